Source: an optimization exercise on an open RTL-to-GDS flow (aim: small area, a short achievable clock period and few clock cycles per item). Production flows keep margins and buffers that such runs may drop.
RTL that was checked went through simulation tests only; none was proved equivalent to the original.
The runs stand in the order in which they began. Some may have run side by side, so a run need not build on the results above it, and the first need not be the original design.
Not every run is shown, and edits may drop behaviour that the tests do not exercise.
No functional check of the RTL was part of runs 1 to 8.

$ cat design/flow/design.v
module p_datapath
	(clk, counter, data_ina, data_inb, data_rdy,key_ina, key_inb, cipher_out);
input clk, data_ina, data_inb;
input [1:0] data_rdy;
input [7:0] counter;
input [63:0] key_ina, key_inb;	
output [127:0] cipher_out;
wire [63:0] Xout_a, Xout_b, Yout_a, Yout_b;
data_share2 share_a(.clk(clk), .data_rdy(data_rdy), .counter(counter[0]), .data_in(data_ina), 
						 .key_in(key_ina), .X_out(Xout_a), .Y_out(Yout_a), .Y_in(Yout_b));				 
data_share2 share_b(.clk(clk), .data_rdy(data_rdy), .counter(counter[0]), .data_in(data_inb), 
						 .key_in(key_inb), .X_out(Xout_b), .Y_out(Yout_b), .Y_in(Yout_a));
wire [127:0] res1, res2;
reg sel1, sel2;
always @(*) begin
	if (134 <= counter) begin
		sel1 <= 1;
		sel2 <= 1;
	end
	else begin		
		sel1 <= 0;
		sel2 <= 0;
	end
end
quick_mux_128 SHARE_A_OUT_MUX_128( .in1({Xout_a, Yout_a}), .in2(128'd0), .out(res1), .sel(sel1) );
quick_mux_128 SHARE_B_OUT_MUX_128( .in1({Xout_b, Yout_b}), .in2(128'd0), .out(res2), .sel(sel2) );
assign cipher_out = res1 ^ res2;
endmodule  
module data_share2(clk, data_rdy, counter, data_in,key_in, X_out, Y_out, Y_in);
input clk, counter, data_in;
input [63:0] key_in;
input [1:0] data_rdy;	
input [63:0] Y_in;
output [63:0] X_out, Y_out;
reg [63:0] X, Y;
wire [63:0] XL1_1, XL2_1, XL8_1;
assign XL1_1 = {X[62:0], X[63]}; 
assign XL2_1 = {X[61:0], X[63:62]}; 
assign XL8_1 = {X[55:0], X[63:56]}; 
wire [63:0] YL1_1, YL8_2;
assign YL1_1 = {Y[62:0], Y[63]}; 
assign YL8_2 = {Y_in[55:0], Y_in[63:56]}; 
wire [63:0] sout1, sout2;
sub1 s1(Y, XL2_1, XL8_1, XL1_1, sout1);
sub1 s2(X, key_in, YL1_1, YL8_2, sout2);
always@(posedge clk)
begin
   if(data_rdy ==1) begin
		{X, Y} <= {data_in, X, Y[63:1]};
	end
	else if(data_rdy ==3) begin			
		if (counter == 1'b0) begin							
			X <= sout1 ;
			Y <= X;
		end
		else begin
			X <= sout2;
		end
	end
end
assign X_out = X;
assign Y_out = Y;
endmodule
module sub1(i1, i2, i3, i4, o1);
input [63:0] i1, i2, i3, i4;
output [63:0] o1;
wire [63:0] andout;
and4 a1(i3[3:0], i4[3:0], andout[3:0]);
and4 a2(i3[7:4], i4[7:4], andout[7:4]);
and4 a3(i3[11:8], i4[11:8], andout[11:8]);
and4 a4(i3[15:12], i4[15:12], andout[15:12]);
and4 a5(i3[19:16], i4[19:16], andout[19:16]);
and4 a6(i3[23:20], i4[23:20], andout[23:20]);
and4 a7(i3[27:24], i4[27:24], andout[27:24]);
and4 a8(i3[31:28], i4[31:28], andout[31:28]);
and4 a9(i3[35:32], i4[35:32], andout[35:32]);
and4 a10(i3[39:36], i4[39:36], andout[39:36]);
and4 a11(i3[43:40], i4[43:40], andout[43:40]);
and4 a12(i3[47:44], i4[47:44], andout[47:44]);
and4 a13(i3[51:48], i4[51:48], andout[51:48]);
and4 a14(i3[55:52], i4[55:52], andout[55:52]);
and4 a15(i3[59:56], i4[59:56], andout[59:56]);
and4 a16(i3[63:60], i4[63:60], andout[63:60]);
assign o1 = i1 ^ i2 ^ andout;
endmodule
module and4(a1, a2, andout);
input [3:0] a1,a2;
output [3:0] andout;
assign andout = a1 & a2;
endmodule
module quick_mux_128(in1, in2, out, sel);
input [127:0] in1,in2;
input sel;
output [127:0] out;
assign out = sel?(in1):in2;
endmodule	
`timescale 1ns / 1ps
module p_keysch10(clk, counter, data_in, data_rdy, key_out);
input clk, data_in;
input [1:0] data_rdy;
input [7:0] counter;
output [63:0] key_out;
reg [63:0] KX, KY;
localparam [0:67] Z = 68'b10101111011100000011010010011000101000010001111110010110110011101011;
localparam [63:0] c = 64'hfffffffffffffffc;
always@(posedge clk)
begin
	if(data_rdy == 2) begin
		{KX, KY} <= {data_in, KX, KY[63:1]};
	end
	else if(data_rdy == 3) begin
		if(counter[0] == 1'b1) begin
			KX <= c ^ Z[counter[7:1]] ^ KY ^ {KX[2:0],KX[63:3]} ^ {KX[3:0],KX[63:4]};
			KY <= KX;
		end
	end
end
assign key_out = KY ;
endmodule
`timescale 1ns / 1ps
module p_keysch11(clk, counter, data_in, data_rdy, key_out);
input clk, data_in;
input [1:0] data_rdy;
input [7:0] counter;
output [63:0] key_out;
reg [63:0] KX, KY;
always@(posedge clk)
begin
	if(data_rdy ==2) begin
		{KX, KY} <= {data_in, KX, KY[63:1]};
	end
	else if(data_rdy ==3) begin
		if(counter[0] == 1'b1) begin
			KX <= KY ^ {KX[2:0],KX[63:3]} ^ {KX[3:0],KX[63:4]};
			KY <= KX;
		end
	end
end
assign key_out = KY ;
endmodule
`timescale 1ns / 1ps
module simon2share(clk, data_ina, data_inb, data_rdy, cipher_out, Done);
input clk;
input data_ina, data_inb;
input [1:0] data_rdy;
output [127:0] cipher_out;
output reg Done;
reg [7:0] counter;
wire [63:0] keya, keyb;
always@(posedge clk)
begin
	if(data_rdy==0) begin
		counter <= 0;
	end
	else if(data_rdy ==3) begin			
		counter <= counter + 1;
	end
end
always @(posedge clk) begin
	if(data_rdy == 3 && (counter == 135))
		Done <= 1;			
	else
		Done <= 0;
end
p_datapath mydatapath(.clk(clk), .counter(counter), 
							 .data_ina(data_ina), .data_inb(data_inb),
							 .data_rdy(data_rdy), 
							 .key_ina(keya), .key_inb(keyb), 
							 .cipher_out(cipher_out));
p_keysch10 mykeysch_a(.clk(clk), .counter(counter), 
							 .data_in(data_ina), .data_rdy(data_rdy), .key_out(keya));
p_keysch11 mykeysch_b(.clk(clk), .counter(counter), 
							 .data_in(data_inb), .data_rdy(data_rdy), .key_out(keyb));						 
endmodule
$ cat design/flow/run.sh
#!/bin/bash
# synth_recipe.tcl (not shown) runs the flow's synth.tcl, then flattens the netlist and writes it again
# the make line also repeats each setting of config.mk as NAME=value (left out here)
make -C /OpenROAD-flow-scripts/flow DESIGN_CONFIG=/design/flow/config.mk WORK_HOME=/design/flow/orfs CLKGATE_MAP_FILE= SYNTH_SCRIPT=/design/flow/synth_recipe.tcl finish
$ cat design/flow/config.mk
export PLATFORM = sky130hd
export DESIGN_NAME = simon2share
export DESIGN_NICKNAME = simon2share
export VERILOG_FILES = /design/flow/design.v
export SDC_FILE = /design/flow/constraint.sdc
export NUM_CORES = 4
export LEC_CHECK = 0
export CAP_MARGIN = 20
export CORE_MARGIN = 2
export CORE_UTILIZATION = 40
export PLACE_DENSITY = 0.6
export SLEW_MARGIN = 20
$ cat design/flow/constraint.sdc
create_clock -name core_clock -period 5.0 [get_ports {clk}]
set_input_delay 1.0000 -clock core_clock [delete_from_list [all_inputs] [get_ports {clk}]]
set_output_delay 1.0000 -clock core_clock [all_outputs]
set_load 0.01 [all_outputs]
==> qor.txt, run 1 <==
gate count after technology mapping -> 3439
# port buffers -> 133
most frequent cell after synthesis -> nand2_1
area delta synth->final -> 12.06%
ANT nets after route -> 0
Post-synth ARST share -> 0
largest area contributor in the netlist -> edfxtp_1
CTS H-tree lvls -> 2
Worst Setup SP -> counter[0]$_SDFFE_PN0P_
crit path buf inv count -> 3
Yosys top cell area share -> 0.4702
Starting Density -> 0.4053
worst skew pair latency -> 0.62 ns
Via-to-Cell Ratio -> 5.149
row count -> 104
Die Area -> 84050 sq um
worst path required time -> 4.00 ns
# hold bufs at CTS -> 0
hold path startpoint -> mykeysch_a.KY[49]$_DFFE_PP_
Post-route DRC -> 0
total gr overflow -> 0
Fmax achieved -> 223.9 MHz
GPL Wtd Cong -> 0.8336
Die W -> 289.9 um
Yosys cell types -> 40
crit-path max FO -> 69
minimum clock period -> 4.467 ns
Initial DRC Count -> 2448
RR Endpoint -> mykeysch_a.KX[0]$_DFFE_PP_
layout cells sized above 1 -> 0.07159
worst reg2reg setup slack -> 2.50 ns
diode count -> 0
initial antenna violation count -> 0
drt wl/cell -> 19.84 um
Slew @ Worst Pin -> 0.9708 ns
Synthesis Warnings -> 5
crit share post-route -> 0.8934
R2R cell count -> 7
CTS tree -> yes
slowest cell on the critical path -> dfxtp_4
post-DP HPWL -> 61880 um
Synth area leaders -> edfxtp_1, xnor2_1, nand2_1
number of global-route vias before repair -> 21753
first-pass GRT wire length -> 137000 um
hold path endpoint -> mykeysch_a.KY[48]$_DFFE_PP_
Seq cells post-synth -> 521
Main synth FF type -> edfxtp_1
synthesized net count -> 3448
DR pass1 iterations -> 5
syn_area_per_cell -> 9.509 sq um
Setup CP Type -> register to primary output
Hold Path Depth -> 2
RSZ-0062 raised after global routing -> no
Critical Path AT -> 3.47 ns
clk_skew -> 0.01972 ns
worst reg2reg startpoint -> counter[3]$_SDFFE_PN0P_
Mapped Area -> 32700 sq um
Core Area -> 80680 sq um
die height -> 289.9 um
clk sinks -> 521
clock-pin slew on the worst setup and hold paths -> 0.06 ns
most common library cells after synthesis -> nand2_1, xnor2_1, edfxtp_1
Slew Limit Headroom -> 0.3528
Max-Cap Viols -> 0
status -> no timing/DRC/antenna violations
largest delay contributor family on the critical path -> buffers and inverters
gr usage total -> 0.2079
Via Count -> 23150
IO Pins -> 134
Post-synth EDFFs -> 512
post-CTS setup buffers -> 0
Worst Setup Start Kind -> register
CP Cell Sequence -> inv_1, ha_1, o21ai_0, nand2_1, nand2_4, buf_12, nor2_1, clkdlybuf4s50_1
worst min path class -> register to register
Clock Path Buffers -> 3
CTS buffer count -> 59
final hold slack -> 0.6170 ns
Total Wirelength -> 89210 um
final-stage net count -> 3400
fin. max-slew vios -> 0
Final setup violation count -> 0
pin count of the biggest net entering global routing -> 211
sequential share of the synthesized area -> 0.4757
kind of end point of the critical path -> primary output
clk root buf -> clkbuf_16
Final Hold Fails -> 0
post-CTS resize count -> 0
Worst path max stage delay -> 0.68 ns
## sequential cells by signal (all words and copies together), names as in the netlist
register and count:
counter 8, mydatapath.share_a.Y 64, Done 1, mydatapath.share_a.X 64, mydatapath.share_b.Y 64, mykeysch_b.KX 64, mydatapath.share_b.X 64, mykeysch_b.KY 64
mykeysch_a.KX 64, mykeysch_a.KY 64
## area by class of cell
type,instances,area [sq um]
Clock inverter,27,166.4
Sequential cell,521,15560
Clock buffer,79,1594
Tap cell,1060,1326
Multi-Input combinational cell,2636,16110
Inverter,3,11.26
Timing Repair Buffer,170,1881
Fill cell,7712,44030
## per-layer routing
metal,vias up,track usage,share of wire
li1,11153,-,-
met1,11110,0.2921,0.45
met2,747,0.3371,0.47
met3,140,0.02696,0.059
met4,0,0.05780,0.026
met5,-,0,0
## cells in the final DEF, fill, tap and decap left out, types with 8 or more instances in the layout
cell type and count:
clkbuf_16 61, nand2_1 842, clkinv_1 18, xor2_1 196
mux2_2 128, xnor2_1 708, buf_12 20, dfxtp_1 8
o21ai_0 199, clkbuf_1 18, buf_4 16, nor2_1 326
clkdlybuf4s50_1 132, edfxtp_1 512, a21oi_1 191
## worst max-delay path by stage
stage               cells after the start  slack, ns                         end
floorplan                               2      -0.99  mykeysch_a.KX[0]$_DFFE_PP_
global placement                        8       1.16              cipher_out[33]
detailed placement                      8       1.09              cipher_out[79]
CTS                                     8       0.42              cipher_out[79]
global route                            8       0.17              cipher_out[71]
finish                                  8       0.53              cipher_out[20]
## worst reg2reg max path, stage by stage, from the launching register on
cell	delay (ns)
dfxtp_1	0.48
inv_1	0.18
ha_1	0.21
or3b_1	0.40
o32ai_1	0.30
a311oi_1	0.14
a311oi_1	0.38
mux2i_1	0.13
## logic make-up after synthesis
logic type	count (synthesis)	share of synthesized area
fa+ha+maj	4	0.001531
buf+inv	282	0.03333
compound gates	407	0.06413
xor+xnor	904	0.2421
flops	521	0.4757
simple gates	1191	0.1385
mux	130	0.04469
## per-stage QoR
stage / setup WS, ns / instances / utilization / setup TNS, ns / cell area, sq um
6_report: 0.5331 / 4496 / 0.4542 / 0 / 36650
5_1_grt: 0.1727 / 4496 / 0.4542 / 0 / 36650
4_1_cts: 0.4210 / 4495 / 0.4539 / 0 / 36620
3_5_place_dp: 1.093 / 4389 / 0.4321 / 0 / 34860
3_3_place_gp: 1.159 / 4389 / 0.4321 / 0 / 34860
2_1_floorplan: -0.9947 / 3439 / - / -265.34 / 32740
Power of run 1 is not shown: the default activity estimate is doubtful for this run.
==> run 2, diff against run 1 <==
==> design/flow/design.v (replaced) <==
`timescale 1ns / 1ps
module p_datapath(clk, comp, Done, data_ina, data_inb, key_ina, key_inb, cipher_out);
input clk, comp, Done, data_ina, data_inb;
input [63:0] key_ina, key_inb;
output [127:0] cipher_out;
wire [63:0] Xout_a, Xout_b, Yout_a, Yout_b;
data_share2 share_a(.clk(clk), .comp(comp), .data_in(data_ina), .key_in(key_ina),
		    .X_out(Xout_a), .Y_out(Yout_a), .X_in(Xout_b));
data_share2 share_b(.clk(clk), .comp(comp), .data_in(data_inb), .key_in(key_inb),
		    .X_out(Xout_b), .Y_out(Yout_b), .X_in(Xout_a));
wire [127:0] res1 = {Xout_a, Yout_a} & {128{Done}};
wire [127:0] res2 = {Xout_b, Yout_b} & {128{Done}};
assign cipher_out = res1 ^ res2;
endmodule
module data_share2(clk, comp, data_in, key_in, X_out, Y_out, X_in);
input clk, comp, data_in;
input [63:0] key_in;
input [63:0] X_in;
output [63:0] X_out, Y_out;
reg [63:0] X, Y;
wire [63:0] XL1 = {X[62:0], X[63]};
wire [63:0] XL2 = {X[61:0], X[63:62]};
wire [63:0] XL8 = {X[55:0], X[63:56]};
wire [63:0] XoL8 = {X_in[55:0], X_in[63:56]};
wire [63:0] own = XL1 & XL8;
wire [63:0] xprod = XL1 & XoL8;
always@(posedge clk)
begin
	if (comp) begin
		X <= Y ^ XL2 ^ own ^ xprod ^ key_in;
		Y <= X;
	end
	else begin
		{X, Y} <= {data_in, X, Y[63:1]};
	end
end
assign X_out = X;
assign Y_out = Y;
endmodule
`timescale 1ns / 1ps
module p_keysch10(clk, comp, load_key, z, data_in, key_out);
input clk, comp, load_key, z, data_in;
output [63:0] key_out;
reg [63:0] KX, KY;
localparam [63:0] c = 64'hfffffffffffffffc;
always@(posedge clk)
begin
	if (comp) begin
		KX <= c ^ {63'd0, z} ^ KY ^ {KX[2:0],KX[63:3]} ^ {KX[3:0],KX[63:4]};
		KY <= KX;
	end
	else begin
		{KX, KY} <= {load_key ? data_in : KY[0], KX, KY[63:1]};
	end
end
assign key_out = KY;
endmodule
`timescale 1ns / 1ps
module p_keysch11(clk, comp, load_key, data_in, key_out);
input clk, comp, load_key, data_in;
output [63:0] key_out;
reg [63:0] KX, KY;
always@(posedge clk)
begin
	if (comp) begin
		KX <= KY ^ {KX[2:0],KX[63:3]} ^ {KX[3:0],KX[63:4]};
		KY <= KX;
	end
	else begin
		{KX, KY} <= {load_key ? data_in : KY[0], KX, KY[63:1]};
	end
end
assign key_out = KY;
endmodule
`timescale 1ns / 1ps
module simon2share(clk, data_ina, data_inb, data_rdy, cipher_out, Done);
input clk;
input data_ina, data_inb;
input [1:0] data_rdy;
output [127:0] cipher_out;
output reg Done;
localparam [0:127] Z = {68'b10101111011100000011010010011000101000010001111110010110110011101011, 60'd0};
reg [6:0] counter;	 
reg comp;		 
wire load_key = (data_rdy == 2);
always @(posedge clk)
begin
	if (data_rdy == 0 || data_rdy == 2)
		counter <= 0;
	else
		counter <= counter + 1;
end
always @(posedge clk)
begin
	comp <= (data_rdy == 1 && counter == 127) || (data_rdy == 3 && comp);
	Done <= (data_rdy == 3) && comp && (counter == 67);
end
wire z = Z[counter];
wire [63:0] keya, keyb;
p_datapath mydatapath(.clk(clk), .comp(comp), .Done(Done),
		      .data_ina(data_ina), .data_inb(data_inb),
		      .key_ina(keya), .key_inb(keyb),
		      .cipher_out(cipher_out));
p_keysch10 mykeysch_a(.clk(clk), .comp(comp), .load_key(load_key), .z(z),
		      .data_in(data_ina), .key_out(keya));
p_keysch11 mykeysch_b(.clk(clk), .comp(comp), .load_key(load_key),
		      .data_in(data_inb), .key_out(keyb));
endmodule
==> run 2 against run 1 <==
First-iteration DRC count down 71%. Register-to-register slack better by 0.30 ns. Worst setup slack better by 1.1 ns. Highest routed layer unchanged. Count of clock-buffer cells in the layout down 2. Flip-flop and latch count unchanged.
==> qor.txt, run 2 <==
status -> no timing/DRC/antenna violations (unchanged)
final-stage net count -> 2525 (was 3400)
Synth area leaders -> dfxtp_1, xnor2_1, mux2_2 (was edfxtp_1, xnor2_1, nand2_1)
minimum clock period -> 3.363 ns (was 4.467 ns)
CTS H-tree lvls -> 2 (unchanged)
Mapped Area -> 24560 sq um (was 32700 sq um)
layout cells sized above 1 -> 0.1654 (was 0.07159)
CTS buffer count -> 56 (was 59)
Die Area -> 63400 sq um (was 84050 sq um)
ANT nets after route -> 0 (unchanged)
Core Area -> 60580 sq um (was 80680 sq um)
post-CTS resize count -> 0 (unchanged)
GPL Wtd Cong -> 0.7952 (was 0.8336)
worst path required time -> 4.00 ns (about the same)
Seq cells post-synth -> 521 (unchanged)
Slew Limit Headroom -> 0.4149 (was 0.3528)
clk root buf -> clkbuf_16 (unchanged)
R2R cell count -> 2 (was 7)
Fmax achieved -> 297.3 MHz (was 223.9 MHz)
most common cell after layout, fill and taps aside -> dfxtp_1 (was nand2_1)
Setup CP Type -> register to primary output (unchanged)
diode count -> 0 (unchanged)
Via-to-Cell Ratio -> 4.711 (was 5.149)
gr usage total -> 0.1650 (was 0.2079)
crit-path max FO -> 5 (was 69)
Yosys top cell area share -> 0.4247 (was 0.4702)
Setup TNS Final -> 0 ns (unchanged)
syn_area_per_cell -> 10.20 sq um (was 9.509 sq um)
final hold slack -> 0.5160 ns (was 0.6170 ns)
first-pass GRT wire length -> 85480 um (was 137000 um)
row count -> 90 (was 104)
total gr overflow -> 0 (unchanged)
Hold Path Depth -> 2 (unchanged)
most frequent cell after synthesis -> dfxtp_1 (was nand2_1)
kind of end point of the critical path -> primary output (unchanged)
Die W -> 251.8 um (was 289.9 um)
# hold bufs at CTS -> 0 (unchanged)
Layout fillers -> 5683 (was 7712)
initial antenna violation count -> 0 (unchanged)
synthesized net count -> 2420 (was 3448)
gate count after technology mapping -> 2407 (was 3439)
crit share post-route -> 0.6726 (was 0.8934)
DR pass1 iterations -> 4 (was 5)
worst skew pair latency -> 0.60 ns (was 0.62 ns)
most common library cells after synthesis -> dfxtp_1, xnor2_1, mux2_2 (was nand2_1, xnor2_1, edfxtp_1)
most frequent cells in the layout -> dfxtp_1, xnor2_1, mux2_2 (was nand2_1, xnor2_1, edfxtp_1)
post-CTS setup buffers -> 0 (unchanged)
Clock Path Buffers -> 3 (unchanged)
CTS tree -> yes (unchanged)
Final Hold Fails -> 0 (unchanged)
post-DP HPWL -> 36960 um (was 61880 um)
drt wl/cell -> 15.75 um (was 19.84 um)
Main synth FF type -> dfxtp_1 (was edfxtp_1)
fin. max-slew vios -> 0 (unchanged)
Slew @ Worst Pin -> 0.8776 ns (was 0.9708 ns)
clock-pin slew on the worst setup and hold paths -> 0.06 ns (about the same)
Max-Cap Viols -> 0 (unchanged)
Via Count -> 15707 (was 23150)
Yosys cell types -> 35 (was 40)
Final setup violation count -> 0 (unchanged)
worst min path class -> register to register (unchanged)
Worst Setup Start Kind -> register (unchanged)
clk sinks -> 521 (unchanged)
sequential share of the synthesized area -> 0.4247 (was 0.4757)
RSZ-0062 raised after global routing -> no (unchanged)
die height -> 251.8 um (was 289.9 um)
Post-route DRC -> 0 (unchanged)
# port buffers -> 133 (unchanged)
number of global-route vias before repair -> 15685 (was 21753)
Starting Density -> 0.4054 (was 0.4053)
Total Wirelength -> 52500 um (was 89210 um)
Critical Path AT -> 2.36 ns (was 3.47 ns)
pin count of the biggest net entering global routing -> 130 (was 211)
Post-synth EDFFs -> 0 (was 512)
IO Pins -> 134 (unchanged)
Synthesis Warnings -> 4 (was 5)
largest area contributor in the netlist -> dfxtp_1 (was edfxtp_1)
Initial DRC Count -> 720 (was 2448)
Post-synth ARST share -> 0 (unchanged)
area delta synth->final -> 16.17% (was 12.06%)
clk_skew -> 0.02166 ns (was 0.01972 ns)
-- run 2: cell count changes after synthesis, moves of 3 or more --
cell | previous run | this run
o21ai_0 | 199 | 5
mux2_2 | 128 | 320
edfxtp_1 | 512 | 0
a211oi_1 | 0 | 3
inv_1 | 3 | 6
xor2_1 | 196 | 259
and2_1 | 1 | 133
dfxtp_1 | 9 | 521
nor2_1 | 326 | 192
nand2_1 | 843 | 134
ha_1 | 4 | 8
xnor2_1 | 708 | 513
clkbuf_1 | 250 | 70
-- run 2: cells by family after synthesis --
| kind of cell | Yosys count | share of synthesized area |
|---|---|---|
| XOR/XNOR | 772 | 0.2753 |
| AO/OA/AOI/OAI | 206 | 0.04366 |
| adder cells (fa/ha/maj) | 8 | 0.004076 |
| multiplexers | 322 | 0.1475 |
| AND/OR/NAND/NOR | 476 | 0.08788 |
| flip-flops | 521 | 0.4247 |
| buffers and inverters | 102 | 0.01686 |
-- run 2: worst paths after layout --
kind | start | to | slack, ns
setup / recovery | mydatapath.share_b.X[18]$_DFF_P_ | cipher_out[82] | 1.64
hold / removal | counter[6]$_SDFF_PP0_ | Done$_DFF_P_ | 0.52
setup reg to reg | comp$_DFF_P_ | mykeysch_a.KY[22]$_DFF_P_ | 2.80
hold reg to reg | counter[6]$_SDFF_PP0_ | Done$_DFF_P_ | 0.52
-- run 2: layout make-up --
cell class,instances,area [sq um],area share
clock buffer,77,1612,0.05649
sequential,521,10440,0.3658
tap,782,978.4,0.03430
timing repair buffer,142,1474,0.05166
clock inverter,21,284.0,0.009955
multi-input combinational,1784,13720,0.4807
inverter,7,28.78,0.001009
-- run 2: worst max-delay path, stage by stage, from the launching register on --
cell and delay [ns]:
dfxtp_1 0.42, xor2_1 0.58, and2_1 0.22, clkdlybuf4s50_1 0.55
-- run 2: routing by layer --
metal,vias to the layer above,global-route usage,share of wire
met2,163,0.2699,0.47
met1,7418,0.2281,0.49
met3,62,0.02641,0.029
met4,0,0.03804,0.018
li1,8064,-,-
met5,-,0,0
-- run 2: metrics by stage --
step	util	setup slack [ns]	std cells	area [sq um]
5_1_grt	0.4709	1.535	3334	28530
2_1_floorplan	-	2.965	2407	24560
3_5_place_dp	0.4393	2.118	3235	26610
4_1_cts	0.4706	1.450	3333	28510
6_report	0.4709	1.637	3334	28530
3_3_place_gp	0.4393	2.229	3235	26610
Power of run 2 is not shown: the default activity estimate is doubtful for this run.
==> run 3, diff against run 2 <==
--- a/design/flow/config.mk
+++ b/design/flow/config.mk
@@ -11,2 +11,3 @@
 export PLACE_DENSITY = 0.6
+export SETUP_SLACK_MARGIN = 2.6
 export SLEW_MARGIN = 20
==> run 3 against run 2 <==
Cell area rose by 8.0%. Via count rose by 3.9%. Count of clock-buffer cells in the layout did not move. Global-route usage rose by 0.80 points. Non-clock buffer count rose by 110. Core utilization rose by 3.8 points. Sequential share of layout area fell by 2.0 points. Synthesized area did not move. First-iteration DRC count rose by 19%. Critical path type unchanged. Critical endpoint is now cipher_out[111].
==> qor.txt, run 3 <==
Worst Setup Start Kind -> register (unchanged)
Via Count -> 16313 (was 15707)
GPL Wtd Cong -> 0.7952 (unchanged)
clk sinks -> 521 (unchanged)
Synthesis Warnings -> 4 (unchanged)
Die Area -> 63400 sq um (unchanged)
Clock Path Buffers -> 3 (unchanged)
initial antenna violation count -> 2 (was 0)
synthesized net count -> 2420 (unchanged)
Die W -> 251.8 um (unchanged)
gate count after technology mapping -> 2407 (unchanged)
crit-path max FO -> 7 (was 5)
post-DP HPWL -> 36960 um (unchanged)
Slew @ Worst Pin -> 0.8748 ns (was 0.8776 ns)
clk root buf -> clkbuf_16 (unchanged)
# port buffers -> 133 (unchanged)
Hold Path Depth -> 1 (was 2)
most frequent cell after synthesis -> dfxtp_1 (unchanged)
gr usage total -> 0.1730 (was 0.1650)
hold path endpoint -> mydatapath.share_b.Y[38]$_DFF_P_ (was Done$_DFF_P_)
Most common cell on crit path -> buf_12
worst min path class -> register to register (unchanged)
Synth area leaders -> dfxtp_1, xnor2_1, mux2_2 (unchanged)
slowest cell on the critical path -> dfxtp_4 (was xor2_1)
clock-pin slew on the worst setup and hold paths -> 0.06 ns (about the same)
Yosys top cell area share -> 0.4247 (unchanged)
Main synth FF type -> dfxtp_1 (unchanged)
largest delay contributor family on the critical path -> buffers and inverters (was XOR/XNOR gates)
crit path buf inv count -> 4 (was 1)
Final setup violation count -> 0 (unchanged)
CP Cell Sequence -> buf_12, clkbuf_16, buf_12, and2_4, buf_6 (was xor2_1, and2_1, clkdlybuf4s50_1)
Post-route DRC -> 0 (unchanged)
pre-CTS WS -> 2.118 ns (unchanged)
worst reg2reg setup slack -> 2.81 ns (was 2.80 ns)
Design Area, Final -> 30810 sq um (was 28530 sq um)
RSZ-0062 raised after global routing -> yes (was no)
status -> no timing/DRC/antenna violations (unchanged)
pin count of the biggest net entering global routing -> 117 (was 130)
most frequent cells in the layout -> xnor2_1, dfxtp_1, mux2_2 (was dfxtp_1, xnor2_1, mux2_2)
worst skew pair latency -> 0.61 ns (was 0.60 ns)
RR Endpoint -> mykeysch_a.KY[22]$_DFF_P_ (unchanged)
clk_skew -> 0.02286 ns (was 0.02166 ns)
layout cells sized above 1 -> 0.3080 (was 0.1654)
CTS tree -> yes (unchanged)
Critical Path AT -> 1.71 ns (was 2.36 ns)
Setup TNS Final -> 0 ns (unchanged)
WL met3 -> 1776 um (was 1502 um)
most common library cells after synthesis -> dfxtp_1, xnor2_1, mux2_2 (unchanged)
Slew Limit Headroom -> 0.4168 (was 0.4149)
minimum clock period -> 2.709 ns (was 3.363 ns)
final worst slack -> 2.291 ns (was 1.637 ns)
Seq cells post-synth -> 521 (unchanged)
IO Pins -> 134 (unchanged)
# hold bufs at CTS -> 0 (unchanged)
sequential share of the synthesized area -> 0.4247 (unchanged)
die height -> 251.8 um (unchanged)
total gr overflow -> 0 (unchanged)
wire length on met2 -> 27880 um (was 24440 um)
ANT nets after route -> 0 (unchanged)
DR pass1 iterations -> 5 (was 4)
worst path required time -> 4.00 ns (about the same)
CTS H-tree lvls -> 2 (unchanged)
final-stage net count -> 2635 (was 2525)
row count -> 90 (unchanged)
Starting Density -> 0.4054 (unchanged)
hold path startpoint -> mydatapath.share_b.Y[39]$_DFF_P_ (was counter[6]$_SDFF_PP0_)
area delta synth->final -> 25.43% (was 16.17%)
Core Area -> 60580 sq um (unchanged)
Initial DRC Count -> 857 (was 720)
dpl cell area -> 26610 sq um (unchanged)
Max Used Layer -> met4 (unchanged)
final hold slack -> 0.5163 ns (was 0.5160 ns)
Post-synth ARST share -> 0 (unchanged)
Layout fillers -> 5449 (was 5683)
Final Hold Fails -> 0 (unchanged)
most common cell after layout, fill and taps aside -> xnor2_1 (was dfxtp_1)
Met1 Wirelength -> 27670 um (was 25630 um)
Setup CP Type -> register to primary output (unchanged)
Post-synth EDFFs -> 0 (unchanged)
Fmax achieved -> 369.1 MHz (was 297.3 MHz)
Yosys cell types -> 35 (unchanged)
crit share post-route -> 0.5419 (was 0.6726)
Max-Cap Viols -> 0 (unchanged)
Total Wirelength -> 58360 um (was 52500 um)
Via-to-Cell Ratio -> 4.734 (was 4.711)
fin. max-slew vios -> 0 (unchanged)
largest area contributor in the netlist -> dfxtp_1 (unchanged)
Worst path max stage delay -> 0.42 ns (was 0.58 ns)
number of global-route vias before repair -> 16116 (was 15685)
R2R cell count -> 2 (unchanged)
CTS buffer count -> 56 (unchanged)
drt wl/cell -> 16.94 um (was 15.75 um)
syn_area_per_cell -> 10.20 sq um (unchanged)
kind of end point of the critical path -> primary output (unchanged)
Mapped Area -> 24560 sq um (unchanged)
worst reg2reg startpoint -> comp$_DFF_P_ (unchanged)
first-pass GRT wire length -> 88690 um (was 85480 um)
-- run 3: cell count changes in the layout (fill, tap and decap cells not counted), sizes merged --
cell,before,now
dlymetal6s2s,0,56
buf,9,157
diode,0,2
clkdlybuf4s50,133,4
clkbuf,77,112
-- run 3: repair_timing --
action	CTS	global route
pin swaps	62	15
cloned	0	9
resized for setup	238	357
setup endpoints to repair	129	129
setup buffers	68	34
-- run 3: how the worst max path moves through the flow --
stage / startpoint / slack [ns] / end / depth (start not counted)
floorplan: Done$_DFF_P_ / 2.96 / cipher_out[100] / 3
global placement: Done$_DFF_P_ / 2.23 / cipher_out[90] / 2
detailed placement: Done$_DFF_P_ / 2.12 / cipher_out[82] / 2
CTS: Done$_DFF_P_ / 1.97 / cipher_out[109] / 3
global route: Done$_DFF_P_ / 2.24 / cipher_out[111] / 5
finish: Done$_DFF_P_ / 2.29 / cipher_out[111] / 5
-- run 3: cell families after synthesis --
family,after synthesis,share of synthesized area
xor+xnor,772,0.2753
simple gates,476,0.08788
compound gates,206,0.04366
flops,521,0.4247
buf+inv,102,0.01686
fa+ha+maj,8,0.004076
mux,322,0.1475
-- run 3: final cells by class --
class | count | area, sq um | area share
sequential | 521 | 10670 | 0.3463
antenna | 2 | 5.005 | 0.0001625
clock buffer | 77 | 1612 | 0.05231
inverter | 7 | 28.78 | 0.0009342
multi-input combinational | 1784 | 14680 | 0.4765
tap | 782 | 978.4 | 0.03176
clock inverter | 21 | 284.0 | 0.009220
timing repair buffer | 252 | 2551 | 0.08282
-- run 3: through the flow --
stage / util / instances
final: 0.5085 / 3446
after global routing: 0.5085 / 3446
after CTS: 0.4965 / 3401
after detailed placement: 0.4393 / 3235
after global placement: 0.4393 / 3235
after floorplan: - / 2407
-- run 3: metal layers --
metal / global-route usage / vias up
met2: 0.2878 / 210
met4: 0.04007 / 0
met1: 0.2367 / 7825
met5: 0 / -
li1: - / 8216
met3: 0.02589 / 62
Power of run 3 is not shown: the default activity estimate is doubtful for this run.
==> run 4, diff against run 3 <==
--- a/design/flow/config.mk
+++ b/design/flow/config.mk
@@ -11,3 +11,3 @@
 export PLACE_DENSITY = 0.6
-export SETUP_SLACK_MARGIN = 2.6
+export SETUP_SLACK_MARGIN = 2.0
 export SLEW_MARGIN = 20
==> run 4 against run 3 <==
Core utilization is 1.2 points lower. Global-route usage up 0.19 points. Flip-flop and latch count unchanged. Hold slack lost 0.00097 ns.
==> qor.txt, run 4 <==
Setup TNS Final -> 0 ns (unchanged)
most common library cells after synthesis -> dfxtp_1, xnor2_1, mux2_2 (unchanged)
Yosys top cell area share -> 0.4247 (unchanged)
die height -> 251.8 um (unchanged)
status -> no timing/DRC/antenna violations (unchanged)
sequential share of the synthesized area -> 0.4247 (unchanged)
most common cell after layout, fill and taps aside -> xnor2_1 (unchanged)
Clock Path Buffers -> 3 (unchanged)
syn_area_per_cell -> 10.20 sq um (unchanged)
CTS tree -> yes (unchanged)
hold path endpoint -> Done$_DFF_P_ (was mydatapath.share_b.Y[38]$_DFF_P_)
most frequent cell after synthesis -> dfxtp_1 (unchanged)
Post-synth ARST share -> 0 (unchanged)
most frequent cells in the layout -> xnor2_1, dfxtp_1, mux2_2 (unchanged)
gate count after technology mapping -> 2407 (unchanged)
# port buffers -> 133 (unchanged)
Mapped Area -> 24560 sq um (unchanged)
crit share post-route -> 0.5966 (was 0.5419)
drt wl/cell -> 16.39 um (was 16.94 um)
total gr overflow -> 0 (unchanged)
post-DP HPWL -> 36960 um (unchanged)
Slew @ Worst Pin -> 0.8730 ns (was 0.8748 ns)
Total Wirelength -> 55760 um (was 58360 um)
CTS H-tree lvls -> 2 (unchanged)
Worst Setup Start Kind -> register (unchanged)
final-stage net count -> 2589 (was 2635)
Hold Path Depth -> 2 (was 1)
row count -> 90 (unchanged)
Post-route DRC -> 0 (unchanged)
R2R cell count -> 2 (unchanged)
minimum clock period -> 2.983 ns (was 2.709 ns)
Yosys cell types -> 35 (unchanged)
Initial DRC Count -> 729 (was 857)
RSZ-0062 raised after global routing -> yes (unchanged)
Core Area -> 60580 sq um (unchanged)
CTS buffer count -> 56 (unchanged)
worst reg2reg startpoint -> comp$_DFF_P_ (unchanged)
crit-path max FO -> 36 (was 7)
Starting Density -> 0.4054 (unchanged)
Via Count -> 16002 (was 16313)
Final Hold Fails -> 0 (unchanged)
first-pass GRT wire length -> 89440 um (was 88690 um)
clk root buf -> clkbuf_16 (unchanged)
area of the multi-input gates -> 14540 sq um (was 14680 sq um)
clk_skew -> 0.02261 ns (was 0.02286 ns)
synthesized net count -> 2420 (unchanged)
dpl cell area -> 26610 sq um (unchanged)
fin. max-slew vios -> 0 (unchanged)
number of global-route vias before repair -> 16181 (was 16116)
hold path startpoint -> counter[6]$_SDFF_PP0_ (was mydatapath.share_b.Y[39]$_DFF_P_)
largest area contributor in the netlist -> dfxtp_1 (unchanged)
Synth area leaders -> dfxtp_1, xnor2_1, mux2_2 (unchanged)
Die Area -> 63400 sq um (unchanged)
Post-synth EDFFs -> 0 (unchanged)
clock-pin slew on the worst setup and hold paths -> 0.06 ns (about the same)
Critical Path AT -> 1.98 ns (was 1.71 ns)
Fmax achieved -> 335.2 MHz (was 369.1 MHz)
Seq cells post-synth -> 521 (unchanged)
Synthesis Warnings -> 4 (unchanged)
Final setup violation count -> 0 (unchanged)
Main synth FF type -> dfxtp_1 (unchanged)
worst path required time -> 4.00 ns (about the same)
DR pass1 iterations -> 7 (was 5)
worst min path class -> register to register (unchanged)
clk sinks -> 521 (unchanged)
area delta synth->final -> 22.55% (was 25.43%)
Design Area, Final -> 30100 sq um (was 30810 sq um)
gr usage total -> 0.1749 (was 0.1730)
layout cells sized above 1 -> 0.2443 (was 0.3080)
ANT nets after route -> 0 (unchanged)
GPL Wtd Cong -> 0.7952 (unchanged)
Slew Limit Headroom -> 0.4180 (was 0.4168)
Setup CP Type -> register to primary output (unchanged)
Layout fillers -> 5509 (was 5449)
worst skew pair latency -> 0.60 ns (was 0.61 ns)
FF+latch area -> 10600 sq um (was 10670 sq um)
# hold bufs at CTS -> 0 (unchanged)
worst reg2reg setup slack -> 2.81 ns (about the same)
pin count of the biggest net entering global routing -> 117 (unchanged)
initial antenna violation count -> 2 (unchanged)
Max-Cap Viols -> 0 (unchanged)
RR Endpoint -> mykeysch_a.KY[22]$_DFF_P_ (unchanged)
Worst Setup SP -> Done$_DFF_P_ (unchanged)
IO Pins -> 134 (unchanged)
Via-to-Cell Ratio -> 4.705 (was 4.734)
Die W -> 251.8 um (unchanged)
kind of end point of the critical path -> primary output (unchanged)
-- run 4: cell count changes in the layout (fill, tap and decap cells not counted), sizes merged --
cell and change:
buf -85, clkdlybuf4s50 +61, diode +1, clkbuf -34, dlymetal6s2s -45, dlygate4sd2 +57
-- run 4: kinds of logic after synthesis --
logic type	Yosys count	synth area share
adders and majority gates	8	0.004076
muxes	322	0.1475
xor gates and xnor gates	772	0.2753
and+or+nand+nor	476	0.08788
DFF	521	0.4247
AOI/OAI and AO/OA	206	0.04366
buffers and inverters	102	0.01686
-- run 4: metal layers --
layer	GRT usage	part of all wire	vias to the layer above	routed length, um
li1	-	-	8151	-
met1	0.2406	0.48	7594	26700
met2	0.2903	0.47	193	26320
met3	0.02589	0.032	64	1766
met4	0.03905	0.017	0	969
met5	0	0	-	0
-- run 4: layout make-up --
class	count	area share
Sequential cell	521	0.3522
Antenna cell	3	0.0002494
Clock inverter	21	0.009437
Timing Repair Buffer	206	0.06797
Multi-Input combinational cell	1784	0.4831
Inverter	7	0.0009561
Clock buffer	77	0.05354
Tap cell	782	0.03251
-- run 4: worst max path at each step --
stage | to | slack, ns
2_1_floorplan | cipher_out[100] | 2.96
3_3_place_gp | cipher_out[90] | 2.23
3_5_place_dp | cipher_out[82] | 2.12
4_1_cts | cipher_out[92] | 1.88
5_1_grt | cipher_out[102] | 1.88
6_report | cipher_out[99] | 2.02
-- run 4: repair_timing --
item                                    CTS  global route
gates cloned                              2             1
pin swaps                                55             1
buffers inserted                         58             4
endpoints found under the setup margin  129            71
resized for setup                       246            29
-- run 4: stage by stage --
stage	std cells	util	worst slack [ns]	hold WS, ns
global placement	3235	0.4393	2.229	0.5027
floorplan	2407	-	2.965	0.4809
global route	3401	0.4968	1.884	0.5394
finish	3401	0.4968	2.017	0.5153
CTS	3393	0.4943	1.879	0.5117
detailed placement	3235	0.4393	2.118	0.4956
-- run 4: worst max-delay path, cell delays in order, from the launching register on --
cell and delay [ns]:
dfxtp_4 0.43, buf_12 0.22, and2_1 0.17, clkdlybuf4s50_1 0.53
Power of run 4 is not shown: the default activity estimate is doubtful for this run.
==> run 5, diff against run 4 <==
--- a/design/flow/design.v
+++ b/design/flow/design.v
@@ -1,4 +1,4 @@
 `timescale 1ns / 1ps
-module p_datapath(clk, comp, Done, data_ina, data_inb, key_ina, key_inb, cipher_out);
-input clk, comp, Done, data_ina, data_inb;
+module p_datapath(clk, comp, gate_x, gate_y, data_ina, data_inb, key_ina, key_inb, cipher_out);
+input clk, comp, gate_x, gate_y, data_ina, data_inb;
 input [63:0] key_ina, key_inb;
@@ -10,4 +10,5 @@
 		    .X_out(Xout_b), .Y_out(Yout_b), .X_in(Xout_a));
-wire [127:0] res1 = {Xout_a, Yout_a} & {128{Done}};
-wire [127:0] res2 = {Xout_b, Yout_b} & {128{Done}};
+wire [127:0] gate = {{64{gate_x}}, {64{gate_y}}};
+wire [127:0] res1 = {Xout_a, Yout_a} & gate;
+wire [127:0] res2 = {Xout_b, Yout_b} & gate;
 assign cipher_out = res1 ^ res2;
@@ -84,2 +85,3 @@
 reg comp;		 
+reg last;		 
 wire load_key = (data_rdy == 2);
@@ -96,2 +98,3 @@
 	Done <= (data_rdy == 3) && comp && (counter == 67);
+	last <= (data_rdy == 3) && ((comp && counter == 66) || last);
 end
@@ -99,3 +102,3 @@
 wire [63:0] keya, keyb;
-p_datapath mydatapath(.clk(clk), .comp(comp), .Done(Done),
+p_datapath mydatapath(.clk(clk), .comp(comp), .gate_x(last), .gate_y(Done),
 		      .data_ina(data_ina), .data_inb(data_inb),
--- a/design/flow/config.mk
+++ b/design/flow/config.mk
@@ -7,2 +7,3 @@
 export LEC_CHECK = 0
+export ABC_AREA = 1
 export CAP_MARGIN = 20
@@ -11,3 +12,3 @@
 export PLACE_DENSITY = 0.6
-export SETUP_SLACK_MARGIN = 2.0
+export SETUP_SLACK_MARGIN = 2.6
 export SLEW_MARGIN = 20
==> run 5 against run 4 <==
Still clean. Worst setup slack improved by 0.085 ns. Synthesized area rose by 0.94%. First-iteration DRC count rose by 77%. Hold slack got worse by 0.044 ns. Global-route usage rose by 2.9 points. Critical path depth rose by 5. Non-clock buffer count rose by 46. Final cell count rose by 23%. Cell area rose by 2.8%. Routed wire length rose by 23%. Critical path type unchanged. Highest routed layer unchanged.
==> qor.txt, run 5 <==
Core Util, Final -> 0.5033 (was 0.4968)
GPL Wtd Cong -> 0.8388 (was 0.7952)
Critical Path AT -> 1.90 ns (was 1.98 ns)
crit-path max FO -> 7 (was 36)
largest family of logic cells by synthesized area -> XOR/XNOR gates (unchanged)
Mapped Area -> 24790 sq um (was 24560 sq um)
DR pass1 iterations -> 7 (unchanged)
clock-pin slew on the worst setup and hold paths -> 0.06 ns (about the same)
pre-CTS WS -> 1.782 ns (was 2.118 ns)
Seq cells post-synth -> 522 (was 521)
fin. max-slew vios -> 0 (unchanged)
wire length on met2 -> 31870 um (was 26320 um)
Initial DRC Count -> 1293 (was 729)
most frequent cell after synthesis -> nand2_1 (was dfxtp_1)
Via Count -> 20625 (was 16002)
Most common cell on crit path -> buf_6
kind of end point of the critical path -> primary output (unchanged)
CTS H-tree lvls -> 2 (unchanged)
row count -> 91 (was 90)
Core Area -> 61480 sq um (was 60580 sq um)
Synthesis Warnings -> 4 (unchanged)
clk root buf -> clkbuf_16 (unchanged)
Fmax achieved -> 345.1 MHz (was 335.2 MHz)
Setup CP Type -> register to primary output (unchanged)
Post-route DRC -> 0 (unchanged)
sequential share of the synthesized area -> 0.4215 (was 0.4247)
Starting Density -> 0.4032 (was 0.4054)
ANT nets after route -> 0 (unchanged)
Die W -> 252.9 um (was 251.8 um)
slowest cell on the critical path -> dfxtp_4 (was clkdlybuf4s50_1)
area delta synth->final -> 24.83% (was 22.55%)
Clock Path Buffers -> 3 (unchanged)
most frequent cells in the layout -> nand2_1, dfxtp_1, o21ai_0 (was xnor2_1, dfxtp_1, mux2_2)
Final Hold Fails -> 0 (unchanged)
synthesized net count -> 3178 (was 2420)
initial antenna violation count -> 0 (was 2)
gr usage total -> 0.2040 (was 0.1749)
crit path buf inv count -> 7 (was 2)
Worst path max stage delay -> 0.37 ns (was 0.53 ns)
die height -> 252.9 um (was 251.8 um)
Setup TNS Final -> 0 ns (unchanged)
clk sinks -> 522 (was 521)
Yosys top cell area share -> 0.4215 (was 0.4247)
post-DP HPWL -> 42630 um (was 36960 um)
number of global-route vias before repair -> 19075 (was 16181)
CTS buffer count -> 57 (was 56)
simple-gate portion of the synthesized area -> 0.1668 (was 0.08788)
Synth area leaders -> dfxtp_1, xor2_1, nand2_1 (was dfxtp_1, xnor2_1, mux2_2)
crit share post-route -> 0.5796 (was 0.5966)
worst skew pair latency -> 0.61 ns (was 0.60 ns)
worst min path class -> register to register (unchanged)
Final setup violation count -> 0 (unchanged)
CP Cell Sequence -> buf_12, inv_16, buf_16, buf_4, buf_8, buf_6, nor2_4, buf_6 (was buf_12, and2_1, clkdlybuf4s50_1)
worst path required time -> 4.00 ns (about the same)
Max Used Layer -> met4 (unchanged)
XOR/XNOR Fraction of Synth Area -> 0.1908 (was 0.2753)
Met1 Wirelength -> 32290 um (was 26700 um)
most common library cells after synthesis -> nand2_1, dfxtp_1, o21ai_0 (was dfxtp_1, xnor2_1, mux2_2)
Max-Cap Viols -> 0 (unchanged)
Die Area -> 63980 sq um (was 63400 sq um)
gate count after technology mapping -> 3165 (was 2407)
compound-gate portion of the synthesized area -> 0.1412 (was 0.04366)
minimum clock period -> 2.898 ns (was 2.983 ns)
Post-Synth Adder-Cell Area -> 0.004038 (was 0.004076)
final worst slack -> 2.102 ns (was 2.017 ns)
final-stage net count -> 3361 (was 2589)
syn_area_per_cell -> 7.833 sq um (was 10.20 sq um)
clk_skew -> 0.01486 ns (was 0.02261 ns)
most common cell after layout, fill and taps aside -> nand2_1 (was xnor2_1)
diode count -> 0 (was 3)
drt wl/cell -> 16.36 um (was 16.39 um)
IO Pins -> 134 (unchanged)
post-synthesis mux area share -> 0 (was 0.1475)
layout cells sized above 1 -> 0.1812 (was 0.2443)
WL met3 -> 2422 um (was 1766 um)
first-pass GRT wire length -> 104000 um (was 89440 um)
total gr overflow -> 0 (unchanged)
Slew Limit Headroom -> 0.4732 (was 0.4180)
Post-synth EDFFs -> 0 (unchanged)
Via-to-Cell Ratio -> 4.929 (was 4.705)
largest delay contributor family on the critical path -> buffers and inverters (unchanged)
RSZ-0062 raised after global routing -> yes (unchanged)
largest area contributor in the netlist -> dfxtp_1 (unchanged)
status -> no timing/DRC/antenna violations (unchanged)
CTS tree -> yes (unchanged)
# port buffers -> 133 (unchanged)
Post-synth ARST share -> 0 (unchanged)
Slew @ Worst Pin -> 0.7902 ns (was 0.8730 ns)
pin count of the biggest net entering global routing -> 247 (was 117)
Yosys cell types -> 28 (was 35)
Total Wirelength -> 68470 um (was 55760 um)
Worst Setup Start Kind -> register (unchanged)
Main synth FF type -> dfxtp_1 (unchanged)
==> run 5: changes by cell type after synthesis, moves of 34 or more <==
cell	previous run	this run
a21oi_1	189	71
and2_1	133	0
inv_1	6	256
nand2_1	134	723
buf_6	1	41
mux2_2	320	0
o221ai_1	1	35
xor2_1	259	315
xnor2_1	513	225
nand3_1	4	97
o21ai_0	5	448
==> run 5: metrics by stage <==
stage | instance area (sq um) | hold slack [ns] | std cells
final | 30950 | 0.4717 | 4184
after global routing | 30950 | 0.4893 | 4184
after global placement | 26340 | 0.4659 | 3969
after CTS | 30110 | 0.4706 | 4151
after detailed placement | 26340 | 0.4666 | 3969
after floorplan | 24790 | 0.4358 | 3165
==> run 5: area by class of cell <==
| cell class | instances | area, sq um |
|---|---|---|
| fillers | 5787 | 30540 |
| inverters | 260 | 1018 |
| repair inverters | 2 | 31.28 |
| repair buffers | 252 | 2406 |
| clock inverters | 25 | 264.0 |
| clock buffers | 80 | 1655 |
| flip-flops and latches | 522 | 10560 |
| multi-input cells | 2253 | 14020 |
| well taps | 790 | 988.4 |
==> run 5: logic make-up after synthesis <==
| family | after synthesis |
|---|---|
| simple gates | 1059 |
| compound gates | 646 |
| xor+xnor | 540 |
| flops | 522 |
| buf+inv | 390 |
| fa+ha+maj | 8 |
==> run 5: worst paths after layout <==
path / startpoint / end / slack, ns / cells past startpoint
hold / removal: mykeysch_a.KX[57]$_DFF_P_ / mykeysch_a.KX[54]$_DFF_P_ / 0.47 / 1
hold reg to reg: mykeysch_a.KX[57]$_DFF_P_ / mykeysch_a.KX[54]$_DFF_P_ / 0.47 / 1
setup / recovery: last$_DFF_P_ / cipher_out[73] / 2.10 / 8
setup reg to reg: comp$_DFF_P_ / mykeysch_b.KX[16]$_DFF_P_ / 2.81 / 6
==> run 5: what timing repair did <==
item,4_1_cts,5_1_grt
buffers inserted,70,29
pin swaps,56,23
cloned,7,4
hold buffers,0,0
gates resized for setup,665,332
endpoints found under the setup margin,129,174
==> run 5: metal layers <==
metal / up-vias / track usage
met2: 347 / 0.3275
met4: 0 / 0.07540
met3: 101 / 0.02590
met1: 9617 / 0.2801
li1: 10560 / -
met5: - / 0
Power of run 5 is not shown: the default activity estimate is doubtful for this run.
==> run 6, diff against run 5 <==
--- a/design/flow/config.mk
+++ b/design/flow/config.mk
@@ -7,7 +7,6 @@
 export LEC_CHECK = 0
-export ABC_AREA = 1
 export CAP_MARGIN = 20
 export CORE_MARGIN = 2
-export CORE_UTILIZATION = 40
-export PLACE_DENSITY = 0.6
+export CORE_UTILIZATION = 65
+export PLACE_DENSITY = 0.75
 export SETUP_SLACK_MARGIN = 2.6
==> run 6 against run 5 <==
Core utilization rose by 31 points. Die area is 38% lower. First-iteration DRC count down 41%. Register-to-register slack hardly changed. Routed wire length shrank 12%. Global-route usage up 9.9 points. Maximum frequency is 0.12% higher. Clock skew fell by 0.0042 ns.
==> qor.txt, run 6 <==
status -> no timing/DRC/antenna violations (unchanged)
RR Endpoint -> mydatapath.share_a.Y[26]$_DFF_P_ (was mykeysch_b.KX[16]$_DFF_P_)
Post-route DRC -> 0 (unchanged)
most common cell after layout, fill and taps aside -> xnor2_1 (was nand2_1)
Die Area -> 39390 sq um (was 63980 sq um)
RSZ-0062 raised after global routing -> yes (unchanged)
Initial DRC Count -> 762 (was 1293)
diode count -> 0 (unchanged)
Final setup violation count -> 0 (unchanged)
CTS H-tree lvls -> 2 (unchanged)
CP Cell Sequence -> buf_4, and2_1, clkdlybuf4s50_1 (was buf_12, inv_16, buf_16, buf_4, buf_8, buf_6, nor2_4, buf_6)
Via-to-Cell Ratio -> 5.364 (was 4.929)
Critical Path AT -> 1.89 ns (was 1.90 ns)
CTS buffer count -> 53 (was 57)
fin. max-slew vios -> 0 (unchanged)
worst reg2reg setup slack -> 2.81 ns (about the same)
row count -> 71 (was 91)
Yosys top cell area share -> 0.4251 (was 0.4215)
Worst Setup Start Kind -> register (unchanged)
worst skew pair latency -> 0.58 ns (was 0.61 ns)
Core Area -> 37490 sq um (was 61480 sq um)
crit path buf inv count -> 2 (was 7)
Setup TNS Final -> 0 ns (unchanged)
Synthesis Warnings -> 4 (unchanged)
number of global-route vias before repair -> 16889 (was 19075)
clk root buf -> clkbuf_16 (unchanged)
worst reg2reg startpoint -> comp$_DFF_P_ (unchanged)
clock-pin slew on the worst setup and hold paths -> 0.06 ns (about the same)
final-stage net count -> 2636 (was 3361)
most frequent cell after synthesis -> dfxtp_1 (was nand2_1)
Slew @ Worst Pin -> 0.8008 ns (was 0.7902 ns)
Final Hold Fails -> 0 (unchanged)
crit share post-route -> 0.5789 (was 0.5796)
# port buffers -> 133 (unchanged)
syn_area_per_cell -> 10.21 sq um (was 7.833 sq um)
initial antenna violation count -> 0 (unchanged)
slowest cell on the critical path -> clkdlybuf4s50_1 (was dfxtp_4)
Hold Path Depth -> 1 (unchanged)
worst path required time -> 4.00 ns (about the same)
Yosys cell types -> 33 (was 28)
Synth area leaders -> dfxtp_1, xnor2_1, mux2_2 (was dfxtp_1, xor2_1, nand2_1)
largest delay contributor family on the critical path -> buffers and inverters (unchanged)
post-DP HPWL -> 35610 um (was 42630 um)
layout cells sized above 1 -> 0.3261 (was 0.1812)
largest area contributor in the netlist -> dfxtp_1 (unchanged)
first-pass GRT wire length -> 93430 um (was 104000 um)
DR pass1 iterations -> 5 (was 7)
CTS tree -> yes (unchanged)
crit-path max FO -> 4 (was 7)
Seq cells post-synth -> 522 (unchanged)
Main synth FF type -> dfxtp_1 (unchanged)
total gr overflow -> 0 (unchanged)
minimum clock period -> 2.895 ns (was 2.898 ns)
pin count of the biggest net entering global routing -> 163 (was 247)
clk sinks -> 522 (unchanged)
hold path endpoint -> mydatapath.share_b.Y[37]$_DFF_P_ (was mykeysch_a.KX[54]$_DFF_P_)
Layout fillers -> 2317 (was 5787)
# hold bufs at CTS -> 0 (unchanged)
Post-synth EDFFs -> 0 (unchanged)
Die W -> 198.5 um (was 252.9 um)
Total Wirelength -> 60510 um (was 68470 um)
most common library cells after synthesis -> dfxtp_1, xnor2_1, mux2_2 (was nand2_1, dfxtp_1, o21ai_0)
most frequent cells in the layout -> xnor2_1, dfxtp_1, mux2_2 (was nand2_1, dfxtp_1, o21ai_0)
R2R cell count -> 2 (was 6)
synthesized net count -> 2420 (was 3178)
Fmax achieved -> 345.5 MHz (was 345.1 MHz)
Post-synth ARST share -> 0 (unchanged)
Max-Cap Viols -> 0 (unchanged)
gr usage total -> 0.3030 (was 0.2040)
worst min path class -> register to register (unchanged)
clk_skew -> 0.01066 ns (was 0.01486 ns)
Setup CP Type -> register to primary output (unchanged)
ANT nets after route -> 0 (unchanged)
Mapped Area -> 24580 sq um (was 24790 sq um)
GPL Wtd Cong -> 0.8073 (was 0.8388)
Worst path max stage delay -> 0.54 ns (was 0.37 ns)
die height -> 198.5 um (was 252.9 um)
IO Pins -> 134 (unchanged)
Starting Density -> 0.6558 (was 0.4032)
kind of end point of the critical path -> primary output (unchanged)
Via Count -> 17005 (was 20625)
Slew Limit Headroom -> 0.4662 (was 0.4732)
drt wl/cell -> 19.09 um (was 16.36 um)
sequential share of the synthesized area -> 0.4251 (was 0.4215)
gate count after technology mapping -> 2407 (was 3165)
hold path startpoint -> mydatapath.share_b.Y[38]$_DFF_P_ (was mykeysch_a.KX[57]$_DFF_P_)
Clock Path Buffers -> 3 (unchanged)
area delta synth->final -> 24.37% (was 24.83%)
run 6: per-stage QoR:
stage | cells | cell area, sq um | utilization | hold WS [ns] | setup slack [ns]
after floorplan | 2407 | 24580 | - | 0.4697 | 3.014
after global placement | 2962 | 26290 | 0.7012 | 0.4899 | 2.199
after detailed placement | 2962 | 26290 | 0.7012 | 0.5016 | 2.130
after CTS | 3152 | 30150 | 0.8042 | 0.5200 | 2.099
after global routing | 3170 | 30570 | 0.8156 | 0.5376 | 2.041
final | 3170 | 30570 | 0.8156 | 0.5179 | 2.105
run 6: final cells by class:
| type | count | area [sq um] | area share |
|---|---|---|---|
| clock buffer | 75 | 1540 | 0.05038 |
| clock inverter | 16 | 111.4 | 0.003642 |
| inverter | 6 | 22.52 | 0.0007366 |
| multi-input combinational | 1783 | 14760 | 0.4828 |
| sequential | 522 | 10830 | 0.3542 |
| tap | 511 | 639.4 | 0.02091 |
| timing repair buffer | 257 | 2670 | 0.08733 |
run 6: cell families (layout without fill, tap and decap cells):
logic type / Yosys count / count (layout) / share of synthesized area
xor gates and xnor gates: 772 / 772 / 0.2750
muxes: 324 / 324 / 0.1487
DFF: 522 / 522 / 0.4251
adders and majority gates: 8 / 8 / 0.004072
AOI/OAI and AO/OA: 199 / 199 / 0.04138
buffers and inverters: 102 / 354 / 0.01674
and+or+nand+nor: 480 / 480 / 0.08897
run 6: layer usage:
| metal | track usage | up-vias | routed length [um] |
|---|---|---|---|
| li1 | - | 8260 | - |
| met1 | 0.4012 | 8311 | 26580 |
| met2 | 0.5196 | 329 | 29640 |
| met3 | 0.03120 | 105 | 2274 |
| met4 | 0.1017 | 0 | 2007 |
| met5 | 0 | - | 0 |
run 6: worst max-delay path by stage:
stage	from	endpoint	slack [ns]	cells past startpoint
global route	mydatapath.share_b.Y[63]$_DFF_P_	cipher_out[63]	2.04	3
finish	Done$_DFF_P_	cipher_out[12]	2.11	3
detailed placement	Done$_DFF_P_	cipher_out[38]	2.13	2
floorplan	counter[0]$_SDFF_PP0_	mykeysch_a.KX[0]$_DFF_P_	3.01	6
global placement	Done$_DFF_P_	cipher_out[34]	2.20	2
CTS	Done$_DFF_P_	cipher_out[13]	2.10	3
run 6: what timing repair did:
action	4_1_cts	5_1_grt
setup buffers	96	17
endpoints found under the hold margin	0	0
cloned	3	1
resized for setup	584	138
setup endpoints to repair	129	129
pin swaps	64	11
Power of run 6 is not shown: the default activity estimate is doubtful for this run.
==> run 7, diff against run 6 <==
==> design/flow/flow/run.sh (new file) <==
#!/bin/bash
# Standard ORFS layout, with each tool's output logged here.
cp standard.sh std_copy.sh.txt
bash standard.sh > standard.log 2>&1
==> design/flow/standard.sh (new file) <==
#!/bin/bash
# synth_recipe.tcl (not shown) runs the flow's synth.tcl, then flattens the netlist and writes it again
# the make line also repeats each setting of config.mk as NAME=value (left out here)
make -C /OpenROAD-flow-scripts/flow DESIGN_CONFIG=/design/flow/config.mk WORK_HOME=/design/flow/orfs CLKGATE_MAP_FILE= SYNTH_SCRIPT=/design/flow/synth_recipe.tcl "${@:-finish}"
--- a/design/flow/config.mk
+++ b/design/flow/config.mk
@@ -9,4 +9,4 @@
 export CORE_MARGIN = 2
-export CORE_UTILIZATION = 65
-export PLACE_DENSITY = 0.75
+export CORE_UTILIZATION = 40
+export PLACE_DENSITY = 0.6
 export SETUP_SLACK_MARGIN = 2.6
removed: design/flow/run.sh
==> run 7 against run 6 <==
Still clean on timing, DRC and antenna. Flip-flop and latch count stayed put. Critical path depth is the same. Sequential share of layout area down 0.95 points. Die area up 61%. Count of clock-buffer cells in the layout increased by 7. First-iteration DRC count rose by 3.0%. Non-clock buffer count grew 15. Maximum frequency down 0.98%.
==> qor.txt, run 7 <==
Post-route DRC -> 0 (unchanged)
fin. max-slew vios -> 0 (unchanged)
status -> no timing/DRC/antenna violations (unchanged)
hold path endpoint -> mykeysch_a.KX[29]$_DFF_P_ (was mydatapath.share_b.Y[37]$_DFF_P_)
post-DP HPWL -> 37710 um (was 35610 um)
gr usage total -> 0.1865 (was 0.3030)
most common cell after layout, fill and taps aside -> xnor2_1 (unchanged)
gate count after technology mapping -> 2407 (unchanged)
worst path required time -> 4.00 ns (about the same)
clk_skew -> 0.02884 ns (was 0.01066 ns)
Synthesis Warnings -> 4 (unchanged)
first-pass GRT wire length -> 94450 um (was 93430 um)
area delta synth->final -> 27.92% (was 24.37%)
Fmax achieved -> 342.1 MHz (was 345.5 MHz)
clock-pin slew on the worst setup and hold paths -> 0.06 ns (about the same)
Slew Limit Headroom -> 0.4993 (was 0.4662)
ANT nets after route -> 0 (unchanged)
most frequent cell after synthesis -> dfxtp_1 (unchanged)
drt wl/cell -> 17.04 um (was 19.09 um)
crit-path max FO -> 32 (was 4)
Starting Density -> 0.4058 (was 0.6558)
Slew @ Worst Pin -> 0.7511 ns (was 0.8008 ns)
Yosys cell types -> 33 (unchanged)
Post-synth EDFFs -> 0 (unchanged)
row count -> 90 (was 71)
worst reg2reg setup slack -> 2.88 ns (was 2.81 ns)
Seq cells post-synth -> 522 (unchanged)
final worst slack -> 2.077 ns (was 2.105 ns)
pre-CTS WS -> 1.997 ns (was 2.130 ns)
kind of end point of the critical path -> primary output (unchanged)
largest area contributor in the netlist -> dfxtp_1 (unchanged)
Max-Cap Viols -> 0 (unchanged)
crit share post-route -> 0.5846 (was 0.5789)
Setup CP Type -> register to primary output (unchanged)
R2R cell count -> 6 (was 2)
Initial DRC Count -> 785 (was 762)
Final setup violation count -> 0 (unchanged)
Via-to-Cell Ratio -> 4.741 (was 5.364)
Total Wirelength -> 59090 um (was 60510 um)
Post-synth ARST share -> 0 (unchanged)
Yosys top cell area share -> 0.4251 (unchanged)
Critical Path AT -> 1.92 ns (was 1.89 ns)
sequential share of the synthesized area -> 0.4251 (unchanged)
syn_area_per_cell -> 10.21 sq um (unchanged)
most common library cells after synthesis -> dfxtp_1, xnor2_1, mux2_2 (unchanged)
hold path startpoint -> mykeysch_a.KX[30]$_DFF_P_ (was mydatapath.share_b.Y[38]$_DFF_P_)
Clock Path Buffers -> 3 (unchanged)
Main synth FF type -> dfxtp_1 (unchanged)
number of global-route vias before repair -> 16794 (was 16889)
most frequent cells in the layout -> xnor2_1, dfxtp_1, mux2_2 (unchanged)
Synth area leaders -> dfxtp_1, xnor2_1, mux2_2 (unchanged)
# port buffers -> 133 (unchanged)
RSZ-0062 raised after global routing -> yes (unchanged)
worst min path class -> register to register (unchanged)
# hold bufs at CTS -> 0 (unchanged)
minimum clock period -> 2.923 ns (was 2.895 ns)
Mapped Area -> 24580 sq um (unchanged)
Hold Path Depth -> 2 (was 1)
Setup TNS Final -> 0 ns (unchanged)
pin count of the biggest net entering global routing -> 124 (was 163)
clk sinks -> 522 (unchanged)
RR Endpoint -> mykeysch_a.KX[0]$_DFF_P_ (was mydatapath.share_a.Y[26]$_DFF_P_)
layout cells sized above 1 -> 0.3340 (was 0.3261)
die height -> 251.9 um (was 198.5 um)
initial antenna violation count -> 1 (was 0)
Die W -> 251.9 um (was 198.5 um)
total gr overflow -> 0 (unchanged)
GPL Wtd Cong -> 0.7737 (was 0.8073)
worst skew pair latency -> 0.62 ns (was 0.58 ns)
CTS buffer count -> 55 (was 53)
CTS tree -> yes (unchanged)
final-stage net count -> 2653 (was 2636)
Final Hold Fails -> 0 (unchanged)
DR pass1 iterations -> 4 (was 5)
clk root buf -> clkbuf_16 (unchanged)
Die Area -> 63460 sq um (was 39390 sq um)
synthesized net count -> 2420 (unchanged)
Core Area -> 60580 sq um (was 37490 sq um)
CTS H-tree lvls -> 2 (unchanged)
Via Count -> 16443 (was 17005)
IO Pins -> 134 (unchanged)
worst reg2reg startpoint -> counter[1]$_SDFF_PP0_ (was comp$_DFF_P_)
Worst Setup Start Kind -> register (unchanged)
Layout fillers -> 5371 (was 2317)
diode count -> 0 (unchanged)
## run 7: cell families (layout without fill, tap and decap cells)
kind of cell,Yosys count,count (layout),share of synthesized area
fa+ha+maj,8,8,0.004072
flops,522,522,0.4251
simple gates,480,480,0.08897
mux,324,324,0.1487
compound gates,199,199,0.04138
buf+inv,102,381,0.01674
xor+xnor,772,772,0.2750
## run 7: per-stage QoR
| stage | hold slack (ns) | instances | util | area, sq um |
|---|---|---|---|---|
| after global placement | 0.4921 | 3235 | 0.4395 | 26630 |
| after floorplan | 0.4697 | 2407 | - | 24580 |
| after CTS | 0.5227 | 3461 | 0.5139 | 31130 |
| after detailed placement | 0.5109 | 3235 | 0.4395 | 26630 |
| final | 0.5147 | 3468 | 0.5191 | 31450 |
| after global routing | 0.5393 | 3468 | 0.5191 | 31450 |
## run 7: final cells by class
cell class / instances / area [sq um] / area share
Multi-Input combinational cell: 1783 / 14890 / 0.4734
Timing Repair Buffer: 272 / 2786 / 0.08861
Inverter: 6 / 22.52 / 0.0007162
Tap cell: 782 / 978.4 / 0.03111
Sequential cell: 522 / 10840 / 0.3447
Clock inverter: 21 / 281.5 / 0.008952
Clock buffer: 82 / 1649 / 0.05244
## run 7: routing by layer
metal,track usage,part of all wire
met4,0.05427,0.026
met5,0,0
met3,0.02806,0.032
met1,0.2483,0.46
met2,0.3134,0.48
## run 7: repair_timing
item	in CTS	in global routing
setup endpoints to repair	129	129
setup buffers	117	7
gates resized for setup	729	78
gates cloned	6	0
pin swaps	73	9
## run 7: how the worst max path moves through the flow
| stage | start | to | slack (ns) | cells after the start |
|---|---|---|---|---|
| 6_report | last$_DFF_P_ | cipher_out[72] | 2.08 | 3 |
| 3_3_place_gp | Done$_DFF_P_ | cipher_out[49] | 2.08 | 3 |
| 3_5_place_dp | Done$_DFF_P_ | cipher_out[44] | 2.00 | 3 |
| 4_1_cts | last$_DFF_P_ | cipher_out[84] | 2.04 | 3 |
| 5_1_grt | last$_DFF_P_ | cipher_out[116] | 1.98 | 3 |
| 2_1_floorplan | counter[0]$_SDFF_PP0_ | mykeysch_a.KX[0]$_DFF_P_ | 3.01 | 6 |
## run 7: worst max-delay path, stage by stage (launching register included)
cell,delay (ns)
dfxtp_4,0.39
buf_12,0.23
and2_1,0.17
clkdlybuf4s50_1,0.53
Power of run 7 is not shown: the default activity estimate is doubtful for this run.
==> run 8, diff against run 7 <==
==> design/flow/flow/run.sh (replaced) <==
#!/bin/bash
# Standard ORFS layout with two changes to how buffers are made:
#  - ports get a buf_2 instead of the default port buffer cell;
#  - before placement repair, high-fanout nets (the output gates, the
#    round/shift select) are split into buffer trees by repair_design.
# make's full output goes to standard.log; ORFS keeps per-step logs in orfs/logs.
set -uo pipefail
here=$(pwd)
export BUFFER_PORTS_ARGS="-buffer_cell sky130_fd_sc_hd__buf_2"
export PRE_RESIZE_TCL="$here/flow/pre_resize.tcl"
bash standard.sh > standard.log 2>&1
==> design/flow/flow/pre_resize.tcl (new file) <==
# Limit fanout so repair_design builds balanced buffer trees for wide nets.
set_max_fanout 16 [current_design]
==> run 8 against run 7 <==
Still clean. Global-route usage shrank 0.74 points. Die area unchanged. First-iteration DRC count is 4.5% lower. Clock skew shrank 0.0097 ns. Critical path type unchanged. Routed wire length down 0.88%. Maximum frequency up 0.12%. Hold slack lost 0.014 ns.
==> qor.txt, run 8 <==
status -> no timing/DRC/antenna violations (unchanged)
Yosys cell types -> 33 (unchanged)
Post-route DRC -> 0 (unchanged)
Starting Density -> 0.4058 (unchanged)
post-synthesis mux area share -> 0.1487 (unchanged)
Final Hold Fails -> 0 (unchanged)
worst reg2reg startpoint -> comp$_DFF_P_ (was counter[1]$_SDFF_PP0_)
RSZ-0062 raised after global routing -> yes (unchanged)
clock-pin slew on the worst setup and hold paths -> 0.06 ns (about the same)
row count -> 90 (unchanged)
initial antenna violation count -> 0 (was 1)
Die Area -> 63460 sq um (unchanged)
post-DP HPWL -> 41710 um (was 37710 um)
Yosys top cell area share -> 0.4251 (unchanged)
pin count of the biggest net entering global routing -> 17 (was 124)
Mapped Area -> 24580 sq um (unchanged)
crit-path max FO -> 8 (was 32)
diode count -> 0 (unchanged)
Setup CP Type -> register to primary output (unchanged)
Seq cells post-synth -> 522 (unchanged)
Total Wirelength -> 58570 um (was 59090 um)
most common library cells after synthesis -> dfxtp_1, xnor2_1, mux2_2 (unchanged)
Met1 Wirelength -> 26940 um (was 27300 um)
sequential share of the synthesized area -> 0.4251 (unchanged)
IO Pins -> 134 (unchanged)
Main synth FF type -> dfxtp_1 (unchanged)
clk_skew -> 0.01910 ns (was 0.02884 ns)
first-pass GRT wire length -> 91130 um (was 94450 um)
clk sinks -> 522 (unchanged)
Post-synth ARST share -> 0 (unchanged)
wire length on met2 -> 28540 um (was 28340 um)
Worst Setup Start Kind -> register (unchanged)
fin. max-slew vios -> 0 (unchanged)
compound-gate portion of the synthesized area -> 0.04138 (unchanged)
DR pass1 iterations -> 5 (was 4)
Post-Synth Adder-Cell Area -> 0.004072 (unchanged)
minimum clock period -> 2.920 ns (was 2.923 ns)
Max-Cap Viols -> 0 (unchanged)
largest family of logic cells by synthesized area -> XOR/XNOR gates (unchanged)
Via-to-Cell Ratio -> 4.720 (was 4.741)
total gr overflow -> 0 (unchanged)
Final setup violation count -> 0 (unchanged)
Slew @ Worst Pin -> 0.6367 ns (was 0.7511 ns)
GPL Wtd Cong -> 0.7699 (was 0.7737)
crit share post-route -> 0.5839 (was 0.5846)
worst reg2reg setup slack -> 2.71 ns (was 2.88 ns)
most frequent cells in the layout -> xnor2_1, dfxtp_1, mux2_2 (unchanged)
worst path required time -> 4.00 ns (about the same)
worst skew pair latency -> 0.60 ns (was 0.62 ns)
Max Used Layer -> met4 (unchanged)
RR Endpoint -> mydatapath.share_b.Y[23]$_DFF_P_ (was mykeysch_a.KX[0]$_DFF_P_)
die height -> 251.9 um (unchanged)
Initial DRC Count -> 750 (was 785)
gate count after technology mapping -> 2407 (unchanged)
gr usage total -> 0.1792 (was 0.1865)
dpl cell area -> 26570 sq um (was 26630 sq um)
number of global-route vias before repair -> 16458 (was 16794)
Layout fillers -> 5403 (was 5371)
XOR/XNOR Fraction of Synth Area -> 0.2750 (unchanged)
WL met3 -> 1760 um (was 1899 um)
final-stage net count -> 2674 (was 2653)
CTS tree -> yes (unchanged)
Slew Limit Headroom -> 0.5755 (was 0.4993)
Synth area leaders -> dfxtp_1, xnor2_1, mux2_2 (unchanged)
Fmax achieved -> 342.5 MHz (was 342.1 MHz)
CTS H-tree lvls -> 2 (unchanged)
most common cell after layout, fill and taps aside -> xnor2_1 (unchanged)
simple-gate portion of the synthesized area -> 0.08897 (unchanged)
Synthesis Warnings -> 4 (unchanged)
CTS buffer count -> 54 (was 55)
Clock Path Buffers -> 3 (unchanged)
worst min path class -> register to register (unchanged)
R2R cell count -> 6 (unchanged)
synthesized net count -> 2420 (unchanged)
clk root buf -> clkbuf_16 (unchanged)
syn_area_per_cell -> 10.21 sq um (unchanged)
most frequent cell after synthesis -> dfxtp_1 (unchanged)
Via Count -> 16432 (was 16443)
Critical Path AT -> 1.92 ns (about the same)
ANT nets after route -> 0 (unchanged)
largest area contributor in the netlist -> dfxtp_1 (unchanged)
Design Area, Final -> 30910 sq um (was 31450 sq um)
kind of end point of the critical path -> primary output (unchanged)
Worst Setup SP -> Done$_DFF_P_ (was last$_DFF_P_)
drt wl/cell -> 16.82 um (was 17.04 um)
# port buffers -> 133 (unchanged)
layout cells sized above 1 -> 0.3346 (was 0.3340)
critical path endpoint -> cipher_out[46] (was cipher_out[72])
area delta synth->final -> 25.74% (was 27.92%)
Post-synth EDFFs -> 0 (unchanged)
Core Area -> 60580 sq um (unchanged)
Die W -> 251.9 um (unchanged)
==> run 8: worst min path at each step <==
stage	depth (start not counted)	end	from	slack [ns]
detailed placement	1	counter[0]$_SDFF_PP0_	counter[0]$_SDFF_PP0_	0.52
finish	1	mydatapath.share_b.Y[17]$_DFF_P_	mydatapath.share_b.Y[18]$_DFF_P_	0.50
global placement	1	counter[0]$_SDFF_PP0_	counter[0]$_SDFF_PP0_	0.50
floorplan	1	counter[0]$_SDFF_PP0_	counter[0]$_SDFF_PP0_	0.47
CTS	2	mykeysch_a.KX[13]$_DFF_P_	mykeysch_a.KX[14]$_DFF_P_	0.53
global route	1	mydatapath.share_a.Y[17]$_DFF_P_	mydatapath.share_a.Y[18]$_DFF_P_	0.52
==> run 8: final cells by class <==
type / instances / area [sq um] / share of cell area
repair buffers: 294 / 2858 / 0.09245
inverters: 6 / 22.52 / 0.0007286
multi-input cells: 1783 / 14750 / 0.4771
clock buffers: 85 / 1599 / 0.05173
well taps: 782 / 978.4 / 0.03165
clock inverters: 9 / 73.82 / 0.002388
flip-flops and latches: 522 / 10630 / 0.3439
==> run 8: repair_timing <==
item / 4_1_cts / 5_1_grt
pin swaps: 21 / 43
gates resized for setup: 339 / 319
setup endpoints to repair: 623 / 219
hold buffers: 0 / 0
cloned: 4 / 4
buffers inserted: 38 / 45
==> run 8: kinds of logic (layout without fill, tap and decap cells) <==
group | after synthesis | in the layout
AOI/OAI and AO/OA | 199 | 199
xor gates and xnor gates | 772 | 772
adders and majority gates | 8 | 8
buffers and inverters | 102 | 394
DFF | 522 | 522
muxes | 324 | 324
and+or+nand+nor | 480 | 480
==> run 8: metal layers <==
metal	up-vias	global-route usage
li1	8317	-
met1	7839	0.2365
met2	201	0.3033
met3	75	0.02682
met4	0	0.05258
met5	-	0
==> run 8: critical path: stages, from the launching register on <==
cell and delay (ns):
dfxtp_4 0.35, buf_12 0.13, buf_12 0.12, buf_12 0.13
buf_16 0.15, clkbuf_16 0.17, and2_4 0.14, buf_6 0.11
==> run 8: through the flow <==
stage | worst slack [ns] | utilization | std cells | hold WS [ns] | TNS [ns]
floorplan | 3.014 | - | 2407 | 0.4697 | 0
CTS | 2.045 | 0.4811 | 3432 | 0.5316 | 0
detailed placement | -1.460 | 0.4386 | 3296 | 0.5151 | -69.72
global placement | 2.486 | 0.4285 | 3235 | 0.4978 | 0
global route | 2.034 | 0.5102 | 3481 | 0.5199 | 0
finish | 2.080 | 0.5102 | 3481 | 0.5012 | 0
Power of run 8 is not shown: the default activity estimate is doubtful for this run.
==> run 9, diff against run 8 <==
--- a/design/flow/design.v
+++ b/design/flow/design.v
@@ -82,3 +82,3 @@
 output reg Done;
-localparam [0:127] Z = {68'b10101111011100000011010010011000101000010001111110010110110011101011, 60'd0};
+localparam [0:127] ZN = {67'b0101111011100000011010010011000101000010001111110010110110011101011, 60'd0, 1'b1};
 reg [6:0] counter;	 
@@ -100,3 +100,5 @@
 end
-wire z = Z[counter];
+reg z;
+always @(posedge clk)
+	z <= ZN[counter];
 wire [63:0] keya, keyb;
==> design/flow/flow/run.sh (replaced) <==
#!/bin/bash
# Standard ORFS layout (standard.sh) with two changes to buffering:
#  - ports get a buf_2 as port buffer instead of the default cell;
#  - after global placement, each output-gate flip-flop (Done, last) gets a
#    two-level buffer tree: one buffer per cluster of its loads (gate_tree.tcl).
# make's full output goes to standard.log; ORFS keeps per-step logs in orfs/logs.
set -uo pipefail
here=$(pwd)
export BUFFER_PORTS_ARGS="-buffer_cell sky130_fd_sc_hd__buf_2"
export POST_GLOBAL_PLACE_TCL="$here/flow/gate_tree.tcl"
export GATE_TREE_FANOUT=16
export GATE_TREE_CELL=sky130_fd_sc_hd__buf_4
bash standard.sh > standard.log 2>&1
==> design/flow/flow/gate_tree.tcl (new file) <==
# Build a two-level buffer tree for each output-gate net: the gate flip-flop
# drives one buffer per cluster of loads, placed at the cluster's centre.
proc gate_tree_kmeans {pts k} {
  # pts: list of {x y}; returns list of cluster indices
  set n [llength $pts]
  set cent {}
  for {set c 0} {$c < $k} {incr c} {
    lappend cent [lindex [lsort -real -index 2 [lmap p $pts {list {*}$p [expr {atan2([lindex $p 1]-0.0, [lindex $p 0]-0.0)}]}]] [expr {($c * $n) / $k}]]
  }
  set cent [lmap c $cent {lrange $c 0 1}]
  set asg [lrepeat $n 0]
  for {set it 0} {$it < 30} {incr it} {
    set i 0
    foreach p $pts {
      set best 0; set bd 1e30
      set c 0
      foreach q $cent {
        set d [expr {abs([lindex $p 0]-[lindex $q 0]) + abs([lindex $p 1]-[lindex $q 1])}]
        if {$d < $bd} { set bd $d; set best $c }
        incr c
      }
      lset asg $i $best
      incr i
    }
    set newc {}
    for {set c 0} {$c < $k} {incr c} {
      set sx 0.0; set sy 0.0; set m 0
      set i 0
      foreach p $pts {
        if {[lindex $asg $i] == $c} { set sx [expr {$sx + [lindex $p 0]}]; set sy [expr {$sy + [lindex $p 1]}]; incr m }
        incr i
      }
      if {$m > 0} { lappend newc [list [expr {$sx/$m}] [expr {$sy/$m}]] } else { lappend newc [lindex $cent $c] }
    }
    set cent $newc
  }
  return [list $asg $cent]
}

proc gate_tree {flop_name per_buf cell} {
  set block [ord::get_db_block]
  set dbu [$block getDbUnitsPerMicron]
  set inst [$block findInst $flop_name]
  if {$inst == "NULL"} { puts "gate_tree: no instance $flop_name"; return }
  set net [[$inst findITerm Q] getNet]
  # drop buffers already hanging on the net, so the tree sees the real loads
  for {set pass 0} {$pass < 8} {incr pass} {
    set bufs {}
    foreach it [$net getITerms] {
      if {[$it isOutputSignal]} continue
      set li [$it getInst]
      set m [$li getMaster]
      if {[string match "*__buf_*" [$m getName]] || [string match "*__clkbuf_*" [$m getName]]} {
        set onet [[$li findITerm X] getNet]
        # keep port buffers
        if {[llength [$onet getBTerms]] > 0} continue
        lappend bufs [get_cells [$li getName]]
      }
    }
    if {[llength $bufs] == 0} break
    remove_buffers $bufs
    set net [[$inst findITerm Q] getNet]
  }
  set pins {}; set pts {}
  foreach it [$net getITerms] {
    if {[$it isOutputSignal]} continue
    set li [$it getInst]
    set loc [$it getAvgXY]
    if {[lindex $loc 0] == 0} { set b [$li getBBox]; set loc [list 1 [expr {([$b xMin]+[$b xMax])/2}] [expr {([$b yMin]+[$b yMax])/2}]] }
    lappend pins "[$li getName]/[[$it getMTerm] getName]"
    lappend pts [list [expr {double([lindex $loc 1])/$dbu}] [expr {double([lindex $loc 2])/$dbu}]]
  }
  set n [llength $pins]
  set k [expr {max(1, int(ceil(double($n) / $per_buf)))}]
  puts "gate_tree: $flop_name net [$net getName] loads $n clusters $k"
  lassign [gate_tree_kmeans $pts $k] asg cent
  for {set c 0} {$c < $k} {incr c} {
    set lp {}
    set i 0
    foreach p $pins { if {[lindex $asg $i] == $c} { lappend lp [get_pins $p] }; incr i }
    if {[llength $lp] == 0} continue
    set xy [lindex $cent $c]
    insert_buffer -buffer_cell $cell -net [get_nets [$net getName]] -load_pins $lp -location $xy
  }
}

# Hook body (sourced after global placement): one tree per output-gate flop.
foreach flop {Done$_DFF_P_ last$_DFF_P_} {
  gate_tree $flop $::env(GATE_TREE_FANOUT) $::env(GATE_TREE_CELL)
}
removed: design/flow/flow/pre_resize.tcl
==> run 9 against run 8 <==
Still clean on timing, DRC and antenna. Maximum frequency increased by 13%. Worst setup slack improved by 0.34 ns. Clock skew increased by 0.0062 ns. Cell area decreased by 0.45%. Flip-flop and latch count increased by 1. Count of clock-buffer cells in the layout increased by 2. Synthesized area increased by 0.16%. Final cell count decreased by 1.9%. Routed wire length decreased by 5.4%. Core utilization decreased by 0.23 points. Highest routed layer unchanged.
==> qor.txt, run 9 <==
status -> no timing/DRC/antenna violations (unchanged)
Mapped Area -> 24620 sq um (was 24580 sq um)
# port buffers -> 133 (unchanged)
Core Area -> 60580 sq um (unchanged)
Die W -> 252.1 um (was 251.9 um)
Post-Synth Adder-Cell Area -> 0.002541 (was 0.004072)
diode count -> 0 (unchanged)
ANT nets after route -> 0 (unchanged)
layout cells sized above 1 -> 0.3543 (was 0.3346)
Clock Path Buffers -> 3 (unchanged)
total gr overflow -> 0 (unchanged)
Total Wirelength -> 55410 um (was 58570 um)
Worst Setup SP -> last$_DFF_P_ (was Done$_DFF_P_)
clock-pin slew on the worst setup and hold paths -> 0.06 ns (about the same)
post-DP HPWL -> 37450 um (was 41710 um)
die height -> 252.1 um (was 251.9 um)
gate count after technology mapping -> 2401 (was 2407)
minimum clock period -> 2.584 ns (was 2.920 ns)
Seq cells post-synth -> 523 (was 522)
Fmax achieved -> 387.0 MHz (was 342.5 MHz)
sequential share of the synthesized area -> 0.4252 (was 0.4251)
clk_skew -> 0.02530 ns (was 0.01910 ns)
post-synthesis mux area share -> 0.1505 (was 0.1487)
worst reg2reg setup slack -> 2.87 ns (was 2.71 ns)
largest family of logic cells by synthesized area -> XOR/XNOR gates (unchanged)
final-stage net count -> 2599 (was 2674)
initial antenna violation count -> 0 (unchanged)
Post-synth EDFFs -> 0 (unchanged)
worst skew pair latency -> 0.60 ns (about the same)
fin. max-slew vios -> 0 (unchanged)
number of global-route vias before repair -> 16268 (was 16458)
drt wl/cell -> 16.22 um (was 16.82 um)
CTS H-tree lvls -> 2 (unchanged)
Setup TNS Final -> 0 ns (unchanged)
row count -> 90 (unchanged)
CTS buffer count -> 56 (was 54)
Yosys top cell area share -> 0.4252 (was 0.4251)
IO Pins -> 134 (unchanged)
pin count of the biggest net entering global routing -> 191 (was 17)
compound-gate portion of the synthesized area -> 0.04009 (was 0.04138)
Final setup violation count -> 0 (unchanged)
XOR/XNOR Fraction of Synth Area -> 0.2760 (was 0.2750)
worst reg2reg startpoint -> comp$_DFF_P_ (unchanged)
area delta synth->final -> 24.96% (was 25.74%)
RSZ-0062 raised after global routing -> yes (unchanged)
Post-synth ARST share -> 0 (unchanged)
simple-gate portion of the synthesized area -> 0.08760 (was 0.08897)
clk sinks -> 523 (was 522)
worst path required time -> 4.00 ns (about the same)
Starting Density -> 0.4064 (was 0.4058)
most common cell after layout, fill and taps aside -> xnor2_1 (unchanged)
most frequent cell after synthesis -> dfxtp_1 (unchanged)
Via-to-Cell Ratio -> 4.711 (was 4.720)
first-pass GRT wire length -> 87900 um (was 91130 um)
Synthesis Warnings -> 4 (unchanged)
DR pass1 iterations -> 5 (unchanged)
hold path startpoint -> mydatapath.share_a.X[53]$_DFF_P_ (was mydatapath.share_b.Y[18]$_DFF_P_)
gr usage total -> 0.1705 (was 0.1792)
synthesized net count -> 2411 (was 2420)
Post-route DRC -> 0 (unchanged)
Main synth FF type -> dfxtp_1 (unchanged)
Slew Limit Headroom -> 0.3711 (was 0.5755)
Non-Filler Instances -> 3415 (was 3481)
Max-Cap Viols -> 0 (unchanged)
clk root buf -> clkbuf_16 (unchanged)
Setup CP Type -> register to primary output (unchanged)
crit share post-route -> 0.5167 (was 0.5839)
placed cell count -> 3237 (was 3296)
Worst Setup Start Kind -> register (unchanged)
Via Count -> 16088 (was 16432)
# hold bufs at CTS -> 0 (unchanged)
Die Area -> 63560 sq um (was 63460 sq um)
most frequent cells in the layout -> xnor2_1, dfxtp_1, mux2_2 (unchanged)
crit-path max FO -> 6 (was 8)
kind of end point of the critical path -> primary output (unchanged)
syn_area_per_cell -> 10.26 sq um (was 10.21 sq um)
Layout fillers -> 5346 (was 5403)
Final Hold Fails -> 0 (unchanged)
Slew @ Worst Pin -> 0.9433 ns (was 0.6367 ns)
Synth area leaders -> dfxtp_1, xnor2_1, mux2_2 (unchanged)
Yosys cell types -> 28 (was 33)
CTS tree -> yes (unchanged)
Critical Path AT -> 1.58 ns (was 1.92 ns)
Initial DRC Count -> 803 (was 750)
worst min path class -> register to register (unchanged)
most common library cells after synthesis -> dfxtp_1, xnor2_1, mux2_2 (unchanged)
largest area contributor in the netlist -> dfxtp_1 (unchanged)
run 9: cell types whose count changed after synthesis, sizes merged, moves of 2 or more:
| cell | previous run | this run |
|---|---|---|
| xnor2 | 514 | 517 |
| buf | 27 | 69 |
| nor3 | 4 | 0 |
| clkbuf | 69 | 26 |
| ha | 8 | 5 |
| mux2i | 3 | 8 |
| nor2b | 5 | 3 |
| inv | 6 | 2 |
| nand3 | 3 | 5 |
run 9: cell type report:
cell class                      count  area, sq um  share of cell area
Clock buffer                       87         1729             0.05619
Clock inverter                     15        131.4            0.004270
Inverter                            2        7.507           0.0002440
Multi-Input combinational cell   1781        14910              0.4845
Sequential cell                   523        10700              0.3477
Tap cell                          782        978.4             0.03180
Timing Repair Buffer              225         2315             0.07522
run 9: routing by layer:
metal  global-route usage  part of all wire
met1               0.2284              0.48
met2               0.2844              0.47
met3              0.02657             0.028
met4              0.04920             0.021
met5                    0                 0
run 9: logic make-up (layout without fill, tap and decap cells):
kind of cell             count (synthesis)  count (layout)
adder cells (fa/ha/maj)                  5               5
AO/OA/AOI/OAI                          196             196
AND/OR/NAND/NOR                        475             475
flip-flops                             523             523
multiplexers                           329             329
XOR/XNOR                               776             776
buffers and inverters                   97             329
run 9: path summary, 6_finish.rpt:
kind / to / cells past startpoint
setup / recovery: cipher_out[70] / 4
hold / removal: mydatapath.share_a.X[52]$_DFF_P_ / 2
setup reg to reg: mydatapath.share_b.Y[34]$_DFF_P_ / 2
hold reg to reg: mydatapath.share_a.X[52]$_DFF_P_ / 2
run 9: timing repair:
| action | 4_1_cts | 5_1_grt |
|---|---|---|
| resized for setup | 323 | 161 |
| buffers inserted | 61 | 5 |
| pin swaps | 59 | 6 |
| setup endpoints to repair | 129 | 129 |
| gates cloned | 4 | 6 |
| endpoints found under the hold margin | 0 | 0 |
run 9: stage by stage:
stage / instance area [sq um] / setup WS, ns / utilization / hold WS (ns)
2_1_floorplan: 24620 / 3.074 / - / 0.4889
3_3_place_gp: 25940 / 2.508 / 0.4282 / 0.5156
3_5_place_dp: 26010 / 2.646 / 0.4293 / 0.5255
4_1_cts: 29900 / 2.395 / 0.4935 / 0.5209
5_1_grt: 30770 / 2.353 / 0.5079 / 0.5383
6_report: 30770 / 2.416 / 0.5079 / 0.5213
run 9: critical path, cell delays in order (launching register included):
cell	delay, ns
dfxtp_4	0.41
buf_12	0.18
clkbuf_16	0.16
and2_4	0.14
buf_6	0.09
Testbench counts for the RTL of run 9, summed over its fixed seeds: cycles 20,800, items 64.
Power of run 9 is not shown: the default activity estimate is doubtful for this run.
==> run 10, diff against run 9 <==
==> design/flow/run.sh (new file) <==
#!/bin/bash
# synth_recipe.tcl (not shown) runs the flow's synth.tcl, then flattens the netlist and writes it again
# the make line also repeats each setting of config.mk as NAME=value (left out here)
make -C /OpenROAD-flow-scripts/flow DESIGN_CONFIG=/design/flow/config.mk WORK_HOME=/design/flow/orfs CLKGATE_MAP_FILE= SYNTH_SCRIPT=/design/flow/synth_recipe.tcl finish
removed: design/flow/flow/run.sh
removed: design/flow/flow/gate_tree.tcl
removed: design/flow/standard.sh
==> run 10 against run 9 <==
Register-to-register slack better by 0.07 ns. Count of clock-buffer cells in the layout grew 2. Global-route usage increased by 1.5 points. Non-clock buffer count is 86 higher. Highest routed layer unchanged. Via count increased by 3.3%. Core utilization up 2.0 points. Critical endpoint is now cipher_out[41]. Synthesized area did not move. Sequential share of layout area is 0.67 points lower. Worst setup slack worse by 0.23 ns. Cell area grew 4.0%. Still clean. Hold slack worse by 0.0023 ns. First-iteration DRC count decreased by 6.6%.
==> qor.txt, run 10 <==
status -> no timing/DRC/antenna violations (unchanged)
minimum clock period -> 2.817 ns (was 2.584 ns)
Die W -> 252.1 um (unchanged)
sequential share of the synthesized area -> 0.4252 (unchanged)
Synthesis Warnings -> 4 (unchanged)
Slew @ Worst Pin -> 0.9674 ns (was 0.9433 ns)
die height -> 252.1 um (unchanged)
post-DP HPWL -> 37570 um (was 37450 um)
final worst slack -> 2.183 ns (was 2.416 ns)
Worst path max stage delay -> 0.38 ns (was 0.41 ns)
worst path required time -> 4.00 ns (about the same)
synthesized net count -> 2411 (unchanged)
Core Area -> 60580 sq um (unchanged)
diode count -> 0 (unchanged)
most common cell after layout, fill and taps aside -> xnor2_1 (unchanged)
syn_area_per_cell -> 10.26 sq um (unchanged)
initial antenna violation count -> 1 (was 0)
Fmax achieved -> 355.0 MHz (was 387.0 MHz)
Synth area leaders -> dfxtp_1, xnor2_1, mux2_2 (unchanged)
drt wl/cell -> 17.53 um (was 16.22 um)
kind of end point of the critical path -> primary output (unchanged)
CTS H-tree lvls -> 2 (unchanged)
FF+latch area -> 10910 sq um (was 10700 sq um)
# port buffers -> 133 (unchanged)
fin. max-slew vios -> 0 (unchanged)
gr usage total -> 0.1859 (was 0.1705)
Main synth FF type -> dfxtp_1 (unchanged)
area delta synth->final -> 29.90% (was 24.96%)
clk sinks -> 523 (unchanged)
total gr overflow -> 0 (unchanged)
most common library cells after synthesis -> dfxtp_1, xnor2_1, mux2_2 (unchanged)
number of global-route vias before repair -> 16814 (was 16268)
Core Util, Final -> 0.5280 (was 0.5079)
crit share post-route -> 0.5634 (was 0.5167)
Clock Path Buffers -> 3 (unchanged)
final-stage net count -> 2686 (was 2599)
slowest cell on the critical path -> dfxtp_4 (unchanged)
Initial DRC Count -> 750 (was 803)
Setup TNS Final -> 0 ns (unchanged)
Yosys top cell area share -> 0.4252 (unchanged)
crit-path max FO -> 6 (unchanged)
Post-synth ARST share -> 0 (unchanged)
Max-Cap Viols -> 0 (unchanged)
Worst Setup Start Kind -> register (unchanged)
GPL Wtd Cong -> 0.7758
Die Area -> 63560 sq um (unchanged)
row count -> 90 (unchanged)
gate count after technology mapping -> 2401 (unchanged)
Mapped Area -> 24620 sq um (unchanged)
clock-pin slew on the worst setup and hold paths -> 0.06 ns (about the same)
Via Count -> 16615 (was 16088)
worst min path class -> register to register (unchanged)
Setup CP Type -> register to primary output (unchanged)
Layout fillers -> 5289 (was 5346)
final hold slack -> 0.5190 ns (was 0.5213 ns)
most frequent cell after synthesis -> dfxtp_1 (unchanged)
Final Hold Fails -> 0 (unchanged)
layout cells sized above 1 -> 0.3816 (was 0.3543)
CP Cell Sequence -> buf_12, buf_12, buf_16, buf_6, and2_4, buf_6 (was buf_12, clkbuf_16, and2_4, buf_6)
Total Wirelength -> 61440 um (was 55410 um)
Critical Path AT -> 1.82 ns (was 1.58 ns)
ANT nets after route -> 0 (unchanged)
worst skew pair latency -> 0.60 ns (about the same)
CTS buffer count -> 57 (was 56)
pin count of the biggest net entering global routing -> 117 (was 191)
Slew Limit Headroom -> 0.3551 (was 0.3711)
clk root buf -> clkbuf_16 (unchanged)
Post-synth EDFFs -> 0 (unchanged)
pre-CTS WS -> 2.024 ns (was 2.646 ns)
Starting Density -> 0.4064 (unchanged)
area of the multi-input gates -> 14870 sq um (was 14910 sq um)
CTS tree -> yes (unchanged)
Seq cells post-synth -> 523 (unchanged)
first-pass GRT wire length -> 94060 um (was 87900 um)
Post-route DRC -> 0 (unchanged)
Yosys cell types -> 28 (unchanged)
RSZ-0062 raised after global routing -> yes (unchanged)
Final setup violation count -> 0 (unchanged)
largest area contributor in the netlist -> dfxtp_1 (unchanged)
Via-to-Cell Ratio -> 4.740 (was 4.711)
most frequent cells in the layout -> xnor2_1, dfxtp_1, mux2_2 (unchanged)
DR pass1 iterations -> 4 (was 5)
IO Pins -> 134 (unchanged)
clk_skew -> 0.01386 ns (was 0.02530 ns)
==> run 10: cell counts after synthesis <==
No cell type changed its count.
==> run 10: final timing paths <==
| kind | from | to | slack [ns] | cells past startpoint |
|---|---|---|---|---|
| setup reg to reg | comp$_DFF_P_ | mydatapath.share_a.Y[33]$_DFF_P_ | 2.94 | 2 |
| hold / removal | mydatapath.share_a.Y[10]$_DFF_P_ | mydatapath.share_a.Y[9]$_DFF_P_ | 0.52 | 1 |
| setup / recovery | Done$_DFF_P_ | cipher_out[41] | 2.18 | 6 |
| hold reg to reg | mydatapath.share_a.Y[10]$_DFF_P_ | mydatapath.share_a.Y[9]$_DFF_P_ | 0.52 | 1 |
==> run 10: worst max-delay path, delay by kind of cell (launching register included) <==
family | cells | cell delay, ns
buf+inv | 5 | 0.68
flops | 1 | 0.38
simple gates | 1 | 0.13
==> run 10: cells by family (layout without fill, tap and decap cells) <==
group | Yosys count | count (layout) | synth area share
muxes | 329 | 329 | 0.1505
xor gates and xnor gates | 776 | 776 | 0.2760
adders and majority gates | 5 | 5 | 0.002541
DFF | 523 | 523 | 0.4252
and+or+nand+nor | 475 | 475 | 0.08760
AOI/OAI and AO/OA | 196 | 196 | 0.04009
buffers and inverters | 97 | 419 | 0.01804
==> run 10: cell type report <==
type	count	share of cell area
Tap cell	782	0.03059
Clock buffer	89	0.05437
Multi-Input combinational cell	1781	0.4647
Sequential cell	523	0.3410
Timing Repair Buffer	311	0.1037
Inverter	2	0.0002347
Clock inverter	17	0.005320
==> run 10: what timing repair did <==
item,4_1_cts,5_1_grt
hold buffers,0,0
buffers inserted,125,36
gates cloned,6,3
pin swaps,71,4
endpoints found under the setup margin,129,129
resized for setup,675,375
==> run 10: stage by stage <==
| stage | cells | area, sq um |
|---|---|---|
| finish | 3505 | 31990 |
| global route | 3505 | 31990 |
| detailed placement | 3229 | 26650 |
| floorplan | 2401 | 24620 |
| CTS | 3466 | 31160 |
| global placement | 3229 | 26650 |
==> run 10: routing by layer <==
metal / GRT usage / vias up / routed length (um)
met5: 0 / - / 0
met4: 0.04970 / 0 / 1305
met3: 0.02513 / 74 / 1891
met2: 0.3125 / 207 / 29310
met1: 0.2506 / 7992 / 28930
li1: - / 8342 / -
Power of run 10 is not shown: the default activity estimate is doubtful for this run.
==> run 11, diff against run 10 <==
==> design/flow/flow/run.sh (new file) <==
#!/bin/bash
# Standard ORFS layout (standard.sh) with two changes to buffering:
#  - ports get a buf_2 as port buffer instead of the default cell;
#  - after global placement, each output-gate flip-flop (Done, last) gets a
#    two-level buffer tree: one buffer per cluster of its loads (gate_tree.tcl).
# make's full output goes to standard.log; ORFS keeps per-step logs in orfs/logs.
set -uo pipefail
here=$(pwd)
export BUFFER_PORTS_ARGS="-buffer_cell sky130_fd_sc_hd__buf_2"
export POST_GLOBAL_PLACE_TCL="$here/flow/gate_tree.tcl"
export GATE_TREE_FANOUT=16
export GATE_TREE_CELL=sky130_fd_sc_hd__buf_4
bash standard.sh > standard.log 2>&1
==> design/flow/flow/gate_tree.tcl: back to that of run 9 <==
==> design/flow/standard.sh (new file) <==
#!/bin/bash
# synth_recipe.tcl (not shown) runs the flow's synth.tcl, then flattens the netlist and writes it again
# the make line also repeats each setting of config.mk as NAME=value (left out here)
make -C /OpenROAD-flow-scripts/flow DESIGN_CONFIG=/design/flow/config.mk WORK_HOME=/design/flow/orfs CLKGATE_MAP_FILE= SYNTH_SCRIPT=/design/flow/synth_recipe.tcl "${@:-finish}"
--- a/design/flow/config.mk
+++ b/design/flow/config.mk
@@ -10,2 +10,4 @@
 export CORE_UTILIZATION = 40
+export CTS_CLUSTER_DIAMETER = 60
+export CTS_CLUSTER_SIZE = 20
 export PLACE_DENSITY = 0.6
removed: design/flow/run.sh
==> run 11 against run 10 <==
Sequential share of layout area increased by 1.0 points. Largest cell class unchanged. Flip-flop and latch count unchanged. Critical endpoint is now cipher_out[70]. Synthesized cell count unchanged. Still clean.
==> qor.txt, run 11 <==
status -> no timing/DRC/antenna violations (unchanged)
Main synth FF type -> dfxtp_1 (unchanged)
most common cell after layout, fill and taps aside -> xnor2_1 (unchanged)
Slew Limit Headroom -> 0.3400 (was 0.3551)
clk sinks -> 523 (unchanged)
first-pass GRT wire length -> 87600 um (was 94060 um)
slowest cell on the critical path -> dfxtp_4 (unchanged)
DR pass1 iterations -> 5 (was 4)
largest delay contributor family on the critical path -> buffers and inverters (unchanged)
busiest grt layer -> met2 (unchanged)
CTS tree -> yes (unchanged)
row count -> 90 (unchanged)
Post-synth EDFFs -> 0 (unchanged)
Worst path max stage delay -> 0.42 ns (was 0.38 ns)
Mapped Area -> 24620 sq um (unchanged)
initial antenna violation count -> 0 (was 1)
met1 global-route usage -> 0.2290 (was 0.2506)
number of global-route vias before repair -> 16120 (was 16814)
worst min path class -> register to register (unchanged)
Final setup violation count -> 0 (unchanged)
CP Cell Sequence -> buf_12, clkbuf_16, and2_4, buf_6 (was buf_12, buf_12, buf_16, buf_6, and2_4, buf_6)
Die Area -> 63560 sq um (unchanged)
sequential share of the synthesized area -> 0.4252 (unchanged)
gr usage total -> 0.1699 (was 0.1859)
pre-CTS WS -> 2.646 ns (was 2.024 ns)
Post-synth ARST share -> 0 (unchanged)
clk_skew -> 0.01711 ns (was 0.01386 ns)
Worst Setup Start Kind -> register (unchanged)
gate count after technology mapping -> 2401 (unchanged)
final-stage net count -> 2591 (was 2686)
Seq cells post-synth -> 523 (unchanged)
Yosys cell types -> 28 (unchanged)
minimum clock period -> 2.568 ns (was 2.817 ns)
CTS H-tree lvls -> 2 (unchanged)
Core Area -> 60580 sq um (unchanged)
synthesized net count -> 2411 (unchanged)
Initial DRC Count -> 838 (was 750)
Die W -> 252.1 um (unchanged)
Via-to-Cell Ratio -> 4.740 (about the same)
most frequent cell after synthesis -> dfxtp_1 (unchanged)
IO Pins -> 134 (unchanged)
Synthesis Warnings -> 4 (unchanged)
most common library cells after synthesis -> dfxtp_1, xnor2_1, mux2_2 (unchanged)
M3 GR Usage -> 0.02626 (was 0.02513)
Post-route DRC -> 0 (unchanged)
Critical Path AT -> 1.57 ns (was 1.82 ns)
final worst slack -> 2.432 ns (was 2.183 ns)
Setup CP Type -> register to primary output (unchanged)
Synth area leaders -> dfxtp_1, xnor2_1, mux2_2 (unchanged)
crit share post-route -> 0.5135 (was 0.5634)
total gr overflow -> 0 (unchanged)
crit path buf inv count -> 3 (was 5)
layout cells sized above 1 -> 0.3523 (was 0.3816)
met2 capacity usage during global routing -> 0.2848 (was 0.3125)
worst skew pair latency -> 0.58 ns (was 0.60 ns)
Setup TNS Final -> 0 ns (unchanged)
# port buffers -> 133 (unchanged)
ANT nets after route -> 0 (unchanged)
die height -> 252.1 um (unchanged)
clock-pin slew on the worst setup and hold paths -> 0.08 ns (was 0.06 ns)
Final Hold Fails -> 0 (unchanged)
RSZ-0062 raised after global routing -> yes (unchanged)
diode count -> 0 (unchanged)
Starting Density -> 0.4064 (unchanged)
worst path required time -> 4.00 ns (about the same)
fin. max-slew vios -> 0 (unchanged)
Slew @ Worst Pin -> 0.9900 ns (was 0.9674 ns)
clk root buf -> clkbuf_16 (unchanged)
pin count of the biggest net entering global routing -> 191 (was 117)
Via Count -> 16098 (was 16615)
Fmax achieved -> 389.5 MHz (was 355.0 MHz)
Clock Path Buffers -> 3 (unchanged)
largest area contributor in the netlist -> dfxtp_1 (unchanged)
Yosys top cell area share -> 0.4252 (unchanged)
drt wl/cell -> 16.26 um (was 17.53 um)
post-DP HPWL -> 37450 um (was 37570 um)
crit-path max FO -> 6 (unchanged)
Core Util, Final -> 0.5034 (was 0.5280)
Max-Cap Viols -> 0 (unchanged)
syn_area_per_cell -> 10.26 sq um (unchanged)
most frequent cells in the layout -> xnor2_1, dfxtp_1, mux2_2 (unchanged)
Total Wirelength -> 55210 um (was 61440 um)
kind of end point of the critical path -> primary output (unchanged)
area delta synth->final -> 23.86% (was 29.90%)
CTS buffer count -> 42 (was 57)
==> run 11: cell counts after synthesis <==
No cell type changed its count.
==> run 11: layout make-up <==
| cell class | count | area [sq um] |
|---|---|---|
| clock buffer | 48 | 1157 |
| clock inverter | 29 | 366.6 |
| multi-input combinational | 1781 | 14920 |
| fill | 5373 | 30090 |
| timing repair buffer | 231 | 2362 |
| inverter | 2 | 7.507 |
| sequential | 523 | 10710 |
| tap | 782 | 978.4 |
==> run 11: through the flow <==
step / area, sq um / hold slack, ns / cells
detailed placement: 26010 / 0.5255 / 3237
CTS: 29570 / 0.5206 / 3387
global placement: 25940 / 0.5156 / 3228
global route: 30500 / 0.5445 / 3396
finish: 30500 / 0.5255 / 3396
floorplan: 24620 / 0.4889 / 2401
==> run 11: what timing repair did <==
action	in CTS	in global routing
pin swaps	59	6
gates cloned	4	6
resized for setup	314	173
endpoints found under the setup margin	129	129
buffers inserted	69	3
hold buffers	0	0
==> run 11: layer usage <==
layer	vias up	routed length, um
met1	7713	26140
met5	-	0
met2	180	26300
li1	8140	-
met3	65	1700
met4	0	1056
==> run 11: kinds of logic (layout without fill, tap and decap cells) <==
logic type,Yosys count,count (layout),share of synthesized area
buffers and inverters,97,310,0.01804
AND/OR/NAND/NOR,475,475,0.08760
XOR/XNOR,776,776,0.2760
multiplexers,329,329,0.1505
adder cells (fa/ha/maj),5,5,0.002541
flip-flops,523,523,0.4252
AO/OA/AOI/OAI,196,196,0.04009
==> run 11: final timing paths <==
check,startpoint,cells past startpoint,slack [ns],endpoint
setup / recovery,last$_DFF_P_,4,2.43,cipher_out[70]
hold / removal,mydatapath.share_a.X[50]$_DFF_P_,2,0.53,mydatapath.share_a.X[49]$_DFF_P_
setup reg to reg,comp$_DFF_P_,2,2.86,mykeysch_b.KY[33]$_DFF_P_
hold reg to reg,mydatapath.share_a.X[50]$_DFF_P_,2,0.53,mydatapath.share_a.X[49]$_DFF_P_
==> run 11: worst min-delay path, stage by stage, from the launching register on <==
cell and delay, ns:
dfxtp_2 0.36, nor2_1 0.10, a21oi_1 0.04
Power of run 11 is not shown: the default activity estimate is doubtful for this run.
==> run 12, diff against run 11 <==
--- a/design/flow/config.mk
+++ b/design/flow/config.mk
@@ -10,4 +10,4 @@
 export CORE_UTILIZATION = 40
-export CTS_CLUSTER_DIAMETER = 60
-export CTS_CLUSTER_SIZE = 20
+export CTS_CLUSTER_DIAMETER = 80
+export CTS_CLUSTER_SIZE = 30
 export PLACE_DENSITY = 0.6
==> run 12 against run 11 <==
Still clean. Count of clock-buffer cells in the layout down 20. Synthesized area is the same. Worst setup slack worse by 0.034 ns. Synthesized cell count stayed put. Largest cell class unchanged.
==> qor.txt, run 12 <==
status -> no timing/DRC/antenna violations (unchanged)
clk root buf -> clkbuf_16 (unchanged)
clock-pin slew on the worst setup and hold paths -> 0.10 ns (was 0.08 ns)
# port buffers -> 133 (unchanged)
Critical Path AT -> 1.60 ns (was 1.57 ns)
CTS buffer count -> 28 (was 42)
worst reg2reg setup slack -> 2.86 ns (about the same)
Starting Density -> 0.4064 (unchanged)
CTS H-tree lvls -> 1 (was 2)
XOR/XNOR Fraction of Synth Area -> 0.2760 (unchanged)
Main synth FF type -> dfxtp_1 (unchanged)
row count -> 90 (unchanged)
hold path startpoint -> mydatapath.share_a.X[17]$_DFF_P_ (was mydatapath.share_a.X[50]$_DFF_P_)
Max-Cap Viols -> 0 (unchanged)
Mapped Area -> 24620 sq um (unchanged)
crit share post-route -> 0.5202 (was 0.5135)
CTS tree -> yes (unchanged)
fin. max-slew vios -> 0 (unchanged)
IO Pins -> 134 (unchanged)
minimum clock period -> 2.601 ns (was 2.568 ns)
gate count after technology mapping -> 2401 (unchanged)
hold path endpoint -> mydatapath.share_a.X[16]$_DFF_P_ (was mydatapath.share_a.X[49]$_DFF_P_)
compound-gate portion of the synthesized area -> 0.04009 (unchanged)
worst skew pair latency -> 0.61 ns (was 0.58 ns)
most common cell after layout, fill and taps aside -> xnor2_1 (unchanged)
kind of end point of the critical path -> primary output (unchanged)
Core Area -> 60580 sq um (unchanged)
RR Endpoint -> mydatapath.share_b.Y[37]$_DFF_P_ (was mykeysch_b.KY[33]$_DFF_P_)
Total Wirelength -> 54140 um (was 55210 um)
Die Area -> 63560 sq um (unchanged)
syn_area_per_cell -> 10.26 sq um (unchanged)
Final Hold Fails -> 0 (unchanged)
DR pass1 iterations -> 4 (was 5)
post-DP HPWL -> 37450 um (unchanged)
Hold Path Depth -> 2 (unchanged)
Post-Synth Adder-Cell Area -> 0.002541 (unchanged)
sequential share of the synthesized area -> 0.4252 (unchanged)
Yosys top cell area share -> 0.4252 (unchanged)
Seq cells post-synth -> 523 (unchanged)
Fmax achieved -> 384.4 MHz (was 389.5 MHz)
total gr overflow -> 0 (unchanged)
worst reg2reg startpoint -> comp$_DFF_P_ (unchanged)
largest area contributor in the netlist -> dfxtp_1 (unchanged)
die height -> 252.1 um (unchanged)
clk sinks -> 523 (unchanged)
final-stage net count -> 2570 (was 2591)
pin count of the biggest net entering global routing -> 191 (unchanged)
first-pass GRT wire length -> 86150 um (was 87600 um)
Clock Path Buffers -> 3 (unchanged)
post-synthesis mux area share -> 0.1505 (unchanged)
Via-to-Cell Ratio -> 4.724 (was 4.740)
layout cells sized above 1 -> 0.3495 (was 0.3523)
number of global-route vias before repair -> 15854 (was 16120)
most common library cells after synthesis -> dfxtp_1, xnor2_1, mux2_2 (unchanged)
synthesized net count -> 2411 (unchanged)
most frequent cells in the layout -> xnor2_1, dfxtp_1, mux2_2 (unchanged)
Yosys cell types -> 28 (unchanged)
Slew Limit Headroom -> 0.3402 (was 0.3400)
crit-path max FO -> 6 (unchanged)
Initial DRC Count -> 846 (was 838)
R2R cell count -> 2 (unchanged)
ANT nets after route -> 0 (unchanged)
initial antenna violation count -> 0 (unchanged)
Setup CP Type -> register to primary output (unchanged)
Worst Setup Start Kind -> register (unchanged)
Via Count -> 15886 (was 16098)
simple-gate portion of the synthesized area -> 0.08760 (unchanged)
worst path required time -> 4.00 ns (about the same)
Layout fillers -> 5408 (was 5373)
RSZ-0062 raised after global routing -> yes (unchanged)
worst min path class -> register to register (unchanged)
drt wl/cell -> 16.10 um (was 16.26 um)
Die W -> 252.1 um (unchanged)
most frequent cell after synthesis -> dfxtp_1 (unchanged)
Synth area leaders -> dfxtp_1, xnor2_1, mux2_2 (unchanged)
diode count -> 0 (unchanged)
Post-synth ARST share -> 0 (unchanged)
Post-route DRC -> 0 (unchanged)
largest family of logic cells by synthesized area -> XOR/XNOR gates (unchanged)
Post-synth EDFFs -> 0 (unchanged)
Setup TNS Final -> 0 ns (unchanged)
Final setup violation count -> 0 (unchanged)
Slew @ Worst Pin -> 0.9897 ns (was 0.9900 ns)
Synthesis Warnings -> 4 (unchanged)
clk_skew -> 0.02178 ns (was 0.01711 ns)
area delta synth->final -> 22.24% (was 23.86%)
gr usage total -> 0.1656 (was 0.1699)
==> run 12: how the worst max path moves through the flow <==
stage,cells past startpoint,slack (ns),startpoint,to
global route,4,2.34,last$_DFF_P_,cipher_out[125]
finish,4,2.40,last$_DFF_P_,cipher_out[70]
CTS,4,2.37,last$_DFF_P_,cipher_out[74]
floorplan,3,3.07,last$_DFF_P_,cipher_out[118]
global placement,3,2.51,Done$_DFF_P_,cipher_out[42]
detailed placement,3,2.65,last$_DFF_P_,cipher_out[110]
==> run 12: kinds of logic (layout without fill, tap and decap cells) <==
group / after synthesis / after routing
adders and majority gates: 5 / 5
buffers and inverters: 97 / 277
muxes: 329 / 329
AOI/OAI and AO/OA: 196 / 196
xor gates and xnor gates: 776 / 776
DFF: 523 / 523
and+or+nand+nor: 475 / 475
==> run 12: area by class of cell <==
| class | count | area (sq um) | area share |
|---|---|---|---|
| clock buffer | 28 | 700.7 | 0.02328 |
| clock inverter | 23 | 325.3 | 0.01081 |
| inverter | 2 | 7.507 | 0.0002494 |
| multi-input combinational | 1781 | 15000 | 0.4982 |
| sequential | 523 | 10750 | 0.3570 |
| tap | 782 | 978.4 | 0.03251 |
| timing repair buffer | 224 | 2345 | 0.07790 |
==> run 12: layer usage <==
layer / GRT usage / share of wire / vias up
met4: 0.03060 / 0.012 / 0
met2: 0.2850 / 0.48 / 136
met3: 0.01565 / 0.021 / 36
met5: 0 / 0 / -
li1: - / - / 8099
met1: 0.2274 / 0.48 / 7615
==> run 12: stage by stage <==
step | setup slack (ns) | hold WS [ns] | cell area (sq um) | instances | utilization
floorplan | 3.074 | 0.4889 | 24620 | 2401 | -
global placement | 2.508 | 0.5156 | 25940 | 3228 | 0.4282
detailed placement | 2.646 | 0.5255 | 26010 | 3237 | 0.4293
CTS | 2.367 | 0.5279 | 29110 | 3349 | 0.4805
global route | 2.336 | 0.5431 | 30100 | 3363 | 0.4968
finish | 2.399 | 0.5304 | 30100 | 3363 | 0.4968
==> run 12: what timing repair did <==
action | 4_1_cts | 5_1_grt
gates resized for setup | 338 | 186
pin swaps | 55 | 7
setup buffers | 57 | 8
endpoints found under the setup margin | 129 | 129
hold buffers | 0 | 0
gates cloned | 4 | 6
==> run 12: worst max-delay path, stage by stage, from the launching register on <==
cell	delay, ns
dfxtp_4	0.43
buf_12	0.18
clkbuf_16	0.15
and2_4	0.13
buf_6	0.09
Power of run 12 is not shown: the default activity estimate is doubtful for this run.
==> run 13, diff against run 12 <==
--- a/design/flow/config.mk
+++ b/design/flow/config.mk
@@ -10,6 +10,4 @@
 export CORE_UTILIZATION = 40
-export CTS_CLUSTER_DIAMETER = 80
-export CTS_CLUSTER_SIZE = 30
 export PLACE_DENSITY = 0.6
-export SETUP_SLACK_MARGIN = 2.6
+export SETUP_SLACK_MARGIN = 2.45
 export SLEW_MARGIN = 20
==> run 13 against run 12 <==
Largest cell class unchanged. Maximum frequency up 1.3%. Non-clock buffer count down 2. Still clean on timing, DRC and antenna. Via count increased by 0.97%. Clock skew is 0.0026 ns higher. First-iteration DRC count down 8.9%. Cell area increased by 0.65%. Highest routed layer unchanged. Synthesized cell count unchanged.
==> qor.txt, run 13 <==
status -> no timing/DRC/antenna violations (unchanged)
Final setup violation count -> 0 (unchanged)
critical path endpoint -> cipher_out[43] (was cipher_out[70])
Initial DRC Count -> 771 (was 846)
Met1 Wirelength -> 26270 um (was 26250 um)
Synthesis Warnings -> 4 (unchanged)
Slew @ Worst Pin -> 0.9465 ns (was 0.9897 ns)
Yosys top cell area share -> 0.4252 (unchanged)
Critical Path Stages -> 4 (unchanged)
WL met3 -> 1653 um (was 1157 um)
wire length on met2 -> 26010 um (was 26070 um)
Clock Path Buffers -> 3 (unchanged)
Yosys cell types -> 28 (unchanged)
row count -> 90 (unchanged)
fin. max-slew vios -> 0 (unchanged)
Seq cells post-synth -> 523 (unchanged)
initial antenna violation count -> 0 (unchanged)
Via-to-Cell Ratio -> 4.701 (was 4.724)
Setup TNS Final -> 0 ns (unchanged)
Final Hold Fails -> 0 (unchanged)
Mapped Area -> 24620 sq um (unchanged)
placed cell count -> 3237 (unchanged)
CTS H-tree lvls -> 2 (was 1)
slowest cell on the critical path -> dfxtp_4 (unchanged)
CTS tree -> yes (unchanged)
largest area contributor in the netlist -> dfxtp_1 (unchanged)
Max Used Layer -> met4 (unchanged)
Critical Path AT -> 1.57 ns (was 1.60 ns)
synthesized net count -> 2411 (unchanged)
kind of end point of the critical path -> primary output (unchanged)
layout cells sized above 1 -> 0.3392 (was 0.3495)
area of the multi-input gates -> 14810 sq um (was 15000 sq um)
area delta synth->final -> 23.03% (was 22.24%)
Core Area -> 60580 sq um (unchanged)
number of global-route vias before repair -> 16149 (was 15854)
first-pass GRT wire length -> 87110 um (was 86150 um)
most frequent cell after synthesis -> dfxtp_1 (unchanged)
minimum clock period -> 2.567 ns (was 2.601 ns)
Die W -> 252.1 um (unchanged)
crit share post-route -> 0.5134 (was 0.5202)
gr usage total -> 0.1689 (was 0.1656)
worst reg2reg setup slack -> 2.87 ns (was 2.86 ns)
ANT nets after route -> 0 (unchanged)
final-stage net count -> 2596 (was 2570)
worst reg2reg startpoint -> comp$_DFF_P_ (unchanged)
Fmax achieved -> 389.5 MHz (was 384.4 MHz)
pin count of the biggest net entering global routing -> 191 (unchanged)
total gr overflow -> 0 (unchanged)
worst path required time -> 4.00 ns (about the same)
RSZ-0062 raised after global routing -> yes (unchanged)
drt wl/cell -> 16.12 um (was 16.10 um)
crit-path max FO -> 6 (unchanged)
post-DP HPWL -> 37450 um (unchanged)
Worst Setup SP -> Done$_DFF_P_ (was last$_DFF_P_)
FF+latch area -> 10700 sq um (was 10750 sq um)
most common library cells after synthesis -> dfxtp_1, xnor2_1, mux2_2 (unchanged)
clk_skew -> 0.02440 ns (was 0.02178 ns)
Post-synth EDFFs -> 0 (unchanged)
Slew Limit Headroom -> 0.3690 (was 0.3402)
diode count -> 0 (unchanged)
sequential share of the synthesized area -> 0.4252 (unchanged)
clk sinks -> 523 (unchanged)
CP Cell Sequence -> buf_12, clkbuf_16, and2_4, buf_6 (unchanged)
syn_area_per_cell -> 10.26 sq um (unchanged)
clock-pin slew on the worst setup and hold paths -> 0.06 ns (was 0.10 ns)
largest delay contributor family on the critical path -> buffers and inverters (was flip-flops)
Worst path max stage delay -> 0.37 ns (was 0.43 ns)
Post-synth ARST share -> 0 (unchanged)
crit path buf inv count -> 3 (unchanged)
worst min path class -> register to register (unchanged)
RR Endpoint -> mydatapath.share_b.Y[34]$_DFF_P_ (was mydatapath.share_b.Y[37]$_DFF_P_)
Main synth FF type -> dfxtp_1 (unchanged)
die height -> 252.1 um (unchanged)
DR pass1 iterations -> 4 (unchanged)
Max-Cap Viols -> 0 (unchanged)
clk root buf -> clkbuf_16 (unchanged)
worst skew pair latency -> 0.60 ns (was 0.61 ns)
R2R cell count -> 2 (unchanged)
gate count after technology mapping -> 2401 (unchanged)
Die Area -> 63560 sq um (unchanged)
most frequent cells in the layout -> xnor2_1, dfxtp_1, mux2_2 (unchanged)
Synth area leaders -> dfxtp_1, xnor2_1, mux2_2 (unchanged)
Total Wirelength -> 55010 um (was 54140 um)
most common cell after layout, fill and taps aside -> xnor2_1 (unchanged)
Non-Filler Instances -> 3412 (was 3363)
CTS buffer count -> 56 (was 28)
Starting Density -> 0.4064 (unchanged)
Layout fillers -> 5425 (was 5408)
# port buffers -> 133 (unchanged)
Post-route DRC -> 0 (unchanged)
IO Pins -> 134 (unchanged)
Via Count -> 16040 (was 15886)
Setup CP Type -> register to primary output (unchanged)
Worst Setup Start Kind -> register (unchanged)
## run 13: cell count changes in the layout (fill, tap and decap cells not counted), sizes merged
cell / before / now
buf: 219 / 217
bufinv: 1 / 2
clkbuf: 33 / 92
clkinv: 10 / 11
inv: 13 / 3
## run 13: kinds of logic (layout without fill, tap and decap cells)
group | after synthesis | in the layout | share of synthesized area
buffers and inverters | 97 | 326 | 0.01804
flip-flops | 523 | 523 | 0.4252
multiplexers | 329 | 329 | 0.1505
AND/OR/NAND/NOR | 475 | 475 | 0.08760
AO/OA/AOI/OAI | 196 | 196 | 0.04009
adder cells (fa/ha/maj) | 5 | 5 | 0.002541
XOR/XNOR | 776 | 776 | 0.2760
## run 13: worst min-delay path by stage
stage | from | endpoint | slack, ns | cells after the start
detailed placement | mykeysch_a.KX[27]$_DFF_P_ | mykeysch_a.KX[26]$_DFF_P_ | 0.53 | 2
global placement | mykeysch_a.KX[32]$_DFF_P_ | mykeysch_a.KX[31]$_DFF_P_ | 0.52 | 2
floorplan | counter[0]$_SDFF_PP0_ | counter[0]$_SDFF_PP0_ | 0.49 | 1
finish | mykeysch_a.KX[22]$_DFF_P_ | mykeysch_a.KX[21]$_DFF_P_ | 0.52 | 2
global route | mydatapath.share_a.X[53]$_DFF_P_ | mydatapath.share_a.X[52]$_DFF_P_ | 0.54 | 2
CTS | mykeysch_a.KX[22]$_DFF_P_ | mykeysch_a.KX[21]$_DFF_P_ | 0.52 | 2
## run 13: layout make-up
type	count	area share
clock buffer	87	0.05708
clock inverter	15	0.004337
inverter	2	0.0002478
multi-input combinational	1781	0.4887
sequential	523	0.3531
tap	782	0.03230
timing repair buffer	222	0.06418
## run 13: metrics by stage
stage / utilization / hold slack [ns] / worst slack [ns] / instance area, sq um
finish: 0.5000 / 0.5214 / 2.433 / 30290
global route: 0.5000 / 0.5383 / 2.366 / 30290
CTS: 0.4877 / 0.5209 / 2.395 / 29540
detailed placement: 0.4293 / 0.5255 / 2.646 / 26010
global placement: 0.4282 / 0.5156 / 2.508 / 25940
floorplan: - / 0.4889 / 3.074 / 24620
## run 13: tightest hold or removal path: stages (launching register included)
cell	delay, ns
dfxtp_1	0.35
nor2_1	0.10
a21oi_1	0.04
## run 13: timing repair
action | CTS | global route
pin swaps | 58 | 8
setup endpoints to repair | 129 | 118
hold buffers | 0 | 0
gates cloned | 1 | 6
gates resized for setup | 256 | 139
buffers inserted | 59 | 7
## run 13: per-layer routing
layer / vias to the layer above / track usage
met1: 7660 / 0.2262
met2: 181 / 0.2826
met4: 0 / 0.04582
met3: 57 / 0.02667
li1: 8142 / -
met5: - / 0
Power of run 13 is not shown: the default activity estimate is doubtful for this run.
==> run 14, diff against run 13 <==
--- a/design/flow/config.mk
+++ b/design/flow/config.mk
@@ -9,4 +9,4 @@
 export CORE_MARGIN = 2
-export CORE_UTILIZATION = 40
-export PLACE_DENSITY = 0.6
+export CORE_UTILIZATION = 55
+export PLACE_DENSITY = 0.7
 export SETUP_SLACK_MARGIN = 2.45
==> run 14 against run 13 <==
Flip-flop and latch count is the same. Routed wire length down 2.4%. First-iteration DRC count rose by 6.7%. Clock skew shrank 0.0076 ns. Maximum frequency increased by 0.90%. Sequential share of layout area is 0.86 points higher. Cell area down 1.9%. Hold slack worse by 0.0077 ns. Via count is 1.3% higher. Final cell count shrank 5.4%. Synthesized cell count unchanged. Core utilization up 17 points. Critical endpoint is now cipher_out[64].
==> qor.txt, run 14 <==
Initial DRC Count -> 823 (was 771)
fin. max-slew vios -> 0 (unchanged)
Via-to-Cell Ratio -> 5.035 (was 4.701)
Setup CP Type -> register to primary output (unchanged)
Via Count -> 16254 (was 16040)
Worst Setup SP -> mydatapath.share_b.X[0]$_DFF_P_ (was Done$_DFF_P_)
Main synth FF type -> dfxtp_1 (unchanged)
final-stage net count -> 2600 (was 2596)
ANT nets after route -> 0 (unchanged)
Yosys cell types -> 28 (unchanged)
CTS H-tree lvls -> 2 (unchanged)
most common library cells after synthesis -> dfxtp_1, xnor2_1, mux2_2 (unchanged)
crit share post-route -> 0.5089 (was 0.5134)
die height -> 215.6 um (was 252.1 um)
worst skew pair latency -> 0.59 ns (was 0.60 ns)
largest area contributor in the netlist -> dfxtp_1 (unchanged)
IO Pins -> 134 (unchanged)
pin count of the biggest net entering global routing -> 170 (was 191)
drt wl/cell -> 16.63 um (was 16.12 um)
Slew @ Worst Pin -> 0.9236 ns (was 0.9465 ns)
crit-path max FO -> 5 (was 6)
CTS buffer count -> 55 (was 56)
area delta synth->final -> 20.69% (was 23.03%)
Die Area -> 46480 sq um (was 63560 sq um)
gr usage total -> 0.2255 (was 0.1689)
diode count -> 0 (unchanged)
hold path startpoint -> mykeysch_a.KX[39]$_DFF_P_ (was mykeysch_a.KX[22]$_DFF_P_)
Final Hold Fails -> 0 (unchanged)
post-DP HPWL -> 35440 um (was 37450 um)
Core Area -> 44220 sq um (was 60580 sq um)
Setup TNS Final -> 0 ns (unchanged)
Post-synth ARST share -> 0 (unchanged)
initial antenna violation count -> 0 (unchanged)
Mapped Area -> 24620 sq um (unchanged)
sequential share of the synthesized area -> 0.4252 (unchanged)
first-pass GRT wire length -> 86000 um (was 87110 um)
Fmax achieved -> 393.0 MHz (was 389.5 MHz)
worst path required time -> 4.00 ns (about the same)
kind of end point of the critical path -> primary output (unchanged)
Non-Filler Instances -> 3228 (was 3412)
placed cell count -> 3047 (was 3237)
clock-pin slew on the worst setup and hold paths -> 0.06 ns (about the same)
status -> no timing/DRC/antenna violations (unchanged)
Critical Path AT -> 1.54 ns (was 1.57 ns)
Core Util, Final -> 0.6720 (was 0.5000)
clk_skew -> 0.01684 ns (was 0.02440 ns)
syn_area_per_cell -> 10.26 sq um (unchanged)
Synthesis Warnings -> 4 (unchanged)
minimum clock period -> 2.544 ns (was 2.567 ns)
total gr overflow -> 0 (unchanged)
most frequent cells in the layout -> xnor2_1, dfxtp_1, mux2_2 (unchanged)
gate count after technology mapping -> 2401 (unchanged)
Total Wirelength -> 53690 um (was 55010 um)
# port buffers -> 133 (unchanged)
most frequent cell after synthesis -> dfxtp_1 (unchanged)
Final setup violation count -> 0 (unchanged)
worst min path class -> register to register (unchanged)
Slew Limit Headroom -> 0.3843 (was 0.3690)
row count -> 77 (was 90)
Max-Cap Viols -> 0 (unchanged)
Die W -> 215.6 um (was 252.1 um)
Clock Path Buffers -> 3 (unchanged)
RSZ-0062 raised after global routing -> yes (unchanged)
Starting Density -> 0.5568 (was 0.4064)
clk root buf -> clkbuf_16 (unchanged)
synthesized net count -> 2411 (unchanged)
Seq cells post-synth -> 523 (unchanged)
layout cells sized above 1 -> 0.3244 (was 0.3392)
DR pass1 iterations -> 4 (unchanged)
worst reg2reg startpoint -> comp$_DFF_P_ (unchanged)
clk sinks -> 523 (unchanged)
Post-route DRC -> 0 (unchanged)
Post-synth EDFFs -> 0 (unchanged)
Synth area leaders -> dfxtp_1, xnor2_1, mux2_2 (unchanged)
Worst Setup Start Kind -> register (unchanged)
number of global-route vias before repair -> 16180 (was 16149)
most common cell after layout, fill and taps aside -> xnor2_1 (unchanged)
Yosys top cell area share -> 0.4252 (unchanged)
Layout fillers -> 3337 (was 5425)
CTS tree -> yes (unchanged)
[run 14: cell counts after synthesis]
No cell type changed its count.
[run 14: path summary, 6_finish.rpt]
| path | endpoint | slack [ns] | depth (start not counted) |
|---|---|---|---|
| setup / recovery | cipher_out[64] | 2.46 | 3 |
| setup reg to reg | mykeysch_a.KY[28]$_DFF_P_ | 2.83 | 2 |
| hold reg to reg | mykeysch_a.KX[38]$_DFF_P_ | 0.51 | 2 |
| hold / removal | mykeysch_a.KX[38]$_DFF_P_ | 0.51 | 2 |
[run 14: final cells by class]
class                      count  area, sq um  area share
clock buffer                  88         1703     0.05730
clock inverter                15        156.4    0.005263
inverter                       2        7.507   0.0002526
multi-input combinational   1781        14620      0.4919
sequential                   523        10750      0.3617
tap                          592        740.7     0.02493
timing repair buffer         227         1743     0.05865
[run 14: through the flow]
| stage | instance area, sq um | worst slack [ns] | hold WS, ns |
|---|---|---|---|
| after floorplan | 24620 | 3.074 | 0.4889 |
| after global placement | 25680 | 2.579 | 0.5145 |
| after detailed placement | 25760 | 2.739 | 0.5146 |
| after CTS | 29170 | 2.449 | 0.5215 |
| after global routing | 29720 | 2.399 | 0.5435 |
| final | 29720 | 2.456 | 0.5137 |
[run 14: cells by family (layout without fill, tap and decap cells)]
| kind of cell | Yosys count | after routing | share of synthesized area |
|---|---|---|---|
| AOI/OAI and AO/OA | 196 | 196 | 0.04009 |
| xor gates and xnor gates | 776 | 776 | 0.2760 |
| adders and majority gates | 5 | 5 | 0.002541 |
| buffers and inverters | 97 | 332 | 0.01804 |
| DFF | 523 | 523 | 0.4252 |
| muxes | 329 | 329 | 0.1505 |
| and+or+nand+nor | 475 | 475 | 0.08760 |
[run 14: critical path, cell delays in order, from the launching register on]
cell	delay [ns]
dfxtp_1	0.46
xor2_2	0.18
and2_1	0.16
buf_2	0.14
[run 14: layer usage]
metal  GRT usage  share of wire  vias up
li1            -              -     8160
met1      0.3152           0.48     7804
met2      0.3693           0.47      220
met3     0.02988          0.032       70
met4     0.05632          0.019        0
met5           0              0        -
[run 14: what timing repair did]
| item | 4_1_cts | 5_1_grt |
|---|---|---|
| hold buffers | 0 | 0 |
| resized for setup | 211 | 124 |
| setup endpoints to repair | 129 | 118 |
| pin swaps | 64 | 8 |
| gates cloned | 0 | 5 |
| buffers inserted | 69 | 4 |
Power of run 14 is not shown: the default activity estimate is doubtful for this run.
==> run 15, diff against run 14 <==
--- a/design/flow/design.v
+++ b/design/flow/design.v
@@ -1,4 +1,4 @@
 `timescale 1ns / 1ps
-module p_datapath(clk, comp, gate_x, gate_y, data_ina, data_inb, key_ina, key_inb, cipher_out);
-input clk, comp, gate_x, gate_y, data_ina, data_inb;
+module p_datapath(clk, comp, gate_x_n, gate_y_n, data_ina, data_inb, key_ina, key_inb, cipher_out);
+input clk, comp, gate_x_n, gate_y_n, data_ina, data_inb;
 input [63:0] key_ina, key_inb;
@@ -10,3 +10,3 @@
 		    .X_out(Xout_b), .Y_out(Yout_b), .X_in(Xout_a));
-wire [127:0] gate = {{64{gate_x}}, {64{gate_y}}};
+wire [127:0] gate = ~{{64{gate_x_n}}, {64{gate_y_n}}};
 wire [127:0] res1 = {Xout_a, Yout_a} & gate;
@@ -20,3 +20,7 @@
 output [63:0] X_out, Y_out;
-reg [63:0] X, Y;
+localparam [63:0] PX = 64'haaaaaaaaaaaaaaaa;
+localparam [63:0] PY = ~PX;
+reg [63:0] Xs, Ys;
+wire [63:0] X = Xs ^ PX;
+wire [63:0] Y = Ys ^ PY;
 wire [63:0] XL1 = {X[62:0], X[63]};
@@ -30,7 +34,7 @@
 	if (comp) begin
-		X <= Y ^ XL2 ^ own ^ xprod ^ key_in;
-		Y <= X;
+		Xs <= (Y ^ XL2 ^ own ^ xprod ^ key_in) ^ PX;
+		Ys <= X ^ PY;
 	end
 	else begin
-		{X, Y} <= {data_in, X, Y[63:1]};
+		{Xs, Ys} <= {data_in, X, Y[63:1]} ^ {PX, PY};
 	end
@@ -44,3 +48,7 @@
 output [63:0] key_out;
-reg [63:0] KX, KY;
+localparam [63:0] PX = 64'haaaaaaaaaaaaaaaa;
+localparam [63:0] PY = ~PX;
+reg [63:0] KXs, KYs;
+wire [63:0] KX = KXs ^ PX;
+wire [63:0] KY = KYs ^ PY;
 localparam [63:0] c = 64'hfffffffffffffffc;
@@ -49,7 +57,7 @@
 	if (comp) begin
-		KX <= c ^ {63'd0, z} ^ KY ^ {KX[2:0],KX[63:3]} ^ {KX[3:0],KX[63:4]};
-		KY <= KX;
+		KXs <= (c ^ {63'd0, z} ^ KY ^ {KX[2:0],KX[63:3]} ^ {KX[3:0],KX[63:4]}) ^ PX;
+		KYs <= KX ^ PY;
 	end
 	else begin
-		{KX, KY} <= {load_key ? data_in : KY[0], KX, KY[63:1]};
+		{KXs, KYs} <= {load_key ? data_in : KY[0], KX, KY[63:1]} ^ {PX, PY};
 	end
@@ -62,3 +70,7 @@
 output [63:0] key_out;
-reg [63:0] KX, KY;
+localparam [63:0] PX = 64'haaaaaaaaaaaaaaaa;
+localparam [63:0] PY = ~PX;
+reg [63:0] KXs, KYs;
+wire [63:0] KX = KXs ^ PX;
+wire [63:0] KY = KYs ^ PY;
 always@(posedge clk)
@@ -66,7 +78,7 @@
 	if (comp) begin
-		KX <= KY ^ {KX[2:0],KX[63:3]} ^ {KX[3:0],KX[63:4]};
-		KY <= KX;
+		KXs <= (KY ^ {KX[2:0],KX[63:3]} ^ {KX[3:0],KX[63:4]}) ^ PX;
+		KYs <= KX ^ PY;
 	end
 	else begin
-		{KX, KY} <= {load_key ? data_in : KY[0], KX, KY[63:1]};
+		{KXs, KYs} <= {load_key ? data_in : KY[0], KX, KY[63:1]} ^ {PX, PY};
 	end
@@ -85,3 +97,3 @@
 reg comp;		 
-reg last;		 
+reg last_n, done_n;
 wire load_key = (data_rdy == 2);
@@ -98,3 +110,4 @@
 	Done <= (data_rdy == 3) && comp && (counter == 67);
-	last <= (data_rdy == 3) && ((comp && counter == 66) || last);
+	done_n <= !((data_rdy == 3) && comp && (counter == 67));
+	last_n <= !((data_rdy == 3) && ((comp && counter == 66) || !last_n));
 end
@@ -104,3 +117,3 @@
 wire [63:0] keya, keyb;
-p_datapath mydatapath(.clk(clk), .comp(comp), .gate_x(last), .gate_y(Done),
+p_datapath mydatapath(.clk(clk), .comp(comp), .gate_x_n(last_n), .gate_y_n(done_n),
 		      .data_ina(data_ina), .data_inb(data_inb),
--- a/design/flow/flow/run.sh
+++ b/design/flow/flow/run.sh
@@ -3,3 +3,3 @@
 #  - ports get a buf_2 as port buffer instead of the default cell;
-#  - after global placement, each output-gate flip-flop (Done, last) gets a
+#  - after global placement, each output-gate flip-flop (done_n, last_n) gets a
 #    two-level buffer tree: one buffer per cluster of its loads (gate_tree.tcl).
@@ -10,2 +10,3 @@
 export POST_GLOBAL_PLACE_TCL="$here/flow/gate_tree.tcl"
+export GATE_TREE_FLOPS='done_n$_DFF_P_ last_n$_DFF_P_'
 export GATE_TREE_FANOUT=16
--- a/design/flow/flow/gate_tree.tcl
+++ b/design/flow/flow/gate_tree.tcl
@@ -87,3 +87,3 @@
 # Hook body (sourced after global placement): one tree per output-gate flop.
-foreach flop {Done$_DFF_P_ last$_DFF_P_} {
+foreach flop $::env(GATE_TREE_FLOPS) {
   gate_tree $flop $::env(GATE_TREE_FANOUT) $::env(GATE_TREE_CELL)
--- a/design/flow/config.mk
+++ b/design/flow/config.mk
@@ -9,4 +9,4 @@
 export CORE_MARGIN = 2
-export CORE_UTILIZATION = 55
-export PLACE_DENSITY = 0.7
+export CORE_UTILIZATION = 40
+export PLACE_DENSITY = 0.6
 export SETUP_SLACK_MARGIN = 2.45
==> run 15 against run 14 <==
Highest routed layer unchanged. Sequential share of layout area is 0.67 points lower. Critical endpoint is now cipher_out[99]. Core utilization is 16 points lower. Clock skew is 0.0037 ns higher. Maximum frequency is 0.67% lower. Critical path type unchanged. Still clean. Routed wire length is 1.8% higher. Synthesized area is 2.1% lower.
==> qor.txt, run 15 <==
number of global-route vias before repair -> 15653 (was 16180)
worst reg2reg startpoint -> comp$_DFF_P_ (unchanged)
Core Area -> 59350 sq um (was 44220 sq um)
Slew Limit Headroom -> 0.3869 (was 0.3843)
Critical Path Stages -> 4 (was 3)
diode count -> 0 (unchanged)
Worst path max stage delay -> 0.38 ns (was 0.46 ns)
pin count of the biggest net entering global routing -> 131 (was 170)
CTS tree -> yes (unchanged)
Yosys top cell area share -> 0.4352 (was 0.4252)
Final setup violation count -> 0 (unchanged)
# hold bufs at CTS -> 0 (unchanged)
slowest cell on the critical path -> dfxtp_4 (was dfxtp_1)
minimum clock period -> 2.561 ns (was 2.544 ns)
layout cells sized above 1 -> 0.2266 (was 0.3244)
fin. max-slew vios -> 0 (unchanged)
worst skew pair latency -> 0.61 ns (was 0.59 ns)
Clock Path Buffers -> 3 (unchanged)
initial antenna violation count -> 0 (unchanged)
most common library cells after synthesis -> xnor2_1, dfxtp_1, mux2i_1 (was dfxtp_1, xnor2_1, mux2_2)
most frequent cell after synthesis -> xnor2_1 (was dfxtp_1)
area delta synth->final -> 25.42% (was 20.69%)
ANT nets after route -> 0 (unchanged)
CP Cell Sequence -> buf_12, buf_12, nor2b_1, buf_2 (was xor2_2, and2_1, buf_2)
R2R cell count -> 2 (unchanged)
crit path buf inv count -> 3 (was 1)
Main synth FF type -> dfxtp_1 (unchanged)
Die Area -> 62240 sq um (was 46480 sq um)
final hold slack -> 0.4784 ns (was 0.5137 ns)
gate count after technology mapping -> 2272 (was 2401)
Critical Path AT -> 1.56 ns (was 1.54 ns)
largest area contributor in the netlist -> dfxtp_1 (unchanged)
Max-Cap Viols -> 0 (unchanged)
Fmax achieved -> 390.4 MHz (was 393.0 MHz)
Slew @ Worst Pin -> 0.9197 ns (was 0.9236 ns)
sequential share of the synthesized area -> 0.4352 (was 0.4252)
critical path endpoint -> cipher_out[99] (was cipher_out[64])
Most common cell on crit path -> buf_12
CTS buffer count -> 57 (was 55)
final-stage net count -> 2472 (was 2600)
total gr overflow -> 0 (unchanged)
most common cell after layout, fill and taps aside -> xnor2_1 (unchanged)
worst reg2reg setup slack -> 2.86 ns (was 2.83 ns)
Initial DRC Count -> 663 (was 823)
Total Wirelength -> 54640 um (was 53690 um)
Via-to-Cell Ratio -> 4.717 (was 5.035)
die height -> 249.5 um (was 215.6 um)
status -> no timing/DRC/antenna violations (unchanged)
crit share post-route -> 0.5123 (was 0.5089)
DR pass1 iterations -> 4 (unchanged)
Mapped Area -> 24110 sq um (was 24620 sq um)
Synth area leaders -> dfxtp_1, xnor2_1, mux2i_1 (was dfxtp_1, xnor2_1, mux2_2)
kind of end point of the critical path -> primary output (unchanged)
Layout fillers -> 5226 (was 3337)
clk_skew -> 0.02057 ns (was 0.01684 ns)
most frequent cells in the layout -> xnor2_1, mux2i_1, dfxtp_1 (was xnor2_1, dfxtp_1, mux2_2)
clock-pin slew on the worst setup and hold paths -> 0.06 ns (about the same)
IO Pins -> 134 (unchanged)
largest delay contributor family on the critical path -> buffers and inverters (was flip-flops)
# port buffers -> 133 (unchanged)
Post-synth ARST share -> 0 (unchanged)
clk root buf -> clkbuf_16 (unchanged)
first-pass GRT wire length -> 87700 um (was 86000 um)
Setup CP Type -> register to primary output (unchanged)
FF+latch area -> 10730 sq um (was 10750 sq um)
post-DP HPWL -> 37750 um (was 35440 um)
Yosys cell types -> 33 (was 28)
RSZ-0062 raised after global routing -> yes (unchanged)
Setup TNS Final -> 0 ns (unchanged)
gr usage total -> 0.1736 (was 0.2255)
Worst Setup SP -> last_n$_DFF_P_ (was mydatapath.share_b.X[0]$_DFF_P_)
clk sinks -> 524 (was 523)
worst min path class -> register to register (unchanged)
Seq cells post-synth -> 524 (was 523)
crit-path max FO -> 10 (was 5)
Synthesis Warnings -> 4 (unchanged)
Final Hold Fails -> 0 (unchanged)
CTS H-tree lvls -> 2 (unchanged)
Post-route DRC -> 0 (unchanged)
Die W -> 249.5 um (was 215.6 um)
worst path required time -> 4.00 ns (about the same)
syn_area_per_cell -> 10.61 sq um (was 10.26 sq um)
area of the multi-input gates -> 14600 sq um (was 14620 sq um)
drt wl/cell -> 16.64 um (was 16.63 um)
row count -> 89 (was 77)
RR Endpoint -> mydatapath.share_a.Xs[26]$_DFF_P_ (was mykeysch_a.KY[28]$_DFF_P_)
Via Count -> 15491 (was 16254)
synthesized net count -> 2282 (was 2411)
Starting Density -> 0.4061 (was 0.5568)
Worst Setup Start Kind -> register (unchanged)
Post-synth EDFFs -> 0 (unchanged)
## run 15: cell count changes in the layout (fill, tap and decap cells not counted), moves of 24 or more
cell / change
xor2_1: -65
xnor2_1: +64
mux2_2: -319
buf_6: +27
buf_2: -28
and2_1: -104
nor2_4: +41
a21oi_1: -185
and2_4: -24
o21ai_0: +64
mux2i_1: +437
nor2_1: -87
## run 15: final cells by class
class                   instances  share of cell area
inverters                       5           0.0006208
clock buffers                  85             0.05636
clock inverters                23            0.009518
repair buffers                214             0.06348
flip-flops and latches        524              0.3550
multi-input cells            1660              0.4830
well taps                     773             0.03199
## run 15: through the flow
stage,utilization,area [sq um],instances,setup slack (ns)
2_1_floorplan,-,24110,2272,3.027
3_3_place_gp,0.4296,25500,3103,2.416
3_5_place_dp,0.4305,25550,3110,2.738
4_1_cts,0.4952,29390,3276,2.383
5_1_grt,0.5094,30230,3284,2.338
6_report,0.5094,30230,3284,2.439
## run 15: cell families (layout without fill, tap and decap cells)
logic type | count (synthesis) | count (layout) | share of synthesized area
adder cells (fa/ha/maj) | 5 | 5 | 0.002595
XOR/XNOR | 774 | 774 | 0.2812
multiplexers | 448 | 448 | 0.1868
flip-flops | 524 | 524 | 0.4352
buffers and inverters | 88 | 327 | 0.01651
AND/OR/NAND/NOR | 354 | 354 | 0.06052
AO/OA/AOI/OAI | 79 | 79 | 0.01718
## run 15: repair_timing
action | in CTS | in global routing
pin swaps | 44 | 43
buffers inserted | 54 | 4
gates resized for setup | 284 | 168
cloned | 4 | 4
endpoints found under the setup margin | 128 | 114
## run 15: how the worst min path moves through the flow
stage               cells after the start                           endpoint                               from
floorplan                               1  mydatapath.share_a.Ys[10]$_DFF_P_  mydatapath.share_a.Ys[11]$_DFF_P_
global placement                        1  mydatapath.share_b.Ys[41]$_DFF_P_  mydatapath.share_b.Ys[42]$_DFF_P_
detailed placement                      1  mydatapath.share_b.Ys[10]$_DFF_P_  mydatapath.share_b.Ys[11]$_DFF_P_
CTS                                     1  mydatapath.share_b.Ys[26]$_DFF_P_  mydatapath.share_b.Ys[27]$_DFF_P_
global route                            1  mydatapath.share_b.Ys[26]$_DFF_P_  mydatapath.share_b.Ys[27]$_DFF_P_
finish                                  1  mydatapath.share_b.Ys[26]$_DFF_P_  mydatapath.share_b.Ys[27]$_DFF_P_
## run 15: worst reg2reg max path, cell delays in order, from the launching register on
cell and delay, ns:
dfxtp_4 0.93, buf_12 0.62, mux2i_1 0.50
## run 15: layer usage
| metal | wire length (um) | share of wire | up-vias | GRT usage |
|---|---|---|---|---|
| li1 | - | - | 7807 | - |
| met4 | 960 | 0.018 | 0 | 0.04492 |
| met1 | 26580 | 0.49 | 7426 | 0.2400 |
| met5 | 0 | 0 | - | 0 |
| met3 | 1770 | 0.032 | 67 | 0.02587 |
| met2 | 25320 | 0.46 | 191 | 0.2835 |
Testbench counts for the RTL of run 15, summed over its fixed seeds: cycles 20,800, items 64.
Power of run 15 is not shown: the default activity estimate is doubtful for this run.
==> run 16, diff against run 15 <==
--- a/design/flow/config.mk
+++ b/design/flow/config.mk
@@ -9,4 +9,4 @@
 export CORE_MARGIN = 2
-export CORE_UTILIZATION = 40
-export PLACE_DENSITY = 0.6
+export CORE_UTILIZATION = 60
+export PLACE_DENSITY = 0.75
 export SETUP_SLACK_MARGIN = 2.45
==> run 16 against run 15 <==
Maximum frequency grew 0.71%. Final cell count fell by 7.8%. Global-route usage is 7.4 points higher. Clock skew down 0.0071 ns. Critical path type unchanged.
==> qor.txt, run 16 <==
status -> no timing/DRC/antenna violations (unchanged)
gr usage total -> 0.2474 (was 0.1736)
Core Area -> 39730 sq um (was 59350 sq um)
Mapped Area -> 24110 sq um (unchanged)
worst reg2reg startpoint -> comp$_DFF_P_ (unchanged)
worst skew pair latency -> 0.59 ns (was 0.61 ns)
pin count of the biggest net entering global routing -> 138 (was 131)
syn_area_per_cell -> 10.61 sq um (unchanged)
IO Pins -> 134 (unchanged)
die height -> 204.4 um (was 249.5 um)
hold path startpoint -> mydatapath.share_b.Ys[60]$_DFF_P_ (was mydatapath.share_b.Ys[27]$_DFF_P_)
total gr overflow -> 0 (unchanged)
drt wl/cell -> 17.46 um (was 16.64 um)
largest family of logic cells by synthesized area -> XOR/XNOR gates (unchanged)
initial antenna violation count -> 0 (unchanged)
fin. max-slew vios -> 0 (unchanged)
XOR/XNOR Fraction of Synth Area -> 0.2812 (unchanged)
synthesized net count -> 2282 (unchanged)
Via-to-Cell Ratio -> 5.188 (was 4.717)
Core Util, Final -> 0.7255 (was 0.5094)
Slew Limit Headroom -> 0.3777 (was 0.3869)
Layout fillers -> 2786 (was 5226)
# port buffers -> 133 (unchanged)
Critical Path AT -> 1.54 ns (was 1.56 ns)
CTS H-tree lvls -> 2 (unchanged)
Max-Cap Viols -> 0 (unchanged)
final worst slack -> 2.457 ns (was 2.439 ns)
Final Hold Fails -> 0 (unchanged)
Worst Setup Start Kind -> register (unchanged)
post-synthesis mux area share -> 0.1868 (unchanged)
final-stage net count -> 2468 (was 2472)
RSZ-0062 raised after global routing -> yes (unchanged)
area delta synth->final -> 19.58% (was 25.42%)
number of global-route vias before repair -> 15459 (was 15653)
Post-route DRC -> 0 (unchanged)
diode count -> 0 (unchanged)
simple-gate portion of the synthesized area -> 0.06052 (unchanged)
crit share post-route -> 0.5087 (was 0.5123)
ANT nets after route -> 0 (unchanged)
Synth area leaders -> dfxtp_1, xnor2_1, mux2i_1 (unchanged)
first-pass GRT wire length -> 83060 um (was 87700 um)
row count -> 73 (was 89)
Fmax achieved -> 393.2 MHz (was 390.4 MHz)
gate count after technology mapping -> 2272 (unchanged)
clk root buf -> clkbuf_16 (unchanged)
worst path required time -> 4.00 ns (about the same)
Starting Density -> 0.6067 (was 0.4061)
FF+latch area -> 10660 sq um (was 10730 sq um)
minimum clock period -> 2.543 ns (was 2.561 ns)
Slew @ Worst Pin -> 0.9334 ns (was 0.9197 ns)
clock-pin slew on the worst setup and hold paths -> 0.06 ns (about the same)
CTS tree -> yes (unchanged)
most frequent cell after synthesis -> xnor2_1 (unchanged)
clk sinks -> 524 (unchanged)
Die W -> 204.4 um (was 249.5 um)
Die Area -> 41800 sq um (was 62240 sq um)
DR pass1 iterations -> 5 (was 4)
Initial DRC Count -> 825 (was 663)
Clock Path Buffers -> 3 (unchanged)
compound-gate portion of the synthesized area -> 0.01718 (unchanged)
worst min path class -> register to register (unchanged)
crit-path max FO -> 9 (was 10)
Total Wirelength -> 52870 um (was 54640 um)
clk_skew -> 0.01343 ns (was 0.02057 ns)
Yosys top cell area share -> 0.4352 (unchanged)
Design Area, Final -> 28830 sq um (was 30230 sq um)
Synthesis Warnings -> 4 (unchanged)
sequential share of the synthesized area -> 0.4352 (unchanged)
most common cell after layout, fill and taps aside -> xnor2_1 (unchanged)
post-DP HPWL -> 35170 um (was 37750 um)
kind of end point of the critical path -> primary output (unchanged)
most frequent cells in the layout -> xnor2_1, mux2i_1, dfxtp_1 (unchanged)
Setup TNS Final -> 0 ns (unchanged)
Seq cells post-synth -> 524 (unchanged)
pre-CTS WS -> 2.791 ns (was 2.738 ns)
Via Count -> 15704 (was 15491)
Final setup violation count -> 0 (unchanged)
Post-synth EDFFs -> 0 (unchanged)
most common library cells after synthesis -> xnor2_1, dfxtp_1, mux2i_1 (unchanged)
largest area contributor in the netlist -> dfxtp_1 (unchanged)
area of the multi-input gates -> 14060 sq um (was 14600 sq um)
dpl cell area -> 25240 sq um (was 25550 sq um)
Worst Setup SP -> last_n$_DFF_P_ (unchanged)
Post-Synth Adder-Cell Area -> 0.002595 (unchanged)
Main synth FF type -> dfxtp_1 (unchanged)
Yosys cell types -> 33 (unchanged)
Setup CP Type -> register to primary output (unchanged)
layout cells sized above 1 -> 0.1942 (was 0.2266)
Post-synth ARST share -> 0 (unchanged)
CTS buffer count -> 54 (was 57)
run 16: stage by stage:
step | hold WS, ns | std cells
final | 0.4821 | 3027
after global routing | 0.5010 | 3027
after CTS | 0.4899 | 3004
after detailed placement | 0.4780 | 2863
after global placement | 0.4693 | 2856
after floorplan | 0.4591 | 2272
run 16: per-layer routing:
| metal | GRT usage | up-vias | share of wire |
|---|---|---|---|
| met5 | 0 | - | 0 |
| met4 | 0.06237 | 0 | 0.022 |
| met3 | 0.03938 | 76 | 0.035 |
| met2 | 0.4044 | 247 | 0.47 |
| met1 | 0.3418 | 7587 | 0.47 |
| li1 | - | 7794 | - |
run 16: cell families after synthesis:
kind of cell / Yosys count
buffers and inverters: 88
adder cells (fa/ha/maj): 5
multiplexers: 448
AO/OA/AOI/OAI: 79
AND/OR/NAND/NOR: 354
flip-flops: 524
XOR/XNOR: 774
run 16: repair_timing:
action	CTS	global route
gates resized for setup	152	103
setup buffers	41	16
setup endpoints to repair	128	89
hold buffers	0	0
cloned	0	7
pin swaps	41	21
run 16: final timing paths:
check	endpoint	slack, ns	cells past startpoint
max	cipher_out[97]	2.46	4
min	mydatapath.share_b.Ys[59]$_DFF_P_	0.48	1
max reg2reg	mykeysch_b.KXs[45]$_DFF_P_	2.91	2
min reg2reg	mydatapath.share_b.Ys[59]$_DFF_P_	0.48	1
run 16: cell type report:
type | instances | area share
Clock inverter | 17 | 0.006771
Timing Repair Buffer | 213 | 0.05482
Multi-Input combinational cell | 1660 | 0.4877
Inverter | 5 | 0.0006511
Clock buffer | 83 | 0.05738
Sequential cell | 524 | 0.3699
Tap cell | 525 | 0.02279
run 16: critical path: stages, from the launching register on:
cell and delay (ns):
dfxtp_4 0.35, buf_12 0.17, clkbuf_16 0.18, nor2b_1 0.11, buf_2 0.13
Power of run 16 is not shown: the default activity estimate is doubtful for this run.
==> run 17, diff against run 16 <==
--- a/design/flow/config.mk
+++ b/design/flow/config.mk
@@ -11,3 +11,2 @@
 export PLACE_DENSITY = 0.75
-export SETUP_SLACK_MARGIN = 2.45
 export SLEW_MARGIN = 20
==> run 17 against run 16 <==
Register-to-register slack improved by 0.03 ns. Count of clock-buffer cells in the layout unchanged. Via count down 2.1%. Critical path type unchanged. Largest cell class unchanged.
==> qor.txt, run 17 <==
Synthesis Warnings -> 4 (unchanged)
Max-Cap Viols -> 0 (unchanged)
kind of end point of the critical path -> primary output (unchanged)
clk sinks -> 524 (unchanged)
die height -> 204.4 um (unchanged)
CTS buffer count -> 54 (unchanged)
Total Wirelength -> 49750 um (was 52870 um)
post-synthesis mux area share -> 0.1868 (unchanged)
Slew @ Worst Pin -> 0.9169 ns (was 0.9334 ns)
# hold bufs at CTS -> 0 (unchanged)
ANT nets after route -> 0 (unchanged)
Yosys cell types -> 33 (unchanged)
diode count -> 0 (unchanged)
Core Area -> 39730 sq um (unchanged)
largest family of logic cells by synthesized area -> XOR/XNOR gates (unchanged)
Setup CP Type -> register to primary output (unchanged)
worst skew pair latency -> 0.59 ns (about the same)
most frequent cells in the layout -> xnor2_1, dfxtp_1, mux2i_1 (was xnor2_1, mux2i_1, dfxtp_1)
minimum clock period -> 2.840 ns (was 2.543 ns)
Slew Limit Headroom -> 0.3887 (was 0.3777)
post-CTS resize count -> 0 (was 152)
drt wl/cell -> 16.79 um (was 17.46 um)
CTS H-tree lvls -> 2 (unchanged)
gate count after technology mapping -> 2272 (unchanged)
area delta synth->final -> 12.37% (was 19.58%)
final-stage net count -> 2404 (was 2468)
layout cells sized above 1 -> 0.1005 (was 0.1942)
sequential share of the synthesized area -> 0.4352 (unchanged)
total gr overflow -> 0 (unchanged)
crit share post-route -> 0.5679 (was 0.5087)
clk_skew -> 0.01917 ns (was 0.01343 ns)
syn_area_per_cell -> 10.61 sq um (unchanged)
gr usage total -> 0.2396 (was 0.2474)
largest area contributor in the netlist -> dfxtp_1 (unchanged)
compound-gate portion of the synthesized area -> 0.01718 (unchanged)
hold path startpoint -> mydatapath.share_b.Ys[60]$_DFF_P_ (unchanged)
CTS tree -> yes (unchanged)
Die W -> 204.4 um (unchanged)
Die Area -> 41800 sq um (unchanged)
most frequent cell after synthesis -> xnor2_1 (unchanged)
initial antenna violation count -> 0 (unchanged)
fin. max-slew vios -> 0 (unchanged)
Via Count -> 15368 (was 15704)
simple-gate portion of the synthesized area -> 0.06052 (unchanged)
Seq cells post-synth -> 524 (unchanged)
worst min path class -> register to register (unchanged)
Clock Path Buffers -> 3 (unchanged)
Setup TNS Final -> 0 ns (unchanged)
post-CTS setup buffers -> 0 (was 41)
crit-path max FO -> 5 (was 9)
row count -> 73 (unchanged)
Mapped Area -> 24110 sq um (unchanged)
Post-synth EDFFs -> 0 (unchanged)
post-DP HPWL -> 35170 um (unchanged)
most common cell after layout, fill and taps aside -> xnor2_1 (unchanged)
Synth area leaders -> dfxtp_1, xnor2_1, mux2i_1 (unchanged)
first-pass GRT wire length -> 80720 um (was 83060 um)
Post-Synth Adder-Cell Area -> 0.002595 (unchanged)
Starting Density -> 0.6067 (unchanged)
# port buffers -> 133 (unchanged)
Worst Setup Start Kind -> register (unchanged)
Final Hold Fails -> 0 (unchanged)
Post-route DRC -> 0 (unchanged)
Post-synth ARST share -> 0 (unchanged)
worst reg2reg startpoint -> comp$_DFF_P_ (unchanged)
Via-to-Cell Ratio -> 5.187 (was 5.188)
Fmax achieved -> 352.2 MHz (was 393.2 MHz)
clock-pin slew on the worst setup and hold paths -> 0.06 ns (about the same)
Final setup violation count -> 0 (unchanged)
most common library cells after synthesis -> xnor2_1, dfxtp_1, mux2i_1 (unchanged)
Main synth FF type -> dfxtp_1 (unchanged)
Worst Setup SP -> mydatapath.share_b.Xs[11]$_DFF_P_ (was last_n$_DFF_P_)
RSZ-0062 raised after global routing -> no (was yes)
synthesized net count -> 2282 (unchanged)
IO Pins -> 134 (unchanged)
Initial DRC Count -> 682 (was 825)
Critical Path AT -> 1.84 ns (was 1.54 ns)
DR pass1 iterations -> 5 (unchanged)
status -> no timing/DRC/antenna violations (unchanged)
Yosys top cell area share -> 0.4352 (unchanged)
worst path required time -> 4.00 ns (about the same)
clk root buf -> clkbuf_16 (unchanged)
XOR/XNOR Fraction of Synth Area -> 0.2812 (unchanged)
number of global-route vias before repair -> 15099 (was 15459)
pin count of the biggest net entering global routing -> 138 (unchanged)
## run 17: layout make-up
type                       instances  area (sq um)
fill                            3101         12640
timing repair buffer             149         848.3
sequential                       524         10500
clock buffer                      83          1654
clock inverter                    17         195.2
multi-input combinational       1660         13220
tap                              525         656.9
inverter                           5         18.77
## run 17: routing by layer
layer | wire length [um] | GRT usage | vias up
li1 | - | - | 7687
met1 | 24470 | 0.3342 | 7393
met2 | 22720 | 0.3866 | 215
met3 | 1536 | 0.03731 | 73
met4 | 1019 | 0.06341 | 0
met5 | 0 | 0 | -
## run 17: cells by family after synthesis
family	after synthesis
buffers and inverters	88
AOI/OAI and AO/OA	79
adders and majority gates	5
xor gates and xnor gates	774
muxes	448
DFF	524
and+or+nand+nor	354
## run 17: metrics by stage
step | setup WS, ns | utilization | area (sq um) | cells | hold WS, ns
floorplan | 3.027 | - | 24110 | 2272 | 0.4591
global placement | 2.441 | 0.6339 | 25190 | 2856 | 0.4693
detailed placement | 2.791 | 0.6352 | 25240 | 2863 | 0.4780
CTS | 2.148 | 0.6818 | 27090 | 2963 | 0.4900
global route | 2.048 | 0.6818 | 27090 | 2963 | 0.5016
finish | 2.160 | 0.6818 | 27090 | 2963 | 0.4815
## run 17: final timing paths
path	to	cells after the start	slack [ns]
max	cipher_out[75]	3	2.16
min	mydatapath.share_b.Ys[59]$_DFF_P_	1	0.48
max reg2reg	mykeysch_b.KXs[32]$_DFF_P_	2	2.94
min reg2reg	mydatapath.share_b.Ys[59]$_DFF_P_	1	0.48
## run 17: worst max-delay path, cell delays in order, from the launching register on
cell	delay [ns]
dfxtp_1	0.43
xor2_1	0.49
nor2b_1	0.19
buf_2	0.13
Power of run 17 is not shown: the default activity estimate is doubtful for this run.
==> run 18, diff against run 17 <==
--- a/design/flow/config.mk
+++ b/design/flow/config.mk
@@ -11,2 +11,3 @@
 export PLACE_DENSITY = 0.75
+export SETUP_SLACK_MARGIN = 2.2
 export SLEW_MARGIN = 20
==> run 18 against run 17 <==
Critical path depth unchanged. Critical path type unchanged. Still clean on timing, DRC and antenna. Count of clock-buffer cells in the layout unchanged. Maximum frequency increased by 3.9%. Routed wire length increased by 0.38%.
==> qor.txt, run 18 <==
Slew @ Worst Pin -> 0.9183 ns (was 0.9169 ns)
diode count -> 0 (unchanged)
CTS buffer count -> 54 (unchanged)
CTS H-tree lvls -> 2 (unchanged)
post-CTS resize count -> 13 (was 0)
# port buffers -> 133 (unchanged)
crit-path max FO -> 5 (unchanged)
number of global-route vias before repair -> 15136 (was 15099)
CP Cell Sequence -> xor2_1, nor2b_1, buf_2 (unchanged)
Layout fillers -> 3060 (was 3101)
clk_skew -> 0.01333 ns (was 0.01917 ns)
Core Util, Final -> 0.6877 (was 0.6818)
Clock Path Buffers -> 3 (unchanged)
Total Wirelength -> 49940 um (was 49750 um)
CTS tree -> yes (unchanged)
ANT nets after route -> 0 (unchanged)
hold path startpoint -> mydatapath.share_b.Ys[60]$_DFF_P_ (unchanged)
total gr overflow -> 0 (unchanged)
Worst path max stage delay -> 0.44 ns (was 0.49 ns)
Seq cells post-synth -> 524 (unchanged)
gr usage total -> 0.2400 (was 0.2396)
clk sinks -> 524 (unchanged)
Yosys top cell area share -> 0.4352 (unchanged)
placed cell count -> 2863 (unchanged)
Die W -> 204.4 um (unchanged)
Initial DRC Count -> 663 (was 682)
Main synth FF type -> dfxtp_1 (unchanged)
Setup CP Type -> register to primary output (unchanged)
layout cells sized above 1 -> 0.1132 (was 0.1005)
post-CTS setup buffers -> 0 (unchanged)
most common library cells after synthesis -> xnor2_1, dfxtp_1, mux2i_1 (unchanged)
Worst Setup SP -> mydatapath.share_a.Xs[55]$_DFF_P_ (was mydatapath.share_b.Xs[11]$_DFF_P_)
Yosys cell types -> 33 (unchanged)
crit share post-route -> 0.5469 (was 0.5679)
crit path buf inv count -> 1 (unchanged)
slowest cell on the critical path -> dfxtp_1 (was xor2_1)
Synth area leaders -> dfxtp_1, xnor2_1, mux2i_1 (unchanged)
Post-synth ARST share -> 0 (unchanged)
sequential share of the synthesized area -> 0.4352 (unchanged)
initial antenna violation count -> 0 (unchanged)
IO Pins -> 134 (unchanged)
most frequent cells in the layout -> xnor2_1, dfxtp_1, mux2i_1 (unchanged)
Critical Path AT -> 1.73 ns (was 1.84 ns)
fin. max-slew vios -> 0 (unchanged)
Non-Filler Instances -> 2963 (unchanged)
Setup TNS Final -> 0 ns (unchanged)
Slew Limit Headroom -> 0.3878 (was 0.3887)
row count -> 73 (unchanged)
synthesized net count -> 2282 (unchanged)
most common cell after layout, fill and taps aside -> xnor2_1 (unchanged)
final-stage net count -> 2404 (unchanged)
DR pass1 iterations -> 5 (unchanged)
Final setup violation count -> 0 (unchanged)
clock-pin slew on the worst setup and hold paths -> 0.06 ns (about the same)
area delta synth->final -> 13.36% (was 12.37%)
gate count after technology mapping -> 2272 (unchanged)
Post-synth EDFFs -> 0 (unchanged)
worst path required time -> 4.00 ns (about the same)
kind of end point of the critical path -> primary output (unchanged)
Final Hold Fails -> 0 (unchanged)
die height -> 204.4 um (unchanged)
post-DP HPWL -> 35170 um (unchanged)
worst reg2reg startpoint -> comp$_DFF_P_ (unchanged)
worst min path class -> register to register (unchanged)
Die Area -> 41800 sq um (unchanged)
Fmax achieved -> 365.7 MHz (was 352.2 MHz)
worst skew pair latency -> 0.59 ns (about the same)
RSZ-0062 raised after global routing -> no (unchanged)
Core Area -> 39730 sq um (unchanged)
Via-to-Cell Ratio -> 5.180 (was 5.187)
syn_area_per_cell -> 10.61 sq um (unchanged)
most frequent cell after synthesis -> xnor2_1 (unchanged)
# hold bufs at CTS -> 0 (unchanged)
pin count of the biggest net entering global routing -> 138 (unchanged)
Synthesis Warnings -> 4 (unchanged)
clk root buf -> clkbuf_16 (unchanged)
largest area contributor in the netlist -> dfxtp_1 (unchanged)
minimum clock period -> 2.734 ns (was 2.840 ns)
first-pass GRT wire length -> 80850 um (was 80720 um)
Max-Cap Viols -> 0 (unchanged)
status -> no timing/DRC/antenna violations (unchanged)
Design Area, Final -> 27330 sq um (was 27090 sq um)
Starting Density -> 0.6067 (unchanged)
Mapped Area -> 24110 sq um (unchanged)
Post-route DRC -> 0 (unchanged)
dpl cell area -> 25240 sq um (unchanged)
Worst Setup Start Kind -> register (unchanged)
Via Count -> 15347 (was 15368)
drt wl/cell -> 16.85 um (was 16.79 um)
largest delay contributor family on the critical path -> flip-flops (was XOR/XNOR gates)
run 18: path summary, 6_finish.rpt:
path	slack, ns	cells after the start	to
setup / recovery	2.27	3	cipher_out[119]
hold / removal	0.48	1	mydatapath.share_b.Ys[59]$_DFF_P_
setup reg to reg	2.93	2	mykeysch_b.KXs[45]$_DFF_P_
hold reg to reg	0.48	1	mydatapath.share_b.Ys[59]$_DFF_P_
run 18: cell type report:
cell class                 count  area, sq um  share of cell area
tap                          525        656.9             0.02404
timing repair buffer         149        848.3             0.03105
clock buffer                  83         1654             0.06053
multi-input combinational   1660        13450              0.4922
inverter                       5        18.77           0.0006868
sequential                   524        10500              0.3843
clock inverter                17        195.2            0.007143
run 18: cell families after synthesis:
family / Yosys count / synth area share
xor+xnor: 774 / 0.2812
flops: 524 / 0.4352
mux: 448 / 0.1868
buf+inv: 88 / 0.01651
compound gates: 79 / 0.01718
simple gates: 354 / 0.06052
fa+ha+maj: 5 / 0.002595
run 18: worst register-to-register path, stage by stage (launching register included):
cell	delay, ns
dfxtp_4	0.94
buf_12	0.54
o21ai_0	0.43
run 18: per-stage QoR:
step                      hold slack (ns)  setup slack [ns]
after global placement             0.4693             2.441
after global routing               0.5016             2.205
final                              0.4834             2.266
after detailed placement           0.4780             2.791
after floorplan                    0.4591             3.027
after CTS                          0.4899             2.202
run 18: per-layer routing:
layer,vias up,track usage,share of wire
li1,7659,-,-
met1,7382,0.3338,0.49
met2,232,0.3874,0.46
met3,74,0.03731,0.032
met4,0,0.06599,0.021
met5,-,0,0
Power of run 18 is not shown: the default activity estimate is doubtful for this run.
==> run 19, diff against run 18 <==
--- a/design/flow/config.mk
+++ b/design/flow/config.mk
@@ -10,4 +10,6 @@
 export CORE_UTILIZATION = 60
+export CTS_CLUSTER_DIAMETER = 90
+export CTS_CLUSTER_SIZE = 28
 export PLACE_DENSITY = 0.75
-export SETUP_SLACK_MARGIN = 2.2
+export SETUP_SLACK_MARGIN = 2.45
 export SLEW_MARGIN = 20
==> run 19 against run 18 <==
Highest routed layer unchanged. Global-route usage down 0.56 points. Cell area up 0.56%. Worst setup slack better by 0.19 ns. First-iteration DRC count up 2.3%. Count of clock-buffer cells in the layout down 57. Sequential share of layout area up 0.45 points. Core utilization up 0.38 points. Non-clock buffer count up 49. Maximum frequency up 7.4%. Register-to-register slack worse by 0.02 ns. Final cell count down 0.81%. Clock skew up 0.017 ns.
==> qor.txt, run 19 <==
Synthesis Warnings -> 4 (unchanged)
final-stage net count -> 2421 (was 2404)
RSZ-0062 raised after global routing -> yes (was no)
Initial DRC Count -> 678 (was 663)
slowest cell on the critical path -> dfxtp_4 (was dfxtp_1)
largest delay contributor family on the critical path -> flip-flops (unchanged)
row count -> 73 (unchanged)
Yosys cell types -> 33 (unchanged)
pin count of the biggest net entering global routing -> 138 (unchanged)
minimum clock period -> 2.547 ns (was 2.734 ns)
initial antenna violation count -> 0 (unchanged)
synthesized net count -> 2282 (unchanged)
area delta synth->final -> 13.99% (was 13.36%)
fin. max-slew vios -> 0 (unchanged)
kind of end point of the critical path -> primary output (unchanged)
# port buffers -> 133 (unchanged)
gate count after technology mapping -> 2272 (unchanged)
Final setup violation count -> 0 (unchanged)
DR pass1 iterations -> 4 (was 5)
clk sinks -> 524 (unchanged)
clk root buf -> clkbuf_16 (unchanged)
R2R cell count -> 2 (unchanged)
Worst Setup Start Kind -> register (unchanged)
Clock Path Buffers -> 3 (unchanged)
Die W -> 204.4 um (unchanged)
Final Hold Fails -> 0 (unchanged)
Max-Cap Viols -> 0 (unchanged)
die height -> 204.4 um (unchanged)
clk_skew -> 0.03072 ns (was 0.01333 ns)
CTS tree -> yes (unchanged)
post-DP HPWL -> 35170 um (unchanged)
diode count -> 0 (unchanged)
most frequent cell after synthesis -> xnor2_1 (unchanged)
Slew @ Worst Pin -> 0.8948 ns (was 0.9183 ns)
CTS buffer count -> 22 (was 54)
worst skew pair latency -> 0.57 ns (was 0.59 ns)
Seq cells post-synth -> 524 (unchanged)
Worst path max stage delay -> 0.42 ns (was 0.44 ns)
sequential share of the synthesized area -> 0.4352 (unchanged)
CP Cell Sequence -> xor2_4, nor2b_1, buf_2 (was xor2_1, nor2b_1, buf_2)
Core Area -> 39730 sq um (unchanged)
Post-synth EDFFs -> 0 (unchanged)
Core Util, Final -> 0.6916 (was 0.6877)
Die Area -> 41800 sq um (unchanged)
Via Count -> 15268 (was 15347)
ANT nets after route -> 0 (unchanged)
gr usage total -> 0.2344 (was 0.2400)
total gr overflow -> 0 (unchanged)
number of global-route vias before repair -> 14764 (was 15136)
Setup TNS Final -> 0 ns (unchanged)
Post-route DRC -> 0 (unchanged)
Via-to-Cell Ratio -> 5.195 (was 5.180)
crit-path max FO -> 5 (unchanged)
Hold Path Depth -> 1 (unchanged)
most frequent cells in the layout -> xnor2_1, mux2i_1, dfxtp_1 (was xnor2_1, dfxtp_1, mux2i_1)
crit share post-route -> 0.5094 (was 0.5469)
CTS H-tree lvls -> 1 (was 2)
most common library cells after synthesis -> xnor2_1, dfxtp_1, mux2i_1 (unchanged)
Critical Path AT -> 1.55 ns (was 1.73 ns)
IO Pins -> 134 (unchanged)
largest area contributor in the netlist -> dfxtp_1 (unchanged)
Synth area leaders -> dfxtp_1, xnor2_1, mux2i_1 (unchanged)
Post-synth ARST share -> 0 (unchanged)
crit path buf inv count -> 1 (unchanged)
Mapped Area -> 24110 sq um (unchanged)
worst path required time -> 4.00 ns (about the same)
Layout fillers -> 3018 (was 3060)
Fmax achieved -> 392.6 MHz (was 365.7 MHz)
Starting Density -> 0.6067 (unchanged)
Slew Limit Headroom -> 0.4035 (was 0.3878)
most common cell after layout, fill and taps aside -> xnor2_1 (unchanged)
status -> no timing/DRC/antenna violations (unchanged)
first-pass GRT wire length -> 79540 um (was 80850 um)
final hold slack -> 0.4955 ns (was 0.4834 ns)
Main synth FF type -> dfxtp_1 (unchanged)
clock-pin slew on the worst setup and hold paths -> 0.11 ns (was 0.06 ns)
syn_area_per_cell -> 10.61 sq um (unchanged)
Yosys top cell area share -> 0.4352 (unchanged)
Critical Path Stages -> 3 (unchanged)
layout cells sized above 1 -> 0.1649 (was 0.1132)
drt wl/cell -> 17.12 um (was 16.85 um)
worst min path class -> register to register (unchanged)
Total Wirelength -> 50320 um (was 49940 um)
Setup CP Type -> register to primary output (unchanged)
==> run 19: cell count changes in the layout (fill, tap and decap cells not counted), sizes merged <==
cell      previous run  this run
buf                149       193
clkinv               9         0
clkinvlp             4         1
bufinv               4         0
clkbuf              83        31
==> run 19: through the flow <==
stage                     instances  worst slack, ns  instance area (sq um)
after global routing           2939            2.422                  27480
after floorplan                2272            3.027                  24110
final                          2939            2.453                  27480
after CTS                      2914            2.309                  26810
after global placement         2856            2.441                  25190
after detailed placement       2863            2.791                  25240
==> run 19: worst paths after layout <==
path                                                        start                           endpoint  slack (ns)
worst max-delay path            mydatapath.share_b.Xs[35]$_DFF_P_                     cipher_out[99]        2.45
worst min-delay path            mydatapath.share_a.Ys[39]$_DFF_P_  mydatapath.share_a.Ys[38]$_DFF_P_        0.50
worst max register to register                       comp$_DFF_P_  mydatapath.share_a.Xs[26]$_DFF_P_        2.91
worst min register to register  mydatapath.share_a.Ys[39]$_DFF_P_  mydatapath.share_a.Ys[38]$_DFF_P_        0.50
==> run 19: cells by family after synthesis <==
group,share of synthesized area
xor gates and xnor gates,0.2812
DFF,0.4352
muxes,0.1868
and+or+nand+nor,0.06052
buffers and inverters,0.01651
AOI/OAI and AO/OA,0.01718
adders and majority gates,0.002595
==> run 19: cell type report <==
| type | count | area, sq um | area share |
|---|---|---|---|
| multi-input cells | 1660 | 14080 | 0.5124 |
| well taps | 525 | 656.9 | 0.02391 |
| repair buffers | 198 | 1434 | 0.05218 |
| clock inverters | 1 | 7.507 | 0.0002732 |
| clock buffers | 26 | 596.8 | 0.02172 |
| flip-flops and latches | 524 | 10680 | 0.3888 |
| inverters | 5 | 18.77 | 0.0006830 |
==> run 19: what timing repair did <==
| action | 4_1_cts | 5_1_grt |
|---|---|---|
| hold buffers | 0 | 0 |
| gates resized for setup | 137 | 114 |
| endpoints found under the setup margin | 128 | 83 |
| gates cloned | 0 | 5 |
| setup buffers | 24 | 20 |
| pin swaps | 26 | 21 |
| hold endpoints to repair | 0 | 0 |
==> run 19: worst register-to-register path, stage by stage (launching register included) <==
cell and delay (ns):
dfxtp_4 0.95, buf_12 0.64, mux2i_1 0.39
==> run 19: metal layers <==
layer	wire, um	track usage
met1	24440	0.3335
met2	23530	0.3904
met3	1328	0.02344
met4	1013	0.04141
met5	0	0
Power of run 19 is not shown: the default activity estimate is doubtful for this run.
==> run 20, diff against run 19 <==
--- a/design/flow/config.mk
+++ b/design/flow/config.mk
@@ -9,6 +9,6 @@
 export CORE_MARGIN = 2
-export CORE_UTILIZATION = 60
+export CORE_UTILIZATION = 80
 export CTS_CLUSTER_DIAMETER = 90
 export CTS_CLUSTER_SIZE = 28
-export PLACE_DENSITY = 0.75
+export PLACE_DENSITY = 0.9
 export SETUP_SLACK_MARGIN = 2.45
==> run 20 against run 19 <==
Still clean. Core utilization grew 22 points. Clock skew shrank 0.0087 ns. Cell area shrank 1.9%. Register-to-register slack lost 0.35 ns. Synthesized area is the same. Critical path depth grew 1. Synthesized cell count is the same. Critical path type unchanged. Largest cell class unchanged.
==> qor.txt, run 20 <==
synthesized net count -> 2282 (unchanged)
Mapped Area -> 24110 sq um (unchanged)
IO Pins -> 134 (unchanged)
CP Cell Sequence -> buf_12, buf_6, nor2_1, buf_2 (was xor2_4, nor2b_1, buf_2)
Critical Path AT -> 1.58 ns (was 1.55 ns)
Core Area -> 29640 sq um (was 39730 sq um)
Layout fillers -> 1204 (was 3018)
area delta synth->final -> 11.80% (was 13.99%)
initial antenna violation count -> 0 (unchanged)
layout cells sized above 1 -> 0.1455 (was 0.1649)
DR pass1 iterations -> 5 (was 4)
status -> no timing/DRC/antenna violations (unchanged)
Synthesis Warnings -> 4 (unchanged)
post-DP HPWL -> 36430 um (was 35170 um)
kind of end point of the critical path -> primary output (unchanged)
Non-Filler Instances -> 2781 (was 2939)
final-stage net count -> 2400 (was 2421)
clk sinks -> 524 (unchanged)
sequential share of the synthesized area -> 0.4352 (unchanged)
CTS buffer count -> 22 (unchanged)
Starting Density -> 0.8133 (was 0.6067)
largest delay contributor family on the critical path -> buffers and inverters (was flip-flops)
Slew @ Worst Pin -> 1.057 ns (was 0.8948 ns)
worst min path class -> register to register (unchanged)
Total Wirelength -> 59120 um (was 50320 um)
Post-synth ARST share -> 0 (unchanged)
syn_area_per_cell -> 10.61 sq um (unchanged)
total gr overflow -> 0 (unchanged)
most common cell after layout, fill and taps aside -> xnor2_1 (unchanged)
Via Count -> 16426 (was 15268)
Setup CP Type -> register to primary output (unchanged)
worst reg2reg setup slack -> 2.56 ns (was 2.91 ns)
Via-to-Cell Ratio -> 5.907 (was 5.195)
worst skew pair latency -> 0.57 ns (about the same)
dpl cell area -> 25060 sq um (was 25240 sq um)
area of the multi-input gates -> 14060 sq um (was 14080 sq um)
Synth area leaders -> dfxtp_1, xnor2_1, mux2i_1 (unchanged)
Final setup violation count -> 0 (unchanged)
placed cell count -> 2728 (was 2863)
fin. max-slew vios -> 0 (unchanged)
Seq cells post-synth -> 524 (unchanged)
FF+latch area -> 10700 sq um (was 10680 sq um)
pin count of the biggest net entering global routing -> 130 (was 138)
most common library cells after synthesis -> xnor2_1, dfxtp_1, mux2i_1 (unchanged)
Post-synth EDFFs -> 0 (unchanged)
Setup TNS Final -> 0 ns (unchanged)
Yosys cell types -> 33 (unchanged)
row count -> 63 (was 73)
crit-path max FO -> 15 (was 5)
crit share post-route -> 0.5165 (was 0.5094)
minimum clock period -> 2.582 ns (was 2.547 ns)
die height -> 177.6 um (was 204.4 um)
Worst path max stage delay -> 0.38 ns (was 0.42 ns)
slowest cell on the critical path -> dfxtp_4 (unchanged)
drt wl/cell -> 21.26 um (was 17.12 um)
Initial DRC Count -> 1371 (was 678)
Yosys top cell area share -> 0.4352 (unchanged)
first-pass GRT wire length -> 85550 um (was 79540 um)
final hold slack -> 0.5036 ns (was 0.4955 ns)
Die W -> 177.6 um (was 204.4 um)
Post-route DRC -> 0 (unchanged)
Max-Cap Viols -> 0 (unchanged)
Design Area, Final -> 26950 sq um (was 27480 sq um)
clk_skew -> 0.02198 ns (was 0.03072 ns)
CTS tree -> yes (unchanged)
number of global-route vias before repair -> 15822 (was 14764)
Clock Path Buffers -> 3 (unchanged)
gr usage total -> 0.3406 (was 0.2344)
Slew Limit Headroom -> 0.2951 (was 0.4035)
Main synth FF type -> dfxtp_1 (unchanged)
diode count -> 0 (unchanged)
Final Hold Fails -> 0 (unchanged)
CTS H-tree lvls -> 1 (unchanged)
largest area contributor in the netlist -> dfxtp_1 (unchanged)
Fmax achieved -> 387.2 MHz (was 392.6 MHz)
Worst Setup Start Kind -> register (unchanged)
worst path required time -> 4.00 ns (about the same)
Die Area -> 31540 sq um (was 41800 sq um)
gate count after technology mapping -> 2272 (unchanged)
# port buffers -> 133 (unchanged)
clock-pin slew on the worst setup and hold paths -> 0.11 ns (about the same)
RSZ-0062 raised after global routing -> yes (unchanged)
ANT nets after route -> 0 (unchanged)
crit path buf inv count -> 3 (was 1)
most frequent cell after synthesis -> xnor2_1 (unchanged)
clk root buf -> clkbuf_16 (unchanged)
most frequent cells in the layout -> xnor2_1, dfxtp_1, mux2i_1 (was xnor2_1, mux2i_1, dfxtp_1)
run 20: changes by cell type in the layout (fill, tap and decap cells not counted), moves of 5 or more:
cell	delta
dfxtp_1	+11
clkbuf_16	-5
buf_12	-7
dfxtp_4	+10
dfxtp_2	-21
nor2b_1	+6
nor2_2	-9
xor2_2	-8
nor2_1	+11
xor2_4	+8
nor2b_4	-7
buf_4	-9
run 20: worst register-to-register path, cell delays in order (launching register included):
cell	delay (ns)
dfxtp_4	1.05
buf_4	0.56
buf_4	0.42
mux2i_1	0.31
run 20: worst paths after layout:
| path | from | endpoint | cells past startpoint |
|---|---|---|---|
| worst max-delay path | done_n$_DFF_P_ | cipher_out[49] | 4 |
| worst min-delay path | mydatapath.share_b.Ys[45]$_DFF_P_ | mydatapath.share_b.Ys[44]$_DFF_P_ | 1 |
| worst max register to register | comp$_DFF_P_ | mydatapath.share_b.Ys[26]$_DFF_P_ | 3 |
| worst min register to register | mydatapath.share_b.Ys[45]$_DFF_P_ | mydatapath.share_b.Ys[44]$_DFF_P_ | 1 |
run 20: per-stage QoR:
stage | worst slack [ns] | utilization
after detailed placement | 2.728 | 0.8454
after global routing | 2.393 | 0.9093
after global placement | 2.517 | 0.8436
after CTS | 2.335 | 0.8902
after floorplan | 3.027 | -
final | 2.418 | 0.9093
run 20: cell type report:
cell class / count / share of cell area
Multi-Input combinational cell: 1660 / 0.5217
Sequential cell: 524 / 0.3968
Timing Repair Buffer: 177 / 0.04085
Clock buffer: 24 / 0.02149
Tap cell: 390 / 0.01811
Inverter: 5 / 0.0006964
Clock inverter: 1 / 0.0003250
run 20: routing by layer:
metal / global-route usage / up-vias / routed length [um]
met5: 0 / - / 0
met4: 0.09665 / 0 / 1876
met2: 0.5743 / 537 / 29160
met1: 0.4617 / 8144 / 24970
met3: 0.04156 / 142 / 3102
li1: - / 7603 / -
run 20: timing repair:
action                     CTS  global route
hold buffers                 0             0
gates resized for setup    135            87
setup endpoints to repair  128            92
buffers inserted             7            21
cloned                       0             0
pin swaps                   14            15
run 20: kinds of logic after synthesis:
| logic type | count (synthesis) | share of synthesized area |
|---|---|---|
| AO/OA/AOI/OAI | 79 | 0.01718 |
| XOR/XNOR | 774 | 0.2812 |
| adder cells (fa/ha/maj) | 5 | 0.002595 |
| buffers and inverters | 88 | 0.01651 |
| flip-flops | 524 | 0.4352 |
| multiplexers | 448 | 0.1868 |
| AND/OR/NAND/NOR | 354 | 0.06052 |
Power of run 20 is not shown: the default activity estimate is doubtful for this run.
==> run 21, diff against run 20 <==
--- a/design/flow/config.mk
+++ b/design/flow/config.mk
@@ -9,7 +9,7 @@
 export CORE_MARGIN = 2
-export CORE_UTILIZATION = 80
+export CORE_UTILIZATION = 70
 export CTS_CLUSTER_DIAMETER = 90
 export CTS_CLUSTER_SIZE = 28
-export PLACE_DENSITY = 0.9
-export SETUP_SLACK_MARGIN = 2.45
+export PLACE_DENSITY = 0.82
+export SETUP_SLACK_MARGIN = 2.6
 export SLEW_MARGIN = 20
==> run 21 against run 20 <==
Worst setup slack better by 0.033 ns. Critical path depth unchanged. Routed wire length shrank 5.4%. Clock skew is 0.00068 ns lower. Count of clock-buffer cells in the layout unchanged. Flip-flop and latch count unchanged. Non-clock buffer count increased by 63. Register-to-register slack better by 0.23 ns. Hold slack worse by 0.015 ns. Cell area rose by 4.6%. Sequential share of layout area down 1.6 points. Maximum frequency increased by 1.3%.
==> qor.txt, run 21 <==
fin. max-slew vios -> 0 (unchanged)
Die W -> 189.6 um (was 177.6 um)
worst min path class -> register to register (unchanged)
Post-synth ARST share -> 0 (unchanged)
worst path required time -> 4.00 ns (about the same)
most common cell after layout, fill and taps aside -> xnor2_1 (unchanged)
Post-synth EDFFs -> 0 (unchanged)
synthesized net count -> 2282 (unchanged)
Post-route DRC -> 0 (unchanged)
worst skew pair latency -> 0.55 ns (was 0.57 ns)
post-DP HPWL -> 35820 um (was 36430 um)
CTS tree -> yes (unchanged)
final-stage net count -> 2463 (was 2400)
final hold slack -> 0.4884 ns (was 0.5036 ns)
status -> no timing/DRC/antenna violations (unchanged)
Yosys cell types -> 33 (unchanged)
Yosys top cell area share -> 0.4352 (unchanged)
area delta synth->final -> 16.96% (was 11.80%)
most frequent cell after synthesis -> xnor2_1 (unchanged)
most frequent cells in the layout -> xnor2_1, mux2i_1, dfxtp_1 (was xnor2_1, dfxtp_1, mux2i_1)
initial antenna violation count -> 0 (unchanged)
Fmax achieved -> 392.3 MHz (was 387.2 MHz)
ANT nets after route -> 0 (unchanged)
Main synth FF type -> dfxtp_1 (unchanged)
first-pass GRT wire length -> 87210 um (was 85550 um)
DR pass1 iterations -> 5 (unchanged)
clock-pin slew on the worst setup and hold paths -> 0.11 ns (about the same)
Clock Path Buffers -> 3 (unchanged)
Max Used Layer -> met4 (unchanged)
Mapped Area -> 24110 sq um (unchanged)
Final setup violation count -> 0 (unchanged)
clk root buf -> clkbuf_16 (unchanged)
clk sinks -> 524 (unchanged)
diode count -> 0 (unchanged)
WL met3 -> 1867 um (was 3102 um)
Final Hold Fails -> 0 (unchanged)
# hold bufs at CTS -> 0 (unchanged)
die height -> 189.6 um (was 177.6 um)
row count -> 67 (was 63)
crit share post-route -> 0.5099 (was 0.5165)
pin count of the biggest net entering global routing -> 120 (was 130)
number of global-route vias before repair -> 16134 (was 15822)
Seq cells post-synth -> 524 (unchanged)
Via-to-Cell Ratio -> 5.561 (was 5.907)
Setup CP Type -> register to primary output (unchanged)
layout cells sized above 1 -> 0.1993 (was 0.1455)
gr usage total -> 0.3007 (was 0.3406)
Synth area leaders -> dfxtp_1, xnor2_1, mux2i_1 (unchanged)
# port buffers -> 133 (unchanged)
Via Count -> 16138 (was 16426)
drt wl/cell -> 19.26 um (was 21.26 um)
Critical Path AT -> 1.55 ns (was 1.58 ns)
CTS H-tree lvls -> 1 (unchanged)
total gr overflow -> 0 (unchanged)
sequential share of the synthesized area -> 0.4352 (unchanged)
Layout fillers -> 1947 (was 1204)
Slew @ Worst Pin -> 1.110 ns (was 1.057 ns)
Core Area -> 33700 sq um (was 29640 sq um)
kind of end point of the critical path -> primary output (unchanged)
Total Wirelength -> 55900 um (was 59120 um)
gate count after technology mapping -> 2272 (unchanged)
Die Area -> 35940 sq um (was 31540 sq um)
most common library cells after synthesis -> xnor2_1, dfxtp_1, mux2i_1 (unchanged)
Slew Limit Headroom -> 0.2598 (was 0.2951)
syn_area_per_cell -> 10.61 sq um (unchanged)
Setup TNS Final -> 0 ns (unchanged)
Synthesis Warnings -> 4 (unchanged)
Max-Cap Viols -> 0 (unchanged)
IO Pins -> 134 (unchanged)
largest area contributor in the netlist -> dfxtp_1 (unchanged)
Worst Setup Start Kind -> register (unchanged)
clk_skew -> 0.02131 ns (was 0.02198 ns)
minimum clock period -> 2.549 ns (was 2.582 ns)
wire length on met2 -> 27040 um (was 29160 um)
crit-path max FO -> 6 (was 15)
RSZ-0062 raised after global routing -> yes (unchanged)
Met1 Wirelength -> 25690 um (was 24970 um)
Starting Density -> 0.7153 (was 0.8133)
Initial DRC Count -> 1066 (was 1371)
CTS buffer count -> 22 (unchanged)
run 21: routing by layer:
metal,vias up,GRT usage
li1,7743,-
met1,7975,0.4219
met2,331,0.5062
met3,89,0.02767
met4,0,0.07036
met5,-,0
run 21: timing repair:
| action | in CTS | in global routing |
|---|---|---|
| resized for setup | 265 | 112 |
| setup buffers | 79 | 5 |
| endpoints found under the setup margin | 128 | 128 |
| pin swaps | 75 | 19 |
| gates cloned | 3 | 3 |
run 21: path summary, 6_finish.rpt:
check,start,end,slack (ns),cells past startpoint
max,last_n$_DFF_P_,cipher_out[103],2.45,4
min,mydatapath.share_a.Xs[1]$_DFF_P_,mydatapath.share_a.Xs[0]$_DFF_P_,0.49,1
max reg2reg,comp$_DFF_P_,mydatapath.share_a.Ys[29]$_DFF_P_,2.79,2
min reg2reg,mydatapath.share_a.Xs[1]$_DFF_P_,mydatapath.share_a.Xs[0]$_DFF_P_,0.49,1
run 21: cell families (layout without fill, tap and decap cells):
| family | count (synthesis) | count (layout) | share of synthesized area |
|---|---|---|---|
| AND/OR/NAND/NOR | 354 | 354 | 0.06052 |
| buffers and inverters | 88 | 270 | 0.01651 |
| AO/OA/AOI/OAI | 79 | 79 | 0.01718 |
| XOR/XNOR | 774 | 774 | 0.2812 |
| adder cells (fa/ha/maj) | 5 | 5 | 0.002595 |
| flip-flops | 524 | 524 | 0.4352 |
| multiplexers | 448 | 448 | 0.1868 |
run 21: worst max-delay path: stages, from the launching register on:
cell and delay [ns]:
dfxtp_4 0.38, buf_12 0.16, clkbuf_16 0.17, nor2b_1 0.13, buf_2 0.15
run 21: area by class of cell:
| class | count | area (sq um) | share of cell area |
|---|---|---|---|
| clock buffers | 24 | 579.3 | 0.02055 |
| clock inverters | 1 | 8.758 | 0.0003106 |
| inverters | 5 | 18.77 | 0.0006657 |
| multi-input cells | 1660 | 14330 | 0.5083 |
| flip-flops and latches | 524 | 10740 | 0.3808 |
| well taps | 448 | 560.5 | 0.01988 |
| repair buffers | 240 | 1961 | 0.06954 |
run 21: stage by stage:
step / cell area [sq um] / util / instances / worst slack (ns)
global placement: 25100 / 0.7447 / 2780 / 2.493
CTS: 27630 / 0.8199 / 2894 / 2.491
finish: 28190 / 0.8366 / 2902 / 2.451
global route: 28190 / 0.8366 / 2902 / 2.412
floorplan: 24110 / - / 2272 / 3.027
detailed placement: 25150 / 0.7463 / 2787 / 2.810
Power of run 21 is not shown: the default activity estimate is doubtful for this run.
==> run 22, diff against run 21 <==
--- a/design/flow/config.mk
+++ b/design/flow/config.mk
@@ -13,3 +13,3 @@
 export PLACE_DENSITY = 0.82
-export SETUP_SLACK_MARGIN = 2.6
+export SETUP_SLACK_MARGIN = 2.45
 export SLEW_MARGIN = 20
==> run 22 against run 21 <==
Still clean. Count of clock-buffer cells in the layout unchanged. Core utilization decreased by 3.5 points. Non-clock buffer count decreased by 63. Critical endpoint is now cipher_out[114].
==> qor.txt, run 22 <==
area delta synth->final -> 12.03% (was 16.96%)
CTS H-tree lvls -> 1 (unchanged)
Total Wirelength -> 51410 um (was 55900 um)
CP Cell Sequence -> xnor2_2, nor2_1, buf_2 (was buf_12, clkbuf_16, nor2b_1, buf_2)
Final Hold Fails -> 0 (unchanged)
kind of end point of the critical path -> primary output (unchanged)
Final setup violation count -> 0 (unchanged)
ANT nets after route -> 0 (unchanged)
Main synth FF type -> dfxtp_1 (unchanged)
Synth area leaders -> dfxtp_1, xnor2_1, mux2i_1 (unchanged)
worst reg2reg setup slack -> 2.73 ns (was 2.79 ns)
crit-path max FO -> 5 (was 6)
drt wl/cell -> 18.11 um (was 19.26 um)
R2R cell count -> 2 (unchanged)
Max-Cap Viols -> 0 (unchanged)
gate count after technology mapping -> 2272 (unchanged)
die height -> 189.6 um (unchanged)
Fmax achieved -> 397.1 MHz (was 392.3 MHz)
most frequent cells in the layout -> xnor2_1, dfxtp_1, mux2i_1 (was xnor2_1, mux2i_1, dfxtp_1)
Via-to-Cell Ratio -> 5.441 (was 5.561)
clk root buf -> clkbuf_16 (unchanged)
Synthesis Warnings -> 4 (unchanged)
Via Count -> 15446 (was 16138)
syn_area_per_cell -> 10.61 sq um (unchanged)
final hold slack -> 0.5004 ns (was 0.4884 ns)
synthesized net count -> 2282 (unchanged)
minimum clock period -> 2.518 ns (was 2.549 ns)
total gr overflow -> 0 (unchanged)
clk_skew -> 0.01665 ns (was 0.02131 ns)
Setup TNS Final -> 0 ns (unchanged)
fin. max-slew vios -> 0 (unchanged)
RR Endpoint -> mydatapath.share_a.Ys[27]$_DFF_P_ (was mydatapath.share_a.Ys[29]$_DFF_P_)
clock-pin slew on the worst setup and hold paths -> 0.11 ns (about the same)
Slew Limit Headroom -> 0.2720 (was 0.2598)
Worst Setup SP -> mydatapath.share_a.Xs[50]$_DFF_P_ (was last_n$_DFF_P_)
row count -> 67 (unchanged)
number of global-route vias before repair -> 15434 (was 16134)
worst path required time -> 4.00 ns (about the same)
CTS tree -> yes (unchanged)
# hold bufs at CTS -> 0 (unchanged)
pin count of the biggest net entering global routing -> 120 (unchanged)
worst skew pair latency -> 0.55 ns (about the same)
Core Area -> 33700 sq um (unchanged)
final-stage net count -> 2400 (was 2463)
final worst slack -> 2.482 ns (was 2.451 ns)
first-pass GRT wire length -> 82480 um (was 87210 um)
Post-route DRC -> 0 (unchanged)
Post-synth EDFFs -> 0 (unchanged)
Clock Path Buffers -> 3 (unchanged)
clk sinks -> 524 (unchanged)
worst min path class -> register to register (unchanged)
critical path endpoint -> cipher_out[114] (was cipher_out[103])
crit share post-route -> 0.5036 (was 0.5099)
Post-synth ARST share -> 0 (unchanged)
diode count -> 0 (unchanged)
Yosys cell types -> 33 (unchanged)
Slew @ Worst Pin -> 1.092 ns (was 1.110 ns)
Worst path max stage delay -> 0.41 ns (was 0.38 ns)
Core Util, Final -> 0.8013 (was 0.8366)
Initial DRC Count -> 919 (was 1066)
CTS buffer count -> 22 (unchanged)
gr usage total -> 0.2831 (was 0.3007)
Seq cells post-synth -> 524 (unchanged)
Die Area -> 35940 sq um (unchanged)
layout cells sized above 1 -> 0.1485 (was 0.1993)
most common cell after layout, fill and taps aside -> xnor2_1 (unchanged)
Yosys top cell area share -> 0.4352 (unchanged)
Mapped Area -> 24110 sq um (unchanged)
status -> no timing/DRC/antenna violations (unchanged)
Setup CP Type -> register to primary output (unchanged)
# port buffers -> 133 (unchanged)
RSZ-0062 raised after global routing -> yes (unchanged)
Die W -> 189.6 um (unchanged)
most frequent cell after synthesis -> xnor2_1 (unchanged)
pre-CTS WS -> 2.810 ns (unchanged)
Worst Setup Start Kind -> register (unchanged)
IO Pins -> 134 (unchanged)
sequential share of the synthesized area -> 0.4352 (unchanged)
most common library cells after synthesis -> xnor2_1, dfxtp_1, mux2i_1 (unchanged)
post-DP HPWL -> 35820 um (unchanged)
largest area contributor in the netlist -> dfxtp_1 (unchanged)
worst reg2reg startpoint -> comp$_DFF_P_ (unchanged)
DR pass1 iterations -> 4 (was 5)
Starting Density -> 0.7153 (unchanged)
slowest cell on the critical path -> dfxtp_1 (was dfxtp_4)
initial antenna violation count -> 0 (unchanged)
Critical Path AT -> 1.52 ns (was 1.55 ns)
-- run 22: cell counts after synthesis --
Identical to the previous run, type by type.
-- run 22: through the flow --
step	std cells	cell area, sq um
detailed placement	2787	25150
CTS	2829	26590
finish	2839	27000
floorplan	2272	24110
global route	2839	27000
global placement	2780	25100
-- run 22: layout make-up --
type                    count  area [sq um]
well taps                 448         560.5
inverters                   5         18.77
clock inverters             1         8.758
clock buffers              24         579.3
fillers                  2201          6695
multi-input cells        1660         14010
flip-flops and latches    524         10670
repair buffers            177          1156
-- run 22: how the worst min path moves through the flow --
stage                     slack [ns]  cells after the start                                 to                         startpoint
after floorplan                 0.46                      1  mydatapath.share_a.Ys[10]$_DFF_P_  mydatapath.share_a.Ys[11]$_DFF_P_
after global placement          0.47                      1  mydatapath.share_b.Ys[44]$_DFF_P_  mydatapath.share_b.Ys[45]$_DFF_P_
after detailed placement        0.48                      1  mydatapath.share_b.Ys[52]$_DFF_P_  mydatapath.share_b.Ys[53]$_DFF_P_
after CTS                       0.51                      1  mydatapath.share_b.Ys[42]$_DFF_P_  mydatapath.share_b.Ys[43]$_DFF_P_
after global routing            0.52                      1  mydatapath.share_b.Ys[42]$_DFF_P_  mydatapath.share_b.Ys[43]$_DFF_P_
final                           0.50                      1  mydatapath.share_b.Ys[42]$_DFF_P_  mydatapath.share_b.Ys[43]$_DFF_P_
-- run 22: routing by layer --
metal	vias to the layer above	track usage	part of all wire
li1	7594	-	-
met1	7546	0.4040	0.47
met2	245	0.4658	0.47
met3	61	0.02822	0.035
met4	0	0.06828	0.019
met5	-	0	0
-- run 22: kinds of logic (layout without fill, tap and decap cells) --
logic type / Yosys count / count (layout) / share of synthesized area
compound gates: 79 / 79 / 0.01718
fa+ha+maj: 5 / 5 / 0.002595
simple gates: 354 / 354 / 0.06052
buf+inv: 88 / 207 / 0.01651
xor+xnor: 774 / 774 / 0.2812
flops: 524 / 524 / 0.4352
mux: 448 / 448 / 0.1868
-- run 22: timing repair --
item | CTS | global route
endpoints found under the setup margin | 128 | 73
setup buffers | 17 | 10
gates cloned | 0 | 0
gates resized for setup | 132 | 84
pin swaps | 19 | 12
-- run 22: worst max-delay path: cells and delay by family, from the launching register on --
kind | cells | cell delay [ns]
xor gates and xnor gates | 1 | 0.34
buffers and inverters | 1 | 0.15
DFF | 1 | 0.41
and+or+nand+nor | 1 | 0.07
Power of run 22 is not shown: the default activity estimate is doubtful for this run.
==> run 23, diff against run 22 <==
--- a/design/flow/config.mk
+++ b/design/flow/config.mk
@@ -15 +15,2 @@
 export SLEW_MARGIN = 20
+export TNS_END_PERCENT = 5
==> run 23 against run 22 <==
Routed wire length down 3.1%. Largest cell class unchanged. Synthesized area unchanged. Final cell count down 0.63%. Sequential share of layout area up 0.65 points. Via count down 0.87%. Die area unchanged. Maximum frequency down 5.3%. Hold slack about the same. Register-to-register slack better by 0.08 ns. Still clean on timing, DRC and antenna. Non-clock buffer count down 18.
==> qor.txt, run 23 <==
status -> no timing/DRC/antenna violations (unchanged)
layout cells sized above 1 -> 0.1146 (was 0.1485)
hold path startpoint -> mydatapath.share_b.Ys[43]$_DFF_P_ (unchanged)
initial antenna violation count -> 0 (unchanged)
clk_skew -> 0.01705 ns (was 0.01665 ns)
Starting Density -> 0.7153 (unchanged)
clock-pin slew on the worst setup and hold paths -> 0.11 ns (about the same)
worst skew pair latency -> 0.55 ns (about the same)
hold path endpoint -> mydatapath.share_b.Ys[42]$_DFF_P_ (unchanged)
R2R cell count -> 2 (unchanged)
crit-path max FO -> 5 (unchanged)
row count -> 67 (unchanged)
Setup CP Type -> register to primary output (unchanged)
Clock Path Buffers -> 3 (unchanged)
Worst Setup Start Kind -> register (unchanged)
ANT nets after route -> 0 (unchanged)
Initial DRC Count -> 969 (was 919)
final-stage net count -> 2382 (was 2400)
Yosys cell types -> 33 (unchanged)
gate count after technology mapping -> 2272 (unchanged)
CTS tree -> yes (unchanged)
Slew @ Worst Pin -> 1.092 ns (about the same)
largest delay contributor family on the critical path -> flip-flops (unchanged)
crit path buf inv count -> 1 (unchanged)
syn_area_per_cell -> 10.61 sq um (unchanged)
most common library cells after synthesis -> xnor2_1, dfxtp_1, mux2i_1 (unchanged)
synthesized net count -> 2282 (unchanged)
Synth area leaders -> dfxtp_1, xnor2_1, mux2i_1 (unchanged)
Post-route DRC -> 0 (unchanged)
largest area contributor in the netlist -> dfxtp_1 (unchanged)
most common cell after layout, fill and taps aside -> xnor2_1 (unchanged)
dpl cell area -> 25150 sq um (unchanged)
Setup TNS Final -> 0 ns (unchanged)
worst reg2reg startpoint -> comp$_DFF_P_ (unchanged)
Core Area -> 33700 sq um (unchanged)
Hold Path Depth -> 1 (unchanged)
most frequent cells in the layout -> xnor2_1, dfxtp_1, mux2i_1 (unchanged)
Yosys top cell area share -> 0.4352 (unchanged)
crit share post-route -> 0.5318 (was 0.5036)
minimum clock period -> 2.659 ns (was 2.518 ns)
gr usage total -> 0.2779 (was 0.2831)
Via-to-Cell Ratio -> 5.428 (was 5.441)
# hold bufs at CTS -> 0 (unchanged)
IO Pins -> 134 (unchanged)
first-pass GRT wire length -> 81250 um (was 82480 um)
Die W -> 189.6 um (unchanged)
Fmax achieved -> 376.1 MHz (was 397.1 MHz)
Layout fillers -> 2377 (was 2201)
sequential share of the synthesized area -> 0.4352 (unchanged)
Total Wirelength -> 49810 um (was 51410 um)
Post-synth EDFFs -> 0 (unchanged)
Main synth FF type -> dfxtp_1 (unchanged)
Seq cells post-synth -> 524 (unchanged)
Synthesis Warnings -> 4 (unchanged)
Final setup violation count -> 0 (unchanged)
drt wl/cell -> 17.66 um (was 18.11 um)
Slew Limit Headroom -> 0.2721 (was 0.2720)
pin count of the biggest net entering global routing -> 120 (unchanged)
DR pass1 iterations -> 5 (was 4)
most frequent cell after synthesis -> xnor2_1 (unchanged)
clk root buf -> clkbuf_16 (unchanged)
kind of end point of the critical path -> primary output (unchanged)
worst reg2reg setup slack -> 2.81 ns (was 2.73 ns)
Critical Path Stages -> 3 (unchanged)
area delta synth->final -> 8.943% (was 12.03%)
number of global-route vias before repair -> 15221 (was 15434)
Die Area -> 35940 sq um (unchanged)
clk sinks -> 524 (unchanged)
CTS H-tree lvls -> 1 (unchanged)
Max-Cap Viols -> 0 (unchanged)
fin. max-slew vios -> 0 (unchanged)
CTS buffer count -> 22 (unchanged)
Final Hold Fails -> 0 (unchanged)
CP Cell Sequence -> xor2_2, nor2b_1, buf_2 (was xnor2_2, nor2_1, buf_2)
worst path required time -> 4.00 ns (about the same)
Via Count -> 15311 (was 15446)
Post-synth ARST share -> 0 (unchanged)
RSZ-0062 raised after global routing -> yes (unchanged)
die height -> 189.6 um (unchanged)
Critical Path AT -> 1.66 ns (was 1.52 ns)
Worst path max stage delay -> 0.50 ns (was 0.41 ns)
total gr overflow -> 0 (unchanged)
RR Endpoint -> mydatapath.share_a.Ys[27]$_DFF_P_ (unchanged)
diode count -> 0 (unchanged)
post-DP HPWL -> 35820 um (unchanged)
worst min path class -> register to register (unchanged)
# port buffers -> 133 (unchanged)
slowest cell on the critical path -> dfxtp_1 (unchanged)
Design Area, Final -> 26260 sq um (was 27000 sq um)
Mapped Area -> 24110 sq um (unchanged)
## run 23: metrics by stage
step	cells	hold slack, ns	worst slack [ns]	util
finish	2821	0.5007	2.341	0.7793
global route	2821	0.5216	2.309	0.7793
floorplan	2272	0.4591	3.027	-
CTS	2817	0.5064	2.325	0.7739
global placement	2780	0.4695	2.493	0.7447
detailed placement	2787	0.4805	2.810	0.7463
## run 23: worst reg2reg max path, cell delays in order (launching register included)
cell	delay, ns
dfxtp_4	1.06
buf_12	0.69
mux2i_1	0.37
## run 23: cell families after synthesis
| group | after synthesis | synth area share |
|---|---|---|
| muxes | 448 | 0.1868 |
| and+or+nand+nor | 354 | 0.06052 |
| xor gates and xnor gates | 774 | 0.2812 |
| adders and majority gates | 5 | 0.002595 |
| DFF | 524 | 0.4352 |
| buffers and inverters | 88 | 0.01651 |
| AOI/OAI and AO/OA | 79 | 0.01718 |
## run 23: worst max-delay path by stage
| stage | startpoint | end | slack (ns) |
|---|---|---|---|
| global route | mydatapath.share_a.Xs[23]$_DFF_P_ | cipher_out[87] | 2.31 |
| finish | mydatapath.share_b.Xs[11]$_DFF_P_ | cipher_out[75] | 2.34 |
| floorplan | last_n$_DFF_P_ | cipher_out[100] | 3.03 |
| global placement | done_n$_DFF_P_ | cipher_out[3] | 2.49 |
| CTS | mydatapath.share_a.Xs[34]$_DFF_P_ | cipher_out[98] | 2.33 |
| detailed placement | mydatapath.share_a.Xs[25]$_DFF_P_ | cipher_out[89] | 2.81 |
## run 23: final cells by class
type,count,area [sq um],share of cell area
Multi-Input combinational cell,1660,13620,0.5185
Sequential cell,524,10550,0.4016
Timing Repair Buffer,159,930.9,0.03545
Clock buffer,24,579.3,0.02206
Tap cell,448,560.5,0.02134
Inverter,5,18.77,0.0007147
Clock inverter,1,8.758,0.0003335
## run 23: repair_timing
item                                    in CTS  in global routing
buffers inserted                             5                  4
resized for setup                           48                 42
endpoints found under the setup margin     128                128
pin swaps                                    6                  6
## run 23: per-layer routing
metal,GRT usage,vias to the layer above,wire length [um]
met4,0.06082,0,1119
met5,0,-,0
li1,-,7559,-
met2,0.4565,237,23270
met3,0.02509,64,1486
met1,0.4011,7451,23940
Power of run 23 is not shown: the default activity estimate is doubtful for this run.
==> run 24, diff against run 23 <==
--- a/design/flow/config.mk
+++ b/design/flow/config.mk
@@ -9,8 +9,7 @@
 export CORE_MARGIN = 2
-export CORE_UTILIZATION = 70
+export CORE_UTILIZATION = 75
 export CTS_CLUSTER_DIAMETER = 90
 export CTS_CLUSTER_SIZE = 28
-export PLACE_DENSITY = 0.82
+export PLACE_DENSITY = 0.86
 export SETUP_SLACK_MARGIN = 2.45
 export SLEW_MARGIN = 20
-export TNS_END_PERCENT = 5
==> run 24 against run 23 <==
Still clean on timing, DRC and antenna. First-iteration DRC count rose by 13%. Non-clock buffer count rose by 14. Final cell count fell by 1.1%. Flip-flop and latch count did not move. Via count rose by 2.6%. Core utilization rose by 7.0 points. Critical endpoint is now cipher_out[127]. Largest cell class unchanged.
==> qor.txt, run 24 <==
Die W -> 183.3 um (was 189.6 um)
layout cells sized above 1 -> 0.1395 (was 0.1146)
Synth area leaders -> dfxtp_1, xnor2_1, mux2i_1 (unchanged)
gr usage total -> 0.3034 (was 0.2779)
first-pass GRT wire length -> 82530 um (was 81250 um)
Mapped Area -> 24110 sq um (unchanged)
Final Hold Fails -> 0 (unchanged)
CTS tree -> yes (unchanged)
IO Pins -> 134 (unchanged)
largest delay contributor family on the critical path -> flip-flops (unchanged)
synthesized net count -> 2282 (unchanged)
FF+latch area -> 10680 sq um (was 10550 sq um)
worst min path class -> register to register (unchanged)
Yosys top cell area share -> 0.4352 (unchanged)
Total Wirelength -> 52290 um (was 49810 um)
Slew Limit Headroom -> 0.2496 (was 0.2721)
clk root buf -> clkbuf_16 (unchanged)
clk_skew -> 0.01851 ns (was 0.01705 ns)
ANT nets after route -> 0 (unchanged)
most common cell after layout, fill and taps aside -> xnor2_1 (unchanged)
Final setup violation count -> 0 (unchanged)
Layout fillers -> 1827 (was 2377)
area of the multi-input gates -> 14000 sq um (was 13620 sq um)
CP Cell Sequence -> xor2_2, nor2b_1, buf_2 (unchanged)
Post-synth ARST share -> 0 (unchanged)
diode count -> 0 (unchanged)
syn_area_per_cell -> 10.61 sq um (unchanged)
die height -> 183.3 um (was 189.6 um)
final-stage net count -> 2396 (was 2382)
drt wl/cell -> 18.75 um (was 17.66 um)
Synthesis Warnings -> 4 (unchanged)
initial antenna violation count -> 0 (unchanged)
area delta synth->final -> 11.52% (was 8.943%)
Max-Cap Viols -> 0 (unchanged)
DR pass1 iterations -> 5 (unchanged)
worst skew pair latency -> 0.55 ns (about the same)
Seq cells post-synth -> 524 (unchanged)
Via Count -> 15710 (was 15311)
Starting Density -> 0.7620 (was 0.7153)
# hold bufs at CTS -> 0 (unchanged)
slowest cell on the critical path -> dfxtp_1 (unchanged)
Post-route DRC -> 0 (unchanged)
post-DP HPWL -> 35730 um (was 35820 um)
number of global-route vias before repair -> 15404 (was 15221)
Setup CP Type -> register to primary output (unchanged)
status -> no timing/DRC/antenna violations (unchanged)
worst path required time -> 4.00 ns (about the same)
row count -> 65 (was 67)
kind of end point of the critical path -> primary output (unchanged)
CTS buffer count -> 22 (unchanged)
Yosys cell types -> 33 (unchanged)
Slew @ Worst Pin -> 1.126 ns (was 1.092 ns)
Core Area -> 31640 sq um (was 33700 sq um)
Post-synth EDFFs -> 0 (unchanged)
clock-pin slew on the worst setup and hold paths -> 0.11 ns (about the same)
total gr overflow -> 0 (unchanged)
fin. max-slew vios -> 0 (unchanged)
gate count after technology mapping -> 2272 (unchanged)
Critical Path AT -> 1.53 ns (was 1.66 ns)
most frequent cells in the layout -> xnor2_1, dfxtp_1, mux2i_1 (unchanged)
Worst Setup Start Kind -> register (unchanged)
sequential share of the synthesized area -> 0.4352 (unchanged)
Die Area -> 33590 sq um (was 35940 sq um)
most frequent cell after synthesis -> xnor2_1 (unchanged)
most common library cells after synthesis -> xnor2_1, dfxtp_1, mux2i_1 (unchanged)
Via-to-Cell Ratio -> 5.633 (was 5.428)
crit-path max FO -> 5 (unchanged)
crit path buf inv count -> 1 (unchanged)
CTS H-tree lvls -> 1 (unchanged)
crit share post-route -> 0.5059 (was 0.5318)
# port buffers -> 133 (unchanged)
pin count of the biggest net entering global routing -> 123 (was 120)
Worst path max stage delay -> 0.47 ns (was 0.50 ns)
Initial DRC Count -> 1095 (was 969)
Fmax achieved -> 395.3 MHz (was 376.1 MHz)
minimum clock period -> 2.530 ns (was 2.659 ns)
RSZ-0062 raised after global routing -> yes (unchanged)
Main synth FF type -> dfxtp_1 (unchanged)
Setup TNS Final -> 0 ns (unchanged)
largest area contributor in the netlist -> dfxtp_1 (unchanged)
Clock Path Buffers -> 3 (unchanged)
clk sinks -> 524 (unchanged)
run 24: cell families after synthesis:
kind of cell | share of synthesized area
DFF | 0.4352
and+or+nand+nor | 0.06052
AOI/OAI and AO/OA | 0.01718
adders and majority gates | 0.002595
buffers and inverters | 0.01651
muxes | 0.1868
xor gates and xnor gates | 0.2812
run 24: timing repair:
action | in CTS | in global routing
setup endpoints to repair | 128 | 61
pin swaps | 14 | 16
buffers inserted | 8 | 13
resized for setup | 131 | 75
run 24: worst paths after layout:
kind	startpoint	end	slack (ns)	cells after the start
worst max-delay path	mydatapath.share_b.Xs[63]$_DFF_P_	cipher_out[127]	2.47	3
worst min-delay path	mykeysch_b.KYs[42]$_DFF_P_	mykeysch_b.KYs[41]$_DFF_P_	0.49	1
worst max register to register	comp$_DFF_P_	mydatapath.share_b.Ys[25]$_DFF_P_	2.72	2
worst min register to register	mykeysch_b.KYs[42]$_DFF_P_	mykeysch_b.KYs[41]$_DFF_P_	0.49	1
run 24: routing by layer:
layer / wire, um / GRT usage / vias to the layer above
met5: 0 / 0 / -
met4: 934 / 0.06272 / 0
met2: 25690 / 0.5164 / 312
li1: - / - / 7603
met1: 23920 / 0.4228 / 7735
met3: 1744 / 0.03018 / 60
run 24: layout make-up:
| cell class | instances | share of cell area |
|---|---|---|
| Multi-Input combinational cell | 1660 | 0.5209 |
| Sequential cell | 524 | 0.3973 |
| Inverter | 5 | 0.0006981 |
| Tap cell | 402 | 0.01871 |
| Clock inverter | 1 | 0.0003258 |
| Timing Repair Buffer | 173 | 0.04044 |
| Clock buffer | 24 | 0.02155 |
run 24: through the flow:
step | hold WS (ns) | utilization | setup WS, ns | cells | area (sq um)
2_1_floorplan | 0.4591 | - | 3.027 | 2272 | 24110
3_5_place_dp | 0.4777 | 0.7944 | 2.771 | 2743 | 25130
5_1_grt | 0.5221 | 0.8498 | 2.394 | 2789 | 26880
4_1_cts | 0.5022 | 0.8358 | 2.337 | 2776 | 26440
6_report | 0.4940 | 0.8498 | 2.470 | 2789 | 26880
3_3_place_gp | 0.4728 | 0.7927 | 2.507 | 2736 | 25080
run 24: worst reg2reg max path, delay by kind of cell, from the launching register on:
family	cells	cell delay (ns)
mux	1	0.49
flops	1	1.11
buf+inv	1	0.61
Power of run 24 is not shown: the default activity estimate is doubtful for this run.
==> run 25, diff against run 24 <==
--- a/design/flow/config.mk
+++ b/design/flow/config.mk
@@ -9,6 +9,6 @@
 export CORE_MARGIN = 2
-export CORE_UTILIZATION = 75
+export CORE_UTILIZATION = 65
 export CTS_CLUSTER_DIAMETER = 90
 export CTS_CLUSTER_SIZE = 28
-export PLACE_DENSITY = 0.86
+export PLACE_DENSITY = 0.78
 export SETUP_SLACK_MARGIN = 2.45
==> run 25 against run 24 <==
Die area up 15%. Clock skew decreased by 0.0020 ns. Core utilization is 9.6 points lower. Critical path depth up 1. Register-to-register slack improved by 0.16 ns. Routed wire length is 1.8% lower. Sequential share of layout area fell by 0.86 points. Global-route usage shrank 4.2 points. Critical path type unchanged. Critical endpoint is now cipher_out[14].
==> qor.txt, run 25 <==
Die W -> 196.6 um (was 183.3 um)
Yosys cell types -> 33 (unchanged)
CTS H-tree lvls -> 1 (unchanged)
DR pass1 iterations -> 5 (unchanged)
diode count -> 0 (unchanged)
simple-gate portion of the synthesized area -> 0.06052 (unchanged)
syn_area_per_cell -> 10.61 sq um (unchanged)
most frequent cell after synthesis -> xnor2_1 (unchanged)
worst skew pair latency -> 0.56 ns (was 0.55 ns)
Post-Synth Adder-Cell Area -> 0.002595 (unchanged)
compound-gate portion of the synthesized area -> 0.01718 (unchanged)
Via Count -> 15430 (was 15710)
Total Wirelength -> 51350 um (was 52290 um)
Slew @ Worst Pin -> 1.104 ns (was 1.126 ns)
final-stage net count -> 2416 (was 2396)
dpl cell area -> 25150 sq um (was 25130 sq um)
Synth area leaders -> dfxtp_1, xnor2_1, mux2i_1 (unchanged)
Initial DRC Count -> 759 (was 1095)
CP Cell Sequence -> buf_12, buf_12, nor2_4, buf_2 (was xor2_2, nor2b_1, buf_2)
Seq cells post-synth -> 524 (unchanged)
# port buffers -> 133 (unchanged)
Critical Path AT -> 1.55 ns (was 1.53 ns)
Setup TNS Final -> 0 ns (unchanged)
die height -> 196.6 um (was 183.3 um)
area delta synth->final -> 14.14% (was 11.52%)
Hold Path Depth -> 1 (unchanged)
Design Area, Final -> 27520 sq um (was 26880 sq um)
Max-Cap Viols -> 0 (unchanged)
CTS tree -> yes (unchanged)
clk_skew -> 0.01649 ns (was 0.01851 ns)
first-pass GRT wire length -> 82070 um (was 82530 um)
XOR/XNOR Fraction of Synth Area -> 0.2812 (unchanged)
worst path required time -> 4.00 ns (about the same)
crit share post-route -> 0.5095 (was 0.5059)
synthesized net count -> 2282 (unchanged)
Via-to-Cell Ratio -> 5.369 (was 5.633)
gate count after technology mapping -> 2272 (unchanged)
Final setup violation count -> 0 (unchanged)
# hold bufs at CTS -> 0 (unchanged)
drt wl/cell -> 17.87 um (was 18.75 um)
Mapped Area -> 24110 sq um (unchanged)
initial antenna violation count -> 0 (unchanged)
number of global-route vias before repair -> 15225 (was 15404)
Fmax achieved -> 392.5 MHz (was 395.3 MHz)
kind of end point of the critical path -> primary output (unchanged)
Main synth FF type -> dfxtp_1 (unchanged)
RR Endpoint -> mykeysch_b.KXs[59]$_DFF_P_ (was mydatapath.share_b.Ys[25]$_DFF_P_)
largest family of logic cells by synthesized area -> XOR/XNOR gates (unchanged)
clk root buf -> clkbuf_16 (unchanged)
Synthesis Warnings -> 4 (unchanged)
Most common cell on crit path -> buf_12
Post-synth EDFFs -> 0 (unchanged)
clk sinks -> 524 (unchanged)
Layout fillers -> 2546 (was 1827)
Post-route DRC -> 0 (unchanged)
layout cells sized above 1 -> 0.1687 (was 0.1395)
row count -> 70 (was 65)
RSZ-0062 raised after global routing -> yes (unchanged)
Yosys top cell area share -> 0.4352 (unchanged)
sequential share of the synthesized area -> 0.4352 (unchanged)
worst reg2reg startpoint -> comp$_DFF_P_ (unchanged)
crit-path max FO -> 8 (was 5)
post-DP HPWL -> 35530 um (was 35730 um)
Starting Density -> 0.6600 (was 0.7620)
gr usage total -> 0.2614 (was 0.3034)
Worst Setup Start Kind -> register (unchanged)
ANT nets after route -> 0 (unchanged)
Final Hold Fails -> 0 (unchanged)
worst min path class -> register to register (unchanged)
minimum clock period -> 2.548 ns (was 2.530 ns)
most common cell after layout, fill and taps aside -> xnor2_1 (unchanged)
Clock Path Buffers -> 3 (unchanged)
largest delay contributor family on the critical path -> flip-flops (unchanged)
worst reg2reg setup slack -> 2.88 ns (was 2.72 ns)
R2R cell count -> 2 (unchanged)
Core Area -> 36520 sq um (was 31640 sq um)
Die Area -> 38640 sq um (was 33590 sq um)
post-synthesis mux area share -> 0.1868 (unchanged)
hold path endpoint -> mydatapath.share_b.Ys[24]$_DFF_P_ (was mykeysch_b.KYs[41]$_DFF_P_)
slowest cell on the critical path -> dfxtp_4 (was dfxtp_1)
CTS buffer count -> 22 (unchanged)
crit path buf inv count -> 3 (was 1)
Worst path max stage delay -> 0.47 ns (about the same)
total gr overflow -> 0 (unchanged)
clock-pin slew on the worst setup and hold paths -> 0.10 ns (was 0.11 ns)
hold path startpoint -> mydatapath.share_b.Ys[25]$_DFF_P_ (was mykeysch_b.KYs[42]$_DFF_P_)
most frequent cells in the layout -> xnor2_1, mux2i_1, dfxtp_1 (was xnor2_1, dfxtp_1, mux2i_1)
fin. max-slew vios -> 0 (unchanged)
largest area contributor in the netlist -> dfxtp_1 (unchanged)
Slew Limit Headroom -> 0.2639 (was 0.2496)
status -> no timing/DRC/antenna violations (unchanged)
IO Pins -> 134 (unchanged)
most common library cells after synthesis -> xnor2_1, dfxtp_1, mux2i_1 (unchanged)
pin count of the biggest net entering global routing -> 160 (was 123)
Post-synth ARST share -> 0 (unchanged)
Setup CP Type -> register to primary output (unchanged)
## run 25: final cells by class
| type | count | area (sq um) | area share |
|---|---|---|---|
| repair buffers | 193 | 1418 | 0.05152 |
| multi-input cells | 1660 | 14210 | 0.5165 |
| flip-flops and latches | 524 | 10700 | 0.3888 |
| inverters | 5 | 18.77 | 0.0006821 |
| well taps | 468 | 585.6 | 0.02128 |
| clock buffers | 23 | 575.6 | 0.02092 |
| clock inverters | 1 | 8.758 | 0.0003183 |
## run 25: repair_timing
action,4_1_cts,5_1_grt
gates resized for setup,142,156
pin swaps,22,26
cloned,0,4
setup buffers,19,20
endpoints found under the setup margin,128,92
## run 25: routing by layer
metal	GRT usage	vias up	part of all wire
li1	-	7633	-
met5	0	-	0
met1	0.3730	7531	0.48
met3	0.02070	59	0.024
met4	0.05180	0	0.018
met2	0.4388	207	0.47
## run 25: logic make-up after synthesis
logic type | count (synthesis)
xor gates and xnor gates | 774
DFF | 524
muxes | 448
and+or+nand+nor | 354
buffers and inverters | 88
AOI/OAI and AO/OA | 79
adders and majority gates | 5
## run 25: worst register-to-register path, cell delays in order (launching register included)
cell and delay, ns:
dfxtp_4 0.77, buf_4 0.88, o21ai_0 0.31
## run 25: how the worst max path moves through the flow
stage                      endpoint                               from  cells after the start
floorplan           cipher_out[100]                     last_n$_DFF_P_                      3
global placement     cipher_out[88]                     last_n$_DFF_P_                      3
detailed placement   cipher_out[75]  mydatapath.share_a.Xs[11]$_DFF_P_                      3
CTS                  cipher_out[73]   mydatapath.share_a.Xs[9]$_DFF_P_                      3
global route        cipher_out[107]                     last_n$_DFF_P_                      4
finish               cipher_out[14]                     done_n$_DFF_P_                      4
## run 25: per-stage QoR
stage                 util  instances  hold slack, ns  worst slack [ns]
floorplan                -       2272          0.4591             3.027
global placement    0.6872       2800          0.4706             2.478
detailed placement  0.6886       2807          0.4777             2.784
CTS                 0.7306       2850          0.5053             2.332
global route        0.7534       2874          0.5248             2.387
finish              0.7534       2874          0.4993             2.452
Power of run 25 is not shown: the default activity estimate is doubtful for this run.
==> run 26, diff against run 25 <==
--- a/design/flow/flow/run.sh
+++ b/design/flow/flow/run.sh
@@ -11,3 +11,3 @@
 export GATE_TREE_FLOPS='done_n$_DFF_P_ last_n$_DFF_P_'
-export GATE_TREE_FANOUT=16
+export GATE_TREE_FANOUT=10
 export GATE_TREE_CELL=sky130_fd_sc_hd__buf_4
--- a/design/flow/config.mk
+++ b/design/flow/config.mk
@@ -9,6 +9,6 @@
 export CORE_MARGIN = 2
-export CORE_UTILIZATION = 65
+export CORE_UTILIZATION = 70
 export CTS_CLUSTER_DIAMETER = 90
 export CTS_CLUSTER_SIZE = 28
-export PLACE_DENSITY = 0.78
+export PLACE_DENSITY = 0.82
 export SETUP_SLACK_MARGIN = 2.45
==> run 26 against run 25 <==
Still clean. Die area decreased by 7.0%. Global-route usage increased by 2.1 points. First-iteration DRC count increased by 16%. Synthesized cell count unchanged. Final cell count decreased by 1.0%. Highest routed layer unchanged.
==> qor.txt, run 26 <==
Setup CP Type -> register to primary output (unchanged)
Critical Path AT -> 1.55 ns (about the same)
fin. max-slew vios -> 0 (unchanged)
worst min path class -> register to register (unchanged)
Final Hold Fails -> 0 (unchanged)
RSZ-0062 raised after global routing -> yes (unchanged)
worst reg2reg setup slack -> 2.81 ns (was 2.88 ns)
Post-route DRC -> 0 (unchanged)
Max-Cap Viols -> 0 (unchanged)
drt wl/cell -> 18.16 um (was 17.87 um)
post-DP HPWL -> 35630 um (was 35530 um)
Mapped Area -> 24110 sq um (unchanged)
Main synth FF type -> dfxtp_1 (unchanged)
gate count after technology mapping -> 2272 (unchanged)
Final setup violation count -> 0 (unchanged)
Seq cells post-synth -> 524 (unchanged)
syn_area_per_cell -> 10.61 sq um (unchanged)
sequential share of the synthesized area -> 0.4352 (unchanged)
clk sinks -> 524 (unchanged)
minimum clock period -> 2.549 ns (was 2.548 ns)
Synthesis Warnings -> 4 (unchanged)
CP Cell Sequence -> buf_12, buf_4, nor2b_1, buf_2 (was buf_12, buf_12, nor2_4, buf_2)
Die Area -> 35940 sq um (was 38640 sq um)
total gr overflow -> 0 (unchanged)
worst reg2reg startpoint -> comp$_DFF_P_ (unchanged)
CTS buffer count -> 22 (unchanged)
placed cell count -> 2792 (was 2807)
Max Used Layer -> met4 (unchanged)
wire length on met2 -> 24700 um (was 24310 um)
Setup TNS Final -> 0 ns (unchanged)
Slew @ Worst Pin -> 1.097 ns (was 1.104 ns)
Slew Limit Headroom -> 0.2687 (was 0.2639)
gr usage total -> 0.2829 (was 0.2614)
clock-pin slew on the worst setup and hold paths -> 0.10 ns (about the same)
Via Count -> 15510 (was 15430)
Synth area leaders -> dfxtp_1, xnor2_1, mux2i_1 (unchanged)
ANT nets after route -> 0 (unchanged)
Hold Path Depth -> 1 (unchanged)
largest area contributor in the netlist -> dfxtp_1 (unchanged)
hold path startpoint -> mydatapath.share_b.Ys[43]$_DFF_P_ (was mydatapath.share_b.Ys[25]$_DFF_P_)
pin count of the biggest net entering global routing -> 120 (was 160)
Non-Filler Instances -> 2844 (was 2874)
synthesized net count -> 2282 (unchanged)
# hold bufs at CTS -> 0 (unchanged)
Clock Path Buffers -> 3 (unchanged)
clk root buf -> clkbuf_16 (unchanged)
most frequent cells in the layout -> xnor2_1, dfxtp_1, mux2i_1 (was xnor2_1, mux2i_1, dfxtp_1)
Fmax achieved -> 392.3 MHz (was 392.5 MHz)
most common cell after layout, fill and taps aside -> xnor2_1 (unchanged)
status -> no timing/DRC/antenna violations (unchanged)
CTS tree -> yes (unchanged)
worst skew pair latency -> 0.56 ns (about the same)
R2R cell count -> 2 (unchanged)
row count -> 67 (was 70)
area delta synth->final -> 12.56% (was 14.14%)
Post-synth ARST share -> 0 (unchanged)
diode count -> 0 (unchanged)
die height -> 189.6 um (was 196.6 um)
hold path endpoint -> mydatapath.share_b.Ys[42]$_DFF_P_ (was mydatapath.share_b.Ys[24]$_DFF_P_)
Total Wirelength -> 51650 um (was 51350 um)
Post-synth EDFFs -> 0 (unchanged)
Worst path max stage delay -> 0.39 ns (was 0.47 ns)
Starting Density -> 0.7153 (was 0.6600)
Die W -> 189.6 um (was 196.6 um)
Initial DRC Count -> 884 (was 759)
CTS H-tree lvls -> 1 (unchanged)
most common library cells after synthesis -> xnor2_1, dfxtp_1, mux2i_1 (unchanged)
crit share post-route -> 0.5099 (was 0.5095)
Met1 Wirelength -> 24380 um (was 24860 um)
slowest cell on the critical path -> dfxtp_4 (unchanged)
initial antenna violation count -> 0 (unchanged)
IO Pins -> 134 (unchanged)
first-pass GRT wire length -> 82720 um (was 82070 um)
worst path required time -> 4.00 ns (about the same)
clk_skew -> 0.01823 ns (was 0.01649 ns)
Yosys top cell area share -> 0.4352 (unchanged)
Worst Setup Start Kind -> register (unchanged)
layout cells sized above 1 -> 0.1544 (was 0.1687)
crit-path max FO -> 6 (was 8)
Core Area -> 33700 sq um (was 36520 sq um)
# port buffers -> 133 (unchanged)
DR pass1 iterations -> 4 (was 5)
number of global-route vias before repair -> 15446 (was 15225)
RR Endpoint -> mydatapath.share_b.Ys[24]$_DFF_P_ (was mykeysch_b.KXs[59]$_DFF_P_)
Via-to-Cell Ratio -> 5.454 (was 5.369)
WL met3 -> 1673 um (was 1242 um)
kind of end point of the critical path -> primary output (unchanged)
most frequent cell after synthesis -> xnor2_1 (unchanged)
Yosys cell types -> 33 (unchanged)
final-stage net count -> 2406 (was 2416)
-- run 26: cell count changes in the layout (fill, tap and decap cells not counted), sizes merged --
cell / previous run / this run
buf: 190 / 183
clkbuf: 26 / 23
-- run 26: logic make-up (layout without fill, tap and decap cells) --
group | after synthesis | after routing | synth area share
mux | 448 | 448 | 0.1868
flops | 524 | 524 | 0.4352
fa+ha+maj | 5 | 5 | 0.002595
compound gates | 79 | 79 | 0.01718
buf+inv | 88 | 212 | 0.01651
xor+xnor | 774 | 774 | 0.2812
simple gates | 354 | 354 | 0.06052
-- run 26: final cells by class --
class / count / area (sq um)
Inverter: 5 / 18.77
Clock buffer: 23 / 575.6
Fill cell: 2150 / 6568
Timing Repair Buffer: 183 / 1190
Multi-Input combinational cell: 1660 / 14080
Tap cell: 448 / 560.5
Clock inverter: 1 / 8.758
Sequential cell: 524 / 10700
-- run 26: worst max path at each step --
stage	end	start	slack (ns)
global route	cipher_out[111]	last_n$_DFF_P_	2.37
detailed placement	cipher_out[2]	done_n$_DFF_P_	2.77
floorplan	cipher_out[100]	last_n$_DFF_P_	3.03
global placement	cipher_out[3]	done_n$_DFF_P_	2.49
CTS	cipher_out[124]	last_n$_DFF_P_	2.45
finish	cipher_out[111]	last_n$_DFF_P_	2.45
-- run 26: per-stage QoR --
step | utilization | hold slack, ns | area (sq um) | setup slack (ns)
finish | 0.8051 | 0.5007 | 27130 | 2.451
global route | 0.8051 | 0.5214 | 27130 | 2.366
CTS | 0.7912 | 0.5034 | 26660 | 2.448
detailed placement | 0.7474 | 0.4760 | 25190 | 2.771
global placement | 0.7447 | 0.4695 | 25100 | 2.493
floorplan | - | 0.4591 | 24110 | 3.027
-- run 26: worst max-delay path: cells and delay by family (launching register included) --
kind | cells | cell delay, ns
buffers and inverters | 3 | 0.45
DFF | 1 | 0.39
and+or+nand+nor | 1 | 0.15
-- run 26: timing repair --
| action | CTS | global route |
|---|---|---|
| resized for setup | 138 | 104 |
| pin swaps | 17 | 13 |
| setup buffers | 16 | 12 |
| endpoints found under the setup margin | 128 | 78 |
-- run 26: metal layers --
| metal | global-route usage | vias to the layer above |
|---|---|---|
| met4 | 0.05665 | 0 |
| met5 | 0 | - |
| li1 | - | 7644 |
| met3 | 0.02583 | 54 |
| met1 | 0.3998 | 7562 |
| met2 | 0.4769 | 250 |
Power of run 26 is not shown: the default activity estimate is doubtful for this run.
==> run 27, diff against run 26 <==
--- a/design/flow/flow/run.sh
+++ b/design/flow/flow/run.sh
@@ -11,4 +11,4 @@
 export GATE_TREE_FLOPS='done_n$_DFF_P_ last_n$_DFF_P_'
-export GATE_TREE_FANOUT=10
-export GATE_TREE_CELL=sky130_fd_sc_hd__buf_4
+export GATE_TREE_FANOUT=22
+export GATE_TREE_CELL=sky130_fd_sc_hd__buf_8
 bash standard.sh > standard.log 2>&1
==> run 27 against run 26 <==
Still clean. Maximum frequency shrank 0.73%. Flip-flop and latch count unchanged. Hold slack gained 0.0019 ns. Final cell count barely moved. Count of clock-buffer cells in the layout grew 1. Via count up 0.53%. Global-route usage about the same. Critical endpoint is now cipher_out[11]. Largest cell class unchanged.
==> qor.txt, run 27 <==
Initial DRC Count -> 808 (was 884)
worst skew pair latency -> 0.56 ns (about the same)
drt wl/cell -> 18.26 um (was 18.16 um)
Worst path max stage delay -> 0.43 ns (was 0.39 ns)
Mapped Area -> 24110 sq um (unchanged)
Via Count -> 15592 (was 15510)
largest area contributor in the netlist -> dfxtp_1 (unchanged)
crit share post-route -> 0.5136 (was 0.5099)
Final Hold Fails -> 0 (unchanged)
worst min path class -> register to register (unchanged)
clk root buf -> clkbuf_16 (unchanged)
Die W -> 189.6 um (unchanged)
Setup CP Type -> register to primary output (unchanged)
Max-Cap Viols -> 0 (unchanged)
final hold slack -> 0.5025 ns (was 0.5007 ns)
CTS H-tree lvls -> 1 (unchanged)
crit-path max FO -> 7 (was 6)
synthesized net count -> 2282 (unchanged)
worst path required time -> 4.00 ns (about the same)
gr usage total -> 0.2829 (about the same)
area delta synth->final -> 12.62% (was 12.56%)
pin count of the biggest net entering global routing -> 120 (unchanged)
clk_skew -> 0.01675 ns (was 0.01823 ns)
most common cell after layout, fill and taps aside -> xnor2_1 (unchanged)
post-DP HPWL -> 35850 um (was 35630 um)
Die Area -> 35940 sq um (unchanged)
Worst Setup Start Kind -> register (unchanged)
Slew Limit Headroom -> 0.2735 (was 0.2687)
Non-Filler Instances -> 2842 (was 2844)
Synth area leaders -> dfxtp_1, xnor2_1, mux2i_1 (unchanged)
first-pass GRT wire length -> 82800 um (was 82720 um)
IO Pins -> 134 (unchanged)
die height -> 189.6 um (unchanged)
Main synth FF type -> dfxtp_1 (unchanged)
Critical Path AT -> 1.57 ns (was 1.55 ns)
fin. max-slew vios -> 0 (unchanged)
Yosys cell types -> 33 (unchanged)
clk sinks -> 524 (unchanged)
CP Cell Sequence -> buf_12, clkbuf_16, nor2_2, buf_2 (was buf_12, buf_4, nor2b_1, buf_2)
Post-route DRC -> 0 (unchanged)
slowest cell on the critical path -> dfxtp_4 (unchanged)
final-stage net count -> 2403 (was 2406)
Post-synth EDFFs -> 0 (unchanged)
clock-pin slew on the worst setup and hold paths -> 0.11 ns (was 0.10 ns)
CTS tree -> yes (unchanged)
kind of end point of the critical path -> primary output (unchanged)
R2R cell count -> 2 (unchanged)
Setup TNS Final -> 0 ns (unchanged)
Fmax achieved -> 389.4 MHz (was 392.3 MHz)
Core Area -> 33700 sq um (unchanged)
worst reg2reg setup slack -> 2.77 ns (was 2.81 ns)
Hold Path Depth -> 1 (unchanged)
RSZ-0062 raised after global routing -> yes (unchanged)
Starting Density -> 0.7153 (unchanged)
placed cell count -> 2784 (was 2792)
sequential share of the synthesized area -> 0.4352 (unchanged)
Total Wirelength -> 51900 um (was 51650 um)
Layout fillers -> 2185 (was 2150)
diode count -> 0 (unchanged)
Via-to-Cell Ratio -> 5.486 (was 5.454)
total gr overflow -> 0 (unchanged)
syn_area_per_cell -> 10.61 sq um (unchanged)
gate count after technology mapping -> 2272 (unchanged)
most frequent cells in the layout -> xnor2_1, dfxtp_1, mux2i_1 (unchanged)
# hold bufs at CTS -> 0 (unchanged)
Final setup violation count -> 0 (unchanged)
Synthesis Warnings -> 4 (unchanged)
Post-synth ARST share -> 0 (unchanged)
number of global-route vias before repair -> 15402 (was 15446)
Yosys top cell area share -> 0.4352 (unchanged)
Slew @ Worst Pin -> 1.090 ns (was 1.097 ns)
most common library cells after synthesis -> xnor2_1, dfxtp_1, mux2i_1 (unchanged)
Clock Path Buffers -> 3 (unchanged)
minimum clock period -> 2.568 ns (was 2.549 ns)
# port buffers -> 133 (unchanged)
layout cells sized above 1 -> 0.1512 (was 0.1544)
status -> no timing/DRC/antenna violations (unchanged)
most frequent cell after synthesis -> xnor2_1 (unchanged)
CTS buffer count -> 22 (unchanged)
DR pass1 iterations -> 4 (unchanged)
ANT nets after route -> 0 (unchanged)
row count -> 67 (unchanged)
Seq cells post-synth -> 524 (unchanged)
initial antenna violation count -> 0 (unchanged)
==> run 27: routing by layer <==
layer	vias up	routed length [um]	share of wire	track usage
li1	7612	-	-	-
met2	264	24620	0.47	0.4701
met4	0	1113	0.021	0.05844
met3	64	1858	0.036	0.02619
met1	7652	24310	0.47	0.4046
met5	-	0	0	0
==> run 27: logic make-up (layout without fill, tap and decap cells) <==
| family | after synthesis | after routing | synth area share |
|---|---|---|---|
| xor gates and xnor gates | 774 | 774 | 0.2812 |
| DFF | 524 | 524 | 0.4352 |
| muxes | 448 | 448 | 0.1868 |
| and+or+nand+nor | 354 | 354 | 0.06052 |
| buffers and inverters | 88 | 210 | 0.01651 |
| AOI/OAI and AO/OA | 79 | 79 | 0.01718 |
| adders and majority gates | 5 | 5 | 0.002595 |
==> run 27: worst paths after layout <==
check	start	endpoint
setup reg to reg	comp$_DFF_P_	mydatapath.share_a.Ys[31]$_DFF_P_
setup / recovery	done_n$_DFF_P_	cipher_out[11]
hold reg to reg	mydatapath.share_b.Ys[39]$_DFF_P_	mydatapath.share_b.Ys[38]$_DFF_P_
hold / removal	mydatapath.share_b.Ys[39]$_DFF_P_	mydatapath.share_b.Ys[38]$_DFF_P_
==> run 27: repair_timing <==
action / in CTS / in global routing
setup endpoints to repair: 128 / 90
setup buffers: 16 / 15
pin swaps: 19 / 19
gates resized for setup: 131 / 99
cloned: 0 / 2
==> run 27: final cells by class <==
| class | count | area [sq um] | area share |
|---|---|---|---|
| multi-input combinational | 1660 | 14060 | 0.5179 |
| sequential | 524 | 10670 | 0.3930 |
| timing repair buffer | 180 | 1251 | 0.04609 |
| clock buffer | 24 | 579.3 | 0.02134 |
| tap | 448 | 560.5 | 0.02065 |
| inverter | 5 | 18.77 | 0.0006913 |
| clock inverter | 1 | 8.758 | 0.0003226 |
==> run 27: through the flow <==
step           area, sq um  utilization  setup WS [ns]
2_1_floorplan        24110            -          3.027
3_3_place_gp         25100       0.7447          2.493
3_5_place_dp         25170       0.7469          2.803
4_1_cts              26620       0.7898          2.438
5_1_grt              27150       0.8056          2.383
6_report             27150       0.8056          2.432
==> run 27: worst max-delay path, delay by kind of cell, from the launching register on <==
kind / cells / cell delay, ns
AND/OR/NAND/NOR: 1 / 0.12
buffers and inverters: 3 / 0.47
flip-flops: 1 / 0.43
Power of run 27 is not shown: the default activity estimate is doubtful for this run.
==> run 28, diff against run 27 <==
--- a/design/flow/flow/run.sh
+++ b/design/flow/flow/run.sh
@@ -11,4 +11,4 @@
 export GATE_TREE_FLOPS='done_n$_DFF_P_ last_n$_DFF_P_'
-export GATE_TREE_FANOUT=22
-export GATE_TREE_CELL=sky130_fd_sc_hd__buf_8
+export GATE_TREE_FANOUT=16
+export GATE_TREE_CELL=sky130_fd_sc_hd__buf_4
 bash standard.sh > standard.log 2>&1
--- a/design/flow/config.mk
+++ b/design/flow/config.mk
@@ -13,3 +13,3 @@
 export PLACE_DENSITY = 0.82
-export SETUP_SLACK_MARGIN = 2.45
+export SETUP_SLACK_MARGIN = 2.5
 export SLEW_MARGIN = 20
==> run 28 against run 27 <==
Sequential share of layout area down 1.5 points. Maximum frequency down 2.6%. Highest routed layer unchanged. Routed wire length up 8.8%. Global-route usage up 0.89 points. Final cell count up 1.7%. Flip-flop and latch count unchanged. Register-to-register slack worse by 0.04 ns. Worst setup slack worse by 0.068 ns.
==> qor.txt, run 28 <==
status -> no timing/DRC/antenna violations (unchanged)
compound-gate portion of the synthesized area -> 0.01718 (unchanged)
Initial DRC Count -> 921 (was 808)
simple-gate portion of the synthesized area -> 0.06052 (unchanged)
minimum clock period -> 2.636 ns (was 2.568 ns)
row count -> 67 (unchanged)
most frequent cells in the layout -> xnor2_1, mux2i_1, dfxtp_1 (was xnor2_1, dfxtp_1, mux2i_1)
Layout fillers -> 1912 (was 2185)
total gr overflow -> 0 (unchanged)
Design Area, Final -> 28330 sq um (was 27150 sq um)
Fmax achieved -> 379.3 MHz (was 389.4 MHz)
Slew Limit Headroom -> 0.2618 (was 0.2735)
Critical Path AT -> 1.64 ns (was 1.57 ns)
worst reg2reg startpoint -> comp$_DFF_P_ (unchanged)
Hold Path Depth -> 1 (unchanged)
pre-CTS WS -> 2.810 ns (was 2.803 ns)
clk sinks -> 524 (unchanged)
Final setup violation count -> 0 (unchanged)
Max-Cap Viols -> 0 (unchanged)
largest area contributor in the netlist -> dfxtp_1 (unchanged)
clock-pin slew on the worst setup and hold paths -> 0.11 ns (about the same)
Setup CP Type -> register to primary output (unchanged)
Total Wirelength -> 56470 um (was 51900 um)
pin count of the biggest net entering global routing -> 120 (unchanged)
Main synth FF type -> dfxtp_1 (unchanged)
Setup TNS Final -> 0 ns (unchanged)
syn_area_per_cell -> 10.61 sq um (unchanged)
most common library cells after synthesis -> xnor2_1, dfxtp_1, mux2i_1 (unchanged)
area delta synth->final -> 17.53% (was 12.62%)
IO Pins -> 134 (unchanged)
sequential share of the synthesized area -> 0.4352 (unchanged)
Final Hold Fails -> 0 (unchanged)
kind of end point of the critical path -> primary output (unchanged)
Post-Synth Adder-Cell Area -> 0.002595 (unchanged)
Die W -> 189.6 um (unchanged)
Mapped Area -> 24110 sq um (unchanged)
Starting Density -> 0.7153 (unchanged)
Seq cells post-synth -> 524 (unchanged)
layout cells sized above 1 -> 0.2018 (was 0.1512)
first-pass GRT wire length -> 84870 um (was 82800 um)
Yosys top cell area share -> 0.4352 (unchanged)
die height -> 189.6 um (unchanged)
CTS tree -> yes (unchanged)
diode count -> 0 (unchanged)
Clock Path Buffers -> 3 (unchanged)
worst reg2reg setup slack -> 2.73 ns (was 2.77 ns)
R2R cell count -> 2 (unchanged)
crit-path max FO -> 5 (was 7)
worst min path class -> register to register (unchanged)
initial antenna violation count -> 0 (unchanged)
gate count after technology mapping -> 2272 (unchanged)
gr usage total -> 0.2917 (was 0.2829)
Post-synth ARST share -> 0 (unchanged)
final worst slack -> 2.364 ns (was 2.432 ns)
# port buffers -> 133 (unchanged)
number of global-route vias before repair -> 15721 (was 15402)
crit share post-route -> 0.5273 (was 0.5136)
Via-to-Cell Ratio -> 5.541 (was 5.486)
post-synthesis mux area share -> 0.1868 (unchanged)
fin. max-slew vios -> 0 (unchanged)
Yosys cell types -> 33 (unchanged)
Synth area leaders -> dfxtp_1, xnor2_1, mux2i_1 (unchanged)
worst path required time -> 4.00 ns (about the same)
Worst Setup Start Kind -> register (unchanged)
Synthesis Warnings -> 4 (unchanged)
hold path endpoint -> mykeysch_b.KYs[24]$_DFF_P_ (was mydatapath.share_b.Ys[38]$_DFF_P_)
CTS buffer count -> 22 (unchanged)
RSZ-0062 raised after global routing -> yes (unchanged)
clk_skew -> 0.02134 ns (was 0.01675 ns)
hold path startpoint -> mykeysch_b.KYs[25]$_DFF_P_ (was mydatapath.share_b.Ys[39]$_DFF_P_)
XOR/XNOR Fraction of Synth Area -> 0.2812 (unchanged)
Die Area -> 35940 sq um (unchanged)
RR Endpoint -> mydatapath.share_a.Xs[38]$_DFF_P_ (was mydatapath.share_a.Ys[31]$_DFF_P_)
drt wl/cell -> 19.53 um (was 18.26 um)
post-DP HPWL -> 35820 um (was 35850 um)
synthesized net count -> 2282 (unchanged)
dpl cell area -> 25150 sq um (was 25170 sq um)
Post-synth EDFFs -> 0 (unchanged)
Slew @ Worst Pin -> 1.107 ns (was 1.090 ns)
Via Count -> 16018 (was 15592)
ANT nets after route -> 0 (unchanged)
DR pass1 iterations -> 5 (was 4)
worst skew pair latency -> 0.56 ns (about the same)
Post-route DRC -> 0 (unchanged)
CTS H-tree lvls -> 1 (unchanged)
most common cell after layout, fill and taps aside -> xnor2_1 (unchanged)
final-stage net count -> 2452 (was 2403)
largest family of logic cells by synthesized area -> XOR/XNOR gates (unchanged)
most frequent cell after synthesis -> xnor2_1 (unchanged)
clk root buf -> clkbuf_16 (unchanged)
Core Area -> 33700 sq um (unchanged)
## run 28: cell counts after synthesis
No cell type changed its count.
## run 28: cells by family after synthesis
family                     after synthesis
xor gates and xnor gates               774
and+or+nand+nor                        354
DFF                                    524
muxes                                  448
adders and majority gates                5
AOI/OAI and AO/OA                       79
buffers and inverters                   88
## run 28: how the worst max path moves through the flow
stage / startpoint / endpoint / slack (ns)
final: last_n$_DFF_P_ / cipher_out[97] / 2.36
after global routing: last_n$_DFF_P_ / cipher_out[97] / 2.37
after CTS: mydatapath.share_b.Xs[25]$_DFF_P_ / cipher_out[89] / 2.45
after detailed placement: mydatapath.share_a.Xs[25]$_DFF_P_ / cipher_out[89] / 2.81
after global placement: done_n$_DFF_P_ / cipher_out[3] / 2.49
after floorplan: last_n$_DFF_P_ / cipher_out[100] / 3.03
## run 28: stage by stage
stage	hold WS, ns	instances	util
2_1_floorplan	0.4591	2272	-
3_3_place_gp	0.4695	2780	0.7447
3_5_place_dp	0.4805	2787	0.7463
4_1_cts	0.5064	2846	0.8053
5_1_grt	0.5216	2891	0.8407
6_report	0.4998	2891	0.8407
## run 28: cell type report
type	instances	area, sq um	share of cell area
well taps	448	560.5	0.01978
flip-flops and latches	524	10720	0.3782
clock inverters	1	8.758	0.0003091
inverters	5	18.77	0.0006624
clock buffers	24	579.3	0.02045
repair buffers	229	1999	0.07057
multi-input cells	1660	14450	0.5100
## run 28: per-layer routing
metal / vias up / track usage / share of wire
li1: 7719 / - / -
met1: 7899 / 0.4132 / 0.45
met2: 326 / 0.4901 / 0.49
met3: 74 / 0.02564 / 0.035
met4: 0 / 0.06202 / 0.021
met5: - / 0 / 0
## run 28: timing repair
action / in CTS / in global routing
buffers inserted: 31 / 38
endpoints found under the setup margin: 128 / 126
cloned: 3 / 7
resized for setup: 218 / 192
endpoints found under the hold margin: 0 / 0
hold buffers: 0 / 0
pin swaps: 36 / 63
## run 28: worst max-delay path, stage by stage (launching register included)
cell and delay (ns):
dfxtp_4 0.39, buf_12 0.15, clkbuf_16 0.17, nor2b_1 0.20, buf_2 0.17
Power of run 28 is not shown: the default activity estimate is doubtful for this run.
==> run 29, diff against run 28 <==
--- a/design/flow/config.mk
+++ b/design/flow/config.mk
@@ -13,3 +13,3 @@
 export PLACE_DENSITY = 0.82
-export SETUP_SLACK_MARGIN = 2.5
+export SETUP_SLACK_MARGIN = 2.4
 export SLEW_MARGIN = 20
==> run 29 against run 28 <==
Critical path depth down 1. Final cell count down 2.2%. Cell area down 6.3%. Global-route usage down 1.1 points. Highest routed layer unchanged. Worst setup slack better by 0.062 ns. Synthesized cell count unchanged. Synthesized area unchanged. Core utilization down 5.3 points. Still clean. Maximum frequency up 2.4%. Non-clock buffer count down 65. Routed wire length down 11%.
==> qor.txt, run 29 <==
status -> no timing/DRC/antenna violations (unchanged)
Synth area leaders -> dfxtp_1, xnor2_1, mux2i_1 (unchanged)
most common library cells after synthesis -> xnor2_1, dfxtp_1, mux2i_1 (unchanged)
Setup TNS Final -> 0 ns (unchanged)
largest family of logic cells by synthesized area -> XOR/XNOR gates (unchanged)
CTS tree -> yes (unchanged)
worst reg2reg setup slack -> 2.81 ns (was 2.73 ns)
Slew @ Worst Pin -> 1.113 ns (was 1.107 ns)
clk sinks -> 524 (unchanged)
Clock Path Buffers -> 3 (unchanged)
area delta synth->final -> 10.15% (was 17.53%)
Core Area -> 33700 sq um (unchanged)
gr usage total -> 0.2805 (was 0.2917)
ANT nets after route -> 0 (unchanged)
Worst path max stage delay -> 0.42 ns (was 0.39 ns)
crit share post-route -> 0.5148 (was 0.5273)
Synthesis Warnings -> 4 (unchanged)
compound-gate portion of the synthesized area -> 0.01718 (unchanged)
Via-to-Cell Ratio -> 5.428 (was 5.541)
most common cell after layout, fill and taps aside -> xnor2_1 (unchanged)
pin count of the biggest net entering global routing -> 120 (unchanged)
Post-Synth Adder-Cell Area -> 0.002595 (unchanged)
Total Wirelength -> 50180 um (was 56470 um)
kind of end point of the critical path -> primary output (unchanged)
Starting Density -> 0.7153 (unchanged)
Final setup violation count -> 0 (unchanged)
sequential share of the synthesized area -> 0.4352 (unchanged)
largest area contributor in the netlist -> dfxtp_1 (unchanged)
layout cells sized above 1 -> 0.1312 (was 0.2018)
row count -> 67 (unchanged)
# port buffers -> 133 (unchanged)
slowest cell on the critical path -> dfxtp_2 (was dfxtp_4)
Post-synth ARST share -> 0 (unchanged)
most frequent cells in the layout -> xnor2_1, dfxtp_1, mux2i_1 (was xnor2_1, mux2i_1, dfxtp_1)
IO Pins -> 134 (unchanged)
clock-pin slew on the worst setup and hold paths -> 0.11 ns (about the same)
synthesized net count -> 2282 (unchanged)
Post-route DRC -> 0 (unchanged)
Hold Path Depth -> 1 (unchanged)
DR pass1 iterations -> 5 (unchanged)
CTS H-tree lvls -> 1 (unchanged)
Die Area -> 35940 sq um (unchanged)
Yosys top cell area share -> 0.4352 (unchanged)
clk_skew -> 0.02138 ns (was 0.02134 ns)
XOR/XNOR Fraction of Synth Area -> 0.2812 (unchanged)
Die W -> 189.6 um (unchanged)
gate count after technology mapping -> 2272 (unchanged)
die height -> 189.6 um (unchanged)
worst skew pair latency -> 0.56 ns (about the same)
hold path startpoint -> mydatapath.share_b.Ys[43]$_DFF_P_ (was mykeysch_b.KYs[25]$_DFF_P_)
Yosys cell types -> 33 (unchanged)
Main synth FF type -> dfxtp_1 (unchanged)
Final Hold Fails -> 0 (unchanged)
Worst Setup Start Kind -> register (unchanged)
Via Count -> 15339 (was 16018)
Critical Path AT -> 1.57 ns (was 1.64 ns)
Setup CP Type -> register to primary output (unchanged)
first-pass GRT wire length -> 81930 um (was 84870 um)
total gr overflow -> 0 (unchanged)
Fmax achieved -> 388.5 MHz (was 379.3 MHz)
RSZ-0062 raised after global routing -> yes (unchanged)
Mapped Area -> 24110 sq um (unchanged)
RR Endpoint -> mykeysch_a.KXs[20]$_DFF_P_ (was mydatapath.share_a.Xs[38]$_DFF_P_)
post-DP HPWL -> 35820 um (unchanged)
post-synthesis mux area share -> 0.1868 (unchanged)
worst path required time -> 4.00 ns (about the same)
crit-path max FO -> 5 (unchanged)
R2R cell count -> 2 (unchanged)
minimum clock period -> 2.574 ns (was 2.636 ns)
syn_area_per_cell -> 10.61 sq um (unchanged)
diode count -> 0 (unchanged)
Initial DRC Count -> 875 (was 921)
CTS buffer count -> 22 (unchanged)
Seq cells post-synth -> 524 (unchanged)
largest delay contributor family on the critical path -> flip-flops (was buffers and inverters)
CP Cell Sequence -> xor2_2, nor2b_1, buf_2 (was buf_12, clkbuf_16, nor2b_1, buf_2)
Slew Limit Headroom -> 0.2582 (was 0.2618)
Post-synth EDFFs -> 0 (unchanged)
simple-gate portion of the synthesized area -> 0.06052 (unchanged)
worst reg2reg startpoint -> comp$_DFF_P_ (unchanged)
drt wl/cell -> 17.76 um (was 19.53 um)
final-stage net count -> 2387 (was 2452)
initial antenna violation count -> 0 (unchanged)
worst min path class -> register to register (unchanged)
Max-Cap Viols -> 0 (unchanged)
crit path buf inv count -> 1 (was 3)
clk root buf -> clkbuf_16 (unchanged)
most frequent cell after synthesis -> xnor2_1 (unchanged)
number of global-route vias before repair -> 15350 (was 15721)
fin. max-slew vios -> 0 (unchanged)
hold path endpoint -> mydatapath.share_b.Ys[42]$_DFF_P_ (was mykeysch_b.KYs[24]$_DFF_P_)
[run 29: how the worst max path moves through the flow]
stage / slack (ns) / end / from / cells past startpoint
2_1_floorplan: 3.03 / cipher_out[100] / last_n$_DFF_P_ / 3
3_3_place_gp: 2.49 / cipher_out[3] / done_n$_DFF_P_ / 3
3_5_place_dp: 2.81 / cipher_out[89] / mydatapath.share_a.Xs[25]$_DFF_P_ / 3
4_1_cts: 2.31 / cipher_out[89] / mydatapath.share_a.Xs[25]$_DFF_P_ / 3
5_1_grt: 2.37 / cipher_out[89] / mydatapath.share_a.Xs[25]$_DFF_P_ / 3
6_report: 2.43 / cipher_out[89] / mydatapath.share_a.Xs[25]$_DFF_P_ / 3
[run 29: worst register-to-register path: cells and delay by family (launching register included)]
kind / cells / cell delay (ns)
buffers and inverters: 1 / 0.71
DFF: 1 / 1.08
muxes: 1 / 0.32
[run 29: cells by family after synthesis]
logic type      Yosys count
mux                     448
fa+ha+maj                 5
buf+inv                  88
simple gates            354
flops                   524
compound gates           79
xor+xnor                774
[run 29: cell type report]
cell class	count	area, sq um
clock buffer	24	579.3
multi-input combinational	1660	13840
timing repair buffer	164	972.2
tap	448	560.5
inverter	5	18.77
fill	2329	7148
clock inverter	1	8.758
sequential	524	10570
[run 29: timing repair]
item / CTS / global route
hold buffers: 0 / 0
resized for setup: 98 / 36
setup buffers: 14 / 0
gates cloned: 0 / 0
pin swaps: 18 / 0
endpoints found under the setup margin: 128 / 70
[run 29: metal layers]
| metal | wire, um | GRT usage |
|---|---|---|
| met5 | 0 | 0 |
| met4 | 1077 | 0.06142 |
| met3 | 1530 | 0.02269 |
| met2 | 23510 | 0.4632 |
| met1 | 24070 | 0.4044 |
[run 29: stage by stage]
step	area, sq um	util	hold WS [ns]	worst slack, ns	instances
after global placement	25100	0.7447	0.4695	2.493	2780
final	26550	0.7879	0.5010	2.426	2826
after CTS	26310	0.7806	0.5064	2.311	2826
after detailed placement	25150	0.7463	0.4805	2.810	2787
after floorplan	24110	-	0.4591	3.027	2272
after global routing	26550	0.7879	0.5216	2.371	2826
Power of run 29 is not shown: the default activity estimate is doubtful for this run.
==> run 30, diff against run 29 <==
==> design/flow/flow/run.sh (replaced) <==
#!/bin/bash
# Standard ORFS layout (standard.sh) with changes to buffering only:
#  - ports get a buf_2 as port buffer instead of the default cell;
#  - after global placement (post_gp.tcl):
#    * each output-gate flip-flop (done_n, last_n) gets a two-level buffer
#      tree, one buffer per cluster of its loads (gate_tree.tcl);
#    * each output's share-combining XOR that also feeds the round logic gets
#      a private copy placed at the output gate (clone_out.tcl).
# make's full output goes to standard.log; ORFS keeps per-step logs in orfs/logs.
set -uo pipefail
here=$(pwd)
export FLOW_DIR_V="$here/flow"
export BUFFER_PORTS_ARGS="-buffer_cell sky130_fd_sc_hd__buf_2"
export POST_GLOBAL_PLACE_TCL="$here/flow/post_gp.tcl"
export GATE_TREE_FLOPS='done_n$_DFF_P_ last_n$_DFF_P_'
export GATE_TREE_FANOUT=16
export GATE_TREE_CELL=sky130_fd_sc_hd__buf_4
bash standard.sh > standard.log 2>&1
==> design/flow/flow/clone_out.tcl (new file) <==
# Give each output's share-combining gate (the XOR/XNOR of the two shares that
# feeds the output gate) a private copy when the same gate also feeds the round
# logic, so the output path drives one nearby load.
proc clone_out_xor {port_pattern} {
  set block [ord::get_db_block]
  set n 0
  foreach bt [$block getBTerms] {
    if {![string match $port_pattern [$bt getName]]} continue
    set pnet [$bt getNet]
    # port buffer
    set pbuf ""
    foreach it [$pnet getITerms] { if {[$it isOutputSignal]} { set pbuf [$it getInst] } }
    if {$pbuf == ""} continue
    set gnet [[$pbuf findITerm A] getNet]
    set gate ""
    foreach it [$gnet getITerms] { if {[$it isOutputSignal]} { set gate [$it getInst] } }
    if {$gate == ""} continue
    foreach git [$gate getITerms] {
      if {![$git isInputSignal]} continue
      set xnet [$git getNet]
      if {$xnet == "NULL"} continue
      set x ""
      foreach it [$xnet getITerms] { if {[$it isOutputSignal]} { set x [$it getInst] } }
      if {$x == ""} continue
      set m [[$x getMaster] getName]
      if {![string match "*xor2*" $m] && ![string match "*xnor2*" $m]} continue
      set nloads 0
      foreach it [$xnet getITerms] { if {[$it isInputSignal]} { incr nloads } }
      if {$nloads < 2} continue
      set cname "[$x getName]_oclone"
      set c [odb::dbInst_create $block [$x getMaster] $cname]
      foreach xit [$x getITerms] {
        if {![$xit isInputSignal]} continue
        [$c findITerm [[$xit getMTerm] getName]] connect [$xit getNet]
      }
      set cnet [odb::dbNet_create $block "${cname}_net"]
      set oname [[[lindex [lmap t [$x getITerms] {expr {[$t isOutputSignal] ? $t : [continue]}}] 0] getMTerm] getName]
      [$c findITerm $oname] connect $cnet
      $git disconnect
      $git connect $cnet
      set loc [$gate getLocation]
      $c setLocation [lindex $loc 0] [lindex $loc 1]
      $c setPlacementStatus PLACED
      incr n
    }
  }
  puts "clone_out_xor: cloned $n gates"
}

# Hook body (sourced after global placement, after gate_tree.tcl).
clone_out_xor {cipher_out*}
--- a/design/flow/flow/gate_tree.tcl
+++ b/design/flow/flow/gate_tree.tcl
@@ -56,3 +56,3 @@
         if {[llength [$onet getBTerms]] > 0} continue
-        lappend bufs [get_cells [$li getName]]
+        lappend bufs [$li getName]
       }
@@ -60,3 +60,4 @@
     if {[llength $bufs] == 0} break
-    remove_buffers $bufs
+    # one at a time: remove_buffers is given exactly one instance per call
+    foreach b $bufs { remove_buffers [get_cells $b] }
     set net [[$inst findITerm Q] getNet]
==> design/flow/flow/post_gp.tcl (new file) <==
# After global placement: buffer trees for the output gates, then private
# copies of the output XORs.
source $::env(FLOW_DIR_V)/gate_tree.tcl
source $::env(FLOW_DIR_V)/clone_out.tcl
--- a/design/flow/config.mk
+++ b/design/flow/config.mk
@@ -13,3 +13,3 @@
 export PLACE_DENSITY = 0.82
-export SETUP_SLACK_MARGIN = 2.4
+export SETUP_SLACK_MARGIN = 2.6
 export SLEW_MARGIN = 20
==> run 30 against run 29 <==
Still clean. Non-clock buffer count increased by 21. Final cell count is 3.0% higher. Global-route usage rose by 2.2 points. Worst setup slack worse by 0.074 ns. Cell area increased by 5.3%. Core utilization grew 4.1 points. Sequential share of layout area is 1.6 points lower. Clock skew decreased by 0.0043 ns. Via count is 7.1% higher. Critical path type unchanged.
==> qor.txt, run 30 <==
row count -> 67 (unchanged)
first-pass GRT wire length -> 87800 um (was 81930 um)
Seq cells post-synth -> 524 (unchanged)
Critical Path AT -> 1.65 ns (was 1.57 ns)
syn_area_per_cell -> 10.61 sq um (unchanged)
pre-CTS WS -> 2.858 ns (was 2.810 ns)
worst reg2reg setup slack -> 2.81 ns (about the same)
Post-Synth Adder-Cell Area -> 0.002595 (unchanged)
total gr overflow -> 0 (unchanged)
drt wl/cell -> 20.02 um (was 17.76 um)
gate count after technology mapping -> 2272 (unchanged)
simple-gate portion of the synthesized area -> 0.06052 (unchanged)
# port buffers -> 133 (unchanged)
Core Util, Final -> 0.8294 (was 0.7879)
crit share post-route -> 0.5296 (was 0.5148)
Post-synth ARST share -> 0 (unchanged)
Post-synth EDFFs -> 0 (unchanged)
R2R cell count -> 2 (unchanged)
Via-to-Cell Ratio -> 5.644 (was 5.428)
Core Area -> 33700 sq um (unchanged)
largest area contributor in the netlist -> dfxtp_1 (unchanged)
CTS tree -> yes (unchanged)
Yosys top cell area share -> 0.4352 (unchanged)
layout cells sized above 1 -> 0.1580 (was 0.1312)
largest delay contributor family on the critical path -> buffers and inverters (was flip-flops)
XOR/XNOR Fraction of Synth Area -> 0.2812 (unchanged)
RSZ-0062 raised after global routing -> yes (unchanged)
crit path buf inv count -> 3 (was 1)
diode count -> 0 (unchanged)
worst min path class -> register to register (unchanged)
post-synthesis mux area share -> 0.1868 (unchanged)
Final Hold Fails -> 0 (unchanged)
kind of end point of the critical path -> primary output (unchanged)
most frequent cells in the layout -> xnor2_1, mux2i_1, dfxtp_1 (was xnor2_1, dfxtp_1, mux2i_1)
most common cell after layout, fill and taps aside -> xnor2_1 (unchanged)
Main synth FF type -> dfxtp_1 (unchanged)
Die Area -> 35940 sq um (unchanged)
slowest cell on the critical path -> dfxtp_4 (was dfxtp_2)
die height -> 189.6 um (unchanged)
Max-Cap Viols -> 0 (unchanged)
Initial DRC Count -> 1066 (was 875)
DR pass1 iterations -> 5 (unchanged)
Synth area leaders -> dfxtp_1, xnor2_1, mux2i_1 (unchanged)
Slew Limit Headroom -> 0.2671 (was 0.2582)
Die W -> 189.6 um (unchanged)
FF+latch area -> 10670 sq um (was 10570 sq um)
Yosys cell types -> 33 (unchanged)
# hold bufs at CTS -> 0 (unchanged)
Worst Setup Start Kind -> register (unchanged)
minimum clock period -> 2.648 ns (was 2.574 ns)
CP Cell Sequence -> buf_12, clkbuf_16, nor2b_1, buf_2 (was xor2_2, nor2b_1, buf_2)
RR Endpoint -> mydatapath.share_a.Ys[32]$_DFF_P_ (was mykeysch_a.KXs[20]$_DFF_P_)
CTS buffer count -> 22 (unchanged)
synthesized net count -> 2282 (unchanged)
Fmax achieved -> 377.6 MHz (was 388.5 MHz)
clk root buf -> clkbuf_16 (unchanged)
status -> no timing/DRC/antenna violations (unchanged)
Synthesis Warnings -> 4 (unchanged)
largest family of logic cells by synthesized area -> XOR/XNOR gates (unchanged)
worst path required time -> 4.00 ns (about the same)
busiest grt layer -> met2 (unchanged)
met2 capacity usage during global routing -> 0.4949 (was 0.4632)
M3 GR Usage -> 0.03892 (was 0.02269)
met1 global-route usage -> 0.4193 (was 0.4044)
number of global-route vias before repair -> 16164 (was 15350)
worst skew pair latency -> 0.56 ns (about the same)
Mapped Area -> 24110 sq um (unchanged)
gr usage total -> 0.3023 (was 0.2805)
Critical Path Stages -> 4 (was 3)
Setup TNS Final -> 0 ns (unchanged)
area delta synth->final -> 15.95% (was 10.15%)
Worst path max stage delay -> 0.38 ns (was 0.42 ns)
fin. max-slew vios -> 0 (unchanged)
Clock Path Buffers -> 3 (unchanged)
IO Pins -> 134 (unchanged)
most frequent cell after synthesis -> xnor2_1 (unchanged)
pin count of the biggest net entering global routing -> 120 (unchanged)
most common library cells after synthesis -> xnor2_1, dfxtp_1, mux2i_1 (unchanged)
final worst slack -> 2.352 ns (was 2.426 ns)
Final setup violation count -> 0 (unchanged)
area of the multi-input gates -> 14310 sq um (was 13840 sq um)
sequential share of the synthesized area -> 0.4352 (unchanged)
Via Count -> 16423 (was 15339)
clk_skew -> 0.01712 ns (was 0.02138 ns)
Starting Density -> 0.7153 (unchanged)
clk sinks -> 524 (unchanged)
critical path endpoint -> cipher_out[101] (was cipher_out[89])
Setup CP Type -> register to primary output (unchanged)
CTS H-tree lvls -> 1 (unchanged)
ANT nets after route -> 0 (unchanged)
Layout fillers -> 1979 (was 2329)
final-stage net count -> 2472 (was 2387)
Total Wirelength -> 58270 um (was 50180 um)
Slew @ Worst Pin -> 1.099 ns (was 1.113 ns)
compound-gate portion of the synthesized area -> 0.01718 (unchanged)
Worst Setup SP -> last_n$_DFF_P_ (was mydatapath.share_a.Xs[25]$_DFF_P_)
Post-route DRC -> 0 (unchanged)
clock-pin slew on the worst setup and hold paths -> 0.11 ns (about the same)
crit-path max FO -> 10 (was 5)
initial antenna violation count -> 0 (unchanged)
post-DP HPWL -> 39040 um (was 35820 um)
worst reg2reg startpoint -> comp$_DFF_P_ (unchanged)
-- run 30: cell counts after synthesis --
No cell type changed its count.
-- run 30: worst min-delay path by stage --
stage	start	to	slack [ns]	cells after the start
floorplan	mydatapath.share_a.Ys[11]$_DFF_P_	mydatapath.share_a.Ys[10]$_DFF_P_	0.46	1
global placement	mydatapath.share_b.Ys[45]$_DFF_P_	mydatapath.share_b.Ys[44]$_DFF_P_	0.47	1
detailed placement	mydatapath.share_b.Ys[59]$_DFF_P_	mydatapath.share_b.Ys[58]$_DFF_P_	0.48	1
CTS	mydatapath.share_b.Ys[41]$_DFF_P_	mydatapath.share_b.Ys[40]$_DFF_P_	0.50	1
global route	mydatapath.share_b.Xs[3]$_DFF_P_	mydatapath.share_b.Xs[2]$_DFF_P_	0.50	1
finish	mydatapath.share_b.Xs[3]$_DFF_P_	mydatapath.share_b.Xs[2]$_DFF_P_	0.49	1
-- run 30: metrics by stage --
stage | hold slack (ns) | instances | instance area (sq um)
floorplan | 0.4591 | 2272 | 24110
global placement | 0.4695 | 2780 | 25100
detailed placement | 0.4758 | 2851 | 25710
CTS | 0.5038 | 2884 | 26850
global route | 0.5049 | 2910 | 27950
finish | 0.4885 | 2910 | 27950
-- run 30: metal layers --
layer | wire length (um) | vias up
li1 | - | 7823
met3 | 2491 | 90
met5 | 0 | -
met1 | 25920 | 8099
met4 | 1578 | 0
met2 | 28280 | 411
-- run 30: cells by family (layout without fill, tap and decap cells) --
logic type,after synthesis,after routing
compound gates,79,79
mux,448,448
fa+ha+maj,5,5
buf+inv,88,214
xor+xnor,774,838
simple gates,354,354
flops,524,524
-- run 30: layout make-up --
type | count | share of cell area
Multi-Input combinational cell | 1724 | 0.5121
Sequential cell | 524 | 0.3818
Timing Repair Buffer | 185 | 0.06446
Clock buffer | 23 | 0.02059
Tap cell | 448 | 0.02006
Inverter | 5 | 0.0006715
Clock inverter | 1 | 0.0003134
-- run 30: worst register-to-register path, stage by stage (launching register included) --
cell	delay (ns)
dfxtp_4	1.08
buf_12	0.63
mux2i_1	0.43
-- run 30: what timing repair did --
action                                  in CTS  in global routing
cloned                                       6                  2
pin swaps                                   39                 33
buffers inserted                             3                 24
resized for setup                          128                221
endpoints found under the setup margin     128                128
Power of run 30 is not shown: the default activity estimate is doubtful for this run.
==> run 31, diff against run 30 <==
--- a/design/flow/config.mk
+++ b/design/flow/config.mk
@@ -13,3 +13,3 @@
 export PLACE_DENSITY = 0.82
-export SETUP_SLACK_MARGIN = 2.6
+export SETUP_SLACK_MARGIN = 2.45
 export SLEW_MARGIN = 20
==> run 31 against run 30 <==
Count of clock-buffer cells in the layout stayed put. Sequential share of layout area is 1.8 points higher. Via count is 3.3% lower. Global-route usage is 0.84 points lower. Die area stayed put. Cell area is 5.3% lower. Critical path depth is 1 lower. First-iteration DRC count is 14% lower. Synthesized cell count stayed put. Core utilization is 4.4 points lower. Clock skew is 0.0023 ns lower. Highest routed layer unchanged.
==> qor.txt, run 31 <==
Final Hold Fails -> 0 (unchanged)
Initial DRC Count -> 917 (was 1066)
Slew @ Worst Pin -> 1.108 ns (was 1.099 ns)
Yosys cell types -> 33 (unchanged)
Core Area -> 33700 sq um (unchanged)
Total Wirelength -> 53080 um (was 58270 um)
Mapped Area -> 24110 sq um (unchanged)
R2R cell count -> 2 (unchanged)
crit-path max FO -> 20 (was 10)
RR Endpoint -> mydatapath.share_b.Xs[21]$_DFF_P_ (was mydatapath.share_a.Ys[32]$_DFF_P_)
Clock Path Buffers -> 3 (unchanged)
syn_area_per_cell -> 10.61 sq um (unchanged)
largest delay contributor family on the critical path -> flip-flops (was buffers and inverters)
slowest cell on the critical path -> dfxtp_4 (unchanged)
Via Count -> 15888 (was 16423)
worst reg2reg setup slack -> 2.83 ns (was 2.81 ns)
drt wl/cell -> 18.45 um (was 20.02 um)
area delta synth->final -> 9.779% (was 15.95%)
number of global-route vias before repair -> 15861 (was 16164)
Post-synth ARST share -> 0 (unchanged)
Worst path max stage delay -> 0.52 ns (was 0.38 ns)
Seq cells post-synth -> 524 (unchanged)
Setup TNS Final -> 0 ns (unchanged)
RSZ-0062 raised after global routing -> yes (unchanged)
fin. max-slew vios -> 0 (unchanged)
most frequent cells in the layout -> xnor2_1, dfxtp_1, mux2i_1 (was xnor2_1, mux2i_1, dfxtp_1)
die height -> 189.6 um (unchanged)
Setup CP Type -> register to primary output (unchanged)
crit path buf inv count -> 2 (was 3)
Design Area, Final -> 26460 sq um (was 27950 sq um)
Die Area -> 35940 sq um (unchanged)
CTS H-tree lvls -> 1 (unchanged)
Hold Path Depth -> 1 (unchanged)
Post-synth EDFFs -> 0 (unchanged)
DR pass1 iterations -> 6 (was 5)
Layout fillers -> 2344 (was 1979)
clk_skew -> 0.01479 ns (was 0.01712 ns)
FF+latch area -> 10590 sq um (was 10670 sq um)
layout cells sized above 1 -> 0.1037 (was 0.1580)
Synthesis Warnings -> 4 (unchanged)
CP Cell Sequence -> buf_6, nor2_1, buf_2 (was buf_12, clkbuf_16, nor2b_1, buf_2)
Final setup violation count -> 0 (unchanged)
minimum clock period -> 2.543 ns (was 2.648 ns)
gr usage total -> 0.2939 (was 0.3023)
Main synth FF type -> dfxtp_1 (unchanged)
row count -> 67 (unchanged)
first-pass GRT wire length -> 85450 um (was 87800 um)
worst min path class -> register to register (unchanged)
Critical Path AT -> 1.54 ns (was 1.65 ns)
diode count -> 0 (unchanged)
hold path endpoint -> mydatapath.share_b.Ys[2]$_DFF_P_ (was mydatapath.share_b.Xs[2]$_DFF_P_)
total gr overflow -> 0 (unchanged)
gate count after technology mapping -> 2272 (unchanged)
clock-pin slew on the worst setup and hold paths -> 0.11 ns (about the same)
placed cell count -> 2851 (unchanged)
# port buffers -> 133 (unchanged)
Yosys top cell area share -> 0.4352 (unchanged)
clk sinks -> 524 (unchanged)
most common cell after layout, fill and taps aside -> xnor2_1 (unchanged)
area of the multi-input gates -> 13790 sq um (was 14310 sq um)
CTS buffer count -> 22 (unchanged)
crit share post-route -> 0.5086 (was 0.5296)
Starting Density -> 0.7153 (unchanged)
status -> no timing/DRC/antenna violations (unchanged)
worst reg2reg startpoint -> comp$_DFF_P_ (unchanged)
worst path required time -> 4.00 ns (about the same)
ANT nets after route -> 0 (unchanged)
Fmax achieved -> 393.2 MHz (was 377.6 MHz)
most frequent cell after synthesis -> xnor2_1 (unchanged)
Die W -> 189.6 um (unchanged)
kind of end point of the critical path -> primary output (unchanged)
pin count of the biggest net entering global routing -> 120 (unchanged)
worst skew pair latency -> 0.56 ns (about the same)
post-DP HPWL -> 39040 um (unchanged)
clk root buf -> clkbuf_16 (unchanged)
sequential share of the synthesized area -> 0.4352 (unchanged)
hold path startpoint -> mydatapath.share_b.Ys[3]$_DFF_P_ (was mydatapath.share_b.Xs[3]$_DFF_P_)
most common library cells after synthesis -> xnor2_1, dfxtp_1, mux2i_1 (unchanged)
synthesized net count -> 2282 (unchanged)
largest area contributor in the netlist -> dfxtp_1 (unchanged)
final-stage net count -> 2439 (was 2472)
Worst Setup Start Kind -> register (unchanged)
IO Pins -> 134 (unchanged)
Non-Filler Instances -> 2877 (was 2910)
initial antenna violation count -> 0 (unchanged)
dpl cell area -> 25710 sq um (unchanged)
Slew Limit Headroom -> 0.2612 (was 0.2671)
Synth area leaders -> dfxtp_1, xnor2_1, mux2i_1 (unchanged)
Max-Cap Viols -> 0 (unchanged)
Via-to-Cell Ratio -> 5.522 (was 5.644)
CTS tree -> yes (unchanged)
Post-route DRC -> 0 (unchanged)
run 31: per-stage QoR:
stage               hold WS, ns  utilization  setup slack [ns]
floorplan                0.4591            -             3.027
global placement         0.4695       0.7447             2.493
detailed placement       0.4758       0.7629             2.858
CTS                      0.5038       0.7820             2.447
global route             0.5196       0.7853             2.418
finish                   0.5008       0.7853             2.457
run 31: layer usage:
metal,share of wire,vias up,global-route usage
li1,-,7760,-
met1,0.47,7732,0.4134
met2,0.47,320,0.4837
met3,0.042,76,0.03523
met4,0.023,0,0.07394
met5,0,-,0
run 31: kinds of logic (layout without fill, tap and decap cells):
kind of cell               count (synthesis)  after routing  share of synthesized area
xor gates and xnor gates                 774            838                     0.2812
buffers and inverters                     88            181                    0.01651
and+or+nand+nor                          354            354                    0.06052
adders and majority gates                  5              5                   0.002595
AOI/OAI and AO/OA                         79             79                    0.01718
DFF                                      524            524                     0.4352
muxes                                    448            448                     0.1868
run 31: final cells by class:
type,instances,share of cell area
timing repair buffer,152,0.03485
clock inverter,1,0.0003310
sequential,524,0.4002
clock buffer,23,0.02175
tap,448,0.02118
multi-input combinational,1724,0.5209
inverter,5,0.0007092
run 31: worst max path at each step:
| stage | slack (ns) | endpoint | cells after the start | from |
|---|---|---|---|---|
| final | 2.46 | cipher_out[98] | 3 | last_n$_DFF_P_ |
| after global placement | 2.49 | cipher_out[3] | 3 | done_n$_DFF_P_ |
| after floorplan | 3.03 | cipher_out[100] | 3 | last_n$_DFF_P_ |
| after global routing | 2.42 | cipher_out[63] | 4 | done_n$_DFF_P_ |
| after CTS | 2.45 | cipher_out[96] | 3 | last_n$_DFF_P_ |
| after detailed placement | 2.86 | cipher_out[96] | 3 | last_n$_DFF_P_ |
run 31: repair_timing:
item                       CTS  global route
setup endpoints to repair  128            87
setup buffers                0             2
hold buffers                 0             0
resized for setup           34            46
Power of run 31 is not shown: the default activity estimate is doubtful for this run.
==> run 32, diff against run 31 <==
--- a/design/flow/config.mk
+++ b/design/flow/config.mk
@@ -9,6 +9,6 @@
 export CORE_MARGIN = 2
-export CORE_UTILIZATION = 70
+export CORE_UTILIZATION = 75
 export CTS_CLUSTER_DIAMETER = 90
 export CTS_CLUSTER_SIZE = 28
-export PLACE_DENSITY = 0.82
+export PLACE_DENSITY = 0.86
 export SETUP_SLACK_MARGIN = 2.45
==> run 32 against run 31 <==
Still clean on timing, DRC and antenna. First-iteration DRC count up 26%. Core utilization rose by 5.0 points. Register-to-register slack worse by 0.09 ns. Cell area decreased by 0.19%. Routed wire length about the same. Maximum frequency shrank 0.46%. Final cell count decreased by 1.6%. Count of clock-buffer cells in the layout did not move. Clock skew rose by 0.00083 ns. Non-clock buffer count unchanged. Global-route usage rose by 2.2 points. Critical path type unchanged.
==> qor.txt, run 32 <==
status -> no timing/DRC/antenna violations (unchanged)
worst skew pair latency -> 0.56 ns (about the same)
row count -> 65 (was 67)
RSZ-0062 raised after global routing -> yes (unchanged)
clk sinks -> 524 (unchanged)
Main synth FF type -> dfxtp_1 (unchanged)
Slew Limit Headroom -> 0.2606 (was 0.2612)
CTS buffer count -> 22 (unchanged)
first-pass GRT wire length -> 85230 um (was 85450 um)
sequential share of the synthesized area -> 0.4352 (unchanged)
worst path required time -> 4.00 ns (about the same)
Seq cells post-synth -> 524 (unchanged)
layout cells sized above 1 -> 0.1042 (was 0.1037)
Worst Setup SP -> last_n$_DFF_P_ (unchanged)
clk_skew -> 0.01563 ns (was 0.01479 ns)
gr usage total -> 0.3162 (was 0.2939)
crit share post-route -> 0.5110 (was 0.5086)
Clock Path Buffers -> 3 (unchanged)
simple-gate portion of the synthesized area -> 0.06052 (unchanged)
most common cell after layout, fill and taps aside -> xnor2_1 (unchanged)
crit-path max FO -> 20 (unchanged)
clock-pin slew on the worst setup and hold paths -> 0.11 ns (about the same)
Setup CP Type -> register to primary output (unchanged)
diode count -> 0 (unchanged)
gate count after technology mapping -> 2272 (unchanged)
most frequent cell after synthesis -> xnor2_1 (unchanged)
total gr overflow -> 0 (unchanged)
CTS H-tree lvls -> 1 (unchanged)
hold path startpoint -> mydatapath.share_b.Ys[22]$_DFF_P_ (was mydatapath.share_b.Ys[3]$_DFF_P_)
final-stage net count -> 2439 (unchanged)
Via-to-Cell Ratio -> 5.637 (was 5.522)
Total Wirelength -> 53120 um (was 53080 um)
Worst Setup Start Kind -> register (unchanged)
area of the multi-input gates -> 13780 sq um (was 13790 sq um)
Setup TNS Final -> 0 ns (unchanged)
Initial DRC Count -> 1160 (was 917)
Die W -> 183.3 um (was 189.6 um)
worst min path class -> register to register (unchanged)
placed cell count -> 2807 (was 2851)
area delta synth->final -> 9.571% (was 9.779%)
Slew @ Worst Pin -> 1.109 ns (was 1.108 ns)
# port buffers -> 133 (unchanged)
worst reg2reg startpoint -> comp$_DFF_P_ (unchanged)
Starting Density -> 0.7620 (was 0.7153)
Yosys cell types -> 33 (unchanged)
Final Hold Fails -> 0 (unchanged)
minimum clock period -> 2.555 ns (was 2.543 ns)
Max-Cap Viols -> 0 (unchanged)
most common library cells after synthesis -> xnor2_1, dfxtp_1, mux2i_1 (unchanged)
kind of end point of the critical path -> primary output (unchanged)
initial antenna violation count -> 0 (unchanged)
drt wl/cell -> 18.76 um (was 18.45 um)
# hold bufs at CTS -> 0 (unchanged)
CTS tree -> yes (unchanged)
Core Area -> 31640 sq um (was 33700 sq um)
most frequent cells in the layout -> xnor2_1, dfxtp_1, mux2i_1 (unchanged)
Post-synth EDFFs -> 0 (unchanged)
R2R cell count -> 3 (was 2)
IO Pins -> 134 (unchanged)
ANT nets after route -> 0 (unchanged)
post-DP HPWL -> 38910 um (was 39040 um)
Critical Path AT -> 1.55 ns (was 1.54 ns)
fin. max-slew vios -> 0 (unchanged)
post-synthesis mux area share -> 0.1868 (unchanged)
Fmax achieved -> 391.4 MHz (was 393.2 MHz)
clk root buf -> clkbuf_16 (unchanged)
Synth area leaders -> dfxtp_1, xnor2_1, mux2i_1 (unchanged)
DR pass1 iterations -> 5 (was 6)
post-CTS setup buffers -> 0 (unchanged)
synthesized net count -> 2282 (unchanged)
die height -> 183.3 um (was 189.6 um)
compound-gate portion of the synthesized area -> 0.01718 (unchanged)
Post-route DRC -> 0 (unchanged)
Mapped Area -> 24110 sq um (unchanged)
Layout fillers -> 1929 (was 2344)
Non-Filler Instances -> 2831 (was 2877)
largest family of logic cells by synthesized area -> XOR/XNOR gates (unchanged)
pin count of the biggest net entering global routing -> 123 (was 120)
largest area contributor in the netlist -> dfxtp_1 (unchanged)
Yosys top cell area share -> 0.4352 (unchanged)
Die Area -> 33590 sq um (was 35940 sq um)
Hold Path Depth -> 1 (unchanged)
number of global-route vias before repair -> 15505 (was 15861)
Via Count -> 15959 (was 15888)
Post-synth ARST share -> 0 (unchanged)
syn_area_per_cell -> 10.61 sq um (unchanged)
Synthesis Warnings -> 4 (unchanged)
FF+latch area -> 10600 sq um (was 10590 sq um)
Post-Synth Adder-Cell Area -> 0.002595 (unchanged)
Final setup violation count -> 0 (unchanged)
XOR/XNOR Fraction of Synth Area -> 0.2812 (unchanged)
==> run 32: cell counts after synthesis <==
Identical to the previous run, type by type.
==> run 32: cell families (layout without fill, tap and decap cells) <==
family                   Yosys count  after routing
flip-flops                       524            524
AO/OA/AOI/OAI                     79             79
XOR/XNOR                         774            838
buffers and inverters             88            181
adder cells (fa/ha/maj)            5              5
AND/OR/NAND/NOR                  354            354
multiplexers                     448            448
==> run 32: what timing repair did <==
| action | in CTS | in global routing |
|---|---|---|
| endpoints found under the setup margin | 128 | 54 |
| hold endpoints to repair | 0 | 0 |
| resized for setup | 37 | 47 |
==> run 32: area by class of cell <==
class                   instances  area share
clock buffers                  23     0.02179
clock inverters                 1   0.0003316
inverters                       5   0.0007106
multi-input cells            1724      0.5216
flip-flops and latches        524      0.4013
well taps                     402     0.01904
repair buffers                152     0.03520
==> run 32: worst paths after layout <==
| check | endpoint | slack (ns) |
|---|---|---|
| worst max-delay path | cipher_out[92] | 2.45 |
| worst min-delay path | mydatapath.share_b.Ys[21]$_DFF_P_ | 0.50 |
| worst max register to register | mykeysch_a.KXs[31]$_DFF_P_ | 2.74 |
| worst min register to register | mydatapath.share_b.Ys[21]$_DFF_P_ | 0.50 |
==> run 32: metal layers <==
layer / part of all wire / routed length (um) / GRT usage
met1: 0.46 / 24480 / 0.4467
met2: 0.47 / 25100 / 0.5244
met3: 0.041 / 2194 / 0.02919
met4: 0.025 / 1343 / 0.08032
met5: 0 / 0 / 0
==> run 32: metrics by stage <==
stage | util | setup WS, ns | hold slack (ns) | cell area, sq um
2_1_floorplan | - | 3.027 | 0.4591 | 24110
3_3_place_gp | 0.7927 | 2.507 | 0.4728 | 25080
3_5_place_dp | 0.8121 | 2.791 | 0.4765 | 25690
4_1_cts | 0.8326 | 2.395 | 0.5038 | 26340
5_1_grt | 0.8349 | 2.433 | 0.5180 | 26410
6_report | 0.8349 | 2.445 | 0.4995 | 26410
==> run 32: critical path, cell delays in order (launching register included) <==
cell	delay, ns
dfxtp_4	0.44
buf_8	0.19
nor2_1	0.19
buf_2	0.17
Power of run 32 is not shown: the default activity estimate is doubtful for this run.
==> run 33, diff against run 32 <==
--- a/design/flow/config.mk
+++ b/design/flow/config.mk
@@ -9,7 +9,7 @@
 export CORE_MARGIN = 2
-export CORE_UTILIZATION = 75
+export CORE_UTILIZATION = 70
 export CTS_CLUSTER_DIAMETER = 90
 export CTS_CLUSTER_SIZE = 28
-export PLACE_DENSITY = 0.86
-export SETUP_SLACK_MARGIN = 2.45
+export PLACE_DENSITY = 0.82
+export SETUP_SLACK_MARGIN = 2.4
 export SLEW_MARGIN = 20
==> run 33 against run 32 <==
Maximum frequency fell by 0.14%. Critical path depth rose by 1. Count of clock-buffer cells in the layout did not move. Cell area fell by 0.16%. Global-route usage fell by 2.2 points. Synthesized cell count did not move. Routed wire length fell by 0.52%. Final cell count rose by 1.6%. Worst setup slack got worse by 0.0036 ns. Non-clock buffer count did not move. Critical path type unchanged. Critical endpoint is now cipher_out[49]. Largest cell class unchanged.
==> qor.txt, run 33 <==
status -> no timing/DRC/antenna violations (unchanged)
Final setup violation count -> 0 (unchanged)
crit-path max FO -> 15 (was 20)
Worst path max stage delay -> 0.37 ns (was 0.44 ns)
Via Count -> 15869 (was 15959)
Via-to-Cell Ratio -> 5.516 (was 5.637)
Post-synth EDFFs -> 0 (unchanged)
total gr overflow -> 0 (unchanged)
Synth area leaders -> dfxtp_1, xnor2_1, mux2i_1 (unchanged)
Fmax achieved -> 390.9 MHz (was 391.4 MHz)
final hold slack -> 0.4988 ns (was 0.4995 ns)
syn_area_per_cell -> 10.61 sq um (unchanged)
Initial DRC Count -> 939 (was 1160)
DR pass1 iterations -> 7 (was 5)
die height -> 189.6 um (was 183.3 um)
slowest cell on the critical path -> dfxtp_4 (unchanged)
first-pass GRT wire length -> 85460 um (was 85230 um)
Yosys top cell area share -> 0.4352 (unchanged)
most common cell after layout, fill and taps aside -> xnor2_1 (unchanged)
Die Area -> 35940 sq um (was 33590 sq um)
Post-synth ARST share -> 0 (unchanged)
Starting Density -> 0.7153 (was 0.7620)
CTS buffer count -> 22 (unchanged)
diode count -> 0 (unchanged)
largest delay contributor family on the critical path -> buffers and inverters (was flip-flops)
number of global-route vias before repair -> 15869 (was 15505)
Final Hold Fails -> 0 (unchanged)
fin. max-slew vios -> 0 (unchanged)
Critical Path AT -> 1.56 ns (was 1.55 ns)
pin count of the biggest net entering global routing -> 120 (was 123)
synthesized net count -> 2282 (unchanged)
largest area contributor in the netlist -> dfxtp_1 (unchanged)
Die W -> 189.6 um (was 183.3 um)
sequential share of the synthesized area -> 0.4352 (unchanged)
crit path buf inv count -> 3 (was 2)
IO Pins -> 134 (unchanged)
Worst Setup Start Kind -> register (unchanged)
placed cell count -> 2851 (was 2807)
initial antenna violation count -> 0 (unchanged)
gate count after technology mapping -> 2272 (unchanged)
area delta synth->final -> 9.395% (was 9.571%)
drt wl/cell -> 18.37 um (was 18.76 um)
Yosys cell types -> 33 (unchanged)
Design Area, Final -> 26370 sq um (was 26410 sq um)
worst min path class -> register to register (unchanged)
CTS tree -> yes (unchanged)
post-DP HPWL -> 39040 um (was 38910 um)
Setup TNS Final -> 0 ns (unchanged)
crit share post-route -> 0.5117 (was 0.5110)
Non-Filler Instances -> 2877 (was 2831)
Total Wirelength -> 52840 um (was 53120 um)
ANT nets after route -> 0 (unchanged)
minimum clock period -> 2.558 ns (was 2.555 ns)
most frequent cell after synthesis -> xnor2_1 (unchanged)
dpl cell area -> 25710 sq um (was 25690 sq um)
final-stage net count -> 2439 (unchanged)
Synthesis Warnings -> 4 (unchanged)
clk root buf -> clkbuf_16 (unchanged)
# port buffers -> 133 (unchanged)
Setup CP Type -> register to primary output (unchanged)
Post-route DRC -> 0 (unchanged)
clk_skew -> 0.01520 ns (was 0.01563 ns)
gr usage total -> 0.2939 (was 0.3162)
worst path required time -> 4.00 ns (about the same)
Slew @ Worst Pin -> 1.103 ns (was 1.109 ns)
most frequent cells in the layout -> xnor2_1, dfxtp_1, mux2i_1 (unchanged)
layout cells sized above 1 -> 0.08687 (was 0.1042)
CP Cell Sequence -> buf_4, buf_6, nor2_1, buf_2 (was buf_8, nor2_1, buf_2)
clock-pin slew on the worst setup and hold paths -> 0.11 ns (about the same)
most common library cells after synthesis -> xnor2_1, dfxtp_1, mux2i_1 (unchanged)
Max-Cap Viols -> 0 (unchanged)
Seq cells post-synth -> 524 (unchanged)
Main synth FF type -> dfxtp_1 (unchanged)
Mapped Area -> 24110 sq um (unchanged)
clk sinks -> 524 (unchanged)
# hold bufs at CTS -> 0 (unchanged)
Core Area -> 33700 sq um (was 31640 sq um)
CTS H-tree lvls -> 1 (unchanged)
Slew Limit Headroom -> 0.2644 (was 0.2606)
row count -> 67 (was 65)
worst skew pair latency -> 0.55 ns (was 0.56 ns)
RSZ-0062 raised after global routing -> yes (unchanged)
Clock Path Buffers -> 3 (unchanged)
kind of end point of the critical path -> primary output (unchanged)
[run 33: repair_timing]
item / in CTS / in global routing
pin swaps: 0 / 0
gates cloned: 0 / 0
resized for setup: 9 / 22
setup buffers: 0 / 2
setup endpoints to repair: 122 / 77
[run 33: cell families after synthesis]
kind of cell,share of synthesized area
buf+inv,0.01651
simple gates,0.06052
fa+ha+maj,0.002595
mux,0.1868
flops,0.4352
xor+xnor,0.2812
compound gates,0.01718
[run 33: final cells by class]
type / instances / area, sq um
Timing Repair Buffer: 152 / 894.6
Sequential cell: 524 / 10530
Inverter: 5 / 18.77
Tap cell: 448 / 560.5
Clock inverter: 1 / 8.758
Fill cell: 2363 / 7330
Clock buffer: 23 / 575.6
Multi-Input combinational cell: 1724 / 13780
[run 33: final timing paths]
| check | start | endpoint | slack (ns) | cells after the start |
|---|---|---|---|---|
| setup / recovery | done_n$_DFF_P_ | cipher_out[49] | 2.44 | 4 |
| hold / removal | mykeysch_a.KYs[38]$_DFF_P_ | mykeysch_a.KYs[37]$_DFF_P_ | 0.50 | 1 |
| setup reg to reg | comp$_DFF_P_ | mydatapath.share_a.Ys[27]$_DFF_P_ | 2.83 | 2 |
| hold reg to reg | mykeysch_a.KYs[38]$_DFF_P_ | mykeysch_a.KYs[37]$_DFF_P_ | 0.50 | 1 |
[run 33: worst register-to-register path: stages (launching register included)]
cell	delay, ns
dfxtp_4	1.07
buf_12	0.67
mux2i_1	0.36
[run 33: through the flow]
step                  util  setup slack, ns
finish              0.7825            2.442
global route        0.7825            2.351
global placement    0.7447            2.493
floorplan                -            3.027
CTS                 0.7807            2.402
detailed placement  0.7629            2.858
[run 33: routing by layer]
layer | GRT usage | vias up | routed length (um) | part of all wire
met5 | 0 | - | 0 | 0
met4 | 0.07901 | 0 | 1333 | 0.025
met3 | 0.03966 | 80 | 2343 | 0.044
met2 | 0.4813 | 325 | 24720 | 0.47
met1 | 0.4104 | 7711 | 24440 | 0.46
li1 | - | 7753 | - | -
Power of run 33 is not shown: the default activity estimate is doubtful for this run.
==> run 34, diff against run 33 <==
--- a/design/flow/config.mk
+++ b/design/flow/config.mk
@@ -13,3 +13,3 @@
 export PLACE_DENSITY = 0.82
-export SETUP_SLACK_MARGIN = 2.4
+export SETUP_SLACK_MARGIN = 2.5
 export SLEW_MARGIN = 20
==> run 34 against run 33 <==
Sequential share of layout area down 1.2 points. Flip-flop and latch count unchanged. Non-clock buffer count up 20. Clock skew up 0.0055 ns. Worst setup slack better by 0.019 ns. Cell area up 4.5%. Hold slack better by 0.0048 ns. Via count up 3.1%. Die area unchanged. Global-route usage up 0.13 points. Core utilization up 3.5 points.
==> qor.txt, run 34 <==
ANT nets after route -> 0 (unchanged)
Worst Setup Start Kind -> register (unchanged)
# hold bufs at CTS -> 0 (unchanged)
syn_area_per_cell -> 10.61 sq um (unchanged)
area delta synth->final -> 14.33% (was 9.395%)
kind of end point of the critical path -> primary output (unchanged)
Clock Path Buffers -> 3 (unchanged)
diode count -> 0 (unchanged)
RSZ-0062 raised after global routing -> yes (unchanged)
clock-pin slew on the worst setup and hold paths -> 0.11 ns (about the same)
Layout fillers -> 2083 (was 2363)
Total Wirelength -> 57110 um (was 52840 um)
Seq cells post-synth -> 524 (unchanged)
Slew Limit Headroom -> 0.2706 (was 0.2644)
Yosys cell types -> 33 (unchanged)
Synthesis Warnings -> 4 (unchanged)
die height -> 189.6 um (unchanged)
Post-synth ARST share -> 0 (unchanged)
Final setup violation count -> 0 (unchanged)
Final Hold Fails -> 0 (unchanged)
Die W -> 189.6 um (unchanged)
Synth area leaders -> dfxtp_1, xnor2_1, mux2i_1 (unchanged)
Post-route DRC -> 0 (unchanged)
row count -> 67 (unchanged)
number of global-route vias before repair -> 15942 (was 15869)
Main synth FF type -> dfxtp_1 (unchanged)
total gr overflow -> 0 (unchanged)
layout cells sized above 1 -> 0.1511 (was 0.08687)
most frequent cell after synthesis -> xnor2_1 (unchanged)
fin. max-slew vios -> 0 (unchanged)
Via-to-Cell Ratio -> 5.647 (was 5.516)
most frequent cells in the layout -> xnor2_1, mux2i_1, dfxtp_1 (was xnor2_1, dfxtp_1, mux2i_1)
Via Count -> 16360 (was 15869)
IO Pins -> 134 (unchanged)
Initial DRC Count -> 1038 (was 939)
synthesized net count -> 2282 (unchanged)
Fmax achieved -> 393.9 MHz (was 390.9 MHz)
CTS H-tree lvls -> 1 (unchanged)
most common library cells after synthesis -> xnor2_1, dfxtp_1, mux2i_1 (unchanged)
Setup TNS Final -> 0 ns (unchanged)
clk root buf -> clkbuf_16 (unchanged)
crit-path max FO -> 8 (was 15)
Mapped Area -> 24110 sq um (unchanged)
gate count after technology mapping -> 2272 (unchanged)
clk_skew -> 0.02070 ns (was 0.01520 ns)
Slew @ Worst Pin -> 1.094 ns (was 1.103 ns)
CTS buffer count -> 22 (unchanged)
largest area contributor in the netlist -> dfxtp_1 (unchanged)
initial antenna violation count -> 0 (unchanged)
pin count of the biggest net entering global routing -> 120 (unchanged)
Setup CP Type -> register to primary output (unchanged)
status -> no timing/DRC/antenna violations (unchanged)
Yosys top cell area share -> 0.4352 (unchanged)
Starting Density -> 0.7153 (unchanged)
Critical Path AT -> 1.54 ns (was 1.56 ns)
worst min path class -> register to register (unchanged)
worst path required time -> 4.00 ns (about the same)
worst skew pair latency -> 0.56 ns (was 0.55 ns)
post-DP HPWL -> 39040 um (unchanged)
clk sinks -> 524 (unchanged)
sequential share of the synthesized area -> 0.4352 (unchanged)
CTS tree -> yes (unchanged)
minimum clock period -> 2.539 ns (was 2.558 ns)
# port buffers -> 133 (unchanged)
DR pass1 iterations -> 5 (was 7)
Post-synth EDFFs -> 0 (unchanged)
most common cell after layout, fill and taps aside -> xnor2_1 (unchanged)
drt wl/cell -> 19.71 um (was 18.37 um)
first-pass GRT wire length -> 85820 um (was 85460 um)
gr usage total -> 0.2952 (was 0.2939)
Die Area -> 35940 sq um (unchanged)
crit share post-route -> 0.5078 (was 0.5117)
Core Area -> 33700 sq um (unchanged)
final-stage net count -> 2459 (was 2439)
Max-Cap Viols -> 0 (unchanged)
-- run 34: final timing paths --
kind	slack, ns	start	to	cells past startpoint
setup / recovery	2.46	last_n$_DFF_P_	cipher_out[66]	4
hold / removal	0.50	mykeysch_a.KYs[38]$_DFF_P_	mykeysch_a.KYs[37]$_DFF_P_	1
setup reg to reg	2.80	comp$_DFF_P_	mydatapath.share_b.Xs[21]$_DFF_P_	2
hold reg to reg	0.50	mykeysch_a.KYs[38]$_DFF_P_	mykeysch_a.KYs[37]$_DFF_P_	1
-- run 34: layout make-up --
| class | instances | area, sq um | area share |
|---|---|---|---|
| sequential | 524 | 10670 | 0.3870 |
| clock inverter | 1 | 8.758 | 0.0003178 |
| clock buffer | 23 | 575.6 | 0.02088 |
| inverter | 5 | 18.77 | 0.0006810 |
| tap | 448 | 560.5 | 0.02034 |
| timing repair buffer | 172 | 1496 | 0.05430 |
| multi-input combinational | 1724 | 14230 | 0.5165 |
-- run 34: cell families after synthesis --
kind of cell,share of synthesized area
buffers and inverters,0.01651
muxes,0.1868
xor gates and xnor gates,0.2812
and+or+nand+nor,0.06052
DFF,0.4352
AOI/OAI and AO/OA,0.01718
adders and majority gates,0.002595
-- run 34: repair_timing --
action,4_1_cts,5_1_grt
resized for setup,72,213
pin swaps,0,12
gates cloned,0,11
endpoints found under the setup margin,128,107
buffers inserted,4,7
-- run 34: layer usage --
metal	part of all wire	track usage
met1	0.45	0.4115
met2	0.48	0.4856
met3	0.039	0.03855
met4	0.028	0.07841
met5	0	0
-- run 34: critical path, stage by stage (launching register included) --
cell and delay (ns):
dfxtp_4 0.38, buf_12 0.15, buf_12 0.14, nor2_1 0.16, buf_2 0.16
-- run 34: through the flow --
step | cells | cell area [sq um] | hold WS, ns | util | setup WS (ns)
finish | 2897 | 27560 | 0.5035 | 0.8178 | 2.461
CTS | 2879 | 26500 | 0.5038 | 0.7862 | 2.465
global placement | 2780 | 25100 | 0.4695 | 0.7447 | 2.493
detailed placement | 2851 | 25710 | 0.4758 | 0.7629 | 2.858
floorplan | 2272 | 24110 | 0.4591 | - | 3.027
global route | 2897 | 27560 | 0.5231 | 0.8178 | 2.428
Power of run 34 is not shown: the default activity estimate is doubtful for this run.
==> run 35, diff against run 34 <==
--- a/design/flow/config.mk
+++ b/design/flow/config.mk
@@ -13,3 +13,3 @@
 export PLACE_DENSITY = 0.82
-export SETUP_SLACK_MARGIN = 2.5
+export SETUP_SLACK_MARGIN = 2.55
 export SLEW_MARGIN = 20
==> run 35 against run 34 <==
Largest cell class unchanged. Register-to-register slack improved by 0.04 ns. Flip-flop and latch count is the same. Synthesized cell count unchanged. Sequential share of layout area decreased by 0.47 points. Non-clock buffer count is 8 higher. Maximum frequency decreased by 3.5%.
==> qor.txt, run 35 <==
CP Cell Sequence -> buf_12, clkbuf_16, nor2b_1, buf_2 (was buf_12, buf_12, nor2_1, buf_2)
Yosys top cell area share -> 0.4352 (unchanged)
most common library cells after synthesis -> xnor2_1, dfxtp_1, mux2i_1 (unchanged)
Main synth FF type -> dfxtp_1 (unchanged)
clk sinks -> 524 (unchanged)
Post-synth ARST share -> 0 (unchanged)
Total Wirelength -> 57960 um (was 57110 um)
crit path buf inv count -> 3 (unchanged)
Initial DRC Count -> 1015 (was 1038)
Via Count -> 16421 (was 16360)
diode count -> 0 (unchanged)
Yosys cell types -> 33 (unchanged)
most frequent cells in the layout -> xnor2_1, mux2i_1, dfxtp_1 (unchanged)
Starting Density -> 0.7153 (unchanged)
slowest cell on the critical path -> dfxtp_4 (unchanged)
synthesized net count -> 2282 (unchanged)
worst path required time -> 4.00 ns (about the same)
# port buffers -> 133 (unchanged)
Hold Path Depth -> 1 (unchanged)
Post-synth EDFFs -> 0 (unchanged)
area delta synth->final -> 15.75% (was 14.33%)
worst min path class -> register to register (unchanged)
clock-pin slew on the worst setup and hold paths -> 0.11 ns (about the same)
Critical Path AT -> 1.63 ns (was 1.54 ns)
# hold bufs at CTS -> 0 (unchanged)
Final Hold Fails -> 0 (unchanged)
FF+latch area -> 10670 sq um (about the same)
worst skew pair latency -> 0.56 ns (about the same)
layout cells sized above 1 -> 0.1559 (was 0.1511)
largest delay contributor family on the critical path -> buffers and inverters (unchanged)
Setup TNS Final -> 0 ns (unchanged)
CTS buffer count -> 22 (unchanged)
status -> no timing/DRC/antenna violations (unchanged)
drt wl/cell -> 19.95 um (was 19.71 um)
first-pass GRT wire length -> 87790 um (was 85820 um)
crit share post-route -> 0.5261 (was 0.5078)
Layout fillers -> 1985 (was 2083)
total gr overflow -> 0 (unchanged)
largest area contributor in the netlist -> dfxtp_1 (unchanged)
gr usage total -> 0.3023 (was 0.2952)
ANT nets after route -> 0 (unchanged)
CTS tree -> yes (unchanged)
Core Area -> 33700 sq um (unchanged)
Slew Limit Headroom -> 0.2725 (was 0.2706)
Clock Path Buffers -> 3 (unchanged)
Synth area leaders -> dfxtp_1, xnor2_1, mux2i_1 (unchanged)
area of the multi-input gates -> 14310 sq um (was 14230 sq um)
Worst Setup Start Kind -> register (unchanged)
Fmax achieved -> 380.2 MHz (was 393.9 MHz)
final hold slack -> 0.4905 ns (was 0.5035 ns)
Die W -> 189.6 um (unchanged)
RSZ-0062 raised after global routing -> yes (unchanged)
IO Pins -> 134 (unchanged)
die height -> 189.6 um (unchanged)
Critical Path Stages -> 4 (unchanged)
Worst path max stage delay -> 0.37 ns (was 0.38 ns)
Final setup violation count -> 0 (unchanged)
fin. max-slew vios -> 0 (unchanged)
most frequent cell after synthesis -> xnor2_1 (unchanged)
Seq cells post-synth -> 524 (unchanged)
number of global-route vias before repair -> 16167 (was 15942)
clk_skew -> 0.01561 ns (was 0.02070 ns)
Via-to-Cell Ratio -> 5.653 (was 5.647)
pin count of the biggest net entering global routing -> 120 (unchanged)
clk root buf -> clkbuf_16 (unchanged)
Mapped Area -> 24110 sq um (unchanged)
row count -> 67 (unchanged)
Max-Cap Viols -> 0 (unchanged)
sequential share of the synthesized area -> 0.4352 (unchanged)
minimum clock period -> 2.630 ns (was 2.539 ns)
most common cell after layout, fill and taps aside -> xnor2_1 (unchanged)
DR pass1 iterations -> 5 (unchanged)
R2R cell count -> 2 (unchanged)
final-stage net count -> 2467 (was 2459)
Post-route DRC -> 0 (unchanged)
post-DP HPWL -> 39040 um (unchanged)
crit-path max FO -> 10 (was 8)
syn_area_per_cell -> 10.61 sq um (unchanged)
gate count after technology mapping -> 2272 (unchanged)
initial antenna violation count -> 0 (unchanged)
Die Area -> 35940 sq um (unchanged)
CTS H-tree lvls -> 1 (unchanged)
Slew @ Worst Pin -> 1.091 ns (was 1.094 ns)
Setup CP Type -> register to primary output (unchanged)
kind of end point of the critical path -> primary output (unchanged)
Synthesis Warnings -> 4 (unchanged)
==> run 35: per-stage QoR <==
stage / util / setup WS (ns) / cells / area [sq um]
after floorplan: - / 3.027 / 2272 / 24110
after global placement: 0.7447 / 2.493 / 2780 / 25100
after detailed placement: 0.7629 / 2.858 / 2851 / 25710
after CTS: 0.7967 / 2.478 / 2884 / 26850
after global routing: 0.8280 / 2.345 / 2905 / 27900
final: 0.8280 / 2.370 / 2905 / 27900
==> run 35: routing by layer <==
metal	global-route usage	vias to the layer above	part of all wire
met1	0.4194	8103	0.44
met3	0.03892	97	0.044
li1	-	7821	-
met5	0	-	0
met4	0.09153	0	0.027
met2	0.4949	400	0.48
==> run 35: layout make-up <==
cell class / count / share of cell area
Sequential cell: 524 / 0.3823
Multi-Input combinational cell: 1724 / 0.5127
Clock inverter: 1 / 0.0003139
Inverter: 5 / 0.0006726
Tap cell: 448 / 0.02009
Timing Repair Buffer: 180 / 0.06323
Clock buffer: 23 / 0.02063
==> run 35: final timing paths <==
check,from,end,slack [ns]
worst max-delay path,last_n$_DFF_P_,cipher_out[101],2.37
worst min-delay path,mydatapath.share_b.Xs[3]$_DFF_P_,mydatapath.share_b.Xs[2]$_DFF_P_,0.49
worst max register to register,comp$_DFF_P_,mydatapath.share_a.Ys[39]$_DFF_P_,2.84
worst min register to register,mydatapath.share_b.Xs[3]$_DFF_P_,mydatapath.share_b.Xs[2]$_DFF_P_,0.49
==> run 35: worst register-to-register path, delay by kind of cell, from the launching register on <==
kind                   cells  cell delay, ns
buffers and inverters      1            0.61
flip-flops                 1            1.08
multiplexers               1            0.41
==> run 35: timing repair <==
item	in CTS	in global routing
resized for setup	128	219
pin swaps	35	33
setup endpoints to repair	128	128
cloned	6	2
buffers inserted	3	19
==> run 35: cells by family (layout without fill, tap and decap cells) <==
logic type,count (synthesis),count (layout),synth area share
AOI/OAI and AO/OA,79,79,0.01718
xor gates and xnor gates,774,838,0.2812
adders and majority gates,5,5,0.002595
buffers and inverters,88,209,0.01651
DFF,524,524,0.4352
muxes,448,448,0.1868
and+or+nand+nor,354,354,0.06052
Power of run 35 is not shown: the default activity estimate is doubtful for this run.
==> run 36, diff against run 35 <==
--- a/design/flow/flow/post_gp.tcl
+++ b/design/flow/flow/post_gp.tcl
@@ -4 +4,4 @@
 source $::env(FLOW_DIR_V)/clone_out.tcl
+# The state flip-flops all drive an output path: start them at drive strength 2.
+foreach c [get_cells -hierarchical *share*DFF*] { replace_cell $c sky130_fd_sc_hd__dfxtp_2 }
+foreach f $::env(GATE_TREE_FLOPS) { replace_cell [get_cells $f] sky130_fd_sc_hd__dfxtp_4 }
--- a/design/flow/config.mk
+++ b/design/flow/config.mk
@@ -13,3 +13,3 @@
 export PLACE_DENSITY = 0.82
-export SETUP_SLACK_MARGIN = 2.55
+export SETUP_SLACK_MARGIN = 2.45
 export SLEW_MARGIN = 20
==> run 36 against run 35 <==
Via count down 3.4%. Hold slack got worse by 0.029 ns. Flip-flop and latch count unchanged. Final cell count fell by 0.90%. Still clean. Clock skew is 0.0024 ns higher. Sequential share of layout area grew 2.2 points. Maximum frequency up 2.2%.
==> qor.txt, run 36 <==
status -> no timing/DRC/antenna violations (unchanged)
ANT nets after route -> 0 (unchanged)
M3 GR Usage -> 0.04151 (was 0.03892)
Max-Cap Viols -> 0 (unchanged)
busiest grt layer -> met2 (unchanged)
pre-CTS WS -> 2.885 ns (was 2.858 ns)
most common cell after layout, fill and taps aside -> xnor2_1 (unchanged)
most common library cells after synthesis -> xnor2_1, dfxtp_1, mux2i_1 (unchanged)
diode count -> 0 (unchanged)
post-DP HPWL -> 39270 um (was 39040 um)
Post-route DRC -> 0 (unchanged)
CTS buffer count -> 22 (unchanged)
gate count after technology mapping -> 2272 (unchanged)
Worst Setup Start Kind -> register (unchanged)
pin count of the biggest net entering global routing -> 120 (unchanged)
area delta synth->final -> 11.05% (was 15.75%)
initial antenna violation count -> 0 (unchanged)
Main synth FF type -> dfxtp_1 (unchanged)
worst path required time -> 4.00 ns (about the same)
most frequent cell after synthesis -> xnor2_1 (unchanged)
drt wl/cell -> 18.60 um (was 19.95 um)
final-stage net count -> 2439 (was 2467)
clock-pin slew on the worst setup and hold paths -> 0.11 ns (about the same)
met2 capacity usage during global routing -> 0.4890 (was 0.4949)
IO Pins -> 134 (unchanged)
first-pass GRT wire length -> 85860 um (was 87790 um)
Starting Density -> 0.7153 (unchanged)
Initial DRC Count -> 878 (was 1015)
RSZ-0062 raised after global routing -> yes (unchanged)
# hold bufs at CTS -> 0 (unchanged)
kind of end point of the critical path -> primary output (unchanged)
DR pass1 iterations -> 5 (unchanged)
largest area contributor in the netlist -> dfxtp_1 (unchanged)
clk_skew -> 0.01799 ns (was 0.01561 ns)
Slew Limit Headroom -> 0.2600 (was 0.2725)
crit-path max FO -> 20 (was 10)
Critical Path AT -> 1.57 ns (was 1.63 ns)
Die W -> 189.6 um (unchanged)
Setup CP Type -> register to primary output (unchanged)
final worst slack -> 2.427 ns (was 2.370 ns)
minimum clock period -> 2.573 ns (was 2.630 ns)
Seq cells post-synth -> 524 (unchanged)
Via Count -> 15861 (was 16421)
Die Area -> 35940 sq um (unchanged)
crit share post-route -> 0.5147 (was 0.5261)
Slew @ Worst Pin -> 1.110 ns (was 1.091 ns)
clk sinks -> 524 (unchanged)
Setup TNS Final -> 0 ns (unchanged)
Fmax achieved -> 388.6 MHz (was 380.2 MHz)
sequential share of the synthesized area -> 0.4352 (unchanged)
synthesized net count -> 2282 (unchanged)
clk root buf -> clkbuf_16 (unchanged)
# port buffers -> 133 (unchanged)
CTS H-tree lvls -> 1 (unchanged)
total gr overflow -> 0 (unchanged)
Final setup violation count -> 0 (unchanged)
Via-to-Cell Ratio -> 5.509 (was 5.653)
die height -> 189.6 um (unchanged)
Synth area leaders -> dfxtp_1, xnor2_1, mux2i_1 (unchanged)
Post-synth EDFFs -> 0 (unchanged)
Synthesis Warnings -> 4 (unchanged)
Core Area -> 33700 sq um (unchanged)
worst skew pair latency -> 0.55 ns (was 0.56 ns)
worst min path class -> register to register (unchanged)
Mapped Area -> 24110 sq um (unchanged)
Layout fillers -> 2320 (was 1985)
CTS tree -> yes (unchanged)
fin. max-slew vios -> 0 (unchanged)
Post-synth ARST share -> 0 (unchanged)
met1 global-route usage -> 0.4082 (was 0.4194)
most frequent cells in the layout -> xnor2_1, mux2i_1, dfxtp_1 (unchanged)
number of global-route vias before repair -> 15865 (was 16167)
syn_area_per_cell -> 10.61 sq um (unchanged)
Clock Path Buffers -> 3 (unchanged)
Total Wirelength -> 53560 um (was 57960 um)
Yosys cell types -> 33 (unchanged)
Yosys top cell area share -> 0.4352 (unchanged)
gr usage total -> 0.2965 (was 0.3023)
Final Hold Fails -> 0 (unchanged)
row count -> 67 (unchanged)
layout cells sized above 1 -> 0.1859 (was 0.1559)
-- run 36: area by class of cell --
cell class                 instances  area (sq um)  area share
inverter                           5         18.77   0.0007011
timing repair buffer             152         945.9     0.03534
multi-input combinational       1724         13820      0.5163
sequential                       524         10830      0.4046
clock inverter                     1         8.758   0.0003272
clock buffer                      25         583.1     0.02178
tap                              448         560.5     0.02094
-- run 36: final timing paths --
kind | from | end | slack [ns] | depth (start not counted)
max | last_n$_DFF_P_ | cipher_out[90] | 2.43 | 4
min | mydatapath.share_a.Ys[42]$_DFF_P_ | mydatapath.share_a.Ys[41]$_DFF_P_ | 0.46 | 1
min reg2reg | mydatapath.share_a.Ys[42]$_DFF_P_ | mydatapath.share_a.Ys[41]$_DFF_P_ | 0.46 | 1
max reg2reg | comp$_DFF_P_ | mydatapath.share_b.Xs[21]$_DFF_P_ | 2.81 | 2
-- run 36: timing repair --
action / in CTS / in global routing
buffers inserted: 2 / 0
setup endpoints to repair: 102 / 81
resized for setup: 5 / 27
-- run 36: routing by layer --
layer	vias to the layer above	share of wire	wire length, um
li1	7765	-	-
met1	7723	0.46	24850
met2	305	0.47	25280
met3	68	0.039	2077
met4	0	0.025	1355
met5	-	0	0
-- run 36: logic make-up after synthesis --
group / synth area share
xor gates and xnor gates: 0.2812
muxes: 0.1868
AOI/OAI and AO/OA: 0.01718
and+or+nand+nor: 0.06052
buffers and inverters: 0.01651
DFF: 0.4352
adders and majority gates: 0.002595
-- run 36: stage by stage --
stage	instances	hold WS [ns]	utilization	cell area [sq um]
2_1_floorplan	2272	0.4591	-	24110
3_3_place_gp	2780	0.4695	0.7447	25100
3_5_place_dp	2851	0.4467	0.7726	26040
4_1_cts	2879	0.4629	0.7915	26670
5_1_grt	2879	0.4781	0.7943	26770
6_report	2879	0.4614	0.7943	26770
-- run 36: critical path: stages (launching register included) --
cell and delay, ns:
dfxtp_4 0.37, buf_12 0.15, buf_12 0.16, nor2_1 0.18, buf_2 0.17
Power of run 36 is not shown: the default activity estimate is doubtful for this run.
==> run 37, diff against run 36 <==
==> design/flow/flow/post_gp.tcl (replaced) <==
# After global placement: buffer trees for the output gates, then private
# copies of the output XORs.
source $::env(FLOW_DIR_V)/gate_tree.tcl
source $::env(FLOW_DIR_V)/clone_out.tcl
--- a/design/flow/config.mk
+++ b/design/flow/config.mk
@@ -12,3 +12,3 @@
 export CTS_CLUSTER_SIZE = 28
-export PLACE_DENSITY = 0.82
+export PLACE_DENSITY = 0.75
 export SETUP_SLACK_MARGIN = 2.45
==> run 37 against run 36 <==
Flip-flop and latch count stayed put. Register-to-register slack better by 0.14 ns. Worst setup slack better by 0.057 ns. Clock skew is 0.0035 ns lower. Synthesized area stayed put. Still clean. Final cell count stayed put. Non-clock buffer count is 1 higher.
==> qor.txt, run 37 <==
Worst Setup Start Kind -> register (unchanged)
Core Util, Final -> 0.7873 (was 0.7943)
Post-route DRC -> 0 (unchanged)
minimum clock period -> 2.516 ns (was 2.573 ns)
fin. max-slew vios -> 0 (unchanged)
Final Hold Fails -> 0 (unchanged)
CTS buffer count -> 22 (unchanged)
worst skew pair latency -> 0.56 ns (was 0.55 ns)
Starting Density -> 0.7153 (unchanged)
RSZ-0062 raised after global routing -> yes (unchanged)
R2R cell count -> 5 (was 2)
worst path required time -> 4.00 ns (about the same)
Slew @ Worst Pin -> 0.9166 ns (was 1.110 ns)
Die W -> 189.6 um (unchanged)
Clock Path Buffers -> 3 (unchanged)
# port buffers -> 133 (unchanged)
ANT nets after route -> 0 (unchanged)
Synth area leaders -> dfxtp_1, xnor2_1, mux2i_1 (unchanged)
crit-path max FO -> 6 (was 20)
Seq cells post-synth -> 524 (unchanged)
Total Wirelength -> 53350 um (was 53560 um)
diode count -> 0 (unchanged)
Yosys top cell area share -> 0.4352 (unchanged)
most common cell after layout, fill and taps aside -> xnor2_1 (unchanged)
sequential share of the synthesized area -> 0.4352 (unchanged)
CTS H-tree lvls -> 1 (unchanged)
Core Area -> 33700 sq um (unchanged)
Worst Setup SP -> mydatapath.share_a.Xs[6]$_DFF_P_ (was last_n$_DFF_P_)
Via-to-Cell Ratio -> 5.494 (was 5.509)
clock-pin slew on the worst setup and hold paths -> 0.11 ns (about the same)
Yosys cell types -> 33 (unchanged)
kind of end point of the critical path -> primary output (unchanged)
clk_skew -> 0.01453 ns (was 0.01799 ns)
most common library cells after synthesis -> xnor2_1, dfxtp_1, mux2i_1 (unchanged)
worst min path class -> register to register (unchanged)
Die Area -> 35940 sq um (unchanged)
Fmax achieved -> 397.4 MHz (was 388.6 MHz)
Met1 Wirelength -> 25200 um (was 24850 um)
Design Area, Final -> 26530 sq um (was 26770 sq um)
Synthesis Warnings -> 4 (unchanged)
Mapped Area -> 24110 sq um (unchanged)
worst reg2reg setup slack -> 2.95 ns (was 2.81 ns)
CTS tree -> yes (unchanged)
DR pass1 iterations -> 7 (was 5)
Via Count -> 15816 (was 15861)
Max Used Layer -> met4 (unchanged)
Main synth FF type -> dfxtp_1 (unchanged)
gr usage total -> 0.2948 (was 0.2965)
gate count after technology mapping -> 2272 (unchanged)
most frequent cell after synthesis -> xnor2_1 (unchanged)
worst reg2reg startpoint -> counter[0]$_SDFF_PP0_ (was comp$_DFF_P_)
initial antenna violation count -> 0 (unchanged)
Post-synth ARST share -> 0 (unchanged)
pin count of the biggest net entering global routing -> 145 (was 120)
Max-Cap Viols -> 0 (unchanged)
pre-CTS WS -> 2.840 ns (was 2.885 ns)
Final setup violation count -> 0 (unchanged)
clk root buf -> clkbuf_16 (unchanged)
status -> no timing/DRC/antenna violations (unchanged)
RR Endpoint -> z$_DFF_P_ (was mydatapath.share_b.Xs[21]$_DFF_P_)
Critical Path AT -> 1.52 ns (was 1.57 ns)
drt wl/cell -> 18.53 um (was 18.60 um)
Post-synth EDFFs -> 0 (unchanged)
most frequent cells in the layout -> xnor2_1, dfxtp_1, mux2i_1 (was xnor2_1, mux2i_1, dfxtp_1)
die height -> 189.6 um (unchanged)
Hold Path Depth -> 1 (unchanged)
synthesized net count -> 2282 (unchanged)
WL met3 -> 2108 um (was 2077 um)
final worst slack -> 2.484 ns (was 2.427 ns)
syn_area_per_cell -> 10.61 sq um (unchanged)
layout cells sized above 1 -> 0.1078 (was 0.1859)
largest area contributor in the netlist -> dfxtp_1 (unchanged)
Setup CP Type -> register to primary output (unchanged)
hold path endpoint -> mydatapath.share_a.Ys[58]$_DFF_P_ (was mydatapath.share_a.Ys[41]$_DFF_P_)
hold path startpoint -> mydatapath.share_a.Ys[59]$_DFF_P_ (was mydatapath.share_a.Ys[42]$_DFF_P_)
row count -> 67 (unchanged)
Setup TNS Final -> 0 ns (unchanged)
crit share post-route -> 0.5032 (was 0.5147)
IO Pins -> 134 (unchanged)
Slew Limit Headroom -> 0.3889 (was 0.2600)
total gr overflow -> 0 (unchanged)
clk sinks -> 524 (unchanged)
first-pass GRT wire length -> 85690 um (was 85860 um)
Initial DRC Count -> 923 (was 878)
dpl cell area -> 25670 sq um (was 26040 sq um)
post-DP HPWL -> 39380 um (was 39270 um)
area delta synth->final -> 10.06% (was 11.05%)
number of global-route vias before repair -> 15480 (was 15865)
final-stage net count -> 2440 (was 2439)
wire length on met2 -> 25090 um (was 25280 um)
run 37: cell counts after synthesis:
No cell type changed its count.
run 37: worst max path at each step:
stage                                 end  cells after the start
after floorplan           cipher_out[100]                      3
after global placement     cipher_out[88]                      3
after detailed placement   cipher_out[97]                      3
after CTS                  cipher_out[97]                      3
after global routing       cipher_out[70]                      3
final                      cipher_out[70]                      3
run 37: layout make-up:
class	instances	area, sq um
Tap cell	448	560.5
Multi-Input combinational cell	1724	13820
Fill cell	2351	7168
Inverter	5	18.77
Clock inverter	1	8.758
Clock buffer	24	579.3
Timing Repair Buffer	153	945.9
Sequential cell	524	10600
run 37: critical path, stage by stage (launching register included):
cell and delay [ns]:
dfxtp_1 0.56, xnor2_1 0.13, nor2_1 0.12, buf_2 0.16
run 37: logic make-up (layout without fill, tap and decap cells):
logic type | count (synthesis) | after routing | synth area share
simple gates | 354 | 354 | 0.06052
mux | 448 | 448 | 0.1868
xor+xnor | 774 | 838 | 0.2812
fa+ha+maj | 5 | 5 | 0.002595
buf+inv | 88 | 183 | 0.01651
flops | 524 | 524 | 0.4352
compound gates | 79 | 79 | 0.01718
run 37: timing repair:
item | CTS | global route
setup buffers | 5 | 0
endpoints found under the hold margin | 0 | 0
hold buffers | 0 | 0
endpoints found under the setup margin | 128 | 64
resized for setup | 30 | 66
run 37: per-stage QoR:
step,hold WS (ns),std cells
global route,0.5197,2879
finish,0.5000,2879
detailed placement,0.4780,2849
global placement,0.4691,2778
CTS,0.5058,2879
floorplan,0.4591,2272
run 37: layer usage:
| layer | global-route usage | up-vias |
|---|---|---|
| li1 | - | 7753 |
| met1 | 0.4211 | 7743 |
| met2 | 0.4879 | 270 |
| met3 | 0.03468 | 50 |
| met4 | 0.05337 | 0 |
| met5 | 0 | - |
Power of run 37 is not shown: the default activity estimate is doubtful for this run.
==> run 38, diff against run 37 <==
--- a/design/flow/config.mk
+++ b/design/flow/config.mk
@@ -10,5 +10,5 @@
 export CORE_UTILIZATION = 70
-export CTS_CLUSTER_DIAMETER = 90
-export CTS_CLUSTER_SIZE = 28
-export PLACE_DENSITY = 0.75
+export CTS_CLUSTER_DIAMETER = 80
+export CTS_CLUSTER_SIZE = 24
+export PLACE_DENSITY = 0.82
 export SETUP_SLACK_MARGIN = 2.45
==> run 38 against run 37 <==
Global-route usage grew 0.20 points. Worst setup slack lost 0.039 ns. Via count grew 1.4%. Clock skew grew 0.010 ns. Maximum frequency shrank 1.5%. Sequential share of layout area shrank 0.38 points. Synthesized area is the same. Hold slack lost 0.0096 ns. Critical endpoint is now cipher_out[56]. Highest routed layer unchanged.
==> qor.txt, run 38 <==
CTS buffer count -> 26 (was 22)
Clock Path Buffers -> 3 (unchanged)
FF+latch area -> 10620 sq um (was 10600 sq um)
slowest cell on the critical path -> dfxtp_4 (was dfxtp_1)
CP Cell Sequence -> buf_12, clkbuf_16, nor2_1, buf_2 (was xnor2_1, nor2_1, buf_2)
compound-gate portion of the synthesized area -> 0.01718 (unchanged)
pin count of the biggest net entering global routing -> 120 (was 145)
Die W -> 189.6 um (unchanged)
worst reg2reg startpoint -> comp$_DFF_P_ (was counter[0]$_SDFF_PP0_)
RSZ-0062 raised after global routing -> yes (unchanged)
clock-pin slew on the worst setup and hold paths -> 0.10 ns (was 0.11 ns)
worst path required time -> 4.00 ns (about the same)
Max-Cap Viols -> 0 (unchanged)
Fmax achieved -> 391.4 MHz (was 397.4 MHz)
Yosys cell types -> 33 (unchanged)
Seq cells post-synth -> 524 (unchanged)
gate count after technology mapping -> 2272 (unchanged)
Final Hold Fails -> 0 (unchanged)
Core Area -> 33700 sq um (unchanged)
clk_skew -> 0.02488 ns (was 0.01453 ns)
Post-route DRC -> 0 (unchanged)
DR pass1 iterations -> 5 (was 7)
area delta synth->final -> 11.32% (was 10.06%)
sequential share of the synthesized area -> 0.4352 (unchanged)
most frequent cell after synthesis -> xnor2_1 (unchanged)
worst min path class -> register to register (unchanged)
XOR/XNOR Fraction of Synth Area -> 0.2812 (unchanged)
# port buffers -> 133 (unchanged)
Synthesis Warnings -> 4 (unchanged)
simple-gate portion of the synthesized area -> 0.06052 (unchanged)
total gr overflow -> 0 (unchanged)
Hold Path Depth -> 1 (unchanged)
largest family of logic cells by synthesized area -> XOR/XNOR gates (unchanged)
number of global-route vias before repair -> 15944 (was 15480)
CTS tree -> yes (unchanged)
Mapped Area -> 24110 sq um (unchanged)
Main synth FF type -> dfxtp_1 (unchanged)
post-synthesis mux area share -> 0.1868 (unchanged)
kind of end point of the critical path -> primary output (unchanged)
Total Wirelength -> 54040 um (was 53350 um)
Critical Path AT -> 1.56 ns (was 1.52 ns)
crit-path max FO -> 8 (was 6)
Via-to-Cell Ratio -> 5.545 (was 5.494)
die height -> 189.6 um (unchanged)
final hold slack -> 0.4903 ns (was 0.5000 ns)
clk sinks -> 524 (unchanged)
Slew Limit Headroom -> 0.2690 (was 0.3889)
post-DP HPWL -> 39040 um (was 39380 um)
Worst Setup Start Kind -> register (unchanged)
Final setup violation count -> 0 (unchanged)
initial antenna violation count -> 0 (unchanged)
drt wl/cell -> 18.69 um (was 18.53 um)
diode count -> 0 (unchanged)
hold path startpoint -> mydatapath.share_a.Xs[25]$_DFF_P_ (was mydatapath.share_a.Ys[59]$_DFF_P_)
worst skew pair latency -> 0.57 ns (was 0.56 ns)
crit share post-route -> 0.5110 (was 0.5032)
most frequent cells in the layout -> xnor2_1, dfxtp_1, mux2i_1 (unchanged)
Layout fillers -> 2243 (was 2351)
Initial DRC Count -> 915 (was 923)
Worst Setup SP -> done_n$_DFF_P_ (was mydatapath.share_a.Xs[6]$_DFF_P_)
syn_area_per_cell -> 10.61 sq um (unchanged)
Die Area -> 35940 sq um (unchanged)
clk root buf -> clkbuf_16 (unchanged)
Post-synth ARST share -> 0 (unchanged)
final-stage net count -> 2447 (was 2440)
row count -> 67 (unchanged)
Synth area leaders -> dfxtp_1, xnor2_1, mux2i_1 (unchanged)
gr usage total -> 0.2968 (was 0.2948)
Via Count -> 16031 (was 15816)
first-pass GRT wire length -> 86200 um (was 85690 um)
synthesized net count -> 2282 (unchanged)
Post-synth EDFFs -> 0 (unchanged)
Worst path max stage delay -> 0.37 ns (was 0.56 ns)
Starting Density -> 0.7153 (unchanged)
fin. max-slew vios -> 0 (unchanged)
Slew @ Worst Pin -> 1.096 ns (was 0.9166 ns)
Setup CP Type -> register to primary output (unchanged)
ANT nets after route -> 0 (unchanged)
area of the multi-input gates -> 13870 sq um (was 13820 sq um)
IO Pins -> 134 (unchanged)
CTS H-tree lvls -> 1 (unchanged)
Yosys top cell area share -> 0.4352 (unchanged)
largest area contributor in the netlist -> dfxtp_1 (unchanged)
R2R cell count -> 2 (was 5)
Post-Synth Adder-Cell Area -> 0.002595 (unchanged)
layout cells sized above 1 -> 0.1187 (was 0.1078)
most common cell after layout, fill and taps aside -> xnor2_1 (unchanged)
most common library cells after synthesis -> xnor2_1, dfxtp_1, mux2i_1 (unchanged)
Setup TNS Final -> 0 ns (unchanged)
status -> no timing/DRC/antenna violations (unchanged)
minimum clock period -> 2.555 ns (was 2.516 ns)
[run 38: cell counts after synthesis]
Identical to the previous run, type by type.
[run 38: worst max-delay path: cells and delay by family (launching register included)]
kind	cells	cell delay (ns)
DFF	1	0.37
and+or+nand+nor	1	0.13
buffers and inverters	3	0.47
[run 38: final cells by class]
type | instances | share of cell area
clock buffers | 29 | 0.02546
clock inverters | 5 | 0.001399
inverters | 5 | 0.0006994
multi-input cells | 1724 | 0.5168
flip-flops and latches | 524 | 0.3956
well taps | 448 | 0.02089
repair buffers | 156 | 0.03912
[run 38: cells by family (layout without fill, tap and decap cells)]
kind of cell    Yosys count  in the layout
xor+xnor                774            838
flops                   524            524
mux                     448            448
simple gates            354            354
buf+inv                  88            195
compound gates           79             79
fa+ha+maj                 5              5
[run 38: through the flow]
stage               std cells  cell area (sq um)  setup slack (ns)    util
floorplan                2272              24110             3.027       -
global placement         2780              25100             2.493  0.7447
detailed placement       2851              25710             2.858  0.7629
CTS                      2887              26550             2.452  0.7877
global route             2891              26830             2.429  0.7962
finish                   2891              26830             2.445  0.7962
[run 38: worst paths after layout]
check | end | slack [ns]
setup / recovery | cipher_out[56] | 2.44
setup reg to reg | mydatapath.share_a.Xs[28]$_DFF_P_ | 2.73
hold / removal | mydatapath.share_a.Xs[24]$_DFF_P_ | 0.49
hold reg to reg | mydatapath.share_a.Xs[24]$_DFF_P_ | 0.49
[run 38: routing by layer]
layer  vias to the layer above  global-route usage  wire length (um)
li1                       7793                   -                 -
met1                      7789              0.4132             24870
met2                       355              0.4856             25150
met3                        94             0.03948              2405
met4                         0             0.08497              1619
met5                         -                   0                 0
[run 38: what timing repair did]
action | CTS | global route
hold buffers | 0 | 0
gates resized for setup | 46 | 82
setup buffers | 2 | 2
setup endpoints to repair | 128 | 86
gates cloned | 0 | 2
Power of run 38 is not shown: the default activity estimate is doubtful for this run.

-- static timing again, ports no longer ideal --
In the flow no input, the clock included, has a driving cell. The finished layouts below were timed again as built, in two steps. Step 1 assumes that a clkbuf_16 drives the clock port and a buf_2 every other input. Step 2 moves the port delays by t, midway between the first and last clock arrival at a register: inputs arrive t later, outputs are due t later. That takes back most of the time a late clock gives input paths. a / b / c = ideal ports / drivers / drivers and shift; a / b = the first two.
run	t, ns	slack for setup (ns)	hold slack, ns	worst setup path at the end	worst slew at a driven data input, ns
run 1	0.677	0.533 / 0.470 / 1.147	0.617 / 0.617 / 0.617	register to output	0.04
run 2	0.642	1.637 / 1.583 / 2.225	0.516 / 0.516 / 0.516	register to output	0.03
run 3	0.649	2.291 / 2.237 / 2.563	0.516 / 0.516 / 0.516	input to register	0.03
run 4	0.643	2.017 / 1.963 / 2.577	0.515 / 0.515 / 0.515	input to register	0.03
run 5	0.661	2.102 / 2.041 / 2.557	0.472 / 0.472 / 0.472	input to register	0.03
run 6	0.632	2.105 / 2.049 / 2.474	0.518 / 0.518 / 0.518	input to register	0.04
run 7	0.659	2.077 / 2.020 / 2.544	0.515 / 0.515 / 0.515	input to register	0.03
run 8	0.649	2.080 / 2.021 / 2.670	0.501 / 0.501 / 0.501	register to output	0.03
run 9	0.637	2.416 / 2.362 / 2.865	0.521 / 0.521 / 0.521	register to register	0.03
run 10	0.655	2.183 / 2.124 / 2.480	0.519 / 0.519 / 0.519	input to register	0.03
run 11	0.623	2.432 / 2.378 / 2.863	0.525 / 0.525 / 0.525	register to register	0.03
run 12	0.653	2.399 / 2.345 / 2.855	0.530 / 0.530 / 0.530	register to register	0.03
run 13	0.637	2.433 / 2.379 / 2.870	0.521 / 0.521 / 0.521	register to register	0.03
run 14	0.636	2.456 / 2.406 / 2.826	0.514 / 0.514 / 0.514	register to register	0.03
run 15	0.657	2.439 / 2.380 / 2.858	0.478 / 0.478 / 0.478	register to register	0.04
run 16	0.640	2.457 / 2.402 / 2.907	0.482 / 0.482 / 0.482	register to register	0.03
run 17	0.639	2.160 / 2.104 / 2.744	0.482 / 0.482 / 0.482	register to output	0.03
run 18	0.639	2.266 / 2.209 / 2.849	0.483 / 0.483 / 0.483	register to output	0.03
run 19	0.611	2.453 / 2.397 / 2.914	0.495 / 0.495 / 0.495	register to register	0.03
run 20	0.606	2.418 / 2.364 / 2.560	0.504 / 0.504 / 0.504	register to register	0.04
run 21	0.601	2.451 / 2.394 / 2.785	0.488 / 0.488 / 0.488	register to register	0.03
run 22	0.599	2.482 / 2.427 / 2.735	0.500 / 0.500 / 0.500	register to register	0.03
run 23	0.599	2.341 / 2.286 / 2.807	0.501 / 0.501 / 0.501	register to register	0.03
run 24	0.597	2.470 / 2.415 / 2.720	0.494 / 0.494 / 0.494	register to register	0.03
run 25	0.602	2.452 / 2.397 / 2.878	0.499 / 0.499 / 0.499	register to register	0.03
run 26	0.603	2.451 / 2.396 / 2.814	0.501 / 0.501 / 0.501	register to register	0.03
run 27	0.604	2.432 / 2.376 / 2.775	0.503 / 0.503 / 0.503	register to register	0.03
run 28	0.602	2.364 / 2.307 / 2.732	0.500 / 0.500 / 0.500	register to register	0.03
run 29	0.603	2.426 / 2.370 / 2.806	0.501 / 0.501 / 0.501	register to register	0.03
run 30	0.603	2.352 / 2.297 / 2.808	0.489 / 0.489 / 0.489	register to register	0.03
run 31	0.600	2.457 / 2.403 / 2.832	0.501 / 0.501 / 0.501	register to register	0.03
run 32	0.609	2.445 / 2.390 / 2.738	0.499 / 0.499 / 0.499	register to register	0.03
run 33	0.599	2.442 / 2.388 / 2.834	0.499 / 0.499 / 0.499	register to register	0.03
run 34	0.602	2.461 / 2.407 / 2.804	0.504 / 0.504 / 0.504	register to register	0.04
run 35	0.603	2.370 / 2.314 / 2.836	0.490 / 0.490 / 0.490	register to register	0.03
run 36	0.599	2.427 / 2.370 / 2.808	0.461 / 0.461 / 0.461	register to register	0.03
run 37	0.602	2.484 / 2.429 / 2.951	0.500 / 0.500 / 0.500	register to register	0.03
run 38	0.613	2.445 / 2.391 / 2.735	0.490 / 0.490 / 0.490	register to register	0.03
After both steps setup and hold are still met in every run listed.
